Background: an optimization exercise with open tools, aiming at small area and a short achievable clock period. Do not read the settings as production practice. RTL that was checked went through simulation tests only; none was proved equivalent to the original. Order is by start time. A run may have started before the one above it ended, and the first run may already hold edits. Some runs may be left out. An edit can pass the tests and still lose a function that they never use. Only the layout flow was run in runs 3 to 7, 13, 14, 17, 19, 22, 24, 28, 31 and 33; the RTL was not checked for function there. The clock cells of runs 11 to 39 come from the design's own scripts or RTL, not from TritonCTS. The clock input has no modelled driver; a real chip could not lean on it and would need a root buffer or a full tree. Power is estimated from default activity; no workload was simulated.

<file path="flow/design.v">
`timescale 1ns / 1ps
module APB_slave_interface (
    input pclk, 
    input presetn, 
    input psel, 
    input penable, 
    input pwrite,
    input [31:0] paddr, 
    input [31:0] pwdata, 
    input [31:0] gpio_dat_o, 
    input gpio_inta_o,
    output pready, 
    output sysclk, 
    output sysrst,
    output reg gpio_we, 
    output [31:0] gpio_addr, 
    output reg [31:0] gpio_dat_i, 
    output [31:0] prdata,
    output irq
);
wire access = psel && penable;
assign sysclk = pclk;
assign sysrst = ~presetn;
assign gpio_addr = paddr;
assign irq = gpio_inta_o;
reg [31:0] data_out;
assign prdata = data_out;
always @(*) begin
    gpio_we = 1'b0;
    gpio_dat_i = 32'b0;
    data_out = 32'b0;
    if (pwrite && access) begin
        gpio_dat_i = pwdata;
        gpio_we = 1'b1;
    end
    else if (!pwrite && access) begin
        data_out = gpio_dat_o;
    end
end
assign pready = 1'b1;
endmodule
`timescale 1ns / 1ps
module aux_in (
    input  wire        sys_clk,    
    input  wire        sys_rst,    
    input  wire [31:0] aux_in,     
    output wire [31:0] aux_i       
);
    reg [31:0] aux_reg;
      always @(posedge sys_clk or posedge sys_rst) begin
        if (sys_rst)
            aux_reg <= 32'b0;
        else
            aux_reg <= aux_in;
    end
    assign aux_i = aux_reg;
endmodule
`timescale 1ns / 1ps
module GPIO_register (
    input         sysclk,
    input         sysrst,
    input         gpio_we,
    input  [31:0] gpio_addr,
    input  [31:0] gpio_dat_i,
    input  [31:0] aux_i,
    input  [31:0] in_pad_i,
    input         gpio_eclk,
    output        gpio_inta_o,
    output reg [31:0] gpio_dat_o,
    output [31:0] out_pad_o,
    output [31:0] oen_padoe_o
);
    reg [31:0] rgpio_in;
    reg [31:0] rgpio_out;
    reg [31:0] rgpio_oe;
    reg [31:0] rgpio_inte;
    reg [31:0] rgpio_ptrig;
    reg [31:0] rgpio_aux;
    reg [31:0] rgpio_ints;
    reg [31:0] rgpio_eclk;
    reg [31:0] rgpio_nec;
    reg [1:0]  rgpio_ctrl;
    reg [31:0] data_reg;
    always @(posedge sysclk or posedge sysrst) begin
        if (sysrst)
            rgpio_in <= 32'b0;
        else
            rgpio_in <= in_pad_i;
    end
    assign out_pad_o    = (rgpio_aux & aux_i) | (~rgpio_aux & rgpio_out);
    assign oen_padoe_o  = rgpio_oe;
    always @(posedge sysclk or posedge sysrst) begin
        if (sysrst)
            rgpio_out <= 32'b0;
        else if ((gpio_addr == 32'h04) && gpio_we)
            rgpio_out <= gpio_dat_i;
    end
    always @(posedge sysclk or posedge sysrst) begin
        if (sysrst)
            rgpio_oe <= 32'b0;
        else if ((gpio_addr == 32'h08) && gpio_we)
            rgpio_oe <= gpio_dat_i;
    end
    always @(posedge sysclk or posedge sysrst) begin
        if (sysrst)
            rgpio_inte <= 32'b0;
        else if ((gpio_addr == 32'h0C) && gpio_we)
            rgpio_inte <= gpio_dat_i;
    end
    always @(posedge sysclk or posedge sysrst) begin
        if (sysrst)
            rgpio_ptrig <= 32'b0;
        else if ((gpio_addr == 32'h10) && gpio_we)
            rgpio_ptrig <= gpio_dat_i;
    end
    always @(posedge sysclk or posedge sysrst) begin
        if (sysrst)
            rgpio_aux <= 32'b0;
        else if ((gpio_addr == 32'h14) && gpio_we)
            rgpio_aux <= gpio_dat_i;
    end
    always @(posedge sysclk or posedge sysrst) begin
        if (sysrst)
            rgpio_eclk <= 32'b0;
        else if ((gpio_addr == 32'h20) && gpio_we)
            rgpio_eclk <= gpio_dat_i;
    end
    always @(posedge sysclk or posedge sysrst) begin
        if (sysrst)
            rgpio_nec <= 32'b0;
        else if ((gpio_addr == 32'h24) && gpio_we)
            rgpio_nec <= gpio_dat_i;
    end
    always @(posedge sysclk or posedge sysrst) begin
        if (sysrst)
            rgpio_ctrl <= 2'b00;
        else if ((gpio_addr == 32'h18) && gpio_we)
            rgpio_ctrl <= gpio_dat_i[1:0];
        else if (rgpio_ctrl[1'b0])
            rgpio_ctrl[1'b1] <= rgpio_ctrl[1'b1] | gpio_inta_o;
    end
    always @(posedge sysclk or posedge sysrst) begin
        if (sysrst)
            rgpio_ints <= 32'b0;
        else
            rgpio_ints <= rgpio_inte & (rgpio_in ^ rgpio_ptrig);
    end
    assign gpio_inta_o = |(rgpio_ints);
    always @(*) begin
        case (gpio_addr)
            32'h00:     gpio_dat_o = rgpio_in;
            32'h04:    gpio_dat_o = rgpio_out;
            32'h08:     gpio_dat_o = rgpio_oe;
            32'h0C:   gpio_dat_o = rgpio_inte;
            32'h10:  gpio_dat_o = rgpio_ptrig;
            32'h14:    gpio_dat_o = rgpio_aux;
            32'h18:   gpio_dat_o = {30'b0, rgpio_ctrl};
            32'h1C:   gpio_dat_o = rgpio_ints;
            32'h20:   gpio_dat_o = rgpio_eclk;
            32'h24:    gpio_dat_o = rgpio_nec;
            default:       gpio_dat_o = 32'h00000000;
        endcase
    end
endmodule
`timescale 1ns / 1ps
module gpio_io (
    input         sys_clk,
    input         sys_rst,
    input  [31:0] gpio_data_out,
    input  [31:0] gpio_oe,
    output [31:0] gpio_data_in,
    input  [31:0] pad_i,
    output [31:0] pad_o,
    output [31:0] pad_oe
);
genvar i;
generate
    for (i = 0; i < 32; i = i + 1) begin : io_buf
        assign pad_o[i]        = gpio_data_out[i];
        assign pad_oe[i]       = gpio_oe[i];
        assign gpio_data_in[i] = gpio_oe[i] ? gpio_data_out[i] : pad_i[i];
    end
endgenerate
endmodule
`timescale 1ns / 1ps
module top_module (
    input         pclk,
    input         presetn,
    input         psel,
    input         penable,
    input         pwrite,
    input  [31:0] paddr,
    input  [31:0] pwdata,
    output [31:0] prdata,
    output        pready,
    output        irq,
    input  [31:0] aux_in,
    input  [31:0] pad_in,
    output [31:0] pad_out,
    output [31:0] pad_oe
);
    wire         sysclk;
    wire         sysrst;
    wire         gpio_we;
    wire [31:0]  gpio_addr;
    wire [31:0]  gpio_dat_i;
    wire [31:0]  gpio_dat_o;
    wire [31:0]  aux_i;
    wire [31:0]  in_pad_i;
    wire [31:0]  out_pad_o;
    wire [31:0]  oen_padoe_o;
    wire         gpio_inta_o;
    APB_slave_interface u_apb_slave (
        .pclk        (pclk),
        .presetn     (presetn),
        .psel        (psel),
        .penable     (penable),
        .pwrite      (pwrite),
        .paddr       (paddr),
        .pwdata      (pwdata),
        .gpio_dat_o  (gpio_dat_o),
        .gpio_inta_o (gpio_inta_o),
        .pready      (pready),
        .sysclk      (sysclk),
        .sysrst      (sysrst),
        .gpio_we     (gpio_we),
        .gpio_addr   (gpio_addr),
        .gpio_dat_i  (gpio_dat_i),
        .prdata      (prdata),
        .irq         (irq)
    );
    aux_in u_aux (
        .sys_clk (sysclk),
        .sys_rst (sysrst),
        .aux_in  (aux_in),
        .aux_i   (aux_i)
    );
    GPIO_register u_gpio_reg (
        .sysclk        (sysclk),
        .sysrst        (sysrst),
        .gpio_we       (gpio_we),
        .gpio_addr     (gpio_addr),
        .gpio_dat_i    (gpio_dat_i),
        .aux_i         (aux_i),
        .in_pad_i      (in_pad_i),
        .gpio_eclk     (1'b0),
        .gpio_inta_o   (gpio_inta_o),
        .gpio_dat_o    (gpio_dat_o),
        .out_pad_o     (out_pad_o),
        .oen_padoe_o   (oen_padoe_o)
    );
    gpio_io u_io (
        .sys_clk        (sysclk),
        .sys_rst        (sysrst),
        .gpio_data_out  (out_pad_o),
        .gpio_oe        (oen_padoe_o),
        .gpio_data_in   (in_pad_i),
        .pad_i          (pad_in),
        .pad_o          (pad_out),
        .pad_oe         (pad_oe)
    );
endmodule
</file>
<file path="flow/run.sh">
#!/bin/bash
# synth_recipe.tcl (not shown) runs the flow's synth.tcl, then flattens the netlist and writes it again
# the make line also repeats each setting of config.mk as NAME=value (left out here)
make -C /OpenROAD-flow-scripts/flow DESIGN_CONFIG=/design/flow/config.mk WORK_HOME=/design/flow/orfs CLKGATE_MAP_FILE= SYNTH_SCRIPT=/design/flow/synth_recipe.tcl finish
</file>
<file path="flow/config.mk">
export PLATFORM = sky130hd
export DESIGN_NAME = top_module
export DESIGN_NICKNAME = top_module
export VERILOG_FILES = /design/flow/design.v
export SDC_FILE = /design/flow/constraint.sdc
export NUM_CORES = 4
export LEC_CHECK = 0
export CAP_MARGIN = 20
export CORE_MARGIN = 2
export CORE_UTILIZATION = 40
export SLEW_MARGIN = 20
</file>
<file path="flow/constraint.sdc">
create_clock -name core_clock -period 4.5 [get_ports {pclk}]
set_input_delay 0.9000 -clock core_clock [delete_from_list [all_inputs] [get_ports {pclk}]]
set_output_delay 0.9000 -clock core_clock [all_outputs]
set_load 0.01 [all_outputs]
</file>
==> key figures, run 1 <==
Routing
  • ANT nets after route: 0
  • Top Metal Used: met4
  • Metal2 WL: between 15,000 and 20,000 µm
  • WL final: about 41,000 µm
  • Vias per cell: about 5.5
  • Wl on met1: roughly 18,000 µm
  • DR WL met3: 1680 µm
  • DRC viols: 0
  • DRT iter0 DRCs: ~540
  • Avg WL per Cell: 22.9 µm
  • First-pass detailed-route iteration total: 4
  • Vias: between 9,000 and 10,000

Timing
  • Slew headroom: 0.494
  • Part of the cycle the worst path needs: 0.967
  • Final hold vios: 0
  • Max Clock Skew: between 0.01 and 0.015 ns
  • Worst-margin pin slew: roughly 0.75 ns
  • Fin crit period: 4.35 ns
  • Max Freq: about 230 MHz
  • Hold Slack: 0.336 ns
  • Final setup viols: 0
  • Final slew viol count: 0

Place
  • Area after DPL: ~18,000 µm²
  • PortBufs: about 230
  • GP Congestion: between 0.7 and 0.8
  • Dpl hpwl: 27,400 µm

Synth
  • Synth area leaders: dfrtp_1 (55%), mux2_2 (21%), mux4_2 (5.1%)
  • Post-Synth XOR/XNOR Area: 0.0191
  • Synth Area in Simple Gates: 0.0493
  • Register area share after synthesis: 0.550
  • Yosys cell types: 44
  • Top-area cell type share of the netlist area: 0.550
  • #FFs+latches synth: approximately 320
  • Synthesized cell area: roughly 15,000 µm²
  • Synth Area in Adders: 0
  • Gate Count Post-Synth: 1,029
  • Main combinational cell family by area after synthesis: multiplexers
  • Synth Area in Compound Gates: 0.0647
  • Warning count from the yosys run: 3
  • Top cell type by total area after synthesis: dfrtp_1
  • Post-synthesis average cell area: ~14 µm²
  • Mux contribution to synthesized area: 0.292

Final layout
  • Commonest cells after routing, fill and taps aside: dfrtp_1 (322), mux2_2 (273), clkdlybuf4s50_1 (197)
  • Fill cell count: approximately 3,100
  • Commonest non-fill, non-tap cell in the layout: dfrtp_1
  • Final Instance Area: between 15,000 and 20,000 µm²
  • Share of layout cells above drive strength 1: 0.336
  • Layout Nets: between 1,000 and 1,500
  • Area Growth Syn to Fin: 30.1%

Die
  • Die Area: 38,100 µm²
  • Die Width: roughly 200 µm
  • Core area: 36,300 µm²
  • Die Ht: a little under 200 µm
  • Starting Density: 0.403
  • Cell row count: 70
  • IO Pins: 231

Clocking
  • Clk sinks: around 320
  • CTS hold repair buffers: 0
  • CTS max path bufs: 3
  • Clock Pin Slew Worst Setup and Hold Paths: 0.06 ns
  • CTS buffer count: 37
  • CTS tree: done
  • Root buffer cell: clkbuf_16
  • Htree depth: 2
  • Clock Latency Late Sink: 0.53 ns

Global route
  • Vias in the first global route: between 10,000 and 15,000
  • GRT Resource Usage Total: 0.217
  • Initial antenna violation count: 2
  • First-pass GRT wire length: 63,400 µm
  • Grt ovf: 0
  • Largest net degree at the start of global routing: between 80 and 90

Setup path
  • Worst path max stage delay: ~0.61 ns
  • CP endpoint kind: output pin
  • CP Max Fanout: 3
  • CP Buf/Inv Count: 4
  • Cell family with most CP delay: buffers and inverters
  • CP required: 3.60 ns
  • Critical path, cell by cell: clkdlybuf4s50_1, nor4_2, nand4_1, nor3_1, buf_4, nand4_1, buf_4, o32ai_1, clkdlybuf4s50_1
  • Slowest-stage cell, CP: clkdlybuf4s50_1
  • Crit start category: primary input
  • Kind of critical path: primary input to output pin
  • Critical path arrival: 3.45 ns

Min path
  • Hold WC Path Type: primary input to async pin

Power and ir drop
  • Leakage: about 9.1 nW
  • Total Power: about 6.3 mW
  • PwrDens: ~330 nW/µm²
  • Maximum vdd drop: approximately 0.20 mV

Run status
  • Status: finished clean

Run
  • Max-Cap Viols: 0
==> through the flow <==
step / util / TNS (ns) / worst slack (ns) / cells
floorplan: - / 0 / 1.17 / 1029
global placement: 0.486 / -0.143 / -0.0322 / 1701
detailed placement: 0.486 / -0.949 / -0.0899 / 1701
CTS: 0.521 / 0 / 0.00701 / 1768
global route: 0.524 / -0.0137 / -0.0137 / 1770
finish: 0.524 / 0 / 0.148 / 1771
==> report_power, final <==
part	switching (mW)	leakage (nW)	internal [mW]
logic	0.202	4.16	0.184
clock network	1.19	0.624	1.83
registers	0.0150	4.35	2.93
==> repair_timing <==
| action | CTS | global route |
|---|---|---|
| buffers inserted | 1 | 0 |
| gates resized for setup | 7 | 31 |
| endpoints found under the setup margin | 25 | 28 |
| pin swaps | 1 | 2 |
==> cell families (layout without fill, tap and decap cells) <==
family	Yosys count	after routing
compound gates	134	134
xor+xnor	32	32
buf+inv	70	341
flops	322	322
mux	350	350
other cells	1	4
simple gates	120	120
==> cells in the mapped netlist, drive strengths merged <==
cell and number:
o32ai 29, and2 33, dfrtp 322, mux4 33, clkbuf 28, nand3b 2
a21oi 4, o2bb2ai 1, nor2b 1, nor2 4, and4 2, or2 1
a22o 1, nand2b 1, nand2 37, xor2 32, inv 3, nand3 4
o211ai 29, nor4 16, a22oi 30, buf 39, nand4 8, and3 2
nor3 7, mux2 285, o21ai 36, a211o 1, a221oi 2, a31oi 1
nand4b 1, mux2i 32, nor4b 1, conb 1
==> cell type report <==
cell class	instances	area (µm²)	area share
Clock buffer	54	1150	0.0605
Timing Repair Buffer	272	2850	0.150
Inverter	3	11.3	0.000591
Clock inverter	12	91.3	0.00479
Sequential cell	322	8060	0.423
Antenna cell	3	7.51	0.000394
Multi-Input combinational cell	637	6290	0.330
Tap cell	468	586	0.0307
==> layer usage <==
metal  global-route usage  vias to the layer above
met2                0.353                      203
met1                0.304                     5071
met4               0.0628                        0
li1                     -                     4341
met5                    0                        -
met3               0.0318                       46
==> path summary, 6_finish.rpt <==
check | cells after the start | endpoint | start | slack (ns)
max | 9 | prdata[23] | paddr[30] | 0.15
min | 1 | u_gpio_reg.rgpio_oe[26] | presetn | 0.34
max reg2reg | 5 | u_gpio_reg.rgpio_ctrl[1] | u_gpio_reg.rgpio_ints[23] | 2.32
min reg2reg | 2 | u_gpio_reg.rgpio_eclk[1] | u_gpio_reg.rgpio_eclk[1] | 0.49
max in group asynchronous | 2 | u_gpio_reg.rgpio_aux[7] | presetn | 2.96
min in group core_clock | 2 | u_gpio_reg.rgpio_eclk[1] | u_gpio_reg.rgpio_eclk[1] | 0.49
==> run 2: changes to the inputs <==
==> flow/design.v (replaced) <==
module top_module (
    input         pclk,
    input         presetn,
    input         psel,
    input         penable,
    input         pwrite,
    input  [31:0] paddr,
    input  [31:0] pwdata,
    output [31:0] prdata,
    output        pready,
    output        irq,
    input  [31:0] aux_in,
    input  [31:0] pad_in,
    output [31:0] pad_out,
    output [31:0] pad_oe
);
    reg  [31:0] r_in, r_out, r_oe, r_inte, r_ptrig, r_aux, r_eclk, r_nec;
    reg  [1:0]  r_ctrl;
    reg         v_inte, v_eclk, v_nec;
    reg         r_irq;
    reg  [31:0] r_pad_out;
    reg  [31:0] r_prdata;
    wire        aligned = (paddr[31:6] == 26'd0) && (paddr[1:0] == 2'd0);
    wire [3:0]  a = paddr[5:2];
    wire        wr = psel && penable && pwrite && aligned;
    wire we_out   = wr && (a == 4'd1);
    wire we_oe    = wr && (a == 4'd2);
    wire we_inte  = wr && (a == 4'd3);
    wire we_ptrig = wr && (a == 4'd4);
    wire we_aux   = wr && (a == 4'd5);
    wire we_ctrl  = wr && (a == 4'd6);
    wire we_eclk  = wr && (a == 4'd8);
    wire we_nec   = wr && (a == 4'd9);
    wire [31:0] out_nx  = we_out ? pwdata : r_out;
    wire [31:0] aux_nx  = we_aux ? pwdata : r_aux;
    wire [31:0] pad_nx  = (aux_nx & aux_in) | (~aux_nx & out_nx);
    wire [31:0] pad_val = (r_oe & r_pad_out) | (~r_oe & pad_in);
    wire [31:0] inte    = r_inte & {32{v_inte}};
    wire [31:0] ints_nx = inte & (r_in ^ r_ptrig);
    wire [1:0]  ctrl_nx = we_ctrl ? pwdata[1:0]
                                  : {r_ctrl[1] | (r_ctrl[0] & r_irq), r_ctrl[0]};
    reg  [31:0] rd_nx;
    always @(*) begin
        rd_nx = 32'd0;
        if (aligned) begin
            case (a)
                4'd0: rd_nx = pad_val;
                4'd1: rd_nx = r_out;
                4'd2: rd_nx = r_oe;
                4'd3: rd_nx = inte;
                4'd4: rd_nx = r_ptrig;
                4'd5: rd_nx = r_aux;
                4'd6: rd_nx = {30'd0, ctrl_nx};
                4'd7: rd_nx = ints_nx;
                4'd8: rd_nx = r_eclk & {32{v_eclk}};
                4'd9: rd_nx = r_nec & {32{v_nec}};
                default: rd_nx = 32'd0;
            endcase
        end
    end
    always @(posedge pclk or negedge presetn) begin
        if (!presetn) begin
            r_out     <= 32'd0;
            r_oe      <= 32'd0;
            r_ptrig   <= 32'd0;
            r_aux     <= 32'd0;
            r_ctrl    <= 2'd0;
            v_inte    <= 1'b0;
            v_eclk    <= 1'b0;
            v_nec     <= 1'b0;
            r_irq     <= 1'b0;
            r_pad_out <= 32'd0;
            r_prdata  <= 32'd0;
        end else begin
            r_out     <= out_nx;
            if (we_oe)    r_oe    <= pwdata;
            if (we_ptrig) r_ptrig <= pwdata;
            r_aux     <= aux_nx;
            r_ctrl    <= ctrl_nx;
            if (we_inte)  v_inte  <= 1'b1;
            if (we_eclk)  v_eclk  <= 1'b1;
            if (we_nec)   v_nec   <= 1'b1;
            r_irq     <= |ints_nx;
            r_pad_out <= pad_nx;
            r_prdata  <= rd_nx;
        end
    end
    always @(posedge pclk) begin
        r_in <= pad_val;
        if (we_inte) r_inte <= pwdata;
        if (we_eclk) r_eclk <= pwdata;
        if (we_nec)  r_nec  <= pwdata;
    end
    assign prdata  = r_prdata;
    assign pready  = 1'b1;
    assign irq     = r_irq;
    assign pad_out = r_pad_out;
    assign pad_oe  = r_oe;
endmodule
==> key figures, run 2 <==
Run status
  • Status: finished clean

Global route
  • Grt ovf: 0 (unchanged)
  • Vias in the first global route: 10,700 (+2.9%)
  • Largest net degree at the start of global routing: 97 (+15%)
  • GRT Resource Usage Total: 0.221 (+0.00391)
  • First-pass GRT wire length: 64,600 µm (+2.0%)
  • Initial antenna violation count: 1 (-1)

Synth
  • Synth Area in Adders: 0 (unchanged)
  • Register area share after synthesis: 0.591 (+0.0409)
  • Synth Area in Simple Gates: 0.0871 (+0.0378)
  • Top-area cell type share of the netlist area: 0.346 (-0.205)
  • Yosys cell types: 55 (+25%)
  • Synthesized cell area: 14,300 µm² (-2.1%)
  • Top cell type by total area after synthesis: dfrtp_1
  • Synth Area in Compound Gates: 0.149 (+0.0838)
  • Post-synth EDFFs: 96 (+96)
  • Synth Flop Type: dfrtp_1
  • Warning count from the yosys run: 1 (-2)
  • Async set-reset flop share out of synthesis: 0.607 (-0.393)
  • Gate Count Post-Synth: 1,126 (+9.4%)
  • Post-synthesis average cell area: 12.7 µm² (-10%)
  • Post-Synth XOR/XNOR Area: 0.0195 (+0.000403)
  • Count leader, synth: dfrtp_1
  • #FFs+latches synth: 326 (+1.2%)
  • Mux contribution to synthesized area: 0.127 (-0.165)
  • Main combinational cell family by area after synthesis: compound AO/OA/AOI/OAI gates
  • Commonest cells post-synth: dfrtp_1 (198), mux2_2 (158), nand2_1 (102), edfxtp_1 (96), o21ai_0 (56)
  • Synth area leaders: dfrtp_1 (35%), edfxtp_1 (20%), mux2_2 (12%)

Timing
  • Part of the cycle the worst path needs: 0.702 (-0.265)
  • Max Clock Skew: 0.0203 ns (+0.00671 ns)
  • RSZ-0062 raised after global routing: no
  • Setup TNS: 0 ns (unchanged)
  • Fin worst setup slack: 1.34 ns (+1.19 ns)
  • Final slew viol count: 0 (unchanged)
  • Max Freq: 316 MHz (+38%)
  • Slew headroom: 0.276 (-0.218)
  • Final setup viols: 0 (unchanged)
  • Fin crit period: 3.16 ns (-1.19 ns)
  • Worst-margin pin slew: 1.09 ns (+0.334 ns)
  • Final hold vios: 0 (unchanged)

Setup path
  • Worst path max stage delay: 0.47 ns (-0.14 ns)
  • Critical path, cell by cell: clkdlybuf4s50_1, nor4_1, and4_1, nand3_1, nor2b_4, buf_4, mux2_2
  • CP Max Fanout: 12 (+9)
  • Crit start category: primary input
  • Flop-to-flop setup slack: 2.23 ns (-0.09 ns)
  • Reg2Reg Capture Point: r_prdata[25]
  • Critical path arrival: 3.56 ns (+0.11 ns)
  • CP Buf/Inv Count: 2 (-2)
  • CP endpoint kind: flip-flop
  • Cell family with most CP delay: simple AND/OR/NAND/NOR gates
  • Reg2Reg Depth: 5 (unchanged)
  • CP required: 4.90 ns (+1.30 ns)
  • Slowest-stage cell, CP: and4_1
  • Kind of critical path: primary input to flip-flop
  • R2R Path Start: v_inte

Clocking
  • Clock Pin Slew Worst Setup and Hold Paths: 0.06 ns (about the same)
  • Root buffer cell: clkbuf_16
  • CTS tree: done
  • CTS buffer count: 36 (-2.7%)
  • CTS max path bufs: 3 (unchanged)
  • Htree depth: 2 (unchanged)
  • Post-CTS Resized: 0 (-7)
  • Clk sinks: 326 (+1.2%)
  • Clock Latency Late Sink: 0.52 ns (about the same)
  • CTS hold repair buffers: 0 (unchanged)
  • Post CTS Setup Buffer Count: 0 (-1)

Final layout
  • Commonest non-fill, non-tap cell in the layout: clkdlybuf4s50_1
  • Commonest cells after routing, fill and taps aside: clkdlybuf4s50_1 (228), dfrtp_1 (198), mux2_2 (158)
  • Fill cell count: 3,080 (-0.61%)
  • Area Growth Syn to Fin: 28.4%
  • Ant diodes: 0 (-3)
  • Layout Nets: 1,485 (+5.6%)
  • Share of layout cells above drive strength 1: 0.201 (-0.135)

Routing
  • DRC viols: 0 (unchanged)
  • Vias: 10,600 (+9.3%)
  • ANT nets after route: 0 (unchanged)
  • WL final: 41,900 µm (+3.1%)
  • DRT iter0 DRCs: 922 (+70%)
  • Avg WL per Cell: 22.8 µm (-0.73%)
  • Vias per cell: 5.74 (+5.2%)
  • First-pass detailed-route iteration total: 6 (+2)

Min path
  • Hold WC Path Type: primary input to async pin

Die
  • Die Ht: 193 µm (-1.0%)
  • Die Width: 193 µm (-1.0%)
  • Core area: 35,400 µm² (-2.6%)
  • Die Area: 37,400 µm² (-2.0%)
  • Cell row count: 69 (-1.4%)
  • IO Pins: 231 (unchanged)
  • Starting Density: 0.405 (+0.00230)

Power and ir drop
  • Maximum vdd drop: 0.201 mV (-1.4%)
  • P_int: 4.86 mW (-1.6%)
  • Leakage: 7.33 nW (-20%)
  • PwrDens: 338 nW/µm² (+1.6%)
  • Switching pwr: 1.37 mW (-2.5%)
  • Flop pwr share: 0.493 (+0.029)
  • Clock power frac: 0.454 (-0.022)
  • Switching Share: 0.220 (-0.00149)
  • Combinational Power Share: 0.054 (-0.007)

Place
  • Dpl hpwl: 27,400 µm (-0.29%)
  • GP Congestion: 0.813 (+1.8%)
  • Place WS: 0.772 ns (+0.862 ns)
  • PortBufs: 229 (unchanged)

Run
  • Max-Cap Viols: 0 (unchanged)
-- run 2: power by group through the flow --
| stage | sequential, mW | combinational (mW) | clock (mW) |
|---|---|---|---|
| 3_5_place_dp | 3.13 | 0.336 | 0 |
| 2_1_floorplan | 3.13 | 0.0922 | 0 |
| 4_1_cts | 3.07 | 0.338 | 2.88 |
| 6_report | 3.07 | 0.335 | 2.83 |
| 5_1_grt | 3.07 | 0.364 | 3.01 |
| 3_3_place_gp | 3.13 | 0.334 | 0 |
-- run 2: worst max path at each step --
stage / slack (ns) / cells after the start / start / endpoint
after floorplan: 0.74 / 4 / paddr[21] / r_inte[0]
after global placement: 0.82 / 7 / paddr[21] / r_ptrig[2]
after detailed placement: 0.77 / 7 / paddr[21] / r_ptrig[17]
after CTS: 1.31 / 7 / paddr[21] / r_ptrig[2]
after global routing: 1.13 / 7 / paddr[16] / r_ptrig[7]
final: 1.34 / 7 / paddr[8] / r_ptrig[2]
-- run 2: per-stage QoR --
step                total power [mW]  instance area, µm²  std cells   util  hold slack, ns
global placement                3.46               17300       1775  0.488           0.459
CTS                             6.29               18400       1840  0.520           0.437
floorplan                       3.22               14300       1126      -           0.430
finish                          6.23               18400       1840  0.520           0.412
global route                    6.44               18400       1840  0.520           0.453
detailed placement              3.46               17300       1775  0.488           0.455
-- run 2: logic make-up (layout without fill, tap and decap cells) --
kind of cell	Yosys count	count (layout)
DFF	326	326
AOI/OAI and AO/OA	273	273
and+or+nand+nor	241	241
muxes	162	162
buffers and inverters	91	344
xor gates and xnor gates	32	32
other	1	1
-- run 2: metal layers --
metal	track usage	share of wire
met4	0.0642	0.022
met1	0.304	0.44
met3	0.0326	0.050
met2	0.364	0.49
met5	0	0.00038
-- run 2: worst register-to-register path: stages, from the launching register on --
cell and delay, ns:
dfrtp_1 1.05, inv_1 0.19, nor2_1 0.15, buf_4 0.27, o21ai_0 0.21, a41oi_1 0.31
-- run 2: area by class of cell --
cell class,instances,area (µm²),area share
Clock buffer,44,961,0.0522
Inverter,18,67.6,0.00367
Clock inverter,21,171,0.00931
Timing Repair Buffer,261,2570,0.140
Tap cell,461,577,0.0313
Multi-Input combinational cell,709,5580,0.303
Sequential cell,326,8480,0.460
==> run 3: changes to the inputs <==
--- a/flow/design.v
+++ b/flow/design.v
@@ -22,15 +22,26 @@
     reg  [31:0] r_prdata;
     wire        aligned = (paddr[31:6] == 26'd0) && (paddr[1:0] == 2'd0);
     wire [3:0]  a = paddr[5:2];
-    wire        wr = psel && penable && pwrite && aligned;
-    wire we_out   = wr && (a == 4'd1);
-    wire we_oe    = wr && (a == 4'd2);
-    wire we_inte  = wr && (a == 4'd3);
-    wire we_ptrig = wr && (a == 4'd4);
-    wire we_aux   = wr && (a == 4'd5);
-    wire we_ctrl  = wr && (a == 4'd6);
-    wire we_eclk  = wr && (a == 4'd8);
-    wire we_nec   = wr && (a == 4'd9);
+    wire        wr = psel && penable && pwrite;
+    reg s_out, s_oe, s_inte, s_ptrig, s_aux, s_ctrl, s_eclk, s_nec;
+    always @(posedge pclk) begin
+        s_out   <= aligned && (a == 4'd1);
+        s_oe    <= aligned && (a == 4'd2);
+        s_inte  <= aligned && (a == 4'd3);
+        s_ptrig <= aligned && (a == 4'd4);
+        s_aux   <= aligned && (a == 4'd5);
+        s_ctrl  <= aligned && (a == 4'd6);
+        s_eclk  <= aligned && (a == 4'd8);
+        s_nec   <= aligned && (a == 4'd9);
+    end
+    wire we_out   = wr && s_out;
+    wire we_oe    = wr && s_oe;
+    wire we_inte  = wr && s_inte;
+    wire we_ptrig = wr && s_ptrig;
+    wire we_aux   = wr && s_aux;
+    wire we_ctrl  = wr && s_ctrl;
+    wire we_eclk  = wr && s_eclk;
+    wire we_nec   = wr && s_nec;
     wire [31:0] out_nx  = we_out ? pwdata : r_out;
     wire [31:0] aux_nx  = we_aux ? pwdata : r_aux;
     wire [31:0] pad_nx  = (aux_nx & aux_in) | (~aux_nx & out_nx);
==> key figures, run 3 <==
Clocking
  • Post CTS Setup Buffer Count: 0 (unchanged)
  • CTS tree: done
  • CTS hold repair buffers: 0 (unchanged)
  • Root buffer cell: clkbuf_16
  • CTS buffer count: 36 (unchanged)
  • CTS max path bufs: 3 (unchanged)
  • Clk sinks: 334 (+2.5%)
  • Clock Latency Late Sink: 0.52 ns (about the same)
  • Post-CTS Resized: 0 (unchanged)
  • Clock Pin Slew Worst Setup and Hold Paths: 0.06 ns (about the same)
  • Htree depth: 2 (unchanged)

Die
  • Cell row count: 69 (unchanged)
  • Core area: 35,600 µm² (+0.49%)
  • Die Area: 37,700 µm² (+0.81%)
  • Die Width: 194 µm (+0.41%)
  • Die Ht: 194 µm (+0.41%)
  • Starting Density: 0.407 (+0.00138)
  • IO Pins: 231 (unchanged)

Final layout
  • Register area: 8640 µm² (+1.9%)
  • Ant diodes: 0 (unchanged)
  • Area Growth Syn to Fin: 27.7%
  • Share of layout cells above drive strength 1: 0.157 (-0.0437)
  • Layout Nets: 1,587 (+6.9%)
  • Fill cell count: 3,186 (+3.4%)
  • Commonest non-fill, non-tap cell in the layout: clkdlybuf4s50_1
  • Commonest cells after routing, fill and taps aside: clkdlybuf4s50_1 (228), dfrtp_1 (198), nand2_1 (178)
  • Multi-input logic area: 5340 µm² (-4.3%)

Timing
  • Part of the cycle the worst path needs: 0.718 (+0.0159)
  • Setup TNS: 0 ns (unchanged)
  • Final hold vios: 0 (unchanged)
  • RSZ-0062 raised after global routing: no
  • Final setup viols: 0 (unchanged)
  • Fin crit period: 3.23 ns (+0.0715 ns)
  • Hold Slack: 0.467 ns (+0.0557 ns)
  • Worst-margin pin slew: 1.06 ns (-0.0262 ns)
  • Max Freq: 309 MHz (-2.2%)
  • Slew headroom: 0.288 (+0.0121)
  • Final slew viol count: 0 (unchanged)
  • Max Clock Skew: 0.0230 ns (+0.00272 ns)

Setup path
  • Reg2Reg Capture Point: r_irq
  • CP Max Fanout: 14 (+2)
  • Crit start category: primary input
  • Kind of critical path: primary input to flip-flop
  • R2R Path Start: v_inte
  • Critical path, cell by cell: clkdlybuf4s50_1, inv_1, nand2_1, o21ai_0, a221oi_1, a31oi_1
  • Reg2Reg Depth: 7 (+2)
  • CP required: 4.88 ns (-0.02 ns)
  • CP endpoint kind: flip-flop
  • Worst path max stage delay: 0.98 ns (+0.51 ns)
  • Critical path arrival: 3.61 ns (+0.05 ns)
  • Flop-to-flop setup slack: 2.38 ns (+0.15 ns)
  • Slowest-stage cell, CP: clkdlybuf4s50_1

Synth
  • Gate Count Post-Synth: 1,221 (+8.4%)
  • Warning count from the yosys run: 1 (unchanged)
  • Synth area leaders: dfrtp_1 (34%), edfxtp_1 (20%), mux2_2 (10%)
  • Yosys cell types: 51 (-7.3%)
  • Count leader, synth: dfrtp_1
  • Synth Flop Type: dfrtp_1
  • #FFs+latches synth: 334 (+2.5%)
  • Commonest cells post-synth: dfrtp_1 (198), nand2_1 (181), mux2_2 (130), edfxtp_1 (96), a31oi_1 (59)
  • Register area share after synthesis: 0.597 (+0.00622)
  • Synthesized cell area: 14,500 µm² (+0.83%)
  • Top cell type by total area after synthesis: dfrtp_1
  • Post-synthesis average cell area: 11.8 µm² (-7.0%)
  • Async set-reset flop share out of synthesis: 0.593 (-0.0145)
  • Top-area cell type share of the netlist area: 0.343 (-0.00284)
  • Post-synth EDFFs: 96 (unchanged)

Global route
  • GRT Resource Usage Total: 0.230 (+0.00903)
  • Grt ovf: 0 (unchanged)
  • Met1 usage: 0.324 (+0.0194)
  • M3 GR Usage: 0.0365 (+0.00393)
  • Met2 GRT Util: 0.377 (+0.0133)
  • Vias in the first global route: 10,900 (+2.4%)
  • GRT Max-Usage Layer: met2
  • Largest net degree at the start of global routing: 101 (+4.1%)
  • First-pass GRT wire length: 66,700 µm (+3.3%)
  • Initial antenna violation count: 0 (-1)

Power and ir drop
  • PwrDens: 341 nW/µm² (+0.92%)
  • Total Power: 6.31 mW (+1.2%)
  • Leakage: 7.68 nW (+4.8%)
  • Maximum vdd drop: 0.233 mV (+16%)

Routing
  • Vias: 11,000 (+4.3%)
  • Avg WL per Cell: 22.7 µm (-0.21%)
  • DRC viols: 0 (unchanged)
  • WL final: 44,200 µm (+5.4%)
  • DRT iter0 DRCs: 890 (-3.5%)
  • Vias per cell: 5.67 (-1.2%)
  • First-pass detailed-route iteration total: 6 (unchanged)
  • ANT nets after route: 0 (unchanged)

Run status
  • Status: finished clean

Run
  • Max-Cap Viols: 0 (unchanged)

Place
  • GP Congestion: 0.828 (+1.9%)
  • Dpl hpwl: 29,600 µm (+8.3%)
  • PortBufs: 229 (unchanged)

Min path
  • Hold WC Path Type: primary input to async pin
## run 3: through the flow
| stage | instances | setup slack (ns) | cell area [µm²] | util |
|---|---|---|---|---|
| finish | 1943 | 1.27 | 18500 | 0.519 |
| detailed placement | 1877 | 0.770 | 17400 | 0.488 |
| CTS | 1943 | 1.31 | 18500 | 0.519 |
| global placement | 1877 | 0.897 | 17400 | 0.488 |
| global route | 1943 | 1.05 | 18500 | 0.519 |
| floorplan | 1221 | 2.01 | 14500 | - |
## run 3: how the worst max path moves through the flow
stage	from	to	slack (ns)	depth (start not counted)
floorplan	pwrite	r_eclk[0]	2.01	3
global placement	paddr[5]	r_prdata[12]	0.90	7
detailed placement	paddr[5]	r_prdata[28]	0.77	6
CTS	paddr[5]	r_prdata[28]	1.31	6
global route	paddr[5]	r_prdata[28]	1.05	6
finish	paddr[5]	r_prdata[28]	1.27	6
## run 3: report_power, final
group | total (mW) | switching, mW | internal, mW | leakage [nW]
clock network | 2.83 | 1.20 | 1.63 | 0.540
logic | 0.334 | 0.182 | 0.152 | 3.18
registers | 3.14 | 0.00808 | 3.13 | 3.96
## run 3: critical path: cells and delay by family
kind | cells | cell delay [ns]
AO/OA/AOI/OAI | 3 | 0.73
buffers and inverters | 2 | 1.24
AND/OR/NAND/NOR | 1 | 0.73
## run 3: kinds of logic (layout without fill, tap and decap cells)
logic type,count (synthesis),in the layout,share of synthesized area
flops,334,334,0.597
mux,145,145,0.112
other cells,1,1,0.000259
buf+inv,120,381,0.0355
compound gates,314,314,0.151
simple gates,275,275,0.0851
xor+xnor,32,32,0.0194
## run 3: layout make-up
| cell class | count | share of cell area |
|---|---|---|
| flip-flops and latches | 334 | 0.468 |
| repair buffers | 265 | 0.141 |
| inverters | 50 | 0.0102 |
| clock buffers | 53 | 0.0550 |
| clock inverters | 13 | 0.00529 |
| multi-input cells | 767 | 0.289 |
| well taps | 461 | 0.0312 |
## run 3: per-layer routing
metal,part of all wire,vias up,wire length [µm]
met5,0,-,0
met4,0.015,0,649
met3,0.063,40,2770
met2,0.47,397,20900
met1,0.45,5555,19800
li1,-,5022,-
==> run 4: changes to the inputs <==
==> flow/flow/run.sh (new file) <==
#!/bin/bash
# Standard layout, with the port buffers made of buf_1 cells instead of the
# resizer's default choice.
set -euo pipefail
export BUFFER_PORTS_ARGS="-buffer_cell sky130_fd_sc_hd__buf_1"
bash standard.sh > standard.log 2>&1
==> flow/standard.sh (new file) <==
#!/bin/bash
# synth_recipe.tcl (not shown) runs the flow's synth.tcl, then flattens the netlist and writes it again
# the make line also repeats each setting of config.mk as NAME=value (left out here)
make -C /OpenROAD-flow-scripts/flow DESIGN_CONFIG=/design/flow/config.mk WORK_HOME=/design/flow/orfs CLKGATE_MAP_FILE= SYNTH_SCRIPT=/design/flow/synth_recipe.tcl "${@:-finish}"
removed: flow/run.sh
==> key figures, run 4 <==
Run status
  • Status: finished clean

Place
  • Placed insts: 1,868 (-0.48%)
  • GP Congestion: 0.801 (-3.3%)
  • PortBufs: 229 (unchanged)
  • Place WS: 1.11 ns (+0.343 ns)
  • Dpl hpwl: 29,000 µm (-2.2%)
  • Area after DPL: 15,900 µm² (-8.6%)

Timing
  • Slew headroom: 0.282 (-0.00618)
  • Hold Slack: 0.297 ns (-0.170 ns)
  • Final hold vios: 0 (unchanged)
  • Part of the cycle the worst path needs: 0.647 (-0.0716)
  • Max Clock Skew: 0.0163 ns (-0.00674 ns)
  • Fin worst setup slack: 1.59 ns (+0.322 ns)
  • Max Freq: 344 MHz (+11%)
  • Final setup viols: 0 (unchanged)
  • Worst-margin pin slew: 1.08 ns (+0.0172 ns)
  • Final slew viol count: 0 (unchanged)
  • Setup TNS: 0 ns (unchanged)
  • Fin crit period: 2.91 ns (-0.322 ns)
  • RSZ-0062 raised after global routing: no

Routing
  • ANT nets after route: 0 (unchanged)
  • First-pass detailed-route iteration total: 5 (-1)
  • DRC viols: 0 (unchanged)
  • Avg WL per Cell: 22.2 µm (-2.4%)
  • DRT iter0 DRCs: 916 (+2.9%)
  • Vias per cell: 5.61 (-0.96%)
  • WL final: 43,000 µm (-2.7%)
  • Vias: 10,900 (-1.3%)

Setup path
  • CP endpoint kind: flip-flop
  • CP Max Fanout: 11 (-3)
  • CP required: 4.92 ns (+0.04 ns)
  • Crit start category: primary input
  • Kind of critical path: primary input to flip-flop
  • Critical path arrival: 3.33 ns (-0.28 ns)

Synth
  • Gate Count Post-Synth: 1,221 (unchanged)
  • Count leader, synth: dfrtp_1
  • Commonest cells post-synth: dfrtp_1 (198), nand2_1 (181), mux2_2 (130), edfxtp_1 (96), a31oi_1 (59)
  • Post-synthesis average cell area: 11.8 µm² (unchanged)
  • Post-synth EDFFs: 96 (unchanged)
  • Yosys cell types: 51 (unchanged)
  • Warning count from the yosys run: 1 (unchanged)
  • Top-area cell type share of the netlist area: 0.343 (unchanged)
  • Synth Flop Type: dfrtp_1
  • Synth area leaders: dfrtp_1 (34%), edfxtp_1 (20%), mux2_2 (10%)
  • #FFs+latches synth: 334 (unchanged)
  • Top cell type by total area after synthesis: dfrtp_1
  • Synthesized cell area: 14,500 µm² (unchanged)
  • Register area share after synthesis: 0.597 (unchanged)
  • Async set-reset flop share out of synthesis: 0.593 (unchanged)

Final layout
  • Final Instance Area: 17,100 µm² (-7.6%)
  • Fill cell count: 3,260 (+2.3%)
  • Area Growth Syn to Fin: 18.0%
  • Commonest cells after routing, fill and taps aside: buf_1 (227), dfrtp_1 (198), nand2_1 (178)
  • Share of layout cells above drive strength 1: 0.156 (-0.00129)
  • Layout Nets: 1,579 (-0.50%)
  • Commonest non-fill, non-tap cell in the layout: buf_1
  • Non-filler instance count after layout: 1,937 (-0.31%)
  • Utilization after layout: 0.480 (-0.0394)

Clocking
  • CTS buffer count: 37 (+2.8%)
  • Clk sinks: 334 (unchanged)
  • Root buffer cell: clkbuf_16
  • Clock Latency Late Sink: 0.52 ns (about the same)
  • CTS max path bufs: 3 (unchanged)
  • Clock Pin Slew Worst Setup and Hold Paths: 0.06 ns (about the same)
  • CTS hold repair buffers: 0 (unchanged)
  • CTS tree: done
  • Htree depth: 2 (unchanged)
  • Post-CTS Resized: 0 (unchanged)
  • Post CTS Setup Buffer Count: 0 (unchanged)

Min path
  • Hold WC Path Type: primary input to async pin

Power and ir drop
  • PwrDens: 372 nW/µm² (+9.0%)
  • Switching Share: 0.215 (-0.00484)
  • Total Power: 6.35 mW (+0.70%)
  • Switching pwr: 1.37 mW (-1.5%)
  • Combinational Power Share: 0.040 (-0.013)
  • Flop pwr share: 0.495 (-0.003)
  • Leakage: 7.11 nW (-7.4%)
  • Clock power frac: 0.465 (+0.016)
  • P_int: 4.98 mW (+1.3%)
  • Maximum vdd drop: 0.305 mV (+31%)

Die
  • Starting Density: 0.407 (unchanged)
  • Die Width: 194 µm (unchanged)
  • Die Area: 37,700 µm² (unchanged)
  • Die Ht: 194 µm (unchanged)
  • IO Pins: 231 (unchanged)
  • Core area: 35,600 µm² (unchanged)
  • Cell row count: 69 (unchanged)

Global route
  • GRT Resource Usage Total: 0.226 (-0.00381)
  • Vias in the first global route: 10,500 (-3.6%)
  • First-pass GRT wire length: 65,500 µm (-1.9%)
  • Largest net degree at the start of global routing: 101 (unchanged)
  • Grt ovf: 0 (unchanged)
  • Initial antenna violation count: 1 (+1)

Run
  • Max-Cap Viols: 0 (unchanged)
-- run 4: cell counts after synthesis --
No cell type changed its count.
-- run 4: layout make-up --
| cell class | instances | area (µm²) | share of cell area |
|---|---|---|---|
| antenna | 1 | 2.50 | 0.000147 |
| clock buffer | 61 | 1130 | 0.0661 |
| clock inverter | 7 | 63.8 | 0.00374 |
| inverter | 50 | 188 | 0.0110 |
| multi-input combinational | 767 | 5340 | 0.313 |
| sequential | 334 | 8640 | 0.506 |
| tap | 461 | 577 | 0.0338 |
| timing repair buffer | 256 | 1120 | 0.0657 |
-- run 4: critical path: stages --
cell	delay [ns]
buf_1	0.45
nand2b_1	0.27
nor2_1	0.81
buf_4	0.31
a22oi_1	0.13
o221a_1	0.30
a31oi_1	0.15
-- run 4: power groups by stage --
stage | Clock, mW | Sequential [mW] | Combinational [mW]
after CTS | 3.01 | 3.14 | 0.260
after global placement | 0 | 3.20 | 0.256
after detailed placement | 0 | 3.20 | 0.258
final | 2.95 | 3.14 | 0.257
after global routing | 3.12 | 3.14 | 0.288
after floorplan | 0 | 3.20 | 0.0910
-- run 4: kinds of logic after synthesis --
family,Yosys count,synth area share
xor gates and xnor gates,32,0.0194
and+or+nand+nor,275,0.0851
DFF,334,0.597
muxes,145,0.112
other,1,0.000259
buffers and inverters,120,0.0355
AOI/OAI and AO/OA,314,0.151
-- run 4: final timing paths --
path | from | end | slack, ns | cells after the start
setup / recovery | paddr[3] | r_prdata[17] | 1.59 | 7
hold / removal | presetn | r_pad_out[1] | 0.30 | 1
setup reg to reg | v_inte | r_irq | 2.25 | 7
hold reg to reg | v_nec | v_nec | 0.46 | 1
max in group asynchronous | presetn | r_pad_out[20] | 3.29 | 2
min in group core_clock | v_nec | v_nec | 0.46 | 1
-- run 4: metal layers --
metal	GRT usage	routed length (µm)
met5	0	0
met4	0.0629	855
met3	0.0362	2810
met2	0.357	20100
met1	0.324	19200
==> run 5: changes to the inputs <==
--- a/flow/config.mk
+++ b/flow/config.mk
@@ -5,7 +5,9 @@
 export SDC_FILE = /design/flow/constraint.sdc
 export NUM_CORES = 4
 export LEC_CHECK = 0
+export ABC_CLOCK_PERIOD_IN_PS = 1800
 export CAP_MARGIN = 20
 export CORE_MARGIN = 2
 export CORE_UTILIZATION = 40
+export SETUP_SLACK_MARGIN = 2.6
 export SLEW_MARGIN = 20
==> key figures, run 5 <==
Die
  • Cell row count: 69 (unchanged)
  • IO Pins: 231 (unchanged)
  • Starting Density: 0.407 (unchanged)
  • Die Ht: 194 µm (unchanged)
  • Core area: 35,600 µm² (unchanged)
  • Die Width: 194 µm (unchanged)
  • Die Area: 37,700 µm² (unchanged)

Setup path
  • Critical path, cell by cell: buf_2
  • Cell family with most CP delay: flip-flops
  • Flop-to-flop setup slack: 2.53 ns (+0.28 ns)
  • Worst path max stage delay: 0.43 ns (-0.38 ns)
  • Slowest-stage cell, CP: dfrtp_1
  • CP required: 3.60 ns (-1.32 ns)
  • CP endpoint kind: output pin
  • Kind of critical path: flip-flop to output pin
  • Critical path arrival: 1.12 ns (-2.21 ns)
  • Reg2Reg Capture Point: r_irq
  • Reg2Reg Depth: 7 (unchanged)
  • CP Max Fanout: 2 (-9)
  • CP Buf/Inv Count: 1 (-1)
  • Crit start category: flip-flop
  • R2R Path Start: v_inte

Routing
  • DRT iter0 DRCs: 964 (+5.2%)
  • WL final: 47,200 µm (+9.8%)
  • Vias: 11,500 (+5.6%)
  • ANT nets after route: 0 (unchanged)
  • First-pass detailed-route iteration total: 7 (+2)
  • Vias per cell: 5.66 (+0.73%)
  • Avg WL per Cell: 23.2 µm (+4.8%)
  • DRC viols: 0 (unchanged)

Synth
  • Gate Count Post-Synth: 1,221 (unchanged)
  • #FFs+latches synth: 334 (unchanged)
  • Count leader, synth: dfrtp_1
  • Synthesized cell area: 14,500 µm² (unchanged)
  • Top cell type by total area after synthesis: dfrtp_1
  • Yosys cell types: 51 (unchanged)
  • Synth Flop Type: dfrtp_1
  • Synth area leaders: dfrtp_1 (34%), edfxtp_1 (20%), mux2_2 (10%)
  • Commonest cells post-synth: dfrtp_1 (198), nand2_1 (181), mux2_2 (130), edfxtp_1 (96), a31oi_1 (59)
  • Register area share after synthesis: 0.597 (unchanged)
  • Post-synthesis average cell area: 11.8 µm² (unchanged)
  • Post-synth EDFFs: 96 (unchanged)
  • Warning count from the yosys run: 1 (unchanged)
  • Top-area cell type share of the netlist area: 0.343 (unchanged)
  • Async set-reset flop share out of synthesis: 0.593 (unchanged)

Place
  • Dpl hpwl: 28,700 µm (-1.1%)
  • PortBufs: 229 (unchanged)
  • GP Congestion: 0.784 (-2.1%)
  • Area after DPL: 15,900 µm² (+0.41%)
  • Placed insts: 1,869 (+0.054%)

Final layout
  • Register area: 8650 µm² (+0.10%)
  • Non-filler instance count after layout: 2,030 (+4.8%)
  • Share of layout cells above drive strength 1: 0.300 (+0.144)
  • Final Instance Area: 18,600 µm² (+9.0%)
  • Area Growth Syn to Fin: 28.6%
  • Commonest non-fill, non-tap cell in the layout: dfrtp_1
  • Layout Nets: 1,671 (+5.8%)
  • Commonest cells after routing, fill and taps aside: dfrtp_1 (191), nand2_1 (168), buf_1 (135)
  • Multi-input logic area: 5720 µm² (+7.1%)
  • Fill cell count: 3,132 (-3.9%)

Timing
  • Fin crit period: 2.02 ns (-0.892 ns)
  • Final setup viols: 0 (unchanged)
  • Final slew viol count: 0 (unchanged)
  • RSZ-0062 raised after global routing: yes
  • Part of the cycle the worst path needs: 0.448 (-0.198)
  • Setup TNS: 0 ns (unchanged)
  • Final hold vios: 0 (unchanged)
  • Slew headroom: 0.414 (+0.132)
  • Max Freq: 496 MHz (+44%)
  • Max Clock Skew: 0.0188 ns (+0.00252 ns)
  • Worst-margin pin slew: 0.879 ns (-0.199 ns)

Min path
  • Hold Path End: v_eclk
  • Worst hold stages: 1
  • HP Start: v_eclk
  • Hold WC Path Type: flip-flop to flip-flop

Global route
  • Vias in the first global route: 11,100 (+5.7%)
  • Largest net degree at the start of global routing: 145 (+44%)
  • GRT Resource Usage Total: 0.237 (+0.0109)
  • Initial antenna violation count: 1 (unchanged)
  • Grt ovf: 0 (unchanged)
  • First-pass GRT wire length: 68,100 µm (+4.0%)

Clocking
  • CTS buffer count: 38 (+2.7%)
  • CTS tree: done
  • Clk sinks: 334 (unchanged)
  • Root buffer cell: clkbuf_16
  • Clock Latency Late Sink: 0.53 ns (about the same)
  • CTS max path bufs: 3 (unchanged)
  • Htree depth: 2 (unchanged)
  • Clock Pin Slew Worst Setup and Hold Paths: 0.06 ns (about the same)
  • CTS hold repair buffers: 0 (unchanged)

Power and ir drop
  • PwrDens: 357 nW/µm² (-4.0%)
  • Leakage: 8.21 nW (+15%)
  • Total Power: 6.64 mW (+4.6%)
  • Maximum vdd drop: 0.247 mV (-19%)

Run
  • Max-Cap Viols: 0 (unchanged)

Run status
  • Status: finished clean
run 5: through the flow:
stage               utilization  worst slack [ns]  hold slack, ns
floorplan                     -              2.34           0.432
global placement          0.448              1.41           0.451
detailed placement        0.448              1.28           0.446
CTS                       0.506              2.47           0.468
global route              0.523              2.44           0.483
finish                    0.523              2.48           0.472
run 5: area by class of cell:
cell class	instances	area share
antenna	1	0.000135
clock buffer	56	0.0620
clock inverter	14	0.00794
inverter	50	0.0101
multi-input combinational	771	0.308
sequential	334	0.465
tap	461	0.0310
timing repair buffer	343	0.116
run 5: repair_timing:
item | CTS | global route
resized for setup | 87 | 124
setup buffers | 57 | 25
endpoints found under the setup margin | 200 | 185
pin swaps | 9 | 10
cloned | 5 | 3
run 5: metal layers:
metal | GRT usage | share of wire | vias up
met2 | 0.375 | 0.47 | 503
met3 | 0.0426 | 0.072 | 98
li1 | - | - | 5185
met4 | 0.0864 | 0.034 | 0
met5 | 0.00128 | 0 | -
met1 | 0.327 | 0.43 | 5694
run 5: cell families (layout without fill, tap and decap cells):
family                    after synthesis  in the layout  synth area share
DFF                                   334            334             0.597
AOI/OAI and AO/OA                     314            314             0.151
and+or+nand+nor                       275            279            0.0851
muxes                                 145            145             0.112
buffers and inverters                 120            463            0.0355
xor gates and xnor gates               32             32            0.0194
other                                   1              2          0.000259
run 5: power breakdown:
| part | leakage (nW) | switching, mW | internal, mW |
|---|---|---|---|
| Clock | 0.645 | 1.23 | 1.95 |
| Combinational | 3.62 | 0.202 | 0.107 |
| Sequential | 3.95 | 0.00871 | 3.13 |
| Total | 8.21 | 1.45 | 5.19 |
run 5: worst max-delay path by stage:
stage / from / endpoint / slack [ns] / cells past startpoint
after floorplan: paddr[5] / r_prdata[20] / 2.34 / 9
after global placement: paddr[4] / r_prdata[12] / 1.41 / 7
after detailed placement: paddr[2] / r_prdata[4] / 1.28 / 8
after CTS: r_irq / irq / 2.47 / 1
after global routing: v_inte / r_irq / 2.44 / 7
final: r_irq / irq / 2.48 / 1
==> run 6: changes to the inputs <==
--- a/flow/config.mk
+++ b/flow/config.mk
@@ -5,7 +5,6 @@
 export SDC_FILE = /design/flow/constraint.sdc
 export NUM_CORES = 4
 export LEC_CHECK = 0
-export ABC_CLOCK_PERIOD_IN_PS = 1800
 export CAP_MARGIN = 20
 export CORE_MARGIN = 2
 export CORE_UTILIZATION = 40
==> key figures, run 6 <==
Timing
  • Final hold vios: 0 (unchanged)
  • Max Freq: 496 MHz (unchanged)
  • RSZ-0062 raised after global routing: yes
  • Max Clock Skew: 0.0188 ns (unchanged)
  • Setup TNS: 0 ns (unchanged)
  • Slew headroom: 0.414 (unchanged)
  • Final setup viols: 0 (unchanged)
  • Worst-margin pin slew: 0.879 ns (unchanged)
  • Fin crit period: 2.02 ns (unchanged)
  • Part of the cycle the worst path needs: 0.448 (unchanged)
  • Final slew viol count: 0 (unchanged)

Setup path
  • CP endpoint kind: output pin
  • CP Buf/Inv Count: 1 (unchanged)
  • Slowest-stage cell, CP: dfrtp_1
  • Worst path max stage delay: 0.43 ns (about the same)
  • Critical path arrival: 1.12 ns (about the same)
  • Flop-to-flop setup slack: 2.53 ns (about the same)
  • Cell family with most CP delay: flip-flops
  • Crit start category: flip-flop
  • CP required: 3.60 ns (about the same)
  • Kind of critical path: flip-flop to output pin
  • Worst setup path start: r_irq
  • CP Max Fanout: 2 (unchanged)
  • R2R Path Start: v_inte
  • Critical path, cell by cell: buf_2

Final layout
  • Commonest non-fill, non-tap cell in the layout: dfrtp_1
  • Share of layout cells above drive strength 1: 0.300 (unchanged)
  • Non-filler instance count after layout: 2,030 (unchanged)
  • Commonest cells after routing, fill and taps aside: dfrtp_1 (191), nand2_1 (168), buf_1 (135)
  • Layout Nets: 1,671 (unchanged)
  • Area Growth Syn to Fin: 28.6% (unchanged)

Global route
  • GRT Resource Usage Total: 0.237 (unchanged)
  • First-pass GRT wire length: 68,100 µm (unchanged)
  • Initial antenna violation count: 1 (unchanged)
  • Largest net degree at the start of global routing: 145 (unchanged)
  • Grt ovf: 0 (unchanged)
  • Vias in the first global route: 11,100 (unchanged)

Synth
  • Yosys cell types: 51 (unchanged)
  • #FFs+latches synth: 334 (unchanged)
  • Synth area leaders: dfrtp_1 (34%), edfxtp_1 (20%), mux2_2 (10%)
  • Top cell type by total area after synthesis: dfrtp_1
  • Synthesized cell area: 14,500 µm² (unchanged)
  • Synth Flop Type: dfrtp_1
  • Warning count from the yosys run: 1 (unchanged)
  • Count leader, synth: dfrtp_1
  • Gate Count Post-Synth: 1,221 (unchanged)
  • Post-synthesis average cell area: 11.8 µm² (unchanged)
  • Register area share after synthesis: 0.597 (unchanged)
  • Async set-reset flop share out of synthesis: 0.593 (unchanged)
  • Top-area cell type share of the netlist area: 0.343 (unchanged)
  • Commonest cells post-synth: dfrtp_1 (198), nand2_1 (181), mux2_2 (130), edfxtp_1 (96), a31oi_1 (59)
  • Post-synth EDFFs: 96 (unchanged)

Power and ir drop
  • PwrDens: 357 nW/µm² (unchanged)
  • Maximum vdd drop: 0.247 mV (unchanged)
  • Leakage: 8.21 nW (unchanged)

Routing
  • Wl on met1: 20,100 µm (unchanged)
  • Vias per cell: 5.66 (unchanged)
  • Avg WL per Cell: 23.2 µm (unchanged)
  • Vias: 11,500 (unchanged)
  • ANT nets after route: 0 (unchanged)
  • DR WL met3: 3390 µm (unchanged)
  • DRT iter0 DRCs: 964 (unchanged)
  • Top Metal Used: met4
  • Metal2 WL: 22,100 µm (unchanged)
  • WL final: 47,200 µm (unchanged)
  • DRC viols: 0 (unchanged)
  • First-pass detailed-route iteration total: 7 (unchanged)

Die
  • Die Width: 194 µm (unchanged)
  • Cell row count: 69 (unchanged)
  • Core area: 35,600 µm² (unchanged)
  • Starting Density: 0.407 (unchanged)
  • Die Area: 37,700 µm² (unchanged)
  • IO Pins: 231 (unchanged)
  • Die Ht: 194 µm (unchanged)

Clocking
  • Clock Latency Late Sink: 0.53 ns (about the same)
  • CTS max path bufs: 3 (unchanged)
  • Root buffer cell: clkbuf_16
  • Clock Pin Slew Worst Setup and Hold Paths: 0.06 ns (about the same)
  • CTS hold repair buffers: 0 (unchanged)
  • Clk sinks: 334 (unchanged)
  • CTS buffer count: 38 (unchanged)
  • Htree depth: 2 (unchanged)
  • CTS tree: done

Min path
  • HP Start: v_eclk
  • Hold WC Path Type: flip-flop to flip-flop

Run status
  • Status: finished clean

Run
  • Max-Cap Viols: 0 (unchanged)

Place
  • PortBufs: 229 (unchanged)
  • GP Congestion: 0.784 (unchanged)
  • Placed insts: 1,869 (unchanged)
  • Dpl hpwl: 28,700 µm (unchanged)
-- run 6: power by group --
part           total, mW  switching (mW)  internal (mW)
clock               3.19            1.23           1.95
sequential          3.14         0.00871           3.13
combinational      0.309           0.202          0.107
-- run 6: repair_timing --
item | 4_1_cts | 5_1_grt
pin swaps | 9 | 10
gates cloned | 5 | 3
setup endpoints to repair | 200 | 185
gates resized for setup | 87 | 124
setup buffers | 57 | 25
-- run 6: metrics by stage --
step	area [µm²]	total power, mW	setup slack (ns)	utilization	hold slack (ns)
floorplan	14800	3.30	2.34	-	0.432
global placement	15900	3.46	1.41	0.448	0.451
detailed placement	15900	3.47	1.28	0.448	0.446
CTS	18000	6.67	2.47	0.506	0.468
global route	18600	6.82	2.44	0.523	0.483
finish	18600	6.64	2.48	0.523	0.472
-- run 6: path summary, 6_finish.rpt --
| path | endpoint | depth (start not counted) |
|---|---|---|
| max | irq | 1 |
| min | v_eclk | 1 |
| max reg2reg | r_irq | 7 |
| min reg2reg | v_eclk | 1 |
| max in group asynchronous | r_oe[22] | 2 |
| min in group asynchronous | r_pad_out[3] | 2 |
-- run 6: cell type report --
type	count	area, µm²
Inverter	50	188
Multi-Input combinational cell	771	5720
Antenna cell	1	2.50
Fill cell	3132	17000
Sequential cell	334	8650
Tap cell	461	577
Clock buffer	56	1150
Clock inverter	14	148
Timing Repair Buffer	343	2150
-- run 6: kinds of logic (layout without fill, tap and decap cells) --
group | Yosys count | in the layout | synth area share
buffers and inverters | 120 | 463 | 0.0355
multiplexers | 145 | 145 | 0.112
AND/OR/NAND/NOR | 275 | 279 | 0.0851
flip-flops | 334 | 334 | 0.597
other | 1 | 2 | 0.000259
XOR/XNOR | 32 | 32 | 0.0194
AO/OA/AOI/OAI | 314 | 314 | 0.151
-- run 6: layer usage --
metal,up-vias,global-route usage
met5,-,0.00128
met4,0,0.0864
met3,98,0.0426
met2,503,0.375
met1,5694,0.327
li1,5185,-
==> run 7: changes to the inputs <==
--- a/flow/config.mk
+++ b/flow/config.mk
@@ -8,5 +8,7 @@
 export CAP_MARGIN = 20
 export CORE_MARGIN = 2
 export CORE_UTILIZATION = 40
-export SETUP_SLACK_MARGIN = 2.6
+export CTS_CLUSTER_DIAMETER = 100
+export CTS_CLUSTER_SIZE = 30
+export SETUP_SLACK_MARGIN = 2.5
 export SLEW_MARGIN = 20
==> key figures, run 7 <==
Final layout
  • Commonest cells after routing, fill and taps aside: buf_1 (201), dfrtp_1 (190), nand2_1 (170)
  • Fill cell count: 3,331 (+6.4%)
  • Commonest non-fill, non-tap cell in the layout: buf_1
  • Layout Nets: 1,609 (-3.7%)
  • Share of layout cells above drive strength 1: 0.209 (-0.0915)
  • Final Instance Area: 17,100 µm² (-8.2%)
  • Area Growth Syn to Fin: 18.1%

Die
  • Die Ht: 194 µm (unchanged)
  • Core area: 35,600 µm² (unchanged)
  • Die Width: 194 µm (unchanged)
  • Cell row count: 69 (unchanged)
  • IO Pins: 231 (unchanged)
  • Starting Density: 0.407 (unchanged)
  • Die Area: 37,700 µm² (unchanged)

Power and ir drop
  • Maximum vdd drop: 0.212 mV (-14%)
  • Leakage: 7.25 nW (-12%)
  • Switching pwr: 1.19 mW (-18%)
  • Flop pwr share: 0.620 (+0.147)
  • P_int: 3.88 mW (-25%)
  • Combinational Power Share: 0.057 (+0.010)
  • Switching Share: 0.234 (+0.0167)
  • PwrDens: 297 nW/µm² (-17%)
  • Clock power frac: 0.324 (-0.156)

Synth
  • Count leader, synth: dfrtp_1
  • Synth Area in Adders: 0 (unchanged)
  • Mux contribution to synthesized area: 0.112 (unchanged)
  • Main combinational cell family by area after synthesis: compound AO/OA/AOI/OAI gates
  • Post-Synth XOR/XNOR Area: 0.0194 (unchanged)
  • Async set-reset flop share out of synthesis: 0.593 (unchanged)
  • Commonest cells post-synth: dfrtp_1 (198), nand2_1 (181), mux2_2 (130), edfxtp_1 (96), a31oi_1 (59)
  • #FFs+latches synth: 334 (unchanged)
  • Top-area cell type share of the netlist area: 0.343 (unchanged)
  • Synth area leaders: dfrtp_1 (34%), edfxtp_1 (20%), mux2_2 (10%)
  • Warning count from the yosys run: 1 (unchanged)
  • Synth Flop Type: dfrtp_1
  • Post-synth EDFFs: 96 (unchanged)
  • Yosys cell types: 51 (unchanged)
  • Top cell type by total area after synthesis: dfrtp_1
  • Synth Area in Simple Gates: 0.0851 (unchanged)
  • Post-synthesis average cell area: 11.8 µm² (unchanged)
  • Synth Area in Compound Gates: 0.151 (unchanged)
  • Synthesized cell area: 14,500 µm² (unchanged)
  • Register area share after synthesis: 0.597 (unchanged)
  • Gate Count Post-Synth: 1,221 (unchanged)

Routing
  • Wl on met1: 20,000 µm (-0.50%)
  • DRT iter0 DRCs: 765 (-21%)
  • Metal2 WL: 21,000 µm (-5.0%)
  • DRC viols: 0 (unchanged)
  • Top Metal Used: met4
  • Vias per cell: 5.67 (+0.20%)
  • WL final: 44,900 µm (-4.8%)
  • DR WL met3: 2780 µm (-18%)
  • Vias: 11,000 (-3.9%)
  • Avg WL per Cell: 23.1 µm (-0.71%)
  • ANT nets after route: 0 (unchanged)
  • First-pass detailed-route iteration total: 8 (+1)

Timing
  • Fin crit period: 2.02 ns (-0.000780 ns)
  • Worst-margin pin slew: 0.921 ns (+0.0425 ns)
  • Final setup viols: 0 (unchanged)
  • Final slew viol count: 0 (unchanged)
  • Max Clock Skew: 0.0340 ns (+0.0152 ns)
  • RSZ-0062 raised after global routing: yes
  • Slew headroom: 0.386 (-0.0283)
  • Final hold vios: 0 (unchanged)
  • Setup TNS: 0 ns (unchanged)
  • Max Freq: 496 MHz (about the same)
  • Hold Slack: 0.499 ns (+0.0271 ns)
  • Part of the cycle the worst path needs: 0.448 (about the same)

Clocking
  • CTS buffer count: 15 (-61%)
  • CTS max path bufs: 3 (unchanged)
  • Htree depth: 1 (-1)
  • CTS tree: done
  • Clock Latency Late Sink: 0.52 ns (about the same)
  • Clk sinks: 334 (unchanged)
  • Root buffer cell: clkbuf_16
  • Clock Pin Slew Worst Setup and Hold Paths: 0.11 ns (+0.05 ns)
  • CTS hold repair buffers: 0 (unchanged)

Setup path
  • CP Max Fanout: 1 (-1)
  • CP endpoint kind: output pin
  • Critical path, cell by cell: buf_2
  • CP required: 3.60 ns (about the same)
  • R2R Path Start: v_inte
  • Kind of critical path: flip-flop to output pin
  • Cell family with most CP delay: flip-flops
  • Reg2Reg Capture Point: r_irq
  • Critical path arrival: 1.12 ns (about the same)
  • Worst path max stage delay: 0.44 ns (about the same)
  • Reg2Reg Depth: 6 (-1)
  • CP Buf/Inv Count: 1 (unchanged)
  • Slowest-stage cell, CP: dfrtp_1
  • Crit start category: flip-flop
  • Flop-to-flop setup slack: 2.56 ns (+0.03 ns)

Global route
  • Grt ovf: 0 (unchanged)
  • First-pass GRT wire length: 66,800 µm (-1.9%)
  • Largest net degree at the start of global routing: 97 (-33%)
  • Initial antenna violation count: 1 (unchanged)
  • GRT Resource Usage Total: 0.231 (-0.00641)
  • Vias in the first global route: 10,600 (-4.7%)

Place
  • Dpl hpwl: 28,500 µm (-0.54%)
  • PortBufs: 229 (unchanged)
  • GP Congestion: 0.794 (+1.3%)
  • Area after DPL: 15,900 µm² (about the same)

Min path
  • Hold WC Path Type: flip-flop to flip-flop
  • Worst hold stages: 1 (unchanged)
  • Hold Path End: v_nec
  • HP Start: v_nec

Run status
  • Status: finished clean

Run
  • Max-Cap Viols: 0 (unchanged)
run 7: final cells by class:
class	instances	area, µm²	share of cell area
clock buffer	23	405	0.0237
sequential	334	8650	0.507
inverter	50	188	0.0110
tap	461	577	0.0338
timing repair buffer	305	1670	0.0976
antenna	1	2.50	0.000147
clock inverter	2	32.5	0.00191
multi-input combinational	770	5550	0.325
run 7: logic make-up after synthesis:
| group | Yosys count |
|---|---|
| XOR/XNOR | 32 |
| AND/OR/NAND/NOR | 275 |
| flip-flops | 334 |
| buffers and inverters | 120 |
| other | 1 |
| AO/OA/AOI/OAI | 314 |
| multiplexers | 145 |
run 7: layer usage:
layer  vias to the layer above  global-route usage
li1                       5028                   -
met1                      5526               0.333
met2                       421               0.372
met3                        52              0.0261
met4                         0              0.0570
met5                         -                   0
run 7: power by group through the flow:
stage	Combinational, mW	Sequential (mW)	Clock (mW)
floorplan	0.0994	3.20	0
global placement	0.264	3.20	0
detailed placement	0.267	3.20	0
CTS	0.281	3.14	1.66
global route	0.314	3.14	1.75
finish	0.287	3.14	1.64
run 7: worst max path at each step:
stage	end	depth (start not counted)	startpoint
after detailed placement	r_prdata[5]	7	paddr[3]
after CTS	pad_out[22]	1	r_pad_out[22]
final	prdata[24]	1	r_prdata[24]
after global routing	pad_oe[19]	1	r_oe[19]
after global placement	r_prdata[17]	6	paddr[2]
after floorplan	r_prdata[20]	9	paddr[5]
run 7: what timing repair did:
item,in CTS,in global routing
cloned,1,2
endpoints found under the setup margin,188,121
pin swaps,2,4
resized for setup,53,47
setup buffers,40,9
run 7: per-stage QoR:
stage / utilization / setup WS, ns / instances / total power [mW]
floorplan: - / 2.34 / 1221 / 3.30
global placement: 0.447 / 1.47 / 1867 / 3.46
detailed placement: 0.448 / 1.41 / 1868 / 3.47
CTS: 0.473 / 2.47 / 1934 / 5.08
global route: 0.480 / 2.46 / 1945 / 5.21
finish: 0.480 / 2.48 / 1946 / 5.06
==> run 8: changes to the inputs <==
--- a/flow/design.v
+++ b/flow/design.v
@@ -16,7 +16,7 @@
 );
     reg  [31:0] r_in, r_out, r_oe, r_inte, r_ptrig, r_aux, r_eclk, r_nec;
     reg  [1:0]  r_ctrl;
-    reg         v_inte, v_eclk, v_nec;
+    reg         v_out, v_inte, v_ptrig, v_aux, v_eclk, v_nec;
     reg         r_irq;
     reg  [31:0] r_pad_out;
     reg  [31:0] r_prdata;
@@ -42,12 +42,21 @@
     wire we_ctrl  = wr && s_ctrl;
     wire we_eclk  = wr && s_eclk;
     wire we_nec   = wr && s_nec;
-    wire [31:0] out_nx  = we_out ? pwdata : r_out;
-    wire [31:0] aux_nx  = we_aux ? pwdata : r_aux;
+    wire        hold_out   = !we_out   && v_out;
+    wire        hold_inte  = !we_inte  && v_inte;
+    wire        hold_ptrig = !we_ptrig && v_ptrig;
+    wire        hold_aux   = !we_aux   && v_aux;
+    wire        hold_eclk  = !we_eclk  && v_eclk;
+    wire        hold_nec   = !we_nec   && v_nec;
+    wire [31:0] out_nx   = ({32{we_out}}   & pwdata) | ({32{hold_out}}   & r_out);
+    wire [31:0] inte_nx  = ({32{we_inte}}  & pwdata) | ({32{hold_inte}}  & r_inte);
+    wire [31:0] ptrig_nx = ({32{we_ptrig}} & pwdata) | ({32{hold_ptrig}} & r_ptrig);
+    wire [31:0] aux_nx   = ({32{we_aux}}   & pwdata) | ({32{hold_aux}}   & r_aux);
+    wire [31:0] eclk_nx  = ({32{we_eclk}}  & pwdata) | ({32{hold_eclk}}  & r_eclk);
+    wire [31:0] nec_nx   = ({32{we_nec}}   & pwdata) | ({32{hold_nec}}   & r_nec);
     wire [31:0] pad_nx  = (aux_nx & aux_in) | (~aux_nx & out_nx);
     wire [31:0] pad_val = (r_oe & r_pad_out) | (~r_oe & pad_in);
-    wire [31:0] inte    = r_inte & {32{v_inte}};
-    wire [31:0] ints_nx = inte & (r_in ^ r_ptrig);
+    wire [31:0] ints_raw = r_inte & (r_in ^ r_ptrig);
     wire [1:0]  ctrl_nx = we_ctrl ? pwdata[1:0]
                                   : {r_ctrl[1] | (r_ctrl[0] & r_irq), r_ctrl[0]};
     reg  [31:0] rd_nx;
@@ -56,51 +65,54 @@
         if (aligned) begin
             case (a)
                 4'd0: rd_nx = pad_val;
-                4'd1: rd_nx = r_out;
+                4'd1: rd_nx = v_out   ? r_out   : 32'd0;
                 4'd2: rd_nx = r_oe;
-                4'd3: rd_nx = inte;
-                4'd4: rd_nx = r_ptrig;
-                4'd5: rd_nx = r_aux;
+                4'd3: rd_nx = v_inte  ? r_inte  : 32'd0;
+                4'd4: rd_nx = v_ptrig ? r_ptrig : 32'd0;
+                4'd5: rd_nx = v_aux   ? r_aux   : 32'd0;
                 4'd6: rd_nx = {30'd0, ctrl_nx};
-                4'd7: rd_nx = ints_nx;
-                4'd8: rd_nx = r_eclk & {32{v_eclk}};
-                4'd9: rd_nx = r_nec & {32{v_nec}};
+                4'd7: rd_nx = v_inte  ? ints_raw : 32'd0;
+                4'd8: rd_nx = v_eclk  ? r_eclk  : 32'd0;
+                4'd9: rd_nx = v_nec   ? r_nec   : 32'd0;
                 default: rd_nx = 32'd0;
             endcase
         end
     end
     always @(posedge pclk or negedge presetn) begin
         if (!presetn) begin
-            r_out     <= 32'd0;
             r_oe      <= 32'd0;
-            r_ptrig   <= 32'd0;
-            r_aux     <= 32'd0;
             r_ctrl    <= 2'd0;
+            v_out     <= 1'b0;
             v_inte    <= 1'b0;
+            v_ptrig   <= 1'b0;
+            v_aux     <= 1'b0;
             v_eclk    <= 1'b0;
             v_nec     <= 1'b0;
             r_irq     <= 1'b0;
             r_pad_out <= 32'd0;
             r_prdata  <= 32'd0;
         end else begin
-            r_out     <= out_nx;
-            if (we_oe)    r_oe    <= pwdata;
-            if (we_ptrig) r_ptrig <= pwdata;
-            r_aux     <= aux_nx;
+            if (we_oe) r_oe <= pwdata;
             r_ctrl    <= ctrl_nx;
+            if (we_out)   v_out   <= 1'b1;
             if (we_inte)  v_inte  <= 1'b1;
+            if (we_ptrig) v_ptrig <= 1'b1;
+            if (we_aux)   v_aux   <= 1'b1;
             if (we_eclk)  v_eclk  <= 1'b1;
             if (we_nec)   v_nec   <= 1'b1;
-            r_irq     <= |ints_nx;
+            r_irq     <= v_inte && (|ints_raw);
             r_pad_out <= pad_nx;
             r_prdata  <= rd_nx;
         end
     end
     always @(posedge pclk) begin
-        r_in <= pad_val;
-        if (we_inte) r_inte <= pwdata;
-        if (we_eclk) r_eclk <= pwdata;
-        if (we_nec)  r_nec  <= pwdata;
+        r_in    <= pad_val;
+        r_out   <= out_nx;
+        r_inte  <= inte_nx;
+        r_ptrig <= ptrig_nx;
+        r_aux   <= aux_nx;
+        r_eclk  <= eclk_nx;
+        r_nec   <= nec_nx;
     end
     assign prdata  = r_prdata;
     assign pready  = 1'b1;
--- a/flow/config.mk
+++ b/flow/config.mk
@@ -7,8 +7,8 @@
 export LEC_CHECK = 0
 export CAP_MARGIN = 20
 export CORE_MARGIN = 2
-export CORE_UTILIZATION = 40
-export CTS_CLUSTER_DIAMETER = 100
-export CTS_CLUSTER_SIZE = 30
+export CORE_UTILIZATION = 55
+export CTS_CLUSTER_DIAMETER = 80
+export CTS_CLUSTER_SIZE = 24
 export SETUP_SLACK_MARGIN = 2.5
 export SLEW_MARGIN = 20
==> key figures, run 8 <==
Clocking
  • CTS tree: done
  • Clock Pin Slew Worst Setup and Hold Paths: 0.10 ns (about the same)
  • Clock Latency Late Sink: 0.52 ns (about the same)
  • Root buffer cell: clkbuf_16
  • Htree depth: 1 (unchanged)
  • CTS buffer count: 18 (+3)
  • CTS hold repair buffers: 0 (unchanged)
  • Clk sinks: 337 (+0.90%)
  • CTS max path bufs: 3 (unchanged)

Final layout
  • Commonest cells after routing, fill and taps aside: nand2_1 (367), dfxtp_1 (232), buf_1 (215)
  • Fill cell count: 2,066 (-38%)
  • Share of layout cells above drive strength 1: 0.159 (-0.0497)
  • Ant diodes: 0 (-1)
  • Area Growth Syn to Fin: 17.9%
  • Non-filler instance count after layout: 2,026 (+4.1%)
  • Layout Nets: 1,823 (+13%)
  • Final Instance Area: 16,100 µm² (-5.5%)
  • Commonest non-fill, non-tap cell in the layout: nand2_1

Place
  • GP Congestion: 0.862 (+8.5%)
  • Dpl hpwl: 27,200 µm (-4.5%)
  • Placed insts: 1,938 (+3.7%)
  • PortBufs: 229 (unchanged)
  • Area after DPL: 14,900 µm² (-6.4%)

Die
  • IO Pins: 231 (unchanged)
  • Core area: 24,400 µm² (-31%)
  • Cell row count: 57 (-17%)
  • Die Ht: 162 µm (-17%)
  • Die Area: 26,200 µm² (-31%)
  • Die Width: 162 µm (-17%)
  • Starting Density: 0.561 (+0.155)

Synth
  • Post-Synth XOR/XNOR Area: 0.0205 (+0.00109)
  • Mux contribution to synthesized area: 0.0797 (-0.0319)
  • Post-synthesis average cell area: 9.37 µm² (-21%)
  • Commonest cells post-synth: nand2_1 (368), dfxtp_1 (232), o21ai_0 (185), dfrtp_1 (105), mux2_2 (96)
  • Synth area leaders: dfxtp_1 (34%), dfrtp_1 (19%), nand2_1 (10%)
  • Main combinational cell family by area after synthesis: compound AO/OA/AOI/OAI gates
  • Register area share after synthesis: 0.531 (-0.0661)
  • Count leader, synth: nand2_1
  • Yosys cell types: 50 (-2.0%)
  • Warning count from the yosys run: 1 (unchanged)
  • Post-synth EDFFs: 0 (-100%)
  • Synth Area in Simple Gates: 0.147 (+0.0618)
  • Gate Count Post-Synth: 1,460 (+20%)
  • Synth Area in Compound Gates: 0.181 (+0.0305)
  • Synth Flop Type: dfxtp_1
  • Synth Area in Adders: 0 (unchanged)
  • Async set-reset flop share out of synthesis: 0.312 (-0.281)
  • Top-area cell type share of the netlist area: 0.339 (-0.00334)
  • Top cell type by total area after synthesis: dfxtp_1
  • #FFs+latches synth: 337 (+0.90%)
  • Synthesized cell area: 13,700 µm² (-5.3%)

Power and ir drop
  • Total Power: 5.07 mW (+0.21%)
  • PwrDens: 314 nW/µm² (+6.0%)
  • Leakage: 5.90 nW (-19%)
  • Maximum vdd drop: 0.297 mV (+40%)

Timing
  • Hold Slack: 0.455 ns (-0.0439 ns)
  • RSZ-0062 raised after global routing: yes
  • Slew headroom: 0.477 (+0.0913)
  • Worst-margin pin slew: 0.784 ns (-0.137 ns)
  • Final setup viols: 0 (unchanged)
  • Final slew viol count: 0 (unchanged)
  • Part of the cycle the worst path needs: 0.456 (+0.00749)
  • Max Clock Skew: 0.0192 ns (-0.0148 ns)
  • Final hold vios: 0 (unchanged)
  • Max Freq: 488 MHz (-1.6%)
  • Fin crit period: 2.05 ns (+0.0337 ns)
  • Setup TNS: 0 ns (unchanged)

Routing
  • Avg WL per Cell: 21.8 µm (-5.4%)
  • DRC viols: 0 (unchanged)
  • Vias: 12,100 (+9.3%)
  • Vias per cell: 5.95 (+5.0%)
  • WL final: 44,200 µm (-1.5%)
  • First-pass detailed-route iteration total: 6 (-2)
  • DRT iter0 DRCs: 1,344 (+76%)
  • ANT nets after route: 0 (unchanged)

Setup path
  • Critical path arrival: 1.15 ns (+0.03 ns)
  • CP Buf/Inv Count: 1 (unchanged)
  • CP required: 3.60 ns (about the same)
  • Slowest-stage cell, CP: dfrtp_1
  • CP endpoint kind: output pin
  • Cell family with most CP delay: flip-flops
  • Worst path max stage delay: 0.46 ns (+0.02 ns)
  • Crit start category: flip-flop
  • R2R Path Start: v_aux
  • Reg2Reg Depth: 6 (unchanged)
  • Critical path, cell by cell: buf_2
  • Kind of critical path: flip-flop to output pin
  • WP depth: 1 (unchanged)
  • Worst setup path start: r_irq
  • CP Max Fanout: 2 (+1)

Global route
  • Largest net degree at the start of global routing: 58 (-40%)
  • Initial antenna violation count: 0 (-1)
  • Vias in the first global route: 11,300 (+6.7%)
  • GRT Resource Usage Total: 0.325 (+0.0943)
  • First-pass GRT wire length: 65,800 µm (-1.5%)
  • Grt ovf: 0 (unchanged)

Min path
  • Hold WC Path Type: primary input to async pin

Run status
  • Status: finished clean

Run
  • Max-Cap Viols: 0 (unchanged)
run 8: layout make-up:
cell class	instances	area, µm²	share of cell area
Inverter	31	116	0.00721
Clock inverter	2	25.0	0.00155
Multi-Input combinational cell	987	6070	0.376
Sequential cell	337	7280	0.451
Clock buffer	30	527	0.0326
Timing Repair Buffer	315	1710	0.106
Tap cell	324	405	0.0251
run 8: where the power goes:
| group | internal [mW] | switching, mW | total, mW | leakage (nW) |
|---|---|---|---|---|
| clock | 0.824 | 1.02 | 1.84 | 0.265 |
| sequential | 3.01 | 0.00900 | 3.02 | 3.34 |
| combinational | 0.0756 | 0.135 | 0.210 | 2.29 |
| total | 3.91 | 1.16 | 5.07 | 5.90 |
run 8: repair_timing:
| item | in CTS | in global routing |
|---|---|---|
| gates resized for setup | 27 | 35 |
| pin swaps | 3 | 4 |
| gates cloned | 1 | 3 |
| setup buffers | 43 | 9 |
| setup endpoints to repair | 171 | 168 |
run 8: through the flow:
| step | utilization | setup WS [ns] |
|---|---|---|
| after floorplan | - | 2.38 |
| after global placement | 0.611 | 1.38 |
| after detailed placement | 0.611 | 1.30 |
| after CTS | 0.653 | 2.28 |
| after global routing | 0.662 | 2.40 |
| final | 0.662 | 2.45 |
run 8: cell families (layout without fill, tap and decap cells):
group | Yosys count | in the layout
other cells | 1 | 1
simple gates | 466 | 468
compound gates | 389 | 389
xor+xnor | 32 | 32
mux | 97 | 97
buf+inv | 138 | 378
flops | 337 | 337
run 8: path summary, 6_finish.rpt:
| check | to | slack, ns |
|---|---|---|
| min in group core_clock | r_eclk[31] | 0.48 |
| setup / recovery | irq | 2.45 |
| hold / removal | r_prdata[1] | 0.46 |
| setup reg to reg | r_prdata[27] | 2.54 |
| max in group asynchronous | v_aux | 3.20 |
| hold reg to reg | r_eclk[31] | 0.48 |
run 8: worst reg2reg max path, stage by stage (launching register included):
cell	delay (ns)
dfrtp_4	0.59
buf_6	0.32
inv_1	0.10
nor2_2	0.13
buf_6	0.33
a22oi_1	0.13
a41oi_1	0.26
run 8: per-layer routing:
metal / vias to the layer above / track usage / share of wire
li1: 5595 / - / -
met2: 591 / 0.523 / 0.45
met4: 0 / 0.119 / 0.036
met5: - / 0 / 0
met3: 99 / 0.0398 / 0.081
met1: 5767 / 0.454 / 0.43
==> run 9: changes to the inputs <==
--- a/flow/config.mk
+++ b/flow/config.mk
@@ -7,8 +7,8 @@
 export LEC_CHECK = 0
 export CAP_MARGIN = 20
 export CORE_MARGIN = 2
-export CORE_UTILIZATION = 55
-export CTS_CLUSTER_DIAMETER = 80
-export CTS_CLUSTER_SIZE = 24
+export CORE_UTILIZATION = 40
+export CTS_CLUSTER_DIAMETER = 100
+export CTS_CLUSTER_SIZE = 30
 export SETUP_SLACK_MARGIN = 2.5
 export SLEW_MARGIN = 20
==> key figures, run 9 <==
Clocking
  • CTS max path bufs: 3 (unchanged)
  • Root buffer cell: clkbuf_16
  • Clock Pin Slew Worst Setup and Hold Paths: 0.12 ns (+0.02 ns)
  • CTS hold repair buffers: 0 (unchanged)
  • Clk sinks: 337 (unchanged)
  • CTS tree: done
  • Clock Latency Late Sink: 0.54 ns (+0.02 ns)
  • CTS buffer count: 15 (-3)
  • Htree depth: 1 (unchanged)

Synth
  • Top cell type by total area after synthesis: dfxtp_1
  • Async set-reset flop share out of synthesis: 0.312 (unchanged)
  • Warning count from the yosys run: 1 (unchanged)
  • #FFs+latches synth: 337 (unchanged)
  • Synth Flop Type: dfxtp_1
  • Count leader, synth: nand2_1
  • Register area share after synthesis: 0.531 (unchanged)
  • Post-synthesis average cell area: 9.37 µm² (unchanged)
  • Gate Count Post-Synth: 1,460 (unchanged)
  • Yosys cell types: 50 (unchanged)
  • Top-area cell type share of the netlist area: 0.339 (unchanged)
  • Post-synth EDFFs: 0 (unchanged)
  • Commonest cells post-synth: nand2_1 (368), dfxtp_1 (232), o21ai_0 (185), dfrtp_1 (105), mux2_2 (96)
  • Synth area leaders: dfxtp_1 (34%), dfrtp_1 (19%), nand2_1 (10%)
  • Synthesized cell area: 13,700 µm² (unchanged)

Setup path
  • CP Max Fanout: 1 (-1)
  • CP Buf/Inv Count: 1 (unchanged)
  • Critical path, cell by cell: buf_2
  • Worst path max stage delay: 0.44 ns (-0.02 ns)
  • Critical path arrival: 1.14 ns (about the same)
  • Slowest-stage cell, CP: dfrtp_1
  • Cell family with most CP delay: flip-flops
  • R2R Path Start: v_inte
  • CP required: 3.60 ns (about the same)
  • CP endpoint kind: output pin
  • Kind of critical path: flip-flop to output pin
  • Crit start category: flip-flop
  • Worst setup path start: r_prdata[10]

Final layout
  • Share of layout cells above drive strength 1: 0.165 (+0.00577)
  • Commonest cells after routing, fill and taps aside: nand2_1 (368), dfxtp_1 (232), buf_1 (192)
  • Layout Nets: 1,815 (-0.44%)
  • Commonest non-fill, non-tap cell in the layout: nand2_1
  • Final Instance Area: 16,100 µm² (-0.25%)
  • Fill cell count: 3,213 (+56%)
  • Area Growth Syn to Fin: 17.6%

Run status
  • Status: finished clean

Die
  • Starting Density: 0.407 (-0.154)
  • Die Area: 35,700 µm² (+37%)
  • Die Ht: 189 µm (+17%)
  • Cell row count: 67 (+18%)
  • Core area: 33,600 µm² (+38%)
  • IO Pins: 231 (unchanged)
  • Die Width: 189 µm (+17%)

Timing
  • Hold Slack: 0.477 ns (+0.0218 ns)
  • Max Freq: 490 MHz (+0.51%)
  • Final slew viol count: 0 (unchanged)
  • Fin crit period: 2.04 ns (-0.0103 ns)
  • Max Clock Skew: 0.0433 ns (+0.0242 ns)
  • Part of the cycle the worst path needs: 0.453 (-0.00229)
  • Setup TNS: 0 ns (unchanged)
  • Slew headroom: 0.389 (-0.0888)
  • Worst-margin pin slew: 0.917 ns (+0.133 ns)
  • Final hold vios: 0 (unchanged)
  • Final setup viols: 0 (unchanged)
  • RSZ-0062 raised after global routing: yes

Place
  • Area after DPL: 15,000 µm² (+0.91%)
  • PortBufs: 229 (unchanged)
  • Dpl hpwl: 28,800 µm (+5.7%)
  • GP Congestion: 0.816 (-5.3%)

Routing
  • Avg WL per Cell: 22.0 µm (+0.91%)
  • DRT iter0 DRCs: 1,121 (-17%)
  • Vias per cell: 5.62 (-5.4%)
  • DRC viols: 0 (unchanged)
  • WL final: 47,100 µm (+6.6%)
  • ANT nets after route: 0 (unchanged)
  • First-pass detailed-route iteration total: 8 (+2)
  • Vias: 12,000 (-0.12%)

Power and ir drop
  • PwrDens: 303 nW/µm² (-3.5%)
  • Maximum vdd drop: 0.223 mV (-25%)
  • Total Power: 4.88 mW (-3.7%)
  • Leakage: 5.86 nW (-0.57%)

Global route
  • First-pass GRT wire length: 67,200 µm (+2.1%)
  • Largest net degree at the start of global routing: 66 (+14%)
  • Grt ovf: 0 (unchanged)
  • GRT Resource Usage Total: 0.243 (-0.0824)
  • Initial antenna violation count: 2 (+2)
  • Vias in the first global route: 11,200 (-1.1%)

Run
  • Max-Cap Viols: 0 (unchanged)

Min path
  • Hold WC Path Type: primary input to async pin
[run 9: layout make-up]
class	count	area, µm²	share of cell area
Antenna cell	1	2.50	0.000155
Clock buffer	23	415	0.0258
Clock inverter	3	36.3	0.00225
Inverter	31	116	0.00723
Multi-Input combinational cell	992	6090	0.378
Sequential cell	337	7280	0.452
Tap cell	448	561	0.0348
Timing Repair Buffer	305	1600	0.0996
[run 9: path summary, 6_finish.rpt]
path                       slack, ns           end  depth (start not counted)
max                             2.46    prdata[10]                          1
min                             0.48  r_pad_out[7]                          1
max reg2reg                     2.60  r_prdata[22]                          6
min reg2reg                     0.48    r_eclk[25]                          2
max in group asynchronous       3.16         v_nec                          2
min in group core_clock         0.48    r_eclk[25]                          2
[run 9: timing repair]
action                                 CTS  global route
pin swaps                                7             8
gates resized for setup                 30            51
setup endpoints to repair              197           149
endpoints found under the hold margin    0             0
setup buffers                           42             7
gates cloned                             1             6
[run 9: through the flow]
stage	utilization	std cells	worst slack, ns
after CTS	0.473	2126	2.44
after detailed placement	0.447	2057	1.07
after global placement	0.447	2057	1.17
after global routing	0.479	2139	2.45
after floorplan	-	1460	2.38
final	0.479	2140	2.46
[run 9: kinds of logic after synthesis]
kind of cell | after synthesis | synth area share
AOI/OAI and AO/OA | 389 | 0.181
xor gates and xnor gates | 32 | 0.0205
buffers and inverters | 138 | 0.0400
DFF | 337 | 0.531
muxes | 97 | 0.0797
other | 1 | 0.000274
and+or+nand+nor | 466 | 0.147
[run 9: routing by layer]
metal  up-vias  part of all wire  track usage
li1       5581                 -            -
met1      5868              0.45        0.346
met2       518              0.45        0.392
met3        70             0.078       0.0293
met4         0             0.023       0.0601
met5         -                 0            0
[run 9: report_power, final]
part,internal [mW],total (mW),leakage (nW),switching [mW]
registers,3.01,3.02,3.34,0.00907
clock network,0.668,1.66,0.218,0.989
logic,0.0689,0.207,2.31,0.138
==> run 10: changes to the inputs <==
--- a/flow/config.mk
+++ b/flow/config.mk
@@ -5,6 +5,7 @@
 export SDC_FILE = /design/flow/constraint.sdc
 export NUM_CORES = 4
 export LEC_CHECK = 0
+export ABC_AREA = 1
 export CAP_MARGIN = 20
 export CORE_MARGIN = 2
 export CORE_UTILIZATION = 40
==> key figures, run 10 <==
Synth
  • Commonest cells post-synth: nand2_1 (401), dfxtp_1 (232), nand3_1 (222), inv_1 (213), o21ai_0 (187)
  • Synth Flop Type: dfxtp_1
  • Synth area leaders: dfxtp_1 (33%), dfrtp_1 (19%), nand2_1 (11%)
  • Warning count from the yosys run: 1 (unchanged)
  • Gate Count Post-Synth: 1,845 (+26%)
  • Top cell type by total area after synthesis: dfxtp_1
  • Yosys cell types: 31 (-38%)
  • Count leader, synth: nand2_1
  • Post-synthesis average cell area: 7.62 µm² (-19%)
  • Synthesized cell area: 14,000 µm² (+2.7%)
  • Register area share after synthesis: 0.518 (-0.0137)
  • Top-area cell type share of the netlist area: 0.331 (-0.00876)
  • #FFs+latches synth: 337 (unchanged)
  • Post-synth EDFFs: 0 (unchanged)
  • Async set-reset flop share out of synthesis: 0.312 (unchanged)

Final layout
  • Non-filler instance count after layout: 2,532 (+18%)
  • Register area: 7280 µm² (about the same)
  • Ant diodes: 0 (-1)
  • Utilization after layout: 0.472 (-0.00724)
  • Commonest non-fill, non-tap cell in the layout: nand2_1
  • Share of layout cells above drive strength 1: 0.0780 (-0.0870)
  • Fill cell count: 3,541 (+10%)
  • Commonest cells after routing, fill and taps aside: nand2_1 (393), dfxtp_1 (232), nand3_1 (222)
  • Layout Nets: 2,202 (+21%)
  • Area Growth Syn to Fin: 15.9%
  • Multi-input logic area: 5620 µm² (-7.7%)

Clocking
  • CTS tree: done
  • Clock Latency Late Sink: 0.52 ns (-0.02 ns)
  • CTS buffer count: 15 (unchanged)
  • Clk sinks: 337 (unchanged)
  • Htree depth: 1 (unchanged)
  • Clock Pin Slew Worst Setup and Hold Paths: 0.12 ns (about the same)
  • Root buffer cell: clkbuf_16
  • CTS hold repair buffers: 0 (unchanged)
  • CTS max path bufs: 3 (unchanged)

Timing
  • Max Freq: 495 MHz (+0.98%)
  • Final hold vios: 0 (unchanged)
  • Slew headroom: 0.455 (+0.0665)
  • Part of the cycle the worst path needs: 0.449 (-0.00438)
  • Final setup viols: 0 (unchanged)
  • Worst-margin pin slew: 0.817 ns (-0.0998 ns)
  • Fin worst setup slack: 2.48 ns (+0.0197 ns)
  • Fin crit period: 2.02 ns (-0.0197 ns)
  • Setup TNS: 0 ns (unchanged)
  • RSZ-0062 raised after global routing: yes
  • Max Clock Skew: 0.0195 ns (-0.0239 ns)
  • Final slew viol count: 0 (unchanged)

Run
  • Max-Cap Viols: 0 (unchanged)

Setup path
  • Worst setup path start: r_prdata[20]
  • Reg2Reg Depth: 7 (+1)
  • WP depth: 1 (unchanged)
  • Crit start category: flip-flop
  • Critical path arrival: 1.12 ns (-0.02 ns)
  • CP endpoint kind: output pin
  • Cell family with most CP delay: flip-flops
  • Kind of critical path: flip-flop to output pin
  • CP required: 3.60 ns (about the same)
  • CP Max Fanout: 1 (unchanged)
  • Reg2Reg Capture Point: r_prdata[22]
  • Critical path, cell by cell: buf_2
  • R2R Path Start: v_ptrig
  • CP Buf/Inv Count: 1 (unchanged)
  • Slowest-stage cell, CP: dfrtp_1
  • Flop-to-flop setup slack: 2.63 ns (+0.03 ns)
  • Worst path max stage delay: 0.45 ns (about the same)

Place
  • Placed insts: 2,458 (+19%)
  • GP Congestion: 0.845 (+3.6%)
  • PortBufs: 229 (unchanged)
  • Dpl hpwl: 30,300 µm (+5.3%)
  • Place WS: 1.59 ns (+0.512 ns)

Routing
  • WL final: 47,600 µm (+1.0%)
  • DRT iter0 DRCs: 1,169 (+4.3%)
  • Avg WL per Cell: 18.8 µm (-15%)
  • Vias: 13,300 (+10%)
  • Vias per cell: 5.25 (-6.7%)
  • First-pass detailed-route iteration total: 6 (-2)
  • ANT nets after route: 0 (unchanged)
  • DRC viols: 0 (unchanged)

Die
  • Die Ht: 191 µm (+1.3%)
  • Die Width: 191 µm (+1.3%)
  • Die Area: 36,600 µm² (+2.6%)
  • Starting Density: 0.407 (-0.000424)
  • Cell row count: 68 (+1.5%)
  • Core area: 34,500 µm² (+2.8%)
  • IO Pins: 231 (unchanged)

Min path
  • Hold WC Path Type: primary input to async pin

Global route
  • GRT Resource Usage Total: 0.257 (+0.0142)
  • Grt ovf: 0 (unchanged)
  • Vias in the first global route: 12,500 (+12%)
  • First-pass GRT wire length: 72,200 µm (+7.6%)
  • Initial antenna violation count: 0 (-2)
  • Largest net degree at the start of global routing: 66 (unchanged)

Power and ir drop
  • Leakage: 7.26 nW (+24%)
  • PwrDens: 303 nW/µm² (about the same)
  • Maximum vdd drop: 0.225 mV (+0.76%)

Run status
  • Status: finished clean
-- run 10: through the flow --
stage                     hold WS [ns]  power, mW  instance area (µm²)
after global placement           0.455       3.34                15200
final                            0.464       4.94                16300
after detailed placement         0.463       3.34                15200
after floorplan                  0.437       3.21                14000
after CTS                        0.480       4.96                16100
after global routing             0.515       5.11                16300
-- run 10: area by class of cell --
class / instances / area share
clock inverter: 3 / 0.00146
multi-input combinational: 1195 / 0.345
inverter: 218 / 0.0518
tap: 455 / 0.0349
timing repair buffer: 302 / 0.0948
sequential: 337 / 0.447
clock buffer: 22 / 0.0253
-- run 10: kinds of logic (layout without fill, tap and decap cells) --
family	Yosys count	in the layout	synth area share
flops	337	337	0.518
other cells	1	1	0.000267
compound gates	349	349	0.136
simple gates	845	845	0.255
buf+inv	313	545	0.0908
-- run 10: worst max-delay path by stage --
stage                    end  slack (ns)
2_1_floorplan  r_pad_out[31]        2.58
3_3_place_gp    r_prdata[31]        1.62
3_5_place_dp    r_prdata[31]        1.59
4_1_cts                  irq        2.46
5_1_grt           pad_oe[27]        2.46
6_report          prdata[20]        2.48
-- run 10: metal layers --
metal,track usage,wire length (µm),vias up
li1,-,-,6456
met1,0.350,20600,6271
met2,0.438,22800,491
met3,0.0244,3020,68
met4,0.0612,1110,0
met5,0,0,-
-- run 10: worst register-to-register path: stages, from the launching register on --
cell and delay, ns:
dfrtp_1 0.82, inv_1 0.20, nor2_4 0.18, buf_4 0.24
nand2_1 0.09, nand3_1 0.07, nor2_1 0.04, a21oi_1 0.13
-- run 10: where the power goes --
| group | switching, mW | leakage, nW | internal (mW) | total [mW] |
|---|---|---|---|---|
| Clock | 0.981 | 0.213 | 0.660 | 1.64 |
| Combinational | 0.177 | 3.75 | 0.0757 | 0.253 |
| Sequential | 0.0177 | 3.29 | 3.03 | 3.05 |
-- run 10: what timing repair did --
action	in CTS	in global routing
buffers inserted	37	11
cloned	0	1
endpoints found under the hold margin	0	0
setup endpoints to repair	120	153
gates resized for setup	36	39
pin swaps	3	3
==> run 11: changes to the inputs <==
==> flow/flow/run.sh (replaced) <==
#!/bin/bash
# Standard layout with two changes: the port buffers are buf_1 cells instead
# of the resizer's default choice, and the clock tree is the two-level tree
# that clock_tree.tcl builds (run by the CTS step in place of
# clock_tree_synthesis). Each tool's output is in the ORFS logs under orfs/,
# and make's own output in standard.log.
set -euo pipefail
export BUFFER_PORTS_ARGS="-buffer_cell sky130_fd_sc_hd__buf_1"
export PRE_CTS_TCL="$PWD/flow/clock_tree.tcl"
export CLOCK_TREE_PORT=pclk
export CLOCK_TREE_TOP_COLS=2 CLOCK_TREE_TOP_ROWS=2
export CLOCK_TREE_LEAF_COLS=2 CLOCK_TREE_LEAF_ROWS=2
bash standard.sh > standard.log 2>&1
==> flow/flow/clock_tree.tcl (new file) <==
# Two-level clock tree, built in place of clock_tree_synthesis (sourced as
# PRE_CTS_TCL). The flip-flops are split by position into quadrants of equal
# size, and each quadrant into groups of equal size (a split is into columns
# of equal count, each cut into rows of equal count). Each group gets a
# clkbuf_16 at its centre, and each quadrant a clkbuf_16 at the centre of its
# groups' buffers, driven by the clock port (4 pins at most). Every
# flip-flop thus sees two buffers with about the same load.
proc my_split {pts cols rows} {
  set n [llength $pts]
  set sx [lsort -integer -index 1 $pts]
  set out {}
  for {set c 0} {$c < $cols} {incr c} {
    set col [lsort -integer -index 2 [lrange $sx [expr {$c * $n / $cols}] [expr {($c + 1) * $n / $cols - 1}]]]
    set m [llength $col]
    for {set r 0} {$r < $rows} {incr r} {
      lappend out [lrange $col [expr {$r * $m / $rows}] [expr {($r + 1) * $m / $rows - 1}]]
    }
  }
  return $out
}

proc my_buffer {name pts innet} {
  set block [ord::get_db_block]
  set master [[ord::get_db] findMaster sky130_fd_sc_hd__clkbuf_16]
  set buf [odb::dbInst_create $block $master $name]
  set net [odb::dbNet_create $block ${name}_net]
  $net setSigType CLOCK
  set x 0; set y 0
  foreach s $pts { incr x [lindex $s 1]; incr y [lindex $s 2] }
  set x [expr {$x / [llength $pts]}]; set y [expr {$y / [llength $pts]}]
  [$buf findITerm A] connect $innet
  [$buf findITerm X] connect $net
  $buf setLocation [expr {$x - [$master getWidth] / 2}] [expr {$y - [$master getHeight] / 2}]
  $buf setPlacementStatus PLACED
  return [list $net $x $y]
}

proc my_clock_tree {} {
  set block [ord::get_db_block]
  set clk [$block findNet $::env(CLOCK_TREE_PORT)]
  set sinks {}
  foreach it [$clk getITerms] {
    set bb [[$it getInst] getBBox]
    lappend sinks [list $it [expr {([$bb xMin] + [$bb xMax]) / 2}] [expr {([$bb yMin] + [$bb yMax]) / 2}]]
  }
  foreach it [$clk getITerms] { $it disconnect }
  set qc $::env(CLOCK_TREE_TOP_COLS); set qr $::env(CLOCK_TREE_TOP_ROWS)
  set lc $::env(CLOCK_TREE_LEAF_COLS); set lr $::env(CLOCK_TREE_LEAF_ROWS)
  puts "clock tree: [llength $sinks] sinks, [expr {$qc * $qr}] top buffers, [expr {$lc * $lr}] leaf buffers each"
  set q 0
  foreach quad [my_split $sinks $qc $qr] {
    set groups [my_split $quad $lc $lr]
    # Top buffer at the centre of its leaf buffers, which sit at the
    # centres of their groups.
    set centres {}
    foreach g $groups {
      set x 0; set y 0
      foreach s $g { incr x [lindex $s 1]; incr y [lindex $s 2] }
      lappend centres [list {} [expr {$x / [llength $g]}] [expr {$y / [llength $g]}]]
    }
    set top [lindex [my_buffer clktree_top_$q $centres $clk] 0]
    set l 0
    foreach g $groups {
      set leaf [lindex [my_buffer clktree_leaf_${q}_$l $g $top] 0]
      foreach s $g { [lindex $s 0] connect $leaf }
      incr l
    }
    incr q
  }
  set_propagated_clock [all_clocks]
}

my_clock_tree
# The tree is built: leave nothing for clock_tree_synthesis to do.
proc clock_tree_synthesis {args} { puts "clock_tree_synthesis skipped: tree built by clock_tree.tcl" }
==> flow/config.mk (replaced) <==
export PLATFORM = sky130hd
export DESIGN_NAME = top_module
export DESIGN_NICKNAME = top_module
export VERILOG_FILES = /design/flow/design.v
export SDC_FILE = /design/flow/constraint.sdc
export NUM_CORES = 4
export LEC_CHECK = 0
export CAP_MARGIN = 20
export CORE_MARGIN = 2
export CORE_UTILIZATION = 40
export SETUP_SLACK_MARGIN = 2.6
export SLEW_MARGIN = 20
==> key figures, run 11 <==
Die
  • Core area: 33,600 µm² (-2.7%)
  • Die Ht: 189 µm (-1.3%)
  • IO Pins: 231 (unchanged)
  • Starting Density: 0.407 (+0.000424)
  • Cell row count: 67 (-1.5%)
  • Die Width: 189 µm (-1.3%)
  • Die Area: 35,700 µm² (-2.5%)

Power and ir drop
  • P_int: 3.91 mW (+3.9%)
  • Switching Share: 0.219 (-0.0187)
  • Leakage: 6.17 nW (-15%)
  • Combinational Power Share: 0.051 (about the same)
  • Clock power frac: 0.346 (+0.014)
  • Maximum vdd drop: 0.235 mV (+4.5%)
  • Switching pwr: 1.10 mW (-6.6%)
  • Total Power: 5.01 mW (+1.4%)
  • PwrDens: 291 nW/µm² (-4.1%)
  • Flop pwr share: 0.603 (-0.014)

Min path
  • Hold Path End: r_eclk[24]
  • Worst hold stages: 2
  • Hold WC Path Type: flip-flop to flip-flop
  • HP Start: r_eclk[24]

Routing
  • Vias per cell: 5.82 (+11%)
  • DRC viols: 0 (unchanged)
  • ANT nets after route: 0 (unchanged)
  • DRT iter0 DRCs: 1,472 (+26%)
  • WL final: 52,000 µm (+9.3%)
  • Avg WL per Cell: 24.1 µm (+28%)
  • First-pass detailed-route iteration total: 7 (+1)
  • Vias: 12,600 (-5.2%)

Global route
  • Grt ovf: 0 (unchanged)
  • Initial antenna violation count: 1 (+1)
  • Largest net degree at the start of global routing: 56 (-15%)
  • Vias in the first global route: 12,000 (-3.8%)
  • First-pass GRT wire length: 76,100 µm (+5.3%)
  • GRT Resource Usage Total: 0.277 (+0.0204)

Place
  • GP Congestion: 0.843 (-0.28%)
  • Placed insts: 2,053 (-16%)
  • PortBufs: 229 (unchanged)
  • Area after DPL: 15,100 µm² (-0.67%)
  • Dpl hpwl: 28,300 µm (-6.4%)

Synth
  • Top cell type by total area after synthesis: dfxtp_1
  • Count leader, synth: nand2_1
  • Synthesized cell area: 13,700 µm² (-2.6%)
  • #FFs+latches synth: 337 (unchanged)
  • Post-synth EDFFs: 0 (unchanged)
  • Post-synthesis average cell area: 9.37 µm² (+23%)
  • Gate Count Post-Synth: 1,460 (-21%)
  • Yosys cell types: 50 (+61%)
  • Top-area cell type share of the netlist area: 0.339 (+0.00876)
  • Async set-reset flop share out of synthesis: 0.312 (unchanged)
  • Synth Flop Type: dfxtp_1
  • Synth area leaders: dfxtp_1 (34%), dfrtp_1 (19%), nand2_1 (10%)
  • Commonest cells post-synth: nand2_1 (368), dfxtp_1 (232), o21ai_0 (185), dfrtp_1 (105), mux2_2 (96)
  • Warning count from the yosys run: 1 (unchanged)
  • Register area share after synthesis: 0.531 (+0.0137)

Final layout
  • Fill cell count: 3,046 (-14%)
  • Area Growth Syn to Fin: 25.8%
  • Final Instance Area: 17,200 µm² (+5.7%)
  • Non-filler instance count after layout: 2,162 (-15%)
  • Commonest cells after routing, fill and taps aside: nand2_1 (355), dfxtp_1 (232), buf_1 (221)
  • Utilization after layout: 0.512 (+0.0406)
  • Share of layout cells above drive strength 1: 0.188 (+0.110)
  • Commonest non-fill, non-tap cell in the layout: nand2_1
  • Layout Nets: 1,848 (-16%)

Clocking
  • Clock Pin Slew Worst Setup and Hold Paths: 0.09 ns (-0.03 ns)
  • CTS hold repair buffers: 0 (unchanged)
  • Clock Latency Late Sink: 0.32 ns (-0.20 ns)

Setup path
  • Critical path, cell by cell: buf_12, or4b_4, buf_12, buf_16, o22ai_4, a221oi_2, a41oi_1
  • Slowest-stage cell, CP: or4b_4
  • Reg2Reg Capture Point: r_prdata[28]
  • Crit start category: primary input
  • Worst path max stage delay: 0.64 ns (+0.19 ns)
  • Kind of critical path: primary input to flip-flop
  • CP endpoint kind: flip-flop
  • CP required: 4.73 ns (+1.13 ns)
  • Critical path arrival: 2.36 ns (+1.24 ns)
  • Flop-to-flop setup slack: 2.59 ns (-0.04 ns)
  • CP Buf/Inv Count: 3 (+2)
  • CP Max Fanout: 6 (+5)
  • Crit-path most repeated cell: buf_12
  • Reg2Reg Depth: 5 (-2)
  • R2R Path Start: v_inte
  • Cell family with most CP delay: simple AND/OR/NAND/NOR gates

Timing
  • Fin crit period: 2.13 ns (+0.110 ns)
  • Max Clock Skew: 0.0144 ns (-0.00510 ns)
  • RSZ-0062 raised after global routing: yes
  • Final setup viols: 0 (unchanged)
  • Setup TNS: 0 ns (unchanged)
  • Worst-margin pin slew: 0.982 ns (+0.164 ns)
  • Slew headroom: 0.346 (-0.109)
  • Max Freq: 469 MHz (-5.2%)
  • Part of the cycle the worst path needs: 0.473 (+0.0245)
  • Final slew viol count: 0 (unchanged)
  • Final hold vios: 0 (unchanged)

Run status
  • Status: finished clean

Run
  • Max-Cap Viols: 0 (unchanged)
==> run 11: how the worst max path moves through the flow <==
stage               cells after the start            to  startpoint  slack, ns
finish                                  7   r_prdata[8]    paddr[5]       2.37
global route                            7  r_prdata[21]    paddr[4]       2.35
CTS                                     7   r_prdata[9]    paddr[4]       2.38
detailed placement                      5  r_prdata[17]    paddr[3]       1.07
global placement                        5   r_prdata[6]    paddr[3]       1.15
floorplan                               6  r_prdata[22]    paddr[3]       2.38
==> run 11: power by group through the flow <==
| stage | registers (mW) | logic, mW | clock network, mW |
|---|---|---|---|
| CTS | 3.02 | 0.241 | 1.75 |
| detailed placement | 3.08 | 0.196 | 0 |
| floorplan | 3.08 | 0.0735 | 0 |
| finish | 3.02 | 0.254 | 1.73 |
| global placement | 3.08 | 0.195 | 0 |
| global route | 3.02 | 0.272 | 1.85 |
==> run 11: worst reg2reg max path: stages, from the launching register on <==
cell and delay, ns:
dfrtp_1 0.71, nand3_4 0.21, buf_4 0.20, nor2_4 0.29
a32oi_1 0.23, a41oi_2 0.20
==> run 11: logic make-up after synthesis <==
logic type                synth area share
muxes                               0.0797
DFF                                  0.531
other                             0.000274
buffers and inverters               0.0400
and+or+nand+nor                      0.147
xor gates and xnor gates            0.0205
AOI/OAI and AO/OA                    0.181
==> run 11: cell type report <==
cell class | count | area [µm²] | area share
multi-input combinational | 1001 | 6560 | 0.381
tap | 448 | 561 | 0.0326
buffer | 20 | 500 | 0.0291
timing repair buffer | 324 | 2210 | 0.128
antenna | 1 | 2.50 | 0.000145
sequential | 337 | 7270 | 0.422
inverter | 31 | 116 | 0.00676
==> run 11: repair_timing <==
item,in CTS,in global routing
resized for setup,105,46
pin swaps,35,20
endpoints found under the setup margin,275,162
buffers inserted,47,18
cloned,20,3
==> run 11: metrics by stage <==
| stage | setup WS [ns] | hold WS, ns |
|---|---|---|
| after floorplan | 2.38 | 0.444 |
| after global placement | 1.15 | 0.451 |
| after detailed placement | 1.07 | 0.458 |
| after CTS | 2.38 | 0.474 |
| after global routing | 2.35 | 0.498 |
| final | 2.37 | 0.478 |
==> run 11: per-layer routing <==
layer  global-route usage  routed length (µm)  vias to the layer above  share of wire
met5                    0                   0                        -              0
met4               0.0974                2170                        0          0.042
met3               0.0436                4930                      124          0.095
met2                0.444               23700                      695           0.46
met1                0.381               21200                     6113           0.41
li1                     -                   -                     5657              -
==> run 12: changes to the inputs <==
--- a/flow/config.mk
+++ b/flow/config.mk
@@ -8,5 +8,5 @@
 export CAP_MARGIN = 20
 export CORE_MARGIN = 2
 export CORE_UTILIZATION = 40
-export SETUP_SLACK_MARGIN = 2.6
+export SETUP_SLACK_MARGIN = 2.5
 export SLEW_MARGIN = 20
==> key figures, run 12 <==
Timing
  • Setup TNS: 0 ns (unchanged)
  • Max Clock Skew: 0.0172 ns (+0.00283 ns)
  • Final setup viols: 0 (unchanged)
  • Slew headroom: 0.377 (+0.0313)
  • Final hold vios: 0 (unchanged)
  • Worst-margin pin slew: 0.935 ns (-0.0470 ns)
  • Final slew viol count: 0 (unchanged)
  • Max Freq: 487 MHz (+3.8%)
  • Part of the cycle the worst path needs: 0.456 (-0.0175)
  • RSZ-0062 raised after global routing: yes
  • Fin crit period: 2.05 ns (-0.0787 ns)

Synth
  • Register area share after synthesis: 0.531 (unchanged)
  • Synth Area in Compound Gates: 0.181 (unchanged)
  • Post-synth EDFFs: 0 (unchanged)
  • Commonest cells post-synth: nand2_1 (368), dfxtp_1 (232), o21ai_0 (185), dfrtp_1 (105), mux2_2 (96)
  • Synthesized cell area: 13,700 µm² (unchanged)
  • Post-Synth XOR/XNOR Area: 0.0205 (unchanged)
  • #FFs+latches synth: 337 (unchanged)
  • Yosys cell types: 50 (unchanged)
  • Gate Count Post-Synth: 1,460 (unchanged)
  • Synth Flop Type: dfxtp_1
  • Post-synthesis average cell area: 9.37 µm² (unchanged)
  • Synth area leaders: dfxtp_1 (34%), dfrtp_1 (19%), nand2_1 (10%)
  • Top-area cell type share of the netlist area: 0.339 (unchanged)
  • Synth Area in Simple Gates: 0.147 (unchanged)
  • Main combinational cell family by area after synthesis: compound AO/OA/AOI/OAI gates
  • Async set-reset flop share out of synthesis: 0.312 (unchanged)
  • Top cell type by total area after synthesis: dfxtp_1
  • Mux contribution to synthesized area: 0.0797 (unchanged)
  • Count leader, synth: nand2_1
  • Synth Area in Adders: 0 (unchanged)
  • Warning count from the yosys run: 1 (unchanged)

Final layout
  • Area Growth Syn to Fin: 20.0%
  • Non-filler instance count after layout: 2,120 (-1.9%)
  • Layout Nets: 1,807 (-2.2%)
  • Ant diodes: 0 (-1)
  • Share of layout cells above drive strength 1: 0.154 (-0.0337)
  • Fill cell count: 3,125 (+2.6%)
  • Commonest cells after routing, fill and taps aside: nand2_1 (368), dfxtp_1 (232), buf_1 (221)
  • Commonest non-fill, non-tap cell in the layout: nand2_1

Routing
  • DRT iter0 DRCs: 1,198 (-19%)
  • Vias: 12,200 (-2.9%)
  • ANT nets after route: 0 (unchanged)
  • Vias per cell: 5.77 (-0.93%)
  • WL final: 48,500 µm (-6.8%)
  • First-pass detailed-route iteration total: 6 (-1)
  • Avg WL per Cell: 22.9 µm (-4.9%)
  • DRC viols: 0 (unchanged)

Clocking
  • Clock Pin Slew Worst Setup and Hold Paths: 0.09 ns (about the same)
  • Clock Latency Late Sink: 0.32 ns (about the same)

Power and ir drop
  • P_int: 3.90 mW (-0.30%)
  • Switching Share: 0.218 (-0.000879)
  • Flop pwr share: 0.605 (+0.002)
  • Leakage: 5.81 nW (-5.8%)
  • Combinational Power Share: 0.047 (-0.004)
  • Switching pwr: 1.09 mW (-0.81%)
  • PwrDens: 304 nW/µm² (+4.4%)
  • Clock power frac: 0.348 (+0.002)
  • Maximum vdd drop: 0.161 mV (-32%)

Run status
  • Status: finished clean

Setup path
  • Critical path, cell by cell: clkbuf_4, and4_2, o21ai_1, mux2_2
  • Worst path max stage delay: 0.68 ns (+0.04 ns)
  • CP Max Fanout: 14 (+8)
  • Critical path arrival: 2.26 ns (-0.10 ns)
  • Cell family with most CP delay: simple AND/OR/NAND/NOR gates
  • CP endpoint kind: flip-flop
  • Crit start category: primary input
  • Slowest-stage cell, CP: and4_2
  • Kind of critical path: primary input to flip-flop
  • CP required: 4.71 ns (-0.02 ns)
  • CP Buf/Inv Count: 1 (-2)

Place
  • Dpl hpwl: 28,800 µm (+1.5%)
  • GP Congestion: 0.816 (-3.2%)
  • PortBufs: 229 (unchanged)
  • Placed insts: 2,057 (+0.19%)

Die
  • Cell row count: 67 (unchanged)
  • Die Area: 35,700 µm² (unchanged)
  • Starting Density: 0.407 (unchanged)
  • Die Ht: 189 µm (unchanged)
  • Die Width: 189 µm (unchanged)
  • Core area: 33,600 µm² (unchanged)
  • IO Pins: 231 (unchanged)

Global route
  • Initial antenna violation count: 0 (-1)
  • Largest net degree at the start of global routing: 56 (unchanged)
  • Vias in the first global route: 11,500 (-4.4%)
  • Grt ovf: 0 (unchanged)
  • GRT Resource Usage Total: 0.258 (-0.0192)
  • First-pass GRT wire length: 71,400 µm (-6.2%)

Run
  • Max-Cap Viols: 0 (unchanged)

Min path
  • Hold WC Path Type: flip-flop to flip-flop
run 12: cell count changes in the layout (fill, tap and decap cells not counted), moves of 6 or more:
| cell | previous run | this run |
|---|---|---|
| o21ai_1 | 17 | 4 |
| nor2_4 | 8 | 2 |
| buf_12 | 28 | 18 |
| nand2_2 | 10 | 0 |
| nand2_1 | 355 | 368 |
| o21ai_0 | 151 | 167 |
| mux2_4 | 15 | 0 |
| buf_4 | 50 | 32 |
| mux2_2 | 81 | 96 |
run 12: cell type report:
cell class,count,area [µm²],share of cell area
flip-flops and latches,337,7270,0.443
multi-input cells,995,6320,0.385
repair buffers,289,1660,0.101
well taps,448,561,0.0341
plain buffers,20,500,0.0305
inverters,31,116,0.00708
run 12: power groups by stage:
| stage | Combinational, mW | Sequential [mW] | Clock (mW) |
|---|---|---|---|
| 3_5_place_dp | 0.195 | 3.09 | 0 |
| 3_3_place_gp | 0.194 | 3.08 | 0 |
| 6_report | 0.235 | 3.02 | 1.73 |
| 5_1_grt | 0.251 | 3.02 | 1.86 |
| 2_1_floorplan | 0.0690 | 3.08 | 0 |
| 4_1_cts | 0.218 | 3.02 | 1.76 |
run 12: tightest hold or removal path, cell delays in order, from the launching register on:
cell     delay, ns
dfxtp_1       0.32
nand2_1       0.05
o21ai_0       0.06
run 12: cells by family after synthesis:
group                     count (synthesis)
DFF                                     337
other                                     1
xor gates and xnor gates                 32
buffers and inverters                   138
AOI/OAI and AO/OA                       389
and+or+nand+nor                         466
muxes                                    97
run 12: path summary, 6_finish.rpt:
| kind | startpoint | end | slack (ns) | cells after the start |
|---|---|---|---|---|
| setup / recovery | penable | r_pad_out[17] | 2.45 | 4 |
| hold / removal | r_eclk[3] | r_eclk[3] | 0.47 | 2 |
| setup reg to reg | v_inte | r_prdata[22] | 2.57 | 6 |
| hold reg to reg | r_eclk[3] | r_eclk[3] | 0.47 | 2 |
| max in group asynchronous | presetn | v_nec | 2.97 | 2 |
| min in group asynchronous | presetn | r_oe[7] | 0.71 | 1 |
run 12: timing repair:
action	CTS	global route
endpoints found under the setup margin	250	149
resized for setup	70	50
setup buffers	17	15
cloned	9	2
pin swaps	18	30
hold buffers	0	0
run 12: per-layer routing:
metal  GRT usage  part of all wire  vias to the layer above
met5           0                 0                        -
li1            -                 -                     5554
met1       0.369              0.44                     5971
met3      0.0389             0.088                       84
met2       0.407              0.45                      621
met4      0.0694             0.028                        0
run 12: metrics by stage:
step           hold WS (ns)  total power, mW   util  cell area, µm²  worst slack [ns]
5_1_grt               0.490             5.13  0.489           16400              2.43
2_1_floorplan         0.444             3.15      -           13900              2.38
6_report              0.474             4.99  0.489           16400              2.45
3_3_place_gp          0.454             3.28  0.447           15000              1.17
4_1_cts               0.474             5.00  0.478           16100              2.47
3_5_place_dp          0.459             3.28  0.447           15000              1.07
==> run 13: changes to the inputs <==
--- a/flow/design.v
+++ b/flow/design.v
@@ -22,26 +22,22 @@
     reg  [31:0] r_prdata;
     wire        aligned = (paddr[31:6] == 26'd0) && (paddr[1:0] == 2'd0);
     wire [3:0]  a = paddr[5:2];
-    wire        wr = psel && penable && pwrite;
-    reg s_out, s_oe, s_inte, s_ptrig, s_aux, s_ctrl, s_eclk, s_nec;
-    always @(posedge pclk) begin
-        s_out   <= aligned && (a == 4'd1);
-        s_oe    <= aligned && (a == 4'd2);
-        s_inte  <= aligned && (a == 4'd3);
-        s_ptrig <= aligned && (a == 4'd4);
-        s_aux   <= aligned && (a == 4'd5);
-        s_ctrl  <= aligned && (a == 4'd6);
-        s_eclk  <= aligned && (a == 4'd8);
-        s_nec   <= aligned && (a == 4'd9);
+    wire        wsetup = psel && !penable && pwrite && aligned;
+    reg we_out, we_oe, we_inte, we_ptrig, we_aux, we_ctrl, we_eclk, we_nec;
+    always @(posedge pclk or negedge presetn) begin
+        if (!presetn) begin
+            {we_out, we_oe, we_inte, we_ptrig, we_aux, we_ctrl, we_eclk, we_nec} <= 8'd0;
+        end else begin
+            we_out   <= wsetup && (a == 4'd1);
+            we_oe    <= wsetup && (a == 4'd2);
+            we_inte  <= wsetup && (a == 4'd3);
+            we_ptrig <= wsetup && (a == 4'd4);
+            we_aux   <= wsetup && (a == 4'd5);
+            we_ctrl  <= wsetup && (a == 4'd6);
+            we_eclk  <= wsetup && (a == 4'd8);
+            we_nec   <= wsetup && (a == 4'd9);
+        end
     end
-    wire we_out   = wr && s_out;
-    wire we_oe    = wr && s_oe;
-    wire we_inte  = wr && s_inte;
-    wire we_ptrig = wr && s_ptrig;
-    wire we_aux   = wr && s_aux;
-    wire we_ctrl  = wr && s_ctrl;
-    wire we_eclk  = wr && s_eclk;
-    wire we_nec   = wr && s_nec;
     wire        hold_out   = !we_out   && v_out;
     wire        hold_inte  = !we_inte  && v_inte;
     wire        hold_ptrig = !we_ptrig && v_ptrig;
@@ -90,7 +86,6 @@
             v_nec     <= 1'b0;
             r_irq     <= 1'b0;
             r_pad_out <= 32'd0;
-            r_prdata  <= 32'd0;
         end else begin
             if (we_oe) r_oe <= pwdata;
             r_ctrl    <= ctrl_nx;
@@ -102,7 +97,6 @@
             if (we_nec)   v_nec   <= 1'b1;
             r_irq     <= v_inte && (|ints_raw);
             r_pad_out <= pad_nx;
-            r_prdata  <= rd_nx;
         end
     end
     always @(posedge pclk) begin
@@ -113,6 +107,7 @@
         r_aux   <= aux_nx;
         r_eclk  <= eclk_nx;
         r_nec   <= nec_nx;
+        r_prdata <= presetn ? rd_nx : 32'd0;
     end
     assign prdata  = r_prdata;
     assign pready  = 1'b1;
--- a/flow/config.mk
+++ b/flow/config.mk
@@ -8,5 +8,5 @@
 export CAP_MARGIN = 20
 export CORE_MARGIN = 2
 export CORE_UTILIZATION = 40
-export SETUP_SLACK_MARGIN = 2.5
+export SETUP_SLACK_MARGIN = 2.6
 export SLEW_MARGIN = 20
==> key figures, run 13 <==
Run status
  • Status: finished clean

Synth
  • Main combinational cell family by area after synthesis: compound AO/OA/AOI/OAI gates
  • Commonest cells post-synth: nand2_1 (428), dfxtp_1 (256), o21ai_0 (253), mux2_2 (93), clkbuf_1 (83)
  • Warning count from the yosys run: 1 (unchanged)
  • #FFs+latches synth: 337 (unchanged)
  • Count leader, synth: nand2_1
  • Synth Area in Adders: 0 (unchanged)
  • Post-Synth XOR/XNOR Area: 0.0205 (about the same)
  • Top-area cell type share of the netlist area: 0.374 (+0.0350)
  • Top cell type by total area after synthesis: dfxtp_1
  • Synth Flop Type: dfxtp_1
  • Synth Area in Compound Gates: 0.176 (-0.00562)
  • Post-synthesis average cell area: 8.91 µm² (-5.0%)
  • Async set-reset flop share out of synthesis: 0.240 (-0.0712)
  • Synth Area in Simple Gates: 0.163 (+0.0161)
  • Gate Count Post-Synth: 1,537 (+5.3%)
  • Post-synth EDFFs: 0 (unchanged)
  • Mux contribution to synthesized area: 0.0798 (about the same)
  • Yosys cell types: 45 (-10%)
  • Register area share after synthesis: 0.522 (-0.00892)
  • Synth area leaders: dfxtp_1 (37%), dfrtp_1 (15%), nand2_1 (12%)
  • Synthesized cell area: 13,700 µm² (about the same)

Setup path
  • CP endpoint kind: flip-flop
  • Worst setup path start: paddr[3]
  • Worst Setup EP: r_prdata[24]
  • CP required: 4.75 ns (+0.04 ns)
  • Critical path arrival: 2.28 ns (+0.02 ns)
  • CP Max Fanout: 4 (-10)
  • Flop-to-flop setup slack: 2.66 ns (+0.09 ns)
  • Reg2Reg Depth: 6 (unchanged)
  • Kind of critical path: primary input to flip-flop
  • Reg2Reg Capture Point: r_prdata[3]
  • Crit start category: primary input
  • R2R Path Start: v_out

Routing
  • Avg WL per Cell: 21.5 µm (-5.9%)
  • WL final: 47,500 µm (-2.1%)
  • First-pass detailed-route iteration total: 5 (-1)
  • Vias per cell: 5.55 (-3.7%)
  • Vias: 12,300 (+0.24%)
  • ANT nets after route: 0 (unchanged)
  • DRT iter0 DRCs: 978 (-18%)
  • DRC viols: 0 (unchanged)

Final layout
  • Non-filler instance count after layout: 2,207 (+4.1%)
  • Commonest cells after routing, fill and taps aside: nand2_1 (426), dfxtp_1 (256), o21ai_0 (237)
  • Layout Nets: 1,893 (+4.8%)
  • Commonest non-fill, non-tap cell in the layout: nand2_1
  • Utilization after layout: 0.499 (+0.0102)
  • Share of layout cells above drive strength 1: 0.166 (+0.0118)
  • Area Growth Syn to Fin: 22.5%

Power and ir drop
  • Flop pwr share: 0.603 (-0.002)
  • P_int: 3.90 mW (+0.18%)
  • Leakage: 6.00 nW (+3.3%)
  • Switching pwr: 1.10 mW (+1.3%)
  • Total Power: 5.01 mW (+0.42%)
  • Switching Share: 0.220 (+0.00190)
  • Clock power frac: 0.347 (about the same)
  • Combinational Power Share: 0.051 (+0.004)
  • Maximum vdd drop: 0.236 mV (+47%)
  • PwrDens: 299 nW/µm² (-1.6%)

Die
  • Core area: 33,600 µm² (unchanged)
  • Die Width: 189 µm (about the same)
  • Starting Density: 0.407 (about the same)
  • Die Area: 35,700 µm² (about the same)
  • Die Ht: 189 µm (about the same)
  • IO Pins: 231 (unchanged)
  • Cell row count: 67 (unchanged)

Global route
  • First-pass GRT wire length: 71,200 µm (-0.26%)
  • Grt ovf: 0 (unchanged)
  • Vias in the first global route: 11,700 (+1.7%)
  • Largest net degree at the start of global routing: 66 (+18%)
  • Initial antenna violation count: 1 (+1)
  • GRT Resource Usage Total: 0.255 (-0.00268)

Timing
  • Fin crit period: 2.03 ns (-0.0226 ns)
  • Slew headroom: 0.262 (-0.115)
  • Max Clock Skew: 0.00894 ns (-0.00828 ns)
  • RSZ-0062 raised after global routing: yes
  • Final slew viol count: 0 (unchanged)
  • Setup TNS: 0 ns (unchanged)
  • Final hold vios: 0 (unchanged)
  • Worst-margin pin slew: 1.11 ns (+0.172 ns)
  • Max Freq: 493 MHz (+1.1%)
  • Final setup viols: 0 (unchanged)
  • Part of the cycle the worst path needs: 0.451 (-0.00503)

Place
  • PortBufs: 229 (unchanged)
  • GP Congestion: 0.866 (+6.2%)
  • Dpl hpwl: 29,800 µm (+3.7%)
  • Placed insts: 2,131 (+3.6%)

Min path
  • Hold WC Path Type: flip-flop to flip-flop

Clocking
  • Clock Latency Late Sink: 0.32 ns (about the same)
  • CTS hold repair buffers: 0 (unchanged)
  • Clock Pin Slew Worst Setup and Hold Paths: 0.09 ns (about the same)

Run
  • Max-Cap Viols: 0 (unchanged)
[run 13: cell count changes in the layout (fill, tap and decap cells not counted), moves of 24 or more]
| cell | before | now |
|---|---|---|
| o31ai_1 | 27 | 0 |
| xnor2_1 | 25 | 0 |
| o21ai_0 | 167 | 237 |
| o2bb2ai_1 | 24 | 0 |
| xor2_1 | 7 | 32 |
| nand2_1 | 368 | 426 |
| dfxtp_1 | 232 | 256 |
| a31oi_1 | 1 | 27 |
| dfrtp_1 | 104 | 69 |
[run 13: cell type report]
| type | instances | area, µm² |
|---|---|---|
| diodes | 1 | 2.50 |
| plain buffers | 20 | 500 |
| fillers | 3196 | 16800 |
| inverters | 24 | 95.1 |
| multi-input cells | 1071 | 6560 |
| flip-flops and latches | 337 | 7170 |
| well taps | 448 | 561 |
| repair buffers | 306 | 1880 |
[run 13: worst min-delay path by stage]
stage	startpoint	end	slack (ns)	cells past startpoint
after floorplan	r_eclk[15]	r_eclk[15]	0.44	2
after global placement	r_eclk[15]	r_eclk[15]	0.45	2
after detailed placement	r_eclk[8]	r_eclk[8]	0.46	2
after CTS	r_nec[13]	r_nec[13]	0.47	2
after global routing	r_nec[18]	r_nec[18]	0.49	2
final	r_nec[13]	r_nec[13]	0.47	2
[run 13: cell families after synthesis]
| family | after synthesis |
|---|---|
| mux | 97 |
| xor+xnor | 32 |
| buf+inv | 132 |
| compound gates | 409 |
| simple gates | 529 |
| flops | 337 |
| other cells | 1 |
[run 13: worst max-delay path: stages]
cell and delay [ns]:
buf_12 0.10, nand2b_4 0.13, or3_4 0.47, buf_12 0.16
buf_16 0.14, o22ai_4 0.14, a21oi_2 0.05, a41oi_2 0.18
[run 13: power groups by stage]
stage / clock network [mW] / logic [mW] / registers (mW)
3_3_place_gp: 0 / 0.196 / 3.08
2_1_floorplan: 0 / 0.0784 / 3.08
6_report: 1.74 / 0.254 / 3.02
3_5_place_dp: 0 / 0.199 / 3.08
5_1_grt: 1.86 / 0.272 / 3.02
4_1_cts: 1.76 / 0.241 / 3.02
[run 13: metal layers]
metal,up-vias,track usage,part of all wire
met5,-,0,0
met4,0,0.0652,0.025
met3,66,0.0226,0.059
met2,441,0.425,0.47
met1,5962,0.358,0.45
li1,5790,-,-
[run 13: timing repair]
| item | CTS | global route |
|---|---|---|
| gates resized for setup | 95 | 40 |
| pin swaps | 14 | 16 |
| setup endpoints to repair | 73 | 122 |
| setup buffers | 34 | 11 |
| gates cloned | 8 | 2 |
[run 13: stage by stage]
stage | setup WS, ns | instance area, µm² | hold slack, ns
floorplan | 2.37 | 14000 | 0.436
global placement | 1.27 | 15100 | 0.447
detailed placement | 1.10 | 15100 | 0.459
CTS | 2.49 | 16400 | 0.473
global route | 2.45 | 16800 | 0.488
finish | 2.47 | 16800 | 0.472
==> run 14: changes to the inputs <==
--- a/flow/config.mk
+++ b/flow/config.mk
@@ -8,5 +8,5 @@
 export CAP_MARGIN = 20
 export CORE_MARGIN = 2
 export CORE_UTILIZATION = 40
-export SETUP_SLACK_MARGIN = 2.6
+export SETUP_SLACK_MARGIN = 2.7
 export SLEW_MARGIN = 20
==> key figures, run 14 <==
Final layout
  • Non-filler instance count after layout: 2,247 (+1.8%)
  • Area Growth Syn to Fin: 28.0%
  • Layout Nets: 1,934 (+2.2%)
  • Share of layout cells above drive strength 1: 0.208 (+0.0424)
  • Final Instance Area: 17,500 µm² (+4.5%)
  • Fill cell count: 3,094 (-3.2%)
  • Commonest cells after routing, fill and taps aside: nand2_1 (422), dfxtp_1 (254), o21ai_0 (239)
  • Commonest non-fill, non-tap cell in the layout: nand2_1
  • Ant diodes: 0 (-1)

Min path
  • Hold Path End: r_nec[20]
  • Worst hold stages: 2 (unchanged)
  • Hold WC Path Type: flip-flop to flip-flop
  • HP Start: r_nec[20]

Global route
  • Grt ovf: 0 (unchanged)
  • First-pass GRT wire length: 72,900 µm (+2.5%)
  • Largest net degree at the start of global routing: 66 (unchanged)
  • Initial antenna violation count: 0 (-1)
  • Vias in the first global route: 11,900 (+1.5%)
  • GRT Resource Usage Total: 0.264 (+0.00829)

Setup path
  • Worst path max stage delay: 0.42 ns (-0.05 ns)
  • Crit start category: primary input
  • Reg2Reg Capture Point: r_prdata[22]
  • CP required: 4.74 ns (about the same)
  • Kind of critical path: primary input to flip-flop
  • CP endpoint kind: flip-flop
  • R2R Path Start: v_nec
  • Crit-path most repeated cell: buf_12
  • CP Max Fanout: 7 (+3)
  • Slowest-stage cell, CP: or3_4
  • Reg2Reg Depth: 4 (-2)
  • Critical path, cell by cell: buf_12, nand2b_4, or3_4, buf_12, buf_12, o21ai_2, a221oi_2, a31oi_1
  • Critical path arrival: 2.30 ns (+0.02 ns)
  • Flop-to-flop setup slack: 2.70 ns (+0.04 ns)

Die
  • Die Ht: 189 µm (unchanged)
  • IO Pins: 231 (unchanged)
  • Starting Density: 0.407 (unchanged)
  • Die Area: 35,700 µm² (unchanged)
  • Die Width: 189 µm (unchanged)
  • Cell row count: 67 (unchanged)
  • Core area: 33,600 µm² (unchanged)

Timing
  • Hold Slack: 0.478 ns (+0.00553 ns)
  • Setup TNS: 0 ns (unchanged)
  • Worst-margin pin slew: 1.12 ns (+0.0160 ns)
  • Max Clock Skew: 0.00878 ns (-0.000165 ns)
  • Final setup viols: 0 (unchanged)
  • RSZ-0062 raised after global routing: yes
  • Final hold vios: 0 (unchanged)
  • Part of the cycle the worst path needs: 0.459 (+0.00811)
  • Max Freq: 484 MHz (-1.8%)
  • Fin crit period: 2.07 ns (+0.0365 ns)
  • Slew headroom: 0.251 (-0.0106)
  • Final slew viol count: 0 (unchanged)

Run
  • Max-Cap Viols: 0 (unchanged)

Synth
  • Warning count from the yosys run: 1 (unchanged)
  • #FFs+latches synth: 337 (unchanged)
  • Commonest cells post-synth: nand2_1 (428), dfxtp_1 (256), o21ai_0 (253), mux2_2 (93), clkbuf_1 (83)
  • Top cell type by total area after synthesis: dfxtp_1
  • Synth Flop Type: dfxtp_1
  • Synthesized cell area: 13,700 µm² (unchanged)
  • Count leader, synth: nand2_1
  • Synth area leaders: dfxtp_1 (37%), dfrtp_1 (15%), nand2_1 (12%)
  • Post-synthesis average cell area: 8.91 µm² (unchanged)
  • Yosys cell types: 45 (unchanged)
  • Register area share after synthesis: 0.522 (unchanged)
  • Async set-reset flop share out of synthesis: 0.240 (unchanged)
  • Top-area cell type share of the netlist area: 0.374 (unchanged)
  • Post-synth EDFFs: 0 (unchanged)
  • Gate Count Post-Synth: 1,537 (unchanged)

Power and ir drop
  • PwrDens: 287 nW/µm² (-3.8%)
  • Leakage: 6.34 nW (+5.6%)
  • Maximum vdd drop: 0.246 mV (+4.2%)

Place
  • GP Congestion: 0.862 (-0.53%)
  • Area after DPL: 15,100 µm² (+0.23%)
  • Dpl hpwl: 29,200 µm (-2.1%)
  • Placed insts: 2,130 (-0.047%)
  • PortBufs: 229 (unchanged)

Routing
  • Vias per cell: 5.58 (+0.43%)
  • Avg WL per Cell: 22.1 µm (+2.7%)
  • DRC viols: 0 (unchanged)
  • WL final: 49,700 µm (+4.6%)
  • DRT iter0 DRCs: 1,159 (+19%)
  • First-pass detailed-route iteration total: 7 (+2)
  • ANT nets after route: 0 (unchanged)
  • Vias: 12,500 (+2.3%)

Run status
  • Status: finished clean

Clocking
  • Clock Latency Late Sink: 0.32 ns (about the same)
  • Clock Pin Slew Worst Setup and Hold Paths: 0.09 ns (about the same)
  • CTS hold repair buffers: 0 (unchanged)
run 14: cell counts after synthesis:
Identical to the previous run, type by type.
run 14: timing repair:
item / CTS / global route
endpoints found under the hold margin: 0 / 0
buffers inserted: 68 / 18
pin swaps: 38 / 26
endpoints found under the setup margin: 129 / 135
gates cloned: 10 / 1
resized for setup: 127 / 61
run 14: cell type report:
cell class	count	area (µm²)	share of cell area
plain buffers	20	500	0.0286
inverters	24	97.6	0.00557
well taps	448	561	0.0320
flip-flops and latches	337	7180	0.410
multi-input cells	1071	6790	0.387
repair buffers	347	2390	0.137
run 14: layer usage:
metal | share of wire | vias up | global-route usage
li1 | - | 5863 | -
met1 | 0.43 | 5999 | 0.366
met2 | 0.45 | 566 | 0.425
met3 | 0.074 | 107 | 0.0271
met4 | 0.041 | 0 | 0.0968
met5 | 0 | - | 0
run 14: how the worst max path moves through the flow:
stage | startpoint | end | slack (ns)
floorplan | paddr[3] | r_prdata[30] | 2.37
global placement | paddr[2] | r_prdata[24] | 1.20
detailed placement | paddr[2] | r_prdata[0] | 1.06
CTS | paddr[5] | r_prdata[0] | 2.43
global route | paddr[5] | r_prdata[22] | 2.41
finish | paddr[3] | r_prdata[22] | 2.43
run 14: logic make-up after synthesis:
| logic type | after synthesis | synth area share |
|---|---|---|
| AND/OR/NAND/NOR | 529 | 0.163 |
| AO/OA/AOI/OAI | 409 | 0.176 |
| flip-flops | 337 | 0.522 |
| buffers and inverters | 132 | 0.0384 |
| multiplexers | 97 | 0.0798 |
| XOR/XNOR | 32 | 0.0205 |
| other | 1 | 0.000274 |
run 14: report_power, final:
group          internal (mW)  switching, mW
Sequential              3.01         0.0124
Combinational          0.114          0.169
Clock                  0.800          0.930
Total                   3.92           1.11
run 14: per-stage QoR:
stage | total power, mW | worst slack (ns) | utilization
after floorplan | 3.16 | 2.37 | -
after global placement | 3.29 | 1.20 | 0.449
after detailed placement | 3.29 | 1.06 | 0.449
after CTS | 5.04 | 2.43 | 0.506
after global routing | 5.18 | 2.41 | 0.521
final | 5.03 | 2.43 | 0.521
run 14: critical path: cells and delay by family:
kind,cells,cell delay [ns]
AND/OR/NAND/NOR,2,0.55
AO/OA/AOI/OAI,3,0.44
buffers and inverters,3,0.41
==> run 15: changes to the inputs <==
--- a/flow/design.v
+++ b/flow/design.v
@@ -38,12 +38,22 @@
             we_nec   <= wsetup && (a == 4'd9);
         end
     end
-    wire        hold_out   = !we_out   && v_out;
-    wire        hold_inte  = !we_inte  && v_inte;
-    wire        hold_ptrig = !we_ptrig && v_ptrig;
-    wire        hold_aux   = !we_aux   && v_aux;
-    wire        hold_eclk  = !we_eclk  && v_eclk;
-    wire        hold_nec   = !we_nec   && v_nec;
+    reg hold_oe;
+    reg hold_out, hold_inte, hold_ptrig, hold_aux, hold_eclk, hold_nec;
+    always @(posedge pclk or negedge presetn) begin
+        if (!presetn) begin
+            hold_oe <= 1'b0;
+            {hold_out, hold_inte, hold_ptrig, hold_aux, hold_eclk, hold_nec} <= 6'd0;
+        end else begin
+            hold_oe    <= !(wsetup && (a == 4'd2));
+            hold_out   <= !(wsetup && (a == 4'd1)) && (v_out   || we_out);
+            hold_inte  <= !(wsetup && (a == 4'd3)) && (v_inte  || we_inte);
+            hold_ptrig <= !(wsetup && (a == 4'd4)) && (v_ptrig || we_ptrig);
+            hold_aux   <= !(wsetup && (a == 4'd5)) && (v_aux   || we_aux);
+            hold_eclk  <= !(wsetup && (a == 4'd8)) && (v_eclk  || we_eclk);
+            hold_nec   <= !(wsetup && (a == 4'd9)) && (v_nec   || we_nec);
+        end
+    end
     wire [31:0] out_nx   = ({32{we_out}}   & pwdata) | ({32{hold_out}}   & r_out);
     wire [31:0] inte_nx  = ({32{we_inte}}  & pwdata) | ({32{hold_inte}}  & r_inte);
     wire [31:0] ptrig_nx = ({32{we_ptrig}} & pwdata) | ({32{hold_ptrig}} & r_ptrig);
@@ -87,7 +97,7 @@
             r_irq     <= 1'b0;
             r_pad_out <= 32'd0;
         end else begin
-            if (we_oe) r_oe <= pwdata;
+            r_oe      <= ({32{we_oe}} & pwdata) | ({32{hold_oe}} & r_oe);
             r_ctrl    <= ctrl_nx;
             if (we_out)   v_out   <= 1'b1;
             if (we_inte)  v_inte  <= 1'b1;
--- a/flow/config.mk
+++ b/flow/config.mk
@@ -8,5 +8,5 @@
 export CAP_MARGIN = 20
 export CORE_MARGIN = 2
 export CORE_UTILIZATION = 40
-export SETUP_SLACK_MARGIN = 2.7
+export SETUP_SLACK_MARGIN = 2.5
 export SLEW_MARGIN = 20
==> key figures, run 15 <==
Run status
  • Status: finished clean

Setup path
  • Crit start category: primary input
  • Slowest-stage cell, CP: a221oi_1
  • Critical path, cell by cell: buf_8, and2b_2, and3_4, buf_4, a22o_1, a221oi_1, a41oi_2
  • Kind of critical path: primary input to flip-flop
  • Worst path max stage delay: 0.32 ns (-0.10 ns)
  • CP Buf/Inv Count: 2 (-1)
  • CP endpoint kind: flip-flop
  • Critical path arrival: 2.33 ns (+0.03 ns)
  • Flop-to-flop setup slack: 2.66 ns (-0.04 ns)
  • CP Max Fanout: 12 (+5)
  • CP required: 4.69 ns (-0.05 ns)
  • Cell family with most CP delay: compound AO/OA/AOI/OAI gates

Power and ir drop
  • Clock power frac: 0.346 (+0.002)
  • P_int: 3.94 mW (+0.46%)
  • PwrDens: 322 nW/µm² (+12%)
  • Total Power: 5.01 mW (-0.50%)
  • Switching Share: 0.213 (-0.00752)
  • Switching pwr: 1.07 mW (-3.9%)
  • Flop pwr share: 0.615 (+0.015)
  • Combinational Power Share: 0.039 (-0.017)
  • Maximum vdd drop: 0.194 mV (-21%)
  • Leakage: 5.91 nW (-6.8%)

Synth
  • Synth Flop Type: dfxtp_1
  • Synthesized cell area: 13,000 µm² (-4.9%)
  • Count leader, synth: dfxtp_1
  • Top-area cell type share of the netlist area: 0.394 (+0.0192)
  • #FFs+latches synth: 344 (+2.1%)
  • Post-synth EDFFs: 0 (unchanged)
  • Yosys cell types: 44 (-2.2%)
  • Register area share after synthesis: 0.563 (+0.0403)
  • Post-synthesis average cell area: 12.4 µm² (+39%)
  • Commonest cells post-synth: dfxtp_1 (256), a22o_1 (249), dfrtp_1 (88), clkbuf_1 (66), mux2_2 (65)
  • Gate Count Post-Synth: 1,050 (-32%)
  • Top cell type by total area after synthesis: dfxtp_1
  • Synth area leaders: dfxtp_1 (39%), dfrtp_1 (17%), a22o_1 (17%)
  • Async set-reset flop share out of synthesis: 0.256 (+0.0155)
  • Warning count from the yosys run: 1 (unchanged)

Global route
  • Vias in the first global route: 10,100 (-15%)
  • Largest net degree at the start of global routing: 55 (-17%)
  • GRT Resource Usage Total: 0.248 (-0.0159)
  • Initial antenna violation count: 0 (unchanged)
  • Grt ovf: 0 (unchanged)
  • First-pass GRT wire length: 64,600 µm (-11%)

Place
  • GP Congestion: 0.827 (-4.0%)
  • Placed insts: 1,648 (-23%)
  • PortBufs: 229 (unchanged)
  • Place WS: 1.20 ns (+0.132 ns)
  • Dpl hpwl: 26,700 µm (-8.7%)

Timing
  • Final hold vios: 0 (unchanged)
  • Slew headroom: 0.337 (+0.0854)
  • Final slew viol count: 0 (unchanged)
  • Max Freq: 466 MHz (-3.8%)
  • Worst-margin pin slew: 0.995 ns (-0.128 ns)
  • Max Clock Skew: 0.0108 ns (+0.00204 ns)
  • Fin crit period: 2.15 ns (+0.0825 ns)
  • Fin worst setup slack: 2.35 ns (-0.0825 ns)
  • Part of the cycle the worst path needs: 0.477 (+0.0183)
  • Setup TNS: 0 ns (unchanged)
  • RSZ-0062 raised after global routing: yes
  • Final setup viols: 0 (unchanged)

Routing
  • Vias per cell: 6.14 (+10%)
  • DRC viols: 0 (unchanged)
  • Avg WL per Cell: 26.0 µm (+18%)
  • DRT iter0 DRCs: 1,066 (-8.0%)
  • WL final: 44,200 µm (-11%)
  • First-pass detailed-route iteration total: 7 (unchanged)
  • Vias: 10,400 (-17%)
  • ANT nets after route: 0 (unchanged)

Clocking
  • Clock Latency Late Sink: 0.32 ns (about the same)
  • Clock Pin Slew Worst Setup and Hold Paths: 0.09 ns (about the same)

Die
  • Core area: 32,300 µm² (-3.9%)
  • Cell row count: 66 (-1.5%)
  • Die Area: 34,000 µm² (-4.8%)
  • Starting Density: 0.403 (-0.00399)
  • Die Ht: 184 µm (-2.4%)
  • IO Pins: 231 (unchanged)
  • Die Width: 184 µm (-2.4%)

Final layout
  • Commonest non-fill, non-tap cell in the layout: dfxtp_1
  • Layout Nets: 1,390 (-28%)
  • Area Growth Syn to Fin: 19.4%
  • Register area: 7340 µm² (+2.2%)
  • Ant diodes: 0 (unchanged)
  • Non-filler instance count after layout: 1,697 (-24%)
  • Commonest cells after routing, fill and taps aside: dfxtp_1 (256), a22o_1 (249), buf_1 (222)
  • Multi-input logic area: 5610 µm² (-17%)
  • Fill cell count: 2,980 (-3.7%)
  • Share of layout cells above drive strength 1: 0.182 (-0.0268)

Min path
  • Hold WC Path Type: flip-flop to flip-flop

Run
  • Max-Cap Viols: 0 (unchanged)
## run 15: power by group through the flow
stage / Sequential (mW) / Clock [mW] / Combinational (mW)
finish: 3.08 / 1.73 / 0.198
global route: 3.08 / 1.86 / 0.214
CTS: 3.08 / 1.75 / 0.192
detailed placement: 3.15 / 0 / 0.177
global placement: 3.15 / 0 / 0.175
floorplan: 3.15 / 0 / 0.0623
## run 15: worst paths after layout
path / cells after the start / to / startpoint
min in group asynchronous: 1 / r_pad_out[15] / presetn
max reg2reg: 2 / r_pad_out[22] / we_aux
max: 7 / r_prdata[28] / paddr[5]
max in group asynchronous: 2 / hold_nec / presetn
min: 1 / r_eclk[28] / r_eclk[28]
min reg2reg: 1 / r_eclk[28] / r_eclk[28]
## run 15: layer usage
layer  vias up  GRT usage  part of all wire
met5         -          0                 0
met4         0     0.0746             0.033
met3        85     0.0211             0.070
met2       527      0.400              0.46
met1      5216      0.354              0.44
li1       4585          -                 -
## run 15: stage by stage
step           hold WS (ns)  instance area (µm²)  utilization
2_1_floorplan         0.439                13200            -
3_3_place_gp          0.455                14300        0.441
3_5_place_dp          0.457                14300        0.441
4_1_cts               0.484                15200        0.471
5_1_grt               0.500                15500        0.481
6_report              0.484                15500        0.481
## run 15: logic make-up (layout without fill, tap and decap cells)
family | Yosys count | count (layout) | synth area share
AO/OA/AOI/OAI | 417 | 417 | 0.276
flip-flops | 344 | 344 | 0.563
buffers and inverters | 103 | 307 | 0.0375
AND/OR/NAND/NOR | 88 | 89 | 0.0459
multiplexers | 65 | 65 | 0.0562
XOR/XNOR | 32 | 32 | 0.0215
other | 1 | 1 | 0.000288
## run 15: cell type report
cell class | count | share of cell area
Buffer | 20 | 0.0322
Tap cell | 442 | 0.0356
Inverter | 12 | 0.00314
Sequential cell | 344 | 0.472
Multi-Input combinational cell | 604 | 0.361
Timing Repair Buffer | 275 | 0.0960
## run 15: timing repair
| action | in CTS | in global routing |
|---|---|---|
| hold buffers | 0 | 0 |
| resized for setup | 51 | 41 |
| setup endpoints to repair | 42 | 53 |
| setup buffers | 22 | 1 |
| pin swaps | 15 | 10 |
| cloned | 3 | 3 |
==> run 16: changes to the inputs <==
--- a/flow/config.mk
+++ b/flow/config.mk
@@ -8,5 +8,5 @@
 export CAP_MARGIN = 20
 export CORE_MARGIN = 2
 export CORE_UTILIZATION = 40
-export SETUP_SLACK_MARGIN = 2.5
+export SETUP_SLACK_MARGIN = 2.4
 export SLEW_MARGIN = 20
==> key figures, run 16 <==
Run status
  • Status: finished clean

Timing
  • Max Freq: 485 MHz (+4.2%)
  • RSZ-0062 raised after global routing: yes
  • Setup TNS: 0 ns (unchanged)
  • Part of the cycle the worst path needs: 0.458 (-0.0194)
  • Worst-margin pin slew: 0.982 ns (-0.0132 ns)
  • Final slew viol count: 0 (unchanged)
  • Fin crit period: 2.06 ns (-0.0874 ns)
  • Final hold vios: 0 (unchanged)
  • Slew headroom: 0.346 (+0.00878)
  • Final setup viols: 0 (unchanged)
  • Max Clock Skew: 0.0135 ns (+0.00267 ns)

Die
  • Cell row count: 66 (unchanged)
  • IO Pins: 231 (unchanged)
  • Die Area: 34,000 µm² (unchanged)
  • Die Width: 184 µm (unchanged)
  • Starting Density: 0.403 (unchanged)
  • Core area: 32,300 µm² (unchanged)
  • Die Ht: 184 µm (unchanged)

Synth
  • Gate Count Post-Synth: 1,050 (unchanged)
  • Count leader, synth: dfxtp_1
  • Synth area leaders: dfxtp_1 (39%), dfrtp_1 (17%), a22o_1 (17%)
  • Post-synth EDFFs: 0 (unchanged)
  • Synth Area in Adders: 0 (unchanged)
  • Mux contribution to synthesized area: 0.0562 (unchanged)
  • #FFs+latches synth: 344 (unchanged)
  • Main combinational cell family by area after synthesis: compound AO/OA/AOI/OAI gates
  • Synthesized cell area: 13,000 µm² (unchanged)
  • Commonest cells post-synth: dfxtp_1 (256), a22o_1 (249), dfrtp_1 (88), clkbuf_1 (66), mux2_2 (65)
  • Warning count from the yosys run: 1 (unchanged)
  • Post-Synth XOR/XNOR Area: 0.0215 (unchanged)
  • Synth Area in Compound Gates: 0.276 (unchanged)
  • Top cell type by total area after synthesis: dfxtp_1
  • Async set-reset flop share out of synthesis: 0.256 (unchanged)
  • Yosys cell types: 44 (unchanged)
  • Top-area cell type share of the netlist area: 0.394 (unchanged)
  • Post-synthesis average cell area: 12.4 µm² (unchanged)
  • Synth Flop Type: dfxtp_1
  • Synth Area in Simple Gates: 0.0459 (unchanged)
  • Register area share after synthesis: 0.563 (unchanged)

Global route
  • Grt ovf: 0 (unchanged)
  • Vias in the first global route: 10,100 (+0.75%)
  • First-pass GRT wire length: 63,700 µm (-1.4%)
  • Initial antenna violation count: 1 (+1)
  • GRT Resource Usage Total: 0.244 (-0.00346)
  • Largest net degree at the start of global routing: 56 (+1.8%)

Min path
  • HP Start: r_eclk[14]
  • Hold WC Path Type: flip-flop to flip-flop

Setup path
  • Worst setup path start: paddr[5]
  • Worst Setup EP: r_prdata[11]
  • Reg2Reg Depth: 2 (unchanged)
  • Flop-to-flop setup slack: 2.72 ns (+0.06 ns)
  • CP endpoint kind: flip-flop
  • CP required: 4.68 ns (about the same)
  • Reg2Reg Capture Point: r_pad_out[1]
  • R2R Path Start: we_aux
  • Kind of critical path: primary input to flip-flop
  • Critical path arrival: 2.24 ns (-0.09 ns)
  • CP Max Fanout: 13 (+1)
  • Crit start category: primary input

Clocking
  • Clock Pin Slew Worst Setup and Hold Paths: 0.08 ns (about the same)
  • CTS hold repair buffers: 0 (unchanged)
  • Clock Latency Late Sink: 0.32 ns (about the same)

Final layout
  • Non-filler instance count after layout: 1,688 (-0.53%)
  • Utilization after layout: 0.466 (-0.0150)
  • Share of layout cells above drive strength 1: 0.148 (-0.0339)
  • Commonest cells after routing, fill and taps aside: dfxtp_1 (256), a22o_1 (249), buf_1 (224)
  • Area Growth Syn to Fin: 15.6%
  • Layout Nets: 1,380 (-0.72%)
  • Commonest non-fill, non-tap cell in the layout: dfxtp_1

Power and ir drop
  • Flop pwr share: 0.615 (about the same)
  • Switching Share: 0.214 (+0.000683)
  • P_int: 3.93 mW (-0.12%)
  • Leakage: 5.80 nW (-1.8%)
  • PwrDens: 332 nW/µm² (+3.2%)
  • Switching pwr: 1.07 mW (+0.29%)
  • Combinational Power Share: 0.037 (-0.002)
  • Clock power frac: 0.348 (+0.002)
  • Total Power: 5.01 mW (about the same)
  • Maximum vdd drop: 0.198 mV (+1.9%)

Routing
  • WL final: 42,800 µm (-3.1%)
  • Avg WL per Cell: 25.4 µm (-2.6%)
  • DRC viols: 0 (unchanged)
  • DRT iter0 DRCs: 969 (-9.1%)
  • ANT nets after route: 0 (unchanged)
  • Vias per cell: 6.10 (-0.64%)
  • First-pass detailed-route iteration total: 7 (unchanged)
  • Vias: 10,300 (-1.2%)

Run
  • Max-Cap Viols: 0 (unchanged)

Place
  • GP Congestion: 0.831 (+0.46%)
  • PortBufs: 229 (unchanged)
  • Dpl hpwl: 27,200 µm (+2.1%)
  • Placed insts: 1,651 (+0.18%)
[run 16: worst min-delay path by stage]
stage	endpoint	slack (ns)	depth (start not counted)
4_1_cts	r_eclk[14]	0.48	1
5_1_grt	r_nec[23]	0.49	1
2_1_floorplan	v_out	0.44	1
3_3_place_gp	v_eclk	0.45	1
3_5_place_dp	r_eclk[30]	0.46	1
6_report	r_eclk[14]	0.48	1
[run 16: layer usage]
metal  wire (µm)  vias up  track usage
li1            -     4553            -
met1       18600     5150        0.347
met2       19600      514        0.394
met3        3530       73       0.0330
met4        1090        2       0.0589
met5          12        -            0
[run 16: metrics by stage]
step	instance area, µm²	hold slack (ns)	setup WS (ns)
after floorplan	13100	0.439	2.26
after global placement	14200	0.450	1.12
after detailed placement	14200	0.456	1.09
after CTS	14900	0.483	2.41
after global routing	15100	0.493	2.38
final	15100	0.482	2.44
[run 16: what timing repair did]
item | 4_1_cts | 5_1_grt
gates resized for setup | 37 | 13
setup buffers | 10 | 5
setup endpoints to repair | 43 | 33
hold endpoints to repair | 0 | 0
pin swaps | 6 | 5
cloned | 1 | 0
[run 16: logic make-up (layout without fill, tap and decap cells)]
kind of cell    after synthesis  after routing
mux                          65             65
xor+xnor                     32             32
simple gates                 88             89
flops                       344            344
compound gates              417            417
other cells                   1              2
buf+inv                     103            297
[run 16: critical path: stages]
cell and delay, ns:
buf_12 0.13, and2b_2 0.26, and3_4 0.20, buf_4 0.21, a22o_1 0.24, a221oi_2 0.17, a31oi_1 0.12
[run 16: area by class of cell]
type	instances	area, µm²
fillers	3032	17200
flip-flops and latches	344	7340
multi-input cells	604	5350
repair buffers	265	1260
well taps	442	553
plain buffers	20	500
inverters	12	45.0
diodes	1	2.50
[run 16: power by group through the flow]
stage                     clock network [mW]  logic, mW  registers (mW)
after CTS                               1.76      0.184            3.08
after global routing                    1.88      0.202            3.08
after global placement                     0      0.173            3.15
after floorplan                            0     0.0611            3.15
final                                   1.74      0.185            3.08
after detailed placement                   0      0.175            3.15
==> run 17: changes to the inputs <==
==> flow/design.v (replaced) <==
module gpio_read_mux (
    input         en,
    input  [9:0]  sel,
    input  [31:0] d0, d1, d2, d3, d4, d5, d6, d7, d8, d9,
    output [31:0] rd
);
    assign rd = {32{en}} & (({32{sel[0]}} & d0) | ({32{sel[1]}} & d1) |
                            ({32{sel[2]}} & d2) | ({32{sel[3]}} & d3) |
                            ({32{sel[4]}} & d4) | ({32{sel[5]}} & d5) |
                            ({32{sel[6]}} & d6) | ({32{sel[7]}} & d7) |
                            ({32{sel[8]}} & d8) | ({32{sel[9]}} & d9));
endmodule
module top_module (
    input         pclk,
    input         presetn,
    input         psel,
    input         penable,
    input         pwrite,
    input  [31:0] paddr,
    input  [31:0] pwdata,
    output [31:0] prdata,
    output        pready,
    output        irq,
    input  [31:0] aux_in,
    input  [31:0] pad_in,
    output [31:0] pad_out,
    output [31:0] pad_oe
);
    reg  [31:0] r_in, r_out, r_oe, r_inte, r_ptrig, r_aux, r_eclk, r_nec;
    reg  [1:0]  r_ctrl;
    reg         r_irq;
    reg  [31:0] r_pad_out;
    reg  [31:0] r_prdata;
    wire        aligned = (paddr[31:6] == 26'd0) && (paddr[1:0] == 2'd0);
    wire [3:0]  a = paddr[5:2];
    wire        wsetup = psel && !penable && pwrite && aligned;
    wire        pick_out   = wsetup && (a == 4'd1);
    wire        pick_oe    = wsetup && (a == 4'd2);
    wire        pick_inte  = wsetup && (a == 4'd3);
    wire        pick_ptrig = wsetup && (a == 4'd4);
    wire        pick_aux   = wsetup && (a == 4'd5);
    wire        pick_ctrl  = wsetup && (a == 4'd6);
    wire        pick_eclk  = wsetup && (a == 4'd8);
    wire        pick_nec   = wsetup && (a == 4'd9);
    reg we_out, we_oe, we_inte, we_ptrig, we_aux, we_ctrl, we_eclk, we_nec;
    reg hold_out, hold_oe, hold_inte, hold_ptrig, hold_aux, hold_eclk, hold_nec;
    always @(posedge pclk or negedge presetn) begin
        if (!presetn) begin
            {we_out, we_oe, we_inte, we_ptrig, we_aux, we_ctrl, we_eclk, we_nec} <= 8'd0;
            {hold_out, hold_oe, hold_inte, hold_ptrig, hold_aux, hold_eclk, hold_nec} <= 7'd0;
        end else begin
            we_out     <= pick_out;
            we_oe      <= pick_oe;
            we_inte    <= pick_inte;
            we_ptrig   <= pick_ptrig;
            we_aux     <= pick_aux;
            we_ctrl    <= pick_ctrl;
            we_eclk    <= pick_eclk;
            we_nec     <= pick_nec;
            hold_out   <= !pick_out   && (hold_out   || we_out);
            hold_oe    <= !pick_oe;
            hold_inte  <= !pick_inte  && (hold_inte  || we_inte);
            hold_ptrig <= !pick_ptrig && (hold_ptrig || we_ptrig);
            hold_aux   <= !pick_aux   && (hold_aux   || we_aux);
            hold_eclk  <= !pick_eclk  && (hold_eclk  || we_eclk);
            hold_nec   <= !pick_nec   && (hold_nec   || we_nec);
        end
    end
    wire [31:0] out_nx   = ({32{we_out}}   & pwdata) | ({32{hold_out}}   & r_out);
    wire [31:0] oe_nx    = ({32{we_oe}}    & pwdata) | ({32{hold_oe}}    & r_oe);
    wire [31:0] inte_nx  = ({32{we_inte}}  & pwdata) | ({32{hold_inte}}  & r_inte);
    wire [31:0] ptrig_nx = ({32{we_ptrig}} & pwdata) | ({32{hold_ptrig}} & r_ptrig);
    wire [31:0] aux_nx   = ({32{we_aux}}   & pwdata) | ({32{hold_aux}}   & r_aux);
    wire [31:0] eclk_nx  = ({32{we_eclk}}  & pwdata) | ({32{hold_eclk}}  & r_eclk);
    wire [31:0] nec_nx   = ({32{we_nec}}   & pwdata) | ({32{hold_nec}}   & r_nec);
    wire [31:0] pad_nx  = (aux_nx & aux_in) | (~aux_nx & out_nx);
    wire [31:0] pad_val = (r_oe & r_pad_out) | (~r_oe & pad_in);
    wire        inte_valid = hold_inte || we_inte;
    wire [31:0] ints_raw = r_inte & (r_in ^ r_ptrig);
    wire [1:0]  ctrl_nx = we_ctrl ? pwdata[1:0]
                                  : {r_ctrl[1] | (r_ctrl[0] & r_irq), r_ctrl[0]};
    wire [9:0]  rsel;
    assign rsel[0] = (a == 4'd0);
    assign rsel[1] = (a == 4'd1) && hold_out;
    assign rsel[2] = (a == 4'd2);
    assign rsel[3] = (a == 4'd3) && hold_inte;
    assign rsel[4] = (a == 4'd4) && hold_ptrig;
    assign rsel[5] = (a == 4'd5) && hold_aux;
    assign rsel[6] = (a == 4'd6);
    assign rsel[7] = (a == 4'd7) && hold_inte;
    assign rsel[8] = (a == 4'd8) && hold_eclk;
    assign rsel[9] = (a == 4'd9) && hold_nec;
    wire [31:0] rd_nx;
    gpio_read_mux u_rd (
        .en   (aligned && presetn),
        .sel  (rsel),
        .d0   (pad_val),
        .d1   (r_out),
        .d2   (r_oe),
        .d3   (r_inte),
        .d4   (r_ptrig),
        .d5   (r_aux),
        .d6   ({30'd0, ctrl_nx}),
        .d7   (ints_raw),
        .d8   (r_eclk),
        .d9   (r_nec),
        .rd   (rd_nx)
    );
    always @(posedge pclk or negedge presetn) begin
        if (!presetn) begin
            r_oe      <= 32'd0;
            r_ctrl    <= 2'd0;
            r_irq     <= 1'b0;
            r_pad_out <= 32'd0;
        end else begin
            r_oe      <= oe_nx;
            r_ctrl    <= ctrl_nx;
            r_irq     <= inte_valid && (|ints_raw);
            r_pad_out <= pad_nx;
        end
    end
    always @(posedge pclk) begin
        r_in    <= pad_val;
        r_out   <= out_nx;
        r_inte  <= inte_nx;
        r_ptrig <= ptrig_nx;
        r_aux   <= aux_nx;
        r_eclk  <= eclk_nx;
        r_nec   <= nec_nx;
        r_prdata <= rd_nx;
    end
    assign prdata  = r_prdata;
    assign pready  = 1'b1;
    assign irq     = r_irq;
    assign pad_out = r_pad_out;
    assign pad_oe  = r_oe;
endmodule
--- a/flow/flow/run.sh
+++ b/flow/flow/run.sh
@@ -10,4 +10,5 @@
 export CLOCK_TREE_PORT=pclk
 export CLOCK_TREE_TOP_COLS=2 CLOCK_TREE_TOP_ROWS=2
 export CLOCK_TREE_LEAF_COLS=2 CLOCK_TREE_LEAF_ROWS=2
+export CLOCK_TREE_TOP_CELL=sky130_fd_sc_hd__clkbuf_16 CLOCK_TREE_LEAF_CELL=sky130_fd_sc_hd__clkbuf_16
 bash standard.sh > standard.log 2>&1
--- a/flow/flow/clock_tree.tcl
+++ b/flow/flow/clock_tree.tcl
@@ -2,9 +2,10 @@
 # PRE_CTS_TCL). The flip-flops are split by position into quadrants of equal
 # size, and each quadrant into groups of equal size (a split is into columns
 # of equal count, each cut into rows of equal count). Each group gets a
-# clkbuf_16 at its centre, and each quadrant a clkbuf_16 at the centre of its
+# buffer at its centre, and each quadrant a buffer at the centre of its
 # groups' buffers, driven by the clock port (4 pins at most). Every
-# flip-flop thus sees two buffers with about the same load.
+# flip-flop thus sees two buffers with about the same load. The cells are
+# CLOCK_TREE_TOP_CELL and CLOCK_TREE_LEAF_CELL.
 proc my_split {pts cols rows} {
   set n [llength $pts]
   set sx [lsort -integer -index 1 $pts]
@@ -19,9 +20,9 @@
   return $out
 }
 
-proc my_buffer {name pts innet} {
+proc my_buffer {name pts innet cell} {
   set block [ord::get_db_block]
-  set master [[ord::get_db] findMaster sky130_fd_sc_hd__clkbuf_16]
+  set master [[ord::get_db] findMaster $cell]
   set buf [odb::dbInst_create $block $master $name]
   set net [odb::dbNet_create $block ${name}_net]
   $net setSigType CLOCK
@@ -58,10 +59,10 @@
       foreach s $g { incr x [lindex $s 1]; incr y [lindex $s 2] }
       lappend centres [list {} [expr {$x / [llength $g]}] [expr {$y / [llength $g]}]]
     }
-    set top [lindex [my_buffer clktree_top_$q $centres $clk] 0]
+    set top [lindex [my_buffer clktree_top_$q $centres $clk $::env(CLOCK_TREE_TOP_CELL)] 0]
     set l 0
     foreach g $groups {
-      set leaf [lindex [my_buffer clktree_leaf_${q}_$l $g $top] 0]
+      set leaf [lindex [my_buffer clktree_leaf_${q}_$l $g $top $::env(CLOCK_TREE_LEAF_CELL)] 0]
       foreach s $g { [lindex $s 0] connect $leaf }
       incr l
     }
==> key figures, run 17 <==
Timing
  • Max Freq: 482 MHz (-0.74%)
  • Slew headroom: 0.356 (+0.0104)
  • Final setup viols: 0 (unchanged)
  • Max Clock Skew: 0.00975 ns (-0.00374 ns)
  • Setup TNS: 0 ns (unchanged)
  • Fin crit period: 2.08 ns (+0.0154 ns)
  • RSZ-0062 raised after global routing: yes
  • Part of the cycle the worst path needs: 0.461 (+0.00343)
  • Final slew viol count: 0 (unchanged)
  • Final hold vios: 0 (unchanged)
  • Fin worst setup slack: 2.42 ns (-0.0154 ns)
  • Worst-margin pin slew: 0.966 ns (-0.0156 ns)

Routing
  • WL final: 46,100 µm (+7.7%)
  • DRC viols: 0 (unchanged)
  • DRT iter0 DRCs: 955 (-1.4%)
  • ANT nets after route: 0 (unchanged)
  • First-pass detailed-route iteration total: 5 (-2)
  • Vias per cell: 6.08 (-0.36%)
  • Vias: 11,100 (+8.1%)
  • Avg WL per Cell: 25.2 µm (-0.75%)

Synth
  • Post-synth EDFFs: 0 (unchanged)
  • Warning count from the yosys run: 1 (unchanged)
  • Register area share after synthesis: 0.545 (-0.0179)
  • Synth Flop Type: dfxtp_1
  • #FFs+latches synth: 338 (-1.7%)
  • Synthesized cell area: 13,200 µm² (+1.2%)
  • Count leader, synth: dfxtp_1
  • Top cell type by total area after synthesis: dfxtp_1
  • Async set-reset flop share out of synthesis: 0.243 (-0.0132)
  • Post-synthesis average cell area: 11.2 µm² (-10%)
  • Gate Count Post-Synth: 1,180 (+12%)
  • Top-area cell type share of the netlist area: 0.389 (-0.00456)
  • Synth area leaders: dfxtp_1 (39%), dfrtp_1 (16%), a22o_1 (14%)
  • Commonest cells post-synth: dfxtp_1 (256), a22o_1 (208), dfrtp_1 (82), nand2_1 (78), clkbuf_1 (72)
  • Yosys cell types: 54 (+23%)

Final layout
  • Commonest cells after routing, fill and taps aside: dfxtp_1 (256), buf_1 (224), a22o_1 (208)
  • Utilization after layout: 0.477 (+0.0112)
  • Share of layout cells above drive strength 1: 0.135 (-0.0133)
  • Ant diodes: 0 (-1)
  • Area Growth Syn to Fin: 17.6%
  • Layout Nets: 1,525 (+11%)
  • Final Instance Area: 15,500 µm² (+2.9%)
  • Commonest non-fill, non-tap cell in the layout: dfxtp_1

Power and ir drop
  • Leakage: 5.90 nW (+1.8%)
  • PwrDens: 322 nW/µm² (-3.1%)
  • Flop pwr share: 0.606 (-0.009)
  • Switching Share: 0.218 (+0.00431)
  • Maximum vdd drop: 0.176 mV (-11%)
  • Switching pwr: 1.09 mW (+1.8%)
  • Clock power frac: 0.348 (about the same)
  • P_int: 3.90 mW (-0.79%)
  • Combinational Power Share: 0.046 (+0.009)

Clocking
  • Clock Latency Late Sink: 0.32 ns (about the same)
  • Clock Pin Slew Worst Setup and Hold Paths: 0.08 ns (about the same)

Die
  • Cell row count: 66 (unchanged)
  • Core area: 32,500 µm² (+0.51%)
  • Die Ht: 185 µm (+0.57%)
  • Die Area: 34,400 µm² (+1.1%)
  • Die Width: 185 µm (+0.57%)
  • IO Pins: 231 (unchanged)
  • Starting Density: 0.406 (+0.00265)

Place
  • PortBufs: 229 (unchanged)
  • Dpl hpwl: 27,800 µm (+2.3%)
  • Area after DPL: 14,300 µm² (+0.42%)
  • GP Congestion: 0.854 (+2.8%)
  • Place WS: 1.16 ns (+0.0659 ns)

Setup path
  • Flop-to-flop setup slack: 2.44 ns (-0.28 ns)
  • Worst path max stage delay: 0.38 ns (+0.12 ns)
  • CP required: 4.72 ns (+0.04 ns)
  • CP Max Fanout: 8 (-5)
  • R2R Path Start: hold_nec
  • Reg2Reg Depth: 5 (+3)
  • Crit start category: primary input
  • Reg2Reg Capture Point: r_prdata[9]
  • Kind of critical path: primary input to flip-flop
  • Slowest-stage cell, CP: and4bb_4
  • Critical path arrival: 2.30 ns (+0.06 ns)
  • Worst Setup EP: r_prdata[5]
  • CP Buf/Inv Count: 3 (+1)
  • CP endpoint kind: flip-flop
  • Worst setup path start: paddr[4]
  • Crit-path most repeated cell: buf_4
  • Critical path, cell by cell: buf_12, buf_4, and4bb_4, buf_4, and3_1, a31oi_1, a41oi_1
  • Cell family with most CP delay: simple AND/OR/NAND/NOR gates
  • WP depth: 7 (unchanged)

Global route
  • Initial antenna violation count: 1 (unchanged)
  • First-pass GRT wire length: 66,500 µm (+4.4%)
  • Largest net degree at the start of global routing: 52 (-7.1%)
  • Grt ovf: 0 (unchanged)
  • Vias in the first global route: 10,800 (+6.8%)
  • GRT Resource Usage Total: 0.255 (+0.0110)

Run status
  • Status: finished clean

Min path
  • Hold WC Path Type: flip-flop to flip-flop

Run
  • Max-Cap Viols: 0 (unchanged)
## run 17: cell types whose count changed after synthesis, moves of 16 or more
cell / delta
a32oi_1: +16
a31oi_1: +18
a221oi_2: -17
nand2_1: +70
xor2_1: -18
a21oi_1: +16
a222oi_1: -23
inv_1: +20
a22o_1: -41
xnor2_1: +18
## run 17: what timing repair did
action | CTS | global route
gates resized for setup | 35 | 22
gates cloned | 4 | 2
setup endpoints to repair | 47 | 37
pin swaps | 16 | 13
hold endpoints to repair | 0 | 0
hold buffers | 0 | 0
setup buffers | 36 | 1
## run 17: area by class of cell
| cell class | instances | area, µm² |
|---|---|---|
| Buffer | 20 | 500 |
| Multi-Input combinational cell | 709 | 5500 |
| Fill cell | 3037 | 17000 |
| Sequential cell | 338 | 7190 |
| Tap cell | 442 | 553 |
| Timing Repair Buffer | 291 | 1630 |
| Inverter | 32 | 120 |
## run 17: worst min-delay path, stage by stage, from the launching register on
cell and delay (ns):
dfxtp_1 0.31, nand2_1 0.06, nand2_1 0.07
## run 17: worst min path at each step
| stage | start | end | slack, ns | cells after the start |
|---|---|---|---|---|
| 5_1_grt | r_eclk[10] | r_eclk[10] | 0.50 | 1 |
| 3_5_place_dp | r_nec[31] | r_nec[31] | 0.45 | 1 |
| 6_report | r_out[9] | r_out[9] | 0.47 | 2 |
| 3_3_place_gp | r_out[9] | r_out[9] | 0.45 | 2 |
| 4_1_cts | r_out[16] | r_out[16] | 0.47 | 2 |
| 2_1_floorplan | r_out[0] | r_out[0] | 0.43 | 2 |
## run 17: per-layer routing
layer,part of all wire,wire length [µm],GRT usage,vias up
met4,0.031,1430,0.0737,2
met1,0.42,19500,0.353,5551
li1,-,-,-,4906
met3,0.085,3920,0.0376,86
met2,0.46,21300,0.416,585
met5,0.00026,12,0,-
## run 17: cells by family after synthesis
kind of cell,Yosys count,share of synthesized area
mux,65,0.0556
buf+inv,135,0.0456
other cells,1,0.000285
compound gates,426,0.257
xor+xnor,32,0.0213
simple gates,183,0.0756
flops,338,0.545
## run 17: metrics by stage
step,std cells,power [mW],hold slack (ns)
after detailed placement,1769,3.28,0.454
final,1832,4.99,0.471
after CTS,1829,5.00,0.474
after floorplan,1180,3.16,0.425
after global placement,1769,3.28,0.447
after global routing,1832,5.14,0.498
## run 17: power groups by stage
stage | logic, mW | clock network, mW | registers (mW)
floorplan | 0.0723 | 0 | 3.09
global placement | 0.187 | 0 | 3.09
detailed placement | 0.190 | 0 | 3.09
CTS | 0.221 | 1.76 | 3.02
global route | 0.247 | 1.87 | 3.03
finish | 0.231 | 1.74 | 3.03
==> run 18: changes to the inputs <==
--- a/flow/design.v
+++ b/flow/design.v
@@ -1,14 +1,44 @@
 module gpio_read_mux (
     input         en,
     input  [9:0]  sel,
-    input  [31:0] d0, d1, d2, d3, d4, d5, d6, d7, d8, d9,
+    input  [31:0] d0, d1, d2, d3, d4, d5, d7, d8, d9,
+    input  [1:0]  d6,
     output [31:0] rd
 );
-    assign rd = {32{en}} & (({32{sel[0]}} & d0) | ({32{sel[1]}} & d1) |
-                            ({32{sel[2]}} & d2) | ({32{sel[3]}} & d3) |
-                            ({32{sel[4]}} & d4) | ({32{sel[5]}} & d5) |
-                            ({32{sel[6]}} & d6) | ({32{sel[7]}} & d7) |
-                            ({32{sel[8]}} & d8) | ({32{sel[9]}} & d9));
+    wire off = !en;
+    genvar i;
+    generate
+        for (i = 0; i < 32; i = i + 1) begin : bit_
+            wire x1, x2, x3;
+            gpio_aoi222 g1 (.a1(sel[0]), .a2(d0[i]), .b1(sel[1]), .b2(d1[i]),
+                            .c1(sel[2]), .c2(d2[i]), .y(x1));
+            gpio_aoi222 g2 (.a1(sel[3]), .a2(d3[i]), .b1(sel[4]), .b2(d4[i]),
+                            .c1(sel[5]), .c2(d5[i]), .y(x2));
+            if (i < 2) begin : ctrl_
+                wire x4;
+                gpio_aoi222 g3 (.a1(sel[7]), .a2(d7[i]), .b1(sel[8]), .b2(d8[i]),
+                                .c1(sel[9]), .c2(d9[i]), .y(x3));
+                gpio_nand2 g4 (.a(sel[6]), .b(d6[i]), .y(x4));
+                gpio_aoi41 g5 (.a1(x1), .a2(x2), .a3(x3), .a4(x4), .b(off), .y(rd[i]));
+            end else begin : data_
+                gpio_aoi222 g3 (.a1(sel[7]), .a2(d7[i]), .b1(sel[8]), .b2(d8[i]),
+                                .c1(sel[9]), .c2(d9[i]), .y(x3));
+                gpio_aoi31 g5 (.a1(x1), .a2(x2), .a3(x3), .b(off), .y(rd[i]));
+            end
+        end
+    endgenerate
+endmodule
+module gpio_aoi222 (input a1, a2, b1, b2, c1, c2, output y);
+    assign y = !((a1 && a2) || (b1 && b2) || (c1 && c2));
+endmodule
+module gpio_aoi31 (input a1, a2, a3, b, output y);
+    assign y = !((a1 && a2 && a3) || b);
+endmodule
+module gpio_aoi41 (input a1, a2, a3, a4, b, output y);
+    assign y = !((a1 && a2 && a3 && a4) || b);
+endmodule
+module gpio_nand2 (input a, b, output y);
+    assign y = !(a && b);
 endmodule
 module top_module (
     input         pclk,
@@ -100,7 +130,7 @@
         .d3   (r_inte),
         .d4   (r_ptrig),
         .d5   (r_aux),
-        .d6   ({30'd0, ctrl_nx}),
+        .d6   (ctrl_nx),
         .d7   (ints_raw),
         .d8   (r_eclk),
         .d9   (r_nec),
--- a/flow/config.mk
+++ b/flow/config.mk
@@ -10,3 +10,4 @@
 export CORE_UTILIZATION = 40
 export SETUP_SLACK_MARGIN = 2.4
 export SLEW_MARGIN = 20
+export SYNTH_HIERARCHICAL = 1
==> key figures, run 18 <==
Setup path
  • Critical path arrival: 2.26 ns (-0.04 ns)
  • Crit start category: primary input
  • CP required: 4.67 ns (-0.05 ns)
  • CP endpoint kind: flip-flop
  • Kind of critical path: primary input to flip-flop
  • CP Max Fanout: 11 (+3)
  • Reg2Reg Depth: 6 (+1)

Synth
  • Register area share after synthesis: 0.585 (+0.0398)
  • Synth area leaders: dfxtp_1 (42%), dfrtp_1 (17%), a22o_1 (16%)
  • Yosys cell types: 36 (-33%)
  • Top-area cell type share of the netlist area: 0.417 (+0.0284)
  • Commonest cells post-synth: dfxtp_1 (256), a22o_1 (224), a222oi_1 (96), dfrtp_1 (82), mux2_2 (65)
  • Async set-reset flop share out of synthesis: 0.243 (unchanged)
  • #FFs+latches synth: 338 (unchanged)
  • Synth Flop Type: dfxtp_1
  • Count leader, synth: dfxtp_1
  • Post-synthesis average cell area: 12.8 µm² (+15%)
  • Warning count from the yosys run: 7 (+6)
  • Gate Count Post-Synth: 958 (-19%)
  • Top cell type by total area after synthesis: dfxtp_1
  • Synthesized cell area: 12,300 µm² (-6.8%)
  • Post-synth EDFFs: 0 (unchanged)

Final layout
  • Utilization after layout: 0.473 (-0.00442)
  • Layout Nets: 1,320 (-13%)
  • Commonest non-fill, non-tap cell in the layout: dfxtp_1
  • Commonest cells after routing, fill and taps aside: dfxtp_1 (256), a22o_1 (224), buf_1 (224)
  • Multi-input logic area: 5010 µm² (-9.0%)
  • Ant diodes: 0 (unchanged)
  • Area Growth Syn to Fin: 17.3%
  • Final Instance Area: 14,400 µm² (-7.1%)
  • Non-filler instance count after layout: 1,581 (-14%)
  • Register area: 7180 µm² (-0.19%)
  • Share of layout cells above drive strength 1: 0.130 (-0.00457)
  • Fill cell count: 2,837 (-6.6%)

Clocking
  • CTS hold repair buffers: 0 (unchanged)
  • Clock Latency Late Sink: 0.31 ns (about the same)
  • Clock Pin Slew Worst Setup and Hold Paths: 0.08 ns (about the same)

Timing
  • Final hold vios: 0 (unchanged)
  • Max Clock Skew: 0.00759 ns (-0.00216 ns)
  • Final slew viol count: 0 (unchanged)
  • Part of the cycle the worst path needs: 0.463 (+0.00142)
  • Slew headroom: 0.337 (-0.0189)
  • Setup TNS: 0 ns (unchanged)
  • Worst-margin pin slew: 0.994 ns (+0.0283 ns)
  • Fin crit period: 2.08 ns (+0.00639 ns)
  • RSZ-0062 raised after global routing: yes
  • Max Freq: 480 MHz (-0.31%)
  • Final setup viols: 0 (unchanged)

Routing
  • Vias: 9,904 (-11%)
  • Metal2 WL: 19,100 µm (-10%)
  • First-pass detailed-route iteration total: 6 (+1)
  • ANT nets after route: 0 (unchanged)
  • WL final: 40,700 µm (-12%)
  • DR WL met3: 3430 µm (-13%)
  • DRC viols: 0 (unchanged)
  • DRT iter0 DRCs: 1,267 (+33%)
  • Top Metal Used: met5
  • Wl on met1: 17,100 µm (-12%)
  • Vias per cell: 6.26 (+3.1%)
  • Avg WL per Cell: 25.7 µm (+2.2%)

Place
  • GP Congestion: 0.789 (-7.6%)
  • PortBufs: 229 (unchanged)
  • Dpl hpwl: 23,000 µm (-17%)
  • Placed insts: 1,546 (-13%)
  • Area after DPL: 13,600 µm² (-4.7%)

Global route
  • Grt ovf: 0 (unchanged)
  • Largest net degree at the start of global routing: 49 (-5.8%)
  • Initial antenna violation count: 1 (unchanged)
  • Vias in the first global route: 9,612 (-11%)
  • First-pass GRT wire length: 59,800 µm (-10%)
  • GRT Resource Usage Total: 0.244 (-0.0109)

Die
  • Starting Density: 0.403 (-0.00248)
  • Die Area: 32,100 µm² (-6.7%)
  • Die Ht: 179 µm (-3.4%)
  • Die Width: 179 µm (-3.4%)
  • Cell row count: 64 (-3.0%)
  • Core area: 30,400 µm² (-6.2%)
  • IO Pins: 231 (unchanged)

Run
  • Max-Cap Viols: 0 (unchanged)

Min path
  • Hold WC Path Type: flip-flop to flip-flop
  • Worst hold stages: 1 (-1)

Power and ir drop
  • Leakage: 5.52 nW (-6.6%)
  • PwrDens: 343 nW/µm² (+6.4%)
  • Maximum vdd drop: 0.234 mV (+33%)

Run status
  • Status: finished clean
-- run 18: cell count changes after synthesis, sizes merged, moves of 21 or more --
cell    previous run  this run
inv               32         2
buf               30         2
nand2             78         4
a41oi             24         3
and2               6        34
a32o              23         0
a222oi             7        96
a21oi             22         1
o21ai             46         1
-- run 18: final cells by class --
type / count / area share
Tap cell: 396 / 0.0344
Sequential cell: 338 / 0.499
Multi-Input combinational cell: 563 / 0.348
Inverter: 2 / 0.000522
Timing Repair Buffer: 262 / 0.0838
Buffer: 20 / 0.0348
-- run 18: final timing paths --
kind                            from           end  slack, ns
max in group asynchronous    presetn  r_pad_out[2]       2.86
setup reg to reg           hold_inte   r_prdata[0]       2.54
setup / recovery            paddr[5]   r_prdata[7]       2.42
min in group asynchronous    presetn  r_pad_out[5]       0.56
hold / removal             r_eclk[4]     r_eclk[4]       0.48
hold reg to reg            r_eclk[4]     r_eclk[4]       0.48
-- run 18: per-module statistics from Yosys (local to each module, per instance) --
module	cells inside	cell area, µm²
top_module	827	11100
gpio_aoi41	1	16.3
gpio_aoi222	1	10.0
gpio_aoi31	1	6.26
gpio_nand2	1	3.75
gpio_read_mux	1	3.75
-- run 18: report_power, final --
group,switching (mW),total (mW),internal [mW]
registers,0.00716,3.02,3.01
logic,0.136,0.203,0.0667
clock network,0.913,1.71,0.800
total,1.06,4.94,3.88
-- run 18: per-stage QoR --
| stage | hold slack [ns] | power, mW | worst slack [ns] |
|---|---|---|---|
| detailed placement | 0.458 | 3.27 | 1.39 |
| global route | 0.493 | 5.09 | 2.36 |
| CTS | 0.481 | 4.95 | 2.40 |
| global placement | 0.457 | 3.27 | 1.42 |
| floorplan | 0.439 | 3.15 | 2.21 |
| finish | 0.483 | 4.94 | 2.42 |
-- run 18: cell families (layout without fill, tap and decap cells) --
| kind of cell | after synthesis | in the layout | synth area share |
|---|---|---|---|
| and+or+nand+nor | 84 | 88 | 0.0423 |
| AOI/OAI and AO/OA | 377 | 377 | 0.271 |
| buffers and inverters | 61 | 284 | 0.0196 |
| DFF | 338 | 338 | 0.585 |
| xor gates and xnor gates | 32 | 32 | 0.0228 |
| muxes | 65 | 65 | 0.0596 |
| other | 1 | 1 | 0.000305 |
-- run 18: repair_timing --
item                       in CTS  in global routing
resized for setup              22                  8
cloned                          4                  0
pin swaps                       7                  7
setup buffers                   7                  4
setup endpoints to repair      34                 45
-- run 18: per-layer routing --
metal | vias up | track usage
li1 | 4373 | -
met2 | 515 | 0.415
met1 | 4949 | 0.340
met5 | - | 0
met4 | 2 | 0.0531
met3 | 65 | 0.0221
-- run 18: critical path: stages --
cell and delay (ns):
buf_2 0.27, nor2_2 0.16, and3_4 0.21, buf_12 0.15
a222oi_1 0.41, a31oi_1 0.15
==> run 19: changes to the inputs <==
--- a/flow/design.v
+++ b/flow/design.v
@@ -1,44 +1,14 @@
 module gpio_read_mux (
     input         en,
     input  [9:0]  sel,
-    input  [31:0] d0, d1, d2, d3, d4, d5, d7, d8, d9,
-    input  [1:0]  d6,
+    input  [31:0] d0, d1, d2, d3, d4, d5, d6, d7, d8, d9,
     output [31:0] rd
 );
-    wire off = !en;
-    genvar i;
-    generate
-        for (i = 0; i < 32; i = i + 1) begin : bit_
-            wire x1, x2, x3;
-            gpio_aoi222 g1 (.a1(sel[0]), .a2(d0[i]), .b1(sel[1]), .b2(d1[i]),
-                            .c1(sel[2]), .c2(d2[i]), .y(x1));
-            gpio_aoi222 g2 (.a1(sel[3]), .a2(d3[i]), .b1(sel[4]), .b2(d4[i]),
-                            .c1(sel[5]), .c2(d5[i]), .y(x2));
-            if (i < 2) begin : ctrl_
-                wire x4;
-                gpio_aoi222 g3 (.a1(sel[7]), .a2(d7[i]), .b1(sel[8]), .b2(d8[i]),
-                                .c1(sel[9]), .c2(d9[i]), .y(x3));
-                gpio_nand2 g4 (.a(sel[6]), .b(d6[i]), .y(x4));
-                gpio_aoi41 g5 (.a1(x1), .a2(x2), .a3(x3), .a4(x4), .b(off), .y(rd[i]));
-            end else begin : data_
-                gpio_aoi222 g3 (.a1(sel[7]), .a2(d7[i]), .b1(sel[8]), .b2(d8[i]),
-                                .c1(sel[9]), .c2(d9[i]), .y(x3));
-                gpio_aoi31 g5 (.a1(x1), .a2(x2), .a3(x3), .b(off), .y(rd[i]));
-            end
-        end
-    endgenerate
-endmodule
-module gpio_aoi222 (input a1, a2, b1, b2, c1, c2, output y);
-    assign y = !((a1 && a2) || (b1 && b2) || (c1 && c2));
-endmodule
-module gpio_aoi31 (input a1, a2, a3, b, output y);
-    assign y = !((a1 && a2 && a3) || b);
-endmodule
-module gpio_aoi41 (input a1, a2, a3, a4, b, output y);
-    assign y = !((a1 && a2 && a3 && a4) || b);
-endmodule
-module gpio_nand2 (input a, b, output y);
-    assign y = !(a && b);
+    assign rd = {32{en}} & (({32{sel[0]}} & d0) | ({32{sel[1]}} & d1) |
+                            ({32{sel[2]}} & d2) | ({32{sel[3]}} & d3) |
+                            ({32{sel[4]}} & d4) | ({32{sel[5]}} & d5) |
+                            ({32{sel[6]}} & d6) | ({32{sel[7]}} & d7) |
+                            ({32{sel[8]}} & d8) | ({32{sel[9]}} & d9));
 endmodule
 module top_module (
     input         pclk,
@@ -130,7 +100,7 @@
         .d3   (r_inte),
         .d4   (r_ptrig),
         .d5   (r_aux),
-        .d6   (ctrl_nx),
+        .d6   ({30'd0, ctrl_nx}),
         .d7   (ints_raw),
         .d8   (r_eclk),
         .d9   (r_nec),
==> key figures, run 19 <==
Run status
  • Status: finished clean

Timing
  • Max Clock Skew: 0.00754 ns (-0.0000493 ns)
  • Hold Slack: 0.479 ns (-0.00368 ns)
  • Slew headroom: 0.359 (+0.0222)
  • Part of the cycle the worst path needs: 0.457 (-0.00541)
  • Final setup viols: 0 (unchanged)
  • Final slew viol count: 0 (unchanged)
  • Setup TNS: 0 ns (unchanged)
  • RSZ-0062 raised after global routing: yes
  • Final hold vios: 0 (unchanged)
  • Max Freq: 486 MHz (+1.2%)
  • Worst-margin pin slew: 0.961 ns (-0.0333 ns)
  • Fin crit period: 2.06 ns (-0.0243 ns)

Synth
  • Commonest cells post-synth: a22o_1 (285), dfxtp_1 (256), dfrtp_1 (82), clkbuf_1 (66), mux2_2 (65)
  • Post-synth EDFFs: 0 (unchanged)
  • Register area share after synthesis: 0.556 (-0.0283)
  • #FFs+latches synth: 338 (unchanged)
  • Async set-reset flop share out of synthesis: 0.243 (unchanged)
  • Yosys cell types: 37 (+2.8%)
  • Post-synthesis average cell area: 12.2 µm² (-4.5%)
  • Gate Count Post-Synth: 1,054 (+10%)
  • Top cell type by total area after synthesis: dfxtp_1
  • Top-area cell type share of the netlist area: 0.397 (-0.0202)
  • Synth Flop Type: dfxtp_1
  • Synthesized cell area: 12,900 µm² (+5.1%)
  • Count leader, synth: a22o_1
  • Synth area leaders: dfxtp_1 (40%), a22o_1 (19%), dfrtp_1 (16%)
  • Warning count from the yosys run: 7 (unchanged)

Power and ir drop
  • Leakage: 5.91 nW (+7.2%)
  • Clock power frac: 0.345 (-0.002)
  • PwrDens: 329 nW/µm² (-4.2%)
  • Maximum vdd drop: 0.176 mV (-25%)
  • P_int: 3.90 mW (+0.39%)
  • Total Power: 4.97 mW (+0.72%)
  • Switching Share: 0.217 (+0.00261)
  • Switching pwr: 1.08 mW (+1.9%)
  • Flop pwr share: 0.607 (-0.005)
  • Combinational Power Share: 0.047 (+0.006)

Final layout
  • Fill cell count: 2,874 (+1.3%)
  • Layout Nets: 1,423 (+7.8%)
  • Ant diodes: 0 (unchanged)
  • Commonest non-fill, non-tap cell in the layout: a22o_1
  • Area Growth Syn to Fin: 17.3% (about the same)
  • Commonest cells after routing, fill and taps aside: a22o_1 (285), dfxtp_1 (256), buf_1 (224)
  • Share of layout cells above drive strength 1: 0.142 (+0.0121)
  • Utilization after layout: 0.478 (+0.00516)
  • Final Instance Area: 15,100 µm² (+5.1%)

Die
  • Starting Density: 0.408 (+0.00434)
  • Die Area: 33,700 µm² (+5.0%)
  • Die Width: 184 µm (+2.5%)
  • Core area: 31,600 µm² (+4.0%)
  • Cell row count: 65 (+1.6%)
  • IO Pins: 231 (unchanged)
  • Die Ht: 184 µm (+2.5%)

Routing
  • First-pass detailed-route iteration total: 6 (unchanged)
  • ANT nets after route: 0 (unchanged)
  • DRT iter0 DRCs: 788 (-38%)
  • Vias per cell: 6.10 (-2.7%)
  • WL final: 42,700 µm (+5.0%)
  • DRC viols: 0 (unchanged)
  • Avg WL per Cell: 25.3 µm (-1.8%)
  • Vias: 10,300 (+4.0%)

Setup path
  • Slowest-stage cell, CP: dfrtp_2
  • CP Buf/Inv Count: 0 (-2)
  • Critical path, cell by cell: and3_4, a221oi_1, a31oi_1
  • CP Max Fanout: 35 (+24)
  • Reg2Reg Depth: 3 (-3)
  • CP required: 4.74 ns (+0.07 ns)
  • WP depth: 3 (-3)
  • CP endpoint kind: flip-flop
  • Cell family with most CP delay: flip-flops
  • Crit start category: flip-flop
  • Critical path arrival: 2.29 ns (+0.03 ns)
  • Worst setup path start: hold_aux
  • Worst path max stage delay: 1.01 ns (+0.60 ns)
  • R2R Path Start: hold_aux
  • Kind of critical path: flip-flop to flip-flop

Min path
  • Worst hold stages: 1 (unchanged)
  • HP Start: r_nec[30]
  • Hold WC Path Type: flip-flop to flip-flop

Run
  • Max-Cap Viols: 0 (unchanged)

Global route
  • Grt ovf: 0 (unchanged)
  • GRT Max-Usage Layer: met2
  • GRT Resource Usage Total: 0.244 (-0.000450)
  • Met1 usage: 0.351 (+0.0113)
  • Vias in the first global route: 10,200 (+5.8%)
  • Initial antenna violation count: 1 (unchanged)
  • First-pass GRT wire length: 63,300 µm (+5.8%)
  • Largest net degree at the start of global routing: 52 (+6.1%)
  • M3 GR Usage: 0.0265 (+0.00449)
  • Met2 GRT Util: 0.398 (-0.0172)

Clocking
  • Clock Pin Slew Worst Setup and Hold Paths: 0.09 ns (about the same)
  • CTS hold repair buffers: 0 (unchanged)
  • Clock Latency Late Sink: 0.32 ns (about the same)

Place
  • Area after DPL: 14,200 µm² (+4.3%)
  • PortBufs: 229 (unchanged)
  • Dpl hpwl: 25,000 µm (+8.6%)
  • GP Congestion: 0.831 (+5.3%)
==> run 19: cells by family (layout without fill, tap and decap cells) <==
kind of cell | count (synthesis) | after routing | share of synthesized area
compound gates | 441 | 441 | 0.289
xor+xnor | 32 | 32 | 0.0217
flops | 338 | 338 | 0.556
other cells | 2 | 31 | 0.000582
buf+inv | 94 | 293 | 0.0361
mux | 65 | 65 | 0.0567
simple gates | 82 | 88 | 0.0392
==> run 19: per-module statistics from Yosys, one instance, submodules excluded <==
module | times used | flip-flops and latches | cell area (µm²) | cells
top_module | 1 | 338 | 11100 | 828
gpio_read_mux | 1 | 0 | 1820 | 226
==> run 19: worst paths after layout <==
check / endpoint / slack (ns)
max: r_prdata[11] / 2.44
min: r_nec[30] / 0.48
max reg2reg: r_prdata[11] / 2.44
min reg2reg: r_nec[30] / 0.48
max in group asynchronous: hold_inte / 2.70
min in group asynchronous: r_pad_out[31] / 0.60
==> run 19: timing repair <==
item,CTS,global route
setup buffers,15,5
setup endpoints to repair,33,46
resized for setup,25,3
cloned,5,1
pin swaps,6,3
hold endpoints to repair,0,0
==> run 19: power groups by stage <==
| stage | Combinational [mW] | Sequential [mW] | Clock [mW] |
|---|---|---|---|
| 3_5_place_dp | 0.205 | 3.09 | 0 |
| 3_3_place_gp | 0.202 | 3.09 | 0 |
| 4_1_cts | 0.231 | 3.02 | 1.75 |
| 2_1_floorplan | 0.0816 | 3.09 | 0 |
| 6_report | 0.236 | 3.02 | 1.72 |
| 5_1_grt | 0.253 | 3.02 | 1.85 |
==> run 19: routing by layer <==
metal | wire, µm | part of all wire
met1 | 19300 | 0.45
met2 | 19500 | 0.46
met3 | 2850 | 0.067
met4 | 1030 | 0.024
met5 | 16 | 0.00037
==> run 19: final cells by class <==
type,count,area (µm²),area share
inverter,2,7.51,0.000496
sequential,338,7190,0.475
multi-input combinational,657,5590,0.370
tap,402,503,0.0332
buffer,20,500,0.0331
timing repair buffer,271,1340,0.0887
==> run 19: through the flow <==
step,setup WS [ns],std cells
3_5_place_dp,1.32,1644
2_1_floorplan,2.41,1083
4_1_cts,2.45,1684
5_1_grt,2.39,1690
6_report,2.44,1690
3_3_place_gp,1.40,1642
==> run 19: worst register-to-register path, delay by kind of cell, from the launching register on <==
kind            cells  cell delay, ns
flops               1            1.01
compound gates      2            0.34
simple gates        1            0.64
==> run 20: changes to the inputs <==
--- a/flow/design.v
+++ b/flow/design.v
@@ -1,14 +1,44 @@
 module gpio_read_mux (
     input         en,
     input  [9:0]  sel,
-    input  [31:0] d0, d1, d2, d3, d4, d5, d6, d7, d8, d9,
+    input  [31:0] d0, d1, d2, d3, d4, d5, d7, d8, d9,
+    input  [1:0]  d6,
     output [31:0] rd
 );
-    assign rd = {32{en}} & (({32{sel[0]}} & d0) | ({32{sel[1]}} & d1) |
-                            ({32{sel[2]}} & d2) | ({32{sel[3]}} & d3) |
-                            ({32{sel[4]}} & d4) | ({32{sel[5]}} & d5) |
-                            ({32{sel[6]}} & d6) | ({32{sel[7]}} & d7) |
-                            ({32{sel[8]}} & d8) | ({32{sel[9]}} & d9));
+    wire off = !en;
+    genvar i;
+    generate
+        for (i = 0; i < 32; i = i + 1) begin : bit_
+            wire x1, x2, x3;
+            gpio_aoi222 g1 (.a1(sel[0]), .a2(d0[i]), .b1(sel[1]), .b2(d1[i]),
+                            .c1(sel[2]), .c2(d2[i]), .y(x1));
+            gpio_aoi222 g2 (.a1(sel[3]), .a2(d3[i]), .b1(sel[4]), .b2(d4[i]),
+                            .c1(sel[5]), .c2(d5[i]), .y(x2));
+            if (i < 2) begin : ctrl_
+                wire x4;
+                gpio_aoi222 g3 (.a1(sel[7]), .a2(d7[i]), .b1(sel[8]), .b2(d8[i]),
+                                .c1(sel[9]), .c2(d9[i]), .y(x3));
+                gpio_nand2 g4 (.a(sel[6]), .b(d6[i]), .y(x4));
+                gpio_aoi41 g5 (.a1(x1), .a2(x2), .a3(x3), .a4(x4), .b(off), .y(rd[i]));
+            end else begin : data_
+                gpio_aoi222 g3 (.a1(sel[7]), .a2(d7[i]), .b1(sel[8]), .b2(d8[i]),
+                                .c1(sel[9]), .c2(d9[i]), .y(x3));
+                gpio_aoi31 g5 (.a1(x1), .a2(x2), .a3(x3), .b(off), .y(rd[i]));
+            end
+        end
+    endgenerate
+endmodule
+module gpio_aoi222 (input a1, a2, b1, b2, c1, c2, output y);
+    assign y = !((a1 && a2) || (b1 && b2) || (c1 && c2));
+endmodule
+module gpio_aoi31 (input a1, a2, a3, b, output y);
+    assign y = !((a1 && a2 && a3) || b);
+endmodule
+module gpio_aoi41 (input a1, a2, a3, a4, b, output y);
+    assign y = !((a1 && a2 && a3 && a4) || b);
+endmodule
+module gpio_nand2 (input a, b, output y);
+    assign y = !(a && b);
 endmodule
 module top_module (
     input         pclk,
@@ -100,7 +130,7 @@
         .d3   (r_inte),
         .d4   (r_ptrig),
         .d5   (r_aux),
-        .d6   ({30'd0, ctrl_nx}),
+        .d6   (ctrl_nx),
         .d7   (ints_raw),
         .d8   (r_eclk),
         .d9   (r_nec),
--- a/flow/config.mk
+++ b/flow/config.mk
@@ -8,6 +8,6 @@
 export CAP_MARGIN = 20
 export CORE_MARGIN = 2
 export CORE_UTILIZATION = 40
-export SETUP_SLACK_MARGIN = 2.4
+export SETUP_SLACK_MARGIN = 2.6
 export SLEW_MARGIN = 20
 export SYNTH_HIERARCHICAL = 1
==> key figures, run 20 <==
Timing
  • Slew headroom: 0.385 (+0.0253)
  • Part of the cycle the worst path needs: 0.430 (-0.0278)
  • Worst-margin pin slew: 0.923 ns (-0.0380 ns)
  • RSZ-0062 raised after global routing: yes
  • Final setup viols: 0 (unchanged)
  • Fin crit period: 1.93 ns (-0.125 ns)
  • Setup TNS: 0 ns (unchanged)
  • Max Freq: 517 MHz (+6.5%)
  • Max Clock Skew: 0.0198 ns (+0.0123 ns)
  • Final slew viol count: 0 (unchanged)
  • Final hold vios: 0 (unchanged)

Routing
  • First-pass detailed-route iteration total: 10 (+4)
  • ANT nets after route: 0 (unchanged)
  • Vias: 10,000 (-2.6%)
  • Avg WL per Cell: 25.6 µm (+1.3%)
  • WL final: 41,000 µm (-4.0%)
  • Wl on met1: 17,900 µm (-7.4%)
  • DR WL met3: 3940 µm (+38%)
  • Vias per cell: 6.27 (+2.8%)
  • DRT iter0 DRCs: 1,468 (+86%)
  • DRC viols: 0 (unchanged)
  • Metal2 WL: 18,300 µm (-6.2%)
  • Top Metal Used: met4

Min path
  • Worst hold stages: 1 (unchanged)
  • Hold WC Path Type: flip-flop to flip-flop
  • Hold Path End: r_eclk[5]
  • HP Start: r_eclk[5]

Synth
  • Top cell type by total area after synthesis: dfxtp_1
  • Async set-reset flop share out of synthesis: 0.243 (unchanged)
  • Top-area cell type share of the netlist area: 0.417 (+0.0202)
  • Synthesized cell area: 12,300 µm² (-4.8%)
  • Synth area leaders: dfxtp_1 (42%), dfrtp_1 (17%), a22o_1 (16%)
  • Yosys cell types: 36 (-2.7%)
  • Register area share after synthesis: 0.585 (+0.0283)
  • Mux contribution to synthesized area: 0.0596 (+0.00289)
  • Synth Area in Adders: 0 (unchanged)
  • #FFs+latches synth: 338 (unchanged)
  • Synth Area in Simple Gates: 0.0423 (+0.00311)
  • Post-synthesis average cell area: 12.8 µm² (+4.7%)
  • Synth Flop Type: dfxtp_1
  • Warning count from the yosys run: 7 (unchanged)
  • Post-synth EDFFs: 0 (unchanged)
  • Main combinational cell family by area after synthesis: compound AO/OA/AOI/OAI gates
  • Commonest cells post-synth: dfxtp_1 (256), a22o_1 (224), a222oi_1 (96), dfrtp_1 (82), mux2_2 (65)
  • Gate Count Post-Synth: 958 (-9.1%)
  • Synth Area in Compound Gates: 0.271 (-0.0186)
  • Post-Synth XOR/XNOR Area: 0.0228 (+0.00110)
  • Count leader, synth: dfxtp_1

Final layout
  • Layout Nets: 1,341 (-5.8%)
  • Ant diodes: 0 (unchanged)
  • Area Growth Syn to Fin: 21.5%
  • Commonest cells after routing, fill and taps aside: dfxtp_1 (256), a22o_1 (224), buf_1 (222)
  • Final Instance Area: 14,900 µm² (-1.4%)
  • Fill cell count: 2,800 (-2.6%)
  • Share of layout cells above drive strength 1: 0.158 (+0.0155)
  • Commonest non-fill, non-tap cell in the layout: dfxtp_1

Global route
  • GRT Resource Usage Total: 0.243 (-0.00145)
  • Grt ovf: 0 (unchanged)
  • Vias in the first global route: 9,857 (-3.1%)
  • Largest net degree at the start of global routing: 49 (-5.8%)
  • Initial antenna violation count: 0 (-1)
  • First-pass GRT wire length: 59,900 µm (-5.5%)

Power and ir drop
  • Leakage: 5.71 nW (-3.4%)
  • Total Power: 4.97 mW (about the same)
  • Maximum vdd drop: 0.235 mV (+34%)
  • PwrDens: 333 nW/µm² (+1.4%)

Die
  • IO Pins: 231 (unchanged)
  • Starting Density: 0.403 (-0.00434)
  • Cell row count: 64 (-1.5%)
  • Die Ht: 179 µm (-2.4%)
  • Die Width: 179 µm (-2.4%)
  • Core area: 30,400 µm² (-3.8%)
  • Die Area: 32,100 µm² (-4.7%)

Clocking
  • Clock Pin Slew Worst Setup and Hold Paths: 0.09 ns (about the same)
  • Clock Latency Late Sink: 0.32 ns (about the same)

Setup path
  • Slowest-stage cell, CP: a222oi_1
  • Reg2Reg Capture Point: r_pad_out[13]
  • Critical path, cell by cell: buf_8, nor4_4, buf_6, buf_12, a222oi_1, a31oi_1
  • Kind of critical path: primary input to flip-flop
  • CP endpoint kind: flip-flop
  • Flop-to-flop setup slack: 2.72 ns (+0.28 ns)
  • Worst path max stage delay: 0.53 ns (-0.48 ns)
  • Critical path arrival: 2.11 ns (-0.18 ns)
  • R2R Path Start: we_aux
  • Crit start category: primary input
  • Reg2Reg Depth: 3 (unchanged)
  • CP required: 4.68 ns (-0.06 ns)
  • CP Max Fanout: 17 (-51%)

Run
  • Max-Cap Viols: 0 (unchanged)

Place
  • Dpl hpwl: 23,900 µm (-4.5%)
  • GP Congestion: 0.808 (-2.9%)
  • Area after DPL: 13,800 µm² (-3.2%)
  • PortBufs: 229 (unchanged)

Run status
  • Status: finished clean
## run 20: cell count changes after synthesis, moves of 9 or more
cell,previous run,this run
a221oi_1,60,0
clkbuf_1,66,57
a222oi_1,0,96
buf_6,12,1
a22oi_1,48,16
a22o_1,285,224
buf_2,12,0
## run 20: logic make-up (layout without fill, tap and decap cells)
kind of cell              Yosys count  in the layout
AOI/OAI and AO/OA                 377            377
buffers and inverters              61            304
DFF                               338            338
other                               1              1
muxes                              65             65
and+or+nand+nor                    84             89
xor gates and xnor gates           32             32
## run 20: routing by layer
| layer | track usage | vias to the layer above |
|---|---|---|
| li1 | - | 4422 |
| met1 | 0.350 | 5005 |
| met2 | 0.383 | 557 |
| met3 | 0.0337 | 55 |
| met4 | 0.0605 | 0 |
| met5 | 0 | - |
## run 20: layout make-up
class,instances,area [µm²],area share
multi-input combinational,564,5160,0.346
tap,396,495,0.0332
buffer,20,500,0.0336
timing repair buffer,282,1570,0.105
inverter,2,7.51,0.000503
sequential,338,7180,0.481
## run 20: worst max-delay path: cells and delay by family
family	cells	cell delay, ns
AOI/OAI and AO/OA	2	0.67
and+or+nand+nor	1	0.06
buffers and inverters	3	0.47
## run 20: how the worst max path moves through the flow
stage	startpoint	endpoint	slack, ns	cells past startpoint
4_1_cts	paddr[3]	r_prdata[13]	2.59	6
6_report	paddr[5]	r_prdata[7]	2.57	6
2_1_floorplan	paddr[4]	r_prdata[0]	2.21	3
3_5_place_dp	paddr[3]	r_prdata[0]	1.33	6
5_1_grt	paddr[8]	we_inte	2.50	7
3_3_place_gp	paddr[4]	r_prdata[1]	1.35	5
## run 20: report_power, final
part	internal [mW]	total, mW	leakage [nW]	switching, mW
sequential	3.01	3.02	3.18	0.00734
clock	0.800	1.72	0.246	0.915
combinational	0.0855	0.234	2.29	0.148
total	3.90	4.97	5.71	1.07
## run 20: what timing repair did
action	CTS	global route
resized for setup	45	17
setup endpoints to repair	64	47
pin swaps	15	7
setup buffers	19	8
hold buffers	0	0
cloned	5	2
## run 20: stage by stage
stage,setup slack (ns),util,hold WS (ns),instances
global placement,1.35,0.451,0.457,1546
CTS,2.59,0.483,0.481,1592
detailed placement,1.33,0.452,0.454,1548
finish,2.57,0.490,0.481,1602
global route,2.50,0.490,0.491,1602
floorplan,2.21,-,0.439,958
## run 20: per-module statistics from Yosys, one instance, submodules excluded
| module | area, µm² | flip-flops and latches | cells | times used |
|---|---|---|---|---|
| gpio_aoi31 | 6.26 | 0 | 1 | 30 |
| gpio_nand2 | 3.75 | 0 | 1 | 2 |
| top_module | 11100 | 338 | 827 | 1 |
| gpio_read_mux | 3.75 | 0 | 1 | 1 |
| gpio_aoi222 | 10.0 | 0 | 1 | 96 |
| gpio_aoi41 | 16.3 | 0 | 1 | 2 |
==> run 21: changes to the inputs <==
--- a/flow/config.mk
+++ b/flow/config.mk
@@ -8,6 +8,6 @@
 export CAP_MARGIN = 20
 export CORE_MARGIN = 2
 export CORE_UTILIZATION = 40
-export SETUP_SLACK_MARGIN = 2.6
+export SETUP_SLACK_MARGIN = 2.5
 export SLEW_MARGIN = 20
 export SYNTH_HIERARCHICAL = 1
==> key figures, run 21 <==
Run status
  • Status: finished clean

Synth
  • Async set-reset flop share out of synthesis: 0.243 (unchanged)
  • Main combinational cell family by area after synthesis: compound AO/OA/AOI/OAI gates
  • Post-Synth XOR/XNOR Area: 0.0228 (unchanged)
  • Top-area cell type share of the netlist area: 0.417 (unchanged)
  • Post-synthesis average cell area: 12.8 µm² (unchanged)
  • #FFs+latches synth: 338 (unchanged)
  • Synth area leaders: dfxtp_1 (42%), dfrtp_1 (17%), a22o_1 (16%)
  • Synth Flop Type: dfxtp_1
  • Register area share after synthesis: 0.585 (unchanged)
  • Mux contribution to synthesized area: 0.0596 (unchanged)
  • Synth Area in Simple Gates: 0.0423 (unchanged)
  • Count leader, synth: dfxtp_1
  • Synth Area in Compound Gates: 0.271 (unchanged)
  • Yosys cell types: 36 (unchanged)
  • Top cell type by total area after synthesis: dfxtp_1
  • Warning count from the yosys run: 7 (unchanged)
  • Synth Area in Adders: 0 (unchanged)
  • Gate Count Post-Synth: 958 (unchanged)
  • Post-synth EDFFs: 0 (unchanged)
  • Commonest cells post-synth: dfxtp_1 (256), a22o_1 (224), a222oi_1 (96), dfrtp_1 (82), mux2_2 (65)
  • Synthesized cell area: 12,300 µm² (unchanged)

Timing
  • Part of the cycle the worst path needs: 0.434 (+0.00402)
  • RSZ-0062 raised after global routing: yes
  • Final hold vios: 0 (unchanged)
  • Final setup viols: 0 (unchanged)
  • Final slew viol count: 0 (unchanged)
  • Fin crit period: 1.95 ns (+0.0181 ns)
  • Max Freq: 512 MHz (-0.93%)
  • Max Clock Skew: 0.0102 ns (-0.00957 ns)
  • Worst-margin pin slew: 0.714 ns (-0.209 ns)
  • Slew headroom: 0.524 (+0.139)
  • Setup TNS: 0 ns (unchanged)

Final layout
  • Commonest cells after routing, fill and taps aside: dfxtp_1 (256), a22o_1 (224), buf_1 (224)
  • Layout Nets: 1,334 (-0.52%)
  • Share of layout cells above drive strength 1: 0.144 (-0.0133)
  • Area Growth Syn to Fin: 19.8%
  • Utilization after layout: 0.483 (-0.00658)
  • Commonest non-fill, non-tap cell in the layout: dfxtp_1

Routing
  • ANT nets after route: 0 (unchanged)
  • DRT iter0 DRCs: 1,439 (-2.0%)
  • DRC viols: 0 (unchanged)
  • WL final: 40,700 µm (-0.69%)
  • Vias per cell: 6.26 (-0.10%)
  • First-pass detailed-route iteration total: 7 (-3)
  • Vias: 9,991 (-0.48%)
  • Avg WL per Cell: 25.5 µm (-0.32%)

Die
  • Core area: 30,400 µm² (unchanged)
  • Cell row count: 64 (unchanged)
  • Die Width: 179 µm (unchanged)
  • IO Pins: 231 (unchanged)
  • Starting Density: 0.403 (unchanged)
  • Die Ht: 179 µm (unchanged)
  • Die Area: 32,100 µm² (unchanged)

Run
  • Max-Cap Viols: 0 (unchanged)

Global route
  • First-pass GRT wire length: 59,900 µm (+0.13%)
  • Largest net degree at the start of global routing: 47 (-4.1%)
  • Initial antenna violation count: 1 (+1)
  • Vias in the first global route: 9,835 (-0.22%)
  • Grt ovf: 0 (unchanged)
  • GRT Resource Usage Total: 0.242 (about the same)

Setup path
  • Reg2Reg Depth: 6 (+3)
  • Flop-to-flop setup slack: 2.71 ns (about the same)
  • Crit start category: primary input
  • Worst setup path start: paddr[5]
  • Worst Setup EP: r_prdata[1]
  • CP required: 4.69 ns (about the same)
  • CP Max Fanout: 7 (-10)
  • Critical path arrival: 2.14 ns (+0.03 ns)
  • R2R Path Start: hold_inte
  • Reg2Reg Capture Point: r_prdata[30]
  • Kind of critical path: primary input to flip-flop
  • CP endpoint kind: flip-flop

Place
  • Dpl hpwl: 23,400 µm (-2.1%)
  • GP Congestion: 0.793 (-1.8%)
  • PortBufs: 229 (unchanged)

Clocking
  • Clock Latency Late Sink: 0.32 ns (about the same)
  • CTS hold repair buffers: 0 (unchanged)
  • Clock Pin Slew Worst Setup and Hold Paths: 0.09 ns (about the same)

Power and ir drop
  • PwrDens: 338 nW/µm² (+1.4%)
  • Maximum vdd drop: 0.199 mV (-16%)
  • Leakage: 5.64 nW (-1.3%)

Min path
  • HP Start: r_eclk[31]
  • Hold WC Path Type: flip-flop to flip-flop
## run 21: kinds of logic after synthesis
group	count (synthesis)
XOR/XNOR	32
AND/OR/NAND/NOR	84
buffers and inverters	61
multiplexers	65
AO/OA/AOI/OAI	377
flip-flops	338
other	1
## run 21: through the flow
step / total power, mW / hold slack [ns] / setup slack, ns / area [µm²] / std cells
final: 4.97 / 0.481 / 2.55 / 14700 / 1596
after CTS: 4.98 / 0.480 / 2.50 / 14400 / 1580
after global placement: 3.27 / 0.457 / 1.47 / 13600 / 1546
after detailed placement: 3.27 / 0.455 / 1.42 / 13600 / 1546
after global routing: 5.11 / 0.490 / 2.49 / 14700 / 1595
after floorplan: 3.15 / 0.439 / 2.21 / 12300 / 958
## run 21: what timing repair did
item	4_1_cts	5_1_grt
gates cloned	4	0
setup endpoints to repair	48	32
buffers inserted	10	15
gates resized for setup	35	14
pin swaps	9	13
## run 21: final cells by class
| type | count | area (µm²) |
|---|---|---|
| buffer | 20 | 500 |
| antenna | 1 | 2.50 |
| timing repair buffer | 276 | 1490 |
| multi-input combinational | 563 | 5040 |
| fill | 2795 | 15700 |
| tap | 396 | 495 |
| inverter | 2 | 7.51 |
| sequential | 338 | 7180 |
## run 21: worst min-delay path by stage
stage	cells after the start	to
after floorplan	1	r_nec[31]
after detailed placement	1	r_eclk[31]
after global routing	1	r_eclk[27]
after global placement	1	r_nec[21]
final	1	r_eclk[31]
after CTS	1	r_eclk[31]
## run 21: modules after synthesis, one instance, submodules excluded
module,cells,area [µm²],times used
gpio_read_mux,1,3.75,1
gpio_aoi222,1,10.0,96
gpio_nand2,1,3.75,2
top_module,827,11100,1
gpio_aoi31,1,6.26,30
gpio_aoi41,1,16.3,2
## run 21: worst max-delay path, stage by stage
cell and delay (ns):
buf_12 0.12, nor2b_4 0.15, buf_6 0.12, and3_4 0.19, buf_12 0.14, a222oi_1 0.36, a41oi_2 0.15
## run 21: report_power, final
group	total, mW	switching, mW	internal (mW)
Sequential	3.02	0.00699	3.01
Clock	1.73	0.930	0.800
Combinational	0.221	0.140	0.0811
Total	4.97	1.08	3.90
## run 21: per-layer routing
layer | wire length [µm] | GRT usage
met5 | 0 | 0
met3 | 3340 | 0.0320
met2 | 19000 | 0.397
met4 | 1000 | 0.0632
met1 | 17400 | 0.338
==> run 22: changes to the inputs <==
--- a/flow/design.v
+++ b/flow/design.v
@@ -9,33 +9,30 @@
     genvar i;
     generate
         for (i = 0; i < 32; i = i + 1) begin : bit_
-            wire x1, x2, x3;
-            gpio_aoi222 g1 (.a1(sel[0]), .a2(d0[i]), .b1(sel[1]), .b2(d1[i]),
-                            .c1(sel[2]), .c2(d2[i]), .y(x1));
-            gpio_aoi222 g2 (.a1(sel[3]), .a2(d3[i]), .b1(sel[4]), .b2(d4[i]),
-                            .c1(sel[5]), .c2(d5[i]), .y(x2));
+            wire x1, x2, x3, x4, x5, all4;
+            gpio_aoi22 g1 (.a1(sel[0]), .a2(d0[i]), .b1(sel[1]), .b2(d1[i]), .y(x1));
+            gpio_aoi22 g2 (.a1(sel[2]), .a2(d2[i]), .b1(sel[3]), .b2(d3[i]), .y(x2));
+            gpio_aoi22 g3 (.a1(sel[4]), .a2(d4[i]), .b1(sel[5]), .b2(d5[i]), .y(x3));
             if (i < 2) begin : ctrl_
-                wire x4;
-                gpio_aoi222 g3 (.a1(sel[7]), .a2(d7[i]), .b1(sel[8]), .b2(d8[i]),
-                                .c1(sel[9]), .c2(d9[i]), .y(x3));
-                gpio_nand2 g4 (.a(sel[6]), .b(d6[i]), .y(x4));
-                gpio_aoi41 g5 (.a1(x1), .a2(x2), .a3(x3), .a4(x4), .b(off), .y(rd[i]));
+                gpio_aoi22 g4 (.a1(sel[6]), .a2(d6[i]), .b1(sel[7]), .b2(d7[i]), .y(x4));
+                gpio_aoi22 g5 (.a1(sel[8]), .a2(d8[i]), .b1(sel[9]), .b2(d9[i]), .y(x5));
             end else begin : data_
-                gpio_aoi222 g3 (.a1(sel[7]), .a2(d7[i]), .b1(sel[8]), .b2(d8[i]),
-                                .c1(sel[9]), .c2(d9[i]), .y(x3));
-                gpio_aoi31 g5 (.a1(x1), .a2(x2), .a3(x3), .b(off), .y(rd[i]));
+                gpio_aoi22 g4 (.a1(sel[7]), .a2(d7[i]), .b1(sel[8]), .b2(d8[i]), .y(x4));
+                gpio_nand2 g5 (.a(sel[9]), .b(d9[i]), .y(x5));
             end
+            gpio_and4 g6 (.a(x1), .b(x2), .c(x3), .d(x4), .y(all4));
+            gpio_aoi21 g7 (.a1(all4), .a2(x5), .b(off), .y(rd[i]));
         end
     endgenerate
 endmodule
-module gpio_aoi222 (input a1, a2, b1, b2, c1, c2, output y);
-    assign y = !((a1 && a2) || (b1 && b2) || (c1 && c2));
+module gpio_aoi22 (input a1, a2, b1, b2, output y);
+    assign y = !((a1 && a2) || (b1 && b2));
 endmodule
-module gpio_aoi31 (input a1, a2, a3, b, output y);
-    assign y = !((a1 && a2 && a3) || b);
+module gpio_and4 (input a, b, c, d, output y);
+    assign y = a && b && c && d;
 endmodule
-module gpio_aoi41 (input a1, a2, a3, a4, b, output y);
-    assign y = !((a1 && a2 && a3 && a4) || b);
+module gpio_aoi21 (input a1, a2, b, output y);
+    assign y = !((a1 && a2) || b);
 endmodule
 module gpio_nand2 (input a, b, output y);
     assign y = !(a && b);
==> flow/flow/run.sh (replaced) <==
#!/bin/bash
# Standard layout with three changes: the port buffers are buf_1 cells
# instead of the resizer's default choice; downsize.tcl gives the
# synthesized gates their smallest drive strength before the floorplan
# step sizes them for timing; and the clock tree is the two-level tree that
# clock_tree.tcl builds (run by the CTS step in place of
# clock_tree_synthesis). Each tool's output is in the ORFS logs under orfs/,
# and make's own output in standard.log.
set -euo pipefail
export BUFFER_PORTS_ARGS="-buffer_cell sky130_fd_sc_hd__buf_1"
export PRE_CTS_TCL="$PWD/flow/clock_tree.tcl"
export PRE_FLOORPLAN_TCL="$PWD/flow/downsize.tcl"
export CLOCK_TREE_PORT=pclk
export CLOCK_TREE_TOP_COLS=2 CLOCK_TREE_TOP_ROWS=2
export CLOCK_TREE_LEAF_COLS=2 CLOCK_TREE_LEAF_ROWS=2
export CLOCK_TREE_TOP_CELL=sky130_fd_sc_hd__clkbuf_16 CLOCK_TREE_LEAF_CELL=sky130_fd_sc_hd__clkbuf_16
bash standard.sh > standard.log 2>&1
==> flow/flow/downsize.tcl (new file) <==
# Sourced as PRE_FLOORPLAN_TCL: give every combinational cell the smallest
# drive strength of its kind (same cell name but for the _N suffix), leaving
# the flip-flops as synthesis made them. The floorplan's and later steps'
# timing repair sizes up again where timing needs it.
proc my_downsize {} {
  set n 0
  set saved 0.0
  foreach inst [get_cells *] {
    set cell [get_lib_cells -of_objects $inst]
    set name [get_name $cell]
    if {![regexp {^(sky130_fd_sc_hd__[a-z0-9]+)_([0-9]+)$} $name -> base size]} { continue }
    if {[regexp {__(df|edf|sdf|sedf|dl|conb|tap|fill|decap|diode)} $name]} { continue }
    set best $cell
    set best_area [get_property $cell area]
    foreach c [get_lib_cells ${base}_*] {
      if {![regexp "^${base}_\[0-9\]+\$" [get_name $c]]} { continue }
      set a [get_property $c area]
      if {$a < $best_area} { set best $c; set best_area $a }
    }
    if {$best ne $cell} {
      set saved [expr {$saved + [get_property $cell area] - $best_area}]
      replace_cell $inst $best
      incr n
    }
  }
  puts "downsize: $n cells, [format %.1f $saved] um2"
}
my_downsize
==> key figures, run 22 <==
Run status
  • Status: finished clean

Clocking
  • CTS hold repair buffers: 0 (unchanged)
  • Clock Pin Slew Worst Setup and Hold Paths: 0.08 ns (about the same)
  • Clock Latency Late Sink: 0.32 ns (about the same)

Routing
  • Vias: 10,300 (+3.3%)
  • WL final: 44,000 µm (+8.1%)
  • DRT iter0 DRCs: 1,046 (-27%)
  • ANT nets after route: 0 (unchanged)
  • Vias per cell: 6.08 (-2.9%)
  • First-pass detailed-route iteration total: 6 (-1)
  • DRC viols: 0 (unchanged)
  • Avg WL per Cell: 25.9 µm (+1.6%)

Timing
  • Setup TNS: 0 ns (unchanged)
  • Max Clock Skew: 0.0118 ns (+0.00160 ns)
  • Final hold vios: 0 (unchanged)
  • Worst-margin pin slew: 0.978 ns (+0.263 ns)
  • Max Freq: 500 MHz (-2.3%)
  • Part of the cycle the worst path needs: 0.444 (+0.0104)
  • Fin crit period: 2.00 ns (+0.0468 ns)
  • RSZ-0062 raised after global routing: yes
  • Slew headroom: 0.348 (-0.176)
  • Final slew viol count: 0 (unchanged)
  • Final setup viols: 0 (unchanged)

Setup path
  • CP required: 4.75 ns (+0.06 ns)
  • Critical path arrival: 2.24 ns (+0.10 ns)
  • Kind of critical path: primary input to flip-flop
  • Slowest-stage cell, CP: and3_4
  • CP endpoint kind: flip-flop
  • CP Max Fanout: 8 (+1)
  • Crit start category: primary input
  • Worst path max stage delay: 0.30 ns (-0.06 ns)
  • Critical path, cell by cell: buf_6, nor2b_4, and3_4, buf_4, a22oi_1, and4_1, a21oi_1

Place
  • PortBufs: 229 (unchanged)
  • Area after DPL: 13,900 µm² (+1.9%)
  • Dpl hpwl: 23,600 µm (+0.74%)
  • GP Congestion: 0.775 (-2.2%)

Global route
  • Grt ovf: 0 (unchanged)
  • Initial antenna violation count: 1 (unchanged)
  • First-pass GRT wire length: 64,200 µm (+7.1%)
  • GRT Resource Usage Total: 0.253 (+0.0108)
  • Vias in the first global route: 10,100 (+2.6%)
  • Largest net degree at the start of global routing: 51 (+8.5%)

Min path
  • Hold WC Path Type: flip-flop to flip-flop

Final layout
  • Utilization after layout: 0.493 (+0.00965)
  • Share of layout cells above drive strength 1: 0.135 (-0.00911)
  • Fill cell count: 2,842 (+1.7%)
  • Ant diodes: 0 (-1)
  • Layout Nets: 1,437 (+7.7%)
  • Commonest non-fill, non-tap cell in the layout: dfxtp_1
  • Final Instance Area: 15,200 µm² (+3.1%)
  • Commonest cells after routing, fill and taps aside: dfxtp_1 (256), a22o_1 (224), buf_1 (224)

Die
  • Core area: 30,700 µm² (+1.1%)
  • Die Area: 32,900 µm² (+2.4%)
  • Starting Density: 0.409 (+0.00564)
  • IO Pins: 231 (unchanged)
  • Cell row count: 64 (unchanged)
  • Die Ht: 181 µm (+1.2%)
  • Die Width: 181 µm (+1.2%)

Power and ir drop
  • PwrDens: 328 nW/µm² (-2.9%)
  • Maximum vdd drop: 0.226 mV (+14%)
  • Leakage: 5.73 nW (+1.7%)

Run
  • Max-Cap Viols: 0 (unchanged)

Synth
  • Gate Count Post-Synth: 1,052 (+9.8%)
  • Warning count from the yosys run: 7 (unchanged)
## run 22: power by group
part           switching (mW)  leakage, nW  internal [mW]
Sequential            0.00669         3.17           3.01
Clock                   0.919        0.246          0.800
Combinational           0.148         2.31         0.0876
## run 22: cell type report
type | count | area (µm²) | area share
repair buffers | 283 | 1580 | 0.104
multi-input cells | 659 | 5390 | 0.355
plain buffers | 20 | 500 | 0.0330
inverters | 2 | 7.51 | 0.000495
flip-flops and latches | 338 | 7190 | 0.474
well taps | 396 | 495 | 0.0327
## run 22: stage by stage
stage | power, mW | hold slack (ns) | setup slack [ns] | cells
after global placement | 3.27 | 0.448 | 1.22 | 1635
after floorplan | 3.15 | 0.436 | 2.15 | 1052
after global routing | 5.12 | 0.480 | 2.47 | 1698
after CTS | 4.99 | 0.462 | 2.47 | 1684
final | 4.98 | 0.460 | 2.50 | 1698
after detailed placement | 3.27 | 0.446 | 1.16 | 1635
## run 22: path summary, 6_finish.rpt
kind | startpoint | endpoint | slack [ns] | cells after the start
max reg2reg | we_aux | r_pad_out[22] | 2.65 | 3
max in group asynchronous | presetn | hold_inte | 2.96 | 2
min reg2reg | r_nec[18] | r_prdata[18] | 0.46 | 2
min | r_nec[18] | r_prdata[18] | 0.46 | 2
min in group asynchronous | presetn | r_pad_out[1] | 0.48 | 1
max | paddr[4] | r_prdata[0] | 2.50 | 7
## run 22: timing repair
action	in CTS	in global routing
buffers inserted	22	12
setup endpoints to repair	61	45
gates resized for setup	41	11
cloned	7	2
pin swaps	9	5
## run 22: layer usage
layer / share of wire / global-route usage / wire (µm)
met1: 0.44 / 0.350 / 19300
met2: 0.46 / 0.419 / 20300
met3: 0.069 / 0.0244 / 3030
met4: 0.031 / 0.0790 / 1360
met5: 0.00032 / 0 / 14
## run 22: critical path: cells and delay by family
| kind | cells | cell delay [ns] |
|---|---|---|
| compound gates | 2 | 0.20 |
| simple gates | 3 | 0.80 |
| buf+inv | 2 | 0.34 |
==> run 23: changes to the inputs <==
==> flow/design.v: back to that of run 18 <==
==> key figures, run 23 <==
Run status
  • Status: finished clean

Setup path
  • Reg2Reg Depth: 6 (+3)
  • Kind of critical path: primary input to flip-flop
  • WP depth: 7 (unchanged)
  • Critical path arrival: 2.22 ns (-0.02 ns)
  • CP endpoint kind: flip-flop
  • Critical path, cell by cell: buf_1, nor4_1, nand4_1, nor3_1, inv_1, buf_12, a31oi_1
  • CP required: 4.74 ns (about the same)
  • Cell family with most CP delay: simple AND/OR/NAND/NOR gates
  • CP Max Fanout: 32 (+24)
  • Slowest-stage cell, CP: nor4_1
  • Worst path max stage delay: 0.31 ns (about the same)
  • CP Buf/Inv Count: 3 (+1)
  • Crit start category: primary input

Clocking
  • Clock Latency Late Sink: 0.32 ns (about the same)
  • CTS hold repair buffers: 0 (unchanged)
  • Clock Pin Slew Worst Setup and Hold Paths: 0.08 ns (about the same)

Final layout
  • Final Instance Area: 14,700 µm² (-2.9%)
  • Multi-input logic area: 5020 µm² (-6.8%)
  • Fill cell count: 2,756 (-3.0%)
  • Non-filler instance count after layout: 1,602 (-5.7%)
  • Share of layout cells above drive strength 1: 0.139 (+0.00424)
  • Layout Nets: 1,340 (-6.8%)
  • Register area: 7180 µm² (-0.12%)
  • Commonest cells after routing, fill and taps aside: dfxtp_1 (256), a22o_1 (224), buf_1 (224)
  • Commonest non-fill, non-tap cell in the layout: dfxtp_1

Routing
  • Vias: 9,959 (-3.5%)
  • Avg WL per Cell: 25.2 µm (-2.9%)
  • Vias per cell: 6.22 (+2.3%)
  • First-pass detailed-route iteration total: 10 (+4)
  • WL final: 40,300 µm (-8.4%)
  • DRC viols: 0 (unchanged)
  • ANT nets after route: 0 (unchanged)
  • DRT iter0 DRCs: 1,237 (+18%)

Global route
  • Grt ovf: 0 (unchanged)
  • GRT Resource Usage Total: 0.242 (-0.0118)
  • First-pass GRT wire length: 59,600 µm (-7.3%)
  • Vias in the first global route: 9,833 (-2.6%)
  • Largest net degree at the start of global routing: 48 (-5.9%)
  • Initial antenna violation count: 2 (+1)

Synth
  • Register area share after synthesis: 0.585
  • Count leader, synth: dfxtp_1
  • Synth area leaders: dfxtp_1 (42%), dfrtp_1 (17%), a22o_1 (16%)
  • Top cell type by total area after synthesis: dfxtp_1
  • YS chip area: about 12,000 µm²
  • Synth Flop Type: dfxtp_1
  • Warning count from the yosys run: 7 (unchanged)
  • Commonest cells post-synth: dfxtp_1 (256), a22o_1 (224), a222oi_1 (96), dfrtp_1 (82), mux2_2 (65)
  • #FFs+latches synth: ~340
  • Gate Count Post-Synth: 958 (-8.9%)
  • Async set-reset flop share out of synthesis: 0.243
  • Yosys cell types: 36
  • Top-area cell type share of the netlist area: 0.417
  • Post-synth EDFFs: 0

Timing
  • Part of the cycle the worst path needs: 0.441 (-0.00341)
  • Final slew viol count: 0 (unchanged)
  • Final hold vios: 0 (unchanged)
  • Max Clock Skew: 0.0135 ns (+0.00164 ns)
  • RSZ-0062 raised after global routing: yes
  • Setup TNS: 0 ns (unchanged)
  • Fin crit period: 1.98 ns (-0.0153 ns)
  • Max Freq: 504 MHz (+0.77%)
  • Slew headroom: 0.549 (+0.201)
  • Worst-margin pin slew: 0.677 ns (-0.301 ns)
  • Final setup viols: 0 (unchanged)

Die
  • Die Area: 32,000 µm² (-2.8%)
  • Core area: 30,300 µm² (-1.3%)
  • IO Pins: 231 (unchanged)
  • Cell row count: 64 (unchanged)
  • Starting Density: 0.403 (-0.00631)
  • Die Ht: 179 µm (-1.4%)
  • Die Width: 179 µm (-1.4%)

Place
  • GP Congestion: 0.766 (-1.3%)
  • Placed insts: 1,546 (-5.4%)
  • Area after DPL: 13,600 µm² (-2.3%)
  • PortBufs: 229 (unchanged)
  • Dpl hpwl: 22,800 µm (-3.2%)

Min path
  • Worst hold stages: 1 (-1)
  • Hold WC Path Type: flip-flop to flip-flop

Power and ir drop
  • P_int: 3.90 mW (about the same)
  • Flop pwr share: 0.609 (+0.002)
  • Maximum vdd drop: 0.222 mV (-1.9%)
  • Clock power frac: 0.346 (about the same)
  • Switching pwr: 1.06 mW (-0.92%)
  • Switching Share: 0.214 (-0.00140)
  • PwrDens: 337 nW/µm² (+2.7%)
  • Leakage: 5.67 nW (-1.1%)
  • Combinational Power Share: 0.045 (-0.002)

Run
  • Max-Cap Viols: 0 (unchanged)
-- run 23: worst register-to-register path, stage by stage (launching register included) --
cell and delay (ns):
dfrtp_1 0.35, buf_6 0.35, nand3_2 0.19, nor3_4 0.18, clkbuf_8 0.35, a222oi_1 0.19, a31oi_2 0.20
-- run 23: layout make-up --
class,instances,share of cell area
timing repair buffer,281,0.103
tap,396,0.0337
antenna,1,0.000170
buffer,20,0.0340
multi-input combinational,564,0.341
sequential,338,0.487
inverter,2,0.000510
-- run 23: Yosys stat by module, one instance, submodules excluded --
module         flops+latches  cell area [µm²]  cells inside
top_module               338            11100           827
gpio_aoi41                 0             16.3             1
gpio_aoi222                0             10.0             1
gpio_aoi31                 0             6.26             1
gpio_nand2                 0             3.75             1
gpio_read_mux              0             3.75             1
-- run 23: what timing repair did --
| item | in CTS | in global routing |
|---|---|---|
| setup endpoints to repair | 47 | 47 |
| pin swaps | 8 | 19 |
| setup buffers | 11 | 18 |
| cloned | 4 | 2 |
| resized for setup | 30 | 24 |
-- run 23: power by group through the flow --
stage	combinational (mW)	sequential, mW	clock (mW)
2_1_floorplan	0.0567	3.09	0
5_1_grt	0.240	3.02	1.84
3_3_place_gp	0.177	3.09	0
3_5_place_dp	0.178	3.09	0
6_report	0.224	3.02	1.72
4_1_cts	0.199	3.02	1.74
-- run 23: metal layers --
layer  share of wire  global-route usage
met1            0.43               0.329
met2            0.46               0.400
met3           0.079              0.0267
met4           0.034              0.0810
met5         0.00035                   0
-- run 23: cells by family after synthesis --
| group | count (synthesis) | synth area share |
|---|---|---|
| xor gates and xnor gates | 32 | 0.0228 |
| buffers and inverters | 61 | 0.0196 |
| AOI/OAI and AO/OA | 377 | 0.271 |
| other | 1 | 0.000305 |
| muxes | 65 | 0.0596 |
| DFF | 338 | 0.585 |
| and+or+nand+nor | 84 | 0.0423 |
-- run 23: metrics by stage --
step | setup WS, ns | power (mW) | hold WS [ns] | utilization
2_1_floorplan | 2.22 | 3.14 | 0.439 | -
6_report | 2.52 | 4.96 | 0.483 | 0.485
4_1_cts | 2.48 | 4.96 | 0.480 | 0.473
3_5_place_dp | 1.30 | 3.27 | 0.454 | 0.448
3_3_place_gp | 1.37 | 3.27 | 0.455 | 0.448
5_1_grt | 2.46 | 5.10 | 0.492 | 0.485
-- run 23: final timing paths --
| check | from | end | slack [ns] |
|---|---|---|---|
| min | r_eclk[14] | r_eclk[14] | 0.48 |
| max in group asynchronous | presetn | r_pad_out[23] | 3.03 |
| min reg2reg | r_eclk[14] | r_eclk[14] | 0.48 |
| min in group asynchronous | presetn | r_oe[2] | 0.49 |
| max reg2reg | hold_inte | r_prdata[29] | 2.61 |
| max | paddr[16] | r_prdata[14] | 2.52 |
==> run 24: changes to the inputs <==
--- a/flow/design.v
+++ b/flow/design.v
@@ -9,36 +9,39 @@
     genvar i;
     generate
         for (i = 0; i < 32; i = i + 1) begin : bit_
-            wire x1, x2, x3;
-            gpio_aoi222 g1 (.a1(sel[0]), .a2(d0[i]), .b1(sel[1]), .b2(d1[i]),
-                            .c1(sel[2]), .c2(d2[i]), .y(x1));
-            gpio_aoi222 g2 (.a1(sel[3]), .a2(d3[i]), .b1(sel[4]), .b2(d4[i]),
-                            .c1(sel[5]), .c2(d5[i]), .y(x2));
+            wire x1, x2, x3, x4, x5, all4;
+            gpio_aoi22 g1 (.a1(sel[0]), .a2(d0[i]), .b1(sel[1]), .b2(d1[i]), .y(x1));
+            gpio_aoi22 g2 (.a1(sel[2]), .a2(d2[i]), .b1(sel[3]), .b2(d3[i]), .y(x2));
+            gpio_aoi22 g3 (.a1(sel[4]), .a2(d4[i]), .b1(sel[5]), .b2(d5[i]), .y(x3));
             if (i < 2) begin : ctrl_
-                wire x4;
-                gpio_aoi222 g3 (.a1(sel[7]), .a2(d7[i]), .b1(sel[8]), .b2(d8[i]),
-                                .c1(sel[9]), .c2(d9[i]), .y(x3));
-                gpio_nand2 g4 (.a(sel[6]), .b(d6[i]), .y(x4));
-                gpio_aoi41 g5 (.a1(x1), .a2(x2), .a3(x3), .a4(x4), .b(off), .y(rd[i]));
+                gpio_aoi22 g4 (.a1(sel[6]), .a2(d6[i]), .b1(sel[7]), .b2(d7[i]), .y(x4));
+                gpio_aoi22 g5 (.a1(sel[8]), .a2(d8[i]), .b1(sel[9]), .b2(d9[i]), .y(x5));
             end else begin : data_
-                gpio_aoi222 g3 (.a1(sel[7]), .a2(d7[i]), .b1(sel[8]), .b2(d8[i]),
-                                .c1(sel[9]), .c2(d9[i]), .y(x3));
-                gpio_aoi31 g5 (.a1(x1), .a2(x2), .a3(x3), .b(off), .y(rd[i]));
+                gpio_aoi22 g4 (.a1(sel[7]), .a2(d7[i]), .b1(sel[8]), .b2(d8[i]), .y(x4));
+                gpio_nand2 g5 (.a(sel[9]), .b(d9[i]), .y(x5));
             end
+            gpio_and4 g6 (.a(x1), .b(x2), .c(x3), .d(x4), .y(all4));
+            gpio_aoi21 g7 (.a1(all4), .a2(x5), .b(off), .y(rd[i]));
         end
     endgenerate
 endmodule
-module gpio_aoi222 (input a1, a2, b1, b2, c1, c2, output y);
-    assign y = !((a1 && a2) || (b1 && b2) || (c1 && c2));
+module gpio_aoi22 (input a1, a2, b1, b2, output y);
+    assign y = !((a1 && a2) || (b1 && b2));
 endmodule
-module gpio_aoi31 (input a1, a2, a3, b, output y);
-    assign y = !((a1 && a2 && a3) || b);
+module gpio_and4 (input a, b, c, d, output y);
+    assign y = a && b && c && d;
 endmodule
-module gpio_aoi41 (input a1, a2, a3, a4, b, output y);
-    assign y = !((a1 && a2 && a3 && a4) || b);
+module gpio_aoi21 (input a1, a2, b, output y);
+    assign y = !((a1 && a2) || b);
 endmodule
 module gpio_nand2 (input a, b, output y);
     assign y = !(a && b);
+endmodule
+module gpio_and2 (input a, b, output y);
+    assign y = a && b;
+endmodule
+module gpio_and3 (input a, b, c, output y);
+    assign y = a && b && c;
 endmodule
 module top_module (
     input         pclk,
@@ -109,17 +112,19 @@
     wire [31:0] ints_raw = r_inte & (r_in ^ r_ptrig);
     wire [1:0]  ctrl_nx = we_ctrl ? pwdata[1:0]
                                   : {r_ctrl[1] | (r_ctrl[0] & r_irq), r_ctrl[0]};
+    wire [3:0]  lo = {a[1:0] == 2'd3, a[1:0] == 2'd2, a[1:0] == 2'd1, a[1:0] == 2'd0};
+    wire [2:0]  hi = {a[3:2] == 2'd2, a[3:2] == 2'd1, a[3:2] == 2'd0};
     wire [9:0]  rsel;
-    assign rsel[0] = (a == 4'd0);
-    assign rsel[1] = (a == 4'd1) && hold_out;
-    assign rsel[2] = (a == 4'd2);
-    assign rsel[3] = (a == 4'd3) && hold_inte;
-    assign rsel[4] = (a == 4'd4) && hold_ptrig;
-    assign rsel[5] = (a == 4'd5) && hold_aux;
-    assign rsel[6] = (a == 4'd6);
-    assign rsel[7] = (a == 4'd7) && hold_inte;
-    assign rsel[8] = (a == 4'd8) && hold_eclk;
-    assign rsel[9] = (a == 4'd9) && hold_nec;
+    gpio_and2 s0 (.a(hi[0]), .b(lo[0]),               .y(rsel[0]));
+    gpio_and3 s1 (.a(hi[0]), .b(lo[1]), .c(hold_out),   .y(rsel[1]));
+    gpio_and2 s2 (.a(hi[0]), .b(lo[2]),               .y(rsel[2]));
+    gpio_and3 s3 (.a(hi[0]), .b(lo[3]), .c(hold_inte),  .y(rsel[3]));
+    gpio_and3 s4 (.a(hi[1]), .b(lo[0]), .c(hold_ptrig), .y(rsel[4]));
+    gpio_and3 s5 (.a(hi[1]), .b(lo[1]), .c(hold_aux),   .y(rsel[5]));
+    gpio_and2 s6 (.a(hi[1]), .b(lo[2]),               .y(rsel[6]));
+    gpio_and3 s7 (.a(hi[1]), .b(lo[3]), .c(hold_inte),  .y(rsel[7]));
+    gpio_and3 s8 (.a(hi[2]), .b(lo[0]), .c(hold_eclk),  .y(rsel[8]));
+    gpio_and3 s9 (.a(hi[2]), .b(lo[1]), .c(hold_nec),   .y(rsel[9]));
     wire [31:0] rd_nx;
     gpio_read_mux u_rd (
         .en   (aligned && presetn),
==> key figures, run 24 <==
Final layout
  • Ant diodes: 0 (-1)
  • Multi-input logic area: 5430 µm² (+8.1%)
  • Layout Nets: 1,448 (+8.1%)
  • Commonest non-fill, non-tap cell in the layout: dfxtp_1
  • Register area: 7180 µm² (about the same)
  • Commonest cells after routing, fill and taps aside: dfxtp_1 (256), a22o_1 (224), buf_1 (224)
  • Share of layout cells above drive strength 1: 0.145 (+0.00605)
  • Fill cell count: 2,797 (+1.5%)

Global route
  • GRT Resource Usage Total: 0.256 (+0.0149)
  • Largest net degree at the start of global routing: 52 (+8.3%)
  • First-pass GRT wire length: 64,600 µm (+8.5%)
  • Initial antenna violation count: 0 (-2)
  • Grt ovf: 0 (unchanged)
  • Vias in the first global route: 10,200 (+4.1%)

Min path
  • Hold WC Path Type: flip-flop to flip-flop

Die
  • Starting Density: 0.409 (+0.00639)
  • IO Pins: 231 (unchanged)
  • Die Width: 181 µm (+1.4%)
  • Die Ht: 181 µm (+1.4%)
  • Cell row count: 64 (unchanged)
  • Core area: 30,700 µm² (+1.3%)
  • Die Area: 32,900 µm² (+2.9%)

Setup path
  • Cell family with most CP delay: simple AND/OR/NAND/NOR gates
  • Critical path arrival: 2.29 ns (+0.07 ns)
  • Kind of critical path: primary input to flip-flop
  • Slowest-stage cell, CP: and3_2
  • Crit start category: primary input
  • CP required: 4.75 ns (about the same)
  • CP Buf/Inv Count: 1 (-2)
  • CP Max Fanout: 8 (-75%)
  • Critical path, cell by cell: buf_2, nor2b_4, and3_2, a22oi_1, and4_1, a21oi_1
  • Worst path max stage delay: 0.45 ns (+0.14 ns)
  • CP endpoint kind: flip-flop

Routing
  • ANT nets after route: 0 (unchanged)
  • DRT iter0 DRCs: 1,020 (-18%)
  • DRC viols: 0 (unchanged)
  • Vias: 10,600 (+6.1%)
  • Vias per cell: 6.18 (-0.55%)
  • Avg WL per Cell: 26.2 µm (+4.2%)
  • First-pass detailed-route iteration total: 6 (-4)
  • WL final: 44,800 µm (+11%)

Timing
  • Max Freq: 492 MHz (-2.4%)
  • Part of the cycle the worst path needs: 0.452 (+0.0109)
  • Slew headroom: 0.346 (-0.203)
  • Worst-margin pin slew: 0.981 ns (+0.305 ns)
  • Fin crit period: 2.03 ns (+0.0492 ns)
  • RSZ-0062 raised after global routing: yes
  • Hold Slack: 0.460 ns (-0.0230 ns)
  • Max Clock Skew: 0.0115 ns (-0.00200 ns)
  • Final slew viol count: 0 (unchanged)
  • Fin worst setup slack: 2.47 ns (-0.0492 ns)
  • Setup TNS: 0 ns (unchanged)
  • Final setup viols: 0 (unchanged)
  • Final hold vios: 0 (unchanged)

Place
  • GP Congestion: 0.807 (+5.3%)
  • Dpl hpwl: 23,800 µm (+4.5%)
  • PortBufs: 229 (unchanged)
  • Place WS: 1.77 ns (+0.462 ns)

Synth
  • Warning count from the yosys run: 7 (unchanged)
  • Gate Count Post-Synth: 1,051 (+9.7%)

Clocking
  • CTS hold repair buffers: 0 (unchanged)
  • Clock Pin Slew Worst Setup and Hold Paths: 0.09 ns (about the same)
  • Clock Latency Late Sink: 0.32 ns (about the same)

Power and ir drop
  • Leakage: 5.84 nW (+3.0%)
  • Maximum vdd drop: 0.233 mV (+5.2%)
  • PwrDens: 325 nW/µm² (-3.5%)
  • Total Power: 5.00 mW (+0.76%)

Run status
  • Status: finished clean

Run
  • Max-Cap Viols: 0 (unchanged)
[run 24: cell types whose count changed in the layout (fill, tap and decap cells not counted), moves of 14 or more]
cell | previous run | this run
a21oi_1 | 1 | 29
nand2_1 | 4 | 31
buf_12 | 16 | 30
and4_1 | 1 | 32
a22oi_1 | 16 | 146
a31oi_1 | 34 | 6
a222oi_1 | 96 | 0
[run 24: metrics by stage]
stage | utilization | cell area (µm²) | std cells
CTS | 0.493 | 15200 | 1697
floorplan | - | 12600 | 1051
detailed placement | 0.452 | 13900 | 1632
global route | 0.500 | 15400 | 1709
global placement | 0.452 | 13900 | 1632
finish | 0.500 | 15400 | 1709
[run 24: tightest hold or removal path, stage by stage (launching register included)]
cell and delay [ns]:
dfxtp_1 0.32, nand2_1 0.05, a21oi_1 0.05
[run 24: cell type report]
type	instances	share of cell area
timing repair inverter	1	0.000570
inverter	2	0.00220
tap	396	0.0322
timing repair buffer	289	0.112
buffer	20	0.0326
sequential	338	0.467
multi-input combinational	663	0.353
[run 24: per-layer routing]
layer	part of all wire	wire length (µm)	global-route usage	up-vias
met5	0	0	0	-
met1	0.43	19300	0.365	5279
met3	0.087	3910	0.0403	82
met4	0.030	1330	0.0667	0
met2	0.45	20300	0.406	574
li1	-	-	-	4631
[run 24: final timing paths]
check	end	start	cells past startpoint	slack, ns
max in group asynchronous	hold_inte	presetn	2	2.93
min in group asynchronous	r_pad_out[1]	presetn	1	0.48
min reg2reg	r_prdata[20]	r_nec[20]	2	0.46
min	r_prdata[20]	r_nec[20]	2	0.46
max reg2reg	r_prdata[10]	hold_out	5	2.50
max	r_prdata[23]	paddr[5]	6	2.47
[run 24: where the power goes]
part	switching [mW]	internal, mW	leakage [nW]	total (mW)
Clock	0.927	0.800	0.246	1.73
Sequential	0.00619	3.01	3.18	3.02
Combinational	0.154	0.0981	2.42	0.252
[run 24: what timing repair did]
| item | in CTS | in global routing |
|---|---|---|
| cloned | 9 | 3 |
| pin swaps | 14 | 8 |
| resized for setup | 26 | 16 |
| setup endpoints to repair | 63 | 47 |
| buffers inserted | 36 | 9 |
==> run 25: changes to the inputs <==
==> flow/design.v: back to that of run 18 <==
==> flow/flow/run.sh (replaced) <==
#!/bin/bash
# Standard layout with two changes: the port buffers are buf_1 cells instead
# of the resizer's default choice, and the clock tree is the two-level tree
# that clock_tree.tcl builds (run by the CTS step in place of
# clock_tree_synthesis). Each tool's output is in the ORFS logs under orfs/,
# and make's own output in standard.log.
set -euo pipefail
export BUFFER_PORTS_ARGS="-buffer_cell sky130_fd_sc_hd__buf_1"
export PRE_CTS_TCL="$PWD/flow/clock_tree.tcl"
export CLOCK_TREE_PORT=pclk
export CLOCK_TREE_TOP_COLS=2 CLOCK_TREE_TOP_ROWS=2
export CLOCK_TREE_LEAF_COLS=2 CLOCK_TREE_LEAF_ROWS=2
export CLOCK_TREE_TOP_CELL=sky130_fd_sc_hd__clkbuf_16 CLOCK_TREE_LEAF_CELL=sky130_fd_sc_hd__clkbuf_16
bash standard.sh > standard.log 2>&1
--- a/flow/config.mk
+++ b/flow/config.mk
@@ -7,7 +7,7 @@
 export LEC_CHECK = 0
 export CAP_MARGIN = 20
 export CORE_MARGIN = 2
-export CORE_UTILIZATION = 40
+export CORE_UTILIZATION = 55
 export SETUP_SLACK_MARGIN = 2.5
 export SLEW_MARGIN = 20
 export SYNTH_HIERARCHICAL = 1
removed: flow/flow/downsize.tcl
==> key figures, run 25 <==
Synth
  • Warning count from the yosys run: 7 (unchanged)
  • Yosys cell types: 36
  • Gate Count Post-Synth: 958 (-8.8%)
  • Register area share after synthesis: 0.585
  • Post-synth EDFFs: 0
  • Post-synthesis average cell area: around 13 µm²
  • Top-area cell type share of the netlist area: 0.417
  • Count leader, synth: dfxtp_1
  • Synthesized cell area: between 10,000 and 15,000 µm²
  • Synth Flop Type: dfxtp_1
  • Top cell type by total area after synthesis: dfxtp_1
  • Async set-reset flop share out of synthesis: 0.243
  • Commonest cells post-synth: dfxtp_1 (256), a22o_1 (224), a222oi_1 (96), dfrtp_1 (82), mux2_2 (65)
  • Synth area leaders: dfxtp_1 (42%), dfrtp_1 (17%), a22o_1 (16%)
  • #FFs+latches synth: ~340

Setup path
  • Kind of critical path: primary input to flip-flop
  • Slowest-stage cell, CP: a222oi_1
  • CP endpoint kind: flip-flop
  • Critical path, cell by cell: buf_6, nor2b_4, buf_12, and3_4, buf_4, a222oi_1, a31oi_1
  • CP Max Fanout: 7 (-1)
  • R2R Path Start: we_out
  • Worst path max stage delay: 0.37 ns (-0.08 ns)
  • Worst setup path start: paddr[2]
  • Critical path arrival: 2.17 ns (-0.12 ns)
  • Crit start category: primary input
  • CP required: 4.68 ns (-0.07 ns)

Timing
  • Fin worst setup slack: 2.52 ns (+0.0487 ns)
  • Final slew viol count: 0 (unchanged)
  • Worst-margin pin slew: 0.846 ns (-0.135 ns)
  • Max Clock Skew: 0.0107 ns (-0.000784 ns)
  • Final hold vios: 0 (unchanged)
  • Setup TNS: 0 ns (unchanged)
  • Fin crit period: 1.98 ns (-0.0487 ns)
  • RSZ-0062 raised after global routing: yes
  • Slew headroom: 0.436 (+0.0900)
  • Part of the cycle the worst path needs: 0.441 (-0.0108)
  • Max Freq: 504 MHz (+2.5%)
  • Final setup viols: 0 (unchanged)

Global route
  • Grt ovf: 0 (unchanged)
  • Largest net degree at the start of global routing: 48 (-7.7%)
  • GRT Resource Usage Total: 0.321 (+0.0646)
  • First-pass GRT wire length: 59,400 µm (-8.0%)
  • Vias in the first global route: 9,896 (-3.3%)
  • Initial antenna violation count: 0 (unchanged)

Routing
  • Vias per cell: 6.89 (+11%)
  • WL final: 39,700 µm (-11%)
  • Vias: 10,200 (-3.8%)
  • First-pass detailed-route iteration total: 7 (+1)
  • ANT nets after route: 0 (unchanged)
  • DRT iter0 DRCs: 1,512 (+48%)
  • Avg WL per Cell: 26.9 µm (+2.6%)
  • DRC viols: 0 (unchanged)

Clocking
  • Clock Latency Late Sink: 0.31 ns (about the same)
  • CTS hold repair buffers: 0 (unchanged)
  • Clock Pin Slew Worst Setup and Hold Paths: 0.08 ns (about the same)

Final layout
  • Area Growth Syn to Fin: 18.2%
  • Fill cell count: 1,722 (-38%)
  • Multi-input logic area: 5040 µm² (-7.2%)
  • Share of layout cells above drive strength 1: 0.141 (-0.00405)
  • Commonest non-fill, non-tap cell in the layout: dfxtp_1
  • Ant diodes: 0 (unchanged)
  • Register area: 7180 µm² (about the same)
  • Commonest cells after routing, fill and taps aside: dfxtp_1 (256), a22o_1 (224), buf_1 (224)
  • Layout Nets: 1,330 (-8.1%)

Power and ir drop
  • Leakage: 5.62 nW (-3.9%)
  • Total Power: 4.94 mW (-1.2%)
  • Maximum vdd drop: 0.273 mV (+17%)
  • PwrDens: 340 nW/µm² (+4.7%)

Die
  • Cell row count: 54 (-16%)
  • Starting Density: 0.561 (+0.152)
  • Die Area: 23,500 µm² (-28%)
  • Core area: 21,900 µm² (-29%)
  • Die Ht: 153 µm (-15%)
  • Die Width: 153 µm (-15%)
  • IO Pins: 231 (unchanged)

Min path
  • HP Start: r_nec[7]
  • Hold WC Path Type: flip-flop to flip-flop

Place
  • PortBufs: 229 (unchanged)
  • Dpl hpwl: 22,100 µm (-7.1%)
  • Place WS: 1.38 ns (-0.387 ns)
  • GP Congestion: 0.776 (-3.8%)

Run
  • Max-Cap Viols: 0 (unchanged)

Run status
  • Status: finished clean
run 25: cells by family (layout without fill, tap and decap cells):
logic type | Yosys count | in the layout | synth area share
AO/OA/AOI/OAI | 377 | 377 | 0.271
flip-flops | 338 | 338 | 0.585
AND/OR/NAND/NOR | 84 | 88 | 0.0423
multiplexers | 65 | 65 | 0.0596
buffers and inverters | 61 | 294 | 0.0196
XOR/XNOR | 32 | 32 | 0.0228
other | 1 | 1 | 0.000305
run 25: per-module statistics from Yosys (local to each module, per instance):
module         times used  cells inside
gpio_aoi41              2             1
gpio_read_mux           1             1
gpio_aoi31             30             1
gpio_nand2              2             1
gpio_aoi222            96             1
top_module              1           827
run 25: worst paths after layout:
check,slack (ns),to,depth (start not counted)
max in group asynchronous,2.93,we_aux,2
min in group asynchronous,0.50,r_oe[10],1
hold reg to reg,0.48,r_nec[7],1
setup / recovery,2.52,r_prdata[13],7
setup reg to reg,2.65,r_pad_out[6],3
hold / removal,0.48,r_nec[7],1
run 25: power by group:
part           switching [mW]  leakage (nW)  internal [mW]
sequential            0.00696          3.18           3.01
combinational           0.138          2.19         0.0791
clock                   0.900         0.246          0.799
total                    1.05          5.62           3.89
run 25: area by class of cell:
type                    count  area share
well taps                 280      0.0241
plain buffers              20      0.0345
repair buffers            272      0.0989
flip-flops and latches    338       0.495
multi-input cells         563       0.347
inverters                   2    0.000517
run 25: timing repair:
item                       CTS  global route
gates cloned                 4             1
setup endpoints to repair   63            32
buffers inserted            17             1
pin swaps                    8            15
resized for setup           31            12
run 25: stage by stage:
stage,instances,instance area (µm²),utilization,hold slack (ns)
2_1_floorplan,958,12300,-,0.439
3_3_place_gp,1431,13500,0.617,0.455
3_5_place_dp,1432,13500,0.617,0.454
4_1_cts,1473,14400,0.659,0.481
5_1_grt,1475,14500,0.663,0.489
6_report,1475,14500,0.663,0.482
run 25: critical path: cells and delay by family:
family,cells,cell delay [ns]
compound gates,2,0.51
buf+inv,3,0.41
simple gates,2,0.34
run 25: per-layer routing:
layer,global-route usage,vias up,wire length (µm)
met1,0.487,5030,16900
met2,0.489,647,17400
li1,-,4399,-
met5,0,-,0
met4,0.0917,0,1230
met3,0.0337,85,4180
==> run 26: changes to the inputs <==
--- a/flow/config.mk
+++ b/flow/config.mk
@@ -7,7 +7,7 @@
 export LEC_CHECK = 0
 export CAP_MARGIN = 20
 export CORE_MARGIN = 2
-export CORE_UTILIZATION = 55
+export CORE_UTILIZATION = 65
 export SETUP_SLACK_MARGIN = 2.5
 export SLEW_MARGIN = 20
 export SYNTH_HIERARCHICAL = 1
==> key figures, run 26 <==
Die
  • Cell row count: 50 (-7.4%)
  • Die Width: 141 µm (-7.8%)
  • Starting Density: 0.659 (+0.0977)
  • Core area: 18,600 µm² (-15%)
  • IO Pins: 231 (unchanged)
  • Die Ht: 141 µm (-7.8%)
  • Die Area: 20,000 µm² (-15%)

Clocking
  • Clock Latency Late Sink: 0.31 ns (about the same)
  • Clock Pin Slew Worst Setup and Hold Paths: 0.08 ns (about the same)
  • CTS hold repair buffers: 0 (unchanged)

Timing
  • Final slew viol count: 0 (unchanged)
  • Slew headroom: 0.202 (-0.234)
  • Max Clock Skew: 0.00968 ns (-0.000999 ns)
  • Setup TNS: 0 ns (unchanged)
  • Final setup viols: 0 (unchanged)
  • Fin crit period: 2.04 ns (+0.0524 ns)
  • Final hold vios: 0 (unchanged)
  • Hold Slack: 0.483 ns (+0.000993 ns)
  • Max Freq: 491 MHz (-2.6%)
  • Worst-margin pin slew: 1.20 ns (+0.351 ns)
  • Part of the cycle the worst path needs: 0.452 (+0.0116)
  • RSZ-0062 raised after global routing: yes

Synth
  • Synthesized cell area: 12,300 µm² (unchanged)
  • Commonest cells post-synth: dfxtp_1 (256), a22o_1 (224), a222oi_1 (96), dfrtp_1 (82), mux2_2 (65)
  • Warning count from the yosys run: 7 (unchanged)
  • Top cell type by total area after synthesis: dfxtp_1
  • Count leader, synth: dfxtp_1
  • Async set-reset flop share out of synthesis: 0.243 (unchanged)
  • Top-area cell type share of the netlist area: 0.417 (unchanged)
  • Register area share after synthesis: 0.585 (unchanged)
  • Synth Flop Type: dfxtp_1
  • Post-synth EDFFs: 0 (unchanged)
  • Yosys cell types: 36 (unchanged)
  • Synth area leaders: dfxtp_1 (42%), dfrtp_1 (17%), a22o_1 (16%)
  • Post-synthesis average cell area: 12.8 µm² (unchanged)
  • #FFs+latches synth: 338 (unchanged)
  • Gate Count Post-Synth: 958 (unchanged)

Place
  • Placed insts: 1,383 (-3.4%)
  • PortBufs: 229 (unchanged)
  • GP Congestion: 0.832 (+7.2%)
  • Dpl hpwl: 21,200 µm (-4.2%)

Run status
  • Status: finished clean

Setup path
  • Crit start category: primary input
  • Flop-to-flop setup slack: 2.61 ns (-0.04 ns)
  • CP endpoint kind: flip-flop
  • CP Max Fanout: 32 (+25)
  • Critical path arrival: 2.27 ns (+0.10 ns)
  • CP required: 4.73 ns (+0.05 ns)
  • Kind of critical path: primary input to flip-flop

Routing
  • ANT nets after route: 0 (unchanged)
  • First-pass detailed-route iteration total: 8 (+1)
  • Avg WL per Cell: 26.9 µm (-0.19%)
  • Vias per cell: 7.27 (+5.6%)
  • Vias: 10,400 (+2.4%)
  • DRT iter0 DRCs: 1,587 (+5.0%)
  • WL final: 38,500 µm (-3.2%)
  • DRC viols: 0 (unchanged)

Final layout
  • Area Growth Syn to Fin: 17.8%
  • Share of layout cells above drive strength 1: 0.140 (-0.00179)
  • Non-filler instance count after layout: 1,431 (-3.0%)
  • Commonest non-fill, non-tap cell in the layout: dfxtp_1
  • Commonest cells after routing, fill and taps aside: dfxtp_1 (256), a22o_1 (224), buf_1 (224)
  • Layout Nets: 1,331 (+0.075%)

Global route
  • Initial antenna violation count: 1 (+1)
  • Largest net degree at the start of global routing: 62 (+29%)
  • Vias in the first global route: 10,200 (+3.0%)
  • First-pass GRT wire length: 57,800 µm (-2.7%)
  • GRT Resource Usage Total: 0.368 (+0.0465)
  • Grt ovf: 0 (unchanged)

Power and ir drop
  • Leakage: 5.62 nW (about the same)
  • Maximum vdd drop: 0.289 mV (+5.7%)
  • PwrDens: 341 nW/µm² (+0.18%)
  • Total Power: 4.93 mW (-0.13%)

Run
  • Max-Cap Viols: 0 (unchanged)

Min path
  • Hold WC Path Type: flip-flop to flip-flop
-- run 26: cell counts after synthesis --
No cell type changed its count.
-- run 26: critical path, stage by stage --
cell     delay [ns]
buf_1          0.09
nor4_1         0.35
nand4_1        0.19
nor3_1         0.21
inv_1          0.07
buf_6          0.22
a31oi_1        0.21
-- run 26: logic make-up (layout without fill, tap and decap cells) --
family | count (synthesis) | count (layout) | share of synthesized area
XOR/XNOR | 32 | 32 | 0.0228
buffers and inverters | 61 | 294 | 0.0196
multiplexers | 65 | 65 | 0.0596
flip-flops | 338 | 338 | 0.585
other | 1 | 2 | 0.000305
AO/OA/AOI/OAI | 377 | 377 | 0.271
AND/OR/NAND/NOR | 84 | 89 | 0.0423
-- run 26: area by class of cell --
class / count / area, µm²
sequential: 338 / 7180
buffer: 20 / 500
antenna: 1 / 2.50
tap: 234 / 293
timing repair buffer: 272 / 1450
multi-input combinational: 564 / 5040
inverter: 2 / 7.51
fill: 1242 / 4180
-- run 26: routing by layer --
layer,part of all wire,global-route usage,vias up
met5,0,0,-
met4,0.023,0.0974,0
met3,0.12,0.0607,83
met2,0.45,0.572,825
met1,0.40,0.539,5106
li1,-,-,4393
-- run 26: what timing repair did --
item / 4_1_cts / 5_1_grt
cloned: 4 / 1
gates resized for setup: 30 / 10
setup endpoints to repair: 40 / 47
pin swaps: 8 / 10
buffers inserted: 10 / 12
-- run 26: stage by stage --
step	setup slack [ns]	cell area, µm²	utilization
2_1_floorplan	2.21	12300	-
3_3_place_gp	1.52	13400	0.720
3_5_place_dp	1.40	13400	0.720
4_1_cts	2.50	14200	0.763
5_1_grt	2.45	14500	0.776
6_report	2.46	14500	0.776
-- run 26: where the power goes --
part | switching, mW | internal [mW] | total, mW
sequential | 0.00742 | 3.01 | 3.02
combinational | 0.139 | 0.0776 | 0.217
clock | 0.895 | 0.799 | 1.69
-- run 26: Yosys stat by module (local to each module, per instance) --
| module | times used | flops+latches |
|---|---|---|
| gpio_aoi222 | 96 | 0 |
| gpio_aoi31 | 30 | 0 |
| gpio_aoi41 | 2 | 0 |
| gpio_nand2 | 2 | 0 |
| gpio_read_mux | 1 | 0 |
| top_module | 1 | 338 |
-- run 26: worst paths after layout --
kind	end	depth (start not counted)	start
setup / recovery	r_prdata[25]	7	paddr[16]
hold / removal	r_nec[7]	1	r_nec[7]
min in group asynchronous	r_oe[8]	1	presetn
max in group asynchronous	r_oe[29]	2	presetn
hold reg to reg	r_nec[7]	1	r_nec[7]
setup reg to reg	r_pad_out[14]	3	we_aux
==> run 27: changes to the inputs <==
--- a/flow/config.mk
+++ b/flow/config.mk
@@ -7,7 +7,7 @@
 export LEC_CHECK = 0
 export CAP_MARGIN = 20
 export CORE_MARGIN = 2
-export CORE_UTILIZATION = 65
-export SETUP_SLACK_MARGIN = 2.5
+export CORE_UTILIZATION = 40
+export SETUP_SLACK_MARGIN = 2.55
 export SLEW_MARGIN = 20
 export SYNTH_HIERARCHICAL = 1
==> key figures, run 27 <==
Min path
  • HP Start: r_eclk[9]
  • Worst hold stages: 1 (unchanged)
  • Hold Path End: r_eclk[9]
  • Hold WC Path Type: flip-flop to flip-flop

Place
  • Area after DPL: 13,600 µm² (+1.6%)
  • GP Congestion: 0.755 (-9.2%)
  • Placed insts: 1,546 (+12%)
  • Place WS: 1.42 ns (+0.0172 ns)
  • PortBufs: 229 (unchanged)
  • Dpl hpwl: 23,000 µm (+8.5%)

Timing
  • Max Freq: 509 MHz (+3.6%)
  • Final slew viol count: 0 (unchanged)
  • Max Clock Skew: 0.0150 ns (+0.00537 ns)
  • Part of the cycle the worst path needs: 0.437 (-0.0157)
  • Final hold vios: 0 (unchanged)
  • Fin crit period: 1.97 ns (-0.0705 ns)
  • Fin worst setup slack: 2.53 ns (+0.0705 ns)
  • RSZ-0062 raised after global routing: yes
  • Final setup viols: 0 (unchanged)
  • Worst-margin pin slew: 0.690 ns (-0.507 ns)
  • Slew headroom: 0.540 (+0.338)
  • Hold Slack: 0.479 ns (-0.00408 ns)
  • Setup TNS: 0 ns (unchanged)

Die
  • Starting Density: 0.403 (-0.255)
  • Cell row count: 64 (+28%)
  • Core area: 30,400 µm² (+63%)
  • Die Ht: 179 µm (+27%)
  • Die Area: 32,100 µm² (+61%)
  • Die Width: 179 µm (+27%)
  • IO Pins: 231 (unchanged)

Global route
  • Initial antenna violation count: 1 (unchanged)
  • Grt ovf: 0 (unchanged)
  • Vias in the first global route: 9,730 (-4.6%)
  • Largest net degree at the start of global routing: 50 (-19%)
  • First-pass GRT wire length: 60,100 µm (+4.0%)
  • GRT Resource Usage Total: 0.244 (-0.123)

Setup path
  • Reg2Reg Depth: 6 (+3)
  • Flop-to-flop setup slack: 2.62 ns (about the same)
  • Reg2Reg Capture Point: r_prdata[21]
  • CP required: 4.68 ns (-0.05 ns)
  • CP Max Fanout: 7 (-78%)
  • CP endpoint kind: flip-flop
  • R2R Path Start: hold_inte
  • Crit start category: primary input
  • Kind of critical path: primary input to flip-flop
  • Critical path arrival: 2.15 ns (-0.12 ns)
  • Worst setup path start: paddr[5]

Power and ir drop
  • PwrDens: 334 nW/µm² (-2.1%)
  • Total Power: 4.96 mW (+0.61%)
  • Maximum vdd drop: 0.200 mV (-31%)
  • Leakage: 5.69 nW (+1.3%)

Run status
  • Status: finished clean

Clocking
  • Clock Pin Slew Worst Setup and Hold Paths: 0.08 ns (about the same)
  • CTS hold repair buffers: 0 (unchanged)
  • Clock Latency Late Sink: 0.32 ns (about the same)

Final layout
  • Utilization after layout: 0.489 (-0.287)
  • Final Instance Area: 14,900 µm² (+2.8%)
  • Share of layout cells above drive strength 1: 0.157 (+0.0172)
  • Non-filler instance count after layout: 1,601 (+12%)
  • Commonest non-fill, non-tap cell in the layout: dfxtp_1
  • Commonest cells after routing, fill and taps aside: dfxtp_1 (256), a22o_1 (224), buf_1 (224)
  • Layout Nets: 1,340 (+0.68%)
  • Area Growth Syn to Fin: 21.1%
  • Ant diodes: 0 (-1)

Synth
  • Gate Count Post-Synth: 958 (unchanged)
  • Synth area leaders: dfxtp_1 (42%), dfrtp_1 (17%), a22o_1 (16%)
  • Top-area cell type share of the netlist area: 0.417 (unchanged)
  • Synth Flop Type: dfxtp_1
  • Warning count from the yosys run: 7 (unchanged)
  • Post-synth EDFFs: 0 (unchanged)
  • Post-synthesis average cell area: 12.8 µm² (unchanged)
  • Async set-reset flop share out of synthesis: 0.243 (unchanged)
  • Top cell type by total area after synthesis: dfxtp_1
  • Register area share after synthesis: 0.585 (unchanged)
  • #FFs+latches synth: 338 (unchanged)
  • Synthesized cell area: 12,300 µm² (unchanged)
  • Yosys cell types: 36 (unchanged)
  • Commonest cells post-synth: dfxtp_1 (256), a22o_1 (224), a222oi_1 (96), dfrtp_1 (82), mux2_2 (65)
  • Count leader, synth: dfxtp_1

Run
  • Max-Cap Viols: 0 (unchanged)

Routing
  • First-pass detailed-route iteration total: 10 (+2)
  • DRT iter0 DRCs: 1,265 (-20%)
  • Vias per cell: 6.26 (-14%)
  • Vias: 10,000 (-3.7%)
  • ANT nets after route: 0 (unchanged)
  • DRC viols: 0 (unchanged)
  • Avg WL per Cell: 25.7 µm (-4.4%)
  • WL final: 41,100 µm (+7.0%)
run 27: how the worst max path moves through the flow:
stage	endpoint	slack (ns)	cells past startpoint
5_1_grt	r_prdata[15]	2.51	7
2_1_floorplan	r_prdata[0]	2.21	3
4_1_cts	r_prdata[21]	2.52	6
6_report	r_prdata[26]	2.53	6
3_3_place_gp	r_prdata[29]	1.42	5
3_5_place_dp	r_prdata[0]	1.42	5
run 27: cell type report:
type / instances / area (µm²)
Buffer: 20 / 500
Fill cell: 2781 / 15600
Inverter: 2 / 7.51
Multi-Input combinational cell: 564 / 5110
Sequential cell: 338 / 7180
Tap cell: 396 / 495
Timing Repair Buffer: 281 / 1580
run 27: metal layers:
layer,track usage,share of wire,up-vias
met5,0,0.00034,-
met4,0.0655,0.027,2
met3,0.0252,0.082,75
met2,0.406,0.47,506
met1,0.339,0.42,5024
li1,-,-,4419
run 27: what timing repair did:
item                                    4_1_cts  5_1_grt
resized for setup                            34       29
buffers inserted                             21        6
pin swaps                                    11       13
endpoints found under the hold margin         0        0
cloned                                        4        4
endpoints found under the setup margin       49       40
run 27: modules after synthesis (local to each module, per instance):
| module | area (µm²) | copies in the design | cells |
|---|---|---|---|
| gpio_aoi31 | 6.26 | 30 | 1 |
| gpio_read_mux | 3.75 | 1 | 1 |
| gpio_aoi41 | 16.3 | 2 | 1 |
| top_module | 11100 | 1 | 827 |
| gpio_aoi222 | 10.0 | 96 | 1 |
| gpio_nand2 | 3.75 | 2 | 1 |
run 27: cell families (layout without fill, tap and decap cells):
family | after synthesis | in the layout | synth area share
AO/OA/AOI/OAI | 377 | 377 | 0.271
multiplexers | 65 | 65 | 0.0596
buffers and inverters | 61 | 303 | 0.0196
flip-flops | 338 | 338 | 0.585
XOR/XNOR | 32 | 32 | 0.0228
AND/OR/NAND/NOR | 84 | 89 | 0.0423
other | 1 | 1 | 0.000305
run 27: critical path, cell delays in order:
cell	delay, ns
buf_12	0.11
nor2b_4	0.15
and3_4	0.22
buf_12	0.15
a222oi_1	0.46
a31oi_2	0.15
run 27: power by group:
part | switching [mW] | internal [mW] | leakage [nW]
sequential | 0.00692 | 3.01 | 3.18
combinational | 0.143 | 0.0848 | 2.26
clock | 0.914 | 0.800 | 0.246
total | 1.06 | 3.90 | 5.69
==> run 28: changes to the inputs <==
--- a/flow/design.v
+++ b/flow/design.v
@@ -1,6 +1,6 @@
 module gpio_read_mux (
     input         en,
-    input  [9:0]  sel,
+    input  [39:0] sel,      
     input  [31:0] d0, d1, d2, d3, d4, d5, d7, d8, d9,
     input  [1:0]  d6,
     output [31:0] rd
@@ -9,20 +9,21 @@
     genvar i;
     generate
         for (i = 0; i < 32; i = i + 1) begin : bit_
+            wire [9:0] s = sel[(i / 8) * 10 +: 10];
             wire x1, x2, x3;
-            gpio_aoi222 g1 (.a1(sel[0]), .a2(d0[i]), .b1(sel[1]), .b2(d1[i]),
-                            .c1(sel[2]), .c2(d2[i]), .y(x1));
-            gpio_aoi222 g2 (.a1(sel[3]), .a2(d3[i]), .b1(sel[4]), .b2(d4[i]),
-                            .c1(sel[5]), .c2(d5[i]), .y(x2));
+            gpio_aoi222 g1 (.a1(s[0]), .a2(d0[i]), .b1(s[1]), .b2(d1[i]),
+                            .c1(s[2]), .c2(d2[i]), .y(x1));
+            gpio_aoi222 g2 (.a1(s[3]), .a2(d3[i]), .b1(s[4]), .b2(d4[i]),
+                            .c1(s[5]), .c2(d5[i]), .y(x2));
             if (i < 2) begin : ctrl_
                 wire x4;
-                gpio_aoi222 g3 (.a1(sel[7]), .a2(d7[i]), .b1(sel[8]), .b2(d8[i]),
-                                .c1(sel[9]), .c2(d9[i]), .y(x3));
-                gpio_nand2 g4 (.a(sel[6]), .b(d6[i]), .y(x4));
+                gpio_aoi222 g3 (.a1(s[7]), .a2(d7[i]), .b1(s[8]), .b2(d8[i]),
+                                .c1(s[9]), .c2(d9[i]), .y(x3));
+                gpio_nand2 g4 (.a(s[6]), .b(d6[i]), .y(x4));
                 gpio_aoi41 g5 (.a1(x1), .a2(x2), .a3(x3), .a4(x4), .b(off), .y(rd[i]));
             end else begin : data_
-                gpio_aoi222 g3 (.a1(sel[7]), .a2(d7[i]), .b1(sel[8]), .b2(d8[i]),
-                                .c1(sel[9]), .c2(d9[i]), .y(x3));
+                gpio_aoi222 g3 (.a1(s[7]), .a2(d7[i]), .b1(s[8]), .b2(d8[i]),
+                                .c1(s[9]), .c2(d9[i]), .y(x3));
                 gpio_aoi31 g5 (.a1(x1), .a2(x2), .a3(x3), .b(off), .y(rd[i]));
             end
         end
@@ -39,6 +40,22 @@
 endmodule
 module gpio_nand2 (input a, b, output y);
     assign y = !(a && b);
+endmodule
+module gpio_read_decode (
+    input  [3:0] a,
+    input        hold_out, hold_inte, hold_ptrig, hold_aux, hold_eclk, hold_nec,
+    output [9:0] sel
+);
+    assign sel[0] = (a == 4'd0);
+    assign sel[1] = (a == 4'd1) && hold_out;
+    assign sel[2] = (a == 4'd2);
+    assign sel[3] = (a == 4'd3) && hold_inte;
+    assign sel[4] = (a == 4'd4) && hold_ptrig;
+    assign sel[5] = (a == 4'd5) && hold_aux;
+    assign sel[6] = (a == 4'd6);
+    assign sel[7] = (a == 4'd7) && hold_inte;
+    assign sel[8] = (a == 4'd8) && hold_eclk;
+    assign sel[9] = (a == 4'd9) && hold_nec;
 endmodule
 module top_module (
     input         pclk,
@@ -109,17 +126,22 @@
     wire [31:0] ints_raw = r_inte & (r_in ^ r_ptrig);
     wire [1:0]  ctrl_nx = we_ctrl ? pwdata[1:0]
                                   : {r_ctrl[1] | (r_ctrl[0] & r_irq), r_ctrl[0]};
-    wire [9:0]  rsel;
-    assign rsel[0] = (a == 4'd0);
-    assign rsel[1] = (a == 4'd1) && hold_out;
-    assign rsel[2] = (a == 4'd2);
-    assign rsel[3] = (a == 4'd3) && hold_inte;
-    assign rsel[4] = (a == 4'd4) && hold_ptrig;
-    assign rsel[5] = (a == 4'd5) && hold_aux;
-    assign rsel[6] = (a == 4'd6);
-    assign rsel[7] = (a == 4'd7) && hold_inte;
-    assign rsel[8] = (a == 4'd8) && hold_eclk;
-    assign rsel[9] = (a == 4'd9) && hold_nec;
+    wire [39:0] rsel;
+    genvar lane;
+    generate
+        for (lane = 0; lane < 4; lane = lane + 1) begin : lane_
+            gpio_read_decode u_dec (
+                .a          (a),
+                .hold_out   (hold_out),
+                .hold_inte  (hold_inte),
+                .hold_ptrig (hold_ptrig),
+                .hold_aux   (hold_aux),
+                .hold_eclk  (hold_eclk),
+                .hold_nec   (hold_nec),
+                .sel        (rsel[lane*10 +: 10])
+            );
+        end
+    endgenerate
     wire [31:0] rd_nx;
     gpio_read_mux u_rd (
         .en   (aligned && presetn),
--- a/flow/config.mk
+++ b/flow/config.mk
@@ -8,6 +8,6 @@
 export CAP_MARGIN = 20
 export CORE_MARGIN = 2
 export CORE_UTILIZATION = 40
-export SETUP_SLACK_MARGIN = 2.55
+export SETUP_SLACK_MARGIN = 2.5
 export SLEW_MARGIN = 20
 export SYNTH_HIERARCHICAL = 1
==> key figures, run 28 <==
Setup path
  • CP Max Fanout: 8 (+1)
  • R2R Path Start: hold_aux
  • CP Buf/Inv Count: 2 (unchanged)
  • CP required: 4.74 ns (+0.06 ns)
  • Crit start category: primary input
  • Critical path, cell by cell: buf_1, nor4_2, nand3_2, nor3_4, bufinv_8, a31oi_1
  • Flop-to-flop setup slack: 2.57 ns (-0.05 ns)
  • CP endpoint kind: flip-flop
  • Reg2Reg Depth: 4 (-2)
  • Worst Setup EP: r_prdata[3]
  • WP depth: 6 (unchanged)
  • Worst setup path start: paddr[29]
  • Kind of critical path: primary input to flip-flop
  • Cell family with most CP delay: simple AND/OR/NAND/NOR gates
  • Reg2Reg Capture Point: r_prdata[20]
  • Worst path max stage delay: 0.32 ns (-0.14 ns)
  • Critical path arrival: 2.28 ns (+0.13 ns)
  • Slowest-stage cell, CP: nor4_2

Die
  • Die Area: 33,000 µm² (+2.7%)
  • IO Pins: 231 (unchanged)
  • Die Width: 182 µm (+1.4%)
  • Starting Density: 0.403 (about the same)
  • Cell row count: 65 (+1.6%)
  • Die Ht: 182 µm (+1.4%)
  • Core area: 31,300 µm² (+2.9%)

Global route
  • Vias in the first global route: 10,300 (+5.6%)
  • Grt ovf: 0 (unchanged)
  • Initial antenna violation count: 0 (-1)
  • First-pass GRT wire length: 61,000 µm (+1.4%)
  • GRT Resource Usage Total: 0.234 (-0.0105)
  • GRT Max-Usage Layer: met2
  • M3 GR Usage: 0.0251 (-0.000163)
  • Largest net degree at the start of global routing: 55 (+10%)
  • Met2 GRT Util: 0.389 (-0.0173)
  • Met1 usage: 0.329 (-0.0105)

Timing
  • Fin worst setup slack: 2.46 ns (-0.0743 ns)
  • Slew headroom: 0.341 (-0.198)
  • Final hold vios: 0 (unchanged)
  • Setup TNS: 0 ns (unchanged)
  • Max Freq: 490 MHz (-3.6%)
  • Hold Slack: 0.484 ns (+0.00570 ns)
  • Max Clock Skew: 0.0123 ns (-0.00275 ns)
  • Final slew viol count: 0 (unchanged)
  • Part of the cycle the worst path needs: 0.453 (+0.0165)
  • Worst-margin pin slew: 0.988 ns (+0.298 ns)
  • Final setup viols: 0 (unchanged)
  • RSZ-0062 raised after global routing: yes
  • Fin crit period: 2.04 ns (+0.0743 ns)

Final layout
  • Fill cell count: 2,828 (+1.7%)
  • Area Growth Syn to Fin: 22.2%
  • Commonest non-fill, non-tap cell in the layout: dfxtp_1
  • Layout Nets: 1,397 (+4.3%)
  • Commonest cells after routing, fill and taps aside: dfxtp_1 (256), a22o_1 (224), buf_1 (222)
  • Final Instance Area: 15,400 µm² (+3.7%)
  • Ant diodes: 0 (unchanged)
  • Non-filler instance count after layout: 1,664 (+3.9%)
  • Utilization after layout: 0.493 (+0.00385)
  • Share of layout cells above drive strength 1: 0.177 (+0.0206)

Routing
  • Vias: 10,400 (+3.7%)
  • First-pass detailed-route iteration total: 7 (-3)
  • WL final: 41,200 µm (+0.18%)
  • DRT iter0 DRCs: 1,318 (+4.2%)
  • DRC viols: 0 (unchanged)
  • Avg WL per Cell: 24.8 µm (-3.6%)
  • ANT nets after route: 0 (unchanged)
  • Vias per cell: 6.25 (-0.27%)

Min path
  • HP Start: r_eclk[29]
  • Hold WC Path Type: flip-flop to flip-flop

Clocking
  • Clock Latency Late Sink: 0.32 ns (about the same)
  • Clock Pin Slew Worst Setup and Hold Paths: 0.08 ns (about the same)

Place
  • Area after DPL: 14,000 µm² (+2.7%)
  • Dpl hpwl: 25,400 µm (+10%)
  • Placed insts: 1,607 (+3.9%)
  • PortBufs: 229 (unchanged)
  • GP Congestion: 0.804 (+6.5%)
  • Place WS: 1.50 ns (+0.0826 ns)

Synth
  • Warning count from the yosys run: 7 (unchanged)
  • Post-synthesis average cell area: 12.5 µm² (-2.8%)
  • Gate Count Post-Synth: 1,013 (+5.7%)
  • Synthesized cell area: 12,600 µm² (+2.8%)

Power and ir drop
  • Leakage: 5.85 nW (+2.9%)
  • Clock power frac: 0.343 (-0.002)
  • PwrDens: 324 nW/µm² (-2.9%)
  • Switching Share: 0.216 (+0.00177)
  • Total Power: 4.99 mW (+0.66%)
  • Flop pwr share: 0.605 (-0.004)
  • Maximum vdd drop: 0.176 mV (-12%)
  • Switching pwr: 1.08 mW (+1.5%)
  • P_int: 3.92 mW (+0.43%)
  • Combinational Power Share: 0.052 (+0.006)

Run status
  • Status: finished clean

Run
  • Max-Cap Viols: 0 (unchanged)
-- run 28: timing repair --
item | in CTS | in global routing
gates resized for setup | 53 | 70
gates cloned | 3 | 6
hold buffers | 0 | 0
hold endpoints to repair | 0 | 0
setup buffers | 10 | 18
setup endpoints to repair | 62 | 47
pin swaps | 13 | 50
-- run 28: layout make-up --
type / instances / area, µm² / share of cell area
timing repair inverter: 2 / 22.5 / 0.00146
timing repair buffer: 284 / 1540 / 0.0996
tap: 402 / 503 / 0.0326
buffer: 20 / 500 / 0.0325
inverter: 3 / 25.0 / 0.00162
multi-input combinational: 615 / 5640 / 0.366
sequential: 338 / 7200 / 0.467
-- run 28: how the worst min path moves through the flow --
stage | cells after the start | slack (ns) | end
5_1_grt | 1 | 0.49 | r_eclk[14]
3_5_place_dp | 1 | 0.46 | r_eclk[17]
2_1_floorplan | 1 | 0.44 | r_nec[31]
6_report | 1 | 0.48 | r_eclk[29]
3_3_place_gp | 1 | 0.45 | r_eclk[30]
4_1_cts | 1 | 0.48 | r_nec[31]
-- run 28: power groups by stage --
stage | logic (mW) | registers [mW] | clock network [mW]
finish | 0.259 | 3.02 | 1.71
global route | 0.279 | 3.02 | 1.86
CTS | 0.218 | 3.02 | 1.75
detailed placement | 0.200 | 3.09 | 0
global placement | 0.196 | 3.09 | 0
floorplan | 0.0636 | 3.09 | 0
-- run 28: metal layers --
layer | wire length (µm) | vias up
met5 | 0 | -
met4 | 1070 | 0
met3 | 2730 | 65
met2 | 19200 | 491
met1 | 18200 | 5229
li1 | - | 4607
==> run 29: changes to the inputs <==
==> flow/design.v: back to that of run 18 <==
--- a/flow/config.mk
+++ b/flow/config.mk
@@ -8,6 +8,7 @@
 export CAP_MARGIN = 20
 export CORE_MARGIN = 2
 export CORE_UTILIZATION = 40
+export PLACE_DENSITY = 0.75
 export SETUP_SLACK_MARGIN = 2.5
 export SLEW_MARGIN = 20
 export SYNTH_HIERARCHICAL = 1
==> key figures, run 29 <==
Timing
  • Max Freq: 498 MHz (+1.6%)
  • Final hold vios: 0 (unchanged)
  • Part of the cycle the worst path needs: 0.446 (-0.00734)
  • Fin crit period: 2.01 ns (-0.0330 ns)
  • RSZ-0062 raised after global routing: yes
  • Final slew viol count: 0 (unchanged)
  • Final setup viols: 0 (unchanged)
  • Setup TNS: 0 ns (unchanged)
  • Max Clock Skew: 0.0181 ns (+0.00584 ns)
  • Worst-margin pin slew: 0.705 ns (-0.284 ns)
  • Hold Slack: 0.480 ns (-0.00414 ns)
  • Slew headroom: 0.530 (+0.189)

Routing
  • ANT nets after route: 0 (unchanged)
  • Avg WL per Cell: 24.8 µm (+0.22%)
  • DRC viols: 0 (unchanged)
  • WL final: 39,400 µm (-4.4%)
  • First-pass detailed-route iteration total: 7 (unchanged)
  • DRT iter0 DRCs: 1,633 (+24%)
  • Vias: 10,100 (-3.3%)
  • Vias per cell: 6.33 (+1.4%)

Synth
  • Yosys cell types: 36
  • Gate Count Post-Synth: 958 (-5.4%)
  • Async set-reset flop share out of synthesis: 0.243
  • Synth area leaders: dfxtp_1 (42%), dfrtp_1 (17%), a22o_1 (16%)
  • Register area share after synthesis: 0.585
  • #FFs+latches synth: approximately 340
  • Commonest cells post-synth: dfxtp_1 (256), a22o_1 (224), a222oi_1 (96), dfrtp_1 (82), mux2_2 (65)
  • Warning count from the yosys run: 7 (unchanged)
  • Top cell type by total area after synthesis: dfxtp_1
  • Post-synthesis average cell area: 12.8 µm² (+2.9%)
  • Count leader, synth: dfxtp_1
  • Synth Flop Type: dfxtp_1
  • Top-area cell type share of the netlist area: 0.417
  • Synthesized cell area: 12,300 µm² (-2.7%)
  • Post-synth EDFFs: 0

Global route
  • GRT Resource Usage Total: 0.234 (about the same)
  • Grt ovf: 0 (unchanged)
  • First-pass GRT wire length: 58,700 µm (-3.8%)
  • Vias in the first global route: 9,823 (-4.4%)
  • Largest net degree at the start of global routing: 48 (-13%)
  • Initial antenna violation count: 2 (+2)

Min path
  • HP Start: r_eclk[9]
  • Hold Path End: r_eclk[9]
  • Hold WC Path Type: flip-flop to flip-flop
  • Worst hold stages: 1 (unchanged)

Setup path
  • R2R Path Start: we_aux
  • Critical path, cell by cell: buf_6, nor2b_4, buf_4, and3_2, a222oi_1, a31oi_1
  • CP endpoint kind: flip-flop
  • Slowest-stage cell, CP: a222oi_1
  • Critical path arrival: 2.19 ns (-0.09 ns)
  • Worst path max stage delay: 0.40 ns (+0.08 ns)
  • CP Buf/Inv Count: 2 (unchanged)
  • CP required: 4.68 ns (-0.06 ns)
  • Kind of critical path: primary input to flip-flop
  • Reg2Reg Capture Point: r_pad_out[7]
  • Cell family with most CP delay: compound AO/OA/AOI/OAI gates
  • CP Max Fanout: 8 (unchanged)
  • Crit start category: primary input
  • Flop-to-flop setup slack: 2.60 ns (+0.03 ns)
  • Reg2Reg Depth: 3 (-1)

Power and ir drop
  • PwrDens: 340 nW/µm² (+5.1%)
  • Maximum vdd drop: 0.170 mV (-3.8%)
  • Leakage: 5.55 nW (-5.1%)

Final layout
  • Commonest non-fill, non-tap cell in the layout: dfxtp_1
  • Area Growth Syn to Fin: 18.0%
  • Share of layout cells above drive strength 1: 0.134 (-0.0430)
  • Fill cell count: 2,763 (-2.3%)
  • Layout Nets: 1,325 (-5.2%)
  • Commonest cells after routing, fill and taps aside: dfxtp_1 (256), a22o_1 (224), buf_1 (224)

Run status
  • Status: finished clean

Die
  • IO Pins: 231 (unchanged)
  • Die Width: 179 µm (-1.3%)
  • Starting Density: 0.403 (about the same)
  • Die Area: 32,100 µm² (-2.7%)
  • Core area: 30,400 µm² (-2.8%)
  • Die Ht: 179 µm (-1.3%)
  • Cell row count: 64 (-1.5%)

Clocking
  • Clock Pin Slew Worst Setup and Hold Paths: 0.08 ns (about the same)
  • Clock Latency Late Sink: 0.32 ns (about the same)

Place
  • Dpl hpwl: 23,500 µm (-7.3%)
  • PortBufs: 229 (unchanged)
  • GP Congestion: 0.781 (-2.8%)

Run
  • Max-Cap Viols: 0 (unchanged)
run 29: cell families (layout without fill, tap and decap cells):
group,Yosys count,in the layout,share of synthesized area
AO/OA/AOI/OAI,377,377,0.271
AND/OR/NAND/NOR,84,90,0.0423
multiplexers,65,65,0.0596
XOR/XNOR,32,32,0.0228
flip-flops,338,338,0.585
other,1,2,0.000305
buffers and inverters,61,287,0.0196
run 29: cell type report:
type | count | area [µm²] | share of cell area
multi-input cells | 565 | 5050 | 0.349
flip-flops and latches | 338 | 7180 | 0.495
diodes | 1 | 2.50 | 0.000173
inverters | 2 | 7.51 | 0.000518
repair buffers | 265 | 1250 | 0.0866
plain buffers | 20 | 500 | 0.0345
well taps | 396 | 495 | 0.0342
run 29: power breakdown:
group | switching [mW] | internal (mW) | total (mW)
logic | 0.136 | 0.0701 | 0.206
registers | 0.00723 | 3.01 | 3.02
clock network | 0.902 | 0.800 | 1.70
total | 1.04 | 3.88 | 4.93
run 29: metal layers:
metal / up-vias / global-route usage / routed length, µm
li1: 4374 / - / -
met1: 5069 / 0.320 / 16200
met2: 532 / 0.396 / 18900
met3: 73 / 0.0227 / 3160
met4: 2 / 0.0632 / 1110
met5: - / 0 / 13
run 29: per-module statistics from Yosys (local to each module, per instance):
module / cell area, µm² / flip-flops and latches / copies in the design / cells
gpio_aoi222: 10.0 / 0 / 96 / 1
gpio_aoi31: 6.26 / 0 / 30 / 1
gpio_aoi41: 16.3 / 0 / 2 / 1
gpio_nand2: 3.75 / 0 / 2 / 1
gpio_read_mux: 3.75 / 0 / 1 / 1
top_module: 11100 / 338 / 1 / 827
run 29: how the worst max path moves through the flow:
stage | start | endpoint | slack (ns) | cells past startpoint
2_1_floorplan | paddr[4] | r_prdata[0] | 2.21 | 3
3_3_place_gp | paddr[5] | r_prdata[17] | 1.46 | 6
3_5_place_dp | paddr[5] | r_prdata[27] | 1.37 | 6
4_1_cts | paddr[4] | r_prdata[14] | 2.50 | 6
5_1_grt | paddr[3] | r_prdata[14] | 2.49 | 6
6_report | paddr[5] | r_prdata[18] | 2.49 | 6
run 29: metrics by stage:
stage          utilization  total power [mW]  worst slack (ns)  cells  instance area, µm²
3_5_place_dp         0.448              3.27              1.37   1546               13600
3_3_place_gp         0.448              3.27              1.46   1546               13600
6_report             0.476              4.93              2.49   1587               14500
2_1_floorplan            -              3.15              2.21    958               12300
5_1_grt              0.476              5.07              2.49   1586               14500
4_1_cts              0.474              4.94              2.50   1582               14400
run 29: repair_timing:
| item | 4_1_cts | 5_1_grt |
|---|---|---|
| hold buffers | 0 | 0 |
| endpoints found under the setup margin | 43 | 32 |
| setup buffers | 11 | 3 |
| resized for setup | 32 | 9 |
| cloned | 5 | 1 |
| pin swaps | 8 | 7 |
==> run 30: changes to the inputs <==
--- a/flow/config.mk
+++ b/flow/config.mk
@@ -8,7 +8,7 @@
 export CAP_MARGIN = 20
 export CORE_MARGIN = 2
 export CORE_UTILIZATION = 40
-export PLACE_DENSITY = 0.75
-export SETUP_SLACK_MARGIN = 2.5
+export SETUP_SLACK_MARGIN = 2.6
 export SLEW_MARGIN = 20
 export SYNTH_HIERARCHICAL = 1
+export TNS_END_PERCENT = 20
==> key figures, run 30 <==
Run status
  • Status: finished clean

Timing
  • Part of the cycle the worst path needs: 0.431 (-0.0150)
  • Fin worst setup slack: 2.56 ns (+0.0676 ns)
  • Fin crit period: 1.94 ns (-0.0676 ns)
  • Worst-margin pin slew: 0.757 ns (+0.0526 ns)
  • Slew headroom: 0.495 (-0.0351)
  • Final setup viols: 0 (unchanged)
  • RSZ-0062 raised after global routing: yes
  • Final slew viol count: 0 (unchanged)
  • Setup TNS: 0 ns (unchanged)
  • Max Freq: 516 MHz (+3.5%)
  • Final hold vios: 0 (unchanged)
  • Max Clock Skew: 0.00957 ns (-0.00857 ns)

Synth
  • Yosys cell types: 36 (unchanged)
  • Synthesized cell area: 12,300 µm² (unchanged)
  • Synth Area in Simple Gates: 0.0423 (unchanged)
  • Top-area cell type share of the netlist area: 0.417 (unchanged)
  • Post-Synth XOR/XNOR Area: 0.0228 (unchanged)
  • Synth Area in Compound Gates: 0.271 (unchanged)
  • Mux contribution to synthesized area: 0.0596 (unchanged)
  • Post-synth EDFFs: 0 (unchanged)
  • Count leader, synth: dfxtp_1
  • Commonest cells post-synth: dfxtp_1 (256), a22o_1 (224), a222oi_1 (96), dfrtp_1 (82), mux2_2 (65)
  • Warning count from the yosys run: 7 (unchanged)
  • #FFs+latches synth: 338 (unchanged)
  • Top cell type by total area after synthesis: dfxtp_1
  • Post-synthesis average cell area: 12.8 µm² (unchanged)
  • Synth Flop Type: dfxtp_1
  • Synth Area in Adders: 0 (unchanged)
  • Gate Count Post-Synth: 958 (unchanged)
  • Synth area leaders: dfxtp_1 (42%), dfrtp_1 (17%), a22o_1 (16%)
  • Register area share after synthesis: 0.585 (unchanged)
  • Async set-reset flop share out of synthesis: 0.243 (unchanged)
  • Main combinational cell family by area after synthesis: compound AO/OA/AOI/OAI gates

Setup path
  • CP Max Fanout: 9 (+1)
  • Critical path arrival: 2.13 ns (-0.06 ns)
  • CP required: 4.69 ns (about the same)
  • CP endpoint kind: flip-flop
  • Crit start category: primary input
  • Kind of critical path: primary input to flip-flop

Clocking
  • Clock Pin Slew Worst Setup and Hold Paths: 0.09 ns (about the same)
  • CTS hold repair buffers: 0 (unchanged)
  • Clock Latency Late Sink: 0.32 ns (about the same)

Place
  • PortBufs: 229 (unchanged)
  • Placed insts: 1,544 (-0.13%)
  • GP Congestion: 0.782 (about the same)
  • Dpl hpwl: 23,100 µm (-2.0%)
  • Place WS: 1.40 ns (+0.0293 ns)

Power and ir drop
  • Leakage: 5.71 nW (+2.9%)
  • PwrDens: 333 nW/µm² (-2.2%)
  • Maximum vdd drop: 0.172 mV (+1.7%)
  • Total Power: 4.97 mW (+0.86%)

Global route
  • GRT Resource Usage Total: 0.249 (+0.0148)
  • Initial antenna violation count: 3 (+1)
  • First-pass GRT wire length: 61,300 µm (+4.4%)
  • Vias in the first global route: 10,000 (+1.9%)
  • Largest net degree at the start of global routing: 51 (+6.3%)
  • Grt ovf: 0 (unchanged)

Routing
  • WL final: 41,700 µm (+5.9%)
  • Vias per cell: 6.23 (-1.6%)
  • First-pass detailed-route iteration total: 9 (+2)
  • ANT nets after route: 0 (unchanged)
  • DRC viols: 0 (unchanged)
  • Vias: 10,000 (-0.30%)
  • Avg WL per Cell: 25.9 µm (+4.5%)
  • DRT iter0 DRCs: 1,347 (-18%)

Die
  • Die Area: 32,100 µm² (unchanged)
  • Die Width: 179 µm (unchanged)
  • Core area: 30,400 µm² (unchanged)
  • Die Ht: 179 µm (unchanged)
  • IO Pins: 231 (unchanged)
  • Starting Density: 0.403 (unchanged)
  • Cell row count: 64 (unchanged)

Run
  • Max-Cap Viols: 0 (unchanged)

Min path
  • Hold WC Path Type: primary input to async pin

Final layout
  • Layout Nets: 1,346 (+1.6%)
  • Commonest non-fill, non-tap cell in the layout: dfxtp_1
  • Share of layout cells above drive strength 1: 0.159 (+0.0249)
  • Fill cell count: 2,740 (-0.83%)
  • Commonest cells after routing, fill and taps aside: dfxtp_1 (256), a22o_1 (224), buf_1 (224)
  • Non-filler instance count after layout: 1,608 (+1.3%)
  • Area Growth Syn to Fin: 21.7%
## run 30: per-layer routing
| layer | vias to the layer above | wire length [µm] | GRT usage |
|---|---|---|---|
| met4 | 4 | 1130 | 0.0689 |
| met3 | 63 | 3380 | 0.0322 |
| met5 | - | 32 | 0 |
| met1 | 5004 | 17500 | 0.345 |
| li1 | 4434 | - | - |
| met2 | 515 | 19600 | 0.408 |
## run 30: per-stage QoR
stage                     instance area [µm²]  hold slack, ns  utilization
after detailed placement                13600           0.455        0.447
after global routing                    14900           0.492        0.491
after global placement                  13600           0.454        0.447
after CTS                               14600           0.481        0.479
after floorplan                         12300           0.439            -
final                                   14900           0.481        0.491
## run 30: cells by family after synthesis
group,count (synthesis)
and+or+nand+nor,84
buffers and inverters,61
xor gates and xnor gates,32
AOI/OAI and AO/OA,377
other,1
DFF,338
muxes,65
## run 30: area by class of cell
class / count / area [µm²] / area share
repair buffers: 283 / 1600 / 0.107
diodes: 1 / 2.50 / 0.000167
multi-input cells: 568 / 5160 / 0.345
plain buffers: 20 / 500 / 0.0335
well taps: 396 / 495 / 0.0332
inverters: 2 / 7.51 / 0.000502
flip-flops and latches: 338 / 7180 / 0.480
## run 30: power by group
part           internal [mW]  switching (mW)
clock network          0.800           0.914
registers               3.01         0.00695
logic                 0.0892           0.147
total                   3.90            1.07
## run 30: worst max-delay path, cell delays in order
cell      delay [ns]
buf_6           0.12
nor2b_4         0.16
and3_4          0.19
buf_12          0.14
buf_4           0.14
a222oi_1        0.33
a31oi_1         0.13
## run 30: final timing paths
kind,cells after the start,to,startpoint,slack (ns)
max,7,r_prdata[16],paddr[2],2.56
min,1,r_pad_out[5],presetn,0.48
max reg2reg,6,r_prdata[25],hold_inte,2.69
min reg2reg,1,r_eclk[30],r_eclk[30],0.48
max in group asynchronous,2,we_aux,presetn,2.97
min in group core_clock,1,r_eclk[30],r_eclk[30],0.48
## run 30: modules after synthesis (local to each module, per instance)
module | cells inside | copies in the design | flip-flops and latches
gpio_aoi41 | 1 | 2 | 0
gpio_nand2 | 1 | 2 | 0
gpio_aoi31 | 1 | 30 | 0
gpio_aoi222 | 1 | 96 | 0
top_module | 827 | 1 | 338
gpio_read_mux | 1 | 1 | 0
## run 30: repair_timing
action / 4_1_cts / 5_1_grt
buffers inserted: 20 / 12
gates cloned: 6 / 5
setup endpoints to repair: 67 / 68
pin swaps: 18 / 23
gates resized for setup: 45 / 25
==> run 31: changes to the inputs <==
--- a/flow/design.v
+++ b/flow/design.v
@@ -39,6 +39,9 @@
 endmodule
 module gpio_nand2 (input a, b, output y);
     assign y = !(a && b);
+endmodule
+module gpio_and2 (input a, b, output y);
+    assign y = a && b;
 endmodule
 module top_module (
     input         pclk,
@@ -109,17 +112,25 @@
     wire [31:0] ints_raw = r_inte & (r_in ^ r_ptrig);
     wire [1:0]  ctrl_nx = we_ctrl ? pwdata[1:0]
                                   : {r_ctrl[1] | (r_ctrl[0] & r_irq), r_ctrl[0]};
+    reg         up;
+    always @(posedge pclk or negedge presetn) begin
+        if (!presetn) up <= 1'b0;
+        else          up <= 1'b1;
+    end
+    wire [3:0]  lo = {a[1:0] == 2'd3 && up, a[1:0] == 2'd2 && up,
+                      a[1:0] == 2'd1 && up, a[1:0] == 2'd0};
+    wire [2:0]  hi = {a[3:2] == 2'd2 && up, a[3:2] == 2'd1 && up, a[3:2] == 2'd0};
     wire [9:0]  rsel;
-    assign rsel[0] = (a == 4'd0);
-    assign rsel[1] = (a == 4'd1) && hold_out;
-    assign rsel[2] = (a == 4'd2);
-    assign rsel[3] = (a == 4'd3) && hold_inte;
-    assign rsel[4] = (a == 4'd4) && hold_ptrig;
-    assign rsel[5] = (a == 4'd5) && hold_aux;
-    assign rsel[6] = (a == 4'd6);
-    assign rsel[7] = (a == 4'd7) && hold_inte;
-    assign rsel[8] = (a == 4'd8) && hold_eclk;
-    assign rsel[9] = (a == 4'd9) && hold_nec;
+    gpio_and2 s0 (.a(hi[0]), .b(lo[0]), .y(rsel[0]));
+    gpio_and2 s1 (.a(hi[0]), .b(lo[1]), .y(rsel[1]));
+    gpio_and2 s2 (.a(hi[0]), .b(lo[2]), .y(rsel[2]));
+    gpio_and2 s3 (.a(hi[0]), .b(lo[3]), .y(rsel[3]));
+    gpio_and2 s4 (.a(hi[1]), .b(lo[0]), .y(rsel[4]));
+    gpio_and2 s5 (.a(hi[1]), .b(lo[1]), .y(rsel[5]));
+    gpio_and2 s6 (.a(hi[1]), .b(lo[2]), .y(rsel[6]));
+    gpio_and2 s7 (.a(hi[1]), .b(lo[3]), .y(rsel[7]));
+    gpio_and2 s8 (.a(hi[2]), .b(lo[0]), .y(rsel[8]));
+    gpio_and2 s9 (.a(hi[2]), .b(lo[1]), .y(rsel[9]));
     wire [31:0] rd_nx;
     gpio_read_mux u_rd (
         .en   (aligned && presetn),
--- a/flow/config.mk
+++ b/flow/config.mk
@@ -8,7 +8,6 @@
 export CAP_MARGIN = 20
 export CORE_MARGIN = 2
 export CORE_UTILIZATION = 40
-export SETUP_SLACK_MARGIN = 2.6
+export SETUP_SLACK_MARGIN = 2.5
 export SLEW_MARGIN = 20
 export SYNTH_HIERARCHICAL = 1
-export TNS_END_PERCENT = 20
==> key figures, run 31 <==
Synth
  • Main combinational cell family by area after synthesis: compound AO/OA/AOI/OAI gates
  • #FFs+latches synth: 339 (+0.30%)
  • Mux contribution to synthesized area: 0.0594 (-0.000200)
  • Synth area leaders: dfxtp_1 (42%), dfrtp_1 (17%), a22o_1 (16%)
  • Post-Synth XOR/XNOR Area: 0.0228 (-0.0000765)
  • Synth Area in Adders: 0 (unchanged)
  • Synth Flop Type: dfxtp_1
  • Post-synth EDFFs: 0 (unchanged)
  • Top-area cell type share of the netlist area: 0.416 (-0.00140)
  • Async set-reset flop share out of synthesis: 0.245 (+0.00223)
  • Warning count from the yosys run: 7 (unchanged)
  • Yosys cell types: 33 (-8.3%)
  • Synth Area in Compound Gates: 0.270 (-0.000908)
  • Count leader, synth: dfxtp_1
  • Commonest cells post-synth: dfxtp_1 (256), a22o_1 (224), a222oi_1 (96), dfrtp_1 (83), mux2_2 (65)
  • Synthesized cell area: 12,300 µm² (+0.34%)
  • Register area share after synthesis: 0.585 (about the same)
  • Post-synthesis average cell area: 12.8 µm² (about the same)
  • Gate Count Post-Synth: 962 (+0.42%)
  • Synth Area in Simple Gates: 0.0438 (+0.00148)
  • Top cell type by total area after synthesis: dfxtp_1

Power and ir drop
  • Maximum vdd drop: 0.173 mV (about the same)
  • PwrDens: 335 nW/µm² (+0.70%)
  • Leakage: 5.73 nW (+0.28%)
  • Total Power: 4.97 mW (about the same)

Min path
  • Hold WC Path Type: primary input to async pin

Final layout
  • Commonest cells after routing, fill and taps aside: dfxtp_1 (256), a22o_1 (224), buf_1 (224)
  • Fill cell count: 2,869 (+4.7%)
  • Layout Nets: 1,351 (+0.37%)
  • Share of layout cells above drive strength 1: 0.151 (-0.00806)
  • Area Growth Syn to Fin: 20.4%
  • Register area: 7200 µm² (+0.35%)
  • Commonest non-fill, non-tap cell in the layout: dfxtp_1
  • Multi-input logic area: 5100 µm² (-1.1%)
  • Ant diodes: 0 (-1)

Timing
  • Max Freq: 483 MHz (-6.3%)
  • Fin crit period: 2.07 ns (+0.130 ns)
  • RSZ-0062 raised after global routing: yes
  • Setup TNS: 0 ns (unchanged)
  • Final slew viol count: 0 (unchanged)
  • Part of the cycle the worst path needs: 0.460 (+0.0290)
  • Max Clock Skew: 0.0210 ns (+0.0114 ns)
  • Slew headroom: 0.430 (-0.0655)
  • Final setup viols: 0 (unchanged)
  • Final hold vios: 0 (unchanged)
  • Worst-margin pin slew: 0.855 ns (+0.0983 ns)

Routing
  • First-pass detailed-route iteration total: 9 (unchanged)
  • Avg WL per Cell: 27.1 µm (+4.6%)
  • DRC viols: 0 (unchanged)
  • WL final: 43,800 µm (+4.9%)
  • ANT nets after route: 0 (unchanged)
  • Vias per cell: 6.28 (+0.85%)
  • DRT iter0 DRCs: 1,648 (+22%)
  • Vias: 10,100 (+1.1%)

Die
  • Starting Density: 0.405 (+0.00136)
  • Die Width: 179 µm (+0.16%)
  • Core area: 30,400 µm² (unchanged)
  • Die Ht: 179 µm (+0.16%)
  • Cell row count: 64 (unchanged)
  • IO Pins: 231 (unchanged)
  • Die Area: 32,200 µm² (+0.33%)

Global route
  • Vias in the first global route: 10,100 (+0.45%)
  • First-pass GRT wire length: 63,900 µm (+4.3%)
  • Largest net degree at the start of global routing: 52 (+2.0%)
  • Grt ovf: 0 (unchanged)
  • Initial antenna violation count: 1 (-2)
  • GRT Resource Usage Total: 0.255 (+0.00624)

Setup path
  • CP required: 4.68 ns (about the same)
  • Kind of critical path: primary input to flip-flop
  • Crit start category: primary input
  • CP Max Fanout: 6 (-3)
  • Critical path arrival: 2.25 ns (+0.12 ns)
  • CP endpoint kind: flip-flop

Run status
  • Status: finished clean

Place
  • GP Congestion: 0.785 (+0.38%)
  • PortBufs: 229 (unchanged)
  • Dpl hpwl: 23,300 µm (+0.97%)

Clocking
  • CTS hold repair buffers: 0 (unchanged)
  • Clock Pin Slew Worst Setup and Hold Paths: 0.09 ns (about the same)
  • Clock Latency Late Sink: 0.32 ns (about the same)

Run
  • Max-Cap Viols: 0 (unchanged)
[run 31: cell types whose count changed after synthesis, moves of 2 or more]
cell	delta
nor3_1	-2
and3_1	-2
and2_1	+14
and2_2	-2
[run 31: worst paths after layout]
path / slack (ns) / depth (start not counted) / endpoint / from
setup / recovery: 2.43 / 9 / r_prdata[23] / paddr[2]
setup reg to reg: 2.62 / 3 / r_pad_out[0] / we_out
hold reg to reg: 0.48 / 1 / r_nec[23] / r_nec[23]
min in group core_clock: 0.48 / 1 / r_nec[23] / r_nec[23]
hold / removal: 0.47 / 1 / r_pad_out[1] / presetn
max in group asynchronous: 2.98 / 2 / we_aux / presetn
[run 31: layout make-up]
type / instances / area share
multi-input cells: 579 / 0.344
flip-flops and latches: 339 / 0.486
repair buffers: 276 / 0.102
plain buffers: 20 / 0.0337
inverters: 2 / 0.00143
well taps: 396 / 0.0334
[run 31: kinds of logic after synthesis]
logic type / count (synthesis)
AO/OA/AOI/OAI: 377
flip-flops: 339
AND/OR/NAND/NOR: 88
multiplexers: 65
buffers and inverters: 60
XOR/XNOR: 32
other: 1
[run 31: modules after synthesis (local to each module, per instance)]
module / flip-flops and latches / cells inside / cell area, µm² / copies in the design
gpio_and2: 0 / 1 / 6.26 / 10
gpio_aoi222: 0 / 1 / 10.0 / 96
gpio_nand2: 0 / 1 / 3.75 / 2
gpio_read_mux: 0 / 1 / 3.75 / 1
top_module: 339 / 821 / 11100 / 1
gpio_aoi41: 0 / 1 / 16.3 / 2
gpio_aoi31: 0 / 1 / 6.26 / 30
[run 31: per-layer routing]
layer | track usage | vias to the layer above | share of wire
li1 | - | 4430 | -
met5 | 0 | - | 0.00027
met1 | 0.366 | 5049 | 0.43
met4 | 0.0683 | 2 | 0.029
met3 | 0.0263 | 81 | 0.087
met2 | 0.411 | 568 | 0.46
[run 31: critical path: stages]
cell      delay, ns
buf_12         0.11
nor2b_4        0.12
and2_4         0.16
buf_6          0.11
and2_4         0.19
buf_6          0.14
buf_4          0.13
a222oi_1       0.24
a31oi_1        0.13
[run 31: where the power goes]
part	total, mW	internal [mW]	switching [mW]
combinational	0.212	0.0800	0.132
clock	1.73	0.801	0.925
sequential	3.03	3.02	0.00733
total	4.97	3.90	1.06
[run 31: metrics by stage]
step	hold slack, ns	area (µm²)	utilization	std cells	setup slack (ns)
after floorplan	0.439	12400	-	963	2.49
after global placement	0.453	13600	0.447	1545	1.97
after detailed placement	0.454	13600	0.447	1545	1.91
after CTS	0.479	14700	0.481	1601	2.43
after global routing	0.491	14800	0.487	1612	2.40
final	0.475	14800	0.487	1612	2.43
[run 31: timing repair]
item / in CTS / in global routing
pin swaps: 44 / 68
gates cloned: 16 / 3
endpoints found under the setup margin: 64 / 47
resized for setup: 43 / 10
buffers inserted: 20 / 8
==> run 32: changes to the inputs <==
--- a/flow/design.v
+++ b/flow/design.v
@@ -39,9 +39,6 @@
 endmodule
 module gpio_nand2 (input a, b, output y);
     assign y = !(a && b);
-endmodule
-module gpio_and2 (input a, b, output y);
-    assign y = a && b;
 endmodule
 module top_module (
     input         pclk,
@@ -112,25 +109,17 @@
     wire [31:0] ints_raw = r_inte & (r_in ^ r_ptrig);
     wire [1:0]  ctrl_nx = we_ctrl ? pwdata[1:0]
                                   : {r_ctrl[1] | (r_ctrl[0] & r_irq), r_ctrl[0]};
-    reg         up;
-    always @(posedge pclk or negedge presetn) begin
-        if (!presetn) up <= 1'b0;
-        else          up <= 1'b1;
-    end
-    wire [3:0]  lo = {a[1:0] == 2'd3 && up, a[1:0] == 2'd2 && up,
-                      a[1:0] == 2'd1 && up, a[1:0] == 2'd0};
-    wire [2:0]  hi = {a[3:2] == 2'd2 && up, a[3:2] == 2'd1 && up, a[3:2] == 2'd0};
     wire [9:0]  rsel;
-    gpio_and2 s0 (.a(hi[0]), .b(lo[0]), .y(rsel[0]));
-    gpio_and2 s1 (.a(hi[0]), .b(lo[1]), .y(rsel[1]));
-    gpio_and2 s2 (.a(hi[0]), .b(lo[2]), .y(rsel[2]));
-    gpio_and2 s3 (.a(hi[0]), .b(lo[3]), .y(rsel[3]));
-    gpio_and2 s4 (.a(hi[1]), .b(lo[0]), .y(rsel[4]));
-    gpio_and2 s5 (.a(hi[1]), .b(lo[1]), .y(rsel[5]));
-    gpio_and2 s6 (.a(hi[1]), .b(lo[2]), .y(rsel[6]));
-    gpio_and2 s7 (.a(hi[1]), .b(lo[3]), .y(rsel[7]));
-    gpio_and2 s8 (.a(hi[2]), .b(lo[0]), .y(rsel[8]));
-    gpio_and2 s9 (.a(hi[2]), .b(lo[1]), .y(rsel[9]));
+    assign rsel[0] = (a == 4'd0);
+    assign rsel[1] = (a == 4'd1) && hold_out;
+    assign rsel[2] = (a == 4'd2);
+    assign rsel[3] = (a == 4'd3) && hold_inte;
+    assign rsel[4] = (a == 4'd4) && hold_ptrig;
+    assign rsel[5] = (a == 4'd5) && hold_aux;
+    assign rsel[6] = (a == 4'd6);
+    assign rsel[7] = (a == 4'd7) && hold_inte;
+    assign rsel[8] = (a == 4'd8) && hold_eclk;
+    assign rsel[9] = (a == 4'd9) && hold_nec;
     wire [31:0] rd_nx;
     gpio_read_mux u_rd (
         .en   (aligned && presetn),
--- a/flow/config.mk
+++ b/flow/config.mk
@@ -8,6 +8,7 @@
 export CAP_MARGIN = 20
 export CORE_MARGIN = 2
 export CORE_UTILIZATION = 40
-export SETUP_SLACK_MARGIN = 2.5
+export SETUP_SLACK_MARGIN = 2.65
 export SLEW_MARGIN = 20
 export SYNTH_HIERARCHICAL = 1
+export TNS_END_PERCENT = 5
==> key figures, run 32 <==
Synth
  • Synth Flop Type: dfxtp_1
  • Gate Count Post-Synth: 958 (-0.42%)
  • Commonest cells post-synth: dfxtp_1 (256), a22o_1 (224), a222oi_1 (96), dfrtp_1 (82), mux2_2 (65)
  • Post-synthesis average cell area: 12.8 µm² (about the same)
  • Register area share after synthesis: 0.585 (about the same)
  • #FFs+latches synth: 338 (-0.29%)
  • Async set-reset flop share out of synthesis: 0.243 (-0.00223)
  • Top-area cell type share of the netlist area: 0.417 (+0.00140)
  • Yosys cell types: 36 (+9.1%)
  • Synthesized cell area: 12,300 µm² (-0.34%)
  • Count leader, synth: dfxtp_1
  • Warning count from the yosys run: 7 (unchanged)
  • Post-synth EDFFs: 0 (unchanged)
  • Synth area leaders: dfxtp_1 (42%), dfrtp_1 (17%), a22o_1 (16%)
  • Top cell type by total area after synthesis: dfxtp_1

Setup path
  • CP endpoint kind: flip-flop
  • Reg2Reg Capture Point: r_pad_out[31]
  • Critical path, cell by cell: buf_6, nand3_4, nor3b_4, buf_4, buf_12, a222oi_1, a41oi_2
  • Cell family with most CP delay: compound AO/OA/AOI/OAI gates
  • CP Max Fanout: 16 (+10)
  • Slowest-stage cell, CP: a222oi_1
  • Crit start category: primary input
  • CP required: 4.68 ns (about the same)
  • Critical path arrival: 2.10 ns (-0.15 ns)
  • Flop-to-flop setup slack: 2.65 ns (+0.03 ns)
  • Kind of critical path: primary input to flip-flop
  • Worst path max stage delay: 0.43 ns (+0.19 ns)
  • Reg2Reg Depth: 3 (unchanged)
  • CP Buf/Inv Count: 3 (-1)
  • R2R Path Start: we_aux

Place
  • Area after DPL: 13,700 µm² (+0.28%)
  • GP Congestion: 0.782 (-0.43%)
  • Dpl hpwl: 22,800 µm (-2.3%)
  • PortBufs: 229 (unchanged)

Routing
  • WL final: 40,000 µm (-8.6%)
  • First-pass detailed-route iteration total: 9 (unchanged)
  • DRT iter0 DRCs: 1,271 (-23%)
  • ANT nets after route: 0 (unchanged)
  • Vias per cell: 6.25 (-0.59%)
  • Avg WL per Cell: 25.1 µm (-7.6%)
  • DRC viols: 0 (unchanged)
  • Vias: 9,964 (-1.6%)

Min path
  • Worst hold stages: 1
  • HP Start: r_nec[10]
  • Hold Path End: r_nec[10]
  • Hold WC Path Type: flip-flop to flip-flop

Timing
  • Max Freq: 522 MHz (+8.0%)
  • Fin crit period: 1.92 ns (-0.153 ns)
  • Final setup viols: 0 (unchanged)
  • Setup TNS: 0 ns (unchanged)
  • Worst-margin pin slew: 0.688 ns (-0.167 ns)
  • RSZ-0062 raised after global routing: yes
  • Final hold vios: 0 (unchanged)
  • Part of the cycle the worst path needs: 0.426 (-0.0339)
  • Slew headroom: 0.541 (+0.112)
  • Final slew viol count: 0 (unchanged)
  • Max Clock Skew: 0.0125 ns (-0.00849 ns)

Die
  • Die Area: 32,100 µm² (-0.33%)
  • Core area: 30,400 µm² (unchanged)
  • Cell row count: 64 (unchanged)
  • IO Pins: 231 (unchanged)
  • Die Ht: 179 µm (-0.16%)
  • Die Width: 179 µm (-0.16%)
  • Starting Density: 0.403 (-0.00136)

Global route
  • GRT Max-Usage Layer: met2
  • GRT Resource Usage Total: 0.238 (-0.0166)
  • Vias in the first global route: 9,729 (-3.2%)
  • First-pass GRT wire length: 58,900 µm (-7.9%)
  • Grt ovf: 0 (unchanged)
  • Met2 GRT Util: 0.400 (-0.0120)
  • Largest net degree at the start of global routing: 49 (-5.8%)
  • Initial antenna violation count: 1 (unchanged)
  • Met1 usage: 0.329 (-0.0368)
  • M3 GR Usage: 0.0305 (+0.00420)

Clocking
  • Clock Latency Late Sink: 0.32 ns (about the same)
  • Clock Pin Slew Worst Setup and Hold Paths: 0.09 ns (about the same)

Final layout
  • Layout Nets: 1,334 (-1.3%)
  • Commonest cells after routing, fill and taps aside: dfxtp_1 (256), a22o_1 (224), buf_1 (224)
  • Share of layout cells above drive strength 1: 0.147 (-0.00453)
  • Fill cell count: 2,757 (-3.9%)
  • Commonest non-fill, non-tap cell in the layout: dfxtp_1
  • Area Growth Syn to Fin: 20.1%
  • Ant diodes: 0 (unchanged)
  • Final Instance Area: 14,700 µm² (-0.56%)

Power and ir drop
  • Leakage: 5.64 nW (-1.5%)
  • Maximum vdd drop: 0.174 mV (+0.83%)
  • PwrDens: 336 nW/µm² (+0.17%)

Run
  • Max-Cap Viols: 0 (unchanged)

Run status
  • Status: finished clean
[run 32: worst max path at each step]
| stage | to | cells past startpoint | startpoint |
|---|---|---|---|
| finish | r_prdata[0] | 7 | paddr[3] |
| floorplan | r_prdata[0] | 3 | paddr[4] |
| CTS | r_prdata[0] | 6 | paddr[5] |
| detailed placement | r_prdata[0] | 6 | paddr[5] |
| global route | we_inte | 7 | paddr[30] |
| global placement | r_prdata[1] | 6 | paddr[5] |
[run 32: layer usage]
metal / vias to the layer above / routed length (µm)
li1: 4400 / -
met1: 4976 / 16800
met2: 527 / 18700
met3: 59 / 3480
met4: 2 / 895
met5: - / 8
[run 32: through the flow]
| step | hold WS, ns | utilization | setup slack, ns | std cells | total power, mW |
|---|---|---|---|---|---|
| floorplan | 0.439 | - | 2.18 | 958 | 3.15 |
| global placement | 0.456 | 0.449 | 1.47 | 1547 | 3.27 |
| detailed placement | 0.456 | 0.449 | 1.39 | 1547 | 3.27 |
| CTS | 0.478 | 0.480 | 2.59 | 1590 | 4.98 |
| global route | 0.490 | 0.485 | 2.52 | 1595 | 5.11 |
| finish | 0.480 | 0.485 | 2.58 | 1595 | 4.95 |
[run 32: timing repair]
action                                  in CTS  in global routing
hold buffers                                 0                  0
pin swaps                                   14                 11
setup buffers                               19                  4
gates cloned                                 4                  1
endpoints found under the setup margin      48                 81
resized for setup                           43                 13
[run 32: where the power goes]
part           switching (mW)  internal [mW]  total, mW  leakage, nW
logic                   0.138         0.0802      0.218         2.22
registers             0.00755           3.01       3.02         3.18
clock network           0.910          0.800       1.71        0.246
[run 32: worst reg2reg max path, stage by stage, from the launching register on]
cell and delay [ns]:
dfrtp_1 0.66, buf_4 0.44, a22o_1 0.29, mux2_2 0.35
[run 32: per-module statistics from Yosys, one instance, submodules excluded]
module | area (µm²) | cells | times used
gpio_aoi41 | 16.3 | 1 | 2
gpio_aoi31 | 6.26 | 1 | 30
gpio_nand2 | 3.75 | 1 | 2
top_module | 11100 | 827 | 1
gpio_aoi222 | 10.0 | 1 | 96
gpio_read_mux | 3.75 | 1 | 1
[run 32: final cells by class]
cell class	instances	area (µm²)	area share
buffer	20	500	0.0339
inverter	2	7.51	0.000509
multi-input combinational	563	5070	0.344
timing repair buffer	276	1500	0.101
tap	396	495	0.0336
sequential	338	7180	0.487
[run 32: kinds of logic (layout without fill, tap and decap cells)]
group | count (synthesis) | count (layout) | share of synthesized area
muxes | 65 | 65 | 0.0596
and+or+nand+nor | 84 | 88 | 0.0423
other | 1 | 1 | 0.000305
buffers and inverters | 61 | 298 | 0.0196
xor gates and xnor gates | 32 | 32 | 0.0228
AOI/OAI and AO/OA | 377 | 377 | 0.271
DFF | 338 | 338 | 0.585
==> run 33: changes to the inputs <==
--- a/flow/design.v
+++ b/flow/design.v
@@ -39,6 +39,9 @@
 endmodule
 module gpio_nand2 (input a, b, output y);
     assign y = !(a && b);
+endmodule
+module gpio_and2 (input a, b, output y);
+    assign y = a && b;
 endmodule
 module top_module (
     input         pclk,
@@ -109,17 +112,25 @@
     wire [31:0] ints_raw = r_inte & (r_in ^ r_ptrig);
     wire [1:0]  ctrl_nx = we_ctrl ? pwdata[1:0]
                                   : {r_ctrl[1] | (r_ctrl[0] & r_irq), r_ctrl[0]};
+    reg         up;
+    always @(posedge pclk or negedge presetn) begin
+        if (!presetn) up <= 1'b0;
+        else          up <= 1'b1;
+    end
+    wire [3:0]  lo = {a[1:0] == 2'd3 && up, a[1:0] == 2'd2 && up,
+                      a[1:0] == 2'd1 && up, a[1:0] == 2'd0};
+    wire [2:0]  hi = {a[3:2] == 2'd2 && up, a[3:2] == 2'd1 && up, a[3:2] == 2'd0};
     wire [9:0]  rsel;
-    assign rsel[0] = (a == 4'd0);
-    assign rsel[1] = (a == 4'd1) && hold_out;
-    assign rsel[2] = (a == 4'd2);
-    assign rsel[3] = (a == 4'd3) && hold_inte;
-    assign rsel[4] = (a == 4'd4) && hold_ptrig;
-    assign rsel[5] = (a == 4'd5) && hold_aux;
-    assign rsel[6] = (a == 4'd6);
-    assign rsel[7] = (a == 4'd7) && hold_inte;
-    assign rsel[8] = (a == 4'd8) && hold_eclk;
-    assign rsel[9] = (a == 4'd9) && hold_nec;
+    gpio_and2 s0 (.a(hi[0]), .b(lo[0]), .y(rsel[0]));
+    gpio_and2 s1 (.a(hi[0]), .b(lo[1]), .y(rsel[1]));
+    gpio_and2 s2 (.a(hi[0]), .b(lo[2]), .y(rsel[2]));
+    gpio_and2 s3 (.a(hi[0]), .b(lo[3]), .y(rsel[3]));
+    gpio_and2 s4 (.a(hi[1]), .b(lo[0]), .y(rsel[4]));
+    gpio_and2 s5 (.a(hi[1]), .b(lo[1]), .y(rsel[5]));
+    gpio_and2 s6 (.a(hi[1]), .b(lo[2]), .y(rsel[6]));
+    gpio_and2 s7 (.a(hi[1]), .b(lo[3]), .y(rsel[7]));
+    gpio_and2 s8 (.a(hi[2]), .b(lo[0]), .y(rsel[8]));
+    gpio_and2 s9 (.a(hi[2]), .b(lo[1]), .y(rsel[9]));
     wire [31:0] rd_nx;
     gpio_read_mux u_rd (
         .en   (aligned && presetn),
==> key figures, run 33 <==
Run status
  • Status: finished clean

Place
  • Dpl hpwl: 23,300 µm (+2.3%)
  • GP Congestion: 0.785 (+0.44%)
  • PortBufs: 229 (unchanged)

Run
  • Max-Cap Viols: 0 (unchanged)

Die
  • Starting Density: 0.405 (+0.00136)
  • Core area: 30,400 µm² (unchanged)
  • IO Pins: 231 (unchanged)
  • Die Area: 32,200 µm² (+0.33%)
  • Die Width: 179 µm (+0.16%)
  • Die Ht: 179 µm (+0.16%)
  • Cell row count: 64 (unchanged)

Setup path
  • Cell family with most CP delay: compound AO/OA/AOI/OAI gates
  • Crit start category: primary input
  • R2R Path Start: we_out
  • Reg2Reg Capture Point: r_pad_out[0]
  • Slowest-stage cell, CP: a222oi_1
  • Kind of critical path: primary input to flip-flop
  • CP required: 4.69 ns (about the same)
  • CP endpoint kind: flip-flop
  • Crit-path most repeated cell: and2_4
  • CP Buf/Inv Count: 2 (-1)
  • Reg2Reg Depth: 3 (unchanged)
  • Critical path arrival: 2.34 ns (+0.24 ns)
  • Critical path, cell by cell: buf_2, nor2b_4, and2_4, and2_4, buf_12, a222oi_1, a31oi_2
  • Worst path max stage delay: 0.50 ns (+0.07 ns)
  • CP Max Fanout: 9 (-7)
  • Flop-to-flop setup slack: 2.64 ns (about the same)

Power and ir drop
  • P_int: 3.89 mW (about the same)
  • Combinational Power Share: 0.040 (-0.004)
  • Switching Share: 0.214 (+0.000601)
  • Flop pwr share: 0.612 (about the same)
  • PwrDens: 336 nW/µm² (+0.19%)
  • Clock power frac: 0.348 (+0.003)
  • Switching pwr: 1.06 mW (+0.30%)
  • Leakage: 5.66 nW (+0.19%)
  • Maximum vdd drop: 0.173 mV (-0.41%)

Global route
  • First-pass GRT wire length: 63,600 µm (+8.0%)
  • GRT Resource Usage Total: 0.254 (+0.0159)
  • Vias in the first global route: 10,100 (+3.5%)
  • Initial antenna violation count: 1 (unchanged)
  • Largest net degree at the start of global routing: 52 (+6.1%)
  • Grt ovf: 0 (unchanged)

Timing
  • Part of the cycle the worst path needs: 0.478 (+0.0524)
  • Fin crit period: 2.15 ns (+0.236 ns)
  • Worst-margin pin slew: 0.869 ns (+0.181 ns)
  • Final setup viols: 0 (unchanged)
  • Max Clock Skew: 0.0217 ns (+0.00922 ns)
  • Hold Slack: 0.472 ns (-0.00779 ns)
  • Setup TNS: 0 ns (unchanged)
  • RSZ-0062 raised after global routing: yes
  • Final slew viol count: 0 (unchanged)
  • Final hold vios: 0 (unchanged)
  • Slew headroom: 0.421 (-0.121)
  • Max Freq: 465 MHz (-11%)

Synth
  • Post-synthesis average cell area: 12.8 µm² (about the same)
  • Warning count from the yosys run: 7 (unchanged)
  • Top cell type by total area after synthesis: dfxtp_1
  • Synth Flop Type: dfxtp_1
  • Post-synth EDFFs: 0 (unchanged)
  • Synthesized cell area: 12,300 µm² (+0.34%)
  • Register area share after synthesis: 0.585 (about the same)
  • #FFs+latches synth: 339 (+0.30%)
  • Gate Count Post-Synth: 962 (+0.42%)
  • Commonest cells post-synth: dfxtp_1 (256), a22o_1 (224), a222oi_1 (96), dfrtp_1 (83), mux2_2 (65)
  • Synth area leaders: dfxtp_1 (42%), dfrtp_1 (17%), a22o_1 (16%)
  • Yosys cell types: 33 (-8.3%)
  • Top-area cell type share of the netlist area: 0.416 (-0.00140)
  • Count leader, synth: dfxtp_1
  • Async set-reset flop share out of synthesis: 0.245 (+0.00223)

Final layout
  • Share of layout cells above drive strength 1: 0.146 (-0.000610)
  • Area Growth Syn to Fin: 19.5%
  • Layout Nets: 1,339 (+0.37%)
  • Ant diodes: 0 (unchanged)
  • Commonest cells after routing, fill and taps aside: dfxtp_1 (256), a22o_1 (224), buf_1 (224)
  • Commonest non-fill, non-tap cell in the layout: dfxtp_1

Clocking
  • Clock Pin Slew Worst Setup and Hold Paths: 0.09 ns (about the same)
  • Clock Latency Late Sink: 0.32 ns (about the same)
  • CTS hold repair buffers: 0 (unchanged)

Routing
  • First-pass detailed-route iteration total: 9 (unchanged)
  • Vias: 10,200 (+2.1%)
  • DRT iter0 DRCs: 1,661 (+31%)
  • DRC viols: 0 (unchanged)
  • Vias per cell: 6.36 (+1.8%)
  • WL final: 43,300 µm (+8.3%)
  • Avg WL per Cell: 27.1 µm (+8.0%)
  • ANT nets after route: 0 (unchanged)

Min path
  • Hold WC Path Type: primary input to async pin
## run 33: cell count changes in the layout (fill, tap and decap cells not counted), sizes merged, moves of 2 or more
cell / before / now
buf: 274 / 264
and2: 34 / 57
nor3: 4 / 2
and3: 13 / 8
## run 33: through the flow
step | cell area, µm² | power, mW | instances | utilization | worst slack [ns]
2_1_floorplan | 12400 | 3.15 | 963 | - | 2.49
3_3_place_gp | 13600 | 3.26 | 1545 | 0.447 | 1.97
3_5_place_dp | 13600 | 3.27 | 1545 | 0.447 | 1.91
4_1_cts | 14700 | 4.96 | 1598 | 0.482 | 2.46
5_1_grt | 14700 | 5.08 | 1600 | 0.484 | 2.36
6_report | 14700 | 4.95 | 1600 | 0.484 | 2.35
## run 33: Yosys stat by module, one instance, submodules excluded
module,times used,cells
gpio_aoi41,2,1
gpio_and2,10,1
gpio_aoi31,30,1
top_module,1,821
gpio_aoi222,96,1
gpio_nand2,2,1
gpio_read_mux,1,1
## run 33: kinds of logic (layout without fill, tap and decap cells)
kind of cell              count (synthesis)  after routing  share of synthesized area
xor gates and xnor gates                 32             32                     0.0228
buffers and inverters                    60            290                     0.0192
AOI/OAI and AO/OA                       377            377                      0.270
and+or+nand+nor                          88             99                     0.0438
DFF                                     339            339                      0.585
other                                     1              2                   0.000304
muxes                                    65             65                     0.0594
## run 33: final cells by class
type                    instances  area [µm²]
multi-input cells             575        5090
plain buffers                  20         500
fillers                      2871       15700
well taps                     396         495
repair buffers                266        1380
inverters                       2        33.8
flip-flops and latches        339        7200
repair inverters                2        17.5
## run 33: timing repair
item | 4_1_cts | 5_1_grt
pin swaps | 19 | 5
cloned | 13 | 1
setup buffers | 20 | 1
endpoints found under the setup margin | 66 | 68
resized for setup | 36 | 5
## run 33: worst max path at each step
stage / depth (start not counted) / slack (ns) / end / startpoint
2_1_floorplan: 5 / 2.49 / r_prdata[0] / paddr[2]
3_3_place_gp: 5 / 1.97 / r_prdata[1] / paddr[5]
3_5_place_dp: 5 / 1.91 / r_prdata[12] / paddr[5]
4_1_cts: 7 / 2.46 / r_prdata[16] / paddr[2]
5_1_grt: 7 / 2.36 / r_prdata[14] / paddr[5]
6_report: 7 / 2.35 / r_prdata[14] / paddr[5]
## run 33: power groups by stage
stage / Combinational, mW / Clock [mW] / Sequential (mW)
after floorplan: 0.0539 / 0 / 3.10
after global placement: 0.165 / 0 / 3.10
after detailed placement: 0.167 / 0 / 3.10
after CTS: 0.193 / 1.73 / 3.03
after global routing: 0.210 / 1.84 / 3.03
final: 0.196 / 1.72 / 3.03
## run 33: routing by layer
layer	GRT usage	wire [µm]	vias to the layer above
met5	0	11	-
met4	0.0800	1620	2
met3	0.0350	3750	93
met2	0.404	19500	588
met1	0.359	18400	5091
li1	-	-	4404
==> run 34: changes to the inputs <==
--- a/flow/design.v
+++ b/flow/design.v
@@ -39,9 +39,6 @@
 endmodule
 module gpio_nand2 (input a, b, output y);
     assign y = !(a && b);
-endmodule
-module gpio_and2 (input a, b, output y);
-    assign y = a && b;
 endmodule
 module top_module (
     input         pclk,
@@ -112,25 +109,17 @@
     wire [31:0] ints_raw = r_inte & (r_in ^ r_ptrig);
     wire [1:0]  ctrl_nx = we_ctrl ? pwdata[1:0]
                                   : {r_ctrl[1] | (r_ctrl[0] & r_irq), r_ctrl[0]};
-    reg         up;
-    always @(posedge pclk or negedge presetn) begin
-        if (!presetn) up <= 1'b0;
-        else          up <= 1'b1;
-    end
-    wire [3:0]  lo = {a[1:0] == 2'd3 && up, a[1:0] == 2'd2 && up,
-                      a[1:0] == 2'd1 && up, a[1:0] == 2'd0};
-    wire [2:0]  hi = {a[3:2] == 2'd2 && up, a[3:2] == 2'd1 && up, a[3:2] == 2'd0};
     wire [9:0]  rsel;
-    gpio_and2 s0 (.a(hi[0]), .b(lo[0]), .y(rsel[0]));
-    gpio_and2 s1 (.a(hi[0]), .b(lo[1]), .y(rsel[1]));
-    gpio_and2 s2 (.a(hi[0]), .b(lo[2]), .y(rsel[2]));
-    gpio_and2 s3 (.a(hi[0]), .b(lo[3]), .y(rsel[3]));
-    gpio_and2 s4 (.a(hi[1]), .b(lo[0]), .y(rsel[4]));
-    gpio_and2 s5 (.a(hi[1]), .b(lo[1]), .y(rsel[5]));
-    gpio_and2 s6 (.a(hi[1]), .b(lo[2]), .y(rsel[6]));
-    gpio_and2 s7 (.a(hi[1]), .b(lo[3]), .y(rsel[7]));
-    gpio_and2 s8 (.a(hi[2]), .b(lo[0]), .y(rsel[8]));
-    gpio_and2 s9 (.a(hi[2]), .b(lo[1]), .y(rsel[9]));
+    assign rsel[0] = (a == 4'd0);
+    assign rsel[1] = (a == 4'd1) && hold_out;
+    assign rsel[2] = (a == 4'd2);
+    assign rsel[3] = (a == 4'd3) && hold_inte;
+    assign rsel[4] = (a == 4'd4) && hold_ptrig;
+    assign rsel[5] = (a == 4'd5) && hold_aux;
+    assign rsel[6] = (a == 4'd6);
+    assign rsel[7] = (a == 4'd7) && hold_inte;
+    assign rsel[8] = (a == 4'd8) && hold_eclk;
+    assign rsel[9] = (a == 4'd9) && hold_nec;
     wire [31:0] rd_nx;
     gpio_read_mux u_rd (
         .en   (aligned && presetn),
==> flow/flow/run.sh (replaced) <==
#!/bin/bash
# Standard layout with three changes: the port buffers are buf_1 cells
# instead of the resizer's default choice; outflops.tcl gives the
# flip-flops that drive output ports drive strength 2 before the floorplan;
# and the clock tree is the two-level tree that clock_tree.tcl builds (run
# by the CTS step in place of clock_tree_synthesis). Each tool's output is
# in the ORFS logs under orfs/, and make's own output in standard.log.
set -euo pipefail
export BUFFER_PORTS_ARGS="-buffer_cell sky130_fd_sc_hd__buf_1"
export PRE_CTS_TCL="$PWD/flow/clock_tree.tcl"
export PRE_FLOORPLAN_TCL="$PWD/flow/outflops.tcl"
export CLOCK_TREE_PORT=pclk
export CLOCK_TREE_TOP_COLS=2 CLOCK_TREE_TOP_ROWS=2
export CLOCK_TREE_LEAF_COLS=2 CLOCK_TREE_LEAF_ROWS=2
export CLOCK_TREE_TOP_CELL=sky130_fd_sc_hd__clkbuf_16 CLOCK_TREE_LEAF_CELL=sky130_fd_sc_hd__clkbuf_16
bash standard.sh > standard.log 2>&1
==> flow/flow/outflops.tcl (new file) <==
# Sourced as PRE_FLOORPLAN_TCL: the flip-flops that drive output ports get
# drive strength 2 (same cell type), for their path to the port.
proc my_outflops {} {
  set n 0
  set db [ord::get_db]
  foreach bt [[ord::get_db_block] getBTerms] {
    if {[$bt getIoType] ne "OUTPUT"} { continue }
    set net [$bt getNet]
    if {$net eq "NULL"} { continue }
    foreach it [$net getITerms] {
      if {![$it isOutputSignal]} { continue }
      set inst [$it getInst]
      set name [[$inst getMaster] getName]
      if {[regexp {^(sky130_fd_sc_hd__(df|edf|sdf)[a-z]+)_1$} $name -> base]} {
        $inst swapMaster [$db findMaster ${base}_2]
        incr n
      }
    }
  }
  puts "outflops: $n flip-flops set to drive strength 2"
}
my_outflops
==> key figures, run 34 <==
Die
  • Cell row count: 64 (unchanged)
  • Die Width: 180 µm (+0.32%)
  • Die Ht: 180 µm (+0.32%)
  • Starting Density: 0.405 (+0.000498)
  • Core area: 30,600 µm² (+0.53%)
  • Die Area: 32,400 µm² (+0.64%)
  • IO Pins: 231 (unchanged)

Synth
  • Synth Flop Type: dfxtp_1
  • Yosys cell types: 36 (+9.1%)
  • Synth area leaders: dfxtp_1 (42%), dfrtp_1 (17%), a22o_1 (16%)
  • Gate Count Post-Synth: 958 (-0.42%)
  • Count leader, synth: dfxtp_1
  • Top-area cell type share of the netlist area: 0.417 (+0.00140)
  • Warning count from the yosys run: 7 (unchanged)
  • #FFs+latches synth: 338 (-0.29%)
  • Commonest cells post-synth: dfxtp_1 (256), a22o_1 (224), a222oi_1 (96), dfrtp_1 (82), mux2_2 (65)
  • YS chip area: ~12,000 µm²
  • Async set-reset flop share out of synthesis: 0.243 (-0.00223)
  • Register area share after synthesis: 0.585 (about the same)
  • Post-synth EDFFs: 0 (unchanged)
  • Top cell type by total area after synthesis: dfxtp_1

Setup path
  • Crit start category: primary input
  • Worst path max stage delay: 0.32 ns (-0.18 ns)
  • Reg2Reg Depth: 6 (+3)
  • WP depth: 7 (unchanged)
  • CP Buf/Inv Count: 3 (+1)
  • Slowest-stage cell, CP: a222oi_1
  • Cell family with most CP delay: compound AO/OA/AOI/OAI gates
  • CP required: 4.67 ns (-0.02 ns)
  • Critical path arrival: 2.14 ns (-0.20 ns)
  • CP Max Fanout: 10 (+1)
  • Kind of critical path: primary input to flip-flop
  • CP endpoint kind: flip-flop
  • Critical path, cell by cell: buf_6, nor2b_4, buf_4, and3_4, buf_12, a222oi_1, a41oi_2

Timing
  • Final setup viols: 0 (unchanged)
  • Max Freq: 509 MHz (+9.5%)
  • Part of the cycle the worst path needs: 0.437 (-0.0413)
  • Final slew viol count: 0 (unchanged)
  • Fin crit period: 1.97 ns (-0.186 ns)
  • Max Clock Skew: 0.0111 ns (-0.0107 ns)
  • Worst-margin pin slew: 0.790 ns (-0.0796 ns)
  • Final hold vios: 0 (unchanged)
  • Setup TNS: 0 ns (unchanged)
  • RSZ-0062 raised after global routing: yes
  • Slew headroom: 0.474 (+0.0530)

Routing
  • WL final: 41,400 µm (-4.5%)
  • DRT iter0 DRCs: 1,253 (-25%)
  • Avg WL per Cell: 25.8 µm (-4.6%)
  • First-pass detailed-route iteration total: 8 (-1)
  • DRC viols: 0 (unchanged)
  • Vias per cell: 6.28 (-1.2%)
  • Vias: 10,100 (-1.2%)
  • ANT nets after route: 0 (unchanged)

Final layout
  • Register area: 7300 µm² (+1.3%)
  • Multi-input logic area: 5060 µm² (-0.69%)
  • Final Instance Area: 14,900 µm² (+1.3%)
  • Share of layout cells above drive strength 1: 0.228 (+0.0820)
  • Layout Nets: 1,340 (+0.075%)
  • Ant diodes: 0 (unchanged)
  • Fill cell count: 2,812 (-2.1%)
  • Commonest cells after routing, fill and taps aside: a22o_1 (224), buf_1 (224), dfxtp_1 (224)

Power and ir drop
  • Leakage: 5.59 nW (-1.2%)
  • Clock power frac: 0.347 (about the same)
  • P_int: 3.90 mW (+0.20%)
  • Switching Share: 0.216 (+0.00231)
  • Switching pwr: 1.07 mW (+1.6%)
  • Flop pwr share: 0.607 (-0.005)
  • PwrDens: 334 nW/µm² (-0.78%)
  • Maximum vdd drop: 0.182 mV (+5.2%)
  • Combinational Power Share: 0.046 (+0.006)

Global route
  • Vias in the first global route: 9,907 (-1.6%)
  • Largest net degree at the start of global routing: 49 (-5.8%)
  • Initial antenna violation count: 1 (unchanged)
  • Grt ovf: 0 (unchanged)
  • First-pass GRT wire length: 61,100 µm (-3.9%)
  • GRT Resource Usage Total: 0.238 (-0.0161)

Min path
  • Worst hold stages: 1
  • Hold WC Path Type: flip-flop to flip-flop

Run
  • Max-Cap Viols: 0 (unchanged)

Clocking
  • Clock Latency Late Sink: 0.32 ns (about the same)
  • Clock Pin Slew Worst Setup and Hold Paths: 0.08 ns (about the same)
  • CTS hold repair buffers: 0 (unchanged)

Place
  • Dpl hpwl: 22,900 µm (-1.6%)
  • Area after DPL: 13,700 µm² (+0.94%)
  • PortBufs: 229 (unchanged)
  • GP Congestion: 0.765 (-2.5%)

Run status
  • Status: finished clean
[run 34: cell types whose count changed after synthesis, moves of 2 or more]
cell,previous run,this run
and2_1,46,32
and2_2,0,2
and3_1,4,6
nor3_1,1,3
[run 34: worst paths after layout]
path / end / startpoint / slack [ns]
max in group asynchronous: r_oe[21] / presetn / 2.98
hold reg to reg: r_nec[3] / r_nec[3] / 0.48
hold / removal: r_nec[3] / r_nec[3] / 0.48
min in group asynchronous: r_pad_out[3] / presetn / 0.49
setup reg to reg: r_prdata[30] / hold_inte / 2.56
setup / recovery: r_prdata[0] / paddr[4] / 2.53
[run 34: repair_timing]
action / CTS / global route
pin swaps: 13 / 33
cloned: 6 / 3
resized for setup: 52 / 12
buffers inserted: 17 / 9
endpoints found under the setup margin: 59 / 69
[run 34: cells by family (layout without fill, tap and decap cells)]
family / Yosys count / count (layout) / share of synthesized area
buf+inv: 61 / 303 / 0.0196
compound gates: 377 / 377 / 0.271
xor+xnor: 32 / 32 / 0.0228
mux: 65 / 65 / 0.0596
other cells: 1 / 1 / 0.000305
flops: 338 / 338 / 0.585
simple gates: 84 / 89 / 0.0423
[run 34: per-stage QoR]
| stage | total power, mW | setup slack, ns | hold WS (ns) | std cells | utilization |
|---|---|---|---|---|---|
| floorplan | 3.14 | 2.17 | 0.439 | 958 | - |
| global placement | 3.27 | 1.46 | 0.457 | 1546 | 0.449 |
| detailed placement | 3.27 | 1.38 | 0.458 | 1546 | 0.449 |
| CTS | 4.99 | 2.53 | 0.483 | 1589 | 0.482 |
| global route | 5.12 | 2.53 | 0.490 | 1601 | 0.487 |
| finish | 4.97 | 2.53 | 0.484 | 1601 | 0.487 |
[run 34: power groups by stage]
stage                     Combinational [mW]  Clock [mW]  Sequential (mW)
after global routing                   0.245        1.85             3.02
after floorplan                       0.0574           0             3.09
after detailed placement               0.180           0             3.09
final                                  0.229        1.73             3.02
after CTS                              0.217        1.75             3.02
after global placement                 0.179           0             3.09
[run 34: cell type report]
cell class | instances | area share
buffer | 20 | 0.0336
tap | 396 | 0.0332
inverter | 2 | 0.000503
multi-input combinational | 564 | 0.339
sequential | 338 | 0.489
timing repair buffer | 281 | 0.104
[run 34: layer usage]
layer / track usage / vias up / share of wire
met5: 0 / - / 0.00034
met4: 0.0771 / 2 / 0.030
met3: 0.0307 / 78 / 0.082
met2: 0.389 / 554 / 0.46
met1: 0.329 / 4997 / 0.42
li1: - / 4427 / -
[run 34: Yosys stat by module (local to each module, per instance)]
module / cells inside / flops+latches / cell area, µm² / copies in the design
gpio_aoi41: 1 / 0 / 16.3 / 2
top_module: 827 / 338 / 11100 / 1
gpio_nand2: 1 / 0 / 3.75 / 2
gpio_aoi31: 1 / 0 / 6.26 / 30
gpio_aoi222: 1 / 0 / 10.0 / 96
gpio_read_mux: 1 / 0 / 3.75 / 1
==> run 35: changes to the inputs <==
==> flow/flow/run.sh (replaced) <==
#!/bin/bash
# Standard layout with two changes: the port buffers are buf_1 cells instead
# of the resizer's default choice, and the clock tree is the two-level tree
# that clock_tree.tcl builds (run by the CTS step in place of
# clock_tree_synthesis). Each tool's output is in the ORFS logs under orfs/,
# and make's own output in standard.log.
set -euo pipefail
export BUFFER_PORTS_ARGS="-buffer_cell sky130_fd_sc_hd__buf_1"
export PRE_CTS_TCL="$PWD/flow/clock_tree.tcl"
export CLOCK_TREE_PORT=pclk
export CLOCK_TREE_TOP_COLS=2 CLOCK_TREE_TOP_ROWS=2
export CLOCK_TREE_LEAF_COLS=2 CLOCK_TREE_LEAF_ROWS=2
export CLOCK_TREE_TOP_CELL=sky130_fd_sc_hd__clkbuf_16 CLOCK_TREE_LEAF_CELL=sky130_fd_sc_hd__clkbuf_16
bash standard.sh > standard.log 2>&1
--- a/flow/config.mk
+++ b/flow/config.mk
@@ -11,4 +11,4 @@
 export SETUP_SLACK_MARGIN = 2.65
 export SLEW_MARGIN = 20
 export SYNTH_HIERARCHICAL = 1
-export TNS_END_PERCENT = 5
+export TNS_END_PERCENT = 1
removed: flow/flow/outflops.tcl
==> key figures, run 35 <==
Run status
  • Status: finished clean

Routing
  • Vias: 9,889 (-1.7%)
  • Avg WL per Cell: 25.0 µm (-3.3%)
  • WL final: 39,900 µm (-3.6%)
  • Vias per cell: 6.20 (-1.4%)
  • DRC viols: 0 (unchanged)
  • First-pass detailed-route iteration total: 9 (+1)
  • ANT nets after route: 0 (unchanged)
  • DRT iter0 DRCs: 1,321 (+5.4%)

Setup path
  • Crit start category: primary input
  • Slowest-stage cell, CP: a222oi_1
  • Worst path max stage delay: 0.39 ns (+0.07 ns)
  • Critical path arrival: 2.09 ns (-0.05 ns)
  • CP Max Fanout: 8 (-2)
  • Reg2Reg Capture Point: r_pad_out[31]
  • CP endpoint kind: flip-flop
  • Cell family with most CP delay: compound AO/OA/AOI/OAI gates
  • Flop-to-flop setup slack: 2.66 ns (+0.10 ns)
  • R2R Path Start: we_aux
  • CP required: 4.68 ns (about the same)
  • Reg2Reg Depth: 3 (-3)
  • Critical path, cell by cell: buf_4, nor2b_4, and3_4, buf_12, a222oi_1, a31oi_2
  • CP Buf/Inv Count: 2 (-1)
  • Kind of critical path: primary input to flip-flop

Global route
  • Largest net degree at the start of global routing: 49 (unchanged)
  • Vias in the first global route: 9,735 (-1.7%)
  • Initial antenna violation count: 1 (unchanged)
  • First-pass GRT wire length: 58,900 µm (-3.6%)
  • GRT Resource Usage Total: 0.238 (about the same)
  • Grt ovf: 0 (unchanged)

Timing
  • Part of the cycle the worst path needs: 0.425 (-0.0116)
  • RSZ-0062 raised after global routing: yes
  • Final slew viol count: 0 (unchanged)
  • Max Freq: 522 MHz (+2.7%)
  • Worst-margin pin slew: 0.674 ns (-0.116 ns)
  • Final hold vios: 0 (unchanged)
  • Final setup viols: 0 (unchanged)
  • Fin worst setup slack: 2.59 ns (+0.0522 ns)
  • Slew headroom: 0.551 (+0.0770)
  • Setup TNS: 0 ns (unchanged)
  • Max Clock Skew: 0.0141 ns (+0.00301 ns)
  • Fin crit period: 1.91 ns (-0.0522 ns)
  • Hold Slack: 0.480 ns (-0.00396 ns)

Synth
  • #FFs+latches synth: 338 (unchanged)
  • Synthesized cell area: about 12,000 µm²
  • Top-area cell type share of the netlist area: 0.417 (unchanged)
  • Post-synth EDFFs: 0 (unchanged)
  • Yosys cell types: 36 (unchanged)
  • Post-synthesis average cell area: 12.8 µm²
  • Top cell type by total area after synthesis: dfxtp_1
  • Warning count from the yosys run: 7 (unchanged)
  • Async set-reset flop share out of synthesis: 0.243 (unchanged)
  • Count leader, synth: dfxtp_1
  • Synth Flop Type: dfxtp_1
  • Commonest cells post-synth: dfxtp_1 (256), a22o_1 (224), a222oi_1 (96), dfrtp_1 (82), mux2_2 (65)
  • Gate Count Post-Synth: 958 (unchanged)
  • Synth area leaders: dfxtp_1 (42%), dfrtp_1 (17%), a22o_1 (16%)
  • Register area share after synthesis: 0.585 (unchanged)

Final layout
  • Ant diodes: 0 (unchanged)
  • Fill cell count: 2,758 (-1.9%)
  • Commonest cells after routing, fill and taps aside: dfxtp_1 (256), a22o_1 (224), buf_1 (224)
  • Area Growth Syn to Fin: 20.0%
  • Utilization after layout: 0.484 (-0.00340)
  • Commonest non-fill, non-tap cell in the layout: dfxtp_1
  • Layout Nets: 1,335 (-0.37%)
  • Register area: 7180 µm² (-1.7%)
  • Share of layout cells above drive strength 1: 0.147 (-0.0815)
  • Multi-input logic area: 5060 µm² (about the same)

Clocking
  • Clock Latency Late Sink: 0.32 ns (about the same)
  • Clock Pin Slew Worst Setup and Hold Paths: 0.09 ns (about the same)

Die
  • Cell row count: 64 (unchanged)
  • Die Width: 179 µm (-0.48%)
  • Core area: 30,400 µm² (-0.52%)
  • Die Area: 32,100 µm² (-0.96%)
  • Starting Density: 0.403 (-0.00186)
  • Die Ht: 179 µm (-0.48%)
  • IO Pins: 231 (unchanged)

Place
  • GP Congestion: 0.782 (+2.1%)
  • Dpl hpwl: 22,800 µm (-0.66%)
  • Place WS: 1.39 ns (+0.00815 ns)
  • PortBufs: 229 (unchanged)

Min path
  • Worst hold stages: 1 (unchanged)
  • Hold Path End: r_nec[10]
  • Hold WC Path Type: flip-flop to flip-flop
  • HP Start: r_nec[10]

Run
  • Max-Cap Viols: 0 (unchanged)

Power and ir drop
  • Maximum vdd drop: 0.174 mV (-4.7%)
  • PwrDens: 336 nW/µm² (+0.68%)
  • Leakage: 5.64 nW (+0.93%)
==> run 35: cell counts after synthesis <==
Identical to the previous run, type by type.
==> run 35: per-module statistics from Yosys (local to each module, per instance) <==
module	cells	cell area (µm²)	flops+latches	copies in the design
gpio_aoi222	1	10.0	0	96
gpio_aoi41	1	16.3	0	2
top_module	827	11100	338	1
gpio_aoi31	1	6.26	0	30
gpio_read_mux	1	3.75	0	1
gpio_nand2	1	3.75	0	2
==> run 35: repair_timing <==
| item | CTS | global route |
|---|---|---|
| pin swaps | 13 | 15 |
| endpoints found under the setup margin | 48 | 76 |
| hold buffers | 0 | 0 |
| cloned | 4 | 1 |
| setup buffers | 18 | 6 |
| resized for setup | 39 | 15 |
==> run 35: through the flow <==
step / cells / instance area, µm² / power, mW
2_1_floorplan: 958 / 12300 / 3.15
3_3_place_gp: 1547 / 13700 / 3.27
3_5_place_dp: 1547 / 13700 / 3.27
4_1_cts: 1589 / 14600 / 4.98
5_1_grt: 1596 / 14700 / 5.11
6_report: 1596 / 14700 / 4.95
==> run 35: power by group <==
part / switching, mW / total [mW] / internal [mW]
logic: 0.138 / 0.217 / 0.0795
clock network: 0.909 / 1.71 / 0.800
registers: 0.00747 / 3.02 / 3.01
==> run 35: worst max-delay path by stage <==
stage	start	to	slack (ns)	cells after the start
final	paddr[3]	r_prdata[26]	2.59	6
after detailed placement	paddr[5]	r_prdata[0]	1.39	6
after floorplan	paddr[4]	r_prdata[0]	2.18	3
after CTS	paddr[8]	r_prdata[26]	2.57	7
after global placement	paddr[5]	r_prdata[1]	1.47	6
after global routing	paddr[30]	we_inte	2.55	7
==> run 35: cell families after synthesis <==
group	Yosys count	share of synthesized area
other	1	0.000305
xor gates and xnor gates	32	0.0228
and+or+nand+nor	84	0.0423
DFF	338	0.585
buffers and inverters	61	0.0196
AOI/OAI and AO/OA	377	0.271
muxes	65	0.0596
==> run 35: per-layer routing <==
layer / global-route usage / part of all wire
met1: 0.328 / 0.43
met2: 0.398 / 0.47
met3: 0.0324 / 0.083
met4: 0.0568 / 0.025
met5: 0 / 0.00020
==> run 35: final cells by class <==
cell class | count | area share
plain buffers | 20 | 0.0340
multi-input cells | 563 | 0.344
flip-flops and latches | 338 | 0.487
well taps | 396 | 0.0336
repair buffers | 277 | 0.101
inverters | 2 | 0.000510
==> run 36: changes to the inputs <==
--- a/flow/config.mk
+++ b/flow/config.mk
@@ -8,7 +8,7 @@
 export CAP_MARGIN = 20
 export CORE_MARGIN = 2
 export CORE_UTILIZATION = 40
-export SETUP_SLACK_MARGIN = 2.65
+export SETUP_SLACK_MARGIN = 2.8
 export SLEW_MARGIN = 20
 export SYNTH_HIERARCHICAL = 1
-export TNS_END_PERCENT = 1
+export TNS_END_PERCENT = 5
==> key figures, run 36 <==
Run status
  • Status: finished clean

Clocking
  • Clock Latency Late Sink: 0.32 ns (about the same)
  • Clock Pin Slew Worst Setup and Hold Paths: 0.09 ns (about the same)
  • CTS hold repair buffers: 0 (unchanged)

Final layout
  • Ant diodes: 0 (unchanged)
  • Commonest non-fill, non-tap cell in the layout: dfxtp_1
  • Share of layout cells above drive strength 1: 0.157 (+0.0102)
  • Layout Nets: 1,340 (+0.37%)
  • Fill cell count: 2,755 (-0.11%)
  • Commonest cells after routing, fill and taps aside: dfxtp_1 (256), a22o_1 (224), buf_1 (224)
  • Area Growth Syn to Fin: 21.0%
  • Multi-input logic area: 5100 µm² (+0.69%)
  • Utilization after layout: 0.488 (+0.00407)
  • Register area: 7180 µm² (about the same)

Synth
  • Synthesized cell area: 12,300 µm² (unchanged)
  • Yosys cell types: 36 (unchanged)
  • Top-area cell type share of the netlist area: 0.417 (unchanged)
  • #FFs+latches synth: 338 (unchanged)
  • Post-synthesis average cell area: 12.8 µm² (unchanged)
  • Top cell type by total area after synthesis: dfxtp_1
  • Async set-reset flop share out of synthesis: 0.243 (unchanged)
  • Count leader, synth: dfxtp_1
  • Synth Flop Type: dfxtp_1
  • Gate Count Post-Synth: 958 (unchanged)
  • Commonest cells post-synth: dfxtp_1 (256), a22o_1 (224), a222oi_1 (96), dfrtp_1 (82), mux2_2 (65)
  • Synth area leaders: dfxtp_1 (42%), dfrtp_1 (17%), a22o_1 (16%)
  • Post-synth EDFFs: 0 (unchanged)
  • Register area share after synthesis: 0.585 (unchanged)
  • Warning count from the yosys run: 7 (unchanged)

Routing
  • Vias: 9,948 (+0.60%)
  • Vias per cell: 6.21 (+0.28%)
  • Top Metal Used: met5
  • Wl on met1: 17,100 µm (+0.58%)
  • ANT nets after route: 0 (unchanged)
  • DRC viols: 0 (unchanged)
  • Metal2 WL: 18,900 µm (+1.7%)
  • DRT iter0 DRCs: 1,277 (-3.3%)
  • WL final: 40,300 µm (+1.2%)
  • First-pass detailed-route iteration total: 6 (-3)
  • Avg WL per Cell: 25.2 µm (+0.84%)
  • DR WL met3: 3410 µm (+3.3%)

Setup path
  • Flop-to-flop setup slack: 2.73 ns (+0.07 ns)
  • CP required: 4.69 ns (about the same)
  • Crit-path most repeated cell: buf_12
  • Slowest-stage cell, CP: a222oi_1
  • Critical path arrival: 2.09 ns (about the same)
  • Critical path, cell by cell: buf_12, nor2b_4, and3_4, buf_12, a222oi_1, a31oi_2
  • CP Max Fanout: 9 (+1)
  • CP endpoint kind: flip-flop
  • CP Buf/Inv Count: 2 (unchanged)
  • Worst path max stage delay: 0.41 ns (+0.02 ns)
  • Kind of critical path: primary input to flip-flop
  • Cell family with most CP delay: compound AO/OA/AOI/OAI gates
  • Crit start category: primary input

Global route
  • Grt ovf: 0 (unchanged)
  • GRT Resource Usage Total: 0.240 (+0.00191)
  • Largest net degree at the start of global routing: 49 (unchanged)
  • Initial antenna violation count: 1 (unchanged)
  • Vias in the first global route: 9,742 (+0.072%)
  • First-pass GRT wire length: 59,300 µm (+0.62%)

Power and ir drop
  • Total Power: 4.96 mW (+0.19%)
  • Clock power frac: 0.345 (about the same)
  • Combinational Power Share: 0.045 (about the same)
  • Maximum vdd drop: 0.174 mV (+0.21%)
  • Flop pwr share: 0.610 (about the same)
  • Leakage: 5.68 nW (+0.67%)
  • PwrDens: 334 nW/µm² (-0.64%)
  • Switching Share: 0.214 (+0.000520)
  • P_int: 3.90 mW (+0.13%)
  • Switching pwr: 1.06 mW (+0.44%)

Die
  • Die Ht: 179 µm (unchanged)
  • Cell row count: 64 (unchanged)
  • IO Pins: 231 (unchanged)
  • Starting Density: 0.403 (unchanged)
  • Die Area: 32,100 µm² (unchanged)
  • Core area: 30,400 µm² (unchanged)
  • Die Width: 179 µm (unchanged)

Place
  • Dpl hpwl: 22,800 µm (unchanged)
  • GP Congestion: 0.782 (unchanged)
  • PortBufs: 229 (unchanged)

Timing
  • Fin crit period: 1.90 ns (-0.0135 ns)
  • Hold Slack: 0.480 ns (-0.000110 ns)
  • Part of the cycle the worst path needs: 0.422 (-0.00301)
  • Worst-margin pin slew: 0.678 ns (+0.00380 ns)
  • Max Clock Skew: 0.0129 ns (-0.00121 ns)
  • Final slew viol count: 0 (unchanged)
  • RSZ-0062 raised after global routing: yes
  • Final setup viols: 0 (unchanged)
  • Max Freq: 526 MHz (+0.71%)
  • Final hold vios: 0 (unchanged)
  • Slew headroom: 0.548 (-0.00253)
  • Setup TNS: 0 ns (unchanged)

Min path
  • Hold WC Path Type: flip-flop to flip-flop

Run
  • Max-Cap Viols: 0 (unchanged)
## run 36: area by class of cell
type	count	share of cell area
plain buffers	20	0.0337
repair buffers	282	0.106
multi-input cells	563	0.343
inverters	2	0.000505
well taps	396	0.0334
flip-flops and latches	338	0.483
## run 36: Yosys stat by module, one instance, submodules excluded
module | cell area (µm²) | cells inside | flip-flops and latches | times used
gpio_aoi31 | 6.26 | 1 | 0 | 30
gpio_read_mux | 3.75 | 1 | 0 | 1
gpio_aoi41 | 16.3 | 1 | 0 | 2
top_module | 11100 | 827 | 338 | 1
gpio_aoi222 | 10.0 | 1 | 0 | 96
gpio_nand2 | 3.75 | 1 | 0 | 2
## run 36: cell families (layout without fill, tap and decap cells)
| kind of cell | count (synthesis) | in the layout | synth area share |
|---|---|---|---|
| XOR/XNOR | 32 | 32 | 0.0228 |
| AND/OR/NAND/NOR | 84 | 88 | 0.0423 |
| flip-flops | 338 | 338 | 0.585 |
| other | 1 | 1 | 0.000305 |
| AO/OA/AOI/OAI | 377 | 377 | 0.271 |
| buffers and inverters | 61 | 304 | 0.0196 |
| multiplexers | 65 | 65 | 0.0596 |
## run 36: path summary, 6_finish.rpt
kind	endpoint	depth (start not counted)	start
max	r_prdata[28]	6	paddr[2]
min	r_eclk[24]	1	r_eclk[24]
max reg2reg	r_prdata[21]	5	hold_out
min reg2reg	r_eclk[24]	1	r_eclk[24]
max in group asynchronous	we_aux	2	presetn
min in group asynchronous	r_pad_out[3]	1	presetn
## run 36: power groups by stage
| stage | clock network [mW] | registers (mW) | logic (mW) |
|---|---|---|---|
| global route | 1.86 | 3.02 | 0.241 |
| finish | 1.71 | 3.02 | 0.224 |
| global placement | 0 | 3.09 | 0.180 |
| floorplan | 0 | 3.09 | 0.0574 |
| detailed placement | 0 | 3.09 | 0.180 |
| CTS | 1.74 | 3.02 | 0.216 |
## run 36: timing repair
item	in CTS	in global routing
buffers inserted	22	5
resized for setup	54	17
endpoints found under the setup margin	211	161
cloned	6	1
pin swaps	46	19
## run 36: layer usage
layer	global-route usage	vias to the layer above
met2	0.403	532
met3	0.0288	60
met5	0	-
li1	-	4410
met4	0.0571	2
met1	0.331	4944
## run 36: worst register-to-register path: stages (launching register included)
cell and delay [ns]:
dfrtp_1 0.38, buf_4 0.30, and3_4 0.27, buf_12 0.14
a222oi_1 0.41, a31oi_1 0.14
## run 36: through the flow
step	worst slack (ns)	instances	area, µm²
after floorplan	2.18	958	12300
after global placement	1.47	1547	13700
after detailed placement	1.39	1547	13700
after CTS	2.66	1595	14700
after global routing	2.52	1601	14900
final	2.60	1601	14900
==> run 37: changes to the inputs <==
--- a/flow/config.mk
+++ b/flow/config.mk
@@ -8,7 +8,7 @@
 export CAP_MARGIN = 20
 export CORE_MARGIN = 2
 export CORE_UTILIZATION = 40
-export SETUP_SLACK_MARGIN = 2.8
+export SETUP_SLACK_MARGIN = 3.0
 export SLEW_MARGIN = 20
 export SYNTH_HIERARCHICAL = 1
 export TNS_END_PERCENT = 5
==> key figures, run 37 <==
Run status
  • Status: finished clean

Synth
  • Synth Flop Type: dfxtp_1
  • Post-synth EDFFs: 0 (unchanged)
  • Synth area leaders: dfxtp_1 (42%), dfrtp_1 (17%), a22o_1 (16%)
  • Yosys cell types: 36 (unchanged)
  • Count leader, synth: dfxtp_1
  • Register area share after synthesis: 0.585 (unchanged)
  • Warning count from the yosys run: 7 (unchanged)
  • Commonest cells post-synth: dfxtp_1 (256), a22o_1 (224), a222oi_1 (96), dfrtp_1 (82), mux2_2 (65)
  • Top-area cell type share of the netlist area: 0.417 (unchanged)
  • Synthesized cell area: 12,300 µm² (unchanged)
  • Async set-reset flop share out of synthesis: 0.243 (unchanged)
  • #FFs+latches synth: 338 (unchanged)
  • Top cell type by total area after synthesis: dfxtp_1
  • Gate Count Post-Synth: 958 (unchanged)
  • Post-synthesis average cell area: 12.8 µm² (unchanged)

Timing
  • Slew headroom: 0.534 (-0.0145)
  • Part of the cycle the worst path needs: 0.432 (+0.0101)
  • Worst-margin pin slew: 0.700 ns (+0.0218 ns)
  • Final slew viol count: 0 (unchanged)
  • Fin crit period: 1.95 ns (+0.0455 ns)
  • Max Freq: 514 MHz (-2.3%)
  • Setup TNS: 0 ns (unchanged)
  • Max Clock Skew: 0.0126 ns (-0.000296 ns)
  • RSZ-0062 raised after global routing: yes
  • Final hold vios: 0 (unchanged)
  • Final setup viols: 0 (unchanged)

Setup path
  • Cell family with most CP delay: compound AO/OA/AOI/OAI gates
  • CP Buf/Inv Count: 3 (+1)
  • CP endpoint kind: flip-flop
  • Critical path arrival: 2.13 ns (+0.04 ns)
  • Slowest-stage cell, CP: a222oi_1
  • Crit-path most repeated cell: buf_12
  • CP required: 4.68 ns (about the same)
  • Crit start category: primary input
  • CP Max Fanout: 10 (+1)
  • Worst path max stage delay: 0.32 ns (-0.09 ns)
  • Critical path, cell by cell: buf_12, nor2b_4, buf_4, and3_4, buf_12, a222oi_1, a31oi_2
  • Kind of critical path: primary input to flip-flop

Place
  • GP Congestion: 0.772 (-1.3%)
  • PortBufs: 229 (unchanged)
  • Placed insts: 1,547 (unchanged)
  • Dpl hpwl: 22,800 µm (+0.42%)

Power and ir drop
  • Switching Share: 0.215 (+0.00162)
  • Switching pwr: 1.07 mW (+1.2%)
  • PwrDens: 332 nW/µm² (-0.48%)
  • Clock power frac: 0.346 (about the same)
  • Flop pwr share: 0.607 (-0.003)
  • Combinational Power Share: 0.047 (+0.002)
  • P_int: 3.91 mW (+0.22%)
  • Leakage: 5.73 nW (+0.85%)
  • Maximum vdd drop: 0.189 mV (+8.6%)

Clocking
  • Clock Latency Late Sink: 0.32 ns (about the same)
  • Clock Pin Slew Worst Setup and Hold Paths: 0.08 ns (about the same)
  • CTS hold repair buffers: 0 (unchanged)

Final layout
  • Commonest cells after routing, fill and taps aside: dfxtp_1 (256), a22o_1 (224), buf_1 (224)
  • Area Growth Syn to Fin: 22.1%
  • Layout Nets: 1,342 (+0.15%)
  • Ant diodes: 0 (unchanged)
  • Share of layout cells above drive strength 1: 0.158 (+0.00140)
  • Non-filler instance count after layout: 1,603 (+0.12%)
  • Commonest non-fill, non-tap cell in the layout: dfxtp_1

Global route
  • First-pass GRT wire length: 60,900 µm (+2.7%)
  • Largest net degree at the start of global routing: 49 (unchanged)
  • GRT Resource Usage Total: 0.248 (+0.00737)
  • Grt ovf: 0 (unchanged)
  • Initial antenna violation count: 1 (unchanged)
  • Vias in the first global route: 10,000 (+2.8%)

Die
  • Die Ht: 179 µm (unchanged)
  • Starting Density: 0.403 (unchanged)
  • IO Pins: 231 (unchanged)
  • Die Width: 179 µm (unchanged)
  • Core area: 30,400 µm² (unchanged)
  • Cell row count: 64 (unchanged)
  • Die Area: 32,100 µm² (unchanged)

Routing
  • Vias: 9,970 (+0.22%)
  • First-pass detailed-route iteration total: 8 (+2)
  • Avg WL per Cell: 25.6 µm (+1.8%)
  • DRT iter0 DRCs: 1,420 (+11%)
  • DRC viols: 0 (unchanged)
  • Vias per cell: 6.22 (about the same)
  • WL final: 41,100 µm (+1.9%)
  • ANT nets after route: 0 (unchanged)

Min path
  • Hold WC Path Type: primary input to async pin

Run
  • Max-Cap Viols: 0 (unchanged)
run 37: changes by cell type in the layout (fill, tap and decap cells not counted), sizes merged:
cell    before  now
nor2b        5    4
clkbuf      22   21
buf        280  284
run 37: per-stage QoR:
step | total power, mW | instance area [µm²] | setup slack, ns | hold WS, ns | utilization
finish | 4.98 | 15000 | 2.55 | 0.479 | 0.493
global route | 5.12 | 15000 | 2.48 | 0.494 | 0.493
CTS | 5.00 | 14900 | 2.61 | 0.481 | 0.490
detailed placement | 3.27 | 13700 | 1.40 | 0.454 | 0.449
global placement | 3.27 | 13700 | 1.46 | 0.457 | 0.449
floorplan | 3.15 | 12300 | 2.18 | 0.439 | -
run 37: cell families (layout without fill, tap and decap cells):
kind of cell | count (synthesis) | in the layout | share of synthesized area
buffers and inverters | 61 | 307 | 0.0196
and+or+nand+nor | 84 | 87 | 0.0423
muxes | 65 | 65 | 0.0596
other | 1 | 1 | 0.000305
DFF | 338 | 338 | 0.585
xor gates and xnor gates | 32 | 32 | 0.0228
AOI/OAI and AO/OA | 377 | 377 | 0.271
run 37: cell type report:
type	count	area [µm²]
plain buffers	20	500
fillers	2786	15400
inverters	2	7.51
multi-input cells	562	5100
flip-flops and latches	338	7180
well taps	396	495
repair buffers	285	1710
run 37: worst reg2reg max path, delay by kind of cell (launching register included):
family                 cells  cell delay (ns)
buffers and inverters      1             0.48
flip-flops                 1             0.68
multiplexers               1             0.35
AO/OA/AOI/OAI              1             0.30
run 37: power groups by stage:
stage	clock network, mW	registers (mW)	logic, mW
floorplan	0	3.09	0.0574
global placement	0	3.09	0.179
detailed placement	0	3.09	0.181
CTS	1.74	3.02	0.231
global route	1.84	3.02	0.252
finish	1.72	3.02	0.235
run 37: path summary, 6_finish.rpt:
path | from | to | slack [ns] | cells after the start
hold reg to reg | r_eclk[2] | r_eclk[2] | 0.48 | 1
max in group asynchronous | presetn | r_pad_out[21] | 3.00 | 2
hold / removal | presetn | r_pad_out[3] | 0.48 | 1
setup reg to reg | we_aux | r_pad_out[7] | 2.59 | 3
min in group core_clock | r_eclk[2] | r_eclk[2] | 0.48 | 1
setup / recovery | paddr[2] | r_prdata[16] | 2.55 | 7
run 37: modules after synthesis, one instance, submodules excluded:
module	area, µm²	copies in the design	cells inside	flops+latches
gpio_aoi222	10.0	96	1	0
gpio_aoi31	6.26	30	1	0
gpio_aoi41	16.3	2	1	0
gpio_read_mux	3.75	1	1	0
gpio_nand2	3.75	2	1	0
top_module	11100	1	827	338
run 37: what timing repair did:
action	4_1_cts	5_1_grt
buffers inserted	29	2
cloned	5	0
gates resized for setup	63	12
setup endpoints to repair	225	243
pin swaps	46	9
run 37: layer usage:
| layer | track usage | vias to the layer above | part of all wire |
|---|---|---|---|
| met4 | 0.0722 | 2 | 0.023 |
| met2 | 0.412 | 525 | 0.48 |
| met5 | 0 | - | 0.00032 |
| met3 | 0.0327 | 60 | 0.085 |
| li1 | - | 4410 | - |
| met1 | 0.337 | 4973 | 0.42 |
==> run 38: changes to the inputs <==
--- a/flow/config.mk
+++ b/flow/config.mk
@@ -8,7 +8,7 @@
 export CAP_MARGIN = 20
 export CORE_MARGIN = 2
 export CORE_UTILIZATION = 40
-export SETUP_SLACK_MARGIN = 3.0
+export SETUP_SLACK_MARGIN = 2.7
 export SLEW_MARGIN = 20
 export SYNTH_HIERARCHICAL = 1
 export TNS_END_PERCENT = 5
==> key figures, run 38 <==
Min path
  • HP Start: r_nec[10]
  • Worst hold stages: 1
  • Hold Path End: r_nec[10]
  • Hold WC Path Type: flip-flop to flip-flop

Setup path
  • CP required: 4.74 ns (+0.06 ns)
  • Crit start category: primary input
  • Critical path arrival: 2.13 ns (about the same)
  • Kind of critical path: primary input to flip-flop
  • Reg2Reg Depth: 3 (unchanged)
  • CP endpoint kind: flip-flop
  • CP Max Fanout: 16 (+6)
  • R2R Path Start: we_aux
  • Reg2Reg Capture Point: r_pad_out[31]
  • Flop-to-flop setup slack: 2.64 ns (+0.05 ns)

Synth
  • Warning count from the yosys run: 7 (unchanged)
  • Synth Flop Type: dfxtp_1
  • Commonest cells post-synth: dfxtp_1 (256), a22o_1 (224), a222oi_1 (96), dfrtp_1 (82), mux2_2 (65)
  • #FFs+latches synth: 338 (unchanged)
  • Synth area leaders: dfxtp_1 (42%), dfrtp_1 (17%), a22o_1 (16%)
  • Register area share after synthesis: 0.585 (unchanged)
  • Post-synthesis average cell area: 12.8 µm² (unchanged)
  • Count leader, synth: dfxtp_1
  • Yosys cell types: 36 (unchanged)
  • Top-area cell type share of the netlist area: 0.417 (unchanged)
  • Top cell type by total area after synthesis: dfxtp_1
  • Synthesized cell area: 12,300 µm² (unchanged)
  • Async set-reset flop share out of synthesis: 0.243 (unchanged)
  • Post-synth EDFFs: 0 (unchanged)
  • Gate Count Post-Synth: 958 (unchanged)

Timing
  • Max Clock Skew: 0.0129 ns (+0.000311 ns)
  • Final slew viol count: 0 (unchanged)
  • Max Freq: 529 MHz (+3.0%)
  • Fin crit period: 1.89 ns (-0.0569 ns)
  • Worst-margin pin slew: 0.683 ns (-0.0167 ns)
  • Slew headroom: 0.545 (+0.0111)
  • Hold Slack: 0.480 ns (+0.000475 ns)
  • Final hold vios: 0 (unchanged)
  • RSZ-0062 raised after global routing: yes
  • Final setup viols: 0 (unchanged)
  • Part of the cycle the worst path needs: 0.420 (-0.0126)
  • Setup TNS: 0 ns (unchanged)

Die
  • Die Area: 32,100 µm² (unchanged)
  • Die Width: 179 µm (unchanged)
  • Starting Density: 0.403 (unchanged)
  • IO Pins: 231 (unchanged)
  • Cell row count: 64 (unchanged)
  • Core area: 30,400 µm² (unchanged)
  • Die Ht: 179 µm (unchanged)

Power and ir drop
  • Total Power: 4.95 mW (-0.52%)
  • PwrDens: 335 nW/µm² (+1.0%)
  • Leakage: 5.65 nW (-1.3%)
  • Maximum vdd drop: 0.173 mV (-8.4%)

Final layout
  • Final Instance Area: 14,800 µm² (-1.5%)
  • Commonest cells after routing, fill and taps aside: dfxtp_1 (256), a22o_1 (224), buf_1 (224)
  • Ant diodes: 0 (unchanged)
  • Fill cell count: 2,756 (-1.1%)
  • Utilization after layout: 0.485 (-0.00740)
  • Commonest non-fill, non-tap cell in the layout: dfxtp_1
  • Area Growth Syn to Fin: 20.3%
  • Layout Nets: 1,335 (-0.52%)
  • Share of layout cells above drive strength 1: 0.148 (-0.0107)

Routing
  • Avg WL per Cell: 25.1 µm (-2.2%)
  • DRC viols: 0 (unchanged)
  • Top Metal Used: met5
  • Metal2 WL: 18,700 µm (-4.0%)
  • First-pass detailed-route iteration total: 6 (-2)
  • WL final: 40,000 µm (-2.6%)
  • DRT iter0 DRCs: 1,263 (-11%)
  • DR WL met3: 3200 µm (-7.9%)
  • Vias per cell: 6.23 (+0.16%)
  • Wl on met1: 17,200 µm (about the same)
  • ANT nets after route: 0 (unchanged)
  • Vias: 9,942 (-0.28%)

Global route
  • Vias in the first global route: 9,718 (-2.9%)
  • Grt ovf: 0 (unchanged)
  • Largest net degree at the start of global routing: 49 (unchanged)
  • First-pass GRT wire length: 58,900 µm (-3.2%)
  • Initial antenna violation count: 1 (unchanged)
  • GRT Resource Usage Total: 0.238 (-0.00910)

Place
  • GP Congestion: 0.782 (+1.3%)
  • Dpl hpwl: 22,800 µm (-0.42%)
  • Area after DPL: 13,700 µm² (unchanged)
  • PortBufs: 229 (unchanged)

Clocking
  • Clock Pin Slew Worst Setup and Hold Paths: 0.09 ns (about the same)
  • Clock Latency Late Sink: 0.32 ns (about the same)

Run status
  • Status: finished clean

Run
  • Max-Cap Viols: 0 (unchanged)
==> run 38: how the worst max path moves through the flow <==
stage	start	to	cells after the start
6_report	paddr[3]	r_prdata[29]	6
5_1_grt	paddr[30]	we_inte	7
4_1_cts	paddr[2]	r_prdata[21]	6
3_5_place_dp	paddr[5]	r_prdata[0]	6
3_3_place_gp	paddr[5]	r_prdata[1]	6
2_1_floorplan	paddr[4]	r_prdata[0]	3
==> run 38: worst max-delay path: stages <==
cell and delay [ns]:
buf_6 0.14, nand3_4 0.11, nor3b_4 0.31, bufbuf_16 0.37, a222oi_1 0.12, a31oi_1 0.17
==> run 38: metal layers <==
| layer | vias to the layer above | track usage |
|---|---|---|
| li1 | 4394 | - |
| met1 | 4967 | 0.329 |
| met2 | 521 | 0.400 |
| met3 | 58 | 0.0305 |
| met4 | 2 | 0.0538 |
| met5 | - | 0 |
==> run 38: power by group <==
part           internal (mW)  total [mW]  switching (mW)  leakage, nW
registers               3.01        3.02         0.00749         3.18
clock network          0.800        1.71           0.911        0.246
logic                 0.0816       0.220           0.138         2.23
total                   3.90        4.95            1.06         5.65
==> run 38: cell families (layout without fill, tap and decap cells) <==
| group | count (synthesis) | after routing | synth area share |
|---|---|---|---|
| AO/OA/AOI/OAI | 377 | 377 | 0.271 |
| XOR/XNOR | 32 | 32 | 0.0228 |
| buffers and inverters | 61 | 299 | 0.0196 |
| flip-flops | 338 | 338 | 0.585 |
| multiplexers | 65 | 65 | 0.0596 |
| other | 1 | 1 | 0.000305 |
| AND/OR/NAND/NOR | 84 | 88 | 0.0423 |
==> run 38: layout make-up <==
cell class	instances	area, µm²	area share
plain buffers	20	500	0.0339
flip-flops and latches	338	7180	0.486
repair buffers	277	1510	0.102
multi-input cells	563	5070	0.343
well taps	396	495	0.0336
inverters	2	7.51	0.000508
==> run 38: per-stage QoR <==
| stage | instances | setup slack [ns] |
|---|---|---|
| after floorplan | 958 | 2.18 |
| after global placement | 1547 | 1.47 |
| after detailed placement | 1547 | 1.39 |
| after CTS | 1591 | 2.61 |
| after global routing | 1596 | 2.49 |
| final | 1596 | 2.61 |
==> run 38: per-module statistics from Yosys, one instance, submodules excluded <==
module         flip-flops and latches  times used
gpio_aoi41                          0           2
gpio_aoi31                          0          30
gpio_nand2                          0           2
top_module                        338           1
gpio_aoi222                         0          96
gpio_read_mux                       0           1
==> run 38: timing repair <==
action | CTS | global route
resized for setup | 45 | 13
pin swaps | 17 | 12
hold buffers | 0 | 0
setup endpoints to repair | 76 | 103
gates cloned | 4 | 1
setup buffers | 20 | 4
==> run 39: changes to the inputs <==
--- a/flow/config.mk
+++ b/flow/config.mk
@@ -8,6 +8,7 @@
 export CAP_MARGIN = 20
 export CORE_MARGIN = 2
 export CORE_UTILIZATION = 40
+export PLACE_DENSITY = 0.7
 export SETUP_SLACK_MARGIN = 2.7
 export SLEW_MARGIN = 20
 export SYNTH_HIERARCHICAL = 1
==> key figures, run 39 <==
Routing
  • Vias: 9,962 (+0.20%)
  • DRC viols: 0 (unchanged)
  • WL final: 39,600 µm (-0.99%)
  • Vias per cell: 6.28 (+0.77%)
  • ANT nets after route: 0 (unchanged)
  • DRT iter0 DRCs: 1,281 (+1.4%)
  • Avg WL per Cell: 25.0 µm (-0.43%)
  • First-pass detailed-route iteration total: 9 (+3)

Setup path
  • R2R Path Start: we_aux
  • Flop-to-flop setup slack: 2.65 ns (about the same)
  • CP required: 4.74 ns (about the same)
  • CP Max Fanout: 16 (unchanged)
  • CP endpoint kind: flip-flop
  • Reg2Reg Depth: 3 (unchanged)
  • Reg2Reg Capture Point: r_pad_out[30]
  • Critical path arrival: 2.17 ns (+0.04 ns)
  • Crit start category: primary input
  • Kind of critical path: primary input to flip-flop

Synth
  • Top cell type by total area after synthesis: dfxtp_1
  • Register area share after synthesis: 0.585 (unchanged)
  • #FFs+latches synth: 338 (unchanged)
  • Post-synthesis average cell area: 12.8 µm² (unchanged)
  • Async set-reset flop share out of synthesis: 0.243 (unchanged)
  • Commonest cells post-synth: dfxtp_1 (256), a22o_1 (224), a222oi_1 (96), dfrtp_1 (82), mux2_2 (65)
  • Count leader, synth: dfxtp_1
  • Warning count from the yosys run: 7 (unchanged)
  • Top-area cell type share of the netlist area: 0.417 (unchanged)
  • Synth Flop Type: dfxtp_1
  • Yosys cell types: 36 (unchanged)
  • Post-synth EDFFs: 0 (unchanged)
  • Synthesized cell area: 12,300 µm² (unchanged)
  • Synth area leaders: dfxtp_1 (42%), dfrtp_1 (17%), a22o_1 (16%)
  • Gate Count Post-Synth: 958 (unchanged)

Die
  • Cell row count: 64 (unchanged)
  • Die Area: 32,100 µm² (unchanged)
  • Starting Density: 0.403 (unchanged)
  • Core area: 30,400 µm² (unchanged)
  • Die Ht: 179 µm (unchanged)
  • Die Width: 179 µm (unchanged)
  • IO Pins: 231 (unchanged)

Global route
  • Initial antenna violation count: 2 (+1)
  • Grt ovf: 0 (unchanged)
  • Met2 GRT Util: 0.401 (+0.00112)
  • Met1 usage: 0.317 (-0.0112)
  • Vias in the first global route: 9,816 (+1.0%)
  • GRT Max-Usage Layer: met2
  • GRT Resource Usage Total: 0.236 (-0.00253)
  • Largest net degree at the start of global routing: 49 (unchanged)
  • M3 GR Usage: 0.0293 (-0.00127)
  • First-pass GRT wire length: 58,400 µm (-0.82%)

Min path
  • Hold WC Path Type: primary input to async pin

Final layout
  • Area Growth Syn to Fin: 19.0%
  • Ant diodes: 0 (unchanged)
  • Fill cell count: 2,797 (+1.5%)
  • Layout Nets: 1,326 (-0.67%)
  • Commonest cells after routing, fill and taps aside: dfxtp_1 (256), a22o_1 (224), buf_1 (224)
  • Commonest non-fill, non-tap cell in the layout: dfxtp_1
  • Utilization after layout: 0.480 (-0.00514)
  • Final Instance Area: 14,600 µm² (-1.1%)
  • Share of layout cells above drive strength 1: 0.139 (-0.00896)

Run status
  • Status: finished clean

Timing
  • Final setup viols: 0 (unchanged)
  • RSZ-0062 raised after global routing: yes
  • Final hold vios: 0 (unchanged)
  • Part of the cycle the worst path needs: 0.431 (+0.0107)
  • Worst-margin pin slew: 0.730 ns (+0.0471 ns)
  • Max Freq: 516 MHz (-2.5%)
  • Fin crit period: 1.94 ns (+0.0480 ns)
  • Final slew viol count: 0 (unchanged)
  • Slew headroom: 0.513 (-0.0314)
  • Hold Slack: 0.480 ns (+0.000234 ns)
  • Max Clock Skew: 0.0127 ns (-0.000249 ns)
  • Setup TNS: 0 ns (unchanged)

Clocking
  • Clock Pin Slew Worst Setup and Hold Paths: 0.08 ns (about the same)
  • Clock Latency Late Sink: 0.32 ns (about the same)

Power and ir drop
  • PwrDens: 337 nW/µm² (+0.60%)
  • Leakage: 5.59 nW (-1.2%)
  • Maximum vdd drop: 0.240 mV (+39%)

Run
  • Max-Cap Viols: 0 (unchanged)

Place
  • PortBufs: 229 (unchanged)
  • Dpl hpwl: 23,100 µm (+1.6%)
  • Area after DPL: 13,600 µm² (about the same)
  • GP Congestion: 0.762 (-2.5%)
[run 39: layer usage]
layer	part of all wire	wire [µm]
met5	0.00063	25
met4	0.025	995
met1	0.41	16200
met3	0.086	3420
met2	0.48	18900
[run 39: worst max path at each step]
stage	slack [ns]	from	endpoint
6_report	2.56	paddr[7]	r_prdata[9]
5_1_grt	2.46	paddr[13]	r_prdata[11]
4_1_cts	2.54	paddr[3]	r_prdata[26]
3_5_place_dp	1.33	paddr[4]	r_prdata[5]
3_3_place_gp	1.47	paddr[4]	r_prdata[1]
2_1_floorplan	2.18	paddr[4]	r_prdata[0]
[run 39: cells by family (layout without fill, tap and decap cells)]
group                  Yosys count  in the layout  synth area share
AND/OR/NAND/NOR                 84             89            0.0423
multiplexers                    65             65            0.0596
other                            1              1          0.000305
XOR/XNOR                        32             32            0.0228
buffers and inverters           61            289            0.0196
flip-flops                     338            338             0.585
AO/OA/AOI/OAI                  377            377             0.271
[run 39: cell type report]
type	count	area [µm²]	share of cell area
well taps	396	495	0.0339
multi-input cells	564	5050	0.346
plain buffers	20	500	0.0343
repair buffers	267	1380	0.0942
flip-flops and latches	338	7180	0.491
inverters	2	7.51	0.000514
[run 39: Yosys stat by module, one instance, submodules excluded]
module | cells inside | cell area (µm²) | flip-flops and latches | copies in the design
gpio_aoi41 | 1 | 16.3 | 0 | 2
gpio_aoi31 | 1 | 6.26 | 0 | 30
gpio_read_mux | 1 | 3.75 | 0 | 1
gpio_aoi222 | 1 | 10.0 | 0 | 96
top_module | 827 | 11100 | 338 | 1
gpio_nand2 | 1 | 3.75 | 0 | 2
[run 39: through the flow]
stage,power (mW),setup WS [ns],cells
after floorplan,3.15,2.18,958
after global placement,3.26,1.47,1547
after detailed placement,3.27,1.33,1547
after CTS,4.95,2.54,1585
after global routing,5.09,2.46,1587
final,4.93,2.56,1587
[run 39: repair_timing]
item                                    in CTS  in global routing
endpoints found under the setup margin      89                100
pin swaps                                   15                  5
hold endpoints to repair                     0                  0
setup buffers                               11                  2
gates cloned                                 7                  0
gates resized for setup                     48                  5
hold buffers                                 0                  0
[run 39: worst max-delay path, stage by stage]
cell,delay (ns)
buf_1,0.07
nor4_1,0.28
nand4_1,0.19
nor3_2,0.24
inv_2,0.13
buf_12,0.18
a31oi_1,0.17
[run 39: report_power, final]
group | internal [mW] | switching, mW
clock network | 0.799 | 0.898
logic | 0.0751 | 0.135
registers | 3.01 | 0.00756

## port drivers added, routing unchanged
The flow's constraints put no driver on any port. The routed layouts listed below were extracted and timed again, unchanged, in two steps.
Step 1 (the two cells are an assumption about what drives the block):
set clk [get_ports {pclk}]
set_driving_cell -lib_cell sky130_fd_sc_hd__clkbuf_16 $clk
set_driving_cell -lib_cell sky130_fd_sc_hd__buf_2 [delete_from_list [all_inputs] $clk]
Step 2 also shifts input and output timing later by t, the mid clock arrival at the registers, as if the neighbouring blocks saw the same clock.
a / b / c = ideal / step 1 / step 2; a / b = the first two.
| run | shift t [ns] | slack for setup (ns) | worst setup path at the end | slew at the worst register clock pin (ns) | pins driven straight from the clock port |
|---|---|---|---|---|---|
| run 1 | 0.577 | 0.148 / 0.119 / 0.119 | input to output | 0.06 / 0.06 | 1 |
| run 2 | 0.561 | 1.339 / 1.362 / 0.801 | input to register | 0.06 / 0.06 | 1 |
| run 3 | 0.565 | 1.268 / 1.299 / 0.734 | input to register | 0.06 / 0.06 | 1 |
| run 4 | 0.565 | 1.590 / 1.578 / 1.013 | input to register | 0.06 / 0.06 | 1 |
| run 5 | 0.573 | 2.483 / 2.426 / 2.077 | input to register | 0.06 / 0.06 | 1 |
| run 6 | 0.573 | 2.483 / 2.426 / 2.077 | input to register | 0.06 / 0.06 | 1 |
| run 7 | 0.555 | 2.483 / 2.433 / 1.980 | input to register | 0.12 / 0.12 | 1 |
| run 8 | 0.565 | 2.450 / 2.400 / 1.921 | input to register | 0.10 / 0.10 | 1 |
| run 9 | 0.569 | 2.460 / 2.408 / 2.011 | input to register | 0.12 / 0.12 | 1 |
| run 10 | 0.559 | 2.480 / 2.430 / 2.009 | input to register | 0.12 / 0.12 | 1 |
| run 11 | 0.430 | 2.370 / 2.432 / 2.002 | input to register | 0.09 / 0.09 | 4 |
| run 12 | 0.428 | 2.448 / 2.406 / 2.075 | input to register | 0.09 / 0.09 | 4 |
| run 13 | 0.432 | 2.471 / 2.498 / 2.084 | input to register | 0.09 / 0.09 | 4 |
| run 14 | 0.420 | 2.434 / 2.489 / 2.068 | input to register | 0.09 / 0.09 | 4 |
| run 15 | 0.416 | 2.352 / 2.389 / 1.973 | input to register | 0.09 / 0.09 | 4 |
| run 16 | 0.421 | 2.439 / 2.484 / 2.063 | input to register | 0.09 / 0.09 | 4 |
| run 17 | 0.432 | 2.424 / 2.436 / 2.038 | input to register | 0.09 / 0.09 | 4 |
| run 18 | 0.416 | 2.417 / 2.479 / 2.086 | input to register | 0.09 / 0.09 | 4 |
| run 19 | 0.419 | 2.442 / 2.442 / 2.093 | input to register | 0.09 / 0.09 | 4 |
| run 20 | 0.414 | 2.567 / 2.526 / 2.199 | input to register | 0.09 / 0.09 | 4 |
| run 21 | 0.417 | 2.549 / 2.493 / 2.183 | input to register | 0.09 / 0.09 | 4 |
| run 22 | 0.416 | 2.502 / 2.468 / 2.149 | input to register | 0.09 / 0.09 | 4 |
| run 23 | 0.414 | 2.517 / 2.558 / 2.176 | input to register | 0.09 / 0.09 | 4 |
| run 24 | 0.423 | 2.468 / 2.499 / 2.131 | input to register | 0.09 / 0.09 | 4 |
| run 25 | 0.410 | 2.517 / 2.526 / 2.173 | input to register | 0.09 / 0.09 | 4 |
| run 26 | 0.407 | 2.464 / 2.543 / 2.136 | input to register | 0.09 / 0.09 | 4 |
| run 27 | 0.415 | 2.535 / 2.462 / 2.165 | input to register | 0.09 / 0.09 | 4 |
| run 28 | 0.425 | 2.461 / 2.540 / 2.115 | input to register | 0.09 / 0.09 | 4 |
| run 29 | 0.412 | 2.494 / 2.522 / 2.134 | input to register | 0.09 / 0.09 | 4 |
| run 30 | 0.414 | 2.561 / 2.484 / 2.220 | input to register | 0.09 / 0.09 | 4 |
| run 31 | 0.421 | 2.431 / 2.490 / 2.069 | input to register | 0.09 / 0.09 | 4 |
| run 32 | 0.415 | 2.583 / 2.535 / 2.237 | input to register | 0.09 / 0.09 | 4 |
| run 33 | 0.421 | 2.348 / 2.433 / 2.012 | input to register | 0.09 / 0.09 | 4 |
| run 34 | 0.418 | 2.534 / 2.536 / 2.161 | input to register | 0.09 / 0.09 | 4 |
| run 35 | 0.413 | 2.586 / 2.548 / 2.244 | input to register | 0.09 / 0.09 | 4 |
| run 36 | 0.419 | 2.599 / 2.563 / 2.236 | input to register | 0.09 / 0.09 | 4 |
| run 37 | 0.420 | 2.554 / 2.547 / 2.188 | input to register | 0.09 / 0.09 | 4 |
| run 38 | 0.414 | 2.611 / 2.533 / 2.253 | input to register | 0.09 / 0.09 | 4 |
| run 39 | 0.406 | 2.563 / 2.582 / 2.223 | input to register | 0.09 / 0.09 | 4 |
After both steps every run listed still meets setup and hold. For run 4, which loses most, drivers alone change the setup slack by -0.012 ns; drivers and shift together by -0.577 ns.
